Source: an optimization exercise on an open RTL-to-GDS flow (aim: small area, a short achievable clock period and few clock cycles per item). Production flows keep margins and buffers that such runs may drop.
RTL that was checked went through simulation tests only; none was proved equivalent to the original.
Order is by start time. A run may have started before the one above it ended, and the first run may already hold edits.
The series may have gaps, and a smaller design here may also do less where the tests do not look.
The RTL of runs 3 to 14 and 37 to 47 was laid out without a check of its function.

==> flow/design.v <==
module division(input clk, input rst, input start, input [31:0] dividendo, divisor,
                output [31:0] cociente, residuo, output done);
reg [31:0] shift_register;
reg [31:0] pre_divisor;
reg [31:0] cont;
reg idle;                       
reg done_r;                     
reg [15:0] resta, pre_cocido, res, cocido;
always @ (posedge clk) begin
  done_r <= 1'b0;
  if (rst) begin
    idle = 1'b1;
  end else if (idle) begin
    if (start) begin
      cont = 32'b0;
      shift_register = {8'b0, dividendo[15:0]};
      pre_cocido = 16'b0;
      pre_divisor = divisor;
      shift_register = shift_register << 1;
      cont = cont + 1'b1;
      idle = 1'b0;
    end
  end else begin
    if (cont < 5'd17) begin
      if (shift_register[31:16] < pre_divisor[15:0]) begin
        pre_cocido = pre_cocido << 1;
      end else begin
        resta = shift_register[31:16] - pre_divisor[15:0];
        pre_cocido = pre_cocido << 1;
        pre_cocido[0] = 1'b1;
        shift_register[31:16] = resta;
      end
      shift_register = shift_register << 1;
      cont = cont + 1'b1;
    end else begin
      cocido = pre_cocido;
      res = shift_register[31:16]>>1;
      idle = 1'b1;
      done_r <= 1'b1;
    end
  end
end
assign cociente = {16'b0, cocido};
assign residuo = {16'b0, res};
assign done = done_r;
endmodule
==> flow/run.sh <==
#!/bin/bash
# synth_recipe.tcl (not shown) runs the flow's synth.tcl, then flattens the netlist and writes it again
# the make line also repeats each setting of config.mk as NAME=value (left out here)
make -C /OpenROAD-flow-scripts/flow DESIGN_CONFIG=/design/flow/config.mk WORK_HOME=/design/flow/orfs CLKGATE_MAP_FILE= SYNTH_SCRIPT=/design/flow/synth_recipe.tcl finish
==> flow/config.mk <==
export PLATFORM = sky130hd
export DESIGN_NAME = division
export DESIGN_NICKNAME = division
export VERILOG_FILES = /design/flow/design.v
export SDC_FILE = /design/flow/constraint.sdc
export NUM_CORES = 4
export LEC_CHECK = 0
export CAP_MARGIN = 20
export CORE_MARGIN = 2
export CORE_UTILIZATION = 40
export PLACE_DENSITY = 0.6
export SLEW_MARGIN = 20
==> flow/constraint.sdc <==
create_clock -name core_clock -period 10.0 [get_ports {clk}]
set_input_delay 2.0000 -clock core_clock [delete_from_list [all_inputs] [get_ports {clk}]]
set_output_delay 2.0000 -clock core_clock [all_outputs]
set_load 0.01 [all_outputs]
==> results of run 1 <==
-- layout make-up --
type | instances | area share
Clock inverter | 5 | 0.0103
Timing Repair Buffer | 69 | 0.0906
Tap cell | 188 | 0.0312
Sequential cell | 128 | 0.507
Inverter | 23 | 0.0114
Clock buffer | 27 | 0.0680
Multi-Input combinational cell | 317 | 0.281
-- Yosys cell counts, drive strengths merged, types with 2 or more instances --
library cell  count  area, um2
edfxtp          126       3780
nor2             52        205
buf              39        304
xor2             27        236
inv              22       82.6
nand2            22       85.1
a21oi            20        104
ha               18        225
mux2             17        199
nor2b            17        106
o21ai            15       75.1
nand3            12       60.1
xnor2            12        105
mux2i            11        110
nand4            10       77.6
nor3              8       62.6
clkbuf            7       26.3
nand2b            6       37.5
nor4              6       37.5
and3              3       18.8
or3               3       18.8
a211oi            2       25.0
a21o              2       15.0
and2              2       15.0
and4              2       17.5
dfxtp             2       40.0
nor3b             2       20.0
o211ai            2       15.0
o21bai            2       18.8
-- layout by cell type (no fill, tap or decap), types with 2 or more instances in the layout --
cell type | Yosys | layout
inv_1 | 22 | 21
mux2_2 | 15 | 15
clkbuf_1 | 7 | 5
o21ai_0 | 14 | 14
nor3_4 | 2 | 2
bufinv_16 | 0 | 2
buf_4 | 33 | 3
or3_1 | 3 | 3
clkbuf_16 | 0 | 17
a21oi_1 | 19 | 19
edfxtp_1 | 126 | 126
nor4_1 | 6 | 6
xnor2_1 | 12 | 12
nor3_1 | 6 | 5
xor2_1 | 27 | 27
nand3_1 | 12 | 12
mux2i_1 | 11 | 11
nor2_2 | 4 | 4
conb_1 | 1 | 33
nand2_1 | 21 | 21
nor2b_1 | 17 | 17
clkbuf_8 | 0 | 5
and3_1 | 3 | 3
clkdlybuf4s50_1 | 0 | 66
o211ai_1 | 2 | 2
and4_1 | 2 | 2
clkinv_2 | 0 | 2
mux2_4 | 2 | 2
a211oi_2 | 2 | 2
nand2b_1 | 6 | 6
nand4_1 | 9 | 9
nor2_1 | 48 | 48
a21o_1 | 2 | 2
ha_1 | 18 | 18
-- routing by layer --
layer | vias up | global-route usage | part of all wire
li1 | 1814 | - | -
met5 | - | 0 | 0
met4 | 0 | 0.0537 | 0.013
met3 | 12 | 0.0416 | 0.036
met1 | 1771 | 0.166 | 0.44
met2 | 64 | 0.237 | 0.51
-- kinds of logic after synthesis --
logic type	count (synthesis)	synth area share
other cells	1	0.000601
xor+xnor	39	0.0548
fa+ha+maj	19	0.0393
compound gates	49	0.0491
simple gates	149	0.127
mux	28	0.0495
buf+inv	69	0.0668
flops	128	0.613
-- stage by stage --
stage / instances / hold WS, ns / setup WS, ns / instance area (um2) / utilization
after floorplan: 514 / 0.400 / 5.35 / 6360 / -
after global placement: 725 / 0.409 / 5.19 / 6950 / 0.457
after detailed placement: 725 / 0.421 / 5.11 / 6950 / 0.457
after CTS: 757 / 0.434 / 5.55 / 7540 / 0.496
after global routing: 757 / 0.447 / 5.42 / 7540 / 0.496
final: 757 / 0.432 / 5.63 / 7540 / 0.496
-- worst max path at each step --
stage / start / end / slack [ns] / depth (start not counted)
2_1_floorplan: rst / cont[0]$_SDFFCE_PP1P_ / 5.35 / 3
6_report: rst / cont[16]$_SDFFCE_PP0P_ / 5.63 / 5
5_1_grt: rst / shift_register[22]$_SDFFCE_PP0P_ / 5.42 / 5
3_5_place_dp: rst / shift_register[10]$_DFFE_PP_ / 5.11 / 5
4_1_cts: rst / cont[25]$_SDFFCE_PP0P_ / 5.55 / 5
3_3_place_gp: rst / shift_register[17]$_SDFFCE_PP0P_ / 5.19 / 5
-- state kept, by name (all words and copies together) (netlist names) --
name	count
done_r	1
pre_cocido	16
cocido	16
res	15
idle	1
cont	32
shift_register	31
pre_divisor	16
-- worst max-delay path, stage by stage --
cell and delay (ns):
clkdlybuf4s50_1 0.49, and3b_1 0.84, a21oi_1 0.15, inv_2 0.08, buf_4 0.78
==> impl_metrics.yaml, run 1 <==
outcome:
  status: "no timing/DRC/antenna violations"
clocking:
  clock_sinks: 128
  tritoncts: "built"
  cts-buffers-inserted: 17
  ctsHtreeMaxLevel: 4
  clock_insertion_delay_worst_skew_ns: 0.41
  post_cts_hold_buffer_count: 0
  clk_transition_reported_paths_ns: 0.05
  post_cts_setup_buffer_count: 0
  cts_root_buf: "clkbuf_16"
  buffers_from_clock_root_to_sink_at_most: 2
  post_cts.resized_instances: 0
cells_and_area:
  layout.area.seq_um2: 3820
  multi_input_area_um2: 2120
  antenna_cells: 0
  final_layout_size_suffix_gt1_frac: 0.112
  syn_to_final_growth_pct: 20.9
  final.fill_count: 1358
  finalNetCount: 642
yosys:
  ys_ff_latch: 128
  number_of_synthesized_flops_with_an_enable_pin: 126
  post_synth.cell_area_avg_um2: 12.9
  seq_total_area_yosys: 0.613
  synthDistinctLibCells: 55
  postSynthCellCount: 482
  synthArstFlopShare: 0
  mappedNetlistArea_um2: 6240
  ys.warnings.count: 1
  ys.flop_type: "edfxtp_1"
place:
  gp_congestion: 0.811
  placed_wire_length_estimate_after_detailed_placement_mm: 7.08
  io_buffers: 66
sta:
  setup_viol_count_final: 0
  timing.final.hold_violations: 0
  timing_worst_slew_pin_value_ns: 1.04
  max_freq_mhz: 229
  post-route-period-util: 0.437
  grt_setup_unrepaired: "false"
  finalSetupTns_ns: 0
  layout_min_cycle_time_ns: 4.37
  finalMaxSlewViolations: 0
  maxSlewHeadroom: 0.305
  clock-skew-final_ns: 0.0100
die:
  design.portCount: 132
  die_height_um: 129
  coreArea_um2: 15200
  fp-row-count: 45
  floorplan.initialDensity: 0.410
  die_width_um: 129
  design.die.area_um2: 16600
grt:
  first_global_vias: 3598
  grt_start_max_net_pins: 84
  grtUsageTotal: 0.139
  initial_antenna_violation_count: 0
  first_pass_grt_wire_length_mm: 17.7
  grt_overflow_total: 0
detailed_routing:
  drcViolationCount: 0
  wl_per_instance_um: 14.4
  drtAntennaViolNets: 0
  drt-initial-drc-count: 159
  dr_total_vias: 3661
  firstDrtPassIters: 4
  detail_route.wirelength_mm: 10.9
  route.detailed.vias_per_inst: 4.84
min_path:
  min_delay_src: "pre_cocido[15]$_SDFFCE_PP0P_"
  hold-path-endpoint: "cocido[15]$_DFFE_PP_"
  hold_path_depth: 0
  hold_crit_class: "reg2reg"
worst_setup_path:
  critical_path.endpoint_type: "flip-flop"
  critical_path.reg2reg.endpoint: "shift_register[22]$_SDFFCE_PP0P_"
  worst_r2r_startpoint: "pre_divisor[0]$_DFFE_PP_"
  r2r.worst_path.cells: 9
  category_of_the_most_critical_setup_path: "in2reg"
  setup.worst_path.start_class: "primary input"
  regToRegSetupSlack_ns: 6.81
  maximum_fanout_count_along_the_critical_path: 79
  timing.critical_path.required_ns: 10.03
  arrival_ns: 4.40
run:
  max-cap-violations: 0
Testbench counts, summed over its fixed seeds: cycles 72,000, items 4,000.
Power of run 1 is not shown: the default activity estimate is doubtful for this run.
==> run 2: changes to the inputs <==
==> flow/design.v (replaced) <==
module division(input clk, input rst, input start, input [31:0] dividendo, divisor,
                output [31:0] cociente, residuo, output done);
reg [15:0] d;         
reg [15:0] p;         
reg [14:0] r;         
reg [2:0]  cnt;       
reg        busy, norm, done_r;
function [4:0] lzc16(input [15:0] v);
  integer i;
  reg found;
  begin
    lzc16 = 5'd16;
    found = 1'b0;
    for (i = 15; i >= 0; i = i - 1)
      if (!found && v[i]) begin
        lzc16 = 5'd15 - i[4:0];
        found = 1'b1;
      end
  end
endfunction
wire [4:0] lzn = lzc16(p);
wire [4:0] lzd = lzc16(d);
wire       dz  = (d == 16'd0);
wire [5:0] sraw = 6'd15 + {1'b0, lzn} - {1'b0, lzd};    
wire [3:0] s2  = dz ? 4'd0 : (sraw[5] ? 4'd0 : (sraw[4:1] > 4'd8 ? 4'd8 : sraw[4:1]));
wire [31:0] sh = {16'd0, p} << {s2, 1'b0};
wire [3:0] nit = 4'd8 - s2;                               
wire [15:0] h1  = {r, p[15]};
wire        q1  = h1 >= d;
wire [15:0] r1  = q1 ? h1 - d : h1;
wire [15:0] h2  = {r1[14:0], p[14]};
wire        q2  = h2 >= d;
wire [15:0] r2  = q2 ? h2 - d : h2;
always @(posedge clk) begin
  done_r <= 1'b0;
  if (rst) begin
    busy <= 1'b0;
    norm <= 1'b0;
  end else if (!busy) begin
    if (start) begin
      busy <= 1'b1;
      norm <= 1'b1;
    end
  end else if (norm) begin
    norm <= 1'b0;
    if (nit == 4'd0) begin
      busy   <= 1'b0;
      done_r <= 1'b1;
    end
    cnt <= nit[2:0] - 3'd1;
  end else begin
    if (cnt == 3'd0) begin
      busy   <= 1'b0;
      done_r <= 1'b1;
    end
    cnt <= cnt - 3'd1;
  end
end
always @(posedge clk) begin
  if (!busy) begin
    p <= dividendo[15:0];
    d <= divisor[15:0];
  end else if (norm) begin
    p <= sh[15:0];
    r <= sh[30:16];
  end else begin
    p <= {p[13:0], q1, q2};
    r <= r2[14:0];
  end
end
assign cociente = {16'd0, p};
assign residuo  = {17'd0, r};
assign done     = done_r;
endmodule
==> run 2 against run 1 <==
Fmax decreased by 18%. Via count rose by 40%. Wire length increased by 48%. Non-clock buffer count up 1. Sequential cell count shrank 75. Final area shrank 17%. Clock skew decreased by 0.0051 ns. Core utilization shrank 2.4 points. Clock-buffer cell count decreased by 22. Sequential share of layout area shrank 28 points. Critical path depth up 13. Worst hold slack improved by 0.17 ns.
==> impl_metrics.yaml, run 2 <==
worst_setup_path:
  timing.critical_path.required_ns: 10.03
  crit_path_frequent_cell: "a31oi_1"
  arrival_ns: 5.36
  maximum_fanout_count_along_the_critical_path: 25
  critical_path.slowest_cell: "o41ai_1"
  critical_path_buf_inv_count: 3
die:
  design.portCount: 132
  die_width_um: 121
  die_height_um: 121
clocking:
  clock_insertion_delay_worst_skew_ns: 0.31
  post_cts_setup_buffer_count: 0
  cts-buffers-inserted: 5
  ctsHtreeMaxLevel: 2
  clk_transition_reported_paths_ns: 0.08
  tritoncts: "built"
detailed_routing:
  route.detailed.vias_per_inst: 5.79
  dr_total_vias: 5121
  firstDrtPassIters: 5
  drt-initial-drc-count: 505
  drcViolationCount: 0
  drtAntennaViolNets: 0
sta:
  post-route-period-util: 0.534
  finalMaxSlewViolations: 0
  finalSetupTns_ns: 0
  timing_worst_slew_pin_value_ns: 0.897
  clock-skew-final_ns: 0.00491
  postLayoutSetupSlackWorst_ns: 4.66
  layout_min_cycle_time_ns: 5.34
  setup_viol_count_final: 0
  max_freq_mhz: 187
yosys:
  synth_common_cells: "nor2_1 (54), a21oi_1 (53), inv_1 (48), nand2_1 (45), o21ai_0 (44)"
  post-synth-top-area-fraction: 0.188
  netlist.top_cell.by_area: "edfxtp_1"
  post_synth.cell_area_avg_um2: 8.23
  seq_total_area_yosys: 0.258
  mappedNetlistArea_um2: 5440
grt:
  initial_antenna_violation_count: 0
  grt_start_max_net_pins: 51
  grtUsageTotal: 0.229
  first_pass_grt_wire_length_mm: 26.1
min_path:
  hold_crit_class: "reg2reg"
outcome:
  status: "no timing/DRC/antenna violations"
cells_and_area:
  layout_commonest_cell: "clkdlybuf4s50_1"
  final.fill_count: 1301
  stdcell_count: 885
  antenna_cells: 0
  final_cell_mix: "clkdlybuf4s50_1 (66), nor2_1 (54), a21oi_1 (53)"
  layout.area.seq_um2: 1400
place:
  placedCellCount: 877
[run 2: cell families after synthesis]
kind of cell    count (synthesis)  synth area share
buf+inv                       112             0.106
other cells                     1          0.000689
mux                            35            0.0686
fa+ha+maj                      45             0.108
flops                          53             0.258
compound gates                214             0.264
simple gates                  180             0.162
xor+xnor                       21            0.0338
[run 2: worst paths after layout]
| path | startpoint | slack [ns] | end |
|---|---|---|---|
| worst max-delay path | p[15]$_DFF_P_ | 4.66 | r[5]$_DFFE_PP_ |
| worst max register to register | p[15]$_DFF_P_ | 4.66 | r[5]$_DFFE_PP_ |
| worst min-delay path | cnt[0]$_DFFE_PP_ | 0.60 | cnt[0]$_DFFE_PP_ |
| worst min register to register | cnt[0]$_DFFE_PP_ | 0.60 | cnt[0]$_DFFE_PP_ |
[run 2: cell type report]
class	count	share of cell area
clock buffers	5	0.0200
clock inverters	3	0.00401
inverters	50	0.0300
multi-input cells	528	0.576
flip-flops and latches	53	0.225
well taps	176	0.0352
repair buffers	70	0.111
[run 2: layer usage]
metal	track usage	routed length, um	vias to the layer above
li1	-	-	2479
met1	0.305	7330	2421
met2	0.365	7390	192
met3	0.0406	939	29
met4	0.0952	536	0
met5	0	0	-
[run 2: metrics by stage]
stage                util  hold slack, ns
finish              0.472           0.603
global route        0.472           0.636
CTS                 0.471           0.612
detailed placement  0.460           0.601
global placement    0.460           0.589
floorplan               -           0.570
Testbench counts for the RTL of run 2, summed over its fixed seeds: cycles 18,594, items 4,000.
Power of run 2 is not shown: the default activity estimate is doubtful for this run.
==> run 3: changes to the inputs <==
==> flow/design.v (replaced) <==
module division(input clk, input rst, input start, input [31:0] dividendo, divisor,
                output [31:0] cociente, residuo, output done);
reg [15:0] d;         
reg [15:0] p;         
reg [14:0] r;         
reg [2:0]  cnt;       
reg        busy, done_r;
function [4:0] lzc16(input [15:0] v);
  integer i;
  reg found;
  begin
    lzc16 = 5'd16;
    found = 1'b0;
    for (i = 15; i >= 0; i = i - 1)
      if (!found && v[i]) begin
        lzc16 = 5'd15 - i[4:0];
        found = 1'b1;
      end
  end
endfunction
wire [15:0] n_in = dividendo[15:0];
wire [15:0] d_in = divisor[15:0];
wire [4:0] lzn = lzc16(n_in);
wire [4:0] lzd = lzc16(d_in);
wire       dz  = (d_in == 16'd0);
wire [5:0] sraw = 6'd15 + {1'b0, lzn} - {1'b0, lzd};    
wire [3:0] s2  = dz ? 4'd0 : (sraw[5] ? 4'd0 : (sraw[4:1] > 4'd8 ? 4'd8 : sraw[4:1]));
wire [31:0] sh = {16'd0, n_in} << {s2, 1'b0};
wire [3:0] nit = 4'd8 - s2;                               
wire [15:0] h1 = {r, p[15]};
wire [16:0] t1 = {1'b0, h1} - {1'b0, d};
wire        q1 = ~t1[16];
wire [14:0] r1 = q1 ? t1[14:0] : h1[14:0];
wire [15:0] h2 = {r1, p[14]};
wire [16:0] t2 = {1'b0, h2} - {1'b0, d};
wire        q2 = ~t2[16];
wire [14:0] r2 = q2 ? t2[14:0] : h2[14:0];
wire accept = !busy && start;
always @(posedge clk) begin
  done_r <= 1'b0;
  if (rst) begin
    busy <= 1'b0;
  end else if (!busy) begin
    if (start) begin
      if (nit == 4'd0)
        done_r <= 1'b1;
      else
        busy <= 1'b1;
    end
  end else begin
    if (cnt == 3'd0) begin
      busy   <= 1'b0;
      done_r <= 1'b1;
    end
  end
end
always @(posedge clk) begin
  if (!busy) begin
    p   <= sh[15:0];
    r   <= sh[30:16];
    d   <= d_in;
    cnt <= nit[2:0] - 3'd1;
  end else begin
    p   <= {p[13:0], q1, q2};
    r   <= r2;
    cnt <= cnt - 3'd1;
  end
end
assign cociente = {16'd0, p};
assign residuo  = {17'd0, r};
assign done     = done_r;
endmodule
--- a/flow/config.mk
+++ b/flow/config.mk
@@ -6,7 +6,9 @@
 export NUM_CORES = 4
 export LEC_CHECK = 0
+export ABC_CLOCK_PERIOD_IN_PS = 4000
 export CAP_MARGIN = 20
 export CORE_MARGIN = 2
 export CORE_UTILIZATION = 40
 export PLACE_DENSITY = 0.6
+export SETUP_SLACK_MARGIN = 5
 export SLEW_MARGIN = 20
==> run 3 against run 2 <==
Final cell count is 0.79% higher. Core utilization is 8.0 points higher. Synthesized area is 7.1% lower. First-iteration DRC count is 13% lower. Sequential share of layout area is 5.0 points lower. Highest routed layer unchanged. Sequential cell count is 1 lower. Worst hold slack worse by 0.14 ns. Register-to-register slack better by 0.35 ns. Still clean on timing, DRC and antenna.
==> impl_metrics.yaml, run 3 <==
sta:
  grt_setup_unrepaired: "true"
  clock-skew-final_ns: 0.00548
  timing_worst_slew_pin_value_ns: 0.678
  finalMaxSlewViolations: 0
  post-route-period-util: 0.548
  worst_hold_check_slack_ns: 0.467
  layout_min_cycle_time_ns: 5.48
  postLayoutSetupSlackWorst_ns: 4.52
  finalSetupTns_ns: 0
min_path:
  min_delay_src: "cnt[0]$_DFF_P_"
grt:
  grt_start_max_net_pins: 50
  grtUsageTotal: 0.228
  grt_overflow_total: 0
  first_global_vias: 4710
  globalRouteMet1Util: 0.311
  globalRoute.busiestLayer: "met2"
die:
  floorplan.initialDensity: 0.405
  coreArea_um2: 12500
  fp-row-count: 41
  design.portCount: 132
cells_and_area:
  syn_to_final_growth_pct: 36.1
  final.fill_count: 1142
  antenna_cells: 0
  final_layout_size_suffix_gt1_frac: 0.293
  stdcell_count: 892
detailed_routing:
  top_routing_layer_in_use: "met4"
  detailed_route_wirelength_on_metal3_mm: 1.08
  routed-wl-met2_mm: 7.43
  detail_route.wirelength_mm: 15.8
  dr_total_vias: 5046
yosys:
  ys.flop_type: "dfxtp_1"
  postSynthCellCount: 610
  synth_common_cells: "nand2_1 (55), a21oi_1 (53), ha_1 (42), nor2_1 (41), dfxtp_1 (36)"
  mappedNetlistArea_um2: 5050
  post_synth.cell_area_avg_um2: 8.28
worst_setup_path:
  r2r.worst_path.cells: 19
  category_of_the_most_critical_setup_path: "in2reg"
  maximum_fanout_count_along_the_critical_path: 7
  critical_path_buf_inv_count: 4
  critical_path.slowest_cell: "o41ai_2"
  worst_r2r_startpoint: "d[0]$_DFFE_PN_"
  setup.worst_path.start_class: "primary input"
  worst_setup_sp: "dividendo[8]"
  slowest_delay_ns: 0.37
clocking:
  clk_transition_reported_paths_ns: 0.07
  tritoncts: "built"
  clock_insertion_delay_worst_skew_ns: 0.30
run:
  max-cap-violations: 0
outcome:
  status: "no timing/DRC/antenna violations"
-- run 3: worst paths after layout --
check,end,slack (ns)
worst max register to register,r[0]$_DFF_P_,5.01
worst min-delay path,cnt[0]$_DFF_P_,0.47
worst min register to register,cnt[0]$_DFF_P_,0.47
worst max-delay path,r[0]$_DFF_P_,4.52
-- run 3: logic make-up (layout without fill, tap and decap cells) --
kind of cell / count (synthesis) / in the layout / share of synthesized area
mux: 37 / 37 / 0.0773
compound gates: 182 / 182 / 0.244
buf+inv: 96 / 173 / 0.104
other cells: 1 / 33 / 0.000742
fa+ha+maj: 45 / 45 / 0.116
flops: 52 / 52 / 0.238
xor+xnor: 30 / 30 / 0.0550
simple gates: 167 / 168 / 0.166
-- run 3: what timing repair did --
action	4_1_cts	5_1_grt
setup endpoints to repair	36	36
pin swaps	44	34
resized for setup	151	97
buffers inserted	34	23
gates cloned	3	0
-- run 3: layout make-up --
class | count | area [um2] | share of cell area
inverter | 37 | 154 | 0.0224
timing repair inverter | 1 | 8.76 | 0.00127
tap | 172 | 215 | 0.0313
clock inverter | 3 | 46.3 | 0.00673
clock buffer | 5 | 125 | 0.0182
timing repair buffer | 127 | 1090 | 0.159
multi-input combinational | 495 | 4030 | 0.587
sequential | 52 | 1200 | 0.175
-- run 3: per-stage QoR --
stage               area, um2   util
floorplan                5270      -
global placement         5780  0.463
detailed placement       5780  0.463
CTS                      6470  0.519
global route             6880  0.552
finish                   6880  0.552
Power of run 3 is not shown: the default activity estimate is doubtful for this run.
==> run 4: changes to the inputs <==
--- a/flow/config.mk
+++ b/flow/config.mk
@@ -6,9 +6,7 @@
 export NUM_CORES = 4
 export LEC_CHECK = 0
-export ABC_CLOCK_PERIOD_IN_PS = 4000
 export CAP_MARGIN = 20
 export CORE_MARGIN = 2
 export CORE_UTILIZATION = 40
 export PLACE_DENSITY = 0.6
-export SETUP_SLACK_MARGIN = 5
 export SLEW_MARGIN = 20
==> run 4 against run 3 <==
Global-route usage fell by 1.6 points. Die area unchanged. Highest routed layer unchanged. Still clean. Via count is 7.6% lower.
==> impl_metrics.yaml, run 4 <==
outcome:
  status: "no timing/DRC/antenna violations"
worst_setup_path:
  critical_path_buf_inv_count: 3
  r2r.worst_path.cells: 20
  cpLargestDelayFamily: "adder cells"
  critical_path.reg2reg.endpoint: "r[6]$_DFF_P_"
  worst_r2r_startpoint: "p[15]$_DFF_P_"
  setup.worst_path.start_class: "primary input"
die:
  design.portCount: 132
  die_width_um: 116
  die_height_um: 116
yosys:
  yosys-mux-area-fraction: 0.0773
  mappedNetlistArea_um2: 5050
  yosys.area_share.simple: 0.166
  synthArstFlopShare: 0
  post_synth.cell_area_avg_um2: 8.28
  synth_common_cells: "nand2_1 (55), a21oi_1 (53), ha_1 (42), nor2_1 (41), dfxtp_1 (36)"
  seq_total_area_yosys: 0.238
  synthDistinctLibCells: 77
  post-synth-top-area-fraction: 0.143
  ys.warnings.count: 1
clocking:
  post_cts_setup_buffer_count: 0
  buffers_from_clock_root_to_sink_at_most: 2
  cts-buffers-inserted: 5
  clock_insertion_delay_worst_skew_ns: 0.30
  tritoncts: "built"
  ctsHtreeMaxLevel: 2
  post_cts_hold_buffer_count: 0
  post_cts.resized_instances: 0
  clock_sinks: 52
cells_and_area:
  final_layout_size_suffix_gt1_frac: 0.0817
  final.fill_count: 1239
  antenna_cells: 0
  final_area_um2: 5850
  layout.area.seq_um2: 1200
detailed_routing:
  route.detailed.vias_per_inst: 5.60
  drtAntennaViolNets: 0
  firstDrtPassIters: 5
  drcViolationCount: 0
  wl_per_instance_um: 17.0
grt:
  grtUsageTotal: 0.211
  grt_start_max_net_pins: 50
  first_global_vias: 4295
sta:
  maxSlewHeadroom: 0.313
  postLayoutSetupSlackWorst_ns: 2.74
  layout_min_cycle_time_ns: 7.26
place:
  gp_congestion: 0.934
  dp_slack_ns: 2.45
run:
  max-cap-violations: 0
min_path:
  hold_path_depth: 2
==> run 4: stage by stage <==
stage           util  std cells
3_3_place_gp   0.458        825
5_1_grt        0.469        833
4_1_cts        0.469        833
3_5_place_dp   0.458        825
6_report       0.469        833
2_1_floorplan      -        642
==> run 4: area by class of cell <==
| type | instances | area share |
|---|---|---|
| timing repair buffer | 70 | 0.118 |
| multi-input combinational | 494 | 0.591 |
| sequential | 52 | 0.205 |
| inverter | 37 | 0.0237 |
| clock inverter | 3 | 0.00321 |
| clock buffer | 5 | 0.0214 |
| tap | 172 | 0.0368 |
==> run 4: how the worst min path moves through the flow <==
stage | from | end | slack (ns)
6_report | p[11]$_DFF_P_ | p[13]$_DFF_P_ | 0.46
5_1_grt | p[11]$_DFF_P_ | p[13]$_DFF_P_ | 0.49
4_1_cts | p[11]$_DFF_P_ | p[13]$_DFF_P_ | 0.46
3_5_place_dp | p[11]$_DFF_P_ | p[13]$_DFF_P_ | 0.45
3_3_place_gp | cnt[0]$_DFF_P_ | cnt[0]$_DFF_P_ | 0.44
2_1_floorplan | cnt[0]$_DFF_P_ | cnt[0]$_DFF_P_ | 0.43
==> run 4: per-layer routing <==
metal  part of all wire  vias to the layer above  track usage
met2               0.48                      178        0.357
met4              0.019                        0       0.0675
met1               0.44                     2194        0.284
li1                   -                     2273            -
met5                  0                        -            0
met3              0.057                       19       0.0208
Power of run 4 is not shown: the default activity estimate is doubtful for this run.
==> run 5: changes to the inputs <==
==> flow/design.v (replaced) <==
module division(input clk, input rst, input start, input [31:0] dividendo, divisor,
                output [31:0] cociente, residuo, output done);
reg [15:0] rem;       
reg [15:0] dv;        
reg [15:0] quo;       
reg [3:0]  cnt;       
reg        busy, norm, done_r;
wire [15:0] mn;
genvar i;
generate for (i = 0; i < 16; i = i + 1) begin : g_mn
  assign mn[i] = |rem[15:i];
end endgenerate
wire [31:0] t8 = {16'd0, dv} << 8;
wire        c8 = (t8[31:16] == 16'd0) && ((t8[15:0] & ~mn) == 16'd0);
wire [15:0] d8 = c8 ? t8[15:0] : dv;
wire [31:0] t4 = {16'd0, d8} << 4;
wire        c4 = (t4[31:16] == 16'd0) && ((t4[15:0] & ~mn) == 16'd0);
wire [15:0] d4 = c4 ? t4[15:0] : d8;
wire [31:0] t2 = {16'd0, d4} << 2;
wire        c2 = (t2[31:16] == 16'd0) && ((t2[15:0] & ~mn) == 16'd0);
wire [15:0] d2 = c2 ? t2[15:0] : d4;
wire [31:0] t1 = {16'd0, d2} << 1;
wire        c1 = (t1[31:16] == 16'd0) && ((t1[15:0] & ~mn) == 16'd0);
wire [15:0] d1 = c1 ? t1[15:0] : d2;
wire [16:0] df = {1'b0, rem} - {1'b0, dv};
wire        q  = ~df[16];
always @(posedge clk) begin
  done_r <= 1'b0;
  if (rst) begin
    busy <= 1'b0;
    norm <= 1'b0;
  end else if (!busy) begin
    if (start) begin
      busy <= 1'b1;
      norm <= 1'b1;
    end
  end else if (norm) begin
    norm <= 1'b0;
  end else if (cnt == 4'd0) begin
    busy   <= 1'b0;
    done_r <= 1'b1;
  end
end
always @(posedge clk) begin
  if (!busy) begin
    rem <= dividendo[15:0];
    dv  <= divisor[15:0];
  end else if (norm) begin
    dv  <= d1;
  end else begin
    if (q) rem <= df[15:0];
    dv  <= {1'b0, dv[15:1]};
  end
  if (!busy || norm)
    quo <= 16'd0;
  else
    quo <= {quo[14:0], q};
  if (norm)
    cnt <= {c8, c4, c2, c1};
  else
    cnt <= cnt - 4'd1;
end
assign cociente = {16'd0, quo};
assign residuo  = {17'd0, rem[14:0]};
assign done     = done_r;
endmodule
==> run 5 against run 4 <==
Critical path depth down 1. Core utilization increased by 1.5 points. Synthesized area shrank 10%. Synthesized cell count fell by 6.9%. Worst setup slack improved by 1.2 ns. Register-to-register slack worse by 0.44 ns. Highest routed layer unchanged.
==> impl_metrics.yaml, run 5 <==
detailed_routing:
  detail_route.wirelength_mm: 15.1
  dr_total_vias: 4412
  wl_per_instance_um: 20.0
cells_and_area:
  multi_input_gate_share_of_the_layout_cell_area: 0.546
  inverters_excl_clock: 33
  area.share.sequential: 0.238
  multi_input_logic_cell_count: 450
  layout.area.seq_um2: 1260
yosys:
  ys.flop_type: "dfxtp_1"
  synthXorXnorAreaFrac: 0.0135
  netlist.top_cell.by_area: "dfxtp_1"
  synthDistinctLibCells: 85
  seq_total_area_yosys: 0.278
  post-synth-top-area-fraction: 0.172
  main_combinational_cell_family_by_area_after_synthesis: "compound AO/OA/AOI/OAI gates"
  ys.warnings.count: 1
sta:
  setup_viol_count_final: 0
  grt_setup_unrepaired: "false"
  layout_min_cycle_time_ns: 6.03
  maxSlewHeadroom: 0.358
  timing.final.hold_violations: 0
outcome:
  status: "no timing/DRC/antenna violations"
min_path:
  min_delay_src: "quo[7]$_SDFF_PP0_"
  hold-path-endpoint: "quo[8]$_SDFF_PP0_"
  hold_path_depth: 1
worst_setup_path:
  cpLargestDelayFamily: "simple AND/OR/NAND/NOR gates"
  critical_path.reg2reg.endpoint: "dv[14]$_DFF_P_"
  worst_setup_sp: "rem[15]$_DFFE_PP_"
  worst_r2r_startpoint: "rem[15]$_DFFE_PP_"
  setup.worst_path.start_class: "flip-flop"
  crit_path_frequent_cell: "a211oi_1"
  critical_path.slowest_cell: "and4b_1"
  critical_path.endpoint_type: "flip-flop"
  worst_setup_path_endpoint: "dv[14]$_DFF_P_"
  slowest_delay_ns: 0.90
grt:
  first_global_vias: 4344
  first_pass_grt_wire_length_mm: 24.4
  grt_start_max_net_pins: 35
place:
  io_buffers: 66
  gp_congestion: 0.929
  dp_slack_ns: 4.06
clocking:
  post_cts_hold_buffer_count: 0
  tritoncts: "built"
  post_cts_setup_buffer_count: 0
  clock_insertion_delay_worst_skew_ns: 0.32
  post_cts.resized_instances: 0
  cts_root_buf: "clkbuf_16"
die:
  design.die.area_um2: 12200
run:
  max-cap-violations: 0
-- run 5: cell types whose count changed after synthesis, moves of 10 or more --
cell and delta:
ha_1 -25, nand2_1 -18, a21oi_1 -17, and2_1 +17, o21ai_0 +16, nor2_1 +15, clkbuf_1 +11, mux2_2 -11
xnor2_1 -11, xor2_1 -10
-- run 5: metal layers --
metal	vias up	GRT usage	part of all wire	routed length, um
met5	-	0	0	0
met4	0	0.0850	0.026	392
met3	30	0.0285	0.056	854
met2	180	0.405	0.46	6960
met1	2097	0.341	0.46	6930
li1	2105	-	-	-
-- run 5: kinds of logic after synthesis --
family / after synthesis
multiplexers: 24
adder cells (fa/ha/maj): 18
buffers and inverters: 95
AO/OA/AOI/OAI: 183
XOR/XNOR: 7
other: 1
AND/OR/NAND/NOR: 185
flip-flops: 55
-- run 5: per-stage QoR --
step | util | cells | hold WS (ns) | area (um2)
3_5_place_dp | 0.470 | 749 | 0.442 | 5140
6_report | 0.484 | 757 | 0.454 | 5300
4_1_cts | 0.483 | 757 | 0.461 | 5290
5_1_grt | 0.484 | 757 | 0.484 | 5300
3_3_place_gp | 0.470 | 749 | 0.433 | 5140
2_1_floorplan | - | 600 | 0.426 | 4650
Power of run 5 is not shown: the default activity estimate is doubtful for this run.
==> run 6: changes to the inputs <==
--- a/flow/config.mk
+++ b/flow/config.mk
@@ -10,3 +10,4 @@
 export CORE_UTILIZATION = 40
 export PLACE_DENSITY = 0.6
+export SETUP_SLACK_MARGIN = 5
 export SLEW_MARGIN = 20
==> run 6 against run 5 <==
Global-route usage is 0.24 points higher. Synthesized area unchanged. Via count grew 1.1%. Worst setup slack improved by 1.3 ns. Clock skew is essentially flat. Still clean on timing, DRC and antenna.
==> impl_metrics.yaml, run 6 <==
cells_and_area:
  layout.sequential_cells: 55
  final_cell_mix: "clkdlybuf4s50_1 (66), nor2_1 (56), o21ai_0 (45)"
  final_area_um2: 5390
  syn_to_final_growth_pct: 19.0
  layout_commonest_cell: "clkdlybuf4s50_1"
  finalNetCount: 705
  multi_input_gate_share_of_the_layout_cell_area: 0.546
  largest_cell_class: "multi-input combinational cells"
  final_layout_size_suffix_gt1_frac: 0.0853
  inverters_excl_clock: 33
  antenna_cells: 0
  clockNetworkAreaShare: 0.0274
detailed_routing:
  dr_total_vias: 4461
  route.detailed.vias_per_inst: 5.86
  drcViolationCount: 0
  drt-initial-drc-count: 351
sta:
  clock-skew-final_ns: 0.0147
  timing_worst_slew_pin_value_ns: 0.873
  timing.final.hold_violations: 0
  finalMaxSlewViolations: 0
  maxSlewHeadroom: 0.416
yosys:
  post-synth-top-area-fraction: 0.172
  yosys-top-cells-area: "dfxtp_1 (17%), edfxtp_1 (11%), buf_4 (5.5%)"
  yosys-mux-area-fraction: 0.0624
  ys_ff_latch: 55
  synthDistinctLibCells: 85
  ys.flop_type: "dfxtp_1"
  ys.warnings.count: 1
  post_synth.cell_area_avg_um2: 7.98
  postSynthCellCount: 568
  seq_total_area_yosys: 0.278
  netlist.top_cell.by_area: "dfxtp_1"
  synth_compound_area_frac: 0.271
  synthXorXnorAreaFrac: 0.0135
  main_combinational_cell_family_by_area_after_synthesis: "compound AO/OA/AOI/OAI gates"
die:
  coreArea_um2: 10900
  design.portCount: 132
  design.die.area_um2: 12200
  die_width_um: 110
  die_height_um: 110
  floorplan.initialDensity: 0.414
  taps: 140
clocking:
  tritoncts: "built"
  post_cts_hold_buffer_count: 0
  ctsHtreeMaxLevel: 2
  cts-buffers-inserted: 5
  buffers_from_clock_root_to_sink_at_most: 2
  cts_root_buf: "clkbuf_16"
  clock_sinks: 55
worst_setup_path:
  timing.critical_path.required_ns: 10.26
  cp_num_cells: 12
  arrival_ns: 5.03
  maximum_fanout_count_along_the_critical_path: 23
  worst_setup_sp: "rem[13]$_DFFE_PP_"
  setup.worst_path.start_class: "flip-flop"
  regToRegSetupSlack_ns: 5.23
  critical_path.reg2reg.endpoint: "dv[14]$_DFF_P_"
  critical_path.slowest_cell: "edfxtp_1"
  crit_path_frequent_cell: "a21o_1"
  slowest_delay_ns: 0.58
min_path:
  min_delay_src: "quo[7]$_SDFF_PP0_"
  hold-path-endpoint: "quo[8]$_SDFF_PP0_"
  hold_path_depth: 1
  hold_crit_class: "reg2reg"
place:
  gp_congestion: 0.929
  io_buffers: 66
grt:
  grt_start_max_net_pins: 35
  first_pass_grt_wire_length_mm: 24.6
  grtUsageTotal: 0.251
  first_global_vias: 4359
outcome:
  status: "no timing/DRC/antenna violations"
[run 6: changes by cell type in the layout (fill, tap and decap cells not counted), sizes merged]
cell / previous run / this run
buf: 5 / 9
[run 6: per-layer routing]
layer  vias to the layer above  part of all wire  global-route usage  routed length (um)
met5                         -                 0                   0                   0
met4                         0             0.028              0.0742                 432
met3                        32             0.061              0.0368                 931
met2                       198              0.46               0.408                7100
met1                      2120              0.45               0.345                6910
li1                       2111                 -                   -                   -
[run 6: per-stage QoR]
| step | setup WS, ns | utilization | instances |
|---|---|---|---|
| global route | 5.00 | 0.493 | 761 |
| CTS | 5.03 | 0.488 | 760 |
| floorplan | 5.72 | - | 600 |
| finish | 5.23 | 0.493 | 761 |
| detailed placement | 4.06 | 0.470 | 749 |
| global placement | 4.03 | 0.470 | 749 |
[run 6: what timing repair did]
action | 4_1_cts | 5_1_grt
buffers inserted | 3 | 1
cloned | 0 | 0
endpoints found under the setup margin | 32 | 33
resized for setup | 5 | 9
pin swaps | 1 | 2
[run 6: worst reg2reg max path, cell delays in order (launching register included)]
cell and delay, ns:
edfxtp_1 0.58, nor4_4 0.37, nand2b_2 0.21, a21o_1 0.33, a211oi_4 0.44, o21a_2 0.36
mux2_4 0.45, or4_1 0.57, a22oi_1 0.20, and4b_4 0.49, mux2_1 0.36, a211oi_1 0.24
a21o_1 0.10
Power of run 6 is not shown: the default activity estimate is doubtful for this run.
==> run 7: changes to the inputs <==
==> flow/flow/run.sh (new file) <==
#!/bin/bash
bash standard.sh > standard.log 2>&1
==> flow/standard.sh (new file) <==
#!/bin/bash
# synth_recipe.tcl (not shown) runs the flow's synth.tcl, then flattens the netlist and writes it again
# the make line also repeats each setting of config.mk as NAME=value (left out here)
make -C /OpenROAD-flow-scripts/flow DESIGN_CONFIG=/design/flow/config.mk WORK_HOME=/design/flow/orfs CLKGATE_MAP_FILE= SYNTH_SCRIPT=/design/flow/synth_recipe.tcl "${@:-finish}"
removed: flow/run.sh
==> run 7 against run 6 <==
Still clean. Synthesized cell count did not move. Final cell count did not move. Global-route usage stayed put. Final area is the same.
==> impl_metrics.yaml, run 7 <==
outcome:
  status: "no timing/DRC/antenna violations"
die:
  die_height_um: 110
  floorplan.initialDensity: 0.414
  coreArea_um2: 10900
  design.portCount: 132
  die_width_um: 110
  design.die.area_um2: 12200
  fp-row-count: 38
detailed_routing:
  top_routing_layer_in_use: "met4"
  drcViolationCount: 0
  drtAntennaViolNets: 0
  wl_per_instance_um: 20.2
  routed-wl-met2_mm: 7.10
  route.detailed.vias_per_inst: 5.86
sta:
  clock-skew-final_ns: 0.0147
  timing_worst_slew_pin_value_ns: 0.873
  post-route-period-util: 0.477
  layout_min_cycle_time_ns: 4.77
  grt_setup_unrepaired: "false"
  maxSlewHeadroom: 0.416
  max_freq_mhz: 210
  setup_viol_count_final: 0
  timing.final.hold_violations: 0
yosys:
  main_combinational_cell_family_by_area_after_synthesis: "compound AO/OA/AOI/OAI gates"
  synthArstFlopShare: 0
  ys.warnings.count: 1
  yosys-top-cells-area: "dfxtp_1 (17%), edfxtp_1 (11%), buf_4 (5.5%)"
  post-synth-top-area-fraction: 0.172
  postSynthCellCount: 568
  yosys-mux-area-fraction: 0.0624
  netlist.top_cell.by_area: "dfxtp_1"
  post_synth.cell_area_avg_um2: 7.98
  synth_most_common_cell: "nor2_1"
  mappedNetlistArea_um2: 4530
  synthDistinctLibCells: 85
run:
  max-cap-violations: 0
grt:
  first_global_vias: 4359
  initial_antenna_violation_count: 0
  grt_start_max_net_pins: 35
  grt_overflow_total: 0
  first_pass_grt_wire_length_mm: 24.6
  globalRouteMet1Util: 0.345
  met3_usage: 0.0368
cells_and_area:
  layout.area.seq_um2: 1260
  finalNetCount: 705
  layout_commonest_cell: "clkdlybuf4s50_1"
  final.fill_count: 1119
  syn_to_final_growth_pct: 19.0
  final_area_um2: 5390
  multi_input_area_um2: 2940
  postLayoutCoreUtil: 0.493
  antenna_cells: 0
  final_cell_mix: "clkdlybuf4s50_1 (66), nor2_1 (56), o21ai_0 (45)"
clocking:
  clock_sinks: 55
  tritoncts: "built"
  clk_transition_reported_paths_ns: 0.08
  buffers_from_clock_root_to_sink_at_most: 2
  cts-buffers-inserted: 5
  ctsHtreeMaxLevel: 2
  cts_root_buf: "clkbuf_16"
place:
  dp_slack_ns: 4.06
  placed_wire_length_estimate_after_detailed_placement_mm: 11.2
  gp_congestion: 0.929
  io_buffers: 66
worst_setup_path:
  crit_path_frequent_cell: "a21o_1"
  arrival_ns: 5.03
  critical_path_buf_inv_count: 0
  timing.critical_path.required_ns: 10.26
  setup.worst_path.start_class: "flip-flop"
  category_of_the_most_critical_setup_path: "reg2reg"
  cell_by_cell_trace_of_the_critical_path: "nor4_4 -> nand2b_2 -> a21o_1 -> a211oi_4 -> o21a_2 -> mux2_4 -> or4_1 -> a22oi_1 -> and4b_4 -> mux2_1 -> a211oi_1 -> a21o_1"
[run 7: cell counts after synthesis]
No cell type changed its count.
[run 7: kinds of logic (layout without fill, tap and decap cells)]
logic type / count (synthesis) / in the layout
xor gates and xnor gates: 7 / 7
and+or+nand+nor: 185 / 185
muxes: 24 / 24
buffers and inverters: 95 / 116
AOI/OAI and AO/OA: 183 / 183
DFF: 55 / 55
adders and majority gates: 18 / 18
other: 1 / 33
[run 7: timing repair]
item,CTS,global route
gates resized for setup,5,9
setup buffers,3,1
hold endpoints to repair,0,0
endpoints found under the setup margin,32,33
pin swaps,1,2
[run 7: path summary, 6_finish.rpt]
| path | depth (start not counted) | endpoint | startpoint | slack, ns |
|---|---|---|---|---|
| worst max register to register | 12 | dv[14]$_DFF_P_ | rem[13]$_DFFE_PP_ | 5.23 |
| worst min register to register | 1 | quo[8]$_SDFF_PP0_ | quo[7]$_SDFF_PP0_ | 0.46 |
| worst min-delay path | 1 | quo[8]$_SDFF_PP0_ | quo[7]$_SDFF_PP0_ | 0.46 |
| worst max-delay path | 12 | dv[14]$_DFF_P_ | rem[13]$_DFFE_PP_ | 5.23 |
[run 7: layout make-up]
| class | instances | area share |
|---|---|---|
| multi-input combinational | 450 | 0.546 |
| sequential | 55 | 0.234 |
| timing repair buffer | 75 | 0.137 |
| tap | 140 | 0.0325 |
| clock buffer | 5 | 0.0232 |
| inverter | 33 | 0.0230 |
| clock inverter | 3 | 0.00418 |
Power of run 7 is not shown: the default activity estimate is doubtful for this run.
==> run 8: changes to the inputs <==
==> flow/flow/run.sh (replaced) <==
#!/bin/bash
# Standard layout, with repair_timing aiming at a larger setup margin.
bash standard.sh SETUP_SLACK_MARGIN=7  finish > standard.log 2>&1
==> run 8 against run 7 <==
Sequential cell count stayed put. Synthesized cell count stayed put. Critical endpoint is now dv[1]$_DFF_P_. Critical path depth is 2 higher. Core utilization is 12 points higher.
==> impl_metrics.yaml, run 8 <==
cells_and_area:
  layout_commonest_cell: "buf_4"
  postLayoutCoreUtil: 0.612
  area.share.sequential: 0.190
  inverters_excl_clock: 33
  layout.area.seq_um2: 1270
  stdcell_count: 871
  clockNetworkAreaShare: 0.0243
  number_of_non_clock_buffers: 182
  largest_cell_class: "multi-input combinational cells"
  antenna_cells: 0
  layout.sequential_cells: 55
outcome:
  status: "no timing/DRC/antenna violations"
worst_setup_path:
  arrival_ns: 4.20
  cpLargestDelayFamily: "simple AND/OR/NAND/NOR gates"
  worst_setup_path_endpoint: "dv[1]$_DFF_P_"
  maximum_fanout_count_along_the_critical_path: 6
  cp_num_cells: 14
sta:
  finalMaxSlewViolations: 0
  layout_min_cycle_time_ns: 4.01
  worst_hold_check_slack_ns: 0.454
  timing.final.hold_violations: 0
clocking:
  clock_insertion_delay_worst_skew_ns: 0.30
  cts-buffers-inserted: 5
  clk_transition_reported_paths_ns: 0.08
  cts_root_buf: "clkbuf_16"
  buffers_from_clock_root_to_sink_at_most: 2
  tritoncts: "built"
detailed_routing:
  route.detailed.vias_per_inst: 5.78
  wl_per_instance_um: 19.8
  drcViolationCount: 0
grt:
  grt_start_max_net_pins: 35
  first_pass_grt_wire_length_mm: 26.8
  initial_antenna_violation_count: 0
  grt_overflow_total: 0
die:
  fp-row-count: 38
  floorplan.initialDensity: 0.414
  design.portCount: 132
yosys:
  ys.flop_type: "dfxtp_1"
  seq_total_area_yosys: 0.278
  synth_common_cells: "nor2_1 (56), o21ai_0 (45), dfxtp_1 (39), nand2_1 (37), a21oi_1 (36)"
  ys_ff_latch: 55
  synthArstFlopShare: 0
  number_of_synthesized_flops_with_an_enable_pin: 16
  netlist.top_cell.by_area: "dfxtp_1"
place:
  placed_wire_length_estimate_after_detailed_placement_mm: 11.0
  io_buffers: 66
min_path:
  hold-path-endpoint: "quo[1]$_SDFF_PP0_"
  min_delay_src: "quo[0]$_SDFF_PP0_"
run:
  max-cap-violations: 0
-- run 8: changes by cell type in the layout (fill, tap and decap cells not counted), sizes merged, moves of 2 or more --
| cell | before | now |
|---|---|---|
| and4b | 1 | 3 |
| buf | 9 | 126 |
| clkbuf | 5 | 8 |
| clkdlybuf4s15 | 0 | 3 |
| clkdlybuf4s50 | 66 | 34 |
| clkinvlp | 0 | 2 |
| dlygate4sd2 | 0 | 17 |
| inv | 33 | 30 |
-- run 8: what timing repair did --
action / CTS / global route
resized for setup: 159 / 34
setup endpoints to repair: 76 / 56
endpoints found under the hold margin: 0 / 0
hold buffers: 0 / 0
pin swaps: 24 / 22
buffers inserted: 85 / 25
gates cloned: 3 / 0
-- run 8: kinds of logic (layout without fill, tap and decap cells) --
kind of cell / after synthesis / in the layout / share of synthesized area
and+or+nand+nor: 185 / 187 / 0.209
AOI/OAI and AO/OA: 183 / 183 / 0.271
buffers and inverters: 95 / 223 / 0.114
DFF: 55 / 55 / 0.278
muxes: 24 / 25 / 0.0624
adders and majority gates: 18 / 18 / 0.0514
xor gates and xnor gates: 7 / 7 / 0.0135
other: 1 / 33 / 0.000828
-- run 8: metal layers --
metal  GRT usage  up-vias  share of wire
met1       0.368     2383           0.44
met5           0        -              0
li1            -     2351              -
met3      0.0445       47          0.068
met2       0.440      250           0.46
met4       0.106        0          0.037
Power of run 8 is not shown: the default activity estimate is doubtful for this run.
==> run 9: changes to the inputs <==
==> flow/design.v (replaced) <==
module division(input clk, input rst, input start, input [31:0] dividendo, divisor,
                output [31:0] cociente, residuo, output done);
reg [15:0] rem;       
reg [15:0] dv;        
reg [3:0]  cnt;       
reg [15:0] quo;       
reg        busy, norm, done_r;
function [4:0] lzc16(input [15:0] v);
  integer k;
  reg found;
  begin
    lzc16 = 5'd16;
    found = 1'b0;
    for (k = 15; k >= 0; k = k - 1)
      if (!found && v[k]) begin
        lzc16 = 5'd15 - k[4:0];
        found = 1'b1;
      end
  end
endfunction
wire [4:0]  lzn = lzc16(rem);
wire [4:0]  lzd = lzc16(dv);
wire [5:0]  jr  = {1'b0, lzd} - {1'b0, lzn};
wire [3:0]  j   = lzd[4] ? 4'd15 : (jr[5] ? 4'd0 : jr[3:0]);
wire [15:0] dn  = dv << j;
wire [16:0] df = {1'b0, rem} - {1'b0, dv};
wire        q  = ~df[16];
always @(posedge clk) begin
  done_r <= 1'b0;
  if (rst) begin
    busy <= 1'b0;
    norm <= 1'b0;
  end else if (!busy) begin
    if (start) begin
      busy <= 1'b1;
      norm <= 1'b1;
    end
  end else if (norm) begin
    norm <= 1'b0;
  end else if (cnt == 4'd0) begin
    busy   <= 1'b0;
    done_r <= 1'b1;
  end
end
always @(posedge clk) begin
  if (!busy) begin
    rem <= dividendo[15:0];
    dv  <= divisor[15:0];
  end else if (norm) begin
    dv  <= dn;
  end else begin
    if (q) rem <= df[15:0];
    dv  <= {1'b0, dv[15:1]};
  end
  if (!busy || norm)
    quo <= 16'd0;
  else
    quo <= {quo[14:0], q};
  if (norm)
    cnt <= j;
  else
    cnt <= cnt - 4'd1;
end
assign cociente = {16'd0, quo};
assign residuo  = {17'd0, rem[14:0]};
assign done     = done_r;
endmodule
==> flow/run.sh (new file) <==
#!/bin/bash
# synth_recipe.tcl (not shown) runs the flow's synth.tcl, then flattens the netlist and writes it again
# the make line also repeats each setting of config.mk as NAME=value (left out here)
make -C /OpenROAD-flow-scripts/flow DESIGN_CONFIG=/design/flow/config.mk WORK_HOME=/design/flow/orfs CLKGATE_MAP_FILE= SYNTH_SCRIPT=/design/flow/synth_recipe.tcl finish
removed: flow/flow/run.sh
removed: flow/standard.sh
==> run 9 against run 8 <==
Critical path type unchanged. Sequential share of layout area is 7.7 points higher. Largest cell class unchanged. Final cell count fell by 23%. Clock-buffer cell count shrank 1.
==> impl_metrics.yaml, run 9 <==
detailed_routing:
  detail_route.wirelength_mm: 10.6
  dr_total_vias: 3676
  drtAntennaViolNets: 0
worst_setup_path:
  crit_path_frequent_cell: "o21ai_0"
  critical_path.reg2reg.endpoint: "dv[15]$_DFFE_PP_"
  arrival_ns: 4.64
  worst_r2r_startpoint: "rem[14]$_DFFE_PP_"
  cpLargestDelayFamily: "simple AND/OR/NAND/NOR gates"
  critical_path_buf_inv_count: 1
  critical_path.endpoint_type: "flip-flop"
  regToRegSetupSlack_ns: 5.51
  worst_setup_path_endpoint: "dv[15]$_DFFE_PP_"
  critical_path.slowest_cell: "nor2_1"
sta:
  postLayoutSetupSlackWorst_ns: 5.51
  finalMaxSlewViolations: 0
  maxSlewHeadroom: 0.373
  layout_min_cycle_time_ns: 4.49
  max_freq_mhz: 223
  post-route-period-util: 0.449
cells_and_area:
  layout_commonest_cell: "clkdlybuf4s50_1"
  finalNetCount: 629
  final.fill_count: 1024
  stdcell_count: 675
  postLayoutCoreUtil: 0.470
  antenna_cells: 0
  final_cell_mix: "clkdlybuf4s50_1 (66), nor2_1 (41), a21oi_1 (36), dfxtp_1 (36), conb_1 (33)"
clocking:
  cts-buffers-inserted: 5
  clk_transition_reported_paths_ns: 0.10
  post_cts.resized_instances: 0
  clock_sinks: 55
  buffers_from_clock_root_to_sink_at_most: 2
  ctsHtreeMaxLevel: 2
grt:
  grtUsageTotal: 0.186
  grt_start_max_net_pins: 29
  globalRoute.busiestLayer: "met2"
yosys:
  ys_ff_latch: 55
  post_synth.cell_area_avg_um2: 8.49
  post-synth-top-area-fraction: 0.171
  number_of_synthesized_flops_with_an_enable_pin: 19
  synth_most_common_cell: "buf_4"
  synthArstFlopShare: 0
place:
  placed_wire_length_estimate_after_detailed_placement_mm: 8.14
  gp_congestion: 0.952
  placedCellCount: 667
  place_area_um2: 4720
die:
  die_width_um: 107
  fp-row-count: 37
  die_height_um: 107
outcome:
  status: "no timing/DRC/antenna violations"
[run 9: logic make-up after synthesis]
kind of cell	Yosys count	share of synthesized area
simple gates	157	0.186
buf+inv	92	0.132
other cells	1	0.000891
fa+ha+maj	24	0.0749
mux	23	0.0586
flops	55	0.307
compound gates	129	0.210
xor+xnor	15	0.0312
[run 9: final cells by class]
type                    instances  area, um2  share of cell area
repair buffers                 67        668               0.138
clock buffers                   6       72.6              0.0150
well taps                     136        170              0.0352
multi-input cells             381       2480               0.514
flip-flops and latches         55       1290               0.267
inverters                      28        106              0.0220
clock inverters                 2       38.8             0.00803
[run 9: how the worst min path moves through the flow]
stage,end,slack [ns],start,depth (start not counted)
5_1_grt,quo[13]$_SDFF_PP0_,0.49,quo[12]$_SDFF_PP0_,1
3_5_place_dp,quo[6]$_SDFF_PP0_,0.44,quo[5]$_SDFF_PP0_,1
2_1_floorplan,cnt[0]$_DFF_P_,0.44,cnt[0]$_DFF_P_,1
3_3_place_gp,quo[11]$_SDFF_PP0_,0.44,quo[10]$_SDFF_PP0_,1
4_1_cts,quo[13]$_SDFF_PP0_,0.47,quo[12]$_SDFF_PP0_,1
6_report,quo[13]$_SDFF_PP0_,0.46,quo[12]$_SDFF_PP0_,1
[run 9: routing by layer]
| metal | up-vias | routed length, um |
|---|---|---|
| li1 | 1808 | - |
| met1 | 1684 | 4800 |
| met2 | 162 | 4810 |
| met3 | 22 | 792 |
| met4 | 0 | 212 |
| met5 | - | 0 |
Power of run 9 is not shown: the default activity estimate is doubtful for this run.
==> run 10: changes to the inputs <==
==> flow/flow/run.sh (new file) <==
#!/bin/bash
# Standard layout, with repair_timing aiming at a larger setup margin.
bash standard.sh SETUP_SLACK_MARGIN=7  finish > standard.log 2>&1
==> flow/standard.sh (new file) <==
#!/bin/bash
# synth_recipe.tcl (not shown) runs the flow's synth.tcl, then flattens the netlist and writes it again
# the make line also repeats each setting of config.mk as NAME=value (left out here)
make -C /OpenROAD-flow-scripts/flow DESIGN_CONFIG=/design/flow/config.mk WORK_HOME=/design/flow/orfs CLKGATE_MAP_FILE= SYNTH_SCRIPT=/design/flow/synth_recipe.tcl "${@:-finish}"
removed: flow/run.sh
==> run 10 against run 9 <==
First-iteration DRC count is 2.2% higher. Synthesized cell count stayed put. Die area stayed put. Highest routed layer unchanged.
==> impl_metrics.yaml, run 10 <==
cells_and_area:
  largest_cell_class: "multi-input combinational cells"
  final_area_um2: 5960
  multi_input_area_um2: 3000
  final_cell_mix: "buf_4 (50), clkdlybuf4s50_1 (35), dfxtp_1 (34)"
  layout.sequential_cells: 55
  number_of_non_clock_buffers: 138
  layout.clock_buffers: 6
  syn_to_final_growth_pct: 41.6
  inverters_excl_clock: 28
  stdcell_count: 749
  multi_input_logic_cell_count: 384
  layout.nonclk_buf_frac: 0.213
  clockNetworkAreaShare: 0.0191
  layout_commonest_cell: "buf_4"
sta:
  maxSlewHeadroom: 0.398
  postLayoutSetupSlackWorst_ns: 6.36
  max_freq_mhz: 275
  layout_min_cycle_time_ns: 3.64
  finalSetupTns_ns: 0
  post-route-period-util: 0.364
die:
  design.portCount: 132
  die_height_um: 107
  design.die.area_um2: 11400
  taps: 136
  fp-row-count: 37
place:
  placed_wire_length_estimate_after_detailed_placement_mm: 8.42
  io_buffers: 66
  placedCellCount: 667
  dp_slack_ns: 5.75
  gp_congestion: 0.945
yosys:
  postSynthCellCount: 496
  post_synth.cell_area_avg_um2: 8.49
  post-synth-top-area-fraction: 0.171
  synthDistinctLibCells: 65
  ys.warnings.count: 1
  synth_most_common_cell: "buf_4"
  netlist.top_cell.by_area: "dfxtp_1"
  synthArstFlopShare: 0
  yosys-top-cells-area: "dfxtp_1 (17%), edfxtp_1 (14%), buf_4 (8.6%)"
  ys_ff_latch: 55
  number_of_synthesized_flops_with_an_enable_pin: 19
  ys.flop_type: "dfxtp_1"
clocking:
  buffers_from_clock_root_to_sink_at_most: 2
  post_cts_hold_buffer_count: 0
  ctsHtreeMaxLevel: 2
  clk_transition_reported_paths_ns: 0.12
  cts-buffers-inserted: 5
worst_setup_path:
  critical_path.reg2reg.endpoint: "dv[14]$_DFFE_PP_"
  arrival_ns: 3.71
  setup.worst_path.start_class: "flip-flop"
  worst_r2r_startpoint: "rem[9]$_DFFE_PP_"
  category_of_the_most_critical_setup_path: "reg2reg"
  worst_setup_sp: "rem[9]$_DFFE_PP_"
  critical_path.endpoint_type: "flip-flop"
detailed_routing:
  firstDrtPassIters: 6
  dr_total_vias: 4196
  drcViolationCount: 0
  route.detailed.vias_per_inst: 5.60
  top_routing_layer_in_use: "met4"
  detail_route.wirelength_mm: 13.0
  detail_route.wirelength.met1_mm: 5.44
  drt-initial-drc-count: 277
min_path:
  hold_crit_class: "reg2reg"
  min_delay_src: "quo[14]$_SDFF_PP0_"
grt:
  globalRoute.busiestLayer: "met2"
  first_pass_grt_wire_length_mm: 20.7
  globalRouteMet1Util: 0.288
  met2_usage: 0.383
  initial_antenna_violation_count: 0
run:
  max-cap-violations: 0
outcome:
  status: "no timing/DRC/antenna violations"
==> run 10: cell counts after synthesis <==
Identical to the previous run, type by type.
==> run 10: how the worst max path moves through the flow <==
stage	endpoint	slack [ns]	cells after the start
final	dv[14]$_DFFE_PP_	6.36	14
after global routing	dv[14]$_DFFE_PP_	6.21	14
after CTS	dv[14]$_DFFE_PP_	6.45	14
after detailed placement	dv[15]$_DFFE_PP_	5.75	14
after global placement	dv[15]$_DFFE_PP_	5.78	14
after floorplan	flip-flop	6.69	16
==> run 10: critical path, cell delays in order (launching register included) <==
cell and delay, ns:
edfxtp_1 0.47, nor4_4 0.32, and2_4 0.20, nand2_4 0.07
o32ai_2 0.22, a311o_1 0.16, ha_2 0.20, inv_2 0.05
fa_2 0.61, nor2_2 0.06, nand2_1 0.08, o211ai_1 0.09
a221o_1 0.37, a222oi_1 0.35, nand3_1 0.13
==> run 10: cells by family (layout without fill, tap and decap cells) <==
kind of cell	after synthesis	in the layout	share of synthesized area
AND/OR/NAND/NOR	157	159	0.186
AO/OA/AOI/OAI	129	130	0.210
buffers and inverters	92	174	0.132
flip-flops	55	55	0.307
adder cells (fa/ha/maj)	24	24	0.0749
multiplexers	23	23	0.0586
XOR/XNOR	15	15	0.0312
other	1	33	0.000891
==> run 10: timing repair <==
action / 4_1_cts / 5_1_grt
pin swaps: 35 / 28
setup endpoints to repair: 72 / 58
gates resized for setup: 128 / 44
buffers inserted: 56 / 15
gates cloned: 3 / 0
Power of run 10 is not shown: the default activity estimate is doubtful for this run.
==> run 11: changes to the inputs <==
==> flow/design.v (replaced) <==
module division(input clk, input rst, input start, input [31:0] dividendo, divisor,
                output [31:0] cociente, residuo, output done);
reg [15:0] rem;       
reg [16:0] dv;        
reg [15:0] quo;       
reg [2:0]  cnt;       
reg        busy, done_r;
function [4:0] lzc16(input [15:0] v);
  integer k;
  reg found;
  begin
    lzc16 = 5'd16;
    found = 1'b0;
    for (k = 15; k >= 0; k = k - 1)
      if (!found && v[k]) begin
        lzc16 = 5'd15 - k[4:0];
        found = 1'b1;
      end
  end
endfunction
wire [15:0] n_in = dividendo[15:0];
wire [15:0] d_in = divisor[15:0];
wire [4:0]  lzn  = lzc16(n_in);
wire [4:0]  lzd  = lzc16(d_in);
wire [5:0]  diff = {1'b0, lzd} - {1'b0, lzn};         
wire        imm  = diff[5];                            
wire [2:0]  jh   = lzd[4] ? 3'd7 : diff[3:1];           
wire [16:0] dv0  = {d_in, 1'b0} << {jh, 1'b0};
wire        ge1 = ~dv[16] && (rem >= dv[15:0]);
wire [15:0] r1  = ge1 ? rem - dv[15:0] : rem;
wire        ge2 = (r1 >= dv[16:1]);
wire [15:0] r2  = ge2 ? r1 - dv[16:1] : r1;
always @(posedge clk) begin
  done_r <= 1'b0;
  if (rst) begin
    busy <= 1'b0;
  end else if (!busy) begin
    if (start) begin
      if (imm)
        done_r <= 1'b1;
      else
        busy <= 1'b1;
    end
  end else if (cnt == 3'd0) begin
    busy   <= 1'b0;
    done_r <= 1'b1;
  end
end
always @(posedge clk) begin
  if (!busy) begin
    rem <= n_in;
    dv  <= dv0;
    quo <= 16'd0;
    cnt <= jh;
  end else begin
    rem <= r2;
    dv  <= {2'b0, dv[16:2]};
    quo <= {quo[13:0], ge1, ge2};
    cnt <= cnt - 3'd1;
  end
end
assign cociente = {16'd0, quo};
assign residuo  = {17'd0, rem[14:0]};
assign done     = done_r;
endmodule
==> run 11 against run 10 <==
Still clean on timing, DRC and antenna. Synthesized cell count grew 20%. Non-clock buffer count is 2 higher. Die area is 13% higher. Worst setup slack worse by 1.3 ns. Wire length grew 9.5%. Sequential share of layout area shrank 5.0 points. Critical path depth is 8 higher. Fmax fell by 26%. Clock-buffer cell count unchanged. Via count up 10%. Register-to-register slack worse by 1.3 ns. Worst hold slack worse by 0.030 ns. Highest routed layer unchanged.
==> impl_metrics.yaml, run 11 <==
worst_setup_path:
  worst_r2r_startpoint: "rem[0]$_DFF_P_"
  worst_setup_sp: "rem[0]$_DFF_P_"
  r2r.worst_path.cells: 22
  maximum_fanout_count_along_the_critical_path: 11
  setup.worst_path.start_class: "flip-flop"
  critical_path.endpoint_type: "flip-flop"
  critical_path.reg2reg.endpoint: "rem[5]$_DFF_P_"
  worst_setup_path_endpoint: "rem[5]$_DFF_P_"
  regToRegSetupSlack_ns: 5.06
  arrival_ns: 5.13
die:
  design.portCount: 132
  design.die.area_um2: 12800
  die_width_um: 113
  floorplan.initialDensity: 0.415
yosys:
  post_synth.cell_area_avg_um2: 8.04
  yosys.area_share.simple: 0.196
  synth_fa_ha_area_frac: 0.108
  number_of_synthesized_flops_with_an_enable_pin: 0
  mappedNetlistArea_um2: 4780
  postSynthCellCount: 594
  main_combinational_cell_family_by_area_after_synthesis: "compound AO/OA/AOI/OAI gates"
sta:
  timing_worst_slew_pin_value_ns: 0.686
  clock-skew-final_ns: 0.00424
  finalMaxSlewViolations: 0
  maxSlewHeadroom: 0.543
  max_freq_mhz: 202
clocking:
  clock_insertion_delay_worst_skew_ns: 0.30
  clock_sinks: 54
  tritoncts: "built"
  cts_root_buf: "clkbuf_16"
run:
  max-cap-violations: 0
cells_and_area:
  layout_commonest_cell: "buf_4"
  final_area_um2: 6530
  final_cell_mix: "buf_4 (54), nand2_1 (51), dfxtp_1 (47)"
  layout.area.seq_um2: 1090
  syn_to_final_growth_pct: 36.7
min_path:
  hold_path_depth: 1
  hold-path-endpoint: "cnt[0]$_DFF_P_"
place:
  placed_wire_length_estimate_after_detailed_placement_mm: 10.1
  io_buffers: 66
  gp_congestion: 0.930
grt:
  grt_start_max_net_pins: 65
  first_pass_grt_wire_length_mm: 22.7
  first_global_vias: 4579
  grtUsageTotal: 0.220
detailed_routing:
  detailed_route_wirelength_on_metal3_um: 517
  routed-wl-met2_mm: 7.18
  firstDrtPassIters: 5
outcome:
  status: "no timing/DRC/antenna violations"
run 11: worst max-delay path, stage by stage, from the launching register on:
cell and delay (ns):
dfxtp_2 0.33, inv_2 0.06, ha_4 0.12, inv_2 0.03, fa_2 0.38, a211oi_4 0.29
o211ai_1 0.16, a21oi_2 0.23, nor3_4 0.07, a221oi_4 0.31, buf_6 0.18, buf_4 0.17
nand2_1 0.07, o31ai_1 0.10, ha_1 0.36, and3_1 0.26, a221oi_4 0.31, o21ai_1 0.12
a21oi_2 0.19, o21bai_2 0.09, a221o_4 0.44, mux2_4 0.32, mux2_4 0.25
run 11: per-layer routing:
layer | global-route usage | vias up
met1 | 0.270 | 2185
met3 | 0.0279 | 30
met5 | 0 | -
li1 | - | 2283
met2 | 0.392 | 127
met4 | 0.0854 | 0
run 11: what timing repair did:
item | CTS | global route
setup buffers | 58 | 12
gates resized for setup | 192 | 46
gates cloned | 4 | 0
pin swaps | 47 | 29
hold buffers | 0 | 0
endpoints found under the setup margin | 70 | 44
run 11: metrics by stage:
step,std cells,util
2_1_floorplan,626,-
3_3_place_gp,771,0.472
3_5_place_dp,771,0.472
4_1_cts,841,0.546
5_1_grt,853,0.567
6_report,853,0.567
run 11: area by class of cell:
cell class	instances	share of cell area
clock inverter	2	0.00268
sequential	54	0.167
clock buffer	6	0.0213
multi-input combinational	471	0.578
timing repair buffer	140	0.182
tap	143	0.0274
inverter	37	0.0216
Power of run 11 is not shown: the default activity estimate is doubtful for this run.
==> run 12: changes to the inputs <==
==> flow/run.sh (new file) <==
#!/bin/bash
# synth_recipe.tcl (not shown) runs the flow's synth.tcl, then flattens the netlist and writes it again
# the make line also repeats each setting of config.mk as NAME=value (left out here)
make -C /OpenROAD-flow-scripts/flow DESIGN_CONFIG=/design/flow/config.mk WORK_HOME=/design/flow/orfs CLKGATE_MAP_FILE= SYNTH_SCRIPT=/design/flow/synth_recipe.tcl finish
removed: flow/flow/run.sh
removed: flow/standard.sh
==> run 12 against run 11 <==
Via count decreased by 1.6%. Core utilization decreased by 2.0 points. Final area decreased by 3.5%. Sequential cell count unchanged.
==> impl_metrics.yaml, run 12 <==
worst_setup_path:
  regToRegSetupSlack_ns: 4.88
  timing.critical_path.required_ns: 10.19
  critical_path.slowest_cell: "a221o_2"
  worst_setup_path_endpoint: "rem[5]$_DFF_P_"
  category_of_the_most_critical_setup_path: "reg2reg"
  setup.worst_path.start_class: "flip-flop"
  slowest_delay_ns: 0.44
  worst_setup_sp: "rem[0]$_DFF_P_"
  worst_r2r_startpoint: "rem[0]$_DFF_P_"
  critical_path.reg2reg.endpoint: "rem[5]$_DFF_P_"
  arrival_ns: 5.31
grt:
  met2_usage: 0.377
  grt_overflow_total: 0
  globalRouteMet1Util: 0.266
  grt_start_max_net_pins: 64
  met3_usage: 0.0321
die:
  die_width_um: 113
  design.die.area_um2: 12800
  design.portCount: 132
  coreArea_um2: 11500
sta:
  clock-skew-final_ns: 0.00627
  setup_viol_count_final: 0
  timing_worst_slew_pin_value_ns: 0.637
  finalSetupTns_ns: 0
  layout_min_cycle_time_ns: 5.12
  grt_setup_unrepaired: "true"
  maxSlewHeadroom: 0.570
  finalMaxSlewViolations: 0
  max_freq_mhz: 195
place:
  place_area_um2: 5320
  io_buffers: 66
  gp_congestion: 0.930
  dp_slack_ns: 3.73
  placed_wire_length_estimate_after_detailed_placement_mm: 9.99
yosys:
  post_synth.cell_area_avg_um2: 8.04
  ys.warnings.count: 1
  ys_ff_latch: 54
  synthDistinctLibCells: 66
  seq_total_area_yosys: 0.226
  synth_common_cells: "nand2_1 (56), dfxtp_1 (54), buf_4 (49), a21oi_1 (44), nor2_1 (42)"
  mappedNetlistArea_um2: 4780
  postSynthCellCount: 594
  post-synth-top-area-fraction: 0.226
detailed_routing:
  top_routing_layer_in_use: "met4"
  firstDrtPassIters: 5
  detail_route.wirelength_mm: 14.0
  detailed_route_wirelength_on_metal3_um: 625
  route.detailed.vias_per_inst: 5.45
  drcViolationCount: 0
cells_and_area:
  stdcell_count: 836
  final.fill_count: 1083
  finalNetCount: 799
  final_layout_size_suffix_gt1_frac: 0.216
  syn_to_final_growth_pct: 31.9
  postLayoutCoreUtil: 0.547
  antenna_cells: 0
  final_cell_mix: "nand2_1 (54), dfxtp_1 (51), buf_4 (47)"
  layout_commonest_cell: "nand2_1"
  largest_register_ffs: 17
clocking:
  cts-buffers-inserted: 5
  clock_sinks: 54
  post_cts_setup_buffer_count: 40
  clock_insertion_delay_worst_skew_ns: 0.30
  buffers_from_clock_root_to_sink_at_most: 2
  clk_transition_reported_paths_ns: 0.07
  post_cts.resized_instances: 59
  post_cts_hold_buffer_count: 0
run:
  max-cap-violations: 0
min_path:
  hold_crit_class: "reg2reg"
  min_delay_src: "cnt[0]$_DFF_P_"
outcome:
  status: "no timing/DRC/antenna violations"
==> run 12: cell counts after synthesis <==
Identical to the previous run, type by type.
==> run 12: critical path, delay by kind of cell (launching register included) <==
kind	cells	cell delay, ns
AOI/OAI and AO/OA	10	2.26
adders and majority gates	3	0.86
buffers and inverters	5	0.54
DFF	1	0.33
muxes	3	0.90
and+or+nand+nor	1	0.06
==> run 12: worst min path at each step <==
stage                          end  depth (start not counted)
finish              cnt[0]$_DFF_P_                          1
global route        cnt[0]$_DFF_P_                          1
CTS                 cnt[0]$_DFF_P_                          1
detailed placement  cnt[0]$_DFF_P_                          1
global placement    cnt[0]$_DFF_P_                          1
floorplan           cnt[0]$_DFF_P_                          1
==> run 12: kinds of logic after synthesis <==
group | after synthesis | share of synthesized area
AOI/OAI and AO/OA | 149 | 0.210
xor gates and xnor gates | 27 | 0.0495
adders and majority gates | 40 | 0.108
buffers and inverters | 104 | 0.125
DFF | 54 | 0.226
muxes | 36 | 0.0848
other | 1 | 0.000785
and+or+nand+nor | 183 | 0.196
==> run 12: cell type report <==
| class | instances | area [um2] | area share |
|---|---|---|---|
| Sequential cell | 54 | 1080 | 0.172 |
| Clock inverter | 3 | 48.8 | 0.00774 |
| Timing Repair Buffer | 125 | 1120 | 0.177 |
| Inverter | 37 | 141 | 0.0224 |
| Clock buffer | 5 | 125 | 0.0199 |
| Tap cell | 143 | 179 | 0.0284 |
| Multi-Input combinational cell | 469 | 3600 | 0.572 |
Power of run 12 is not shown: the default activity estimate is doubtful for this run.
==> run 13: changes to the inputs <==
==> flow/flow/run.sh (new file) <==
#!/bin/bash
# Standard layout, with repair_timing aiming at a larger setup margin.
bash standard.sh SETUP_SLACK_MARGIN=6  finish > standard.log 2>&1
==> flow/standard.sh (new file) <==
#!/bin/bash
# synth_recipe.tcl (not shown) runs the flow's synth.tcl, then flattens the netlist and writes it again
# the make line also repeats each setting of config.mk as NAME=value (left out here)
make -C /OpenROAD-flow-scripts/flow DESIGN_CONFIG=/design/flow/config.mk WORK_HOME=/design/flow/orfs CLKGATE_MAP_FILE= SYNTH_SCRIPT=/design/flow/synth_recipe.tcl "${@:-finish}"
removed: flow/run.sh
==> run 13 against run 12 <==
Worst hold slack better by 0.0022 ns. Sequential share of layout area decreased by 0.71 points. Fmax up 1.5%. Final cell count grew 1.6%. Worst setup slack improved by 0.076 ns. Sequential cell count did not move. Die area stayed put. Register-to-register slack better by 0.08 ns. Clock-buffer cell count unchanged.
==> impl_metrics.yaml, run 13 <==
outcome:
  status: "no timing/DRC/antenna violations"
worst_setup_path:
  critical_path.endpoint_type: "flip-flop"
  category_of_the_most_critical_setup_path: "reg2reg"
  slowest_delay_ns: 0.43
  cpLargestDelayFamily: "compound AO/OA/AOI/OAI gates"
  timing.critical_path.required_ns: 10.18
  critical_path.slowest_cell: "a221o_4"
  worst_r2r_startpoint: "rem[0]$_DFF_P_"
  crit_path_frequent_cell: "inv_2"
  regToRegSetupSlack_ns: 4.95
  r2r.worst_path.cells: 23
  maximum_fanout_count_along_the_critical_path: 7
grt:
  grt_start_max_net_pins: 65
  first_pass_grt_wire_length_mm: 22.5
  initial_antenna_violation_count: 0
  first_global_vias: 4559
  globalRouteMet1Util: 0.267
  globalRoute.busiestLayer: "met2"
  met2_usage: 0.392
cells_and_area:
  postLayoutCoreUtil: 0.570
  layout_commonest_cell: "nand2_1"
  largest_register_ffs: 17
  final_cell_mix: "nand2_1 (53), dfxtp_1 (52), buf_4 (50)"
  syn_to_final_growth_pct: 37.4
  final.fill_count: 1044
  antenna_cells: 0
  final_area_um2: 6570
  finalNetCount: 813
yosys:
  synthDistinctLibCells: 66
  ys.flop_type: "dfxtp_1"
  mappedNetlistArea_um2: 4780
  post-synth-top-area-fraction: 0.226
  synth_most_common_cell: "nand2_1"
  number_of_synthesized_flops_with_an_enable_pin: 0
  ys.warnings.count: 1
  yosys-top-cells-area: "dfxtp_1 (23%), ha_1 (10%), buf_4 (7.7%)"
  seq_total_area_yosys: 0.226
  post_synth.cell_area_avg_um2: 8.04
detailed_routing:
  detailed_route_wirelength_on_metal3_um: 687
  routed-wl-met2_mm: 7.51
  wl_per_instance_um: 17.4
  dr_total_vias: 4749
  drt-initial-drc-count: 316
  detail_route.wirelength.met1_mm: 6.08
  detail_route.wirelength_mm: 14.8
  drcViolationCount: 0
  route.detailed.vias_per_inst: 5.59
  top_routing_layer_in_use: "met4"
clocking:
  clk_transition_reported_paths_ns: 0.07
  cts_root_buf: "clkbuf_16"
  tritoncts: "built"
die:
  coreArea_um2: 11500
  die_width_um: 113
  design.die.area_um2: 12800
  floorplan.initialDensity: 0.415
sta:
  finalMaxSlewViolations: 0
  setup_viol_count_final: 0
  maxSlewHeadroom: 0.496
  post-route-period-util: 0.505
  clock-skew-final_ns: 0.00453
  finalSetupTns_ns: 0
  max_freq_mhz: 198
  postLayoutSetupSlackWorst_ns: 4.95
  timing.final.hold_violations: 0
  timing_worst_slew_pin_value_ns: 0.752
  worst_hold_check_slack_ns: 0.434
place:
  gp_congestion: 0.864
  io_buffers: 66
  dp_slack_ns: 4.17
  placedCellCount: 771
run:
  max-cap-violations: 0
==> run 13: cell counts after synthesis <==
No cell type changed its count.
==> run 13: cell type report <==
cell class,instances,area [um2],area share
well taps,143,179,0.0273
multi-input cells,471,3770,0.574
repair buffers,137,1240,0.189
flip-flops and latches,54,1080,0.165
clock inverters,2,13.8,0.00210
clock buffers,5,125,0.0191
inverters,37,151,0.0231
==> run 13: worst max path at each step <==
stage	to	startpoint	slack (ns)	depth (start not counted)
after floorplan	rem[5]$_DFF_P_	rem[0]$_DFF_P_	5.21	24
after global placement	dv[9]$_DFF_P_	dividendo[14]	4.16	13
after detailed placement	dv[9]$_DFF_P_	dividendo[14]	4.17	13
after CTS	rem[5]$_DFF_P_	rem[0]$_DFF_P_	5.08	23
after global routing	rem[5]$_DFF_P_	rem[0]$_DFF_P_	4.82	23
final	rem[5]$_DFF_P_	rem[0]$_DFF_P_	4.95	23
==> run 13: what timing repair did <==
action,CTS,global route
setup endpoints to repair,38,38
hold buffers,0,0
pin swaps,47,41
buffers inserted,50,16
gates cloned,5,0
resized for setup,150,49
==> run 13: kinds of logic after synthesis <==
family / synth area share
muxes: 0.0848
xor gates and xnor gates: 0.0495
adders and majority gates: 0.108
other: 0.000785
buffers and inverters: 0.125
and+or+nand+nor: 0.196
DFF: 0.226
AOI/OAI and AO/OA: 0.210
Power of run 13 is not shown: the default activity estimate is doubtful for this run.
==> run 14: changes to the inputs <==
==> flow/run.sh (new file) <==
#!/bin/bash
# synth_recipe.tcl (not shown) runs the flow's synth.tcl, then flattens the netlist and writes it again
# the make line also repeats each setting of config.mk as NAME=value (left out here)
make -C /OpenROAD-flow-scripts/flow DESIGN_CONFIG=/design/flow/config.mk WORK_HOME=/design/flow/orfs CLKGATE_MAP_FILE= SYNTH_SCRIPT=/design/flow/synth_recipe.tcl finish
--- a/flow/config.mk
+++ b/flow/config.mk
@@ -10,4 +10,4 @@
 export CORE_UTILIZATION = 40
 export PLACE_DENSITY = 0.6
-export SETUP_SLACK_MARGIN = 5
+export SETUP_SLACK_MARGIN = 3.5
 export SLEW_MARGIN = 20
removed: flow/flow/run.sh
removed: flow/standard.sh
==> run 14 against run 13 <==
Still clean on timing, DRC and antenna. Core utilization down 9.2 points. Clock skew grew 0.0021 ns. Non-clock buffer count fell by 67. Sequential share of layout area grew 3.1 points. Final cell count shrank 8.1%. First-iteration DRC count down 38%. Sequential cell count is the same. Synthesized area unchanged. Critical path type unchanged. Largest cell class unchanged.
==> impl_metrics.yaml, run 14 <==
min_path:
  hold_path_depth: 1
  hold-path-endpoint: "cnt[0]$_DFF_P_"
  min_delay_src: "cnt[0]$_DFF_P_"
  hold_crit_class: "reg2reg"
sta:
  maxSlewHeadroom: 0.432
  layout_min_cycle_time_ns: 6.03
  timing_worst_slew_pin_value_ns: 0.829
  post-route-period-util: 0.603
  max_freq_mhz: 166
  clock-skew-final_ns: 0.00661
  grt_setup_unrepaired: "false"
  setup_viol_count_final: 0
die:
  coreArea_um2: 11500
  design.die.area_um2: 12800
  die_height_um: 113
  floorplan.initialDensity: 0.415
  design.portCount: 132
grt:
  first_pass_grt_wire_length_mm: 19.9
  first_global_vias: 4113
  initial_antenna_violation_count: 0
  grt_start_max_net_pins: 64
  grtUsageTotal: 0.193
clocking:
  ctsHtreeMaxLevel: 2
  cts_root_buf: "clkbuf_16"
  clk_transition_reported_paths_ns: 0.07
  buffers_from_clock_root_to_sink_at_most: 2
  post_cts_hold_buffer_count: 0
  clock_insertion_delay_worst_skew_ns: 0.30
  tritoncts: "built"
  clock_sinks: 54
  cts-buffers-inserted: 5
yosys:
  ys_ff_latch: 54
  synthArstFlopShare: 0
  ys.warnings.count: 1
  yosys-mux-area-fraction: 0.0848
  synth_most_common_cell: "nand2_1"
  synth_fa_ha_area_frac: 0.108
  post_synth.cell_area_avg_um2: 8.04
  postSynthCellCount: 594
  post-synth-top-area-fraction: 0.226
  synth_common_cells: "nand2_1 (56), dfxtp_1 (54), buf_4 (49), a21oi_1 (44), nor2_1 (42)"
  synthXorXnorAreaFrac: 0.0495
cells_and_area:
  largest_register_ffs: 17
  final.fill_count: 1139
  layout.area.seq_um2: 1080
  antenna_cells: 0
  syn_to_final_growth_pct: 15.3
  multi_input_area_um2: 3240
  finalNetCount: 743
detailed_routing:
  detail_route.wirelength_mm: 12.6
  dr_total_vias: 4264
  route.detailed.vias_per_inst: 5.47
  firstDrtPassIters: 5
  drt-initial-drc-count: 195
  drcViolationCount: 0
worst_setup_path:
  worst_r2r_startpoint: "rem[0]$_DFF_P_"
  slowest_delay_ns: 0.54
  critical_path.slowest_cell: "a221o_2"
  maximum_fanout_count_along_the_critical_path: 26
  worst_setup_sp: "rem[0]$_DFF_P_"
  crit_path_frequent_cell: "inv_1"
  critical_path.reg2reg.endpoint: "rem[9]$_DFF_P_"
  timing.critical_path.required_ns: 10.19
  cp_num_cells: 24
  cpLargestDelayFamily: "compound AO/OA/AOI/OAI gates"
  setup.worst_path.start_class: "flip-flop"
  category_of_the_most_critical_setup_path: "reg2reg"
  arrival_ns: 6.22
  r2r.worst_path.cells: 24
outcome:
  status: "no timing/DRC/antenna violations"
place:
  io_buffers: 66
==> run 14: cell count changes in the layout (fill, tap and decap cells not counted), sizes merged <==
cell / change
bufinv: +1
buf: -79
mux2: -2
clkbuf: -1
inv: +1
dlygate4sd2: -13
clkdlybuf4s15: -3
nor2: -1
clkdlybuf4s50: +30
clkinv: -2
==> run 14: metal layers <==
layer,track usage,wire length [um],vias to the layer above
met5,0,0,-
met4,0.0715,312,0
met3,0.0193,574,20
met2,0.337,6100,121
met1,0.246,5600,1989
li1,-,-,2134
==> run 14: cell type report <==
type,instances,share of cell area
multi-input combinational,468,0.587
sequential,54,0.197
timing repair buffer,70,0.126
tap,143,0.0325
clock buffer,6,0.0252
inverter,37,0.0252
clock inverter,2,0.00704
==> run 14: metrics by stage <==
step / hold WS (ns) / util / worst slack, ns / instance area [um2] / cells
2_1_floorplan: 0.406 / - / 4.91 / 4900 / 626
3_3_place_gp: 0.418 / 0.461 / 3.47 / 5310 / 771
3_5_place_dp: 0.421 / 0.461 / 3.43 / 5310 / 771
4_1_cts: 0.432 / 0.477 / 3.53 / 5490 / 779
5_1_grt: 0.458 / 0.478 / 3.65 / 5510 / 780
6_report: 0.429 / 0.478 / 3.97 / 5510 / 780
==> run 14: timing repair <==
action / CTS / global route
gates resized for setup: 1 / 2
setup endpoints to repair: 5 / 6
pin swaps: 0 / 1
buffers inserted: 0 / 1
Power of run 14 is not shown: the default activity estimate is doubtful for this run.
==> run 15: changes to the inputs <==
--- a/flow/design.v
+++ b/flow/design.v
@@ -24,7 +24,7 @@
 wire [4:0]  lzd  = lzc16(d_in);
 wire [5:0]  diff = {1'b0, lzd} - {1'b0, lzn};         
-wire        imm  = diff[5];                            
-wire [2:0]  jh   = lzd[4] ? 3'd7 : diff[3:1];           
-wire [16:0] dv0  = {d_in, 1'b0} << {jh, 1'b0};
+wire [4:0]  jr   = {1'b0, diff[3:0]} + 5'd1;
+wire [3:0]  jh   = lzd[4] ? 4'd8 : (diff[5] ? 4'd0 : jr[4:1]);   
+wire [16:0] dv0  = {1'b0, d_in} << {jh, 1'b0};
 wire        ge1 = ~dv[16] && (rem >= dv[15:0]);
 wire [15:0] r1  = ge1 ? rem - dv[15:0] : rem;
@@ -37,5 +37,5 @@
   end else if (!busy) begin
     if (start) begin
-      if (imm)
+      if (jh == 4'd0)
         done_r <= 1'b1;
       else
@@ -52,5 +52,5 @@
     dv  <= dv0;
     quo <= 16'd0;
-    cnt <= jh;
+    cnt <= jh[2:0] - 3'd1;
   end else begin
     rem <= r2;
@@ -60,6 +60,6 @@
   end
 end
-assign cociente = {16'd0, quo};
-assign residuo  = {17'd0, rem[14:0]};
+assign cociente = {16'd0, quo[14:0], ge1};
+assign residuo  = {17'd0, r1[14:0]};
 assign done     = done_r;
 endmodule
==> flow/flow/run.sh (new file) <==
#!/bin/bash
# Standard layout, with repair_timing aiming at a larger setup margin.
bash standard.sh SETUP_SLACK_MARGIN=6  finish > standard.log 2>&1
==> flow/standard.sh (new file) <==
#!/bin/bash
# synth_recipe.tcl (not shown) runs the flow's synth.tcl, then flattens the netlist and writes it again
# the make line also repeats each setting of config.mk as NAME=value (left out here)
make -C /OpenROAD-flow-scripts/flow DESIGN_CONFIG=/design/flow/config.mk WORK_HOME=/design/flow/orfs CLKGATE_MAP_FILE= SYNTH_SCRIPT=/design/flow/synth_recipe.tcl "${@:-finish}"
--- a/flow/config.mk
+++ b/flow/config.mk
@@ -10,4 +10,4 @@
 export CORE_UTILIZATION = 40
 export PLACE_DENSITY = 0.6
-export SETUP_SLACK_MARGIN = 3.5
+export SETUP_SLACK_MARGIN = 5
 export SLEW_MARGIN = 20
removed: flow/run.sh
==> run 15 against run 14 <==
Synthesized cell count grew 5.4%. Sequential share of layout area shrank 5.9 points. Critical endpoint is now dv[13]$_DFF_P_. Still clean. Register-to-register slack better by 1.5 ns.
==> impl_metrics.yaml, run 15 <==
outcome:
  status: "no timing/DRC/antenna violations"
worst_setup_path:
  cp_num_cells: 14
  worst_r2r_startpoint: "rem[0]$_DFF_P_"
  setup.worst_path.start_class: "primary input"
  critical_path.slowest_cell: "or4_4"
  cpLargestDelayFamily: "adder cells"
  critical_path.reg2reg.endpoint: "rem[11]$_DFF_P_"
  worst_setup_sp: "divisor[13]"
  timing.critical_path.required_ns: 10.19
  regToRegSetupSlack_ns: 5.44
  critical_path_buf_inv_count: 3
  arrival_ns: 5.39
  critical_path.endpoint_type: "flip-flop"
detailed_routing:
  detail_route.wirelength.met1_mm: 7.33
  drt-initial-drc-count: 401
  drtAntennaViolNets: 0
  detail_route.wirelength_mm: 18.0
  drcViolationCount: 0
  firstDrtPassIters: 5
  top_routing_layer_in_use: "met4"
  detailed_route_wirelength_on_metal3_um: 902
clocking:
  post_cts_setup_buffer_count: 86
  clock_insertion_delay_worst_skew_ns: 0.30
  cts-buffers-inserted: 5
  post_cts.resized_instances: 275
  ctsHtreeMaxLevel: 2
  tritoncts: "built"
  clk_transition_reported_paths_ns: 0.07
  cts_root_buf: "clkbuf_16"
  buffers_from_clock_root_to_sink_at_most: 2
cells_and_area:
  syn_to_final_growth_pct: 55.7
  layout_commonest_cell: "buf_4"
  final_cell_mix: "buf_4 (78), dfxtp_1 (49), buf_6 (47)"
  final_layout_size_suffix_gt1_frac: 0.397
grt:
  first_global_vias: 5361
  grtUsageTotal: 0.255
  initial_antenna_violation_count: 0
  grt_overflow_total: 0
run:
  max-cap-violations: 0
die:
  die_height_um: 115
  design.die.area_um2: 13300
  floorplan.initialDensity: 0.412
  coreArea_um2: 12100
  fp-row-count: 40
  die_width_um: 115
  design.portCount: 132
sta:
  finalSetupTns_ns: 0
  finalMaxSlewViolations: 0
  layout_min_cycle_time_ns: 5.20
  maxSlewHeadroom: 0.592
  clock-skew-final_ns: 0.00427
  grt_setup_unrepaired: "true"
  timing.final.hold_violations: 0
  max_freq_mhz: 192
  setup_viol_count_final: 0
yosys:
  post_synth.cell_area_avg_um2: 7.93
  mappedNetlistArea_um2: 4970
  ys.warnings.count: 1
  yosys.area_share.simple: 0.202
  postSynthCellCount: 626
  seq_total_area_yosys: 0.214
  netlist.top_cell.by_area: "dfxtp_1"
  synth_compound_area_frac: 0.256
  main_combinational_cell_family_by_area_after_synthesis: "compound AO/OA/AOI/OAI gates"
  number_of_synthesized_flops_with_an_enable_pin: 0
  ys.flop_type: "dfxtp_1"
min_path:
  hold_crit_class: "reg2reg"
  hold-path-endpoint: "quo[14]$_SDFF_PN0_"
  hold_path_depth: 1
  min_delay_src: "quo[12]$_SDFF_PN0_"
place:
  gp_congestion: 0.920
-- run 15: changes by cell type after synthesis, sizes merged, moves of 7 or more --
cell   delta
nand3     +7
buf      -19
nor2     +15
xnor2     -8
nand2    -11
nor3      +8
mux2i     -9
a31oi     +7
-- run 15: cell families after synthesis --
logic type               Yosys count
XOR/XNOR                          27
adder cells (fa/ha/maj)           43
AND/OR/NAND/NOR                  206
buffers and inverters             89
other                              1
flip-flops                        53
multiplexers                      29
AO/OA/AOI/OAI                    178
-- run 15: layout make-up --
cell class	instances	area (um2)	share of cell area
Tap cell	168	210	0.0272
Multi-Input combinational cell	518	4470	0.578
Sequential cell	53	1070	0.138
Timing Repair inverter	1	11.3	0.00146
Clock buffer	5	125	0.0162
Timing Repair Buffer	180	1650	0.213
Inverter	41	179	0.0231
Clock inverter	3	25.0	0.00324
-- run 15: stage by stage --
step                cell area [um2]  worst slack (ns)  cells   util  hold slack, ns
finish                         7730              4.80    969  0.641           0.462
global route                   7730              4.65    969  0.641           0.484
CTS                            7270              4.81    941  0.603           0.464
detailed placement             5880              3.63    845  0.488           0.447
global placement               5880              3.65    845  0.488           0.441
floorplan                      5360              4.72    658      -           0.420
-- run 15: metal layers --
metal / global-route usage / up-vias
met5: 0 / -
met4: 0.104 / 0
met3: 0.0235 / 56
met2: 0.455 / 224
met1: 0.317 / 2664
li1: - / 2598
Testbench counts for the RTL of run 15, summed over its fixed seeds: cycles 12,906, items 4,000.
Power of run 15 is left out: the tool's default activity adds up to more than one toggle a clock period on the data nets, which glitch-free logic cannot reach.
==> run 16: changes to the inputs <==
==> flow/run.sh (new file) <==
#!/bin/bash
# synth_recipe.tcl (not shown) runs the flow's synth.tcl, then flattens the netlist and writes it again
# the make line also repeats each setting of config.mk as NAME=value (left out here)
make -C /OpenROAD-flow-scripts/flow DESIGN_CONFIG=/design/flow/config.mk WORK_HOME=/design/flow/orfs CLKGATE_MAP_FILE= SYNTH_SCRIPT=/design/flow/synth_recipe.tcl finish
removed: flow/flow/run.sh
removed: flow/standard.sh
==> run 16 against run 15 <==
Register-to-register slack got worse by 0.24 ns. Clock-buffer cell count increased by 1. Final cell count shrank 4.6%. Global-route usage fell by 3.0 points. Synthesized area stayed put. Die area stayed put. Worst setup slack hardly changed. Critical endpoint is now dv[12]$_DFF_P_.
==> impl_metrics.yaml, run 16 <==
clocking:
  tritoncts: "built"
  clk_transition_reported_paths_ns: 0.07
  post_cts.resized_instances: 162
  post_cts_setup_buffer_count: 44
  post_cts_hold_buffer_count: 0
  clock_insertion_delay_worst_skew_ns: 0.29
  buffers_from_clock_root_to_sink_at_most: 2
worst_setup_path:
  regToRegSetupSlack_ns: 5.20
  setup.worst_path.start_class: "primary input"
  arrival_ns: 5.38
  r2r.worst_path.cells: 22
  timing.critical_path.required_ns: 10.18
  maximum_fanout_count_along_the_critical_path: 4
  critical_path.slowest_cell: "or4_4"
cells_and_area:
  inverters_excl_clock: 41
  clockNetworkAreaShare: 0.0210
  stdcell_count: 924
  final_layout_size_suffix_gt1_frac: 0.272
  layout_commonest_cell: "buf_4"
  largest_cell_class: "multi-input combinational cells"
  finalNetCount: 865
  largest_register_ffs: 17
  final_cell_mix: "buf_4 (56), dfxtp_1 (51), nor2_1 (46)"
  layout.area.seq_um2: 1060
  multi_input_area_um2: 4010
  syn_to_final_growth_pct: 38.0
  postLayoutCoreUtil: 0.568
  layout.sequential_cells: 53
  number_of_non_clock_buffers: 138
  multi_input_gate_share_of_the_layout_cell_area: 0.585
detailed_routing:
  dr_total_vias: 5191
  wl_per_instance_um: 17.1
  drtAntennaViolNets: 0
  firstDrtPassIters: 5
  drcViolationCount: 0
yosys:
  post_synth.cell_area_avg_um2: 7.93
  synthDistinctLibCells: 76
  synth_most_common_cell: "nor2_1"
  seq_total_area_yosys: 0.214
  yosys-top-cells-area: "dfxtp_1 (21%), ha_1 (10%), buf_4 (5.1%)"
  ys_ff_latch: 53
  mappedNetlistArea_um2: 4970
sta:
  clock-skew-final_ns: 0.00535
  setup_viol_count_final: 0
  maxSlewHeadroom: 0.616
  layout_min_cycle_time_ns: 5.20
  post-route-period-util: 0.520
  worst_hold_check_slack_ns: 0.460
  max_freq_mhz: 192
  timing.final.hold_violations: 0
  finalSetupTns_ns: 0
min_path:
  hold-path-endpoint: "quo[10]$_SDFF_PN0_"
  hold_crit_class: "reg2reg"
  min_delay_src: "quo[8]$_SDFF_PN0_"
die:
  coreArea_um2: 12100
  design.portCount: 132
  die_height_um: 115
  die_width_um: 115
  taps: 168
  floorplan.initialDensity: 0.412
  design.die.area_um2: 13300
place:
  placed_wire_length_estimate_after_detailed_placement_mm: 11.6
  io_buffers: 66
  gp_congestion: 0.893
grt:
  first_pass_grt_wire_length_mm: 24.0
  grt_start_max_net_pins: 56
  grt_overflow_total: 0
  grtUsageTotal: 0.226
  initial_antenna_violation_count: 0
run:
  max-cap-violations: 0
outcome:
  status: "no timing/DRC/antenna violations"
==> run 16: cell counts after synthesis <==
Identical to the previous run, type by type.
==> run 16: per-stage QoR <==
stage	cell area (um2)	worst slack (ns)
finish	6860	4.80
global route	6860	4.72
CTS	6400	4.82
detailed placement	5720	3.60
global placement	5720	3.64
floorplan	5160	4.72
==> run 16: worst max-delay path by stage <==
| stage | startpoint | endpoint | slack (ns) |
|---|---|---|---|
| 3_3_place_gp | divisor[14] | dv[14]$_DFF_P_ | 3.64 |
| 2_1_floorplan | divisor[15] | dv[15]$_SDFF_PP0_ | 4.72 |
| 5_1_grt | dividendo[3] | dv[8]$_DFF_P_ | 4.72 |
| 4_1_cts | divisor[13] | dv[8]$_DFF_P_ | 4.82 |
| 3_5_place_dp | divisor[14] | dv[14]$_DFF_P_ | 3.60 |
| 6_report | divisor[15] | dv[12]$_DFF_P_ | 4.80 |
==> run 16: logic make-up after synthesis <==
| group | share of synthesized area |
|---|---|
| and+or+nand+nor | 0.202 |
| AOI/OAI and AO/OA | 0.256 |
| buffers and inverters | 0.0960 |
| DFF | 0.214 |
| adders and majority gates | 0.113 |
| muxes | 0.0627 |
| xor gates and xnor gates | 0.0564 |
| other | 0.000755 |
==> run 16: layer usage <==
| layer | global-route usage | wire (um) |
|---|---|---|
| met1 | 0.286 | 6880 |
| met2 | 0.387 | 7580 |
| met3 | 0.0241 | 760 |
| met4 | 0.104 | 586 |
| met5 | 0 | 0 |
Power of run 16 is not shown: the default activity estimate is doubtful for this run.
==> run 17: changes to the inputs <==
==> flow/flow/run.sh (new file) <==
#!/bin/bash
# Standard layout with smaller port buffers and a tighter repair target.
bash standard.sh SETUP_SLACK_MARGIN=5 "BUFFER_PORTS_ARGS=-buffer_cell sky130_fd_sc_hd__buf_1"  finish > standard.log 2>&1
==> flow/standard.sh (new file) <==
#!/bin/bash
# synth_recipe.tcl (not shown) runs the flow's synth.tcl, then flattens the netlist and writes it again
# the make line also repeats each setting of config.mk as NAME=value (left out here)
make -C /OpenROAD-flow-scripts/flow DESIGN_CONFIG=/design/flow/config.mk WORK_HOME=/design/flow/orfs CLKGATE_MAP_FILE= SYNTH_SCRIPT=/design/flow/synth_recipe.tcl "${@:-finish}"
removed: flow/run.sh
==> run 17 against run 16 <==
Die area did not move. Worst hold slack better by 0.0024 ns. Via count is 2.4% lower. Register-to-register slack improved by 0.19 ns. Non-clock buffer count down 28. Critical endpoint is now dv[8]$_DFF_P_. Global-route usage is 0.51 points lower. Sequential share of layout area increased by 1.5 points. Final cell count shrank 3.0%. Core utilization shrank 4.9 points. First-iteration DRC count increased by 3.2%. Highest routed layer unchanged. Critical path type unchanged. Worst setup slack got worse by 0.025 ns. Clock skew grew 0.0035 ns.
==> impl_metrics.yaml, run 17 <==
outcome:
  status: "no timing/DRC/antenna violations"
cells_and_area:
  multi_input_logic_cell_count: 516
  largest_register_ffs: 17
  antenna_cells: 0
  final_cell_mix: "buf_1 (57), nor2_1 (54), dfxtp_1 (51)"
  final.fill_count: 1164
  largest_cell_class: "multi-input combinational cells"
  layout_commonest_cell: "buf_1"
  area.share.sequential: 0.170
  inverters_excl_clock: 41
  layout.sequential_cells: 53
worst_setup_path:
  critical_path.endpoint_type: "flip-flop"
  regToRegSetupSlack_ns: 5.39
  cell_by_cell_trace_of_the_critical_path: "buf_6 -> or4_4 -> nand2b_4 -> o32a_1 -> ha_2 -> inv_2 -> fa_1 -> ha_4 -> xor3_2 -> inv_4 -> a211oi_4 -> buf_4 -> buf_6 -> nand3b_1 -> or4_4 -> o221ai_2"
  worst_setup_sp: "divisor[15]"
  r2r.worst_path.cells: 19
  timing.critical_path.required_ns: 10.22
  critical_path.slowest_cell: "or4_4"
clocking:
  clk_transition_reported_paths_ns: 0.07
  tritoncts: "built"
  post_cts_hold_buffer_count: 0
  post_cts.resized_instances: 48
  ctsHtreeMaxLevel: 2
  cts_root_buf: "clkbuf_16"
  buffers_from_clock_root_to_sink_at_most: 2
sta:
  clock-skew-final_ns: 0.00882
  finalSetupTns_ns: 0
  timing_worst_slew_pin_value_ns: 0.605
yosys:
  number_of_synthesized_flops_with_an_enable_pin: 0
  yosys-top-cells-area: "dfxtp_1 (21%), ha_1 (10%), buf_4 (5.1%)"
  synthXorXnorAreaFrac: 0.0564
  ys_ff_latch: 53
  netlist.top_cell.by_area: "dfxtp_1"
  post_synth.cell_area_avg_um2: 7.93
  main_combinational_cell_family_by_area_after_synthesis: "compound AO/OA/AOI/OAI gates"
  yosys-mux-area-fraction: 0.0627
grt:
  first_pass_grt_wire_length_mm: 23.5
  initial_antenna_violation_count: 0
  first_global_vias: 4641
  grt_start_max_net_pins: 56
  grt_overflow_total: 0
die:
  fp-row-count: 40
  die_width_um: 115
detailed_routing:
  dr_total_vias: 5067
  firstDrtPassIters: 5
  wl_per_instance_um: 16.9
place:
  io_buffers: 66
  placed_wire_length_estimate_after_detailed_placement_mm: 11.3
min_path:
  hold-path-endpoint: "quo[8]$_SDFF_PN0_"
-- run 17: cell types whose count changed in the layout (fill, tap and decap cells not counted), sizes merged --
cell,change
clkinvlp,-2
bufinv,+1
clkdlybuf4s15,-4
buf,+15
clkbuf,+1
dlygate4sd2,-16
clkinv,+1
clkdlybuf4s50,-22
dlymetal6s2s,-2
-- run 17: metal layers --
| layer | wire length [um] | track usage | up-vias | share of wire |
|---|---|---|---|---|
| met4 | 489 | 0.0771 | 0 | 0.032 |
| met5 | 0 | 0 | - | 0 |
| met1 | 6490 | 0.286 | 2378 | 0.43 |
| li1 | - | - | 2448 | - |
| met3 | 725 | 0.0183 | 37 | 0.048 |
| met2 | 7400 | 0.386 | 204 | 0.49 |
-- run 17: worst max-delay path: cells and delay by family --
kind,cells,cell delay [ns]
adders and majority gates,3,0.85
xor gates and xnor gates,1,0.26
and+or+nand+nor,4,1.31
buffers and inverters,5,0.55
AOI/OAI and AO/OA,3,0.48
-- run 17: stage by stage --
stage | setup WS, ns | utilization | cell area (um2) | instances | hold WS (ns)
after floorplan | 4.72 | - | 5160 | 658 | 0.420
after global placement | 4.05 | 0.440 | 5310 | 845 | 0.435
after detailed placement | 4.01 | 0.440 | 5310 | 845 | 0.448
after CTS | 4.80 | 0.492 | 5930 | 880 | 0.465
after global routing | 4.68 | 0.519 | 6260 | 896 | 0.471
final | 4.78 | 0.519 | 6260 | 896 | 0.462
Power of run 17 is not shown: the default activity estimate is doubtful for this run.
==> run 18: changes to the inputs <==
==> flow/flow/run.sh (replaced) <==
#!/bin/bash
# Standard layout with smaller port buffers and a tighter repair target.
bash standard.sh SETUP_SLACK_MARGIN=5 "BUFFER_PORTS_ARGS=-buffer_cell sky130_fd_sc_hd__buf_1" GPL_TIMING_DRIVEN=1 finish > standard.log 2>&1
==> run 18 against run 17 <==
Sequential share of layout area stayed put. Via count unchanged. Final cell count unchanged. Global-route usage did not move. Worst setup slack unchanged. Synthesized cell count is the same. Fmax unchanged. Final area unchanged. Critical path depth unchanged. Critical path type unchanged.
==> impl_metrics.yaml, run 18 <==
yosys:
  synth_common_cells: "nor2_1 (58), dfxtp_1 (53), nand2_1 (46), ha_1 (40), a21oi_1 (39)"
  synthDistinctLibCells: 76
  number_of_synthesized_flops_with_an_enable_pin: 0
  postSynthCellCount: 626
  yosys-mux-area-fraction: 0.0627
  synthArstFlopShare: 0
  post_synth.cell_area_avg_um2: 7.93
  yosys-top-cells-area: "dfxtp_1 (21%), ha_1 (10%), buf_4 (5.1%)"
  synth_compound_area_frac: 0.256
  mappedNetlistArea_um2: 4970
  post-synth-top-area-fraction: 0.214
sta:
  clock-skew-final_ns: 0.00882
  postLayoutSetupSlackWorst_ns: 4.78
  timing_worst_slew_pin_value_ns: 0.605
  timing.final.hold_violations: 0
  setup_viol_count_final: 0
  maxSlewHeadroom: 0.595
  layout_min_cycle_time_ns: 5.22
detailed_routing:
  firstDrtPassIters: 5
  drtAntennaViolNets: 0
clocking:
  ctsHtreeMaxLevel: 2
  post_cts_hold_buffer_count: 0
  cts-buffers-inserted: 5
  buffers_from_clock_root_to_sink_at_most: 2
  tritoncts: "built"
  clock_sinks: 53
place:
  io_buffers: 66
  placed_wire_length_estimate_after_detailed_placement_mm: 11.3
worst_setup_path:
  worst_r2r_startpoint: "rem[0]$_DFF_P_"
  timing.critical_path.required_ns: 10.22
  maximum_fanout_count_along_the_critical_path: 5
  critical_path.reg2reg.endpoint: "rem[12]$_DFF_P_"
  setup.worst_path.start_class: "primary input"
  arrival_ns: 5.44
  cpLargestDelayFamily: "simple AND/OR/NAND/NOR gates"
outcome:
  status: "no timing/DRC/antenna violations"
grt:
  grtUsageTotal: 0.221
  initial_antenna_violation_count: 0
die:
  coreArea_um2: 12100
  die_height_um: 115
  fp-row-count: 40
  design.die.area_um2: 13300
cells_and_area:
  largest_register_ffs: 17
  final_layout_size_suffix_gt1_frac: 0.212
  finalNetCount: 837
  syn_to_final_growth_pct: 26.0
  postLayoutCoreUtil: 0.519
  final.fill_count: 1164
min_path:
  hold_path_depth: 1
==> run 18: layout make-up <==
type | instances | area, um2 | share of cell area
Multi-Input combinational cell | 516 | 3970 | 0.634
Inverter | 41 | 166 | 0.0266
Sequential cell | 53 | 1060 | 0.170
Clock inverter | 2 | 38.8 | 0.00620
Clock buffer | 6 | 129 | 0.0206
Timing Repair Buffer | 110 | 682 | 0.109
Tap cell | 168 | 210 | 0.0336
==> run 18: worst max-delay path by stage <==
stage	start	endpoint	depth (start not counted)
3_3_place_gp	divisor[14]	dv[14]$_DFF_P_	13
2_1_floorplan	divisor[15]	dv[15]$_SDFF_PP0_	13
4_1_cts	divisor[15]	dv[13]$_DFF_P_	14
3_5_place_dp	divisor[14]	dv[14]$_DFF_P_	13
6_report	divisor[15]	dv[8]$_DFF_P_	16
5_1_grt	dividendo[5]	dv[13]$_DFF_P_	15
==> run 18: metal layers <==
layer / GRT usage / vias up / routed length (um)
li1: - / 2448 / -
met1: 0.286 / 2378 / 6490
met2: 0.386 / 204 / 7400
met3: 0.0183 / 37 / 725
met4: 0.0771 / 0 / 489
met5: 0 / - / 0
==> run 18: repair_timing <==
| item | in CTS | in global routing |
|---|---|---|
| gates resized for setup | 48 | 59 |
| endpoints found under the setup margin | 54 | 43 |
| pin swaps | 12 | 21 |
| setup buffers | 27 | 16 |
Power of run 18 is not shown: the default activity estimate is doubtful for this run.
==> run 19: changes to the inputs <==
==> flow/flow/run.sh (replaced) <==
#!/bin/bash
# Standard layout with smaller port buffers and a tighter repair target.
bash standard.sh SETUP_SLACK_MARGIN=4 "BUFFER_PORTS_ARGS=-buffer_cell sky130_fd_sc_hd__buf_1"  finish > standard.log 2>&1
==> run 19 against run 18 <==
Sequential cell count unchanged. Sequential share of layout area increased by 2.5 points. Die area unchanged. Via count decreased by 5.0%. Clock skew about the same. First-iteration DRC count decreased by 3.1%. Critical path depth unchanged. Critical path type unchanged.
==> impl_metrics.yaml, run 19 <==
detailed_routing:
  drt-initial-drc-count: 313
  firstDrtPassIters: 7
  routed-wl-met2_mm: 6.70
  wl_per_instance_um: 16.2
  drcViolationCount: 0
  detailed_route_wirelength_on_metal3_um: 766
  route.detailed.vias_per_inst: 5.63
yosys:
  ys.warnings.count: 1
  ys_ff_latch: 53
  number_of_synthesized_flops_with_an_enable_pin: 0
  netlist.top_cell.by_area: "dfxtp_1"
  postSynthCellCount: 626
  post_synth.cell_area_avg_um2: 7.93
  yosys-top-cells-area: "dfxtp_1 (21%), ha_1 (10%), buf_4 (5.1%)"
  seq_total_area_yosys: 0.214
  synthArstFlopShare: 0
  mappedNetlistArea_um2: 4970
  synth_common_cells: "nor2_1 (58), dfxtp_1 (53), nand2_1 (46), ha_1 (40), a21oi_1 (39)"
  ys.flop_type: "dfxtp_1"
die:
  coreArea_um2: 12100
  design.portCount: 132
  design.die.area_um2: 13300
  die_width_um: 115
sta:
  max_freq_mhz: 176
  clock-skew-final_ns: 0.00870
  finalMaxSlewViolations: 0
  timing.final.hold_violations: 0
  postLayoutSetupSlackWorst_ns: 4.32
  post-route-period-util: 0.568
  finalSetupTns_ns: 0
  worst_hold_check_slack_ns: 0.456
  setup_viol_count_final: 0
cells_and_area:
  final_layout_size_suffix_gt1_frac: 0.0597
  final_area_um2: 5430
  layout_commonest_cell: "buf_1"
  syn_to_final_growth_pct: 9.37
  antenna_cells: 0
  final_cell_mix: "buf_1 (66), nor2_1 (58), dfxtp_1 (53)"
  finalNetCount: 796
worst_setup_path:
  setup.worst_path.start_class: "primary input"
  critical_path.reg2reg.endpoint: "rem[12]$_DFF_P_"
  cpLargestDelayFamily: "simple AND/OR/NAND/NOR gates"
  worst_r2r_startpoint: "rem[0]$_DFF_P_"
  critical_path_buf_inv_count: 3
  cp_num_cells: 16
  regToRegSetupSlack_ns: 4.63
  arrival_ns: 5.86
  r2r.worst_path.cells: 19
place:
  placed_wire_length_estimate_after_detailed_placement_mm: 11.3
  dp_slack_ns: 3.86
  io_buffers: 66
  gp_congestion: 0.862
grt:
  grt_start_max_net_pins: 55
  globalRouteMet1Util: 0.264
  initial_antenna_violation_count: 0
  grt_overflow_total: 0
  grtUsageTotal: 0.206
  first_pass_grt_wire_length_mm: 21.9
  met3_usage: 0.0235
  first_global_vias: 4392
  met2_usage: 0.358
min_path:
  hold_crit_class: "reg2reg"
  min_delay_src: "cnt[0]$_DFF_P_"
outcome:
  status: "no timing/DRC/antenna violations"
clocking:
  post_cts.resized_instances: 0
  cts-buffers-inserted: 5
  ctsHtreeMaxLevel: 2
  clock_insertion_delay_worst_skew_ns: 0.30
  clock_sinks: 53
  post_cts_setup_buffer_count: 0
  cts_root_buf: "clkbuf_16"
-- run 19: cell counts after synthesis --
Identical to the previous run, type by type.
-- run 19: kinds of logic after synthesis --
family                     Yosys count  share of synthesized area
buffers and inverters               89                     0.0960
other                                1                   0.000755
DFF                                 53                      0.214
muxes                               29                     0.0627
adders and majority gates           43                      0.113
AOI/OAI and AO/OA                  178                      0.256
and+or+nand+nor                    206                      0.202
xor gates and xnor gates            27                     0.0564
-- run 19: worst register-to-register path, delay by kind of cell, from the launching register on --
kind | cells | cell delay, ns
muxes | 1 | 0.33
and+or+nand+nor | 2 | 0.58
DFF | 1 | 0.30
buffers and inverters | 4 | 0.38
adders and majority gates | 3 | 0.94
AOI/OAI and AO/OA | 9 | 2.73
-- run 19: final cells by class --
class	count	area [um2]
fill	1260	6630
multi-input combinational	516	3560
sequential	53	1060
timing repair buffer	69	270
tap	168	210
inverter	41	159
clock buffer	5	125
clock inverter	3	43.8
-- run 19: worst max-delay path by stage --
stage                            from                end  slack [ns]
after floorplan           divisor[15]  dv[15]$_SDFF_PP0_        4.35
after global placement    divisor[14]     cnt[2]$_DFF_P_        3.91
after detailed placement  divisor[14]     cnt[2]$_DFF_P_        3.86
after CTS                 divisor[14]     cnt[2]$_DFF_P_        4.17
after global routing      divisor[14]     cnt[2]$_DFF_P_        4.07
final                     divisor[14]     cnt[2]$_DFF_P_        4.32
Power of run 19 is not shown: the default activity estimate is doubtful for this run.
==> run 20: changes to the inputs <==
==> flow/flow/run.sh (replaced) <==
#!/bin/bash
# Standard layout with smaller port buffers and a tighter repair target.
bash standard.sh SETUP_SLACK_MARGIN=6 "BUFFER_PORTS_ARGS=-buffer_cell sky130_fd_sc_hd__buf_1"  finish > standard.log 2>&1
==> run 20 against run 19 <==
Fmax up 8.9%. Clock skew down 0.00099 ns. Critical endpoint is now dv[12]$_DFF_P_. Register-to-register slack better by 0.89 ns. Still clean on timing, DRC and antenna. Non-clock buffer count up 90. First-iteration DRC count up 36%.
==> impl_metrics.yaml, run 20 <==
place:
  gp_congestion: 0.859
  io_buffers: 66
  place_area_um2: 5470
  placedCellCount: 845
  dp_slack_ns: 4.00
worst_setup_path:
  cpLargestDelayFamily: "compound AO/OA/AOI/OAI gates"
  critical_path.slowest_cell: "or4_4"
  critical_path_buf_inv_count: 3
  critical_path.endpoint_type: "flip-flop"
  category_of_the_most_critical_setup_path: "in2reg"
  maximum_fanout_count_along_the_critical_path: 5
  slowest_delay_ns: 0.50
sta:
  maxSlewHeadroom: 0.541
  clock-skew-final_ns: 0.00771
  postLayoutSetupSlackWorst_ns: 4.79
  timing_worst_slew_pin_value_ns: 0.687
  setup_viol_count_final: 0
  worst_hold_check_slack_ns: 0.462
  max_freq_mhz: 192
  timing.final.hold_violations: 0
  grt_setup_unrepaired: "true"
yosys:
  synth_compound_area_frac: 0.256
  ys.flop_type: "dfxtp_1"
  synth_fa_ha_area_frac: 0.113
  seq_total_area_yosys: 0.214
  mappedNetlistArea_um2: 4970
  netlist.top_cell.by_area: "dfxtp_1"
  synthDistinctLibCells: 76
  ys_ff_latch: 53
  yosys-top-cells-area: "dfxtp_1 (21%), ha_1 (10%), buf_4 (5.1%)"
  yosys.area_share.simple: 0.202
  post_synth.cell_area_avg_um2: 7.93
  number_of_synthesized_flops_with_an_enable_pin: 0
  synthXorXnorAreaFrac: 0.0564
  postSynthCellCount: 626
  synth_most_common_cell: "nor2_1"
  synthArstFlopShare: 0
run:
  max-cap-violations: 0
cells_and_area:
  layout.area.seq_um2: 1060
  antenna_cells: 0
  stdcell_count: 946
  multi_input_area_um2: 4510
  final.fill_count: 998
  final_layout_size_suffix_gt1_frac: 0.368
  finalNetCount: 887
die:
  design.die.area_um2: 13300
  fp-row-count: 40
  design.portCount: 132
  die_width_um: 115
  die_height_um: 115
  floorplan.initialDensity: 0.412
clocking:
  tritoncts: "built"
  post_cts_hold_buffer_count: 0
  post_cts.resized_instances: 155
  buffers_from_clock_root_to_sink_at_most: 2
  cts-buffers-inserted: 5
  ctsHtreeMaxLevel: 2
  clock_sinks: 53
detailed_routing:
  drt-initial-drc-count: 427
  route.detailed.vias_per_inst: 5.76
  drcViolationCount: 0
  firstDrtPassIters: 5
  dr_total_vias: 5453
  wl_per_instance_um: 18.0
  drtAntennaViolNets: 0
outcome:
  status: "no timing/DRC/antenna violations"
grt:
  initial_antenna_violation_count: 0
  grt_overflow_total: 0
  grtUsageTotal: 0.240
  first_global_vias: 5037
min_path:
  hold_crit_class: "reg2reg"
-- run 20: final timing paths --
kind | start | to | slack [ns] | cells past startpoint
max reg2reg | rem[0]$_DFF_P_ | rem[11]$_DFF_P_ | 5.52 | 21
max | divisor[14] | dv[12]$_DFF_P_ | 4.79 | 14
min reg2reg | quo[5]$_SDFF_PN0_ | quo[7]$_SDFF_PN0_ | 0.46 | 1
min | quo[5]$_SDFF_PN0_ | quo[7]$_SDFF_PN0_ | 0.46 | 1
-- run 20: per-layer routing --
| layer | GRT usage | wire (um) |
|---|---|---|
| met2 | 0.420 | 8710 |
| met1 | 0.304 | 7000 |
| met4 | 0.0924 | 439 |
| met5 | 0 | 0 |
| met3 | 0.0251 | 872 |
-- run 20: logic make-up (layout without fill, tap and decap cells) --
| group | count (synthesis) | after routing |
|---|---|---|
| and+or+nand+nor | 206 | 206 |
| AOI/OAI and AO/OA | 178 | 178 |
| buffers and inverters | 89 | 209 |
| DFF | 53 | 53 |
| adders and majority gates | 43 | 43 |
| muxes | 29 | 29 |
| xor gates and xnor gates | 27 | 27 |
| other | 1 | 33 |
-- run 20: cell type report --
cell class / count / share of cell area
Tap cell: 168 / 0.0285
Inverter: 41 / 0.0233
Clock buffer: 5 / 0.0170
Clock inverter: 3 / 0.00289
Timing Repair Buffer: 159 / 0.170
Sequential cell: 53 / 0.144
Timing Repair inverter: 1 / 0.00221
Multi-Input combinational cell: 516 / 0.612
Power of run 20 is not shown: default switching activity piles up to over one toggle a cycle in this logic, so the estimate is an artifact.
==> run 21: changes to the inputs <==
==> flow/flow/run.sh (replaced) <==
#!/bin/bash
# Standard layout with smaller port buffers and a tighter repair target.
bash standard.sh SETUP_SLACK_MARGIN=5 "BUFFER_PORTS_ARGS=-buffer_cell sky130_fd_sc_hd__buf_1" ADDER_MAP_FILE= finish > standard.log 2>&1
==> run 21 against run 20 <==
Final cell count grew 1.2%. Largest cell class unchanged. Highest routed layer unchanged. Fmax fell by 0.63%. Critical path depth shrank 1. Sequential cell count unchanged. Synthesized area up 8.1%. First-iteration DRC count is 8.9% higher.
==> impl_metrics.yaml, run 21 <==
outcome:
  status: "no timing/DRC/antenna violations"
cells_and_area:
  final_area_um2: 6810
  largest_register_ffs: 17
  antenna_cells: 0
  final_cell_mix: "buf_4 (54), nor2_1 (51), buf_1 (48)"
  syn_to_final_growth_pct: 26.8
  finalNetCount: 847
  final_layout_size_suffix_gt1_frac: 0.314
worst_setup_path:
  worst_setup_path_endpoint: "residuo[14]"
  r2r.worst_path.cells: 21
  critical_path_buf_inv_count: 2
  regToRegSetupSlack_ns: 5.23
  critical_path.endpoint_type: "primary output"
  category_of_the_most_critical_setup_path: "reg2out"
  worst_setup_sp: "rem[3]$_DFF_P_"
  maximum_fanout_count_along_the_critical_path: 4
  cp_num_cells: 13
  critical_path.reg2reg.endpoint: "rem[8]$_DFF_P_"
  setup.worst_path.start_class: "flip-flop"
  crit_path_frequent_cell: "a31oi_4"
  slowest_delay_ns: 0.44
  cpLargestDelayFamily: "compound AO/OA/AOI/OAI gates"
detailed_routing:
  dr_total_vias: 5386
  detail_route.wirelength_mm: 16.8
  route.detailed.vias_per_inst: 5.63
  drcViolationCount: 0
  drt-initial-drc-count: 465
  drtAntennaViolNets: 0
  wl_per_instance_um: 17.6
sta:
  setup_viol_count_final: 0
  worst_hold_check_slack_ns: 0.462
  grt_setup_unrepaired: "true"
  max_freq_mhz: 191
  postLayoutSetupSlackWorst_ns: 4.76
  clock-skew-final_ns: 0.00531
  post-route-period-util: 0.524
  timing.final.hold_violations: 0
yosys:
  mappedNetlistArea_um2: 5370
  synth_most_common_cell: "nor2_1"
  number_of_synthesized_flops_with_an_enable_pin: 0
  seq_total_area_yosys: 0.198
  post-synth-top-area-fraction: 0.198
  netlist.top_cell.by_area: "dfxtp_1"
  ys.flop_type: "dfxtp_1"
  synthArstFlopShare: 0
  post_synth.cell_area_avg_um2: 7.88
die:
  die_width_um: 120
  coreArea_um2: 13200
  design.portCount: 132
  fp-row-count: 42
  floorplan.initialDensity: 0.407
  design.die.area_um2: 14400
grt:
  initial_antenna_violation_count: 0
  first_global_vias: 4993
  grtUsageTotal: 0.221
min_path:
  hold-path-endpoint: "quo[5]$_SDFF_PN0_"
  hold_path_depth: 1
  min_delay_src: "quo[3]$_SDFF_PN0_"
  hold_crit_class: "reg2reg"
clocking:
  post_cts_hold_buffer_count: 0
  cts_root_buf: "clkbuf_16"
  cts-buffers-inserted: 5
  ctsHtreeMaxLevel: 2
  clock_insertion_delay_worst_skew_ns: 0.30
  tritoncts: "built"
  clock_sinks: 53
run:
  max-cap-violations: 0
place:
  gp_congestion: 0.932
  io_buffers: 66
  placed_wire_length_estimate_after_detailed_placement_mm: 11.7
  dp_slack_ns: 4.08
## run 21: timing repair
item | 4_1_cts | 5_1_grt
resized for setup | 67 | 102
pin swaps | 19 | 37
endpoints found under the setup margin | 53 | 37
setup buffers | 20 | 39
cloned | 2 | 0
## run 21: through the flow
| stage | instances | util |
|---|---|---|
| global route | 957 | 0.516 |
| detailed placement | 888 | 0.420 |
| global placement | 888 | 0.420 |
| finish | 957 | 0.516 |
| floorplan | 714 | - |
| CTS | 918 | 0.463 |
## run 21: metal layers
metal | wire length [um] | track usage
met5 | 0 | 0
met4 | 431 | 0.103
met3 | 1030 | 0.0276
met2 | 8290 | 0.374
met1 | 7070 | 0.279
## run 21: worst reg2reg max path, delay by kind of cell (launching register included)
family,cells,cell delay [ns]
buffers and inverters,6,1.00
XOR/XNOR,2,0.35
AO/OA/AOI/OAI,9,1.79
multiplexers,1,0.26
flip-flops,1,0.44
AND/OR/NAND/NOR,3,0.81
## run 21: kinds of logic (layout without fill, tap and decap cells)
kind of cell    count (synthesis)  after routing  synth area share
other cells                     1             33          0.000698
buf+inv                       114            181             0.113
compound gates                165            165             0.238
flops                          53             53             0.198
simple gates                  218            218             0.217
xor+xnor                       69             69             0.114
mux                            44             44            0.0855
fa+ha+maj                      18             18            0.0349
## run 21: final cells by class
cell class,count,area (um2)
timing repair buffer,130,816
clock inverter,3,28.8
multi-input combinational,547,4340
tap,176,220
inverter,43,178
fill,1230,6380
sequential,53,1100
clock buffer,5,125
Power of run 21 is not shown: the default activity estimate is doubtful for this run.
==> run 22: changes to the inputs <==
==> flow/flow/run.sh (replaced) <==
#!/bin/bash
# Standard layout with smaller port buffers and a tighter repair target.
bash standard.sh SETUP_SLACK_MARGIN=6 "BUFFER_PORTS_ARGS=-buffer_cell sky130_fd_sc_hd__buf_1" ADDER_MAP_FILE= finish > standard.log 2>&1
==> run 22 against run 21 <==
Critical path depth did not move. Sequential share of layout area down 3.5 points. Clock skew rose by 0.0043 ns. First-iteration DRC count increased by 9.0%. Sequential cell count unchanged. Critical endpoint unchanged. Largest cell class unchanged. Highest routed layer unchanged.
==> impl_metrics.yaml, run 22 <==
outcome:
  status: "no timing/DRC/antenna violations"
worst_setup_path:
  category_of_the_most_critical_setup_path: "reg2out"
  critical_path.endpoint_type: "primary output"
  maximum_fanout_count_along_the_critical_path: 3
  worst_r2r_startpoint: "rem[2]$_DFF_P_"
  worst_setup_sp: "rem[2]$_DFF_P_"
  arrival_ns: 3.22
  setup.worst_path.start_class: "flip-flop"
cells_and_area:
  area.share.sequential: 0.127
  multi_input_logic_cell_count: 550
  multi_input_area_um2: 4990
  layout_commonest_cell: "buf_4"
  inverters_excl_clock: 44
  final_layout_size_suffix_gt1_frac: 0.518
  layout.sequential_cells: 53
  multi_input_gate_share_of_the_layout_cell_area: 0.568
  final_cell_mix: "buf_4 (128), buf_6 (65), nor2_1 (45)"
  layout.area.seq_um2: 1120
  layout.clock_buffers: 5
detailed_routing:
  firstDrtPassIters: 5
  route.detailed.vias_per_inst: 5.99
  wl_per_instance_um: 20.5
  drt-initial-drc-count: 507
sta:
  clock-skew-final_ns: 0.00962
  maxSlewHeadroom: 0.470
  setup_viol_count_final: 0
grt:
  grt_overflow_total: 0
  grt_start_max_net_pins: 50
  grtUsageTotal: 0.264
  first_global_vias: 5976
min_path:
  hold-path-endpoint: "quo[13]$_SDFF_PN0_"
  min_delay_src: "quo[11]$_SDFF_PN0_"
clocking:
  tritoncts: "built"
  ctsHtreeMaxLevel: 2
  clk_transition_reported_paths_ns: 0.08
  cts_root_buf: "clkbuf_16"
place:
  io_buffers: 66
die:
  taps: 176
  floorplan.initialDensity: 0.407
  fp-row-count: 42
  die_width_um: 120
  design.portCount: 132
  die_height_um: 120
yosys:
  ys.flop_type: "dfxtp_1"
  post_synth.cell_area_avg_um2: 7.88
  synthDistinctLibCells: 93
  netlist.top_cell.by_area: "dfxtp_1"
  synth_most_common_cell: "nor2_1"
  number_of_synthesized_flops_with_an_enable_pin: 0
## run 22: cell counts after synthesis
Identical to the previous run, type by type.
## run 22: repair_timing
action	in CTS	in global routing
cloned	4	1
pin swaps	77	48
resized for setup	236	97
setup buffers	146	35
endpoints found under the setup margin	55	55
## run 22: cell families (layout without fill, tap and decap cells)
group | after synthesis | after routing | synth area share
other | 1 | 33 | 0.000698
DFF | 53 | 53 | 0.198
xor gates and xnor gates | 69 | 69 | 0.114
adders and majority gates | 18 | 18 | 0.0349
muxes | 44 | 44 | 0.0855
buffers and inverters | 114 | 301 | 0.113
AOI/OAI and AO/OA | 165 | 166 | 0.238
and+or+nand+nor | 218 | 220 | 0.217
## run 22: layer usage
metal,vias up,share of wire
met5,-,0
li1,2812,-
met3,120,0.073
met4,0,0.066
met2,379,0.50
met1,3157,0.36
## run 22: stage by stage
step / cell area (um2) / utilization / std cells
after global placement: 5800 / 0.440 / 886
after floorplan: 5870 / - / 714
after detailed placement: 5800 / 0.440 / 886
after CTS: 8070 / 0.612 / 1044
final: 8800 / 0.667 / 1080
after global routing: 8800 / 0.667 / 1080
## run 22: critical path, stage by stage (launching register included)
cell and delay, ns:
dfxtp_2 0.34, nor2b_4 0.12, maj3_2 0.32, or2_4 0.29, a31oi_4 0.22, a21oi_2 0.07, o31a_1 0.32, maj3_2 0.36
o21bai_4 0.21, xnor2_4 0.17, a21oi_2 0.10, a31oi_4 0.20, inv_2 0.07, buf_6 0.12
Power of run 22 is not shown: the default activity estimate is doubtful for this run.
==> run 23: changes to the inputs <==
==> flow/flow/run.sh (replaced) <==
#!/bin/bash
# Standard layout with smaller port buffers and a tighter repair target.
bash standard.sh SETUP_SLACK_MARGIN=2 "BUFFER_PORTS_ARGS=-buffer_cell sky130_fd_sc_hd__buf_1"  finish > standard.log 2>&1
==> run 23 against run 22 <==
Still clean. Sequential share of layout area rose by 6.9 points. Fmax decreased by 11%. First-iteration DRC count decreased by 36%. Non-clock buffer count is 180 lower. Critical endpoint is now cnt[2]$_DFF_P_.
==> impl_metrics.yaml, run 23 <==
outcome:
  status: "no timing/DRC/antenna violations"
sta:
  worst_hold_check_slack_ns: 0.458
  max_freq_mhz: 170
  postLayoutSetupSlackWorst_ns: 4.13
  finalSetupTns_ns: 0
  maxSlewHeadroom: 0.385
  setup_viol_count_final: 0
  finalMaxSlewViolations: 0
worst_setup_path:
  worst_r2r_startpoint: "rem[0]$_DFF_P_"
  arrival_ns: 6.05
  r2r.worst_path.cells: 19
  critical_path.endpoint_type: "flip-flop"
  critical_path.slowest_cell: "or4_1"
  regToRegSetupSlack_ns: 4.40
  category_of_the_most_critical_setup_path: "in2reg"
yosys:
  netlist.top_cell.by_area: "dfxtp_1"
  number_of_synthesized_flops_with_an_enable_pin: 0
  mappedNetlistArea_um2: 4970
  post-synth-top-area-fraction: 0.214
  synthDistinctLibCells: 76
  ys.warnings.count: 1
cells_and_area:
  layout_commonest_cell: "buf_1"
  final_area_um2: 5420
  postLayoutCoreUtil: 0.449
  final_cell_mix: "buf_1 (66), nor2_1 (58), dfxtp_1 (53)"
  stdcell_count: 855
  largest_register_ffs: 17
  multi_input_area_um2: 3550
  final_layout_size_suffix_gt1_frac: 0.0568
place:
  place_area_um2: 5250
  dp_slack_ns: 3.86
  io_buffers: 66
  gp_congestion: 0.862
  placedCellCount: 847
grt:
  globalRouteMet1Util: 0.264
  met2_usage: 0.358
  first_pass_grt_wire_length_mm: 21.9
  grt_overflow_total: 0
detailed_routing:
  drcViolationCount: 0
  dr_total_vias: 4830
  drtAntennaViolNets: 0
  firstDrtPassIters: 4
  route.detailed.vias_per_inst: 5.65
clocking:
  tritoncts: "built"
  cts-buffers-inserted: 5
  clk_transition_reported_paths_ns: 0.07
  clock_sinks: 53
min_path:
  hold-path-endpoint: "quo[12]$_SDFF_PN0_"
run:
  max-cap-violations: 0
==> run 23: area by class of cell <==
type                            instances  share of cell area
Sequential cell                        53               0.196
Multi-Input combinational cell        516               0.655
Timing Repair Buffer                   69              0.0499
Tap cell                              168              0.0388
Inverter                               41              0.0293
Clock buffer                            5              0.0231
Clock inverter                          3             0.00808
==> run 23: logic make-up after synthesis <==
family | Yosys count | share of synthesized area
other cells | 1 | 0.000755
fa+ha+maj | 43 | 0.113
buf+inv | 89 | 0.0960
mux | 29 | 0.0627
flops | 53 | 0.214
compound gates | 178 | 0.256
simple gates | 206 | 0.202
xor+xnor | 27 | 0.0564
==> run 23: layer usage <==
layer  vias to the layer above  wire length, um
met5                         -                0
li1                       2378                -
met4                         0              386
met1                      2239             6070
met2                       187             6670
met3                        26              763
==> run 23: worst max-delay path, delay by kind of cell <==
kind	cells	cell delay, ns
simple gates	4	1.30
fa+ha+maj	4	1.09
compound gates	3	0.99
xor+xnor	2	0.39
buf+inv	3	0.28
==> run 23: worst max-delay path by stage <==
stage / from / to / slack, ns
global route: divisor[14] / cnt[2]$_DFF_P_ / 3.83
CTS: divisor[14] / cnt[2]$_DFF_P_ / 4.17
global placement: divisor[14] / cnt[2]$_DFF_P_ / 3.91
finish: divisor[14] / cnt[2]$_DFF_P_ / 4.13
detailed placement: divisor[14] / cnt[2]$_DFF_P_ / 3.86
floorplan: divisor[15] / dv[15]$_SDFF_PP0_ / 4.35
Power of run 23 is not shown: the default activity estimate is doubtful for this run.
==> run 24: changes to the inputs <==
==> flow/flow/run.sh (replaced) <==
#!/bin/bash
# Standard layout with smaller port buffers and a tighter repair target.
bash standard.sh SETUP_SLACK_MARGIN=3 "BUFFER_PORTS_ARGS=-buffer_cell sky130_fd_sc_hd__buf_1"  finish > standard.log 2>&1
==> run 24 against run 23 <==
Worst hold slack did not move. Highest routed layer unchanged. Final area did not move. Core utilization did not move. Register-to-register slack barely moved. Clock skew did not move. Non-clock buffer count did not move. Global-route usage did not move. First-iteration DRC count did not move.
==> impl_metrics.yaml, run 24 <==
min_path:
  min_delay_src: "quo[10]$_SDFF_PN0_"
  hold_path_depth: 1
yosys:
  ys.warnings.count: 1
  synthDistinctLibCells: 76
  mappedNetlistArea_um2: 4970
  netlist.top_cell.by_area: "dfxtp_1"
  postSynthCellCount: 626
  synth_common_cells: "nor2_1 (58), dfxtp_1 (53), nand2_1 (46), ha_1 (40), a21oi_1 (39)"
  seq_total_area_yosys: 0.214
die:
  design.die.area_um2: 13300
place:
  dp_slack_ns: 3.86
  placedCellCount: 847
  placed_wire_length_estimate_after_detailed_placement_mm: 11.3
  place_area_um2: 5250
grt:
  first_global_vias: 4392
  first_pass_grt_wire_length_mm: 21.9
  globalRouteMet1Util: 0.264
  met2_usage: 0.358
  grt_overflow_total: 0
sta:
  postLayoutSetupSlackWorst_ns: 4.13
  maxSlewHeadroom: 0.385
  finalSetupTns_ns: 0
  max_freq_mhz: 170
  worst_hold_check_slack_ns: 0.458
clocking:
  clock_sinks: 53
  post_cts.resized_instances: 0
  buffers_from_clock_root_to_sink_at_most: 2
  cts-buffers-inserted: 5
  tritoncts: "built"
  clk_transition_reported_paths_ns: 0.07
  clock_insertion_delay_worst_skew_ns: 0.30
  cts_root_buf: "clkbuf_16"
cells_and_area:
  final_cell_mix: "buf_1 (66), nor2_1 (58), dfxtp_1 (53)"
  final_layout_size_suffix_gt1_frac: 0.0568
  layout_commonest_cell: "buf_1"
  finalNetCount: 796
  postLayoutCoreUtil: 0.449
  final_area_um2: 5420
worst_setup_path:
  slowest_delay_ns: 0.56
  critical_path.slowest_cell: "or4_1"
  setup.worst_path.start_class: "primary input"
  timing.critical_path.required_ns: 10.18
  r2r.worst_path.cells: 19
  regToRegSetupSlack_ns: 4.40
  category_of_the_most_critical_setup_path: "in2reg"
  maximum_fanout_count_along_the_critical_path: 9
  arrival_ns: 6.05
outcome:
  status: "no timing/DRC/antenna violations"
detailed_routing:
  firstDrtPassIters: 4
-- run 24: kinds of logic (layout without fill, tap and decap cells) --
logic type | Yosys count | in the layout | synth area share
buf+inv | 89 | 118 | 0.0960
fa+ha+maj | 43 | 43 | 0.113
xor+xnor | 27 | 27 | 0.0564
flops | 53 | 53 | 0.214
other cells | 1 | 33 | 0.000755
mux | 29 | 29 | 0.0627
compound gates | 178 | 178 | 0.256
simple gates | 206 | 206 | 0.202
-- run 24: area by class of cell --
class                           instances  area [um2]
Clock buffer                            5         125
Fill cell                            1261        6640
Multi-Input combinational cell        516        3550
Tap cell                              168         210
Sequential cell                        53        1060
Inverter                               41         159
Clock inverter                          3        43.8
Timing Repair Buffer                   69         270
-- run 24: worst max-delay path by stage --
stage | from | to | slack, ns
after CTS | divisor[14] | cnt[2]$_DFF_P_ | 4.17
after detailed placement | divisor[14] | cnt[2]$_DFF_P_ | 3.86
after global routing | divisor[14] | cnt[2]$_DFF_P_ | 3.83
after floorplan | divisor[15] | dv[15]$_SDFF_PP0_ | 4.35
final | divisor[14] | cnt[2]$_DFF_P_ | 4.13
after global placement | divisor[14] | cnt[2]$_DFF_P_ | 3.91
-- run 24: critical path, delay by kind of cell --
kind	cells	cell delay, ns
AO/OA/AOI/OAI	3	0.99
XOR/XNOR	2	0.39
adder cells (fa/ha/maj)	4	1.09
buffers and inverters	3	0.28
AND/OR/NAND/NOR	4	1.30
Power of run 24 is not shown: the default activity estimate is doubtful for this run.
==> run 25: changes to the inputs <==
==> flow/flow/run.sh (replaced) <==
#!/bin/bash
# Standard layout with smaller port buffers and a tighter repair target.
bash standard.sh SETUP_SLACK_MARGIN=3.5 "BUFFER_PORTS_ARGS=-buffer_cell sky130_fd_sc_hd__buf_1"  finish > standard.log 2>&1
==> run 25 against run 24 <==
Non-clock buffer count stayed put. Largest cell class unchanged. Critical path depth stayed put. Clock-buffer cell count stayed put. Sequential cell count stayed put. Final cell count stayed put. Final area stayed put. Worst hold slack stayed put. Via count stayed put.
==> impl_metrics.yaml, run 25 <==
outcome:
  status: "no timing/DRC/antenna violations"
sta:
  maxSlewHeadroom: 0.385
  clock-skew-final_ns: 0.00872
  timing_worst_slew_pin_value_ns: 0.916
  post-route-period-util: 0.587
  finalSetupTns_ns: 0
  max_freq_mhz: 170
  layout_min_cycle_time_ns: 5.87
  setup_viol_count_final: 0
grt:
  grt_start_max_net_pins: 55
  globalRouteMet1Util: 0.264
  grt_overflow_total: 0
  grtUsageTotal: 0.206
  first_global_vias: 4392
  met3_usage: 0.0235
  globalRoute.busiestLayer: "met2"
  first_pass_grt_wire_length_mm: 21.9
die:
  design.portCount: 132
  die_height_um: 115
  floorplan.initialDensity: 0.412
  coreArea_um2: 12100
  fp-row-count: 40
  design.die.area_um2: 13300
cells_and_area:
  multi_input_area_um2: 3550
  largest_register_ffs: 17
  layout_commonest_cell: "buf_1"
  finalNetCount: 796
  final_cell_mix: "buf_1 (66), nor2_1 (58), dfxtp_1 (53)"
  final_layout_size_suffix_gt1_frac: 0.0568
  syn_to_final_growth_pct: 9.09
worst_setup_path:
  category_of_the_most_critical_setup_path: "in2reg"
  maximum_fanout_count_along_the_critical_path: 9
  worst_setup_sp: "divisor[14]"
  r2r.worst_path.cells: 19
  critical_path.reg2reg.endpoint: "rem[12]$_DFF_P_"
  cpLargestDelayFamily: "simple AND/OR/NAND/NOR gates"
  critical_path_buf_inv_count: 3
  arrival_ns: 6.05
  cp_num_cells: 16
  critical_path.slowest_cell: "or4_1"
  critical_path.endpoint_type: "flip-flop"
  slowest_delay_ns: 0.56
  timing.critical_path.required_ns: 10.18
  worst_setup_path_endpoint: "cnt[2]$_DFF_P_"
clocking:
  clock_insertion_delay_worst_skew_ns: 0.30
  cts-buffers-inserted: 5
  cts_root_buf: "clkbuf_16"
  ctsHtreeMaxLevel: 2
  tritoncts: "built"
yosys:
  post-synth-top-area-fraction: 0.214
  synthDistinctLibCells: 76
  ys.warnings.count: 1
  ys.flop_type: "dfxtp_1"
  synth_most_common_cell: "nor2_1"
  postSynthCellCount: 626
  number_of_synthesized_flops_with_an_enable_pin: 0
  synthArstFlopShare: 0
  synth_common_cells: "nor2_1 (58), dfxtp_1 (53), nand2_1 (46), ha_1 (40), a21oi_1 (39)"
  seq_total_area_yosys: 0.214
  yosys-top-cells-area: "dfxtp_1 (21%), ha_1 (10%), buf_4 (5.1%)"
detailed_routing:
  route.detailed.vias_per_inst: 5.65
  detail_route.wirelength_mm: 13.9
  drtAntennaViolNets: 0
  drcViolationCount: 0
  drt-initial-drc-count: 327
  wl_per_instance_um: 16.3
min_path:
  hold_path_depth: 1
  hold-path-endpoint: "quo[12]$_SDFF_PN0_"
place:
  io_buffers: 66
  placed_wire_length_estimate_after_detailed_placement_mm: 11.3
run:
  max-cap-violations: 0
## run 25: cell counts after synthesis
No cell type changed its count.
## run 25: through the flow
step           hold WS (ns)  cells  setup WS, ns  cell area [um2]  utilization
4_1_cts               0.459    855          4.17             5420        0.449
5_1_grt               0.471    855          3.83             5420        0.449
3_3_place_gp          0.434    847          3.91             5250        0.435
3_5_place_dp          0.444    847          3.86             5250        0.435
6_report              0.458    855          4.13             5420        0.449
2_1_floorplan         0.420    658          4.35             5090            -
## run 25: final cells by class
| class | instances | share of cell area |
|---|---|---|
| Multi-Input combinational cell | 516 | 0.655 |
| Sequential cell | 53 | 0.196 |
| Timing Repair Buffer | 69 | 0.0499 |
| Tap cell | 168 | 0.0388 |
| Inverter | 41 | 0.0293 |
| Clock buffer | 5 | 0.0231 |
| Clock inverter | 3 | 0.00808 |
## run 25: per-layer routing
metal  wire [um]  share of wire
met1        6070           0.44
met5           0              0
met4         386          0.028
met3         763          0.055
met2        6670           0.48
## run 25: logic make-up (layout without fill, tap and decap cells)
group / Yosys count / in the layout / synth area share
simple gates: 206 / 206 / 0.202
compound gates: 178 / 178 / 0.256
xor+xnor: 27 / 27 / 0.0564
mux: 29 / 29 / 0.0627
buf+inv: 89 / 118 / 0.0960
fa+ha+maj: 43 / 43 / 0.113
other cells: 1 / 33 / 0.000755
flops: 53 / 53 / 0.214
Power of run 25 is not shown: the default activity estimate is doubtful for this run.
==> run 26: changes to the inputs <==
==> flow/flow/run.sh (replaced) <==
#!/bin/bash
# Standard layout with smaller port buffers and a tighter repair target.
bash standard.sh SETUP_SLACK_MARGIN=4.5 "BUFFER_PORTS_ARGS=-buffer_cell sky130_fd_sc_hd__buf_1"  finish > standard.log 2>&1
==> run 26 against run 25 <==
Still clean. Clock skew decreased by 0.0011 ns. Fmax is 8.8% higher. Synthesized area did not move. Clock-buffer cell count is the same. Wire length up 3.5%. Final cell count up 1.2%. Die area did not move. Register-to-register slack improved by 0.37 ns. Sequential cell count unchanged. First-iteration DRC count decreased by 8.0%. Critical path type unchanged. Largest cell class unchanged.
==> impl_metrics.yaml, run 26 <==
cells_and_area:
  antenna_cells: 0
  final.fill_count: 1218
  syn_to_final_growth_pct: 12.4
  multi_input_area_um2: 3630
  finalNetCount: 806
  largest_register_ffs: 17
  final_layout_size_suffix_gt1_frac: 0.0890
yosys:
  number_of_synthesized_flops_with_an_enable_pin: 0
  postSynthCellCount: 626
  synthDistinctLibCells: 76
  post_synth.cell_area_avg_um2: 7.93
  post-synth-top-area-fraction: 0.214
  mappedNetlistArea_um2: 4970
  seq_total_area_yosys: 0.214
  ys.flop_type: "dfxtp_1"
sta:
  layout_min_cycle_time_ns: 5.40
  maxSlewHeadroom: 0.513
  setup_viol_count_final: 0
  timing_worst_slew_pin_value_ns: 0.729
  post-route-period-util: 0.540
  timing.final.hold_violations: 0
  grt_setup_unrepaired: "true"
outcome:
  status: "no timing/DRC/antenna violations"
grt:
  grt_overflow_total: 0
  grtUsageTotal: 0.210
  grt_start_max_net_pins: 55
  met3_usage: 0.0157
  first_global_vias: 4466
  globalRouteMet1Util: 0.272
  met2_usage: 0.366
clocking:
  post_cts_hold_buffer_count: 0
  buffers_from_clock_root_to_sink_at_most: 2
  tritoncts: "built"
detailed_routing:
  drt-initial-drc-count: 301
  top_routing_layer_in_use: "met4"
  routed-wl-met2_mm: 6.99
  detailed_route_wirelength_on_metal3_um: 709
worst_setup_path:
  critical_path.endpoint_type: "flip-flop"
  timing.critical_path.required_ns: 10.19
  category_of_the_most_critical_setup_path: "in2reg"
die:
  design.die.area_um2: 13300
  die_height_um: 115
  floorplan.initialDensity: 0.412
  coreArea_um2: 12100
run:
  max-cap-violations: 0
place:
  placedCellCount: 846
  io_buffers: 66
  placed_wire_length_estimate_after_detailed_placement_mm: 11.5
min_path:
  hold_crit_class: "reg2reg"
-- run 26: cell types whose count changed in the layout (fill, tap and decap cells not counted), sizes merged --
cell	previous run	this run
buf	69	79
-- run 26: worst max-delay path: stages --
cell and delay, ns:
buf_1 0.13, or4_4 0.55, nand2b_4 0.17, o32a_1 0.39
ha_1 0.21, inv_1 0.07, fa_1 0.46, ha_4 0.19
xor3_1 0.25, inv_2 0.08, a211oi_4 0.28, buf_6 0.16
mux2i_1 0.17, o22ai_1 0.14, a221o_1 0.33
-- run 26: path summary, 6_finish.rpt --
| check | cells after the start | startpoint | endpoint | slack (ns) |
|---|---|---|---|---|
| worst max-delay path | 15 | divisor[14] | dv[13]$_DFF_P_ | 4.60 |
| worst min-delay path | 1 | quo[11]$_SDFF_PN0_ | quo[13]$_SDFF_PN0_ | 0.46 |
| worst max register to register | 19 | rem[0]$_DFF_P_ | rem[12]$_DFF_P_ | 4.77 |
| worst min register to register | 1 | quo[11]$_SDFF_PN0_ | quo[13]$_SDFF_PN0_ | 0.46 |
-- run 26: kinds of logic after synthesis --
family,synth area share
muxes,0.0627
DFF,0.214
buffers and inverters,0.0960
adders and majority gates,0.113
other,0.000755
xor gates and xnor gates,0.0564
and+or+nand+nor,0.202
AOI/OAI and AO/OA,0.256
-- run 26: layout make-up --
type,instances,share of cell area
sequential,53,0.190
timing repair buffer,79,0.0632
clock buffer,5,0.0224
multi-input combinational,516,0.650
inverter,41,0.0285
tap,168,0.0376
clock inverter,3,0.00784
Power of run 26 is not shown: the default activity estimate is doubtful for this run.
==> run 27: changes to the inputs <==
==> flow/flow/run.sh (replaced) <==
#!/bin/bash
# Standard layout with smaller port buffers and a tighter repair target.
bash standard.sh SETUP_SLACK_MARGIN=4.5 "BUFFER_PORTS_ARGS=-buffer_cell sky130_fd_sc_hd__buf_1" ABC_AREA=1 finish > standard.log 2>&1
==> run 27 against run 26 <==
Still clean. Wire length shrank 4.8%. Final cell count is 11% higher. Final area is 3.7% higher. Register-to-register slack improved by 0.26 ns. Largest cell class unchanged.
==> impl_metrics.yaml, run 27 <==
outcome:
  status: "no timing/DRC/antenna violations"
place:
  placed_wire_length_estimate_after_detailed_placement_mm: 10.4
  gp_congestion: 0.916
  io_buffers: 66
  dp_slack_ns: 3.93
cells_and_area:
  finalNetCount: 926
  final_cell_mix: "nand2_1 (174), inv_1 (92), buf_1 (62)"
  layout_commonest_cell: "nand2_1"
  postLayoutCoreUtil: 0.488
  final_layout_size_suffix_gt1_frac: 0.149
  stdcell_count: 964
  syn_to_final_growth_pct: 20.6
  antenna_cells: 0
  final_area_um2: 5790
detailed_routing:
  route.detailed.vias_per_inst: 5.22
  wl_per_instance_um: 14.2
  drcViolationCount: 0
  detailed_route_wirelength_on_metal3_um: 640
  drtAntennaViolNets: 0
grt:
  first_pass_grt_wire_length_mm: 20.8
  globalRouteMet1Util: 0.254
  grt_overflow_total: 0
  met2_usage: 0.347
  globalRoute.busiestLayer: "met2"
  met3_usage: 0.0223
  grt_start_max_net_pins: 39
sta:
  worst_hold_check_slack_ns: 0.434
  max_freq_mhz: 184
  finalSetupTns_ns: 0
  grt_setup_unrepaired: "true"
  layout_min_cycle_time_ns: 5.43
clocking:
  ctsHtreeMaxLevel: 2
  tritoncts: "built"
  buffers_from_clock_root_to_sink_at_most: 2
die:
  design.portCount: 132
  die_width_um: 114
  floorplan.initialDensity: 0.405
yosys:
  seq_total_area_yosys: 0.221
  yosys-top-cells-area: "dfxtp_1 (22%), nand2_1 (14%), ha_1 (10%)"
  synth_most_common_cell: "nand2_1"
  synth_common_cells: "nand2_1 (184), inv_1 (100), nand3_1 (66), dfxtp_1 (53), a21oi_1 (42)"
  number_of_synthesized_flops_with_an_enable_pin: 0
  yosys.area_share.simple: 0.301
  yosys-mux-area-fraction: 0
worst_setup_path:
  setup.worst_path.start_class: "primary input"
  critical_path.slowest_cell: "fa_2"
  cell_by_cell_trace_of_the_critical_path: "buf_8 -> nor2_4 -> nand4_1 -> nor2_2 -> nand4_1 -> nor2_1 -> nand2_1 -> nor2_2 -> nand2_2 -> nor2_2 -> nand2_1 -> nand4_1 -> ha_2 -> inv_2 -> fa_2 -> ha_4 -> nor2_4 -> nor3_4 -> nand2_4 -> nand2_2 -> o21ai_2 -> ha_4 -> xor2_1"
min_path:
  hold_path_depth: 2
  hold_crit_class: "reg2reg"
## run 27: changes by cell type in the layout (fill, tap and decap cells not counted), moves of 9 or more
cell / before / now
nand3_1: 14 / 51
mux2i_1: 12 / 0
nor2_1: 58 / 22
nor2_4: 0 / 9
nor2_2: 0 / 9
o21ai_0: 21 / 32
and2_1: 16 / 0
buf_4: 11 / 25
inv_1: 37 / 92
nand2_1: 44 / 174
nand3_2: 0 / 14
nor3_1: 20 / 5
mux2_2: 13 / 0
## run 27: path summary, 6_finish.rpt
kind,slack [ns],startpoint,endpoint
max,4.57,dividendo[12],cnt[2]$_DFF_P_
min,0.43,quo[8]$_SDFF_PN0_,quo[10]$_SDFF_PN0_
max reg2reg,5.03,rem[0]$_DFF_P_,rem[12]$_DFF_P_
min reg2reg,0.43,quo[8]$_SDFF_PN0_,quo[10]$_SDFF_PN0_
## run 27: worst max-delay path, delay by kind of cell
kind	cells	cell delay, ns
compound gates	1	0.08
xor+xnor	1	0.15
fa+ha+maj	4	1.15
buf+inv	2	0.14
simple gates	15	2.07
## run 27: repair_timing
item,in CTS,in global routing
setup buffers,1,26
resized for setup,9,106
pin swaps,1,37
gates cloned,0,3
endpoints found under the setup margin,18,22
hold buffers,0,0
## run 27: cell type report
cell class	instances	area, um2
timing repair buffer	97	531
fill	1182	6070
inverter	102	400
clock inverter	2	38.8
multi-input combinational	556	3440
tap	147	184
timing repair inverter	1	6.26
sequential	53	1060
clock buffer	6	129
Power of run 27 is not shown: the default activity estimate is doubtful for this run.
==> run 28: changes to the inputs <==
==> flow/flow/run.sh (replaced) <==
#!/bin/bash
# Standard layout with smaller port buffers and a tighter repair target.
bash standard.sh SETUP_SLACK_MARGIN=5 "BUFFER_PORTS_ARGS=-buffer_cell sky130_fd_sc_hd__buf_1" ABC_AREA=1 finish > standard.log 2>&1
==> run 28 against run 27 <==
Global-route usage grew 0.76 points. Synthesized cell count stayed put. Die area unchanged. Register-to-register slack improved by 0.42 ns. Via count decreased by 0.86%. Sequential share of layout area fell by 0.76 points. Clock-buffer cell count is the same. Sequential cell count unchanged. Non-clock buffer count increased by 5. Wire length is 2.2% higher. Final cell count rose by 0.83%. Highest routed layer unchanged.
==> impl_metrics.yaml, run 28 <==
outcome:
  status: "no timing/DRC/antenna violations"
yosys:
  ys_ff_latch: 53
  number_of_synthesized_flops_with_an_enable_pin: 0
  synthDistinctLibCells: 48
  netlist.top_cell.by_area: "dfxtp_1"
  synthArstFlopShare: 0
  synth_common_cells: "nand2_1 (184), inv_1 (100), nand3_1 (66), dfxtp_1 (53), a21oi_1 (42)"
  postSynthCellCount: 730
  post_synth.cell_area_avg_um2: 6.58
  ys.warnings.count: 1
die:
  coreArea_um2: 11900
  design.die.area_um2: 12900
place:
  dp_slack_ns: 4.08
  gp_congestion: 0.911
  placed_wire_length_estimate_after_detailed_placement_mm: 10.6
sta:
  clock-skew-final_ns: 0.00639
  timing.final.hold_violations: 0
  finalSetupTns_ns: 0
  layout_min_cycle_time_ns: 5.36
  maxSlewHeadroom: 0.437
  postLayoutSetupSlackWorst_ns: 4.64
grt:
  first_global_vias: 4603
  initial_antenna_violation_count: 0
  met2_usage: 0.380
  globalRoute.busiestLayer: "met2"
  grt_overflow_total: 0
  met3_usage: 0.0223
detailed_routing:
  firstDrtPassIters: 4
  top_routing_layer_in_use: "met4"
  detailed_route_wirelength_on_metal3_um: 626
  dr_total_vias: 4985
  detail_route.wirelength.met1_mm: 5.91
  detail_route.wirelength_mm: 14.0
  drt-initial-drc-count: 236
  drtAntennaViolNets: 0
  routed-wl-met2_mm: 7.13
worst_setup_path:
  worst_setup_path_endpoint: "cnt[2]$_DFF_P_"
  maximum_fanout_count_along_the_critical_path: 5
  arrival_ns: 5.59
  category_of_the_most_critical_setup_path: "in2reg"
clocking:
  ctsHtreeMaxLevel: 2
  clock_insertion_delay_worst_skew_ns: 0.30
  cts-buffers-inserted: 5
  clk_transition_reported_paths_ns: 0.07
cells_and_area:
  final_layout_size_suffix_gt1_frac: 0.187
  antenna_cells: 0
  postLayoutCoreUtil: 0.509
  largest_register_ffs: 17
min_path:
  hold_path_depth: 2
==> run 28: changes by cell type in the layout (fill, tap and decap cells not counted), sizes merged <==
cell,change
nand2,+2
inv,-1
clkinvlp,+2
buf,+5
==> run 28: timing repair <==
action,in CTS,in global routing
setup endpoints to repair,34,41
gates cloned,4,2
setup buffers,20,12
pin swaps,22,30
gates resized for setup,42,92
==> run 28: worst max-delay path: stages <==
cell     delay (ns)
buf_6          0.10
nor2_4         0.12
nand4_1        0.15
nor2_2         0.17
nand4_1        0.12
nor2_1         0.15
nand2_1        0.10
nor2_2         0.14
nand2_2        0.08
nor2_2         0.10
nand2_1        0.06
nand4_1        0.19
ha_2           0.22
inv_2          0.04
fa_2           0.33
or2_4          0.27
nand2_4        0.10
inv_4          0.05
nand3_4        0.05
nor2_2         0.05
nor3b_2        0.32
nand2_2        0.22
buf_6          0.18
o21ai_2        0.13
xor2_1         0.15
==> run 28: layout make-up <==
type	instances	share of cell area
Sequential cell	53	0.176
Multi-Input combinational cell	558	0.599
Clock inverter	2	0.00642
Timing Repair Buffer	102	0.0982
Timing Repair inverter	2	0.00228
Clock buffer	6	0.0213
Tap cell	147	0.0304
Inverter	102	0.0669
==> run 28: logic make-up after synthesis <==
logic type	share of synthesized area
other cells	0.000781
simple gates	0.301
buf+inv	0.151
fa+ha+maj	0.117
xor+xnor	0.0492
flops	0.221
compound gates	0.161
Power of run 28 is not shown: the default activity estimate is doubtful for this run.
==> run 29: changes to the inputs <==
==> flow/flow/run.sh (replaced) <==
#!/bin/bash
# Standard layout with smaller port buffers and a tighter repair target.
bash standard.sh SETUP_SLACK_MARGIN=4 "BUFFER_PORTS_ARGS=-buffer_cell sky130_fd_sc_hd__buf_1" ABC_AREA=1 finish > standard.log 2>&1
==> run 29 against run 28 <==
Synthesized area is the same. First-iteration DRC count increased by 8.5%. Wire length is 8.2% lower. Critical path depth up 2. Final area fell by 13%. Die area is the same. Final cell count shrank 3.7%. Clock-buffer cell count unchanged. Synthesized cell count stayed put. Worst setup slack got worse by 0.22 ns. Clock skew is 0.0029 ns lower. Global-route usage decreased by 0.91 points.
==> impl_metrics.yaml, run 29 <==
outcome:
  status: "no timing/DRC/antenna violations"
cells_and_area:
  final_area_um2: 5260
  postLayoutCoreUtil: 0.443
  layout_commonest_cell: "nand2_1"
  antenna_cells: 0
  largest_register_ffs: 17
  finalNetCount: 898
  syn_to_final_growth_pct: 9.54
  final.fill_count: 1225
clocking:
  tritoncts: "built"
  cts-buffers-inserted: 5
  clk_transition_reported_paths_ns: 0.07
  buffers_from_clock_root_to_sink_at_most: 2
grt:
  met2_usage: 0.345
  grt_overflow_total: 0
  grt_start_max_net_pins: 39
  grtUsageTotal: 0.198
  initial_antenna_violation_count: 0
  met3_usage: 0.0223
  first_global_vias: 4434
  first_pass_grt_wire_length_mm: 20.7
detailed_routing:
  drcViolationCount: 0
  route.detailed.vias_per_inst: 5.15
  detail_route.wirelength_mm: 12.8
  drt-initial-drc-count: 256
  wl_per_instance_um: 13.7
die:
  die_height_um: 114
  coreArea_um2: 11900
  die_width_um: 114
  design.portCount: 132
  fp-row-count: 40
min_path:
  hold_crit_class: "reg2reg"
  hold-path-endpoint: "quo[10]$_SDFF_PN0_"
  hold_path_depth: 2
  min_delay_src: "quo[8]$_SDFF_PN0_"
sta:
  worst_hold_check_slack_ns: 0.434
  max_freq_mhz: 179
  timing_worst_slew_pin_value_ns: 0.696
  post-route-period-util: 0.558
  layout_min_cycle_time_ns: 5.58
  grt_setup_unrepaired: "false"
  setup_viol_count_final: 0
  maxSlewHeadroom: 0.532
  timing.final.hold_violations: 0
worst_setup_path:
  r2r.worst_path.cells: 27
  worst_setup_sp: "dividendo[13]"
  critical_path.slowest_cell: "ha_1"
  critical_path.reg2reg.endpoint: "rem[12]$_DFF_P_"
  worst_r2r_startpoint: "rem[0]$_DFF_P_"
  regToRegSetupSlack_ns: 5.04
  timing.critical_path.required_ns: 10.23
  setup.worst_path.start_class: "primary input"
  worst_setup_path_endpoint: "dv[16]$_SDFF_PP0_"
  arrival_ns: 5.82
  category_of_the_most_critical_setup_path: "in2reg"
yosys:
  post-synth-top-area-fraction: 0.221
  synth_common_cells: "nand2_1 (184), inv_1 (100), nand3_1 (66), dfxtp_1 (53), a21oi_1 (42)"
  postSynthCellCount: 730
  ys.warnings.count: 1
  mappedNetlistArea_um2: 4800
  ys_ff_latch: 53
  number_of_synthesized_flops_with_an_enable_pin: 0
  seq_total_area_yosys: 0.221
  post_synth.cell_area_avg_um2: 6.58
  synthDistinctLibCells: 48
  ys.flop_type: "dfxtp_1"
run:
  max-cap-violations: 0
place:
  place_area_um2: 5030
  gp_congestion: 0.916
  io_buffers: 66
  placed_wire_length_estimate_after_detailed_placement_mm: 10.4
## run 29: cell families after synthesis
group / share of synthesized area
AOI/OAI and AO/OA: 0.161
xor gates and xnor gates: 0.0492
adders and majority gates: 0.117
buffers and inverters: 0.151
DFF: 0.221
other: 0.000781
and+or+nand+nor: 0.301
## run 29: repair_timing
action                     in CTS  in global routing
buffers inserted                0                  2
hold buffers                    0                  0
resized for setup               0                  8
setup endpoints to repair       0                 15
## run 29: stage by stage
stage | instances | setup WS [ns]
detailed placement | 926 | 3.93
finish | 936 | 4.42
global placement | 926 | 4.00
CTS | 934 | 4.22
global route | 936 | 4.02
floorplan | 762 | 4.66
## run 29: area by class of cell
class / instances / area [um2] / share of cell area
multi-input combinational: 555 / 3180 / 0.604
sequential: 53 / 1060 / 0.202
inverter: 102 / 387 / 0.0735
timing repair buffer: 71 / 285 / 0.0542
tap: 147 / 184 / 0.0350
clock buffer: 6 / 129 / 0.0245
clock inverter: 2 / 38.8 / 0.00737
## run 29: worst max-delay path, delay by kind of cell
family	cells	cell delay, ns
and+or+nand+nor	16	1.89
AOI/OAI and AO/OA	5	1.07
buffers and inverters	5	0.53
adders and majority gates	1	0.32
## run 29: metal layers
| layer | wire length (um) | part of all wire |
|---|---|---|
| met1 | 5760 | 0.45 |
| met3 | 575 | 0.045 |
| met4 | 285 | 0.022 |
| met5 | 0 | 0 |
| met2 | 6220 | 0.48 |
Power of run 29 is not shown: the default activity estimate is doubtful for this run.
==> run 30: changes to the inputs <==
==> flow/flow/run.sh (replaced) <==
#!/bin/bash
# Standard layout with smaller port buffers and a tighter repair target.
bash standard.sh SETUP_SLACK_MARGIN=4 "BUFFER_PORTS_ARGS=-buffer_cell sky130_fd_sc_hd__buf_1" ABC_AREA=1 ADDER_MAP_FILE= finish > standard.log 2>&1
==> run 30 against run 29 <==
Worst setup slack gained 0.37 ns. Core utilization is 1.1 points lower. Sequential share of layout area decreased by 2.3 points. Critical path depth is 7 lower. Wire length rose by 29%. Largest cell class unchanged. Synthesized cell count rose by 40%. Fmax increased by 7.2%. Register-to-register slack better by 0.83 ns.
==> impl_metrics.yaml, run 30 <==
worst_setup_path:
  arrival_ns: 5.41
  crit_path_frequent_cell: "nor2_1"
  timing.critical_path.required_ns: 10.20
  critical_path.endpoint_type: "flip-flop"
  regToRegSetupSlack_ns: 5.87
  maximum_fanout_count_along_the_critical_path: 29
  slowest_delay_ns: 0.63
  setup.worst_path.start_class: "primary input"
detailed_routing:
  detail_route.wirelength_mm: 16.5
  route.detailed.vias_per_inst: 4.89
  dr_total_vias: 6153
  firstDrtPassIters: 5
  drtAntennaViolNets: 0
  drt-initial-drc-count: 376
cells_and_area:
  stdcell_count: 1258
  finalNetCount: 1144
  antenna_cells: 0
  largest_register_ffs: 17
  final_area_um2: 5940
  final_cell_mix: "nand2_1 (357), inv_1 (141), nand3_1 (102)"
  syn_to_final_growth_pct: 6.89
  postLayoutCoreUtil: 0.433
place:
  gp_congestion: 0.975
  placedCellCount: 1250
  placed_wire_length_estimate_after_detailed_placement_mm: 13.9
  io_buffers: 66
  place_area_um2: 5780
sta:
  setup_viol_count_final: 0
  maxSlewHeadroom: 0.471
  clock-skew-final_ns: 0.00864
  timing.final.hold_violations: 0
  timing_worst_slew_pin_value_ns: 0.784
  max_freq_mhz: 192
  grt_setup_unrepaired: "false"
  worst_hold_check_slack_ns: 0.431
  finalSetupTns_ns: 0
  postLayoutSetupSlackWorst_ns: 4.79
  finalMaxSlewViolations: 0
  layout_min_cycle_time_ns: 5.21
yosys:
  netlist.top_cell.by_area: "nand2_1"
  postSynthCellCount: 1022
  synthArstFlopShare: 0
  synth_common_cells: "nand2_1 (357), inv_1 (141), nand3_1 (102), nor2_1 (94), dfxtp_1 (53)"
  seq_total_area_yosys: 0.191
  post-synth-top-area-fraction: 0.241
  mappedNetlistArea_um2: 5550
  synth_most_common_cell: "nand2_1"
  ys.warnings.count: 1
  ys_ff_latch: 53
  post_synth.cell_area_avg_um2: 5.43
clocking:
  clock_insertion_delay_worst_skew_ns: 0.30
  tritoncts: "built"
  post_cts_hold_buffer_count: 0
  cts_root_buf: "clkbuf_16"
  cts-buffers-inserted: 5
  clk_transition_reported_paths_ns: 0.07
die:
  design.die.area_um2: 14800
  die_height_um: 122
  coreArea_um2: 13700
  die_width_um: 122
  floorplan.initialDensity: 0.405
  design.portCount: 132
  fp-row-count: 43
grt:
  first_pass_grt_wire_length_mm: 26.6
  grt_overflow_total: 0
  first_global_vias: 5581
  grt_start_max_net_pins: 50
  grtUsageTotal: 0.226
  initial_antenna_violation_count: 0
outcome:
  status: "no timing/DRC/antenna violations"
run:
  max-cap-violations: 0
## run 30: final timing paths
kind / from / to / depth (start not counted)
setup / recovery: divisor[15] / dv[0]$_DFF_P_ / 20
hold / removal: quo[11]$_SDFF_PN0_ / quo[13]$_SDFF_PN0_ / 2
setup reg to reg: dv[11]$_DFF_P_ / rem[13]$_DFF_P_ / 25
hold reg to reg: quo[11]$_SDFF_PN0_ / quo[13]$_SDFF_PN0_ / 2
## run 30: area by class of cell
| cell class | instances | area [um2] |
|---|---|---|
| sequential | 53 | 1060 |
| inverter | 155 | 582 |
| multi-input combinational | 795 | 3660 |
| fill | 1615 | 7780 |
| clock buffer | 6 | 139 |
| tap | 180 | 225 |
| timing repair buffer | 67 | 255 |
| clock inverter | 2 | 13.8 |
## run 30: kinds of logic after synthesis
group           synth area share
xor+xnor                  0.0205
buf+inv                    0.172
simple gates               0.491
compound gates             0.126
other cells             0.000675
flops                      0.191
## run 30: per-layer routing
metal  part of all wire  vias up  wire length [um]  GRT usage
li1                   -     3248                 -          -
met1               0.45     2730              7410      0.294
met5                  0        -                 0          0
met2               0.48      163              8020      0.400
met4              0.011        0               186     0.0582
met3              0.055       12               915     0.0215
## run 30: worst max-delay path, delay by kind of cell
family	cells	cell delay (ns)
and+or+nand+nor	16	2.79
buffers and inverters	3	0.48
AOI/OAI and AO/OA	1	0.12
Power of run 30 is not shown: the default activity estimate is doubtful for this run.
==> run 31: changes to the inputs <==
==> flow/flow/run.sh (replaced) <==
#!/bin/bash
# Standard layout with smaller port buffers and a tighter repair target.
bash standard.sh SETUP_SLACK_MARGIN=5 "BUFFER_PORTS_ARGS=-buffer_cell sky130_fd_sc_hd__buf_1" ABC_AREA=1 ADDER_MAP_FILE= finish > standard.log 2>&1
==> run 31 against run 30 <==
Critical endpoint is now residuo[6]. Critical path depth fell by 7. Still clean on timing, DRC and antenna. Clock-buffer cell count unchanged. Global-route usage unchanged. Critical path type is now reg2out. Clock skew hardly changed. Synthesized area stayed put. Largest cell class unchanged. Worst setup slack better by 0.49 ns. Worst hold slack worse by 0.00097 ns. Wire length up 0.31%. Non-clock buffer count unchanged.
==> impl_metrics.yaml, run 31 <==
outcome:
  status: "no timing/DRC/antenna violations"
yosys:
  synth_common_cells: "nand2_1 (357), inv_1 (141), nand3_1 (102), nor2_1 (94), dfxtp_1 (53)"
  ys.flop_type: "dfxtp_1"
  post-synth-top-area-fraction: 0.241
  seq_total_area_yosys: 0.191
  post_synth.cell_area_avg_um2: 5.43
  mappedNetlistArea_um2: 5550
  yosys-top-cells-area: "nand2_1 (24%), dfxtp_1 (19%), inv_1 (9.5%)"
  synthDistinctLibCells: 47
worst_setup_path:
  r2r.worst_path.cells: 25
  maximum_fanout_count_along_the_critical_path: 20
  critical_path_buf_inv_count: 4
  cpLargestDelayFamily: "simple AND/OR/NAND/NOR gates"
  category_of_the_most_critical_setup_path: "reg2out"
  setup.worst_path.start_class: "flip-flop"
  critical_path.slowest_cell: "dfxtp_1"
clocking:
  cts-buffers-inserted: 5
  buffers_from_clock_root_to_sink_at_most: 2
  ctsHtreeMaxLevel: 2
  clock_insertion_delay_worst_skew_ns: 0.30
  cts_root_buf: "clkbuf_16"
  post_cts_setup_buffer_count: 0
grt:
  first_pass_grt_wire_length_mm: 26.6
  initial_antenna_violation_count: 0
  grt_overflow_total: 0
  grtUsageTotal: 0.226
sta:
  maxSlewHeadroom: 0.503
  max_freq_mhz: 212
  layout_min_cycle_time_ns: 4.72
  timing.final.hold_violations: 0
  postLayoutSetupSlackWorst_ns: 5.28
  post-route-period-util: 0.472
  clock-skew-final_ns: 0.00905
detailed_routing:
  top_routing_layer_in_use: "met4"
  route.detailed.vias_per_inst: 4.91
  detail_route.wirelength_mm: 16.6
  drtAntennaViolNets: 0
  drcViolationCount: 0
  detailed_route_wirelength_on_metal3_um: 812
cells_and_area:
  finalNetCount: 1144
  final_layout_size_suffix_gt1_frac: 0.0863
  layout_commonest_cell: "nand2_1"
  stdcell_count: 1258
die:
  die_width_um: 122
  fp-row-count: 43
  die_height_um: 122
  design.die.area_um2: 14800
place:
  gp_congestion: 0.975
min_path:
  hold_crit_class: "reg2reg"
## run 31: cell counts after synthesis
No cell type changed its count.
## run 31: layer usage
layer  up-vias  GRT usage
met5         -          0
met4         0     0.0582
met3        14     0.0215
met2       155      0.400
met1      2748      0.294
li1       3254          -
## run 31: area by class of cell
type | count | area (um2) | area share
multi-input combinational | 795 | 3740 | 0.622
timing repair buffer | 67 | 255 | 0.0424
tap | 180 | 225 | 0.0374
sequential | 53 | 1060 | 0.176
clock buffer | 6 | 139 | 0.0231
inverter | 155 | 584 | 0.0970
clock inverter | 2 | 13.8 | 0.00229
## run 31: worst paths after layout
check	startpoint	to	slack (ns)
hold / removal	quo[11]$_SDFF_PN0_	quo[13]$_SDFF_PN0_	0.43
setup / recovery	dv[13]$_DFF_P_	residuo[6]	5.28
setup reg to reg	dv[13]$_DFF_P_	rem[13]$_DFF_P_	6.15
hold reg to reg	quo[11]$_SDFF_PN0_	quo[13]$_SDFF_PN0_	0.43
## run 31: logic make-up after synthesis
kind of cell | Yosys count | share of synthesized area
other cells | 1 | 0.000675
simple gates | 633 | 0.491
xor+xnor | 13 | 0.0205
flops | 53 | 0.191
buf+inv | 206 | 0.172
compound gates | 116 | 0.126
## run 31: stage by stage
step	cell area (um2)	utilization
final	6020	0.439
after global routing	6020	0.439
after CTS	5940	0.433
after detailed placement	5780	0.422
after global placement	5780	0.422
after floorplan	5670	-
Power of run 31 is not shown: the default activity estimate is doubtful for this run.
==> run 32: changes to the inputs <==
==> flow/flow/run.sh (replaced) <==
#!/bin/bash
# Standard layout with smaller port buffers and a tighter repair target.
bash standard.sh SETUP_SLACK_MARGIN=6 "BUFFER_PORTS_ARGS=-buffer_cell sky130_fd_sc_hd__buf_1" ABC_AREA=1 ADDER_MAP_FILE= finish > standard.log 2>&1
==> run 32 against run 31 <==
Via count grew 19%. Sequential share of layout area shrank 5.1 points. Register-to-register slack lost 0.39 ns. Core utilization grew 21 points. Worst hold slack gained 0.0033 ns. Synthesized area is the same.
==> impl_metrics.yaml, run 32 <==
outcome:
  status: "no timing/DRC/antenna violations"
detailed_routing:
  wl_per_instance_um: 15.7
  detail_route.wirelength_mm: 22.2
  dr_total_vias: 7368
  firstDrtPassIters: 5
  drtAntennaViolNets: 0
  route.detailed.vias_per_inst: 5.22
  drcViolationCount: 0
worst_setup_path:
  slowest_delay_ns: 0.21
  critical_path_buf_inv_count: 5
  crit_path_frequent_cell: "nand2_2"
  timing.critical_path.required_ns: 10.19
  maximum_fanout_count_along_the_critical_path: 8
  category_of_the_most_critical_setup_path: "in2reg"
  setup.worst_path.start_class: "primary input"
  arrival_ns: 4.71
  cpLargestDelayFamily: "simple AND/OR/NAND/NOR gates"
  critical_path.endpoint_type: "flip-flop"
yosys:
  synth_common_cells: "nand2_1 (357), inv_1 (141), nand3_1 (102), nor2_1 (94), dfxtp_1 (53)"
  synthXorXnorAreaFrac: 0.0205
  synthDistinctLibCells: 47
  post_synth.cell_area_avg_um2: 5.43
  yosys.area_share.simple: 0.491
  synthArstFlopShare: 0
  main_combinational_cell_family_by_area_after_synthesis: "simple AND/OR/NAND/NOR gates"
  yosys-mux-area-fraction: 0
  ys.flop_type: "dfxtp_1"
  netlist.top_cell.by_area: "nand2_1"
  number_of_synthesized_flops_with_an_enable_pin: 0
  post-synth-top-area-fraction: 0.241
  synth_compound_area_frac: 0.126
  yosys-top-cells-area: "nand2_1 (24%), dfxtp_1 (19%), inv_1 (9.5%)"
  ys_ff_latch: 53
grt:
  grtUsageTotal: 0.263
  grt_overflow_total: 0
  first_pass_grt_wire_length_mm: 31.0
  first_global_vias: 6388
  grt_start_max_net_pins: 51
clocking:
  cts-buffers-inserted: 5
  tritoncts: "built"
  post_cts_hold_buffer_count: 0
  post_cts_setup_buffer_count: 95
  cts_root_buf: "clkbuf_16"
  clock_insertion_delay_worst_skew_ns: 0.30
sta:
  worst_hold_check_slack_ns: 0.434
  max_freq_mhz: 222
  layout_min_cycle_time_ns: 4.51
  timing_worst_slew_pin_value_ns: 1.01
  maxSlewHeadroom: 0.322
  clock-skew-final_ns: 0.00850
  grt_setup_unrepaired: "true"
  finalMaxSlewViolations: 0
  post-route-period-util: 0.451
cells_and_area:
  final_layout_size_suffix_gt1_frac: 0.436
  stdcell_count: 1411
  syn_to_final_growth_pct: 60.1
  final.fill_count: 1166
  multi_input_area_um2: 5150
  finalNetCount: 1297
  layout_commonest_cell: "nand2_1"
  layout.area.seq_um2: 1110
  final_cell_mix: "nand2_1 (241), buf_4 (117), inv_1 (106)"
die:
  floorplan.initialDensity: 0.405
  die_height_um: 122
  design.die.area_um2: 14800
  die_width_um: 122
  design.portCount: 132
  fp-row-count: 43
place:
  placed_wire_length_estimate_after_detailed_placement_mm: 13.8
  gp_congestion: 0.964
run:
  max-cap-violations: 0
-- run 32: cell counts after synthesis --
Identical to the previous run, type by type.
-- run 32: worst paths after layout --
kind                                           to  slack [ns]  cells after the start              start
worst max register to register     rem[0]$_DFF_P_        5.76                     35      dv[8]$_DFF_P_
worst min-delay path            quo[9]$_SDFF_PN0_        0.43                      2  quo[7]$_SDFF_PN0_
worst max-delay path            dv[16]$_SDFF_PP0_        5.49                     25      dividendo[13]
worst min register to register  quo[9]$_SDFF_PN0_        0.43                      2  quo[7]$_SDFF_PN0_
-- run 32: layer usage --
metal | share of wire | global-route usage | vias to the layer above
met4 | 0.045 | 0.0927 | 0
met2 | 0.49 | 0.460 | 362
met3 | 0.072 | 0.0187 | 74
met5 | 0 | 0 | -
met1 | 0.39 | 0.340 | 3342
li1 | - | - | 3590
-- run 32: per-stage QoR --
stage | util | setup WS (ns) | cell area (um2)
after global placement | 0.426 | 4.87 | 5840
after global routing | 0.648 | 5.38 | 8890
after CTS | 0.562 | 5.64 | 7710
after floorplan | - | 5.77 | 5750
final | 0.648 | 5.49 | 8890
after detailed placement | 0.426 | 4.88 | 5840
-- run 32: final cells by class --
cell class,instances,share of cell area
clock inverter,3,0.00281
timing repair inverter,1,0.00183
timing repair buffer,210,0.181
multi-input combinational,804,0.579
inverter,155,0.0708
sequential,53,0.125
tap,180,0.0253
clock buffer,5,0.0141
Power of run 32 is not shown: the default activity estimate is doubtful for this run.
==> run 33: changes to the inputs <==
==> flow/flow/run.sh (replaced) <==
#!/bin/bash
# The standard layout (standard.sh) with three changes to how it is made:
# - synthesis maps with ABC on a delay-targeted, area-recovering script
#   (flow/abc_custom.script) and without the adder cell step;
# - ports are buffered with the smallest buffer;
# - repair_timing aims at setup margin 4 ns.
# Each ORFS step keeps its own log under orfs/logs; make's output goes to standard.log.
set -euo pipefail
F=$(pwd)/flow
bash standard.sh SETUP_SLACK_MARGIN=4 "BUFFER_PORTS_ARGS=-buffer_cell sky130_fd_sc_hd__buf_1" ADDER_MAP_FILE= SYNTH_SCRIPT=$F/synth_custom.tcl CUSTOM_ABC_SCRIPT=$F/abc_custom.script  finish > standard.log 2>&1
==> flow/flow/abc_custom.script (new file) <==
strash
dch
map -D 2500
topo
stime -c
buffer -c
upsize -c -D 2500
dnsize -c -D 2500
==> flow/flow/synth_custom.tcl (new file) <==
# The standard flow's synthesis script (ORFS synthesis without the fsm and share passes,
# flattened, function nets renamed), with ABC run on a delay-targeted
# area-recovering script instead of the default one.
proc synth {args} { yosys synth -nofsm -noshare {*}$args }
proc abc {args} {
  set i [lsearch -exact $args -script]
  if { $i >= 0 } {
    set args [lreplace $args [expr {$i + 1}] [expr {$i + 1}] $::env(CUSTOM_ABC_SCRIPT)]
  }
  yosys abc {*}$args
}
source $::env(SCRIPTS_DIR)/synth.tcl
# left out here: clear keep_hierarchy, flatten, clean up, hide names made inside functions, write 1_2_yosys.v
--- a/flow/config.mk
+++ b/flow/config.mk
@@ -10,4 +10,4 @@
 export CORE_UTILIZATION = 40
 export PLACE_DENSITY = 0.6
-export SETUP_SLACK_MARGIN = 5
+export SETUP_SLACK_MARGIN = 4
 export SLEW_MARGIN = 20
==> run 33 against run 32 <==
Core utilization fell by 21 points. Non-clock buffer count fell by 142. Worst hold slack lost 0.016 ns. Register-to-register slack got worse by 0.13 ns. Fmax down 18%. Synthesized area fell by 12%. Clock-buffer cell count did not move. Wire length decreased by 43%. Clock skew shrank 0.0025 ns. Synthesized cell count down 24%. Die area down 12%. Final cell count is 31% lower.
==> impl_metrics.yaml, run 33 <==
outcome:
  status: "no timing/DRC/antenna violations"
cells_and_area:
  syn_to_final_growth_pct: 7.11
  layout_commonest_cell: "nor2_1"
  multi_input_area_um2: 3110
  antenna_cells: 0
  final_cell_mix: "nor2_1 (118), nand2_1 (114), inv_1 (96)"
  final.fill_count: 1330
  largest_register_ffs: 17
detailed_routing:
  routed-wl-met2_mm: 5.77
  route.detailed.vias_per_inst: 4.95
  firstDrtPassIters: 5
  top_routing_layer_in_use: "met4"
  detail_route.wirelength.met1_mm: 6.26
die:
  design.die.area_um2: 13000
  die_height_um: 114
  die_width_um: 114
yosys:
  mappedNetlistArea_um2: 4860
  synthArstFlopShare: 0
  synthDistinctLibCells: 60
  ys.flop_type: "dfxtp_1"
grt:
  grtUsageTotal: 0.194
  grt_overflow_total: 0
  initial_antenna_violation_count: 0
sta:
  post-route-period-util: 0.552
  timing_worst_slew_pin_value_ns: 0.725
  finalSetupTns_ns: 0
  clock-skew-final_ns: 0.00605
  setup_viol_count_final: 0
  max_freq_mhz: 181
  grt_setup_unrepaired: "false"
worst_setup_path:
  maximum_fanout_count_along_the_critical_path: 21
  critical_path.slowest_cell: "o21ai_0"
  critical_path.endpoint_type: "flip-flop"
  worst_setup_path_endpoint: "dv[4]$_DFF_P_"
  cp_num_cells: 23
  critical_path.reg2reg.endpoint: "rem[8]$_DFF_P_"
  category_of_the_most_critical_setup_path: "in2reg"
  regToRegSetupSlack_ns: 5.63
clocking:
  cts_root_buf: "clkbuf_16"
  ctsHtreeMaxLevel: 2
  tritoncts: "built"
  clk_transition_reported_paths_ns: 0.08
  buffers_from_clock_root_to_sink_at_most: 2
place:
  io_buffers: 66
  gp_congestion: 0.914
run:
  max-cap-violations: 0
min_path:
  hold_crit_class: "reg2reg"
  hold_path_depth: 2
  hold-path-endpoint: "quo[13]$_SDFF_PN0_"
run 33: cells by family (layout without fill, tap and decap cells):
group / Yosys count / after routing / share of synthesized area
DFF: 53 / 53 / 0.218
buffers and inverters: 169 / 193 / 0.167
AOI/OAI and AO/OA: 212 / 212 / 0.279
and+or+nand+nor: 313 / 313 / 0.290
other: 1 / 33 / 0.000772
xor gates and xnor gates: 25 / 25 / 0.0451
run 33: area by class of cell:
class	instances	share of cell area
Multi-Input combinational cell	583	0.597
Sequential cell	53	0.204
Inverter	117	0.0844
Timing Repair Buffer	68	0.0505
Tap cell	147	0.0353
Clock buffer	5	0.0240
Clock inverter	3	0.00481
run 33: metrics by stage:
step / area (um2) / util / setup slack (ns) / hold WS (ns)
after floorplan: 4980 / - / 5.11 / 0.447
after global placement: 5050 / 0.424 / 4.28 / 0.405
after detailed placement: 5050 / 0.424 / 4.26 / 0.411
after CTS: 5200 / 0.437 / 4.54 / 0.421
after global routing: 5200 / 0.437 / 4.12 / 0.437
final: 5200 / 0.437 / 4.48 / 0.418
run 33: metal layers:
metal  GRT usage  vias up
li1            -     2575
met1       0.272     2151
met2       0.318       90
met3      0.0169       13
met4      0.0553        0
met5           0        -
Power of run 33 is not shown: the default activity estimate is doubtful for this run.
==> run 34: changes to the inputs <==
==> flow/flow/abc_custom.script (replaced) <==
strash
dch
map -D 3000
topo
stime -c
buffer -c
upsize -c -D 3000
dnsize -c -D 3000
==> run 34 against run 33 <==
Still clean. Wire length increased by 2.1%. Highest routed layer unchanged. Synthesized area decreased by 0.36%. Fmax increased by 0.27%. Largest cell class unchanged.
==> impl_metrics.yaml, run 34 <==
outcome:
  status: "no timing/DRC/antenna violations"
grt:
  initial_antenna_violation_count: 0
  first_pass_grt_wire_length_mm: 20.8
  grt_start_max_net_pins: 32
  first_global_vias: 4413
detailed_routing:
  wl_per_instance_um: 13.2
  dr_total_vias: 4839
  detail_route.wirelength_mm: 12.9
  drcViolationCount: 0
  firstDrtPassIters: 4
yosys:
  synth_common_cells: "nor2_1 (122), inv_1 (108), nand2_1 (98), a21oi_1 (63), dfxtp_1 (53)"
  post_synth.cell_area_avg_um2: 6.30
  synthDistinctLibCells: 63
  seq_total_area_yosys: 0.219
  ys_ff_latch: 53
  ys.warnings.count: 1
  synth_most_common_cell: "nor2_1"
  ys.flop_type: "dfxtp_1"
  number_of_synthesized_flops_with_an_enable_pin: 0
  post-synth-top-area-fraction: 0.219
clocking:
  cts_root_buf: "clkbuf_16"
  cts-buffers-inserted: 5
  ctsHtreeMaxLevel: 2
  post_cts_hold_buffer_count: 0
  clk_transition_reported_paths_ns: 0.07
  buffers_from_clock_root_to_sink_at_most: 2
  clock_sinks: 53
  post_cts.resized_instances: 0
  clock_insertion_delay_worst_skew_ns: 0.30
  tritoncts: "built"
  post_cts_setup_buffer_count: 0
place:
  placedCellCount: 962
  io_buffers: 66
  dp_slack_ns: 4.03
  place_area_um2: 5020
cells_and_area:
  antenna_cells: 0
  final_cell_mix: "nor2_1 (121), inv_1 (106), nand2_1 (97)"
  final_area_um2: 5300
  syn_to_final_growth_pct: 9.41
  layout_commonest_cell: "nor2_1"
  final_layout_size_suffix_gt1_frac: 0.147
  postLayoutCoreUtil: 0.445
sta:
  postLayoutSetupSlackWorst_ns: 4.49
  layout_min_cycle_time_ns: 5.51
  post-route-period-util: 0.551
  setup_viol_count_final: 0
  clock-skew-final_ns: 0.00747
  timing.final.hold_violations: 0
  worst_hold_check_slack_ns: 0.420
  maxSlewHeadroom: 0.402
  finalMaxSlewViolations: 0
  max_freq_mhz: 182
min_path:
  min_delay_src: "quo[0]$_SDFF_PN0_"
  hold_path_depth: 2
worst_setup_path:
  critical_path_buf_inv_count: 2
  worst_r2r_startpoint: "dv[7]$_DFF_P_"
  regToRegSetupSlack_ns: 5.25
  r2r.worst_path.cells: 23
  critical_path.slowest_cell: "maj3_1"
  crit_path_frequent_cell: "nand2_1"
  timing.critical_path.required_ns: 10.20
  maximum_fanout_count_along_the_critical_path: 9
  slowest_delay_ns: 0.38
  critical_path.reg2reg.endpoint: "rem[0]$_DFF_P_"
  category_of_the_most_critical_setup_path: "in2reg"
  critical_path.endpoint_type: "flip-flop"
die:
  fp-row-count: 40
  floorplan.initialDensity: 0.407
  design.portCount: 132
  die_height_um: 114
run:
  max-cap-violations: 0
==> run 34: changes by cell type after synthesis, moves of 5 or more <==
cell	change
o21ai_1	+19
a21oi_1	+6
nand2_2	-5
o21ai_0	-25
nand2_1	-16
nor2_2	+9
nand3_1	-6
o211ai_1	-8
inv_1	+12
==> run 34: area by class of cell <==
class                           instances  area, um2
Fill cell                            1335       6610
Multi-Input combinational cell        563       3080
Sequential cell                        53       1060
Inverter                              133        505
Timing Repair Buffer                   75        313
Tap cell                              147        184
Clock buffer                            6        139
Clock inverter                          2       13.8
==> run 34: worst max-delay path by stage <==
stage	startpoint	end	depth (start not counted)
floorplan	dividendo[15]	dv[15]$_SDFF_PP0_	25
global placement	dividendo[15]	dv[0]$_DFF_P_	27
detailed placement	dividendo[15]	dv[14]$_DFF_P_	28
CTS	dividendo[15]	dv[14]$_DFF_P_	28
global route	dividendo[15]	dv[11]$_DFF_P_	30
finish	dividendo[15]	dv[0]$_DFF_P_	27
==> run 34: kinds of logic after synthesis <==
kind of cell,after synthesis,synth area share
simple gates,297,0.278
other cells,1,0.000774
compound gates,204,0.270
fa+ha+maj,1,0.00207
flops,53,0.219
xor+xnor,27,0.0488
buf+inv,185,0.182
==> run 34: layer usage <==
layer	up-vias	wire, um	part of all wire	track usage
met5	-	0	0	0
met1	2128	6010	0.47	0.260
met2	128	5940	0.46	0.333
met4	0	348	0.027	0.0772
met3	22	631	0.049	0.0213
li1	2561	-	-	-
Power of run 34 is not shown: the default activity estimate is doubtful for this run.
==> run 35: changes to the inputs <==
==> flow/flow/run.sh (replaced) <==
#!/bin/bash
# The standard layout (standard.sh) with three changes to how it is made:
# - synthesis maps with ABC on a delay-targeted, area-recovering script
#   (flow/abc_custom.script) and without the adder cell step;
# - ports are buffered with the smallest buffer;
# - repair_timing aims at setup margin 5 ns.
# Each ORFS step keeps its own log under orfs/logs; make's output goes to standard.log.
set -euo pipefail
F=$(pwd)/flow
bash standard.sh SETUP_SLACK_MARGIN=5 "BUFFER_PORTS_ARGS=-buffer_cell sky130_fd_sc_hd__buf_1" ADDER_MAP_FILE= SYNTH_SCRIPT=$F/synth_custom.tcl CUSTOM_ABC_SCRIPT=$F/abc_custom.script  finish > standard.log 2>&1
==> flow/flow/abc_custom.script (replaced) <==
strash
dch
map -D 2500
topo
stime -c
buffer -c
upsize -c -D 2500
dnsize -c -D 2500
==> run 35 against run 34 <==
Still clean. Critical path depth is 6 lower. Sequential cell count stayed put. Final area is 13% higher. Worst setup slack better by 0.54 ns. Non-clock buffer count is 33 higher. Wire length is 11% higher. Critical path type unchanged.
==> impl_metrics.yaml, run 35 <==
detailed_routing:
  detail_route.wirelength.met1_mm: 6.52
  drtAntennaViolNets: 0
  firstDrtPassIters: 4
  detail_route.wirelength_mm: 14.3
  detailed_route_wirelength_on_metal3_um: 542
  route.detailed.vias_per_inst: 5.07
  drt-initial-drc-count: 227
  wl_per_instance_um: 14.1
sta:
  layout_min_cycle_time_ns: 4.97
  timing_worst_slew_pin_value_ns: 0.731
  grt_setup_unrepaired: "true"
  maxSlewHeadroom: 0.511
  worst_hold_check_slack_ns: 0.418
  finalMaxSlewViolations: 0
  clock-skew-final_ns: 0.00738
  post-route-period-util: 0.497
  postLayoutSetupSlackWorst_ns: 5.03
  max_freq_mhz: 201
place:
  place_area_um2: 5050
  io_buffers: 66
  dp_slack_ns: 4.26
yosys:
  synthDistinctLibCells: 60
  synthArstFlopShare: 0
  synth_common_cells: "nor2_1 (118), nand2_1 (114), inv_1 (96), a21oi_1 (57)"
  seq_total_area_yosys: 0.218
  synth_most_common_cell: "nor2_1"
  ys.warnings.count: 1
  post-synth-top-area-fraction: 0.218
  netlist.top_cell.by_area: "dfxtp_1"
  yosys-top-cells-area: "dfxtp_1 (22%), nor2_1 (9.1%), nand2_1 (8.8%)"
  number_of_synthesized_flops_with_an_enable_pin: 0
  mappedNetlistArea_um2: 4860
  post_synth.cell_area_avg_um2: 6.29
worst_setup_path:
  critical_path.slowest_cell: "o21ai_0"
  arrival_ns: 5.16
  cp_num_cells: 21
  critical_path_buf_inv_count: 1
  r2r.worst_path.cells: 22
  crit_path_frequent_cell: "nand2_1"
  critical_path.endpoint_type: "flip-flop"
clocking:
  ctsHtreeMaxLevel: 2
  buffers_from_clock_root_to_sink_at_most: 2
  post_cts_setup_buffer_count: 28
  tritoncts: "built"
  cts_root_buf: "clkbuf_16"
  post_cts.resized_instances: 71
  clock_sinks: 53
  clock_insertion_delay_worst_skew_ns: 0.30
  cts-buffers-inserted: 5
cells_and_area:
  postLayoutCoreUtil: 0.501
  final_area_um2: 5970
  stdcell_count: 1020
  syn_to_final_growth_pct: 22.9
  layout_commonest_cell: "nor2_1"
  final_cell_mix: "nor2_1 (107), nand2_1 (101), inv_1 (90)"
  largest_register_ffs: 17
  final_layout_size_suffix_gt1_frac: 0.233
  final.fill_count: 1264
  antenna_cells: 0
grt:
  grt_start_max_net_pins: 38
  first_pass_grt_wire_length_mm: 22.0
  globalRoute.busiestLayer: "met2"
  globalRouteMet1Util: 0.279
  initial_antenna_violation_count: 0
die:
  die_width_um: 114
  coreArea_um2: 11900
  die_height_um: 114
  floorplan.initialDensity: 0.408
min_path:
  hold_path_depth: 2
run:
  max-cap-violations: 0
outcome:
  status: "no timing/DRC/antenna violations"
-- run 35: changes by cell type in the layout (fill, tap and decap cells not counted), sizes merged, moves of 4 or more --
cell	before	now
buf	75	107
nand2	104	124
nor2	149	134
inv	131	119
a21oi	72	61
nand3	20	30
o211ai	6	14
o21ai	84	92
o21a	1	6
a21o	1	5
a22oi	0	4
-- run 35: cells by family after synthesis --
logic type	share of synthesized area
AO/OA/AOI/OAI	0.279
XOR/XNOR	0.0451
AND/OR/NAND/NOR	0.290
other	0.000772
buffers and inverters	0.167
flip-flops	0.218
-- run 35: worst paths after layout --
path	slack, ns	start	to
worst max-delay path	5.03	dividendo[15]	dv[13]$_DFF_P_
worst max register to register	5.72	dv[5]$_DFF_P_	rem[11]$_DFF_P_
worst min-delay path	0.42	quo[11]$_SDFF_PN0_	quo[13]$_SDFF_PN0_
worst min register to register	0.42	quo[11]$_SDFF_PN0_	quo[13]$_SDFF_PN0_
-- run 35: cell type report --
| cell class | instances | area, um2 | share of cell area |
|---|---|---|---|
| multi-input combinational | 587 | 3510 | 0.589 |
| tap | 147 | 184 | 0.0308 |
| timing repair buffer | 108 | 614 | 0.103 |
| clock buffer | 5 | 125 | 0.0210 |
| sequential | 53 | 1060 | 0.178 |
| clock inverter | 3 | 25.0 | 0.00419 |
| inverter | 117 | 447 | 0.0748 |
Power of run 35 is not shown: the default activity estimate is doubtful for this run.
==> run 36: changes to the inputs <==
==> flow/flow/abc_custom.script (replaced) <==
strash
dch
map -D 3000
topo
stime -c
buffer -c
upsize -c -D 3000
dnsize -c -D 3000
==> run 36 against run 35 <==
Critical endpoint unchanged. Register-to-register slack worse by 0.04 ns. Synthesized area down 0.36%. Global-route usage up 2.2 points. Wire length up 13%. Highest routed layer unchanged. Clock-buffer cell count up 1. Sequential cell count unchanged.
==> impl_metrics.yaml, run 36 <==
outcome:
  status: "no timing/DRC/antenna violations"
cells_and_area:
  multi_input_area_um2: 3640
  largest_cell_class: "multi-input combinational cells"
  area.share.sequential: 0.161
  syn_to_final_growth_pct: 36.0
  clockNetworkAreaShare: 0.0232
  multi_input_logic_cell_count: 566
  layout.area.seq_um2: 1060
  number_of_non_clock_buffers: 153
  largest_register_ffs: 17
  finalNetCount: 979
  postLayoutCoreUtil: 0.553
worst_setup_path:
  arrival_ns: 5.56
  worst_setup_sp: "divisor[13]"
  critical_path.slowest_cell: "maj3_2"
  critical_path.endpoint_type: "flip-flop"
  regToRegSetupSlack_ns: 5.68
  worst_setup_path_endpoint: "dv[13]$_DFF_P_"
  critical_path_buf_inv_count: 4
  crit_path_frequent_cell: "nor2_4"
  slowest_delay_ns: 0.36
grt:
  grt_overflow_total: 0
detailed_routing:
  detail_route.wirelength_mm: 16.2
  drcViolationCount: 0
  detailed_route_wirelength_on_metal3_um: 656
  drtAntennaViolNets: 0
  detail_route.wirelength.met1_mm: 6.90
sta:
  clock-skew-final_ns: 0.00933
  postLayoutSetupSlackWorst_ns: 4.60
  max_freq_mhz: 185
  finalSetupTns_ns: 0
  maxSlewHeadroom: 0.379
  timing_worst_slew_pin_value_ns: 0.930
  grt_setup_unrepaired: "true"
yosys:
  ys_ff_latch: 53
  ys.warnings.count: 1
  synth_most_common_cell: "nor2_1"
  seq_total_area_yosys: 0.219
  netlist.top_cell.by_area: "dfxtp_1"
  postSynthCellCount: 768
clocking:
  tritoncts: "built"
  clock_insertion_delay_worst_skew_ns: 0.30
die:
  taps: 147
  floorplan.initialDensity: 0.407
  design.portCount: 132
min_path:
  min_delay_src: "quo[6]$_SDFF_PN0_"
  hold_path_depth: 2
  hold_crit_class: "reg2reg"
run:
  max-cap-violations: 0
## run 36: cell types whose count changed in the layout (fill, tap and decap cells not counted), moves of 5 or more
cell / previous run / this run
buf_4: 38 / 67
nand2_1: 101 / 79
o21ai_0: 33 / 13
nor2_4: 10 / 29
buf_6: 7 / 19
nand3_1: 22 / 11
o21ai_1: 43 / 54
a21oi_2: 11 / 19
inv_2: 24 / 32
o211ai_1: 12 / 4
inv_1: 90 / 96
a21oi_4: 2 / 7
## run 36: logic make-up (layout without fill, tap and decap cells)
logic type                 Yosys count  in the layout  share of synthesized area
adders and majority gates            1              1                    0.00207
and+or+nand+nor                    297            301                      0.278
AOI/OAI and AO/OA                  204            204                      0.270
buffers and inverters              185            294                      0.182
xor gates and xnor gates            27             27                     0.0488
DFF                                 53             53                      0.219
other                                1             33                   0.000774
## run 36: stage by stage
| stage | area [um2] | cells | hold WS, ns |
|---|---|---|---|
| finish | 6590 | 1060 | 0.419 |
| global route | 6590 | 1060 | 0.437 |
| CTS | 6110 | 1038 | 0.422 |
| detailed placement | 5020 | 962 | 0.410 |
| global placement | 5020 | 962 | 0.409 |
| floorplan | 4960 | 800 | 0.447 |
## run 36: what timing repair did
item                       4_1_cts  5_1_grt
gates cloned                     4        0
gates resized for setup        120       76
setup endpoints to repair       27       35
setup buffers                   64       22
pin swaps                       28       42
## run 36: routing by layer
metal	up-vias	global-route usage
li1	2724	-
met1	2440	0.285
met2	175	0.404
met3	52	0.0218
met4	0	0.104
met5	-	0
Power of run 36 is not shown: the default activity estimate is doubtful for this run.
==> run 37: changes to the inputs <==
--- a/flow/design.v
+++ b/flow/design.v
@@ -4,5 +4,4 @@
 reg [16:0] dv;        
 reg [15:0] quo;       
-reg [2:0]  cnt;       
 reg        busy, done_r;
 function [4:0] lzc16(input [15:0] v);
@@ -27,4 +26,5 @@
 wire [3:0]  jh   = lzd[4] ? 4'd8 : (diff[5] ? 4'd0 : jr[4:1]);   
 wire [16:0] dv0  = {1'b0, d_in} << {jh, 1'b0};
+wire [16:0] mark = 17'h10000 >> {jh, 1'b0};                               
 wire        ge1 = ~dv[16] && (rem >= dv[15:0]);
 wire [15:0] r1  = ge1 ? rem - dv[15:0] : rem;
@@ -42,5 +42,5 @@
         busy <= 1'b1;
     end
-  end else if (cnt == 3'd0) begin
+  end else if (quo[14]) begin
     busy   <= 1'b0;
     done_r <= 1'b1;
@@ -51,11 +51,9 @@
     rem <= n_in;
     dv  <= dv0;
-    quo <= 16'd0;
-    cnt <= jh[2:0] - 3'd1;
+    quo <= mark[15:0];
   end else begin
     rem <= r2;
     dv  <= {2'b0, dv[16:2]};
     quo <= {quo[13:0], ge1, ge2};
-    cnt <= cnt - 3'd1;
   end
 end
==> flow/flow/run.sh (replaced) <==
#!/bin/bash
# Standard layout with smaller port buffers and a tighter repair target.
bash standard.sh SETUP_SLACK_MARGIN=5 "BUFFER_PORTS_ARGS=-buffer_cell sky130_fd_sc_hd__buf_1" ABC_AREA=1 ADDER_MAP_FILE= finish > standard.log 2>&1
--- a/flow/config.mk
+++ b/flow/config.mk
@@ -10,4 +10,4 @@
 export CORE_UTILIZATION = 40
 export PLACE_DENSITY = 0.6
-export SETUP_SLACK_MARGIN = 4
+export SETUP_SLACK_MARGIN = 5
 export SLEW_MARGIN = 20
removed: flow/flow/abc_custom.script
removed: flow/flow/synth_custom.tcl
==> run 37 against run 36 <==
Global-route usage decreased by 0.053 points. First-iteration DRC count increased by 57%. Clock-buffer cell count decreased by 1. Synthesized cell count increased by 34%. Clock skew increased by 0.0016 ns. Worst hold slack improved by 0.014 ns. Critical path type unchanged. Largest cell class unchanged.
==> impl_metrics.yaml, run 37 <==
worst_setup_path:
  setup.worst_path.start_class: "primary input"
  critical_path.slowest_cell: "nand3_4"
  arrival_ns: 4.88
  timing.critical_path.required_ns: 10.19
  critical_path.reg2reg.endpoint: "rem[15]$_DFF_P_"
  cpLargestDelayFamily: "simple AND/OR/NAND/NOR gates"
  critical_path.endpoint_type: "flip-flop"
  regToRegSetupSlack_ns: 6.27
  critical_path_buf_inv_count: 4
yosys:
  number_of_synthesized_flops_with_an_enable_pin: 0
  netlist.top_cell.by_area: "nand2_1"
  ys.flop_type: "dfxtp_1"
  mappedNetlistArea_um2: 5670
  yosys-top-cells-area: "nand2_1 (24%), dfxtp_1 (18%), nand3_1 (8.6%)"
  yosys.area_share.simple: 0.521
  synth_compound_area_frac: 0.113
  postSynthCellCount: 1030
  synth_common_cells: "nand2_1 (370), inv_1 (119), nand3_1 (98), nor2_1 (90), dfxtp_1 (50)"
  post_synth.cell_area_avg_um2: 5.51
  seq_total_area_yosys: 0.176
min_path:
  hold_path_depth: 2
grt:
  initial_antenna_violation_count: 0
  grtUsageTotal: 0.230
  globalRoute.busiestLayer: "met2"
  first_global_vias: 5675
  grt_overflow_total: 0
  first_pass_grt_wire_length_mm: 27.7
  grt_start_max_net_pins: 44
die:
  die_width_um: 123
  fp-row-count: 43
  floorplan.initialDensity: 0.409
cells_and_area:
  final_cell_mix: "nand2_1 (369), inv_1 (119), nand3_1 (98)"
  syn_to_final_growth_pct: 9.95
  finalNetCount: 1167
  stdcell_count: 1281
detailed_routing:
  firstDrtPassIters: 5
  detail_route.wirelength_mm: 17.1
  wl_per_instance_um: 13.3
  dr_total_vias: 6234
  drtAntennaViolNets: 0
  detail_route.wirelength.met1_mm: 7.93
clocking:
  cts_root_buf: "clkbuf_16"
  buffers_from_clock_root_to_sink_at_most: 2
  clock_insertion_delay_worst_skew_ns: 0.30
sta:
  worst_hold_check_slack_ns: 0.434
  max_freq_mhz: 213
  timing_worst_slew_pin_value_ns: 0.638
outcome:
  status: "no timing/DRC/antenna violations"
place:
  placed_wire_length_estimate_after_detailed_placement_mm: 13.8
## run 37: final cells by class
class,instances,area (um2)
clock buffers,5,125
clock inverters,3,28.8
fillers,1586,7640
inverters,151,569
multi-input cells,809,3910
flip-flops and latches,50,1000
well taps,180,225
repair buffers,83,383
## run 37: worst max-delay path by stage
stage | start | to | slack [ns] | cells past startpoint
2_1_floorplan | divisor[13] | dv[14]$_DFF_P_ | 5.69 | 21
3_3_place_gp | dividendo[15] | dv[11]$_DFF_P_ | 4.60 | 22
3_5_place_dp | dividendo[15] | dv[11]$_DFF_P_ | 4.56 | 22
4_1_cts | divisor[13] | dv[9]$_DFF_P_ | 5.03 | 20
5_1_grt | dividendo[15] | dv[16]$_SDFF_PP0_ | 4.98 | 21
6_report | divisor[13] | dv[7]$_DFF_P_ | 5.30 | 22
## run 37: stage by stage
step | utilization | setup WS, ns
floorplan | - | 5.69
global placement | 0.425 | 4.60
detailed placement | 0.425 | 4.56
CTS | 0.437 | 5.03
global route | 0.449 | 4.98
finish | 0.449 | 5.30
## run 37: repair_timing
action,in CTS,in global routing
gates resized for setup,2,10
cloned,0,0
setup buffers,0,15
endpoints found under the setup margin,11,23
pin swaps,0,5
## run 37: kinds of logic after synthesis
group,after synthesis
AND/OR/NAND/NOR,659
XOR/XNOR,15
AO/OA/AOI/OAI,102
flip-flops,50
buffers and inverters,203
other,1
Power of run 37 is not shown: the default activity estimate is doubtful for this run.
==> run 38: changes to the inputs <==
==> flow/flow/run.sh (replaced) <==
#!/bin/bash
# The standard layout (standard.sh) with three changes to how it is made:
# - synthesis maps with ABC on a delay-targeted, area-recovering script
#   (flow/abc_custom.script) and without the adder cell step;
# - ports are buffered with the smallest buffer;
# - repair_timing aims at setup margin 4 ns.
# Each ORFS step keeps its own log under orfs/logs; make's output goes to standard.log.
set -euo pipefail
F=$(pwd)/flow
bash standard.sh SETUP_SLACK_MARGIN=4 "BUFFER_PORTS_ARGS=-buffer_cell sky130_fd_sc_hd__buf_1" ADDER_MAP_FILE= SYNTH_SCRIPT=$F/synth_custom.tcl CUSTOM_ABC_SCRIPT=$F/abc_custom.script  finish > standard.log 2>&1
==> flow/flow/abc_custom.script (new file) <==
strash
dch
map -D 2500
topo
stime -c
buffer -c
upsize -c -D 2500
dnsize -c -D 2500
==> flow/flow/synth_custom.tcl (new file) <==
# The standard flow's synthesis script (ORFS synthesis without the fsm and share passes,
# flattened, function nets renamed), with ABC run on a delay-targeted
# area-recovering script instead of the default one.
proc synth {args} { yosys synth -nofsm -noshare {*}$args }
proc abc {args} {
  set i [lsearch -exact $args -script]
  if { $i >= 0 } {
    set args [lreplace $args [expr {$i + 1}] [expr {$i + 1}] $::env(CUSTOM_ABC_SCRIPT)]
  }
  yosys abc {*}$args
}
source $::env(SCRIPTS_DIR)/synth.tcl
# left out here: clear keep_hierarchy, flatten, clean up, hide names made inside functions, write 1_2_yosys.v
--- a/flow/config.mk
+++ b/flow/config.mk
@@ -10,4 +10,4 @@
 export CORE_UTILIZATION = 40
 export PLACE_DENSITY = 0.6
-export SETUP_SLACK_MARGIN = 5
+export SETUP_SLACK_MARGIN = 4
 export SLEW_MARGIN = 20
==> run 38 against run 37 <==
Still clean on timing, DRC and antenna. Fmax shrank 17%. Sequential cell count did not move. Core utilization is 0.43 points lower. Worst hold slack worse by 0.012 ns.
==> impl_metrics.yaml, run 38 <==
cells_and_area:
  antenna_cells: 0
  final_cell_mix: "nor2_1 (121), inv_1 (110), nand2_1 (105)"
  final_area_um2: 5100
sta:
  finalSetupTns_ns: 0
  maxSlewHeadroom: 0.471
  timing.final.hold_violations: 0
  finalMaxSlewViolations: 0
  layout_min_cycle_time_ns: 5.63
  worst_hold_check_slack_ns: 0.422
clocking:
  cts_root_buf: "clkbuf_16"
  ctsHtreeMaxLevel: 2
  clock_sinks: 50
  post_cts_hold_buffer_count: 0
  post_cts.resized_instances: 0
worst_setup_path:
  cpLargestDelayFamily: "simple AND/OR/NAND/NOR gates"
  crit_path_frequent_cell: "nor2_1"
  timing.critical_path.required_ns: 10.22
  slowest_delay_ns: 0.54
  maximum_fanout_count_along_the_critical_path: 16
detailed_routing:
  route.detailed.vias_per_inst: 5.07
  drt-initial-drc-count: 296
  detail_route.wirelength_mm: 13.1
grt:
  grt_overflow_total: 0
  first_pass_grt_wire_length_mm: 21.5
  first_global_vias: 4451
  grt_start_max_net_pins: 41
yosys:
  synthArstFlopShare: 0
  number_of_synthesized_flops_with_an_enable_pin: 0
  ys.flop_type: "dfxtp_1"
  mappedNetlistArea_um2: 4730
  post-synth-top-area-fraction: 0.212
  yosys-top-cells-area: "dfxtp_1 (21%), nor2_1 (9.6%), inv_1 (8.7%)"
  ys.warnings.count: 1
  post_synth.cell_area_avg_um2: 6.23
  synthDistinctLibCells: 59
  ys_ff_latch: 50
  synth_common_cells: "nor2_1 (121), inv_1 (110), nand2_1 (105), dfxtp_1 (50), o21ai_0 (46)"
  synth_most_common_cell: "nor2_1"
  seq_total_area_yosys: 0.212
place:
  dp_slack_ns: 4.13
  place_area_um2: 4930
  gp_congestion: 0.893
  placedCellCount: 952
die:
  fp-row-count: 39
  die_width_um: 113
  floorplan.initialDensity: 0.412
  coreArea_um2: 11500
outcome:
  status: "no timing/DRC/antenna violations"
run:
  max-cap-violations: 0
[run 38: layout make-up]
cell class / instances / area, um2 / share of cell area
clock buffer: 5 / 125 / 0.0245
clock inverter: 3 / 47.5 / 0.00932
inverter: 124 / 465 / 0.0912
multi-input combinational: 567 / 3020 / 0.592
sequential: 50 / 1000 / 0.196
tap: 143 / 179 / 0.0351
timing repair buffer: 68 / 263 / 0.0515
[run 38: per-layer routing]
layer	global-route usage	routed length [um]	vias to the layer above
met2	0.347	6000	129
li1	-	-	2556
met4	0.0593	293	0
met5	0	0	-
met1	0.285	6260	2161
met3	0.0220	599	20
[run 38: kinds of logic (layout without fill, tap and decap cells)]
| logic type | Yosys count | after routing | synth area share |
|---|---|---|---|
| AO/OA/AOI/OAI | 201 | 201 | 0.265 |
| XOR/XNOR | 24 | 24 | 0.0445 |
| buffers and inverters | 174 | 200 | 0.174 |
| flip-flops | 50 | 50 | 0.212 |
| multiplexers | 3 | 3 | 0.00635 |
| other | 1 | 33 | 0.000794 |
| AND/OR/NAND/NOR | 306 | 306 | 0.298 |
[run 38: worst paths after layout]
path              depth (start not counted)  slack, ns           endpoint               from
setup / recovery                         23       4.37     dv[13]$_DFF_P_      dividendo[15]
hold / removal                            2       0.42  quo[9]$_SDFF_PN0_  quo[7]$_SDFF_PN0_
setup reg to reg                         23       5.39    rem[13]$_DFF_P_      dv[3]$_DFF_P_
hold reg to reg                           2       0.42  quo[9]$_SDFF_PN0_  quo[7]$_SDFF_PN0_
Power of run 38 is not shown: the default activity estimate is doubtful for this run.
==> run 39: changes to the inputs <==
==> flow/flow/run.sh (replaced) <==
#!/bin/bash
# Standard layout with smaller port buffers and a tighter repair target.
bash standard.sh SETUP_SLACK_MARGIN=4 "BUFFER_PORTS_ARGS=-buffer_cell sky130_fd_sc_hd__buf_1" ABC_AREA=1 finish > standard.log 2>&1
--- a/flow/config.mk
+++ b/flow/config.mk
@@ -10,4 +10,4 @@
 export CORE_UTILIZATION = 40
 export PLACE_DENSITY = 0.6
-export SETUP_SLACK_MARGIN = 4
+export SETUP_SLACK_MARGIN = 5
 export SLEW_MARGIN = 20
removed: flow/flow/abc_custom.script
removed: flow/flow/synth_custom.tcl
==> run 39 against run 38 <==
Wire length fell by 4.5%. Non-clock buffer count up 7. Worst setup slack lost 0.0050 ns. Critical endpoint is now dv[14]$_DFF_P_. Clock-buffer cell count unchanged.
==> impl_metrics.yaml, run 39 <==
die:
  floorplan.initialDensity: 0.406
  design.portCount: 132
  design.die.area_um2: 12300
  die_width_um: 111
  fp-row-count: 39
  die_height_um: 111
  coreArea_um2: 11300
clocking:
  buffers_from_clock_root_to_sink_at_most: 2
  cts-buffers-inserted: 5
  tritoncts: "built"
  clock_insertion_delay_worst_skew_ns: 0.30
  cts_root_buf: "clkbuf_16"
place:
  dp_slack_ns: 3.52
  placedCellCount: 889
  io_buffers: 66
  placed_wire_length_estimate_after_detailed_placement_mm: 10.3
  place_area_um2: 4820
  gp_congestion: 0.917
sta:
  timing.final.hold_violations: 0
  postLayoutSetupSlackWorst_ns: 4.37
  post-route-period-util: 0.563
  timing_worst_slew_pin_value_ns: 0.842
  maxSlewHeadroom: 0.438
  grt_setup_unrepaired: "false"
worst_setup_path:
  slowest_delay_ns: 0.37
  worst_setup_sp: "dividendo[15]"
  arrival_ns: 5.88
  crit_path_frequent_cell: "nand2_1"
  regToRegSetupSlack_ns: 4.94
  worst_setup_path_endpoint: "dv[14]$_DFF_P_"
  timing.critical_path.required_ns: 10.24
  category_of_the_most_critical_setup_path: "in2reg"
  maximum_fanout_count_along_the_critical_path: 6
grt:
  globalRouteMet1Util: 0.257
  first_pass_grt_wire_length_mm: 20.6
  grtUsageTotal: 0.202
  first_global_vias: 4448
  initial_antenna_violation_count: 0
  met2_usage: 0.345
  grt_overflow_total: 0
  globalRoute.busiestLayer: "met2"
yosys:
  ys.flop_type: "dfxtp_1"
  synth_fa_ha_area_frac: 0.117
  synth_most_common_cell: "nand2_1"
  synthDistinctLibCells: 47
  post-synth-top-area-fraction: 0.219
  post_synth.cell_area_avg_um2: 6.60
  netlist.top_cell.by_area: "dfxtp_1"
  synth_compound_area_frac: 0.188
  main_combinational_cell_family_by_area_after_synthesis: "simple AND/OR/NAND/NOR gates"
  synthXorXnorAreaFrac: 0.0536
  ys_ff_latch: 50
min_path:
  hold_crit_class: "reg2reg"
  hold-path-endpoint: "quo[7]$_SDFF_PN0_"
  hold_path_depth: 2
  min_delay_src: "quo[5]$_SDFF_PN0_"
cells_and_area:
  final_layout_size_suffix_gt1_frac: 0.0788
  stdcell_count: 904
  antenna_cells: 0
  syn_to_final_growth_pct: 11.8
  postLayoutCoreUtil: 0.454
  finalNetCount: 868
detailed_routing:
  detailed_route_wirelength_on_metal3_um: 593
  dr_total_vias: 4610
  detail_route.wirelength.met1_mm: 5.62
  drtAntennaViolNets: 0
  top_routing_layer_in_use: "met4"
  routed-wl-met2_mm: 5.97
  detail_route.wirelength_mm: 12.6
  drcViolationCount: 0
outcome:
  status: "no timing/DRC/antenna violations"
==> run 39: cell count changes after synthesis, moves of 7 or more <==
cell | before | now
o21ai_1 | 35 | 24
nand3_1 | 18 | 36
o21ai_0 | 46 | 34
o22ai_1 | 18 | 6
ha_1 | 0 | 38
inv_1 | 110 | 87
inv_2 | 14 | 7
nor2_2 | 17 | 4
nor2_1 | 121 | 29
xnor2_1 | 6 | 16
nand2_1 | 105 | 176
==> run 39: final cells by class <==
cell class | instances | area [um2]
fill | 1181 | 6150
multi-input combinational | 533 | 3110
sequential | 50 | 1000
inverter | 95 | 359
timing repair buffer | 75 | 315
tap | 143 | 179
clock buffer | 5 | 125
clock inverter | 3 | 26.3
==> run 39: cell families (layout without fill, tap and decap cells) <==
logic type / after synthesis / count (layout)
compound gates: 148 / 148
xor+xnor: 28 / 28
fa+ha+maj: 41 / 41
buf+inv: 143 / 178
flops: 50 / 50
other cells: 1 / 33
simple gates: 283 / 283
==> run 39: timing repair <==
action / CTS / global route
endpoints found under the hold margin: 0 / 0
buffers inserted: 0 / 7
setup endpoints to repair: 19 / 26
hold buffers: 0 / 0
resized for setup: 2 / 20
pin swaps: 0 / 4
==> run 39: critical path, delay by kind of cell <==
family                     cells  cell delay (ns)
adders and majority gates      2             0.54
buffers and inverters          6             0.58
and+or+nand+nor               22             2.75
Power of run 39 is not shown: the default activity estimate is doubtful for this run.
==> run 40: changes to the inputs <==
==> flow/flow/run.sh (replaced) <==
#!/bin/bash
# The standard layout (standard.sh) with three changes to how it is made:
# - synthesis maps with ABC on a delay-targeted, area-recovering script
#   (flow/abc_custom.script) and without the adder cell step;
# - ports are buffered with the smallest buffer;
# - repair_timing aims at setup margin 4.5 ns.
# Each ORFS step keeps its own log under orfs/logs; make's output goes to standard.log.
set -euo pipefail
F=$(pwd)/flow
bash standard.sh SETUP_SLACK_MARGIN=4.5 "BUFFER_PORTS_ARGS=-buffer_cell sky130_fd_sc_hd__buf_1" ADDER_MAP_FILE= SYNTH_SCRIPT=$F/synth_custom.tcl CUSTOM_ABC_SCRIPT=$F/abc_custom.script  finish > standard.log 2>&1
==> flow/flow/abc_custom.script (new file) <==
strash
dch
map -D 2500
topo
stime -c
buffer -c
upsize -c -D 2500
dnsize -c -D 2500
==> flow/flow/synth_custom.tcl (new file) <==
# The standard flow's synthesis script (ORFS synthesis without the fsm and share passes,
# flattened, function nets renamed), with ABC run on a delay-targeted
# area-recovering script instead of the default one.
proc synth {args} { yosys synth -nofsm -noshare {*}$args }
proc abc {args} {
  set i [lsearch -exact $args -script]
  if { $i >= 0 } {
    set args [lreplace $args [expr {$i + 1}] [expr {$i + 1}] $::env(CUSTOM_ABC_SCRIPT)]
  }
  yosys abc {*}$args
}
source $::env(SCRIPTS_DIR)/synth.tcl
# left out here: clear keep_hierarchy, flatten, clean up, hide names made inside functions, write 1_2_yosys.v
--- a/flow/config.mk
+++ b/flow/config.mk
@@ -10,4 +10,4 @@
 export CORE_UTILIZATION = 40
 export PLACE_DENSITY = 0.6
-export SETUP_SLACK_MARGIN = 5
+export SETUP_SLACK_MARGIN = 4
 export SLEW_MARGIN = 20
==> run 40 against run 39 <==
Still clean. Synthesized cell count increased by 9.4%. First-iteration DRC count increased by 69%. Worst setup slack better by 0.33 ns. Critical path depth shrank 7. Synthesized area increased by 3.2%.
==> impl_metrics.yaml, run 40 <==
outcome:
  status: "no timing/DRC/antenna violations"
yosys:
  number_of_synthesized_flops_with_an_enable_pin: 0
  ys.flop_type: "dfxtp_1"
  mappedNetlistArea_um2: 4730
  seq_total_area_yosys: 0.212
  postSynthCellCount: 759
  post-synth-top-area-fraction: 0.212
  synthDistinctLibCells: 59
  post_synth.cell_area_avg_um2: 6.23
place:
  gp_congestion: 0.893
  placed_wire_length_estimate_after_detailed_placement_mm: 10.7
worst_setup_path:
  arrival_ns: 5.48
  cpLargestDelayFamily: "simple AND/OR/NAND/NOR gates"
  category_of_the_most_critical_setup_path: "in2reg"
  timing.critical_path.required_ns: 10.18
  setup.worst_path.start_class: "primary input"
sta:
  clock-skew-final_ns: 0.00499
  finalMaxSlewViolations: 0
  timing_worst_slew_pin_value_ns: 0.782
  layout_min_cycle_time_ns: 5.31
  max_freq_mhz: 188
  post-route-period-util: 0.531
  timing.final.hold_violations: 0
cells_and_area:
  final_cell_mix: "nor2_1 (119), inv_1 (109), nand2_1 (104)"
  syn_to_final_growth_pct: 11.7
  stdcell_count: 976
  final.fill_count: 1243
  largest_register_ffs: 17
  antenna_cells: 0
  final_layout_size_suffix_gt1_frac: 0.121
grt:
  met2_usage: 0.348
  met3_usage: 0.0220
  initial_antenna_violation_count: 0
  globalRoute.busiestLayer: "met2"
die:
  design.die.area_um2: 12700
  fp-row-count: 39
  floorplan.initialDensity: 0.412
detailed_routing:
  wl_per_instance_um: 13.8
  route.detailed.vias_per_inst: 5.11
  dr_total_vias: 4987
  top_routing_layer_in_use: "met4"
  drtAntennaViolNets: 0
  detailed_route_wirelength_on_metal3_um: 801
clocking:
  clock_insertion_delay_worst_skew_ns: 0.30
  clk_transition_reported_paths_ns: 0.07
  tritoncts: "built"
  buffers_from_clock_root_to_sink_at_most: 2
  cts-buffers-inserted: 5
run:
  max-cap-violations: 0
-- run 40: layout make-up --
class                   instances  area share
repair buffers                 82      0.0697
clock inverters                 3     0.00900
inverters                     124      0.0889
multi-input cells             569       0.585
flip-flops and latches         50       0.190
well taps                     143      0.0339
clock buffers                   5      0.0237
-- run 40: what timing repair did --
action,CTS,global route
gates resized for setup,2,11
buffers inserted,0,14
endpoints found under the setup margin,8,20
cloned,0,2
hold buffers,0,0
pin swaps,0,8
-- run 40: path summary, 6_finish.rpt --
kind                            end  slack (ns)              start  cells past startpoint
setup / recovery     dv[11]$_DFF_P_        4.69      dividendo[15]                     23
hold / removal    quo[9]$_SDFF_PN0_        0.42  quo[7]$_SDFF_PN0_                      2
setup reg to reg    rem[13]$_DFF_P_        5.41      dv[3]$_DFF_P_                     23
hold reg to reg   quo[9]$_SDFF_PN0_        0.42  quo[7]$_SDFF_PN0_                      2
-- run 40: logic make-up after synthesis --
family          Yosys count  share of synthesized area
simple gates            306                      0.298
flops                    50                      0.212
xor+xnor                 24                     0.0445
compound gates          201                      0.265
mux                       3                    0.00635
buf+inv                 174                      0.174
other cells               1                   0.000794
-- run 40: stage by stage --
stage	instance area (um2)	utilization	worst slack, ns
2_1_floorplan	4850	-	5.21
3_3_place_gp	4930	0.430	4.11
3_5_place_dp	4930	0.430	4.13
4_1_cts	5120	0.446	4.57
5_1_grt	5280	0.460	4.45
6_report	5280	0.460	4.69
Power of run 40 is not shown: the default activity estimate is doubtful for this run.
==> run 41: changes to the inputs <==
==> flow/design.v (replaced) <==
module division(input clk, input rst, input start, input [31:0] dividendo, divisor,
                output [31:0] cociente, residuo, output done);
reg [15:0] rem;       
reg [16:0] dv;        
reg [15:0] quo;       
reg        busy, done_r;
wire [15:0] n_in = dividendo[15:0];
wire [15:0] d_in = divisor[15:0];
wire [16:0] m2;
assign m2[0] = 1'b1;
genvar i, t;
generate for (i = 1; i < 17; i = i + 1) begin : g_m2
  assign m2[i] = |n_in[15:i-1];
end endgenerate
wire [9:0] tt;
assign tt[0] = 1'b1;
assign tt[9] = 1'b0;
generate for (t = 1; t < 9; t = t + 1) begin : g_tt
  wire [32:0] sd = {17'd0, d_in} << (2 * t);
  assign tt[t] = ~|(sd & ~{16'd0, m2});
end endgenerate
wire [8:0] sel = tt[8:0] & ~tt[9:1];
reg [16:0] dv0;
integer k;
always @* begin
  dv0 = 17'd0;
  for (k = 0; k < 9; k = k + 1)
    dv0 = dv0 | ({17{sel[k]}} & ({1'b0, d_in} << (2 * k)));
end
wire [15:0] mark;
generate for (t = 0; t < 8; t = t + 1) begin : g_mark
  assign mark[15 - 2*t] = 1'b0;
  assign mark[14 - 2*t] = sel[t + 1];
end endgenerate
wire        ge1 = ~dv[16] && (rem >= dv[15:0]);
wire [15:0] r1  = ge1 ? rem - dv[15:0] : rem;
wire        ge2 = (r1 >= dv[16:1]);
wire [15:0] r2  = ge2 ? r1 - dv[16:1] : r1;
always @(posedge clk) begin
  done_r <= 1'b0;
  if (rst) begin
    busy <= 1'b0;
  end else if (!busy) begin
    if (start) begin
      if (sel[0])
        done_r <= 1'b1;
      else
        busy <= 1'b1;
    end
  end else if (quo[14]) begin
    busy   <= 1'b0;
    done_r <= 1'b1;
  end
end
always @(posedge clk) begin
  if (!busy) begin
    rem <= n_in;
    dv  <= dv0;
    quo <= mark;
  end else begin
    rem <= r2;
    dv  <= {2'b0, dv[16:2]};
    quo <= {quo[13:0], ge1, ge2};
  end
end
assign cociente = {16'd0, quo[14:0], ge1};
assign residuo  = {17'd0, r1[14:0]};
assign done     = done_r;
endmodule
==> flow/flow/run.sh (replaced) <==
#!/bin/bash
# The standard layout (standard.sh) with three changes to how it is made:
# - synthesis maps with ABC on a delay-targeted, area-recovering script
#   (flow/abc_custom.script) and without the adder cell step;
# - ports are buffered with the smallest buffer;
# - repair_timing aims at setup margin 4 ns.
# Each ORFS step keeps its own log under orfs/logs; make's output goes to standard.log.
set -euo pipefail
F=$(pwd)/flow
bash standard.sh SETUP_SLACK_MARGIN=4 "BUFFER_PORTS_ARGS=-buffer_cell sky130_fd_sc_hd__buf_1" ADDER_MAP_FILE= SYNTH_SCRIPT=$F/synth_custom.tcl CUSTOM_ABC_SCRIPT=$F/abc_custom.script  finish > standard.log 2>&1
==> run 41 against run 40 <==
Still clean. Die area up 2.6%. Non-clock buffer count down 11. Worst hold slack worse by 0.0019 ns. Critical path depth rose by 1. Synthesized cell count rose by 0.79%. Sequential share of layout area is 0.27 points higher. Clock skew rose by 0.0038 ns. Sequential cell count is the same. Largest cell class unchanged.
==> impl_metrics.yaml, run 41 <==
worst_setup_path:
  cell_by_cell_trace_of_the_critical_path: "buf_1 -> nor2_1 -> inv_2 -> nor2_1 -> inv_2 -> nor2_1 -> inv_2 -> nor2_1 -> inv_1 -> nor2_2 -> nand2_2 -> nor3_4 -> nand2_1 -> o22ai_1 -> a21o_1 -> nor4_1 -> nand2_2 -> inv_2 -> nand2_1 -> o22ai_1 -> a221oi_1 -> o221ai_1 -> a21oi_1 -> a21oi_1"
  category_of_the_most_critical_setup_path: "in2reg"
  setup.worst_path.start_class: "primary input"
  critical_path.endpoint_type: "flip-flop"
  arrival_ns: 5.60
  regToRegSetupSlack_ns: 5.02
  maximum_fanout_count_along_the_critical_path: 10
  worst_r2r_startpoint: "dv[7]$_DFF_P_"
  timing.critical_path.required_ns: 10.13
  critical_path.reg2reg.endpoint: "rem[7]$_DFF_P_"
  critical_path_buf_inv_count: 6
yosys:
  synth_most_common_cell: "nor2_1"
  number_of_synthesized_flops_with_an_enable_pin: 0
  synth_compound_area_frac: 0.320
  synth_common_cells: "nor2_1 (118), nand2_1 (100), inv_1 (85), dfxtp_1 (50), a21oi_1 (49)"
  synthArstFlopShare: 0
  main_combinational_cell_family_by_area_after_synthesis: "compound AO/OA/AOI/OAI gates"
  ys_ff_latch: 50
run:
  max-cap-violations: 0
cells_and_area:
  antenna_cells: 0
  final_cell_mix: "nor2_1 (117), nand2_1 (98), inv_1 (85)"
  largest_register_ffs: 17
  layout_commonest_cell: "nor2_1"
  syn_to_final_growth_pct: 7.45
clocking:
  clock_sinks: 50
  clk_transition_reported_paths_ns: 0.07
  tritoncts: "built"
  post_cts_hold_buffer_count: 0
  cts_root_buf: "clkbuf_16"
  clock_insertion_delay_worst_skew_ns: 0.30
  cts-buffers-inserted: 5
place:
  placed_wire_length_estimate_after_detailed_placement_mm: 11.9
  gp_congestion: 0.956
grt:
  met2_usage: 0.372
  met3_usage: 0.0249
  globalRouteMet1Util: 0.323
  first_global_vias: 4894
die:
  floorplan.initialDensity: 0.407
  design.die.area_um2: 13000
  die_height_um: 114
  die_width_um: 114
sta:
  grt_setup_unrepaired: "false"
  layout_min_cycle_time_ns: 5.47
  timing.final.hold_violations: 0
  finalMaxSlewViolations: 0
  finalSetupTns_ns: 0
  post-route-period-util: 0.547
  setup_viol_count_final: 0
outcome:
  status: "no timing/DRC/antenna violations"
==> run 41: cell types whose count changed in the layout (fill, tap and decap cells not counted), moves of 7 or more <==
cell,change
nor4_1,+9
nor2_2,-10
o221ai_1,+10
o21ai_0,-9
inv_1,-24
o22ai_1,+13
buf_4,-11
a21oi_1,+7
o21ai_1,-10
==> run 41: area by class of cell <==
cell class	instances	area, um2
Fill cell	1314	6700
Multi-Input combinational cell	584	3190
Sequential cell	50	1000
Inverter	106	398
Timing Repair Buffer	71	285
Tap cell	147	184
Clock buffer	7	143
Clock inverter	1	8.76
==> run 41: worst max path at each step <==
stage,start,to,cells past startpoint
2_1_floorplan,dividendo[15],dv[16]$_SDFF_PP0_,23
3_3_place_gp,dividendo[15],dv[16]$_SDFF_PP0_,24
3_5_place_dp,dividendo[15],dv[16]$_SDFF_PP0_,24
4_1_cts,dividendo[15],dv[12]$_DFF_P_,24
5_1_grt,dividendo[15],dv[12]$_DFF_P_,24
6_report,dividendo[15],dv[16]$_SDFF_PP0_,24
==> run 41: metrics by stage <==
step,hold slack (ns),setup WS (ns),area [um2],util,std cells
floorplan,0.447,5.04,4970,-,797
global placement,0.409,3.86,5020,0.422,955
detailed placement,0.413,3.90,5020,0.422,955
CTS,0.423,4.21,5180,0.435,963
global route,0.442,4.09,5210,0.438,966
finish,0.421,4.53,5210,0.438,966
==> run 41: tightest hold or removal path, cell delays in order (launching register included) <==
cell	delay [ns]
dfxtp_1	0.31
inv_1	0.05
nor2_1	0.03
Power of run 41 is not shown: the default activity estimate is doubtful for this run.
==> run 42: changes to the inputs <==
--- a/flow/flow/run.sh
+++ b/flow/flow/run.sh
@@ -8,3 +8,3 @@
 set -euo pipefail
 F=$(pwd)/flow
-bash standard.sh SETUP_SLACK_MARGIN=4 "BUFFER_PORTS_ARGS=-buffer_cell sky130_fd_sc_hd__buf_1" ADDER_MAP_FILE= SYNTH_SCRIPT=$F/synth_custom.tcl CUSTOM_ABC_SCRIPT=$F/abc_custom.script  finish > standard.log 2>&1
+bash standard.sh SETUP_SLACK_MARGIN=4 "BUFFER_PORTS_ARGS=-buffer_cell sky130_fd_sc_hd__buf_1" ADDER_MAP_FILE= SYNTH_SCRIPT=$F/synth_custom.tcl CUSTOM_ABC_SCRIPT=$F/abc_custom.script CTS_BUF_LIST=sky130_fd_sc_hd__clkbuf_8 finish > standard.log 2>&1
==> run 42 against run 41 <==
Still clean on timing, DRC and antenna. Worst setup slack worse by 0.095 ns. Clock skew up 0.0038 ns. Critical path type unchanged. Final area down 1.1%. Synthesized area unchanged. Via count up 0.57%. Core utilization down 0.49 points. Synthesized cell count unchanged. Sequential cell count unchanged. Global-route usage up 0.056 points. Wire length up 0.32%. Non-clock buffer count unchanged. Worst hold slack better by 0.0012 ns.
==> impl_metrics.yaml, run 42 <==
detailed_routing:
  top_routing_layer_in_use: "met4"
  wl_per_instance_um: 15.7
  drcViolationCount: 0
  drt-initial-drc-count: 326
  routed-wl-met2_mm: 6.64
  route.detailed.vias_per_inst: 5.51
  dr_total_vias: 5318
cells_and_area:
  final_layout_size_suffix_gt1_frac: 0.104
  antenna_cells: 0
  layout_commonest_cell: "nor2_1"
  final_cell_mix: "nor2_1 (118), nand2_1 (98), inv_1 (86)"
die:
  die_height_um: 114
  coreArea_um2: 11900
  die_width_um: 114
  design.portCount: 132
  design.die.area_um2: 13000
sta:
  timing.final.hold_violations: 0
  post-route-period-util: 0.556
  max_freq_mhz: 180
  setup_viol_count_final: 0
  timing_worst_slew_pin_value_ns: 0.980
  maxSlewHeadroom: 0.347
  clock-skew-final_ns: 0.0126
  layout_min_cycle_time_ns: 5.56
grt:
  globalRouteMet1Util: 0.324
  met3_usage: 0.0249
  met2_usage: 0.370
  first_global_vias: 4876
  grt_overflow_total: 0
yosys:
  yosys.area_share.simple: 0.274
  postSynthCellCount: 765
  number_of_synthesized_flops_with_an_enable_pin: 0
  synth_most_common_cell: "nor2_1"
  mappedNetlistArea_um2: 4850
  yosys-mux-area-fraction: 0
  main_combinational_cell_family_by_area_after_synthesis: "compound AO/OA/AOI/OAI gates"
  ys_ff_latch: 50
  synthDistinctLibCells: 60
  synth_compound_area_frac: 0.320
  synth_fa_ha_area_frac: 0
outcome:
  status: "no timing/DRC/antenna violations"
clocking:
  clock_sinks: 50
  clk_transition_reported_paths_ns: 0.10
worst_setup_path:
  maximum_fanout_count_along_the_critical_path: 10
  arrival_ns: 5.73
  crit_path_frequent_cell: "nor2_1"
  category_of_the_most_critical_setup_path: "in2reg"
place:
  io_buffers: 66
run:
  max-cap-violations: 0
[run 42: final cells by class]
cell class                      count  area [um2]
Clock buffer                        6        82.6
Clock inverter                      2        12.5
Fill cell                        1321        6760
Inverter                          106         398
Multi-Input combinational cell    584        3190
Sequential cell                    50        1000
Tap cell                          147         184
Timing Repair Buffer               71         285
[run 42: through the flow]
stage               utilization  cells  worst slack [ns]  cell area, um2  hold slack, ns
global placement          0.422    955              3.86            5020           0.409
detailed placement        0.422    955              3.90            5020           0.413
global route              0.433    966              4.03            5150           0.443
finish                    0.433    966              4.44            5150           0.422
CTS                       0.430    963              4.24            5120           0.426
floorplan                     -    797              5.04            4970           0.447
[run 42: worst max-delay path, delay by kind of cell]
family	cells	cell delay [ns]
AOI/OAI and AO/OA	7	0.97
and+or+nand+nor	11	1.95
buffers and inverters	6	0.79
[run 42: final timing paths]
kind	startpoint	endpoint	slack (ns)	cells after the start
min reg2reg	cociente[6]$_SDFF_PN0_	cociente[8]$_SDFF_PN0_	0.42	2
min	cociente[6]$_SDFF_PN0_	cociente[8]$_SDFF_PN0_	0.42	2
max reg2reg	dv[7]$_DFF_P_	rem[7]$_DFF_P_	5.04	17
max	dividendo[15]	dv[16]$_SDFF_PP0_	4.44	24
[run 42: timing repair]
item,4_1_cts,5_1_grt
endpoints found under the setup margin,0,9
gates resized for setup,0,3
hold buffers,0,0
endpoints found under the hold margin,0,0
buffers inserted,0,3
Power of run 42 is not shown: the default activity estimate is doubtful for this run.
==> run 43: changes to the inputs <==
==> flow/design.v (replaced) <==
module division(input clk, input rst, input start, input [31:0] dividendo, divisor,
                output [31:0] cociente, residuo, output done);
reg [15:0] rem;       
reg [16:0] dv;        
reg [15:0] quo;       
reg        busy, done_r;
wire [16:0] dv0;
wire [15:0] mark;
wire        imm;
division_norm u_norm(.n_in(dividendo[15:0]), .d_in(divisor[15:0]),
                     .dv0(dv0), .mark(mark), .imm(imm));
wire        ge1, ge2;
wire [15:0] r1, r2;
division_step1 u_s1(.rem(rem), .dv(dv), .ge(ge1), .r(r1));
division_step2 u_s2(.rem(r1), .dv(dv[16:1]), .ge(ge2), .r(r2));
always @(posedge clk) begin
  done_r <= 1'b0;
  if (rst) begin
    busy <= 1'b0;
  end else if (!busy) begin
    if (start) begin
      if (imm)
        done_r <= 1'b1;
      else
        busy <= 1'b1;
    end
  end else if (quo[14]) begin
    busy   <= 1'b0;
    done_r <= 1'b1;
  end
end
always @(posedge clk) begin
  if (!busy) begin
    rem <= dividendo[15:0];
    dv  <= dv0;
    quo <= mark;
  end else begin
    rem <= r2;
    dv  <= {2'b0, dv[16:2]};
    quo <= {quo[13:0], ge1, ge2};
  end
end
assign cociente = {16'd0, quo[14:0], ge1};
assign residuo  = {17'd0, r1[14:0]};
assign done     = done_r;
endmodule
module division_norm(input [15:0] n_in, d_in, output reg [16:0] dv0,
                     output [15:0] mark, output imm);
wire [16:0] m2;
assign m2[0] = 1'b1;
genvar i, t;
generate for (i = 1; i < 17; i = i + 1) begin : g_m2
  assign m2[i] = |n_in[15:i-1];
end endgenerate
wire [9:0] tt;
assign tt[0] = 1'b1;
assign tt[9] = 1'b0;
generate for (t = 1; t < 9; t = t + 1) begin : g_tt
  wire [32:0] sd = {17'd0, d_in} << (2 * t);
  assign tt[t] = ~|(sd & ~{16'd0, m2});
end endgenerate
wire [8:0] sel = tt[8:0] & ~tt[9:1];
integer k;
always @* begin
  dv0 = 17'd0;
  for (k = 0; k < 9; k = k + 1)
    dv0 = dv0 | ({17{sel[k]}} & ({1'b0, d_in} << (2 * k)));
end
generate for (t = 0; t < 8; t = t + 1) begin : g_mark
  assign mark[15 - 2*t] = 1'b0;
  assign mark[14 - 2*t] = sel[t + 1];
end endgenerate
assign imm = sel[0];
endmodule
module division_step1(input [15:0] rem, input [16:0] dv, output ge, output [15:0] r);
assign ge = ~dv[16] && (rem >= dv[15:0]);
assign r  = ge ? rem - dv[15:0] : rem;
endmodule
module division_step2(input [15:0] rem, input [15:0] dv, output ge, output [15:0] r);
assign ge = rem >= dv;
assign r  = ge ? rem - dv : rem;
endmodule
==> flow/flow/run.sh (replaced) <==
#!/bin/bash
# The standard layout (standard.sh) with these changes to how it is made:
# - synthesis keeps the three combinational modules apart until ABC maps
#   them, and ABC maps each module with its own delay-targeted,
#   area-recovering script (flow/abc_*.script: normalisation 1500 ps, first
#   step 1500 ps, second step 2000 ps, top 2500 ps), without the adder cell
#   step; the netlist is then flattened as in the standard synthesis;
# - ports are buffered with the smallest buffer;
# - repair_timing aims at setup margin 4 ns.
# Each ORFS step keeps its own log under orfs/logs; make's output goes to standard.log.
set -euo pipefail
F=$(pwd)/flow
bash standard.sh SETUP_SLACK_MARGIN=4 "BUFFER_PORTS_ARGS=-buffer_cell sky130_fd_sc_hd__buf_1" ADDER_MAP_FILE= \
  SYNTH_SCRIPT=$F/synth_mod.tcl "SYNTH_KEEP_MODULES=division_norm division_step1 division_step2" \
  "ABC_MODULES=division division_norm division_step1 division_step2" \
  CUSTOM_ABC_SCRIPT=$F/abc_top.script ABC_SCRIPT_division_norm=$F/abc_norm.script \
  ABC_SCRIPT_division_step1=$F/abc_step1.script ABC_SCRIPT_division_step2=$F/abc_step2.script \
   finish > standard.log 2>&1
==> flow/flow/abc_norm.script (new file) <==
strash
dch
map -D 1500
topo
stime -c
buffer -c
upsize -c -D 1500
dnsize -c -D 1500
==> flow/flow/abc_step1.script (new file) <==
strash
dch
map -D 1500
topo
stime -c
buffer -c
upsize -c -D 1500
dnsize -c -D 1500
==> flow/flow/abc_step2.script (new file) <==
strash
dch
map -D 2000
topo
stime -c
buffer -c
upsize -c -D 2000
dnsize -c -D 2000
==> flow/flow/abc_top.script (new file) <==
strash
dch
map -D 2500
topo
stime -c
buffer -c
upsize -c -D 2500
dnsize -c -D 2500
==> flow/flow/synth_mod.tcl (new file) <==
# The standard flow's synthesis script (ORFS synthesis without the fsm and share passes,
# flattened, function nets renamed).  ABC maps each module of ABC_MODULES
# (the top and the combinational modules kept by SYNTH_KEEP_MODULES) with its
# own delay-targeted script: ABC_SCRIPT_<module> if set, else CUSTOM_ABC_SCRIPT.
proc synth {args} { yosys synth -nofsm -noshare {*}$args }
proc abc {args} {
  set i [lsearch -exact $args -script]
  foreach m $::env(ABC_MODULES) {
    set key ABC_SCRIPT_$m
    set s $::env(CUSTOM_ABC_SCRIPT)
    if { [info exists ::env($key)] } { set s $::env($key) }
    set a [lreplace $args [expr {$i + 1}] [expr {$i + 1}] $s]
    yosys abc {*}$a $m
  }
}
source $::env(SCRIPTS_DIR)/synth.tcl
# left out here: clear keep_hierarchy, flatten, clean up, hide names made inside functions, write 1_2_yosys.v
removed: flow/flow/abc_custom.script
removed: flow/flow/synth_custom.tcl
==> run 43 against run 42 <==
Still clean. Global-route usage decreased by 1.6 points. First-iteration DRC count grew 17%. Via count up 4.2%.
==> impl_metrics.yaml, run 43 <==
worst_setup_path:
  slowest_delay_ns: 0.52
  cpLargestDelayFamily: "simple AND/OR/NAND/NOR gates"
  r2r.worst_path.cells: 21
  arrival_ns: 3.08
  maximum_fanout_count_along_the_critical_path: 33
  critical_path.slowest_cell: "nand2_2"
  category_of_the_most_critical_setup_path: "reg2out"
  cp_num_cells: 9
  setup.worst_path.start_class: "flip-flop"
  timing.critical_path.required_ns: 8.00
  critical_path.endpoint_type: "primary output"
  crit_path_frequent_cell: "nor2_1"
clocking:
  ctsHtreeMaxLevel: 2
  clk_transition_reported_paths_ns: 0.06
  buffers_from_clock_root_to_sink_at_most: 2
  post_cts.resized_instances: 0
  clock_sinks: 50
  post_cts_setup_buffer_count: 0
  cts_root_buf: "clkbuf_16"
  clock_insertion_delay_worst_skew_ns: 0.29
  post_cts_hold_buffer_count: 0
detailed_routing:
  detail_route.wirelength_mm: 15.4
  route.detailed.vias_per_inst: 5.06
  firstDrtPassIters: 5
  drcViolationCount: 0
  drt-initial-drc-count: 382
  dr_total_vias: 5543
  wl_per_instance_um: 14.1
  drtAntennaViolNets: 0
cells_and_area:
  final_cell_mix: "nand2_1 (237), nor2_1 (121), inv_1 (120)"
  postLayoutCoreUtil: 0.435
  finalNetCount: 990
  antenna_cells: 0
  final.fill_count: 1479
  final_layout_size_suffix_gt1_frac: 0.0737
  layout_commonest_cell: "nand2_1"
grt:
  grt_start_max_net_pins: 53
  first_global_vias: 4974
  initial_antenna_violation_count: 0
  first_pass_grt_wire_length_mm: 24.8
  grtUsageTotal: 0.217
min_path:
  hold_path_depth: 2
  hold_crit_class: "reg2reg"
die:
  design.portCount: 132
  die_height_um: 118
  coreArea_um2: 12600
  fp-row-count: 41
  design.die.area_um2: 13800
  die_width_um: 118
sta:
  timing.final.hold_violations: 0
  maxSlewHeadroom: 0.366
  finalMaxSlewViolations: 0
  finalSetupTns_ns: 0
  layout_min_cycle_time_ns: 5.08
  max_freq_mhz: 197
  timing_worst_slew_pin_value_ns: 0.951
  clock-skew-final_ns: 0.00819
  postLayoutSetupSlackWorst_ns: 4.92
  setup_viol_count_final: 0
  post-route-period-util: 0.508
  worst_hold_check_slack_ns: 0.450
  grt_setup_unrepaired: "false"
place:
  placed_wire_length_estimate_after_detailed_placement_mm: 12.1
  io_buffers: 66
  dp_slack_ns: 5.24
  gp_congestion: 0.968
yosys:
  postSynthCellCount: 875
  ys.warnings.count: 2
  mappedNetlistArea_um2: 5170
run:
  max-cap-violations: 0
outcome:
  status: "no timing/DRC/antenna violations"
[run 43: layout make-up]
class / instances / area (um2) / area share
multi-input combinational: 663 / 3370 / 0.613
timing repair buffer: 68 / 263 / 0.0479
tap: 172 / 215 / 0.0392
sequential: 50 / 1000 / 0.183
clock buffer: 6 / 129 / 0.0235
clock inverter: 1 / 7.51 / 0.00137
inverter: 135 / 507 / 0.0923
[run 43: worst min-delay path: cells and delay by family (launching register included)]
kind	cells	cell delay (ns)
flip-flops	1	0.31
AND/OR/NAND/NOR	2	0.10
[run 43: worst paths after layout]
| path | from | end | slack [ns] |
|---|---|---|---|
| max | dv[6]$_DFF_P_ | residuo[1] | 4.92 |
| min reg2reg | quo[8]$_DFF_P_ | quo[10]$_DFF_P_ | 0.45 |
| min | quo[8]$_DFF_P_ | quo[10]$_DFF_P_ | 0.45 |
| max reg2reg | dv[6]$_DFF_P_ | rem[5]$_DFF_P_ | 5.25 |
[run 43: stage by stage]
| step | std cells | area (um2) |
|---|---|---|
| floorplan | 913 | 5310 |
| global placement | 1088 | 5350 |
| detailed placement | 1088 | 5350 |
| CTS | 1095 | 5490 |
| global route | 1095 | 5490 |
| finish | 1095 | 5490 |
[run 43: routing by layer]
layer,vias to the layer above,global-route usage,share of wire
met2,193,0.343,0.44
met1,2453,0.296,0.47
met4,0,0.0881,0.035
met5,-,0,0
li1,2854,-,-
met3,43,0.0310,0.060
Power of run 43 is not shown: the default activity estimate is doubtful for this run.
==> run 44: changes to the inputs <==
--- a/flow/flow/run.sh
+++ b/flow/flow/run.sh
@@ -3,6 +3,6 @@
 # - synthesis keeps the three combinational modules apart until ABC maps
 #   them, and ABC maps each module with its own delay-targeted,
-#   area-recovering script (flow/abc_*.script: normalisation 1500 ps, first
-#   step 1500 ps, second step 2000 ps, top 2500 ps), without the adder cell
+#   area-recovering script (flow/abc_*.script: normalisation 1000 ps, first
+#   step 1200 ps, second step 2000 ps, top 2500 ps), without the adder cell
 #   step; the netlist is then flattened as in the standard synthesis;
 # - ports are buffered with the smallest buffer;
==> flow/flow/abc_norm.script (replaced) <==
strash
dch
map -D 1000
topo
stime -c
buffer -c
upsize -c -D 1000
dnsize -c -D 1000
==> flow/flow/abc_step1.script (replaced) <==
strash
dch
map -D 1200
topo
stime -c
buffer -c
upsize -c -D 1200
dnsize -c -D 1200
==> run 44 against run 43 <==
Still clean. Global-route usage is 1.6 points higher. Fmax rose by 5.5%. Final area rose by 5.4%. Final cell count rose by 5.0%. Non-clock buffer count is the same. Sequential share of layout area decreased by 0.93 points. Worst hold slack lost 0.0017 ns. Sequential cell count unchanged. Synthesized area grew 5.9%. First-iteration DRC count shrank 13%. Via count up 7.0%. Critical endpoint unchanged.
==> impl_metrics.yaml, run 44 <==
die:
  die_height_um: 121
  floorplan.initialDensity: 0.412
sta:
  timing_worst_slew_pin_value_ns: 0.928
  clock-skew-final_ns: 0.00767
  maxSlewHeadroom: 0.381
  timing.final.hold_violations: 0
  postLayoutSetupSlackWorst_ns: 5.19
  finalMaxSlewViolations: 0
  post-route-period-util: 0.481
worst_setup_path:
  regToRegSetupSlack_ns: 5.54
  critical_path.reg2reg.endpoint: "rem[15]$_DFF_P_"
  arrival_ns: 2.81
  setup.worst_path.start_class: "flip-flop"
  slowest_delay_ns: 0.42
  timing.critical_path.required_ns: 8.00
  critical_path_buf_inv_count: 3
  maximum_fanout_count_along_the_critical_path: 27
  cell_by_cell_trace_of_the_critical_path: "inv_1 -> nor2_1 -> nor2_4 -> a31oi_1 -> nand2_2 -> a31oi_2 -> o311ai_2 -> nand2_4 -> clkinv_2 -> o21ai_1 -> buf_1"
place:
  dp_slack_ns: 5.43
  placedCellCount: 1142
  placed_wire_length_estimate_after_detailed_placement_mm: 13.4
  place_area_um2: 5630
detailed_routing:
  wl_per_instance_um: 14.6
  detail_route.wirelength_mm: 16.8
  firstDrtPassIters: 5
  dr_total_vias: 5932
  drt-initial-drc-count: 332
grt:
  first_pass_grt_wire_length_mm: 27.5
  first_global_vias: 5580
  grt_start_max_net_pins: 53
  initial_antenna_violation_count: 0
  grtUsageTotal: 0.233
cells_and_area:
  largest_register_ffs: 17
  final_cell_mix: "nand2_1 (268), nor2_1 (128), inv_1 (118)"
  final_layout_size_suffix_gt1_frac: 0.0637
  layout_commonest_cell: "nand2_1"
  finalNetCount: 1040
  stdcell_count: 1150
  syn_to_final_growth_pct: 5.69
yosys:
  mappedNetlistArea_um2: 5470
  ys.warnings.count: 2
clocking:
  clk_transition_reported_paths_ns: 0.07
  cts_root_buf: "clkbuf_16"
  clock_insertion_delay_worst_skew_ns: 0.29
  clock_sinks: 50
outcome:
  status: "no timing/DRC/antenna violations"
run:
  max-cap-violations: 0
min_path:
  min_delay_src: "quo[7]$_DFF_P_"
  hold-path-endpoint: "quo[9]$_DFF_P_"
-- run 44: cell types whose count changed in the layout (fill, tap and decap cells not counted), moves of 7 or more --
cell,before,now
nand3_1,15,26
o21ai_1,4,12
inv_2,14,1
a21oi_1,42,30
nand2_1,237,268
o22ai_1,22,6
nor2_1,121,128
nand4_1,3,24
-- run 44: layout make-up --
class	count	area, um2
fillers	1515	7510
repair buffers	68	263
clock inverters	3	26.3
flip-flops and latches	50	1000
multi-input cells	728	3690
inverters	120	452
well taps	176	220
clock buffers	5	125
-- run 44: metal layers --
metal  wire [um]  global-route usage
met1        7580               0.310
met2        7770               0.390
met3        1060              0.0301
met4         430              0.0734
met5           0                   0
-- run 44: worst max path at each step --
stage / startpoint / endpoint / cells past startpoint / slack [ns]
floorplan: dv[11]$_DFF_P_ / residuo[5] / 7 / 6.20
global placement: dividendo[15] / dv[10]$_DFF_P_ / 10 / 5.37
detailed placement: dividendo[15] / dv[12]$_DFF_P_ / 10 / 5.43
CTS: dv[3]$_DFF_P_ / residuo[1] / 11 / 5.16
global route: rem[5]$_DFF_P_ / residuo[1] / 11 / 4.91
finish: dv[3]$_DFF_P_ / residuo[1] / 11 / 5.19
-- run 44: tightest hold or removal path, delay by kind of cell, from the launching register on --
kind,cells,cell delay (ns)
DFF,1,0.31
and+or+nand+nor,2,0.10
Power of run 44 is not shown: the default activity estimate is doubtful for this run.
==> run 45: changes to the inputs <==
--- a/flow/flow/run.sh
+++ b/flow/flow/run.sh
@@ -3,6 +3,6 @@
 # - synthesis keeps the three combinational modules apart until ABC maps
 #   them, and ABC maps each module with its own delay-targeted,
-#   area-recovering script (flow/abc_*.script: normalisation 1000 ps, first
-#   step 1200 ps, second step 2000 ps, top 2500 ps), without the adder cell
+#   area-recovering script (flow/abc_*.script: normalisation 1500 ps, first
+#   step 1000 ps, second step 1500 ps, top 2500 ps), without the adder cell
 #   step; the netlist is then flattened as in the standard synthesis;
 # - ports are buffered with the smallest buffer;
==> flow/flow/abc_norm.script (replaced) <==
strash
dch
map -D 1500
topo
stime -c
buffer -c
upsize -c -D 1500
dnsize -c -D 1500
==> flow/flow/abc_step1.script (replaced) <==
strash
dch
map -D 1000
topo
stime -c
buffer -c
upsize -c -D 1000
dnsize -c -D 1000
==> flow/flow/abc_step2.script (replaced) <==
strash
dch
map -D 1500
topo
stime -c
buffer -c
upsize -c -D 1500
dnsize -c -D 1500
==> run 45 against run 44 <==
Clock skew shrank 0.0041 ns. Die area grew 1.8%. Critical path depth shrank 2. Synthesized cell count shrank 0.75%. First-iteration DRC count grew 19%. Final cell count grew 0.26%. Worst setup slack gained 0.11 ns. Fmax grew 2.3%. Final area grew 1.9%. Clock-buffer cell count grew 2. Critical path type unchanged. Critical endpoint is now residuo[0].
==> impl_metrics.yaml, run 45 <==
sta:
  timing_worst_slew_pin_value_ns: 0.961
  finalSetupTns_ns: 0
  timing.final.hold_violations: 0
  grt_setup_unrepaired: "false"
  layout_min_cycle_time_ns: 4.71
  maxSlewHeadroom: 0.359
  max_freq_mhz: 213
  setup_viol_count_final: 0
  post-route-period-util: 0.471
  finalMaxSlewViolations: 0
clocking:
  cts-buffers-inserted: 5
  post_cts.resized_instances: 0
  buffers_from_clock_root_to_sink_at_most: 2
  tritoncts: "built"
  clk_transition_reported_paths_ns: 0.07
  post_cts_setup_buffer_count: 0
  clock_insertion_delay_worst_skew_ns: 0.29
  cts_root_buf: "clkbuf_16"
  ctsHtreeMaxLevel: 2
  post_cts_hold_buffer_count: 0
worst_setup_path:
  worst_r2r_startpoint: "dv[14]$_DFF_P_"
  critical_path.slowest_cell: "nor2_8"
  setup.worst_path.start_class: "flip-flop"
  category_of_the_most_critical_setup_path: "reg2out"
  worst_setup_sp: "dv[14]$_DFF_P_"
  critical_path_buf_inv_count: 1
  arrival_ns: 2.71
  cell_by_cell_trace_of_the_critical_path: "nor2_1 -> nor2_1 -> nand3_2 -> nor3_4 -> a21oi_4 -> nor2_8 -> o21ai_0 -> o21ai_2 -> buf_1"
  cpLargestDelayFamily: "simple AND/OR/NAND/NOR gates"
  slowest_delay_ns: 0.53
  timing.critical_path.required_ns: 8.00
  critical_path.endpoint_type: "primary output"
cells_and_area:
  antenna_cells: 0
  final_area_um2: 5890
  final_cell_mix: "nand2_1 (243), nor2_1 (112), inv_1 (104)"
  largest_register_ffs: 17
  layout_commonest_cell: "nand2_1"
  syn_to_final_growth_pct: 5.79
  final.fill_count: 1577
  final_layout_size_suffix_gt1_frac: 0.122
place:
  placed_wire_length_estimate_after_detailed_placement_mm: 13.4
  gp_congestion: 0.953
  io_buffers: 66
  place_area_um2: 5750
detailed_routing:
  drtAntennaViolNets: 0
  route.detailed.vias_per_inst: 5.15
  dr_total_vias: 5940
  detail_route.wirelength_mm: 16.8
  firstDrtPassIters: 5
  wl_per_instance_um: 14.6
  drcViolationCount: 0
  drt-initial-drc-count: 394
grt:
  first_global_vias: 5385
  grt_start_max_net_pins: 53
  grtUsageTotal: 0.226
  initial_antenna_violation_count: 0
  first_pass_grt_wire_length_mm: 26.8
outcome:
  status: "no timing/DRC/antenna violations"
die:
  fp-row-count: 43
  coreArea_um2: 13700
  floorplan.initialDensity: 0.406
  die_width_um: 122
  design.die.area_um2: 14900
  die_height_um: 122
yosys:
  mappedNetlistArea_um2: 5570
  ys.warnings.count: 2
  post_synth.cell_area_avg_um2: 6.03
  postSynthCellCount: 924
min_path:
  min_delay_src: "quo[5]$_DFF_P_"
  hold_crit_class: "reg2reg"
run:
  max-cap-violations: 0
## run 45: area by class of cell
cell class                 count  area, um2  share of cell area
clock buffer                   7        143              0.0242
clock inverter                 1       5.00            0.000849
inverter                     131        492              0.0834
multi-input combinational    716       3760               0.639
sequential                    50       1000               0.170
tap                          180        225              0.0382
timing repair buffer          68        263              0.0446
## run 45: metrics by stage
step / util / setup WS, ns / instances
after floorplan: - / 6.28 / 962
after global placement: 0.419 / 5.27 / 1145
after detailed placement: 0.419 / 5.31 / 1145
after CTS: 0.430 / 5.28 / 1153
after global routing: 0.430 / 5.03 / 1153
final: 0.430 / 5.29 / 1153
## run 45: path summary, 6_finish.rpt
path	to	slack (ns)	cells after the start
worst min-delay path	quo[7]$_DFF_P_	0.45	2
worst max register to register	rem[2]$_DFF_P_	5.65	21
worst min register to register	quo[7]$_DFF_P_	0.45	2
worst max-delay path	residuo[0]	5.29	9
## run 45: per-layer routing
metal  track usage  wire length [um]
met3        0.0234               987
met1         0.311              7780
met2         0.370              7670
met4        0.0769               375
met5             0                 0
Power of run 45 is not shown: the default activity estimate is doubtful for this run.
==> run 46: changes to the inputs <==
--- a/flow/flow/run.sh
+++ b/flow/flow/run.sh
@@ -4,5 +4,5 @@
 #   them, and ABC maps each module with its own delay-targeted,
 #   area-recovering script (flow/abc_*.script: normalisation 1500 ps, first
-#   step 1000 ps, second step 1500 ps, top 2500 ps), without the adder cell
+#   step 1200 ps, second step 1800 ps, top 2500 ps), without the adder cell
 #   step; the netlist is then flattened as in the standard synthesis;
 # - ports are buffered with the smallest buffer;
==> flow/flow/abc_step1.script (replaced) <==
strash
dch
map -D 1200
topo
stime -c
buffer -c
upsize -c -D 1200
dnsize -c -D 1200
==> flow/flow/abc_step2.script (replaced) <==
strash
dch
map -D 1800
topo
stime -c
buffer -c
upsize -c -D 1800
dnsize -c -D 1800
==> run 46 against run 45 <==
Fmax shrank 2.6%. Via count shrank 7.6%. Worst setup slack lost 0.13 ns. Non-clock buffer count is the same. Final cell count shrank 4.5%. Sequential share of layout area grew 1.0 points. Final area shrank 5.7%. Register-to-register slack lost 0.09 ns. Sequential cell count is the same. First-iteration DRC count grew 6.6%.
==> impl_metrics.yaml, run 46 <==
cells_and_area:
  final_cell_mix: "nand2_1 (240), inv_1 (119), nor2_1 (118)"
  finalNetCount: 995
  largest_register_ffs: 17
  layout_commonest_cell: "nand2_1"
  syn_to_final_growth_pct: 6.75
  final_layout_size_suffix_gt1_frac: 0.0732
  antenna_cells: 0
die:
  floorplan.initialDensity: 0.411
  fp-row-count: 41
  design.die.area_um2: 13900
  die_height_um: 118
  design.portCount: 132
place:
  placedCellCount: 1093
  place_area_um2: 5400
  placed_wire_length_estimate_after_detailed_placement_mm: 12.0
clocking:
  cts-buffers-inserted: 5
  post_cts_setup_buffer_count: 0
  ctsHtreeMaxLevel: 2
  post_cts_hold_buffer_count: 0
  clock_insertion_delay_worst_skew_ns: 0.30
worst_setup_path:
  slowest_delay_ns: 0.47
  arrival_ns: 2.83
  worst_r2r_startpoint: "dv[3]$_DFF_P_"
  regToRegSetupSlack_ns: 5.56
  r2r.worst_path.cells: 23
  timing.critical_path.required_ns: 8.00
yosys:
  ys.warnings.count: 2
  postSynthCellCount: 879
  mappedNetlistArea_um2: 5200
detailed_routing:
  drt-initial-drc-count: 420
  dr_total_vias: 5489
  detail_route.wirelength_mm: 15.4
  drcViolationCount: 0
  wl_per_instance_um: 14.0
  drtAntennaViolNets: 0
sta:
  worst_hold_check_slack_ns: 0.448
  maxSlewHeadroom: 0.358
  postLayoutSetupSlackWorst_ns: 5.17
  grt_setup_unrepaired: "false"
  finalMaxSlewViolations: 0
  layout_min_cycle_time_ns: 4.83
  setup_viol_count_final: 0
  max_freq_mhz: 207
  post-route-period-util: 0.483
  finalSetupTns_ns: 0
outcome:
  status: "no timing/DRC/antenna violations"
grt:
  grtUsageTotal: 0.217
  grt_overflow_total: 0
min_path:
  hold_crit_class: "reg2reg"
[run 46: cell type report]
| class | count | area [um2] |
|---|---|---|
| Clock buffer | 5 | 125 |
| Clock inverter | 3 | 28.8 |
| Fill cell | 1437 | 7110 |
| Inverter | 132 | 497 |
| Multi-Input combinational cell | 671 | 3430 |
| Sequential cell | 50 | 1000 |
| Tap cell | 172 | 215 |
| Timing Repair Buffer | 68 | 263 |
[run 46: per-layer routing]
metal / vias to the layer above / global-route usage / share of wire
met5: - / 0 / 0
met2: 215 / 0.352 / 0.45
met4: 0 / 0.0610 / 0.019
met1: 2380 / 0.303 / 0.47
li1: 2867 / - / -
met3: 27 / 0.0247 / 0.063
[run 46: worst max-delay path, delay by kind of cell, from the launching register on]
kind | cells | cell delay (ns)
flip-flops | 1 | 0.47
AND/OR/NAND/NOR | 4 | 0.65
buffers and inverters | 3 | 0.53
AO/OA/AOI/OAI | 4 | 0.86
[run 46: worst min-delay path by stage]
stage,to,start
after CTS,quo[9]$_DFF_P_,quo[7]$_DFF_P_
after detailed placement,quo[9]$_DFF_P_,quo[7]$_DFF_P_
after global placement,quo[11]$_DFF_P_,quo[9]$_DFF_P_
after global routing,quo[7]$_DFF_P_,quo[5]$_DFF_P_
final,quo[9]$_DFF_P_,quo[7]$_DFF_P_
after floorplan,dv[14]$_DFF_P_,dv[16]$_SDFF_PP0_
Power of run 46 is not shown: the default activity estimate is doubtful for this run.
==> run 47: changes to the inputs <==
--- a/flow/flow/run.sh
+++ b/flow/flow/run.sh
@@ -3,6 +3,6 @@
 # - synthesis keeps the three combinational modules apart until ABC maps
 #   them, and ABC maps each module with its own delay-targeted,
-#   area-recovering script (flow/abc_*.script: normalisation 1500 ps, first
-#   step 1200 ps, second step 1800 ps, top 2500 ps), without the adder cell
+#   area-recovering script (flow/abc_*.script: normalisation 2000 ps, first
+#   step 1000 ps, second step 2000 ps, top 2500 ps), without the adder cell
 #   step; the netlist is then flattened as in the standard synthesis;
 # - ports are buffered with the smallest buffer;
==> flow/flow/abc_norm.script (replaced) <==
strash
dch
map -D 2000
topo
stime -c
buffer -c
upsize -c -D 2000
dnsize -c -D 2000
==> flow/flow/abc_step1.script (replaced) <==
strash
dch
map -D 1000
topo
stime -c
buffer -c
upsize -c -D 1000
dnsize -c -D 1000
==> flow/flow/abc_step2.script (replaced) <==
strash
dch
map -D 2000
topo
stime -c
buffer -c
upsize -c -D 2000
dnsize -c -D 2000
==> run 47 against run 46 <==
First-iteration DRC count decreased by 8.3%. Sequential cell count unchanged. Core utilization increased by 0.25 points. Critical path type unchanged. Critical endpoint is now residuo[0]. Largest cell class unchanged.
==> impl_metrics.yaml, run 47 <==
clocking:
  cts-buffers-inserted: 5
  post_cts_setup_buffer_count: 0
  post_cts_hold_buffer_count: 0
  cts_root_buf: "clkbuf_16"
  clock_sinks: 50
  post_cts.resized_instances: 0
  tritoncts: "built"
  buffers_from_clock_root_to_sink_at_most: 2
  ctsHtreeMaxLevel: 2
  clock_insertion_delay_worst_skew_ns: 0.29
  clk_transition_reported_paths_ns: 0.07
yosys:
  postSynthCellCount: 933
  post_synth.cell_area_avg_um2: 5.82
sta:
  timing_worst_slew_pin_value_ns: 0.709
  postLayoutSetupSlackWorst_ns: 5.24
  finalMaxSlewViolations: 0
  max_freq_mhz: 210
  timing.final.hold_violations: 0
  clock-skew-final_ns: 0.00813
  finalSetupTns_ns: 0
  layout_min_cycle_time_ns: 4.76
  setup_viol_count_final: 0
  maxSlewHeadroom: 0.527
  grt_setup_unrepaired: "false"
  post-route-period-util: 0.476
die:
  floorplan.initialDensity: 0.410
  fp-row-count: 42
  coreArea_um2: 13200
  die_height_um: 121
  design.portCount: 132
  die_width_um: 121
  design.die.area_um2: 14500
cells_and_area:
  antenna_cells: 0
  syn_to_final_growth_pct: 7.48
  largest_register_ffs: 17
  stdcell_count: 1162
  final_layout_size_suffix_gt1_frac: 0.0903
  final_cell_mix: "nand2_1 (254), nor2_1 (133), inv_1 (115)"
  final.fill_count: 1534
  finalNetCount: 1052
detailed_routing:
  firstDrtPassIters: 5
  drt-initial-drc-count: 385
  dr_total_vias: 5910
  detail_route.wirelength_mm: 16.4
  drtAntennaViolNets: 0
  drcViolationCount: 0
  route.detailed.vias_per_inst: 5.09
  wl_per_instance_um: 14.1
place:
  gp_congestion: 0.949
  dp_slack_ns: 5.14
  placedCellCount: 1154
  io_buffers: 66
worst_setup_path:
  setup.worst_path.start_class: "flip-flop"
  cell_by_cell_trace_of_the_critical_path: "nor2_1 -> nor2_1 -> nand3_2 -> nor3_4 -> a21oi_4 -> nor2_8 -> o21ai_0 -> o21ai_2 -> buf_1"
  timing.critical_path.required_ns: 8.00
  critical_path.slowest_cell: "nor2_8"
  maximum_fanout_count_along_the_critical_path: 34
  arrival_ns: 2.76
  slowest_delay_ns: 0.55
  category_of_the_most_critical_setup_path: "reg2out"
  crit_path_frequent_cell: "nor2_1"
  critical_path.endpoint_type: "primary output"
grt:
  grt_overflow_total: 0
  first_global_vias: 5416
  grtUsageTotal: 0.226
  initial_antenna_violation_count: 0
  first_pass_grt_wire_length_mm: 26.6
  grt_start_max_net_pins: 52
min_path:
  hold_crit_class: "reg2reg"
run:
  max-cap-violations: 0
outcome:
  status: "no timing/DRC/antenna violations"
==> run 47: worst paths after layout <==
kind                   from        endpoint  slack [ns]  cells after the start
max          dv[14]$_DFF_P_      residuo[0]        5.24                      9
max reg2reg  dv[14]$_DFF_P_  rem[5]$_DFF_P_        5.52                     22
min reg2reg  quo[7]$_DFF_P_  quo[9]$_DFF_P_        0.45                      2
min          quo[7]$_DFF_P_  quo[9]$_DFF_P_        0.45                      2
==> run 47: layout make-up <==
class / instances / area (um2) / share of cell area
timing repair buffer: 69 / 270 / 0.0463
tap: 176 / 220 / 0.0377
multi-input combinational: 728 / 3660 / 0.627
inverter: 131 / 492 / 0.0842
clock buffer: 5 / 125 / 0.0214
clock inverter: 3 / 68.8 / 0.0118
sequential: 50 / 1000 / 0.171
==> run 47: critical path, delay by kind of cell (launching register included) <==
kind,cells,cell delay [ns]
AND/OR/NAND/NOR,5,1.35
flip-flops,1,0.46
AO/OA/AOI/OAI,3,0.45
buffers and inverters,1,0.18
==> run 47: stage by stage <==
step                      instance area (um2)  utilization  hold WS (ns)
final                                    5840        0.441         0.447
after detailed placement                 5650        0.426         0.435
after CTS                                5840        0.441         0.451
after global routing                     5840        0.441         0.472
after floorplan                          5580            -         0.470
after global placement                   5650        0.426         0.433
==> run 47: routing by layer <==
metal  wire length [um]  vias to the layer above  global-route usage
met5                  0                        -                   0
met4                512                        0              0.0887
met3                714                       37              0.0151
met2               7490                      171               0.375
met1               7710                     2630               0.305
li1                   -                     3072                   -
Power of run 47 is not shown: the default activity estimate is doubtful for this run.
==> run 48: changes to the inputs <==
--- a/flow/design.v
+++ b/flow/design.v
@@ -6,8 +6,14 @@
 reg        busy, done_r;
 wire [16:0] dv0;
+wire [8:0]  sel;
+division_norm u_norm(.n_in(dividendo[15:0]), .d_in(divisor[15:0]),
+                     .dv0(dv0), .sel(sel));
+wire        imm = sel[0];
 wire [15:0] mark;
-wire        imm;
-division_norm u_norm(.n_in(dividendo[15:0]), .d_in(divisor[15:0]),
-                     .dv0(dv0), .mark(mark), .imm(imm));
+genvar t;
+generate for (t = 0; t < 8; t = t + 1) begin : g_mark
+  assign mark[15 - 2*t] = 1'b0;
+  assign mark[14 - 2*t] = sel[t + 1];
+end endgenerate
 wire        ge1, ge2;
 wire [15:0] r1, r2;
@@ -46,5 +52,5 @@
 endmodule
 module division_norm(input [15:0] n_in, d_in, output reg [16:0] dv0,
-                     output [15:0] mark, output imm);
+                     output [8:0] sel);
 wire [16:0] m2;
 assign m2[0] = 1'b1;
@@ -60,5 +66,5 @@
   assign tt[t] = ~|(sd & ~{16'd0, m2});
 end endgenerate
-wire [8:0] sel = tt[8:0] & ~tt[9:1];
+assign sel = tt[8:0] & ~tt[9:1];
 integer k;
 always @* begin
@@ -67,9 +73,4 @@
     dv0 = dv0 | ({17{sel[k]}} & ({1'b0, d_in} << (2 * k)));
 end
-generate for (t = 0; t < 8; t = t + 1) begin : g_mark
-  assign mark[15 - 2*t] = 1'b0;
-  assign mark[14 - 2*t] = sel[t + 1];
-end endgenerate
-assign imm = sel[0];
 endmodule
 module division_step1(input [15:0] rem, input [16:0] dv, output ge, output [15:0] r);
--- a/flow/flow/run.sh
+++ b/flow/flow/run.sh
@@ -3,6 +3,6 @@
 # - synthesis keeps the three combinational modules apart until ABC maps
 #   them, and ABC maps each module with its own delay-targeted,
-#   area-recovering script (flow/abc_*.script: normalisation 2000 ps, first
-#   step 1000 ps, second step 2000 ps, top 2500 ps), without the adder cell
+#   area-recovering script (flow/abc_*.script: normalisation 1500 ps, first
+#   step 1200 ps, second step 1800 ps, top 2500 ps), without the adder cell
 #   step; the netlist is then flattened as in the standard synthesis;
 # - ports are buffered with the smallest buffer;
==> flow/flow/abc_norm.script (replaced) <==
strash
dch
map -D 1500
topo
stime -c
buffer -c
upsize -c -D 1500
dnsize -c -D 1500
==> flow/flow/abc_step1.script (replaced) <==
strash
dch
map -D 1200
topo
stime -c
buffer -c
upsize -c -D 1200
dnsize -c -D 1200
==> flow/flow/abc_step2.script (replaced) <==
strash
dch
map -D 1800
topo
stime -c
buffer -c
upsize -c -D 1800
dnsize -c -D 1800
==> run 48 against run 47 <==
Clock-buffer cell count unchanged. Fmax decreased by 2.6%. Sequential share of layout area increased by 0.96 points. First-iteration DRC count decreased by 15%. Critical path type unchanged. Critical endpoint is now residuo[1].
==> impl_metrics.yaml, run 48 <==
outcome:
  status: "no timing/DRC/antenna violations"
detailed_routing:
  dr_total_vias: 5497
  route.detailed.vias_per_inst: 5.05
  drt-initial-drc-count: 326
  wl_per_instance_um: 13.9
  drtAntennaViolNets: 0
yosys:
  synth_common_cells: "nand2_1 (219), inv_1 (126), nor2_1 (125), dfxtp_1 (50), o21ai_0 (40)"
  ys.warnings.count: 2
  yosys-top-cells-area: "dfxtp_1 (20%), nand2_1 (16%), inv_1 (9.2%)"
  seq_total_area_yosys: 0.196
  ys.flop_type: "dfxtp_1"
  netlist.top_cell.by_area: "dfxtp_1"
  synthArstFlopShare: 0
  synth_most_common_cell: "nand2_1"
  ys_ff_latch: 50
sta:
  grt_setup_unrepaired: "false"
  timing.final.hold_violations: 0
  maxSlewHeadroom: 0.615
  finalMaxSlewViolations: 0
  layout_min_cycle_time_ns: 4.89
  timing_worst_slew_pin_value_ns: 0.577
worst_setup_path:
  cp_num_cells: 11
  critical_path.endpoint_type: "primary output"
  cell_by_cell_trace_of_the_critical_path: "inv_1 -> nor2_1 -> nor2_4 -> a31oi_1 -> nand2_2 -> a31oi_2 -> o311ai_2 -> nand2_4 -> clkinv_2 -> o21ai_1 -> buf_1"
  worst_setup_path_endpoint: "residuo[1]"
  maximum_fanout_count_along_the_critical_path: 27
  slowest_delay_ns: 0.45
  critical_path.reg2reg.endpoint: "rem[2]$_DFF_P_"
  regToRegSetupSlack_ns: 5.52
  timing.critical_path.required_ns: 8.00
place:
  placed_wire_length_estimate_after_detailed_placement_mm: 12.0
grt:
  first_pass_grt_wire_length_mm: 24.2
  grt_start_max_net_pins: 45
  initial_antenna_violation_count: 0
  grt_overflow_total: 0
min_path:
  hold-path-endpoint: "cociente[6]$_SDFF_PN0_"
  min_delay_src: "cociente[4]$_SDFF_PN0_"
  hold_crit_class: "reg2reg"
clocking:
  clock_insertion_delay_worst_skew_ns: 0.30
  ctsHtreeMaxLevel: 2
  cts-buffers-inserted: 5
  post_cts_setup_buffer_count: 0
die:
  die_width_um: 117
  floorplan.initialDensity: 0.407
  coreArea_um2: 12600
  fp-row-count: 41
cells_and_area:
  final_layout_size_suffix_gt1_frac: 0.0742
  finalNetCount: 982
run:
  max-cap-violations: 0
==> run 48: stage by stage <==
| step | std cells | worst slack, ns | utilization | area [um2] | hold slack [ns] |
|---|---|---|---|---|---|
| after global routing | 1088 | 4.92 | 0.440 | 5530 | 0.436 |
| after detailed placement | 1080 | 5.30 | 0.426 | 5360 | 0.412 |
| after CTS | 1088 | 5.12 | 0.440 | 5530 | 0.422 |
| after floorplan | 895 | 6.20 | - | 5240 | 0.447 |
| final | 1088 | 5.11 | 0.440 | 5530 | 0.417 |
| after global placement | 1080 | 5.26 | 0.426 | 5360 | 0.406 |
==> run 48: cell type report <==
cell class,count,area [um2]
Fill cell,1435,7040
Multi-Input combinational cell,650,3350
Sequential cell,50,1000
Inverter,139,523
Timing Repair Buffer,69,270
Tap cell,172,215
Clock buffer,5,125
Clock inverter,3,48.8
==> run 48: logic make-up after synthesis <==
logic type | Yosys count | share of synthesized area
AO/OA/AOI/OAI | 182 | 0.241
flip-flops | 50 | 0.196
XOR/XNOR | 25 | 0.0428
AND/OR/NAND/NOR | 410 | 0.345
buffers and inverters | 195 | 0.175
other | 1 | 0.000733
==> run 48: layer usage <==
| metal | vias to the layer above | part of all wire | GRT usage |
|---|---|---|---|
| met4 | 0 | 0.028 | 0.0863 |
| met3 | 37 | 0.055 | 0.0283 |
| li1 | 2843 | - | - |
| met5 | - | 0 | 0 |
| met1 | 2397 | 0.47 | 0.304 |
| met2 | 220 | 0.45 | 0.362 |
Testbench counts for the RTL of run 48, summed over its fixed seeds: cycles 12,906, items 4,000.
Power of run 48 is not shown: the default activity estimate is doubtful for this run.
==> run 49: changes to the inputs <==
--- a/flow/flow/run.sh
+++ b/flow/flow/run.sh
@@ -3,6 +3,6 @@
 # - synthesis keeps the three combinational modules apart until ABC maps
 #   them, and ABC maps each module with its own delay-targeted,
-#   area-recovering script (flow/abc_*.script: normalisation 1500 ps, first
-#   step 1200 ps, second step 1800 ps, top 2500 ps), without the adder cell
+#   area-recovering script (flow/abc_*.script: normalisation 1800 ps, first
+#   step 1200 ps, second step 1800 ps, top 3000 ps), without the adder cell
 #   step; the netlist is then flattened as in the standard synthesis;
 # - ports are buffered with the smallest buffer;
==> flow/flow/abc_norm.script (replaced) <==
strash
dch
map -D 1800
topo
stime -c
buffer -c
upsize -c -D 1800
dnsize -c -D 1800
==> flow/flow/abc_top.script (replaced) <==
strash
dch
map -D 3000
topo
stime -c
buffer -c
upsize -c -D 3000
dnsize -c -D 3000
==> run 49 against run 48 <==
Non-clock buffer count did not move. Die area down 1.0%. Worst setup slack improved by 0.036 ns. Worst hold slack improved by 0.0053 ns. Critical path depth fell by 2. Via count is 0.82% higher. Clock-buffer cell count rose by 1. Still clean on timing, DRC and antenna. Global-route usage increased by 0.76 points. Synthesized area shrank 1.1%. Largest cell class unchanged. Sequential share of layout area increased by 0.19 points. Synthesized cell count rose by 0.93%.
==> impl_metrics.yaml, run 49 <==
worst_setup_path:
  critical_path.reg2reg.endpoint: "rem[15]$_DFF_P_"
  critical_path.slowest_cell: "o21ai_0"
  regToRegSetupSlack_ns: 5.58
  cell_by_cell_trace_of_the_critical_path: "nor2_1 -> nor2_1 -> inv_1 -> nor2_1 -> a31oi_2 -> o311ai_2 -> nand2_4 -> o21ai_0 -> buf_1"
  worst_setup_path_endpoint: "residuo[5]"
  worst_setup_sp: "dv[5]$_DFF_P_"
yosys:
  mappedNetlistArea_um2: 5060
  ys_ff_latch: 50
  postSynthCellCount: 871
  synthArstFlopShare: 0
  synth_common_cells: "nand2_1 (224), nor2_1 (138), inv_1 (132), dfxtp_1 (50), o21ai_0 (43)"
  synth_most_common_cell: "nand2_1"
  netlist.top_cell.by_area: "dfxtp_1"
  ys.warnings.count: 2
detailed_routing:
  drt-initial-drc-count: 318
  top_routing_layer_in_use: "met4"
  dr_total_vias: 5542
  routed-wl-met2_mm: 6.76
  detail_route.wirelength.met1_mm: 6.97
  detail_route.wirelength_mm: 15.5
  wl_per_instance_um: 14.1
  route.detailed.vias_per_inst: 5.04
  firstDrtPassIters: 5
grt:
  met3_usage: 0.0296
  grt_start_max_net_pins: 45
sta:
  layout_min_cycle_time_ns: 4.85
  max_freq_mhz: 206
  finalMaxSlewViolations: 0
  timing.final.hold_violations: 0
  timing_worst_slew_pin_value_ns: 0.612
  finalSetupTns_ns: 0
  maxSlewHeadroom: 0.592
cells_and_area:
  final_cell_mix: "nand2_1 (224), nor2_1 (138), inv_1 (132)"
  stdcell_count: 1099
  final_layout_size_suffix_gt1_frac: 0.0583
die:
  die_height_um: 117
  die_width_um: 117
  design.die.area_um2: 13600
  fp-row-count: 41
clocking:
  buffers_from_clock_root_to_sink_at_most: 2
  cts_root_buf: "clkbuf_16"
  clock_sinks: 50
  cts-buffers-inserted: 5
outcome:
  status: "no timing/DRC/antenna violations"
min_path:
  hold_crit_class: "reg2reg"
  hold_path_depth: 2
run:
  max-cap-violations: 0
place:
  gp_congestion: 0.949
  placed_wire_length_estimate_after_detailed_placement_mm: 12.4
[run 49: worst max-delay path, delay by kind of cell (launching register included)]
family	cells	cell delay, ns
flops	1	0.44
buf+inv	2	0.30
compound gates	3	1.06
simple gates	4	0.76
[run 49: cells by family (layout without fill, tap and decap cells)]
logic type | after synthesis | count (layout) | share of synthesized area
DFF | 50 | 50 | 0.198
AOI/OAI and AO/OA | 181 | 181 | 0.241
and+or+nand+nor | 421 | 421 | 0.345
xor gates and xnor gates | 25 | 25 | 0.0432
other | 1 | 33 | 0.000740
buffers and inverters | 193 | 217 | 0.173
[run 49: area by class of cell]
type,count,area [um2]
Timing Repair Buffer,69,270
Clock buffer,6,129
Clock inverter,2,13.8
Fill cell,1426,6990
Inverter,140,527
Sequential cell,50,1000
Tap cell,172,215
Multi-Input combinational cell,660,3320
[run 49: modules after synthesis (local to each module, per instance)]
module          area (um2)  flops+latches
division_norm         1110              0
division_step1        1100              0
division_step2        1010              0
division              1840             50
[run 49: metrics by stage]
| step | setup WS (ns) | hold WS [ns] | instance area, um2 |
|---|---|---|---|
| after floorplan | 6.20 | 0.447 | 5180 |
| after global placement | 5.31 | 0.406 | 5330 |
| after detailed placement | 5.36 | 0.414 | 5330 |
| after CTS | 5.15 | 0.426 | 5470 |
| after global routing | 4.90 | 0.440 | 5470 |
| final | 5.15 | 0.423 | 5470 |
Power of run 49 is not shown: the default activity estimate is doubtful for this run.
==> run 50: changes to the inputs <==
--- a/flow/flow/run.sh
+++ b/flow/flow/run.sh
@@ -3,6 +3,6 @@
 # - synthesis keeps the three combinational modules apart until ABC maps
 #   them, and ABC maps each module with its own delay-targeted,
-#   area-recovering script (flow/abc_*.script: normalisation 1800 ps, first
-#   step 1200 ps, second step 1800 ps, top 3000 ps), without the adder cell
+#   area-recovering script (flow/abc_*.script: normalisation 1500 ps, first
+#   step 1100 ps, second step 1800 ps, top 2500 ps), without the adder cell
 #   step; the netlist is then flattened as in the standard synthesis;
 # - ports are buffered with the smallest buffer;
==> flow/flow/abc_norm.script (replaced) <==
strash
dch
map -D 1500
topo
stime -c
buffer -c
upsize -c -D 1500
dnsize -c -D 1500
==> flow/flow/abc_step1.script (replaced) <==
strash
dch
map -D 1100
topo
stime -c
buffer -c
upsize -c -D 1100
dnsize -c -D 1100
==> flow/flow/abc_top.script (replaced) <==
strash
dch
map -D 2500
topo
stime -c
buffer -c
upsize -c -D 2500
dnsize -c -D 2500
==> run 50 against run 49 <==
Clock skew grew 0.0046 ns. Worst setup slack gained 0.20 ns. Final area grew 1.6%. Core utilization grew 0.16 points. Still clean on timing, DRC and antenna. Via count grew 2.0%. Critical path type unchanged.
==> impl_metrics.yaml, run 50 <==
clocking:
  post_cts_hold_buffer_count: 0
  clk_transition_reported_paths_ns: 0.06
  clock_sinks: 50
  clock_insertion_delay_worst_skew_ns: 0.30
  cts-buffers-inserted: 5
  buffers_from_clock_root_to_sink_at_most: 2
  cts_root_buf: "clkbuf_16"
die:
  design.die.area_um2: 13900
  fp-row-count: 41
  die_height_um: 118
  design.portCount: 132
  die_width_um: 118
  coreArea_um2: 12600
detailed_routing:
  route.detailed.vias_per_inst: 5.15
  dr_total_vias: 5655
  drcViolationCount: 0
  drt-initial-drc-count: 428
cells_and_area:
  final_layout_size_suffix_gt1_frac: 0.0864
  antenna_cells: 0
  syn_to_final_growth_pct: 7.19
run:
  max-cap-violations: 0
worst_setup_path:
  worst_r2r_startpoint: "dv[7]$_DFF_P_"
  maximum_fanout_count_along_the_critical_path: 16
  slowest_delay_ns: 0.49
  critical_path.reg2reg.endpoint: "rem[15]$_DFF_P_"
  timing.critical_path.required_ns: 8.00
  r2r.worst_path.cells: 22
  category_of_the_most_critical_setup_path: "reg2out"
  setup.worst_path.start_class: "flip-flop"
  crit_path_frequent_cell: "nand2_1"
  worst_setup_sp: "dv[7]$_DFF_P_"
yosys:
  netlist.top_cell.by_area: "dfxtp_1"
  synthArstFlopShare: 0
  synthDistinctLibCells: 66
  synth_most_common_cell: "nand2_1"
  seq_total_area_yosys: 0.193
  post_synth.cell_area_avg_um2: 5.93
  post-synth-top-area-fraction: 0.193
  ys.warnings.count: 2
sta:
  clock-skew-final_ns: 0.0118
  max_freq_mhz: 215
  finalMaxSlewViolations: 0
grt:
  initial_antenna_violation_count: 0
  grt_overflow_total: 0
  first_pass_grt_wire_length_mm: 24.9
outcome:
  status: "no timing/DRC/antenna violations"
min_path:
  min_delay_src: "cociente[10]$_SDFF_PN0_"
place:
  placed_wire_length_estimate_after_detailed_placement_mm: 12.3
  io_buffers: 66
-- run 50: cell type report --
class / count / area, um2
clock buffers: 5 / 125
multi-input cells: 664 / 3420
fillers: 1439 / 7060
inverters: 135 / 507
well taps: 172 / 215
clock inverters: 3 / 21.3
flip-flops and latches: 50 / 1000
repair buffers: 69 / 270
-- run 50: per-stage QoR --
stage	cells	instance area, um2	setup slack (ns)	utilization
floorplan	906	5310	6.28	-
global placement	1090	5410	5.23	0.429
finish	1098	5560	5.34	0.441
detailed placement	1090	5410	5.28	0.429
global route	1098	5560	5.14	0.441
CTS	1098	5560	5.32	0.441
-- run 50: worst max-delay path: cells and delay by family, from the launching register on --
family                 cells  cell delay (ns)
AOI/OAI and AO/OA          4             0.96
buffers and inverters      1             0.20
and+or+nand+nor            4             0.72
DFF                        1             0.47
-- run 50: metal layers --
metal | track usage | wire length, um
met1 | 0.299 | 7040
met2 | 0.358 | 6970
met3 | 0.0131 | 979
met4 | 0.0821 | 440
met5 | 0 | 0
-- run 50: logic make-up after synthesis --
family,share of synthesized area
flip-flops,0.193
other,0.000723
buffers and inverters,0.172
AO/OA/AOI/OAI,0.253
XOR/XNOR,0.0369
AND/OR/NAND/NOR,0.344
-- run 50: Yosys stat by module (local to each module, per instance) --
module          copies in the design  flops+latches  cells  cell area [um2]
division                           1             50    237             1840
division_norm                      1              0    186             1160
division_step1                     1              0    225             1170
division_step2                     1              0    226             1010
Power of run 50 is not shown: the default activity estimate is doubtful for this run.
==> run 51: changes to the inputs <==
--- a/flow/flow/run.sh
+++ b/flow/flow/run.sh
@@ -7,9 +7,9 @@
 #   step; the netlist is then flattened as in the standard synthesis;
 # - ports are buffered with the smallest buffer;
-# - repair_timing aims at setup margin 4 ns.
+# - repair_timing aims at setup margin 5.3 ns.
 # Each ORFS step keeps its own log under orfs/logs; make's output goes to standard.log.
 set -euo pipefail
 F=$(pwd)/flow
-bash standard.sh SETUP_SLACK_MARGIN=4 "BUFFER_PORTS_ARGS=-buffer_cell sky130_fd_sc_hd__buf_1" ADDER_MAP_FILE= \
+bash standard.sh SETUP_SLACK_MARGIN=5.3 "BUFFER_PORTS_ARGS=-buffer_cell sky130_fd_sc_hd__buf_1" ADDER_MAP_FILE= \
   SYNTH_SCRIPT=$F/synth_mod.tcl "SYNTH_KEEP_MODULES=division_norm division_step1 division_step2" \
   "ABC_MODULES=division division_norm division_step1 division_step2" \
--- a/flow/config.mk
+++ b/flow/config.mk
@@ -10,4 +10,3 @@
 export CORE_UTILIZATION = 40
 export PLACE_DENSITY = 0.6
-export SETUP_SLACK_MARGIN = 4
 export SLEW_MARGIN = 20
==> run 51 against run 50 <==
Still clean on timing, DRC and antenna. Final area barely moved. Fmax rose by 3.8%. Wire length fell by 0.23%. Worst setup slack improved by 0.17 ns. Clock-buffer cell count did not move. Sequential cell count did not move. Critical path depth rose by 4. Core utilization barely moved. Global-route usage did not move. Largest cell class unchanged.
==> impl_metrics.yaml, run 51 <==
yosys:
  synth_common_cells: "nand2_1 (228), inv_1 (118), nor2_1 (114), o21ai_0 (52), dfxtp_1 (50)"
  yosys.area_share.simple: 0.344
  seq_total_area_yosys: 0.193
  synthDistinctLibCells: 66
  netlist.top_cell.by_area: "dfxtp_1"
  mappedNetlistArea_um2: 5190
  synth_compound_area_frac: 0.253
  post-synth-top-area-fraction: 0.193
  synthXorXnorAreaFrac: 0.0369
  synthArstFlopShare: 0
  ys_ff_latch: 50
  ys.warnings.count: 2
  yosys-mux-area-fraction: 0
detailed_routing:
  route.detailed.vias_per_inst: 5.13
  detail_route.wirelength_mm: 15.4
  firstDrtPassIters: 5
min_path:
  min_delay_src: "cociente[10]$_SDFF_PN0_"
  hold_crit_class: "reg2reg"
grt:
  grt_start_max_net_pins: 45
  grt_overflow_total: 0
die:
  die_height_um: 118
  fp-row-count: 41
  die_width_um: 118
  design.portCount: 132
  design.die.area_um2: 13900
  coreArea_um2: 12600
sta:
  max_freq_mhz: 223
  finalMaxSlewViolations: 0
  grt_setup_unrepaired: "false"
  clock-skew-final_ns: 0.0117
place:
  dp_slack_ns: 5.28
  io_buffers: 66
  placedCellCount: 1090
clocking:
  post_cts.resized_instances: 0
  clk_transition_reported_paths_ns: 0.06
  post_cts_setup_buffer_count: 0
  clock_insertion_delay_worst_skew_ns: 0.30
  ctsHtreeMaxLevel: 2
cells_and_area:
  stdcell_count: 1098
  finalNetCount: 992
worst_setup_path:
  critical_path.slowest_cell: "a221oi_1"
  setup.worst_path.start_class: "primary input"
  worst_r2r_startpoint: "dv[8]$_DFF_P_"
  timing.critical_path.required_ns: 10.24
  crit_path_frequent_cell: "nand2_1"
  cell_by_cell_trace_of_the_critical_path: "buf_1 -> inv_1 -> a221oi_1 -> o211ai_1 -> a2111oi_2 -> nand2_2 -> nor2_4 -> inv_2 -> o22ai_1 -> a21oi_1 -> o21ai_1 -> nand2_1 -> nand2_1"
  worst_setup_sp: "dividendo[15]"
run:
  max-cap-violations: 0
outcome:
  status: "no timing/DRC/antenna violations"
run 51: final cells by class:
cell class / instances / area (um2)
fillers: 1438 / 7060
multi-input cells: 664 / 3420
flip-flops and latches: 50 / 1000
inverters: 135 / 507
repair buffers: 69 / 270
well taps: 172 / 215
clock buffers: 5 / 125
clock inverters: 3 / 21.3
run 51: per-module statistics from Yosys (local to each module, per instance):
| module | area, um2 | flops+latches | cells | times used |
|---|---|---|---|---|
| division | 1840 | 50 | 237 | 1 |
| division_step1 | 1170 | 0 | 225 | 1 |
| division_norm | 1160 | 0 | 186 | 1 |
| division_step2 | 1010 | 0 | 226 | 1 |
run 51: kinds of logic after synthesis:
family	count (synthesis)
AO/OA/AOI/OAI	194
AND/OR/NAND/NOR	416
buffers and inverters	192
XOR/XNOR	21
other	1
flip-flops	50
run 51: per-layer routing:
| layer | vias to the layer above | track usage | share of wire |
|---|---|---|---|
| li1 | 2890 | - | - |
| met1 | 2498 | 0.299 | 0.46 |
| met2 | 215 | 0.358 | 0.45 |
| met3 | 34 | 0.0131 | 0.059 |
| met4 | 0 | 0.0821 | 0.029 |
| met5 | - | 0 | 0 |
run 51: final timing paths:
check | end | slack (ns) | depth (start not counted)
worst max register to register | rem[15]$_DFF_P_ | 6.01 | 24
worst max-delay path | dv[7]$_DFF_P_ | 5.51 | 13
worst min-delay path | cociente[12]$_SDFF_PN0_ | 0.42 | 2
worst min register to register | cociente[12]$_SDFF_PN0_ | 0.42 | 2
Power of run 51 is not shown: the default activity estimate is doubtful for this run.
==> run 52: changes to the inputs <==
--- a/flow/flow/run.sh
+++ b/flow/flow/run.sh
@@ -7,12 +7,12 @@
 #   step; the netlist is then flattened as in the standard synthesis;
 # - ports are buffered with the smallest buffer;
-# - repair_timing aims at setup margin 5.3 ns.
+# - repair_timing aims at setup margin 4 ns.
 # Each ORFS step keeps its own log under orfs/logs; make's output goes to standard.log.
 set -euo pipefail
 F=$(pwd)/flow
-bash standard.sh SETUP_SLACK_MARGIN=5.3 "BUFFER_PORTS_ARGS=-buffer_cell sky130_fd_sc_hd__buf_1" ADDER_MAP_FILE= \
+bash standard.sh SETUP_SLACK_MARGIN=4 "BUFFER_PORTS_ARGS=-buffer_cell sky130_fd_sc_hd__buf_1" ADDER_MAP_FILE= \
   SYNTH_SCRIPT=$F/synth_mod.tcl "SYNTH_KEEP_MODULES=division_norm division_step1 division_step2" \
   "ABC_MODULES=division division_norm division_step1 division_step2" \
   CUSTOM_ABC_SCRIPT=$F/abc_top.script ABC_SCRIPT_division_norm=$F/abc_norm.script \
   ABC_SCRIPT_division_step1=$F/abc_step1.script ABC_SCRIPT_division_step2=$F/abc_step2.script \
-   finish > standard.log 2>&1
+  CORE_UTILIZATION=60 PLACE_DENSITY=0.75 finish > standard.log 2>&1
==> run 52 against run 51 <==
Still clean. Core utilization is 21 points higher. Register-to-register slack worse by 0.36 ns. Clock skew about the same. Highest routed layer unchanged.
==> impl_metrics.yaml, run 52 <==
worst_setup_path:
  worst_setup_path_endpoint: "residuo[5]"
  worst_r2r_startpoint: "dv[8]$_DFF_P_"
  r2r.worst_path.cells: 24
  critical_path.slowest_cell: "o21ai_0"
  critical_path_buf_inv_count: 3
  maximum_fanout_count_along_the_critical_path: 16
  arrival_ns: 2.66
  cp_num_cells: 11
  crit_path_frequent_cell: "nand2_2"
  category_of_the_most_critical_setup_path: "reg2out"
detailed_routing:
  top_routing_layer_in_use: "met4"
  detailed_route_wirelength_on_metal3_mm: 1.26
  drcViolationCount: 0
  firstDrtPassIters: 5
  dr_total_vias: 5903
sta:
  timing_worst_slew_pin_value_ns: 0.766
  clock-skew-final_ns: 0.0116
  max_freq_mhz: 215
  maxSlewHeadroom: 0.489
  worst_hold_check_slack_ns: 0.418
  setup_viol_count_final: 0
  finalSetupTns_ns: 0
yosys:
  synth_most_common_cell: "nand2_1"
  seq_total_area_yosys: 0.193
  post_synth.cell_area_avg_um2: 5.93
  mappedNetlistArea_um2: 5190
  synth_common_cells: "nand2_1 (228), inv_1 (118), nor2_1 (114), o21ai_0 (52), dfxtp_1 (50)"
  netlist.top_cell.by_area: "dfxtp_1"
  ys_ff_latch: 50
place:
  io_buffers: 66
  placed_wire_length_estimate_after_detailed_placement_mm: 12.2
  placedCellCount: 1022
clocking:
  cts_root_buf: "clkbuf_8"
  post_cts_setup_buffer_count: 0
  clock_insertion_delay_worst_skew_ns: 0.30
cells_and_area:
  antenna_cells: 0
  finalNetCount: 991
  final_cell_mix: "nand2_1 (228), inv_1 (118), nor2_1 (114)"
  layout.area.seq_um2: 1000
  layout.sequential_cells: 50
  multi_input_gate_share_of_the_layout_cell_area: 0.633
  layout.clock_buffers: 5
  syn_to_final_growth_pct: 4.56
  clockNetworkAreaShare: 0.0152
die:
  taps: 105
grt:
  initial_antenna_violation_count: 0
  grt_overflow_total: 0
  first_global_vias: 5521
outcome:
  status: "no timing/DRC/antenna violations"
[run 52: changes by cell type in the layout (fill, tap and decap cells not counted), moves of 2 or more]
cell and change:
o21ai_0 +4, o21ai_1 -4, clkbuf_8 +5, buf_4 -2, clkbuf_16 -5
[run 52: worst min path at each step]
stage               slack [ns]                 endpoint  cells after the start
global route              0.43   cociente[8]$_SDFF_PN0_                      2
detailed placement        0.41  cociente[12]$_SDFF_PN0_                      2
floorplan                 0.45  cociente[10]$_SDFF_PN0_                      2
global placement          0.40  cociente[10]$_SDFF_PN0_                      2
CTS                       0.42   cociente[8]$_SDFF_PN0_                      2
finish                    0.42   cociente[8]$_SDFF_PN0_                      2
[run 52: cell families (layout without fill, tap and decap cells)]
logic type | after synthesis | count (layout)
AOI/OAI and AO/OA | 194 | 194
xor gates and xnor gates | 21 | 21
DFF | 50 | 50
and+or+nand+nor | 416 | 416
buffers and inverters | 192 | 210
other | 1 | 33
[run 52: through the flow]
| stage | utilization | instance area (um2) | worst slack [ns] |
|---|---|---|---|
| after floorplan | - | 5310 | 6.28 |
| after global placement | 0.640 | 5310 | 5.40 |
| after detailed placement | 0.642 | 5330 | 5.45 |
| after CTS | 0.652 | 5410 | 5.35 |
| after global routing | 0.653 | 5420 | 5.06 |
| final | 0.653 | 5420 | 5.34 |
[run 52: layer usage]
metal,vias to the layer above,global-route usage
met5,-,0
li1,2881,-
met3,62,0.0347
met1,2633,0.403
met2,327,0.546
met4,0,0.143
Power of run 52 is not shown: the default activity estimate is doubtful for this run.
==> run 53: changes to the inputs <==
--- a/flow/flow/run.sh
+++ b/flow/flow/run.sh
@@ -4,5 +4,5 @@
 #   them, and ABC maps each module with its own delay-targeted,
 #   area-recovering script (flow/abc_*.script: normalisation 1500 ps, first
-#   step 1100 ps, second step 1800 ps, top 2500 ps), without the adder cell
+#   step 1000 ps, second step 1800 ps, top 2500 ps), without the adder cell
 #   step; the netlist is then flattened as in the standard synthesis;
 # - ports are buffered with the smallest buffer;
@@ -16,3 +16,3 @@
   CUSTOM_ABC_SCRIPT=$F/abc_top.script ABC_SCRIPT_division_norm=$F/abc_norm.script \
   ABC_SCRIPT_division_step1=$F/abc_step1.script ABC_SCRIPT_division_step2=$F/abc_step2.script \
-  CORE_UTILIZATION=60 PLACE_DENSITY=0.75 finish > standard.log 2>&1
+   finish > standard.log 2>&1
==> flow/flow/abc_step1.script (replaced) <==
strash
dch
map -D 1000
topo
stime -c
buffer -c
upsize -c -D 1000
dnsize -c -D 1000
==> run 53 against run 52 <==
Via count fell by 0.61%. Largest cell class unchanged. First-iteration DRC count rose by 11%. Clock-buffer cell count did not move. Global-route usage fell by 9.0 points. Sequential cell count did not move. Clock skew fell by 0.0033 ns. Register-to-register slack barely moved. Final cell count rose by 10%. Fmax fell by 2.1%.
==> impl_metrics.yaml, run 53 <==
outcome:
  status: "no timing/DRC/antenna violations"
worst_setup_path:
  cp_num_cells: 9
  r2r.worst_path.cells: 22
  cell_by_cell_trace_of_the_critical_path: "nor2_1 -> nor2_1 -> nand3_2 -> nor3_4 -> a21oi_4 -> nor2_8 -> o21ai_0 -> o21ai_2 -> buf_1"
  worst_r2r_startpoint: "dv[14]$_DFF_P_"
  slowest_delay_ns: 0.53
  critical_path_buf_inv_count: 1
  critical_path.reg2reg.endpoint: "rem[15]$_DFF_P_"
yosys:
  ys_ff_latch: 50
  synthArstFlopShare: 0
  yosys-top-cells-area: "dfxtp_1 (18%), nand2_1 (15%), nor2_1 (8.7%)"
  post-synth-top-area-fraction: 0.183
  synthDistinctLibCells: 65
  number_of_synthesized_flops_with_an_enable_pin: 0
  ys.flop_type: "dfxtp_1"
  netlist.top_cell.by_area: "dfxtp_1"
place:
  dp_slack_ns: 5.34
  io_buffers: 66
clocking:
  post_cts_setup_buffer_count: 0
  cts-buffers-inserted: 5
  cts_root_buf: "clkbuf_16"
  ctsHtreeMaxLevel: 2
  clock_insertion_delay_worst_skew_ns: 0.30
  clk_transition_reported_paths_ns: 0.08
  post_cts.resized_instances: 0
sta:
  timing.final.hold_violations: 0
  max_freq_mhz: 210
  setup_viol_count_final: 0
  finalSetupTns_ns: 0
  maxSlewHeadroom: 0.533
  timing_worst_slew_pin_value_ns: 0.701
  grt_setup_unrepaired: "false"
  post-route-period-util: 0.476
die:
  fp-row-count: 42
  design.die.area_um2: 14600
  floorplan.initialDensity: 0.411
  design.portCount: 132
  die_width_um: 121
cells_and_area:
  postLayoutCoreUtil: 0.439
  final_layout_size_suffix_gt1_frac: 0.123
  layout_commonest_cell: "nand2_1"
  stdcell_count: 1137
  largest_register_ffs: 17
grt:
  first_global_vias: 5498
  initial_antenna_violation_count: 0
min_path:
  min_delay_src: "cociente[8]$_SDFF_PN0_"
  hold_path_depth: 2
detailed_routing:
  drt-initial-drc-count: 429
  wl_per_instance_um: 14.6
run 53: cell count changes after synthesis, moves of 3 or more:
cell / previous run / this run
nand2_1: 228 / 224
nor2_2: 5 / 12
nand3_2: 1 / 7
o21a_1: 1 / 4
o211ai_1: 2 / 5
o21ai_2: 9 / 21
xor2_1: 12 / 7
inv_2: 16 / 26
inv_1: 118 / 110
nor2_1: 114 / 127
o21ai_1: 9 / 6
run 53: modules after synthesis (local to each module, per instance):
module	copies in the design	cell area, um2	cells	flip-flops and latches
division_step1	1	1450	260	0
division_step2	1	1010	226	0
division_norm	1	1160	186	0
division	1	1840	237	50
run 53: area by class of cell:
cell class	count	area [um2]	area share
sequential	50	1000	0.171
inverter	137	514	0.0880
clock inverter	3	28.8	0.00493
timing repair buffer	69	270	0.0463
clock buffer	5	125	0.0214
multi-input combinational	697	3680	0.630
tap	176	220	0.0377
run 53: kinds of logic (layout without fill, tap and decap cells):
kind of cell              after synthesis  in the layout  synth area share
and+or+nand+nor                       443            443             0.361
xor gates and xnor gates               13             13            0.0208
AOI/OAI and AO/OA                     208            208             0.268
buffers and inverters                 194            214             0.167
DFF                                    50             50             0.183
other                                   1             33          0.000686
run 53: per-layer routing:
metal  wire, um  GRT usage  vias up
li1           -          -     3019
met1       7640      0.312     2634
met2       7540      0.371      179
met3        914     0.0244       35
met4        502     0.0865        0
met5          0          0        -
Power of run 53 is not shown: the default activity estimate is doubtful for this run.
==> run 54: changes to the inputs <==
--- a/flow/flow/run.sh
+++ b/flow/flow/run.sh
@@ -4,12 +4,12 @@
 #   them, and ABC maps each module with its own delay-targeted,
 #   area-recovering script (flow/abc_*.script: normalisation 1500 ps, first
-#   step 1000 ps, second step 1800 ps, top 2500 ps), without the adder cell
+#   step 1100 ps, second step 1800 ps, top 2500 ps), without the adder cell
 #   step; the netlist is then flattened as in the standard synthesis;
 # - ports are buffered with the smallest buffer;
-# - repair_timing aims at setup margin 4 ns.
+# - repair_timing aims at setup margin 6 ns.
 # Each ORFS step keeps its own log under orfs/logs; make's output goes to standard.log.
 set -euo pipefail
 F=$(pwd)/flow
-bash standard.sh SETUP_SLACK_MARGIN=4 "BUFFER_PORTS_ARGS=-buffer_cell sky130_fd_sc_hd__buf_1" ADDER_MAP_FILE= \
+bash standard.sh SETUP_SLACK_MARGIN=6 "BUFFER_PORTS_ARGS=-buffer_cell sky130_fd_sc_hd__buf_1" ADDER_MAP_FILE= \
   SYNTH_SCRIPT=$F/synth_mod.tcl "SYNTH_KEEP_MODULES=division_norm division_step1 division_step2" \
   "ABC_MODULES=division division_norm division_step1 division_step2" \
==> flow/flow/abc_step1.script (replaced) <==
strash
dch
map -D 1100
topo
stime -c
buffer -c
upsize -c -D 1100
dnsize -c -D 1100
==> run 54 against run 53 <==
Non-clock buffer count increased by 50. Die area decreased by 5.0%. Synthesized cell count decreased by 3.9%. Final cell count increased by 1.1%. Via count increased by 2.3%. Register-to-register slack improved by 0.65 ns.
==> impl_metrics.yaml, run 54 <==
sta:
  maxSlewHeadroom: 0.607
  grt_setup_unrepaired: "true"
  worst_hold_check_slack_ns: 0.419
  postLayoutSetupSlackWorst_ns: 5.75
  finalMaxSlewViolations: 0
  layout_min_cycle_time_ns: 4.25
  post-route-period-util: 0.425
cells_and_area:
  final_layout_size_suffix_gt1_frac: 0.258
  final.fill_count: 1330
  postLayoutCoreUtil: 0.525
  layout_commonest_cell: "nand2_1"
yosys:
  yosys-top-cells-area: "dfxtp_1 (19%), nand2_1 (17%), inv_1 (8.5%)"
  synth_common_cells: "nand2_1 (228), inv_1 (118), nor2_1 (114), o21ai_0 (52), dfxtp_1 (50)"
  synthDistinctLibCells: 66
  netlist.top_cell.by_area: "dfxtp_1"
  ys.warnings.count: 2
  ys_ff_latch: 50
  number_of_synthesized_flops_with_an_enable_pin: 0
  ys.flop_type: "dfxtp_1"
grt:
  grt_start_max_net_pins: 45
  first_global_vias: 5431
  first_pass_grt_wire_length_mm: 26.6
detailed_routing:
  wl_per_instance_um: 14.6
  drcViolationCount: 0
  firstDrtPassIters: 7
  route.detailed.vias_per_inst: 5.22
  dr_total_vias: 6000
worst_setup_path:
  setup.worst_path.start_class: "flip-flop"
  regToRegSetupSlack_ns: 6.30
  cell_by_cell_trace_of_the_critical_path: "inv_4 -> nand2_4 -> nand2_4 -> buf_6 -> nor3_4 -> nand4_1 -> o21ai_4 -> and2_4 -> nand3b_1 -> o21ai_4 -> buf_2"
  critical_path.endpoint_type: "primary output"
  cpLargestDelayFamily: "simple AND/OR/NAND/NOR gates"
  slowest_delay_ns: 0.40
  arrival_ns: 2.25
  maximum_fanout_count_along_the_critical_path: 7
clocking:
  cts-buffers-inserted: 5
  post_cts.resized_instances: 108
  buffers_from_clock_root_to_sink_at_most: 2
  tritoncts: "built"
  ctsHtreeMaxLevel: 2
  post_cts_hold_buffer_count: 0
run:
  max-cap-violations: 0
die:
  coreArea_um2: 12600
  die_width_um: 118
  die_height_um: 118
  fp-row-count: 41
outcome:
  status: "no timing/DRC/antenna violations"
place:
  dp_slack_ns: 5.28
  gp_congestion: 0.959
-- run 54: changes by cell type after synthesis, sizes merged, moves of 3 or more --
cell    delta
o211ai     -3
xor2       +6
o21ai      -8
nor2      -21
o21a       -3
nand3      -6
-- run 54: per-module statistics from Yosys (local to each module, per instance) --
module | times used | cell area (um2)
division | 1 | 1840
division_norm | 1 | 1160
division_step1 | 1 | 1170
division_step2 | 1 | 1010
-- run 54: path summary, 6_finish.rpt --
path / cells after the start / to / from
setup / recovery: 11 / residuo[1] / dv[11]$_DFF_P_
hold / removal: 2 / cociente[12]$_SDFF_PN0_ / cociente[10]$_SDFF_PN0_
setup reg to reg: 24 / rem[2]$_DFF_P_ / dv[11]$_DFF_P_
hold reg to reg: 2 / cociente[12]$_SDFF_PN0_ / cociente[10]$_SDFF_PN0_
-- run 54: cell families after synthesis --
logic type / count (synthesis) / synth area share
xor+xnor: 21 / 0.0369
simple gates: 416 / 0.344
buf+inv: 192 / 0.172
compound gates: 194 / 0.253
flops: 50 / 0.193
other cells: 1 / 0.000723
-- run 54: per-layer routing --
metal  vias to the layer above  GRT usage  share of wire
met5                         -          0              0
met4                         0      0.108          0.038
met3                        55     0.0145          0.066
met2                       267      0.380           0.46
met1                      2686      0.314           0.43
li1                       2992          -              -
-- run 54: final cells by class --
class,count,share of cell area
clock buffers,5,0.0189
clock inverters,3,0.00321
inverters,135,0.0778
multi-input cells,665,0.596
flip-flops and latches,50,0.159
well taps,172,0.0325
repair buffers,119,0.112
Power of run 54 is not shown: the default activity estimate is doubtful for this run.
==> run 55: changes to the inputs <==
--- a/flow/flow/run.sh
+++ b/flow/flow/run.sh
@@ -7,9 +7,9 @@
 #   step; the netlist is then flattened as in the standard synthesis;
 # - ports are buffered with the smallest buffer;
-# - repair_timing aims at setup margin 6 ns.
+# - repair_timing aims at setup margin 5.45 ns.
 # Each ORFS step keeps its own log under orfs/logs; make's output goes to standard.log.
 set -euo pipefail
 F=$(pwd)/flow
-bash standard.sh SETUP_SLACK_MARGIN=6 "BUFFER_PORTS_ARGS=-buffer_cell sky130_fd_sc_hd__buf_1" ADDER_MAP_FILE= \
+bash standard.sh SETUP_SLACK_MARGIN=5.45 "BUFFER_PORTS_ARGS=-buffer_cell sky130_fd_sc_hd__buf_1" ADDER_MAP_FILE= \
   SYNTH_SCRIPT=$F/synth_mod.tcl "SYNTH_KEEP_MODULES=division_norm division_step1 division_step2" \
   "ABC_MODULES=division division_norm division_step1 division_step2" \
==> run 55 against run 54 <==
Worst setup slack got worse by 0.17 ns. Worst hold slack barely moved. Sequential cell count did not move. Critical path type unchanged.
==> impl_metrics.yaml, run 55 <==
grt:
  initial_antenna_violation_count: 0
  met3_usage: 0.0131
  grt_start_max_net_pins: 45
  globalRouteMet1Util: 0.299
worst_setup_path:
  critical_path.slowest_cell: "dfxtp_1"
  arrival_ns: 2.43
  cell_by_cell_trace_of_the_critical_path: "inv_1 -> nand2_2 -> nand2_2 -> nor2_4 -> inv_2 -> nor3_2 -> nand4_1 -> o21ai_2 -> and2_4 -> o21ai_0 -> o21ai_2 -> buf_1"
  regToRegSetupSlack_ns: 5.99
  worst_r2r_startpoint: "dv[8]$_DFF_P_"
clocking:
  cts-buffers-inserted: 5
  ctsHtreeMaxLevel: 2
  tritoncts: "built"
  buffers_from_clock_root_to_sink_at_most: 2
  post_cts_hold_buffer_count: 0
cells_and_area:
  largest_register_ffs: 17
  layout_commonest_cell: "nand2_1"
  layout.area.seq_um2: 1000
  syn_to_final_growth_pct: 8.03
  antenna_cells: 0
  finalNetCount: 996
  number_of_non_clock_buffers: 73
  clockNetworkAreaShare: 0.0261
  layout.sequential_cells: 50
detailed_routing:
  firstDrtPassIters: 5
  detail_route.wirelength_mm: 15.5
  drcViolationCount: 0
  detail_route.wirelength.met1_mm: 7.14
  drtAntennaViolNets: 0
  top_routing_layer_in_use: "met4"
  dr_total_vias: 5643
yosys:
  mappedNetlistArea_um2: 5190
  netlist.top_cell.by_area: "dfxtp_1"
  synthDistinctLibCells: 66
  number_of_synthesized_flops_with_an_enable_pin: 0
  postSynthCellCount: 874
  ys.flop_type: "dfxtp_1"
  seq_total_area_yosys: 0.193
sta:
  timing_worst_slew_pin_value_ns: 0.610
  max_freq_mhz: 226
  timing.final.hold_violations: 0
  clock-skew-final_ns: 0.0121
  layout_min_cycle_time_ns: 4.43
  finalMaxSlewViolations: 0
outcome:
  status: "no timing/DRC/antenna violations"
place:
  placed_wire_length_estimate_after_detailed_placement_mm: 12.3
die:
  floorplan.initialDensity: 0.411
  fp-row-count: 41
  design.die.area_um2: 13900
  coreArea_um2: 12600
run 55: changes by cell type in the layout (fill, tap and decap cells not counted), moves of 12 or more:
cell	change
buf_1	+13
buf_4	-36
buf_6	-12
dfxtp_1	+20
nand2_1	+12
nor2_1	+17
nor2_2	-14
run 55: Yosys stat by module (local to each module, per instance):
module / cells / flops+latches / times used
division_step2: 226 / 0 / 1
division_step1: 225 / 0 / 1
division: 237 / 50 / 1
division_norm: 186 / 0 / 1
run 55: critical path: cells and delay by family, from the launching register on:
kind	cells	cell delay, ns
AOI/OAI and AO/OA	3	0.45
DFF	1	0.44
buffers and inverters	3	0.32
and+or+nand+nor	6	0.92
run 55: logic make-up after synthesis:
group,after synthesis,share of synthesized area
AND/OR/NAND/NOR,416,0.344
AO/OA/AOI/OAI,194,0.253
buffers and inverters,192,0.172
flip-flops,50,0.193
XOR/XNOR,21,0.0369
other,1,0.000723
run 55: stage by stage:
stage               area (um2)  instances  hold slack, ns  utilization  worst slack (ns)
floorplan                 5310        906           0.447            -              6.28
global placement          5410       1090           0.406        0.429              5.23
detailed placement        5410       1090           0.413        0.429              5.28
CTS                       5560       1098           0.422        0.441              5.53
global route              5600       1102           0.437        0.444              5.42
finish                    5600       1102           0.419        0.444              5.57
run 55: timing repair:
action / in CTS / in global routing
pin swaps: 0 / 1
cloned: 0 / 0
gates resized for setup: 3 / 8
buffers inserted: 0 / 4
endpoints found under the setup margin: 4 / 14
Power of run 55 is not shown: the default activity estimate is doubtful for this run.
==> run 56: changes to the inputs <==
--- a/flow/flow/run.sh
+++ b/flow/flow/run.sh
@@ -7,9 +7,9 @@
 #   step; the netlist is then flattened as in the standard synthesis;
 # - ports are buffered with the smallest buffer;
-# - repair_timing aims at setup margin 5.45 ns.
+# - repair_timing aims at setup margin 5.8 ns.
 # Each ORFS step keeps its own log under orfs/logs; make's output goes to standard.log.
 set -euo pipefail
 F=$(pwd)/flow
-bash standard.sh SETUP_SLACK_MARGIN=5.45 "BUFFER_PORTS_ARGS=-buffer_cell sky130_fd_sc_hd__buf_1" ADDER_MAP_FILE= \
+bash standard.sh SETUP_SLACK_MARGIN=5.8 "BUFFER_PORTS_ARGS=-buffer_cell sky130_fd_sc_hd__buf_1" ADDER_MAP_FILE= \
   SYNTH_SCRIPT=$F/synth_mod.tcl "SYNTH_KEEP_MODULES=division_norm division_step1 division_step2" \
   "ABC_MODULES=division division_norm division_step1 division_step2" \
==> run 56 against run 55 <==
Clock skew fell by 0.0016 ns. Critical path type unchanged. Register-to-register slack improved by 0.20 ns. Highest routed layer unchanged. Fmax increased by 3.9%. Synthesized cell count did not move. Synthesized area is the same. Critical path depth decreased by 2. Via count is 4.4% higher.
==> impl_metrics.yaml, run 56 <==
worst_setup_path:
  critical_path_buf_inv_count: 2
  setup.worst_path.start_class: "flip-flop"
  cell_by_cell_trace_of_the_critical_path: "xor2_4 -> nor2_4 -> inv_2 -> nor3_4 -> nand4_1 -> o21ai_4 -> and2_4 -> nand3b_1 -> o21ai_4 -> buf_2"
  r2r.worst_path.cells: 23
  category_of_the_most_critical_setup_path: "reg2out"
  cpLargestDelayFamily: "simple AND/OR/NAND/NOR gates"
  critical_path.slowest_cell: "dfxtp_4"
  slowest_delay_ns: 0.37
  critical_path.endpoint_type: "primary output"
  timing.critical_path.required_ns: 8.00
clocking:
  cts_root_buf: "clkbuf_16"
  tritoncts: "built"
  clock_sinks: 50
  clock_insertion_delay_worst_skew_ns: 0.30
  ctsHtreeMaxLevel: 2
  clk_transition_reported_paths_ns: 0.07
cells_and_area:
  finalNetCount: 1019
  layout_commonest_cell: "nand2_1"
  largest_register_ffs: 17
  final_area_um2: 6070
  antenna_cells: 0
die:
  die_height_um: 118
  fp-row-count: 41
  floorplan.initialDensity: 0.411
grt:
  grtUsageTotal: 0.224
  initial_antenna_violation_count: 0
  first_pass_grt_wire_length_mm: 25.6
  first_global_vias: 5188
  grt_start_max_net_pins: 45
outcome:
  status: "no timing/DRC/antenna violations"
detailed_routing:
  detail_route.wirelength_mm: 16.3
  drtAntennaViolNets: 0
  drcViolationCount: 0
  dr_total_vias: 5892
sta:
  post-route-period-util: 0.426
  grt_setup_unrepaired: "true"
  maxSlewHeadroom: 0.622
  setup_viol_count_final: 0
  max_freq_mhz: 235
  layout_min_cycle_time_ns: 4.26
  finalSetupTns_ns: 0
yosys:
  synth_most_common_cell: "nand2_1"
  synthDistinctLibCells: 66
  ys.warnings.count: 2
  synth_common_cells: "nand2_1 (228), inv_1 (118), nor2_1 (114), o21ai_0 (52), dfxtp_1 (50)"
  post-synth-top-area-fraction: 0.193
place:
  io_buffers: 66
  placed_wire_length_estimate_after_detailed_placement_mm: 12.3
min_path:
  hold_crit_class: "reg2reg"
## run 56: cell counts after synthesis
Identical to the previous run, type by type.
## run 56: cells by family after synthesis
kind of cell | synth area share
simple gates | 0.344
xor+xnor | 0.0369
other cells | 0.000723
compound gates | 0.253
flops | 0.193
buf+inv | 0.172
## run 56: what timing repair did
action                                  in CTS  in global routing
pin swaps                                   10                 10
buffers inserted                            14                 12
endpoints found under the setup margin      27                 36
gates resized for setup                     61                 45
gates cloned                                 1                  0
## run 56: path summary, 6_finish.rpt
kind / end / slack, ns / startpoint
worst max-delay path: residuo[1] / 5.74 / rem[9]$_DFF_P_
worst min-delay path: cociente[12]$_SDFF_PN0_ / 0.42 / cociente[10]$_SDFF_PN0_
worst max register to register: rem[2]$_DFF_P_ / 6.19 / rem[9]$_DFF_P_
worst min register to register: cociente[12]$_SDFF_PN0_ / 0.42 / cociente[10]$_SDFF_PN0_
## run 56: Yosys stat by module, one instance, submodules excluded
module          flops+latches  cells  cell area (um2)  times used
division_step2              0    226             1010           1
division                   50    237             1840           1
division_step1              0    225             1170           1
division_norm               0    186             1160           1
## run 56: area by class of cell
class	instances	area [um2]
Clock buffer	5	125
Clock inverter	3	21.3
Fill cell	1390	6550
Inverter	135	509
Multi-Input combinational cell	665	3680
Sequential cell	50	1030
Tap cell	172	215
Timing Repair Buffer	95	487
## run 56: per-layer routing
metal,track usage,part of all wire
met5,0,0
met4,0.0926,0.033
met3,0.0141,0.064
met2,0.367,0.45
met1,0.304,0.45
Power of run 56 is not shown: the default activity estimate is doubtful for this run.
==> run 57: changes to the inputs <==
--- a/flow/flow/run.sh
+++ b/flow/flow/run.sh
@@ -7,12 +7,12 @@
 #   step; the netlist is then flattened as in the standard synthesis;
 # - ports are buffered with the smallest buffer;
-# - repair_timing aims at setup margin 5.8 ns.
+# - repair_timing aims at setup margin 5.6 ns.
 # Each ORFS step keeps its own log under orfs/logs; make's output goes to standard.log.
 set -euo pipefail
 F=$(pwd)/flow
-bash standard.sh SETUP_SLACK_MARGIN=5.8 "BUFFER_PORTS_ARGS=-buffer_cell sky130_fd_sc_hd__buf_1" ADDER_MAP_FILE= \
+bash standard.sh SETUP_SLACK_MARGIN=5.6 "BUFFER_PORTS_ARGS=-buffer_cell sky130_fd_sc_hd__buf_1" ADDER_MAP_FILE= \
   SYNTH_SCRIPT=$F/synth_mod.tcl "SYNTH_KEEP_MODULES=division_norm division_step1 division_step2" \
   "ABC_MODULES=division division_norm division_step1 division_step2" \
   CUSTOM_ABC_SCRIPT=$F/abc_top.script ABC_SCRIPT_division_norm=$F/abc_norm.script \
   ABC_SCRIPT_division_step1=$F/abc_step1.script ABC_SCRIPT_division_step2=$F/abc_step2.script \
-   finish > standard.log 2>&1
+  CORE_UTILIZATION=60 PLACE_DENSITY=0.75 finish > standard.log 2>&1
==> run 57 against run 56 <==
Fmax down 2.5%. Core utilization rose by 20 points. Register-to-register slack lost 0.33 ns. Clock-buffer cell count did not move. Via count increased by 2.0%. Final cell count fell by 7.8%. Synthesized area is the same. Global-route usage rose by 9.7 points. Worst setup slack worse by 0.11 ns. Die area down 32%. Critical path type unchanged.
==> impl_metrics.yaml, run 57 <==
outcome:
  status: "no timing/DRC/antenna violations"
worst_setup_path:
  arrival_ns: 2.37
  cpLargestDelayFamily: "simple AND/OR/NAND/NOR gates"
  critical_path.reg2reg.endpoint: "rem[1]$_DFF_P_"
  r2r.worst_path.cells: 23
  slowest_delay_ns: 0.37
  critical_path_buf_inv_count: 3
  worst_setup_sp: "dv[11]$_DFF_P_"
yosys:
  number_of_synthesized_flops_with_an_enable_pin: 0
  ys.flop_type: "dfxtp_1"
  ys.warnings.count: 2
  synthArstFlopShare: 0
  ys_ff_latch: 50
  post_synth.cell_area_avg_um2: 5.93
  synth_common_cells: "nand2_1 (228), inv_1 (118), nor2_1 (114), o21ai_0 (52), dfxtp_1 (50)"
  seq_total_area_yosys: 0.193
clocking:
  buffers_from_clock_root_to_sink_at_most: 2
  clock_insertion_delay_worst_skew_ns: 0.30
  tritoncts: "built"
  clock_sinks: 50
  clk_transition_reported_paths_ns: 0.10
place:
  place_area_um2: 5330
  gp_congestion: 1.03
  placed_wire_length_estimate_after_detailed_placement_mm: 12.2
grt:
  first_pass_grt_wire_length_mm: 25.5
  grt_overflow_total: 0
  first_global_vias: 5557
  grt_start_max_net_pins: 46
detailed_routing:
  drt-initial-drc-count: 463
  dr_total_vias: 6010
  wl_per_instance_um: 15.5
  route.detailed.vias_per_inst: 5.80
die:
  design.portCount: 132
  die_width_um: 97.0
  die_height_um: 97.0
  floorplan.initialDensity: 0.625
  fp-row-count: 33
sta:
  layout_min_cycle_time_ns: 4.37
  max_freq_mhz: 229
  setup_viol_count_final: 0
  finalSetupTns_ns: 0
min_path:
  hold_path_depth: 2
  hold_crit_class: "reg2reg"
  hold-path-endpoint: "cociente[8]$_SDFF_PN0_"
  min_delay_src: "cociente[6]$_SDFF_PN0_"
cells_and_area:
  layout_commonest_cell: "nand2_1"
  largest_register_ffs: 17
  antenna_cells: 0
  final_cell_mix: "nand2_1 (226), inv_1 (118), nor2_1 (110)"
-- run 57: cell count changes in the layout (fill, tap and decap cells not counted), moves of 5 or more --
cell	delta
clkbuf_16	-5
buf_2	-6
dfxtp_1	+7
buf_4	-20
buf_1	+5
nor2_2	-7
o21ai_2	-6
o21ai_1	+5
nand2_1	+5
clkbuf_8	+5
nor2_1	+7
-- run 57: cell families (layout without fill, tap and decap cells) --
kind of cell           Yosys count  after routing  synth area share
AO/OA/AOI/OAI                  194            194             0.253
buffers and inverters          192            217             0.172
other                            1             33          0.000723
flip-flops                      50             50             0.193
XOR/XNOR                        21             21            0.0369
AND/OR/NAND/NOR                416            417             0.344
-- run 57: repair_timing --
action | in CTS | in global routing
gates resized for setup | 10 | 43
buffers inserted | 2 | 5
cloned | 0 | 1
endpoints found under the setup margin | 21 | 37
pin swaps | 1 | 3
hold endpoints to repair | 0 | 0
-- run 57: metal layers --
metal  global-route usage  vias up  share of wire
li1                     -     2900              -
met1                0.403     2674           0.40
met2                0.550      351           0.47
met3               0.0347       85          0.084
met4                0.143        0          0.044
met5                    0        -              0
-- run 57: final cells by class --
type                            count  share of cell area
Multi-Input combinational cell    665               0.632
Inverter                          135              0.0901
Tap cell                          105              0.0234
Clock buffer                        5              0.0122
Timing Repair Buffer               75              0.0594
Clock inverter                      2             0.00245
Sequential cell                    50               0.181
Power of run 57 is not shown: the default activity estimate is doubtful for this run.
==> run 58: changes to the inputs <==
--- a/flow/flow/run.sh
+++ b/flow/flow/run.sh
@@ -16,3 +16,3 @@
   CUSTOM_ABC_SCRIPT=$F/abc_top.script ABC_SCRIPT_division_norm=$F/abc_norm.script \
   ABC_SCRIPT_division_step1=$F/abc_step1.script ABC_SCRIPT_division_step2=$F/abc_step2.script \
-  CORE_UTILIZATION=60 PLACE_DENSITY=0.75 finish > standard.log 2>&1
+   finish > standard.log 2>&1
==> run 58 against run 57 <==
Synthesized cell count is the same. Non-clock buffer count shrank 2. Register-to-register slack better by 0.19 ns. Fmax rose by 1.0%. Clock-buffer cell count stayed put. Via count decreased by 4.3%. Global-route usage is 10 points lower. Sequential cell count did not move. Final cell count increased by 6.4%. Critical path depth did not move. Clock skew grew 0.0034 ns. First-iteration DRC count rose by 16%.
==> impl_metrics.yaml, run 58 <==
cells_and_area:
  final_cell_mix: "nand2_1 (224), inv_1 (118), nor2_1 (113)"
  stdcell_count: 1103
  layout_commonest_cell: "nand2_1"
  antenna_cells: 0
  final_layout_size_suffix_gt1_frac: 0.127
  largest_register_ffs: 17
worst_setup_path:
  setup.worst_path.start_class: "flip-flop"
  critical_path.reg2reg.endpoint: "rem[15]$_DFF_P_"
  regToRegSetupSlack_ns: 6.05
  arrival_ns: 2.32
  worst_setup_path_endpoint: "residuo[1]"
  category_of_the_most_critical_setup_path: "reg2out"
  worst_setup_sp: "dv[14]$_DFF_P_"
yosys:
  ys.flop_type: "dfxtp_1"
  post-synth-top-area-fraction: 0.193
  synth_common_cells: "nand2_1 (228), inv_1 (118), nor2_1 (114), o21ai_0 (52), dfxtp_1 (50)"
  ys.warnings.count: 2
  synthDistinctLibCells: 66
  ys_ff_latch: 50
  number_of_synthesized_flops_with_an_enable_pin: 0
  seq_total_area_yosys: 0.193
clocking:
  cts_root_buf: "clkbuf_16"
  ctsHtreeMaxLevel: 2
  cts-buffers-inserted: 5
  clock_insertion_delay_worst_skew_ns: 0.30
  buffers_from_clock_root_to_sink_at_most: 2
  post_cts_hold_buffer_count: 0
die:
  die_height_um: 118
  design.die.area_um2: 13900
sta:
  layout_min_cycle_time_ns: 4.32
  postLayoutSetupSlackWorst_ns: 5.68
  maxSlewHeadroom: 0.601
  timing.final.hold_violations: 0
  finalMaxSlewViolations: 0
outcome:
  status: "no timing/DRC/antenna violations"
grt:
  first_pass_grt_wire_length_mm: 25.0
  first_global_vias: 5043
detailed_routing:
  wl_per_instance_um: 14.3
  dr_total_vias: 5754
  drcViolationCount: 0
  drtAntennaViolNets: 0
  firstDrtPassIters: 5
  detail_route.wirelength_mm: 15.8
  route.detailed.vias_per_inst: 5.22
place:
  placed_wire_length_estimate_after_detailed_placement_mm: 12.3
  place_area_um2: 5410
  placedCellCount: 1090
min_path:
  hold_path_depth: 2
  hold_crit_class: "reg2reg"
==> run 58: cell counts after synthesis <==
Identical to the previous run, type by type.
==> run 58: cell families (layout without fill, tap and decap cells) <==
| kind of cell | Yosys count | in the layout | share of synthesized area |
|---|---|---|---|
| and+or+nand+nor | 416 | 417 | 0.344 |
| AOI/OAI and AO/OA | 194 | 194 | 0.253 |
| buffers and inverters | 192 | 216 | 0.172 |
| DFF | 50 | 50 | 0.193 |
| xor gates and xnor gates | 21 | 21 | 0.0369 |
| other | 1 | 33 | 0.000723 |
==> run 58: area by class of cell <==
class | count | area, um2 | share of cell area
clock buffers | 5 | 125 | 0.0220
clock inverters | 3 | 21.3 | 0.00374
inverters | 135 | 507 | 0.0890
multi-input cells | 665 | 3500 | 0.615
flip-flops and latches | 50 | 1020 | 0.179
well taps | 172 | 215 | 0.0378
repair buffers | 73 | 308 | 0.0541
==> run 58: metal layers <==
layer / GRT usage / part of all wire / up-vias
li1: - / - / 2907
met1: 0.299 / 0.46 / 2581
met2: 0.356 / 0.45 / 223
met3: 0.0131 / 0.058 / 43
met4: 0.0851 / 0.032 / 0
met5: 0 / 0 / -
==> run 58: worst max-delay path, stage by stage (launching register included) <==
cell and delay (ns):
dfxtp_1 0.45, inv_1 0.06, nand2_1 0.09, nand2_1 0.09, inv_1 0.15, nand2_1 0.09, nor3_1 0.24, nor3_2 0.09
o21ai_4 0.10, and2_4 0.24, nand3b_1 0.11, o21ai_2 0.12, buf_1 0.18
Power of run 58 is not shown: the default activity estimate is doubtful for this run.
==> run 59: changes to the inputs <==
==> flow/flow/run.sh (replaced) <==
#!/bin/bash
# The standard layout (standard.sh) with these changes to how it is made:
# - synthesis keeps the three combinational modules apart until ABC maps
#   them, and ABC maps each module with its own delay-targeted,
#   area-recovering script (flow/abc_*.script: normalisation 1300 ps, first
#   step 1100 ps, second step 2000 ps, top 2500 ps), without the adder cell
#   step; the netlist is then flattened as in the standard synthesis;
# - ports are buffered with the smallest buffer;
# - repair_timing aims at setup margin 5.5 ns.
# Each ORFS step keeps its own log under orfs/logs; make's output goes to standard.log.
set -euo pipefail
F=$(pwd)/flow
bash standard.sh SETUP_SLACK_MARGIN=5.5 "BUFFER_PORTS_ARGS=-buffer_cell sky130_fd_sc_hd__buf_1" ADDER_MAP_FILE= \
  SYNTH_SCRIPT=$F/synth_mod.tcl "SYNTH_KEEP_MODULES=division_norm division_step1 division_step2" \
  "ABC_MODULES=division division_norm division_step1 division_step2" \
  CUSTOM_ABC_SCRIPT=$F/abc_top.script ABC_SCRIPT_division_norm=$F/abc_norm.script \
  ABC_SCRIPT_division_step1=$F/abc_step1.script ABC_SCRIPT_division_step2=$F/abc_step2.script \
   finish > standard.log 2>&1
==> flow/flow/abc_norm.script (replaced) <==
strash
dch
map -D 1300
topo
stime -c
buffer -c
upsize -c -D 1300
dnsize -c -D 1300
==> flow/flow/abc_step2.script (replaced) <==
strash
dch
map -D 2000
topo
stime -c
buffer -c
upsize -c -D 2000
dnsize -c -D 2000
==> run 59 against run 58 <==
Via count hardly changed. Synthesized cell count is 0.57% higher. Global-route usage is 0.24 points higher. Clock-buffer cell count is 1 higher. Clock skew is 0.0039 ns lower. Sequential cell count stayed put. Fmax is 2.4% lower. Critical path depth is 2 lower. First-iteration DRC count is 33% lower. Final cell count is 0.45% higher. Register-to-register slack worse by 0.20 ns. Highest routed layer unchanged.
==> impl_metrics.yaml, run 59 <==
detailed_routing:
  drcViolationCount: 0
  drt-initial-drc-count: 362
  detail_route.wirelength.met1_mm: 6.78
  wl_per_instance_um: 14.2
  route.detailed.vias_per_inst: 5.19
  firstDrtPassIters: 5
  routed-wl-met2_mm: 7.36
sta:
  post-route-period-util: 0.443
  setup_viol_count_final: 0
  timing.final.hold_violations: 0
  clock-skew-final_ns: 0.00781
  maxSlewHeadroom: 0.598
  layout_min_cycle_time_ns: 4.43
  max_freq_mhz: 226
  finalMaxSlewViolations: 0
grt:
  met3_usage: 0.0329
  first_global_vias: 5180
  grt_start_max_net_pins: 45
  first_pass_grt_wire_length_mm: 25.3
  grt_overflow_total: 0
cells_and_area:
  finalNetCount: 1002
  final_cell_mix: "nand2_1 (235), inv_1 (121), nor2_1 (116)"
  syn_to_final_growth_pct: 9.01
  antenna_cells: 0
  final_layout_size_suffix_gt1_frac: 0.0983
yosys:
  synthArstFlopShare: 0
  synthXorXnorAreaFrac: 0.0368
  synth_most_common_cell: "nand2_1"
  post-synth-top-area-fraction: 0.193
  yosys-mux-area-fraction: 0
  post_synth.cell_area_avg_um2: 5.91
place:
  placed_wire_length_estimate_after_detailed_placement_mm: 12.3
  gp_congestion: 0.943
worst_setup_path:
  critical_path.slowest_cell: "dfxtp_1"
  critical_path.endpoint_type: "primary output"
  critical_path.reg2reg.endpoint: "rem[2]$_DFF_P_"
  worst_setup_sp: "dv[6]$_DFF_P_"
  cell_by_cell_trace_of_the_critical_path: "nor2_1 -> nor2_2 -> nand2_1 -> nor2_2 -> a21oi_4 -> o21ai_2 -> and2_4 -> o21ai_0 -> o21ai_2 -> buf_1"
  category_of_the_most_critical_setup_path: "reg2out"
  setup.worst_path.start_class: "flip-flop"
run:
  max-cap-violations: 0
die:
  design.portCount: 132
  die_width_um: 118
outcome:
  status: "no timing/DRC/antenna violations"
clocking:
  cts_root_buf: "clkbuf_16"
  ctsHtreeMaxLevel: 2
  clk_transition_reported_paths_ns: 0.07
  buffers_from_clock_root_to_sink_at_most: 2
min_path:
  min_delay_src: "cociente[10]$_SDFF_PN0_"
## run 59: cell types whose count changed in the layout (fill, tap and decap cells not counted), moves of 3 or more
cell / delta
a21oi_1: -4
a22oi_1: +6
buf_1: +5
clkbuf_2: -3
dfxtp_1: +7
dfxtp_2: -6
inv_1: +3
inv_2: -7
nand2_1: +11
nor2_1: +3
nor3_1: +3
o221ai_1: -3
o22ai_1: -6
## run 59: per-stage QoR
stage | utilization | hold slack (ns) | instance area [um2] | worst slack (ns) | cells
global route | 0.447 | 0.441 | 5660 | 5.45 | 1108
global placement | 0.426 | 0.406 | 5400 | 5.24 | 1093
finish | 0.447 | 0.416 | 5660 | 5.57 | 1108
floorplan | - | 0.447 | 5320 | 6.24 | 911
detailed placement | 0.426 | 0.408 | 5400 | 5.28 | 1093
CTS | 0.438 | 0.419 | 5550 | 5.49 | 1101
## run 59: area by class of cell
type / instances / area, um2
Fill cell: 1405 / 7010
Tap cell: 172 / 215
Timing Repair Buffer: 75 / 317
Clock buffer: 6 / 139
Sequential cell: 50 / 1010
Clock inverter: 2 / 16.3
Inverter: 131 / 493
Multi-Input combinational cell: 672 / 3480
## run 59: worst max-delay path: cells and delay by family, from the launching register on
kind	cells	cell delay [ns]
and+or+nand+nor	5	0.90
AOI/OAI and AO/OA	4	0.61
buffers and inverters	1	0.19
DFF	1	0.44
Power of run 59 is not shown: the default activity estimate is doubtful for this run.
==> run 60: changes to the inputs <==
--- a/flow/flow/run.sh
+++ b/flow/flow/run.sh
@@ -3,6 +3,6 @@
 # - synthesis keeps the three combinational modules apart until ABC maps
 #   them, and ABC maps each module with its own delay-targeted,
-#   area-recovering script (flow/abc_*.script: normalisation 1300 ps, first
-#   step 1100 ps, second step 2000 ps, top 2500 ps), without the adder cell
+#   area-recovering script (flow/abc_*.script: normalisation 1500 ps, first
+#   step 1200 ps, second step 2000 ps, top 3000 ps), without the adder cell
 #   step; the netlist is then flattened as in the standard synthesis;
 # - ports are buffered with the smallest buffer;
==> flow/flow/abc_norm.script (replaced) <==
strash
dch
map -D 1500
topo
stime -c
buffer -c
upsize -c -D 1500
dnsize -c -D 1500
==> flow/flow/abc_step1.script (replaced) <==
strash
dch
map -D 1200
topo
stime -c
buffer -c
upsize -c -D 1200
dnsize -c -D 1200
==> flow/flow/abc_top.script (replaced) <==
strash
dch
map -D 3000
topo
stime -c
buffer -c
upsize -c -D 3000
dnsize -c -D 3000
==> run 60 against run 59 <==
Non-clock buffer count up 2. Sequential cell count stayed put. Clock skew is 0.0013 ns lower. Worst hold slack better by 0.0021 ns. Final cell count shrank 0.99%. Fmax up 0.90%. Final area is 2.4% higher.
==> impl_metrics.yaml, run 60 <==
outcome:
  status: "no timing/DRC/antenna violations"
min_path:
  hold_crit_class: "reg2reg"
  hold_path_depth: 2
yosys:
  synth_common_cells: "nand2_1 (219), inv_1 (126), nor2_1 (125), dfxtp_1 (50), o21ai_0 (40)"
  yosys-top-cells-area: "dfxtp_1 (20%), nand2_1 (16%), inv_1 (9.3%)"
  postSynthCellCount: 863
  synthXorXnorAreaFrac: 0.0428
  mappedNetlistArea_um2: 5110
  ys.flop_type: "dfxtp_1"
  ys_ff_latch: 50
  main_combinational_cell_family_by_area_after_synthesis: "simple AND/OR/NAND/NOR gates"
  post_synth.cell_area_avg_um2: 5.92
  yosys.area_share.simple: 0.345
die:
  design.die.area_um2: 13700
  floorplan.initialDensity: 0.407
  die_height_um: 117
  fp-row-count: 41
grt:
  met2_usage: 0.378
  grtUsageTotal: 0.229
  grt_start_max_net_pins: 45
detailed_routing:
  wl_per_instance_um: 14.3
  route.detailed.vias_per_inst: 5.11
  detailed_route_wirelength_on_metal3_mm: 1.03
  drt-initial-drc-count: 411
  drtAntennaViolNets: 0
cells_and_area:
  layout.clock_buffers: 5
  largest_register_ffs: 17
  largest_cell_class: "multi-input combinational cells"
  final_cell_mix: "nand2_1 (215), inv_1 (125), nor2_1 (117)"
  finalNetCount: 991
  final.fill_count: 1390
  syn_to_final_growth_pct: 13.5
  final_layout_size_suffix_gt1_frac: 0.129
  multi_input_logic_cell_count: 651
  clockNetworkAreaShare: 0.0334
  area.share.sequential: 0.176
sta:
  finalSetupTns_ns: 0
  finalMaxSlewViolations: 0
  max_freq_mhz: 228
  post-route-period-util: 0.439
  timing_worst_slew_pin_value_ns: 0.597
worst_setup_path:
  regToRegSetupSlack_ns: 5.85
  worst_r2r_startpoint: "dv[14]$_DFF_P_"
  arrival_ns: 2.39
  r2r.worst_path.cells: 21
  category_of_the_most_critical_setup_path: "reg2out"
clocking:
  clock_sinks: 50
  tritoncts: "built"
place:
  gp_congestion: 0.931
[run 60: worst max-delay path: stages (launching register included)]
cell	delay, ns
dfxtp_1	0.45
nor2_1	0.13
nor2_2	0.27
nand3_2	0.16
o311ai_4	0.38
buf_6	0.18
nand2_8	0.12
o21ai_4	0.22
buf_1	0.17
[run 60: worst max-delay path by stage]
| stage | cells after the start | to | slack (ns) | from |
|---|---|---|---|---|
| 3_3_place_gp | 13 | dv[7]$_DFF_P_ | 5.34 | dividendo[15] |
| 2_1_floorplan | 7 | residuo[5] | 6.20 | dv[11]$_DFF_P_ |
| 5_1_grt | 12 | residuo[11] | 5.49 | rem[5]$_DFF_P_ |
| 3_5_place_dp | 13 | dv[7]$_DFF_P_ | 5.36 | dividendo[15] |
| 6_report | 8 | residuo[12] | 5.61 | dv[14]$_DFF_P_ |
| 4_1_cts | 11 | residuo[1] | 5.50 | dv[6]$_DFF_P_ |
[run 60: Yosys stat by module (local to each module, per instance)]
module          area (um2)  cells inside
division_norm         1160           186
division_step1        1100           214
division_step2        1010           226
division              1840           237
[run 60: through the flow]
stage / std cells / hold slack, ns / utilization / instance area (um2)
after floorplan: 895 / 0.447 / - / 5230
after global placement: 1080 / 0.406 / 0.426 / 5350
after detailed placement: 1080 / 0.413 / 0.426 / 5350
after CTS: 1093 / 0.423 / 0.450 / 5660
after global routing: 1097 / 0.432 / 0.462 / 5800
final: 1097 / 0.418 / 0.462 / 5800
Power of run 60 is not shown: the default activity estimate is doubtful for this run.
==> run 61: changes to the inputs <==
--- a/flow/design.v
+++ b/flow/design.v
@@ -5,8 +5,8 @@
 reg [15:0] quo;       
 reg        busy, done_r;
-wire [16:0] dv0;
+wire [16:0] dv_n;
 wire [8:0]  sel;
 division_norm u_norm(.n_in(dividendo[15:0]), .d_in(divisor[15:0]),
-                     .dv0(dv0), .sel(sel));
+                     .busy(busy), .dv(dv), .dv_n(dv_n), .sel(sel));
 wire        imm = sel[0];
 wire [15:0] mark;
@@ -17,7 +17,8 @@
 end endgenerate
 wire        ge1, ge2;
-wire [15:0] r1, r2;
+wire [15:0] r1, rem_n;
 division_step1 u_s1(.rem(rem), .dv(dv), .ge(ge1), .r(r1));
-division_step2 u_s2(.rem(r1), .dv(dv[16:1]), .ge(ge2), .r(r2));
+division_step2 u_s2(.rem(r1), .dv(dv[16:1]), .busy(busy), .n_in(dividendo[15:0]),
+                    .ge(ge2), .rem_n(rem_n));
 always @(posedge clk) begin
   done_r <= 1'b0;
@@ -37,13 +38,10 @@
 end
 always @(posedge clk) begin
-  if (!busy) begin
-    rem <= dividendo[15:0];
-    dv  <= dv0;
+  rem <= rem_n;
+  dv  <= dv_n;
+  if (!busy)
     quo <= mark;
-  end else begin
-    rem <= r2;
-    dv  <= {2'b0, dv[16:2]};
+  else
     quo <= {quo[13:0], ge1, ge2};
-  end
 end
 assign cociente = {16'd0, quo[14:0], ge1};
@@ -51,6 +49,6 @@
 assign done     = done_r;
 endmodule
-module division_norm(input [15:0] n_in, d_in, output reg [16:0] dv0,
-                     output [8:0] sel);
+module division_norm(input [15:0] n_in, d_in, input busy, input [16:0] dv,
+                     output reg [16:0] dv_n, output [8:0] sel);
 wire [16:0] m2;
 assign m2[0] = 1'b1;
@@ -69,7 +67,7 @@
 integer k;
 always @* begin
-  dv0 = 17'd0;
+  dv_n = {17{busy}} & {2'b0, dv[16:2]};
   for (k = 0; k < 9; k = k + 1)
-    dv0 = dv0 | ({17{sel[k]}} & ({1'b0, d_in} << (2 * k)));
+    dv_n = dv_n | ({17{sel[k] & ~busy}} & ({1'b0, d_in} << (2 * k)));
 end
 endmodule
@@ -78,6 +76,7 @@
 assign r  = ge ? rem - dv[15:0] : rem;
 endmodule
-module division_step2(input [15:0] rem, input [15:0] dv, output ge, output [15:0] r);
-assign ge = rem >= dv;
-assign r  = ge ? rem - dv : rem;
+module division_step2(input [15:0] rem, input [15:0] dv, input busy, input [15:0] n_in,
+                      output ge, output [15:0] rem_n);
+assign ge    = rem >= dv;
+assign rem_n = !busy ? n_in : (ge ? rem - dv : rem);
 endmodule
--- a/flow/flow/run.sh
+++ b/flow/flow/run.sh
@@ -4,5 +4,5 @@
 #   them, and ABC maps each module with its own delay-targeted,
 #   area-recovering script (flow/abc_*.script: normalisation 1500 ps, first
-#   step 1200 ps, second step 2000 ps, top 3000 ps), without the adder cell
+#   step 1100 ps, second step 1800 ps, top 2500 ps), without the adder cell
 #   step; the netlist is then flattened as in the standard synthesis;
 # - ports are buffered with the smallest buffer;
@@ -16,3 +16,3 @@
   CUSTOM_ABC_SCRIPT=$F/abc_top.script ABC_SCRIPT_division_norm=$F/abc_norm.script \
   ABC_SCRIPT_division_step1=$F/abc_step1.script ABC_SCRIPT_division_step2=$F/abc_step2.script \
-   finish > standard.log 2>&1
+  CTS_BUF_LIST=sky130_fd_sc_hd__clkbuf_8 finish > standard.log 2>&1
==> flow/flow/abc_step1.script (replaced) <==
strash
dch
map -D 1100
topo
stime -c
buffer -c
upsize -c -D 1100
dnsize -c -D 1100
==> flow/flow/abc_step2.script (replaced) <==
strash
dch
map -D 1800
topo
stime -c
buffer -c
upsize -c -D 1800
dnsize -c -D 1800
==> flow/flow/abc_top.script (replaced) <==
strash
dch
map -D 2500
topo
stime -c
buffer -c
upsize -c -D 2500
dnsize -c -D 2500
==> run 61 against run 60 <==
Still clean. Clock skew is essentially flat. Critical path depth up 4. Critical endpoint is now residuo[8]. Synthesized cell count decreased by 5.1%. Register-to-register slack better by 0.08 ns. Highest routed layer unchanged. Wire length is 2.1% higher. Non-clock buffer count down 2. Worst hold slack gained 0.0040 ns.
==> impl_metrics.yaml, run 61 <==
sta:
  timing.final.hold_violations: 0
  timing_worst_slew_pin_value_ns: 0.789
  post-route-period-util: 0.439
  grt_setup_unrepaired: "false"
  finalMaxSlewViolations: 0
  max_freq_mhz: 228
  clock-skew-final_ns: 0.00668
  finalSetupTns_ns: 0
  setup_viol_count_final: 0
min_path:
  hold_crit_class: "reg2reg"
detailed_routing:
  firstDrtPassIters: 5
  routed-wl-met2_mm: 7.36
  drt-initial-drc-count: 461
  drtAntennaViolNets: 0
  route.detailed.vias_per_inst: 5.24
  detailed_route_wirelength_on_metal3_mm: 1.02
  detail_route.wirelength_mm: 16.0
  wl_per_instance_um: 15.1
  drcViolationCount: 0
cells_and_area:
  final.fill_count: 1383
  syn_to_final_growth_pct: 9.66
  multi_input_logic_cell_count: 626
  layout.nonclk_buf_frac: 0.0568
  largest_register_ffs: 17
  layout.area.seq_um2: 1020
  layout_commonest_cell: "nand2_1"
  largest_cell_class: "multi-input combinational cells"
  multi_input_area_um2: 3510
yosys:
  yosys-mux-area-fraction: 0
  synth_fa_ha_area_frac: 0
  synthDistinctLibCells: 70
  post-synth-top-area-fraction: 0.195
  synth_compound_area_frac: 0.273
  post_synth.cell_area_avg_um2: 6.28
  yosys-top-cells-area: "dfxtp_1 (19%), nand2_1 (12%), inv_1 (8.3%)"
  postSynthCellCount: 819
  synth_most_common_cell: "nand2_1"
  ys.flop_type: "dfxtp_1"
  netlist.top_cell.by_area: "dfxtp_1"
  synth_common_cells: "nand2_1 (167), inv_1 (114), nor2_1 (110), o21ai_0 (56), dfxtp_1 (50)"
  mappedNetlistArea_um2: 5140
  seq_total_area_yosys: 0.195
  synthXorXnorAreaFrac: 0.0389
  synthArstFlopShare: 0
  number_of_synthesized_flops_with_an_enable_pin: 0
outcome:
  status: "no timing/DRC/antenna violations"
die:
  floorplan.initialDensity: 0.409
  fp-row-count: 41
  design.portCount: 132
  coreArea_um2: 12600
grt:
  grt_overflow_total: 0
  initial_antenna_violation_count: 0
  globalRoute.busiestLayer: "met2"
  first_global_vias: 5156
  grt_start_max_net_pins: 39
worst_setup_path:
  timing.critical_path.required_ns: 8.00
  maximum_fanout_count_along_the_critical_path: 8
  critical_path.endpoint_type: "primary output"
  setup.worst_path.start_class: "flip-flop"
  regToRegSetupSlack_ns: 5.93
clocking:
  clk_transition_reported_paths_ns: 0.10
  cts_root_buf: "clkbuf_8"
  ctsHtreeMaxLevel: 2
  buffers_from_clock_root_to_sink_at_most: 2
  post_cts_hold_buffer_count: 0
  post_cts_setup_buffer_count: 5
  clock_sinks: 50
  post_cts.resized_instances: 9
  tritoncts: "built"
place:
  io_buffers: 66
  placed_wire_length_estimate_after_detailed_placement_mm: 12.5
run 61: logic make-up after synthesis:
| family | count (synthesis) |
|---|---|
| flops | 50 |
| simple gates | 365 |
| other cells | 1 |
| xor+xnor | 22 |
| buf+inv | 176 |
| compound gates | 205 |
run 61: per-stage QoR:
step	cells	area, um2	hold WS, ns	worst slack (ns)	utilization
2_1_floorplan	851	5260	0.447	6.28	-
3_3_place_gp	1041	5360	0.407	5.28	0.426
3_5_place_dp	1041	5360	0.411	5.35	0.426
4_1_cts	1054	5500	0.425	5.53	0.438
5_1_grt	1058	5640	0.445	5.45	0.449
6_report	1058	5640	0.422	5.61	0.449
run 61: final timing paths:
kind                             endpoint  cells after the start                   start
setup reg to reg          rem[12]$_DFF_P_                     26           dv[1]$_DFF_P_
hold reg to reg   cociente[10]$_SDFF_PN0_                      2  cociente[8]$_SDFF_PN0_
setup / recovery               residuo[8]                     12           dv[1]$_DFF_P_
hold / removal    cociente[10]$_SDFF_PN0_                      2  cociente[8]$_SDFF_PN0_
run 61: critical path, cell delays in order (launching register included):
cell and delay, ns:
dfxtp_1 0.38, inv_1 0.05, nand2_1 0.16, nand3_2 0.14, nand2_2 0.13, nand3b_1 0.10, nand2_2 0.12, a21oi_4 0.09
o21ai_4 0.21, and2_4 0.26, o21ai_0 0.16, o21ai_4 0.12, buf_1 0.17
Testbench counts for the RTL of run 61, summed over its fixed seeds: cycles 12,906, items 4,000.
Power of run 61 is not shown: the default activity estimate is doubtful for this run.
==> run 62: changes to the inputs <==
--- a/flow/flow/run.sh
+++ b/flow/flow/run.sh
@@ -7,12 +7,12 @@
 #   step; the netlist is then flattened as in the standard synthesis;
 # - ports are buffered with the smallest buffer;
-# - repair_timing aims at setup margin 5.5 ns.
+# - repair_timing aims at setup margin 5.3 ns.
 # Each ORFS step keeps its own log under orfs/logs; make's output goes to standard.log.
 set -euo pipefail
 F=$(pwd)/flow
-bash standard.sh SETUP_SLACK_MARGIN=5.5 "BUFFER_PORTS_ARGS=-buffer_cell sky130_fd_sc_hd__buf_1" ADDER_MAP_FILE= \
+bash standard.sh SETUP_SLACK_MARGIN=5.3 "BUFFER_PORTS_ARGS=-buffer_cell sky130_fd_sc_hd__buf_1" ADDER_MAP_FILE= \
   SYNTH_SCRIPT=$F/synth_mod.tcl "SYNTH_KEEP_MODULES=division_norm division_step1 division_step2" \
   "ABC_MODULES=division division_norm division_step1 division_step2" \
   CUSTOM_ABC_SCRIPT=$F/abc_top.script ABC_SCRIPT_division_norm=$F/abc_norm.script \
   ABC_SCRIPT_division_step1=$F/abc_step1.script ABC_SCRIPT_division_step2=$F/abc_step2.script \
-  CTS_BUF_LIST=sky130_fd_sc_hd__clkbuf_8 finish > standard.log 2>&1
+   finish > standard.log 2>&1
==> run 62 against run 61 <==
Clock skew decreased by 0.0014 ns. Non-clock buffer count decreased by 4. Global-route usage decreased by 0.092 points. Worst setup slack got worse by 0.13 ns. Still clean on timing, DRC and antenna. First-iteration DRC count decreased by 14%.
==> impl_metrics.yaml, run 62 <==
outcome:
  status: "no timing/DRC/antenna violations"
worst_setup_path:
  critical_path.reg2reg.endpoint: "rem[12]$_DFF_P_"
  timing.critical_path.required_ns: 10.16
  slowest_delay_ns: 0.57
  r2r.worst_path.cells: 26
  worst_r2r_startpoint: "dv[8]$_DFF_P_"
  category_of_the_most_critical_setup_path: "in2reg"
  critical_path_buf_inv_count: 2
  cp_num_cells: 11
  cell_by_cell_trace_of_the_critical_path: "buf_1 -> nor2_8 -> nand3_4 -> o22ai_1 -> a2111oi_0 -> nand4_1 -> and3_4 -> nand2_4 -> inv_2 -> a221oi_2 -> o221ai_1"
  critical_path.endpoint_type: "flip-flop"
  cpLargestDelayFamily: "compound AO/OA/AOI/OAI gates"
yosys:
  ys_ff_latch: 50
  ys.warnings.count: 2
  mappedNetlistArea_um2: 5140
  post_synth.cell_area_avg_um2: 6.28
  synth_common_cells: "nand2_1 (167), inv_1 (114), nor2_1 (110), o21ai_0 (56), dfxtp_1 (50)"
  ys.flop_type: "dfxtp_1"
clocking:
  buffers_from_clock_root_to_sink_at_most: 2
  cts_root_buf: "clkbuf_16"
  post_cts_hold_buffer_count: 0
  tritoncts: "built"
  clock_sinks: 50
  cts-buffers-inserted: 5
  ctsHtreeMaxLevel: 2
die:
  design.die.area_um2: 13800
  fp-row-count: 41
  coreArea_um2: 12600
  floorplan.initialDensity: 0.409
grt:
  globalRouteMet1Util: 0.299
  globalRoute.busiestLayer: "met2"
  met3_usage: 0.0253
  met2_usage: 0.371
cells_and_area:
  final_layout_size_suffix_gt1_frac: 0.109
  layout.area.seq_um2: 1000
  final_area_um2: 5550
  largest_register_ffs: 17
sta:
  setup_viol_count_final: 0
  max_freq_mhz: 221
  timing_worst_slew_pin_value_ns: 0.776
  finalSetupTns_ns: 0
  grt_setup_unrepaired: "true"
run:
  max-cap-violations: 0
detailed_routing:
  firstDrtPassIters: 5
  wl_per_instance_um: 14.9
  dr_total_vias: 5501
place:
  placed_wire_length_estimate_after_detailed_placement_mm: 12.5
min_path:
  min_delay_src: "cociente[8]$_SDFF_PN0_"
  hold_crit_class: "reg2reg"
## run 62: cell counts after synthesis
Identical to the previous run, type by type.
## run 62: routing by layer
layer  vias to the layer above  wire [um]
met5                         -          0
met2                       199       7190
met1                      2477       7040
met3                        33        949
li1                       2792          -
met4                         0        484
## run 62: cell families after synthesis
family / count (synthesis) / share of synthesized area
flip-flops: 50 / 0.195
other: 1 / 0.000729
AND/OR/NAND/NOR: 365 / 0.326
AO/OA/AOI/OAI: 205 / 0.273
buffers and inverters: 176 / 0.166
XOR/XNOR: 22 / 0.0389
## run 62: per-stage QoR
stage / hold slack (ns) / setup WS, ns / utilization / instances
2_1_floorplan: 0.447 / 6.28 / - / 851
3_3_place_gp: 0.407 / 5.28 / 0.426 / 1041
3_5_place_dp: 0.411 / 5.35 / 0.426 / 1041
4_1_cts: 0.423 / 5.31 / 0.438 / 1049
5_1_grt: 0.440 / 5.29 / 0.442 / 1053
6_report: 0.418 / 5.48 / 0.442 / 1053
## run 62: timing repair
item,CTS,global route
endpoints found under the setup margin,2,19
resized for setup,2,8
pin swaps,0,1
setup buffers,0,4
## run 62: cell type report
| type | count | area share |
|---|---|---|
| sequential | 50 | 0.180 |
| timing repair buffer | 71 | 0.0514 |
| clock inverter | 3 | 0.00451 |
| multi-input combinational | 625 | 0.616 |
| tap | 172 | 0.0387 |
| inverter | 127 | 0.0867 |
| clock buffer | 5 | 0.0225 |
Power of run 62 is not shown: the default activity estimate is doubtful for this run.
==> run 63: changes to the inputs <==
--- a/flow/flow/run.sh
+++ b/flow/flow/run.sh
@@ -7,9 +7,9 @@
 #   step; the netlist is then flattened as in the standard synthesis;
 # - ports are buffered with the smallest buffer;
-# - repair_timing aims at setup margin 5.3 ns.
+# - repair_timing aims at setup margin 5.5 ns.
 # Each ORFS step keeps its own log under orfs/logs; make's output goes to standard.log.
 set -euo pipefail
 F=$(pwd)/flow
-bash standard.sh SETUP_SLACK_MARGIN=5.3 "BUFFER_PORTS_ARGS=-buffer_cell sky130_fd_sc_hd__buf_1" ADDER_MAP_FILE= \
+bash standard.sh SETUP_SLACK_MARGIN=5.5 "BUFFER_PORTS_ARGS=-buffer_cell sky130_fd_sc_hd__buf_1" ADDER_MAP_FILE= \
   SYNTH_SCRIPT=$F/synth_mod.tcl "SYNTH_KEEP_MODULES=division_norm division_step1 division_step2" \
   "ABC_MODULES=division division_norm division_step1 division_step2" \
==> run 63 against run 62 <==
Still clean on timing, DRC and antenna. Sequential cell count unchanged. Fmax rose by 4.4%. Worst setup slack better by 0.19 ns. Clock-buffer cell count unchanged. Global-route usage about the same. Worst hold slack worse by 0.0013 ns. Non-clock buffer count rose by 2. First-iteration DRC count up 8.1%. Core utilization is 0.75 points higher. Synthesized cell count unchanged. Critical path type is now reg2out.
==> impl_metrics.yaml, run 63 <==
place:
  placed_wire_length_estimate_after_detailed_placement_mm: 12.5
  gp_congestion: 1.04
  dp_slack_ns: 5.35
cells_and_area:
  final_cell_mix: "nand2_1 (165), inv_1 (114), nor2_1 (109)"
  layout_commonest_cell: "nand2_1"
  postLayoutCoreUtil: 0.449
  final_area_um2: 5650
  stdcell_count: 1056
  largest_register_ffs: 17
  antenna_cells: 0
  final_layout_size_suffix_gt1_frac: 0.132
sta:
  worst_hold_check_slack_ns: 0.417
  grt_setup_unrepaired: "true"
  layout_min_cycle_time_ns: 4.33
  maxSlewHeadroom: 0.483
  finalMaxSlewViolations: 0
  finalSetupTns_ns: 0
  clock-skew-final_ns: 0.00700
  postLayoutSetupSlackWorst_ns: 5.67
grt:
  met3_usage: 0.0253
  grt_overflow_total: 0
  grtUsageTotal: 0.224
  globalRoute.busiestLayer: "met2"
  first_pass_grt_wire_length_mm: 25.4
detailed_routing:
  detailed_route_wirelength_on_metal3_um: 925
  dr_total_vias: 5526
  detail_route.wirelength_mm: 15.8
  detail_route.wirelength.met1_mm: 7.14
  route.detailed.vias_per_inst: 5.23
  wl_per_instance_um: 15.0
  routed-wl-met2_mm: 7.26
  firstDrtPassIters: 5
yosys:
  netlist.top_cell.by_area: "dfxtp_1"
  yosys-mux-area-fraction: 0
  synth_fa_ha_area_frac: 0
  yosys-top-cells-area: "dfxtp_1 (19%), nand2_1 (12%), inv_1 (8.3%)"
  synth_compound_area_frac: 0.273
  seq_total_area_yosys: 0.195
  mappedNetlistArea_um2: 5140
  synth_most_common_cell: "nand2_1"
  synthXorXnorAreaFrac: 0.0389
outcome:
  status: "no timing/DRC/antenna violations"
min_path:
  hold_crit_class: "reg2reg"
die:
  coreArea_um2: 12600
  die_height_um: 117
worst_setup_path:
  category_of_the_most_critical_setup_path: "reg2out"
  critical_path_buf_inv_count: 2
clocking:
  clock_insertion_delay_worst_skew_ns: 0.29
  ctsHtreeMaxLevel: 2
run 63: cell counts after synthesis:
Identical to the previous run, type by type.
run 63: layout make-up:
class | instances | share of cell area
Clock inverter | 3 | 0.00443
Inverter | 127 | 0.0857
Sequential cell | 50 | 0.179
Timing Repair Buffer | 73 | 0.0534
Multi-Input combinational cell | 626 | 0.617
Clock buffer | 5 | 0.0222
Tap cell | 172 | 0.0381
run 63: path summary, 6_finish.rpt:
path | from | end | depth (start not counted)
hold reg to reg | cociente[8]$_SDFF_PN0_ | cociente[10]$_SDFF_PN0_ | 2
setup / recovery | dv[1]$_DFF_P_ | residuo[8] | 12
hold / removal | cociente[8]$_SDFF_PN0_ | cociente[10]$_SDFF_PN0_ | 2
setup reg to reg | dv[1]$_DFF_P_ | rem[12]$_DFF_P_ | 27
run 63: cells by family after synthesis:
| family | count (synthesis) |
|---|---|
| simple gates | 365 |
| compound gates | 205 |
| buf+inv | 176 |
| flops | 50 |
| xor+xnor | 22 |
| other cells | 1 |
run 63: timing repair:
action / in CTS / in global routing
hold buffers: 0 / 0
setup endpoints to repair: 8 / 29
gates cloned: 0 / 1
pin swaps: 0 / 4
resized for setup: 9 / 26
buffers inserted: 0 / 6
run 63: modules after synthesis (local to each module, per instance):
| module | area, um2 | flip-flops and latches | cells inside |
|---|---|---|---|
| division_step1 | 1170 | 0 | 225 |
| division_step2 | 1110 | 0 | 238 |
| division | 1440 | 50 | 132 |
| division_norm | 1410 | 0 | 224 |
Power of run 63 is not shown: the default activity estimate is doubtful for this run.
==> run 64: changes to the inputs <==
--- a/flow/flow/run.sh
+++ b/flow/flow/run.sh
@@ -3,6 +3,6 @@
 # - synthesis keeps the three combinational modules apart until ABC maps
 #   them, and ABC maps each module with its own delay-targeted,
-#   area-recovering script (flow/abc_*.script: normalisation 1500 ps, first
-#   step 1100 ps, second step 1800 ps, top 2500 ps), without the adder cell
+#   area-recovering script (flow/abc_*.script: normalisation 1300 ps, first
+#   step 1000 ps, second step 1800 ps, top 2500 ps), without the adder cell
 #   step; the netlist is then flattened as in the standard synthesis;
 # - ports are buffered with the smallest buffer;
==> flow/flow/abc_norm.script (replaced) <==
strash
dch
map -D 1300
topo
stime -c
buffer -c
upsize -c -D 1300
dnsize -c -D 1300
==> flow/flow/abc_step1.script (replaced) <==
strash
dch
map -D 1000
topo
stime -c
buffer -c
upsize -c -D 1000
dnsize -c -D 1000
==> run 64 against run 63 <==
Still clean. Worst setup slack lost 0.050 ns. Sequential cell count is the same. Wire length grew 7.6%. Final cell count grew 4.5%. Synthesized cell count grew 5.7%. Clock-buffer cell count grew 1. Critical endpoint unchanged.
==> impl_metrics.yaml, run 64 <==
worst_setup_path:
  category_of_the_most_critical_setup_path: "reg2out"
  maximum_fanout_count_along_the_critical_path: 8
  slowest_delay_ns: 0.44
  arrival_ns: 2.38
yosys:
  yosys.area_share.simple: 0.349
  postSynthCellCount: 866
  seq_total_area_yosys: 0.183
  synth_compound_area_frac: 0.282
  post-synth-top-area-fraction: 0.183
  synth_common_cells: "nand2_1 (174), nor2_1 (122), inv_1 (97), o21ai_0 (55), dfxtp_1 (50)"
  main_combinational_cell_family_by_area_after_synthesis: "simple AND/OR/NAND/NOR gates"
  yosys-mux-area-fraction: 0
  ys.warnings.count: 2
  yosys-top-cells-area: "dfxtp_1 (18%), nand2_1 (12%), nor2_1 (8.4%)"
detailed_routing:
  detail_route.wirelength_mm: 17.0
  detailed_route_wirelength_on_metal3_um: 850
  detail_route.wirelength.met1_mm: 7.67
  drt-initial-drc-count: 447
  drcViolationCount: 0
  dr_total_vias: 5873
  routed-wl-met2_mm: 7.98
sta:
  post-route-period-util: 0.438
  timing_worst_slew_pin_value_ns: 0.832
  clock-skew-final_ns: 0.00883
  postLayoutSetupSlackWorst_ns: 5.62
  max_freq_mhz: 228
  timing.final.hold_violations: 0
  finalSetupTns_ns: 0
  layout_min_cycle_time_ns: 4.38
die:
  design.portCount: 132
  fp-row-count: 42
  die_width_um: 121
cells_and_area:
  syn_to_final_growth_pct: 9.10
  postLayoutCoreUtil: 0.449
  final_layout_size_suffix_gt1_frac: 0.175
  layout.area.seq_um2: 1020
  final.fill_count: 1478
  stdcell_count: 1104
  final_cell_mix: "nand2_1 (171), nor2_1 (115), inv_1 (97)"
place:
  io_buffers: 66
  gp_congestion: 0.966
  dp_slack_ns: 5.24
grt:
  initial_antenna_violation_count: 0
  first_global_vias: 5415
  grt_overflow_total: 0
clocking:
  cts-buffers-inserted: 5
  tritoncts: "built"
  post_cts_setup_buffer_count: 3
outcome:
  status: "no timing/DRC/antenna violations"
==> run 64: per-layer routing <==
metal  vias up  GRT usage
met5         -          0
met4         0     0.0734
met3        31     0.0169
met2       208      0.382
met1      2675      0.320
li1       2959          -
==> run 64: kinds of logic after synthesis <==
family / after synthesis
buf+inv: 175
xor+xnor: 14
flops: 50
other cells: 1
simple gates: 407
compound gates: 219
==> run 64: per-module statistics from Yosys, one instance, submodules excluded <==
module,cell area (um2),flip-flops and latches,times used
division_step1,1450,0,1
division_step2,1110,0,1
division,1440,50,1
division_norm,1460,0,1
==> run 64: layout make-up <==
| type | count | area share |
|---|---|---|
| Clock buffer | 6 | 0.0216 |
| Clock inverter | 2 | 0.00629 |
| Inverter | 120 | 0.0754 |
| Multi-Input combinational cell | 675 | 0.634 |
| Sequential cell | 50 | 0.170 |
| Tap cell | 176 | 0.0369 |
| Timing Repair Buffer | 75 | 0.0557 |
==> run 64: path summary, 6_finish.rpt <==
| check | startpoint | to | slack [ns] | cells past startpoint |
|---|---|---|---|---|
| worst max-delay path | dv[3]$_DFF_P_ | residuo[8] | 5.62 | 10 |
| worst min register to register | cociente[10]$_SDFF_PN0_ | cociente[12]$_SDFF_PN0_ | 0.42 | 2 |
| worst min-delay path | cociente[10]$_SDFF_PN0_ | cociente[12]$_SDFF_PN0_ | 0.42 | 2 |
| worst max register to register | dv[3]$_DFF_P_ | rem[14]$_DFF_P_ | 5.90 | 25 |
Power of run 64 is not shown: the default activity estimate is doubtful for this run.
==> run 65: changes to the inputs <==
--- a/flow/flow/run.sh
+++ b/flow/flow/run.sh
@@ -3,6 +3,6 @@
 # - synthesis keeps the three combinational modules apart until ABC maps
 #   them, and ABC maps each module with its own delay-targeted,
-#   area-recovering script (flow/abc_*.script: normalisation 1300 ps, first
-#   step 1000 ps, second step 1800 ps, top 2500 ps), without the adder cell
+#   area-recovering script (flow/abc_*.script: normalisation 1500 ps, first
+#   step 1100 ps, second step 2200 ps, top 3000 ps), without the adder cell
 #   step; the netlist is then flattened as in the standard synthesis;
 # - ports are buffered with the smallest buffer;
==> flow/flow/abc_norm.script (replaced) <==
strash
dch
map -D 1500
topo
stime -c
buffer -c
upsize -c -D 1500
dnsize -c -D 1500
==> flow/flow/abc_step1.script (replaced) <==
strash
dch
map -D 1100
topo
stime -c
buffer -c
upsize -c -D 1100
dnsize -c -D 1100
==> flow/flow/abc_step2.script (replaced) <==
strash
dch
map -D 2200
topo
stime -c
buffer -c
upsize -c -D 2200
dnsize -c -D 2200
==> flow/flow/abc_top.script (replaced) <==
strash
dch
map -D 3000
topo
stime -c
buffer -c
upsize -c -D 3000
dnsize -c -D 3000
==> run 65 against run 64 <==
Still clean on timing, DRC and antenna. Clock-buffer cell count shrank 1. Worst setup slack lost 0.052 ns. Sequential cell count is the same. Critical path type unchanged. Critical endpoint is now residuo[14].
==> impl_metrics.yaml, run 65 <==
outcome:
  status: "no timing/DRC/antenna violations"
cells_and_area:
  stdcell_count: 1059
  largest_cell_class: "multi-input combinational cells"
  layout.area.seq_um2: 1010
  final_cell_mix: "nand2_1 (164), inv_1 (116), nor2_1 (109)"
  syn_to_final_growth_pct: 11.5
  final_area_um2: 5710
  largest_register_ffs: 17
  layout.sequential_cells: 50
  inverters_excl_clock: 129
  antenna_cells: 0
  number_of_non_clock_buffers: 75
  layout.clock_buffers: 5
  area.share.sequential: 0.177
  multi_input_logic_cell_count: 625
  multi_input_gate_share_of_the_layout_cell_area: 0.608
sta:
  finalMaxSlewViolations: 0
  timing_worst_slew_pin_value_ns: 0.773
  clock-skew-final_ns: 0.00676
  timing.final.hold_violations: 0
  worst_hold_check_slack_ns: 0.422
  postLayoutSetupSlackWorst_ns: 5.57
  max_freq_mhz: 226
  layout_min_cycle_time_ns: 4.43
  finalSetupTns_ns: 0
  grt_setup_unrepaired: "true"
worst_setup_path:
  worst_setup_path_endpoint: "residuo[14]"
  critical_path.slowest_cell: "dfxtp_1"
  arrival_ns: 2.43
  category_of_the_most_critical_setup_path: "reg2out"
  regToRegSetupSlack_ns: 5.94
  slowest_delay_ns: 0.38
  timing.critical_path.required_ns: 8.00
  worst_setup_sp: "rem[7]$_DFF_P_"
  r2r.worst_path.cells: 28
  maximum_fanout_count_along_the_critical_path: 7
grt:
  first_global_vias: 5060
  grt_start_max_net_pins: 29
  first_pass_grt_wire_length_mm: 25.2
  initial_antenna_violation_count: 0
min_path:
  hold_path_depth: 2
  min_delay_src: "cociente[8]$_SDFF_PN0_"
  hold_crit_class: "reg2reg"
die:
  taps: 172
  die_width_um: 117
  design.portCount: 132
  die_height_um: 117
  design.die.area_um2: 13700
  coreArea_um2: 12600
yosys:
  synth_most_common_cell: "nand2_1"
  netlist.top_cell.by_area: "dfxtp_1"
  synth_common_cells: "nand2_1 (167), inv_1 (116), nor2_1 (112), o21ai_0 (59), dfxtp_1 (50)"
  ys.flop_type: "dfxtp_1"
  yosys-top-cells-area: "dfxtp_1 (20%), nand2_1 (12%), inv_1 (8.5%)"
  mappedNetlistArea_um2: 5120
detailed_routing:
  drt-initial-drc-count: 391
  drcViolationCount: 0
  firstDrtPassIters: 5
  drtAntennaViolNets: 0
  route.detailed.vias_per_inst: 5.22
  dr_total_vias: 5533
  wl_per_instance_um: 15.1
place:
  placedCellCount: 1043
  dp_slack_ns: 4.88
  gp_congestion: 1.00
  place_area_um2: 5350
run:
  max-cap-violations: 0
clocking:
  clk_transition_reported_paths_ns: 0.07
  cts_root_buf: "clkbuf_16"
  tritoncts: "built"
  ctsHtreeMaxLevel: 2
-- run 65: cell count changes after synthesis, sizes merged, moves of 5 or more --
cell and delta:
nor2 -20, nand2 -8, inv +7, a22oi -6
buf -6, o221ai +6, or2 -6, nor3 -5
o211ai -5, o21ai -5, o22ai +5
-- run 65: per-module statistics from Yosys, one instance, submodules excluded --
| module | times used | cell area [um2] |
|---|---|---|
| division | 1 | 1440 |
| division_norm | 1 | 1410 |
| division_step1 | 1 | 1170 |
| division_step2 | 1 | 1090 |
-- run 65: critical path, delay by kind of cell (launching register included) --
| kind | cells | cell delay (ns) |
|---|---|---|
| flops | 1 | 0.38 |
| simple gates | 5 | 0.70 |
| compound gates | 3 | 0.48 |
| buf+inv | 4 | 0.59 |
-- run 65: kinds of logic after synthesis --
| kind of cell | after synthesis | synth area share |
|---|---|---|
| AO/OA/AOI/OAI | 207 | 0.275 |
| XOR/XNOR | 21 | 0.0374 |
| buffers and inverters | 178 | 0.167 |
| flip-flops | 50 | 0.195 |
| other | 1 | 0.000732 |
| AND/OR/NAND/NOR | 364 | 0.325 |
-- run 65: metal layers --
metal  up-vias  share of wire  GRT usage
li1       2798              -          -
met1      2526           0.46      0.320
met2       177           0.46      0.379
met3        32          0.045     0.0232
met4         0          0.030     0.0776
met5         -              0          0
-- run 65: timing repair --
action,CTS,global route
setup buffers,3,5
pin swaps,1,3
resized for setup,16,32
setup endpoints to repair,25,31
cloned,0,0
Power of run 65 is not shown: the default activity estimate is doubtful for this run.
==> run 66: changes to the inputs <==
--- a/flow/flow/run.sh
+++ b/flow/flow/run.sh
@@ -3,6 +3,6 @@
 # - synthesis keeps the three combinational modules apart until ABC maps
 #   them, and ABC maps each module with its own delay-targeted,
-#   area-recovering script (flow/abc_*.script: normalisation 1500 ps, first
-#   step 1100 ps, second step 2200 ps, top 3000 ps), without the adder cell
+#   area-recovering script (flow/abc_*.script: normalisation 1700 ps, first
+#   step 1000 ps, second step 2000 ps, top 2500 ps), without the adder cell
 #   step; the netlist is then flattened as in the standard synthesis;
 # - ports are buffered with the smallest buffer;
==> flow/flow/abc_norm.script (replaced) <==
strash
dch
map -D 1700
topo
stime -c
buffer -c
upsize -c -D 1700
dnsize -c -D 1700
==> flow/flow/abc_step1.script (replaced) <==
strash
dch
map -D 1000
topo
stime -c
buffer -c
upsize -c -D 1000
dnsize -c -D 1000
==> flow/flow/abc_step2.script (replaced) <==
strash
dch
map -D 2000
topo
stime -c
buffer -c
upsize -c -D 2000
dnsize -c -D 2000
==> flow/flow/abc_top.script (replaced) <==
strash
dch
map -D 2500
topo
stime -c
buffer -c
upsize -c -D 2500
dnsize -c -D 2500
==> run 66 against run 65 <==
Non-clock buffer count is 7 higher. Sequential cell count stayed put. Critical path depth is 2 lower. Synthesized cell count is 3.9% higher. Register-to-register slack better by 0.03 ns. Sequential share of layout area is 1.1 points lower. Via count is 4.5% higher. Largest cell class unchanged.
==> impl_metrics.yaml, run 66 <==
detailed_routing:
  drtAntennaViolNets: 0
  wl_per_instance_um: 15.2
  drcViolationCount: 0
  drt-initial-drc-count: 325
  routed-wl-met2_mm: 7.85
  firstDrtPassIters: 4
worst_setup_path:
  critical_path_buf_inv_count: 3
  critical_path.endpoint_type: "primary output"
  arrival_ns: 2.36
  cpLargestDelayFamily: "compound AO/OA/AOI/OAI gates"
  cell_by_cell_trace_of_the_critical_path: "nor2_2 -> o21a_1 -> o21bai_1 -> o21bai_4 -> a21oi_4 -> nor2_8 -> buf_12 -> buf_4 -> o21ai_2 -> clkbuf_2"
yosys:
  yosys.area_share.simple: 0.342
  netlist.top_cell.by_area: "dfxtp_1"
  mappedNetlistArea_um2: 5440
  synthArstFlopShare: 0
  yosys-mux-area-fraction: 0
  ys.flop_type: "dfxtp_1"
  post-synth-top-area-fraction: 0.184
grt:
  initial_antenna_violation_count: 0
  first_pass_grt_wire_length_mm: 26.9
  grtUsageTotal: 0.232
  globalRoute.busiestLayer: "met2"
  met3_usage: 0.0245
sta:
  timing.final.hold_violations: 0
  grt_setup_unrepaired: "false"
  finalMaxSlewViolations: 0
  layout_min_cycle_time_ns: 4.36
  maxSlewHeadroom: 0.484
  postLayoutSetupSlackWorst_ns: 5.64
  timing_worst_slew_pin_value_ns: 0.769
  finalSetupTns_ns: 0
  clock-skew-final_ns: 0.00770
cells_and_area:
  stdcell_count: 1104
  layout_commonest_cell: "nand2_1"
  postLayoutCoreUtil: 0.458
  final_layout_size_suffix_gt1_frac: 0.172
  antenna_cells: 0
clocking:
  clk_transition_reported_paths_ns: 0.07
  post_cts_hold_buffer_count: 0
place:
  placed_wire_length_estimate_after_detailed_placement_mm: 13.3
  gp_congestion: 0.966
  place_area_um2: 5670
die:
  die_width_um: 121
  floorplan.initialDensity: 0.411
  design.portCount: 132
  die_height_um: 121
  fp-row-count: 42
outcome:
  status: "no timing/DRC/antenna violations"
run:
  max-cap-violations: 0
run 66: changes by cell type in the layout (fill, tap and decap cells not counted), sizes merged, moves of 3 or more:
cell / delta
inv: +3
o21a: +3
nor3: +4
nand2: -10
o21ai: +10
buf: +11
xor2: -6
nor2: +26
nand3: +3
a221oi: +4
clkbuf: -3
run 66: timing repair:
action | CTS | global route
pin swaps | 2 | 3
buffers inserted | 8 | 7
gates resized for setup | 2 | 24
gates cloned | 1 | 0
setup endpoints to repair | 26 | 31
run 66: layout make-up:
type | count | area, um2 | area share
inverter | 131 | 512 | 0.0844
clock inverter | 2 | 16.3 | 0.00268
tap | 176 | 220 | 0.0363
multi-input combinational | 657 | 3740 | 0.618
timing repair buffer | 82 | 419 | 0.0692
sequential | 50 | 1010 | 0.167
clock buffer | 6 | 139 | 0.0229
run 66: worst paths after layout:
kind,endpoint,depth (start not counted)
worst min register to register,cociente[8]$_SDFF_PN0_,2
worst min-delay path,cociente[8]$_SDFF_PN0_,2
worst max-delay path,residuo[0],10
worst max register to register,rem[15]$_DFF_P_,26
run 66: cells by family (layout without fill, tap and decap cells):
family	Yosys count	in the layout
simple gates	388	389
compound gates	222	222
buf+inv	179	221
flops	50	50
xor+xnor	13	13
other cells	1	33
run 66: modules after synthesis, one instance, submodules excluded:
module	flops+latches	area, um2	times used	cells
division_step1	0	1450	1	260
division_step2	0	1100	1	240
division	50	1440	1	132
division_norm	0	1440	1	221
Power of run 66 is not shown: the default activity estimate is doubtful for this run.
==> run 67: changes to the inputs <==
==> flow/flow/run.sh (replaced) <==
#!/bin/bash
# The standard layout (standard.sh) with these changes to how it is made:
# - synthesis keeps the three combinational modules apart until ABC maps
#   them, and ABC maps each module with its own delay-targeted,
#   area-recovering script (flow/abc_*.script: normalisation 1500 ps, first
#   step 1100 ps, second step 1800 ps, top 2500 ps), without the adder cell
#   step; the netlist is then flattened as in the standard synthesis;
# - ports are buffered with the smallest buffer;
# - repair_timing aims at setup margin 5.7 ns.
# Each ORFS step keeps its own log under orfs/logs; make's output goes to standard.log.
set -euo pipefail
F=$(pwd)/flow
bash standard.sh SETUP_SLACK_MARGIN=5.7 "BUFFER_PORTS_ARGS=-buffer_cell sky130_fd_sc_hd__buf_1" ADDER_MAP_FILE= \
  SYNTH_SCRIPT=$F/synth_mod.tcl "SYNTH_KEEP_MODULES=division_norm division_step1 division_step2" \
  "ABC_MODULES=division division_norm division_step1 division_step2" \
  CUSTOM_ABC_SCRIPT=$F/abc_top.script ABC_SCRIPT_division_norm=$F/abc_norm.script \
  ABC_SCRIPT_division_step1=$F/abc_step1.script ABC_SCRIPT_division_step2=$F/abc_step2.script \
   finish > standard.log 2>&1
==> flow/flow/abc_norm.script (replaced) <==
strash
dch
map -D 1500
topo
stime -c
buffer -c
upsize -c -D 1500
dnsize -c -D 1500
==> flow/flow/abc_step1.script (replaced) <==
strash
dch
map -D 1100
topo
stime -c
buffer -c
upsize -c -D 1100
dnsize -c -D 1100
==> flow/flow/abc_step2.script (replaced) <==
strash
dch
map -D 1800
topo
stime -c
buffer -c
upsize -c -D 1800
dnsize -c -D 1800
==> run 67 against run 66 <==
Still clean. Die area fell by 5.4%. Critical path depth did not move. Synthesized area fell by 5.5%. Final cell count fell by 2.3%. Via count barely moved. Register-to-register slack improved by 0.04 ns. Largest cell class unchanged. Highest routed layer unchanged.
==> impl_metrics.yaml, run 67 <==
grt:
  grt_overflow_total: 0
  grtUsageTotal: 0.228
  met3_usage: 0.0253
  globalRouteMet1Util: 0.303
  grt_start_max_net_pins: 39
  globalRoute.busiestLayer: "met2"
cells_and_area:
  finalNetCount: 973
  final_layout_size_suffix_gt1_frac: 0.218
  antenna_cells: 0
  syn_to_final_growth_pct: 19.4
place:
  placed_wire_length_estimate_after_detailed_placement_mm: 12.5
sta:
  finalSetupTns_ns: 0
  timing.final.hold_violations: 0
  layout_min_cycle_time_ns: 4.27
  grt_setup_unrepaired: "true"
  max_freq_mhz: 234
yosys:
  seq_total_area_yosys: 0.195
  number_of_synthesized_flops_with_an_enable_pin: 0
  yosys-top-cells-area: "dfxtp_1 (19%), nand2_1 (12%), inv_1 (8.3%)"
  main_combinational_cell_family_by_area_after_synthesis: "simple AND/OR/NAND/NOR gates"
  synthXorXnorAreaFrac: 0.0389
  synth_fa_ha_area_frac: 0
  synthDistinctLibCells: 70
  mappedNetlistArea_um2: 5140
  synth_compound_area_frac: 0.273
  synthArstFlopShare: 0
  ys.warnings.count: 2
  ys_ff_latch: 50
  post-synth-top-area-fraction: 0.195
  postSynthCellCount: 819
  yosys-mux-area-fraction: 0
  synth_most_common_cell: "nand2_1"
  netlist.top_cell.by_area: "dfxtp_1"
clocking:
  post_cts_hold_buffer_count: 0
  clk_transition_reported_paths_ns: 0.07
  tritoncts: "built"
  ctsHtreeMaxLevel: 2
  clock_sinks: 50
worst_setup_path:
  setup.worst_path.start_class: "flip-flop"
  cp_num_cells: 10
  timing.critical_path.required_ns: 8.00
  category_of_the_most_critical_setup_path: "reg2out"
  arrival_ns: 2.27
  worst_setup_sp: "dv[9]$_DFF_P_"
  critical_path.endpoint_type: "primary output"
  crit_path_frequent_cell: "o21ai_4"
  critical_path_buf_inv_count: 2
  r2r.worst_path.cells: 24
  worst_r2r_startpoint: "dv[9]$_DFF_P_"
  critical_path.slowest_cell: "dfxtp_4"
  cpLargestDelayFamily: "simple AND/OR/NAND/NOR gates"
  regToRegSetupSlack_ns: 6.01
min_path:
  min_delay_src: "cociente[8]$_SDFF_PN0_"
  hold_path_depth: 2
  hold_crit_class: "reg2reg"
  hold-path-endpoint: "cociente[10]$_SDFF_PN0_"
die:
  design.portCount: 132
  fp-row-count: 41
  coreArea_um2: 12600
  die_height_um: 117
  floorplan.initialDensity: 0.409
detailed_routing:
  drt-initial-drc-count: 429
  detail_route.wirelength_mm: 16.7
  firstDrtPassIters: 5
  wl_per_instance_um: 15.5
  detailed_route_wirelength_on_metal3_mm: 1.09
  drtAntennaViolNets: 0
  detail_route.wirelength.met1_mm: 7.24
  top_routing_layer_in_use: "met4"
  routed-wl-met2_mm: 7.75
outcome:
  status: "no timing/DRC/antenna violations"
==> run 67: changes by cell type in the layout (fill, tap and decap cells not counted), moves of 7 or more <==
cell	before	now
o21ai_0	58	44
dfxtp_4	0	7
nand2_4	4	11
buf_1	65	58
nor3_1	19	12
nand3_2	8	1
o21ai_2	24	16
inv_2	22	13
dfxtp_1	43	29
nor2_1	120	99
dfxtp_2	7	14
o21ai_4	1	9
buf_4	12	29
==> run 67: through the flow <==
stage               setup WS (ns)  instances  cell area, um2   util
global placement             5.28       1041            5360  0.426
finish                       5.73       1079            6140  0.489
CTS                          5.70       1056            5660  0.450
global route                 5.65       1079            6140  0.489
detailed placement           5.35       1041            5360  0.426
floorplan                    6.28        851            5260      -
==> run 67: Yosys stat by module, one instance, submodules excluded <==
module | times used | flip-flops and latches | area, um2
division | 1 | 50 | 1440
division_norm | 1 | 0 | 1410
division_step1 | 1 | 0 | 1170
division_step2 | 1 | 0 | 1110
==> run 67: layout make-up <==
class	instances	area (um2)
Inverter	127	489
Multi-Input combinational cell	626	3730
Tap cell	172	215
Fill cell	1304	6430
Timing Repair Buffer	96	512
Clock inverter	3	25.0
Clock buffer	5	125
Sequential cell	50	1040
==> run 67: repair_timing <==
item,4_1_cts,5_1_grt
pin swaps,2,20
endpoints found under the setup margin,17,26
buffers inserted,6,23
cloned,1,0
gates resized for setup,39,101
Power of run 67 is not shown: the default activity estimate is doubtful for this run.
==> run 68: changes to the inputs <==
--- a/flow/flow/run.sh
+++ b/flow/flow/run.sh
@@ -7,9 +7,9 @@
 #   step; the netlist is then flattened as in the standard synthesis;
 # - ports are buffered with the smallest buffer;
-# - repair_timing aims at setup margin 5.7 ns.
+# - repair_timing aims at setup margin 5.5 ns.
 # Each ORFS step keeps its own log under orfs/logs; make's output goes to standard.log.
 set -euo pipefail
 F=$(pwd)/flow
-bash standard.sh SETUP_SLACK_MARGIN=5.7 "BUFFER_PORTS_ARGS=-buffer_cell sky130_fd_sc_hd__buf_1" ADDER_MAP_FILE= \
+bash standard.sh SETUP_SLACK_MARGIN=5.5 "BUFFER_PORTS_ARGS=-buffer_cell sky130_fd_sc_hd__buf_1" ADDER_MAP_FILE= \
   SYNTH_SCRIPT=$F/synth_mod.tcl "SYNTH_KEEP_MODULES=division_norm division_step1 division_step2" \
   "ABC_MODULES=division division_norm division_step1 division_step2" \
==> flow/flow/abc_norm.script (replaced) <==
strash
dch
map -D 1500
topo
stime -c
upsize -c -D 1500
dnsize -c -D 1500
==> flow/flow/abc_step1.script (replaced) <==
strash
dch
map -D 1100
topo
stime -c
upsize -c -D 1100
dnsize -c -D 1100
==> flow/flow/abc_step2.script (replaced) <==
strash
dch
map -D 1800
topo
stime -c
upsize -c -D 1800
dnsize -c -D 1800
==> flow/flow/abc_top.script (replaced) <==
strash
dch
map -D 2500
topo
stime -c
upsize -c -D 2500
dnsize -c -D 2500
==> run 68 against run 67 <==
Still clean on timing, DRC and antenna. Clock skew is 0.0013 ns higher. Critical path depth is 1 higher. Worst setup slack worse by 0.12 ns. Final area is 8.6% lower.
==> impl_metrics.yaml, run 68 <==
outcome:
  status: "no timing/DRC/antenna violations"
place:
  placed_wire_length_estimate_after_detailed_placement_mm: 12.5
  io_buffers: 66
clocking:
  cts-buffers-inserted: 5
  cts_root_buf: "clkbuf_16"
  clock_insertion_delay_worst_skew_ns: 0.30
worst_setup_path:
  cp_num_cells: 11
  setup.worst_path.start_class: "flip-flop"
  r2r.worst_path.cells: 24
  cell_by_cell_trace_of_the_critical_path: "nand2_1 -> nand2_1 -> nor2_1 -> a21oi_2 -> nor3_1 -> nor3_2 -> o21ai_4 -> and2_4 -> buf_4 -> o21ai_2 -> clkbuf_2"
  worst_r2r_startpoint: "dv[11]$_DFF_P_"
  timing.critical_path.required_ns: 8.00
  maximum_fanout_count_along_the_critical_path: 8
cells_and_area:
  final_layout_size_suffix_gt1_frac: 0.134
  syn_to_final_growth_pct: 13.9
  final.fill_count: 1344
  final_cell_mix: "nand2_1 (167), nor2_1 (109), clkinv_1 (103)"
  layout_commonest_cell: "nand2_1"
  largest_register_ffs: 17
yosys:
  postSynthCellCount: 804
  main_combinational_cell_family_by_area_after_synthesis: "simple AND/OR/NAND/NOR gates"
  synthArstFlopShare: 0
  yosys-mux-area-fraction: 0
  number_of_synthesized_flops_with_an_enable_pin: 0
  synth_most_common_cell: "nand2_1"
  yosys.area_share.simple: 0.333
  netlist.top_cell.by_area: "dfxtp_1"
  mappedNetlistArea_um2: 4930
  ys.warnings.count: 2
  synthXorXnorAreaFrac: 0.0406
  post_synth.cell_area_avg_um2: 6.13
sta:
  maxSlewHeadroom: 0.442
  timing_worst_slew_pin_value_ns: 0.832
  finalSetupTns_ns: 0
  layout_min_cycle_time_ns: 4.39
detailed_routing:
  route.detailed.vias_per_inst: 5.38
  routed-wl-met2_mm: 7.41
  detail_route.wirelength.met1_mm: 7.26
  drt-initial-drc-count: 373
  drtAntennaViolNets: 0
  wl_per_instance_um: 15.7
grt:
  met3_usage: 0.0264
  initial_antenna_violation_count: 0
  met2_usage: 0.399
die:
  floorplan.initialDensity: 0.411
  design.portCount: 132
  design.die.area_um2: 13200
  fp-row-count: 40
min_path:
  min_delay_src: "cociente[10]$_SDFF_PN0_"
[run 68: changes by cell type in the layout (fill, tap and decap cells not counted), sizes merged]
cell,before,now
buf,96,67
bufinv,0,2
clkbuf,5,10
clkinv,3,105
clkinvlp,1,0
inv,126,22
nand2,180,181
[run 68: area by class of cell]
| type | instances | area, um2 | share of cell area |
|---|---|---|---|
| Sequential cell | 50 | 1010 | 0.180 |
| Tap cell | 147 | 184 | 0.0328 |
| Clock inverter | 2 | 60.1 | 0.0107 |
| Timing Repair Buffer | 71 | 290 | 0.0517 |
| Inverter | 127 | 489 | 0.0871 |
| Clock buffer | 6 | 139 | 0.0247 |
| Multi-Input combinational cell | 627 | 3440 | 0.613 |
[run 68: through the flow]
stage | util | cell area (um2) | instances | hold WS [ns] | worst slack (ns)
floorplan | - | 5050 | 836 | 0.441 | 6.29
global placement | 0.436 | 5240 | 1016 | 0.401 | 5.42
detailed placement | 0.436 | 5240 | 1016 | 0.402 | 5.42
CTS | 0.454 | 5450 | 1026 | 0.413 | 5.50
global route | 0.467 | 5610 | 1030 | 0.428 | 5.49
finish | 0.467 | 5610 | 1030 | 0.411 | 5.61
[run 68: what timing repair did]
action	in CTS	in global routing
setup endpoints to repair	3	23
gates resized for setup	1	43
endpoints found under the hold margin	0	0
cloned	0	2
pin swaps	1	4
setup buffers	2	2
[run 68: modules after synthesis, one instance, submodules excluded]
module	copies in the design	cells inside
division_step1	1	222
division_norm	1	218
division_step2	1	234
division	1	130
Power of run 68 is not shown: the default activity estimate is doubtful for this run.
==> run 69: changes to the inputs <==
==> flow/flow/abc_norm.script (replaced) <==
strash
dc2
dch
map -D 1500
topo
stime -c
buffer -c
upsize -c -D 1500
dnsize -c -D 1500
==> flow/flow/abc_step1.script (replaced) <==
strash
dc2
dch
map -D 1100
topo
stime -c
buffer -c
upsize -c -D 1100
dnsize -c -D 1100
==> flow/flow/abc_step2.script (replaced) <==
strash
dc2
dch
map -D 1800
topo
stime -c
buffer -c
upsize -c -D 1800
dnsize -c -D 1800
==> flow/flow/abc_top.script (replaced) <==
strash
dc2
dch
map -D 2500
topo
stime -c
buffer -c
upsize -c -D 2500
dnsize -c -D 2500
==> run 69 against run 68 <==
Synthesized cell count down 6.7%. Synthesized area fell by 2.5%. Die area fell by 2.4%. Via count shrank 4.0%. First-iteration DRC count rose by 12%. Register-to-register slack got worse by 0.33 ns. Core utilization increased by 3.7 points. Clock-buffer cell count stayed put. Clock skew increased by 0.0037 ns. Final cell count is 2.8% lower. Wire length fell by 3.5%. Critical path type unchanged. Largest cell class unchanged.
==> impl_metrics.yaml, run 69 <==
outcome:
  status: "no timing/DRC/antenna violations"
cells_and_area:
  layout.nonclk_buf_frac: 0.120
  multi_input_logic_cell_count: 559
  final_layout_size_suffix_gt1_frac: 0.222
  number_of_non_clock_buffers: 111
  syn_to_final_growth_pct: 24.4
  final.fill_count: 1239
  layout.area.seq_um2: 1010
  inverters_excl_clock: 126
  finalNetCount: 920
  layout.clock_buffers: 6
  largest_register_ffs: 17
  antenna_cells: 0
  final_cell_mix: "nand2_1 (126), inv_1 (117), nor2_1 (101)"
  multi_input_gate_share_of_the_layout_cell_area: 0.571
worst_setup_path:
  critical_path.endpoint_type: "primary output"
  setup.worst_path.start_class: "flip-flop"
  category_of_the_most_critical_setup_path: "reg2out"
  cell_by_cell_trace_of_the_critical_path: "inv_1 -> nor2_1 -> o21ai_0 -> o21ai_0 -> a21oi_2 -> o221ai_4 -> buf_12 -> nand2_8 -> buf_6 -> nor3_4 -> a21oi_4 -> buf_2"
  maximum_fanout_count_along_the_critical_path: 6
sta:
  layout_min_cycle_time_ns: 4.55
  post-route-period-util: 0.455
  grt_setup_unrepaired: "true"
  setup_viol_count_final: 0
  postLayoutSetupSlackWorst_ns: 5.45
  finalSetupTns_ns: 0
yosys:
  seq_total_area_yosys: 0.208
  netlist.top_cell.by_area: "dfxtp_1"
  yosys-top-cells-area: "dfxtp_1 (21%), nand2_1 (11%), inv_1 (9.1%)"
  ys_ff_latch: 50
  mappedNetlistArea_um2: 4810
  synth_common_cells: "nand2_1 (141), inv_1 (117), nor2_1 (107), dfxtp_1 (50), buf_4 (35)"
grt:
  grt_overflow_total: 0
  initial_antenna_violation_count: 0
  first_pass_grt_wire_length_mm: 24.2
place:
  place_area_um2: 5000
  placed_wire_length_estimate_after_detailed_placement_mm: 10.9
detailed_routing:
  drt-initial-drc-count: 417
  firstDrtPassIters: 5
  route.detailed.vias_per_inst: 5.31
  detail_route.wirelength_mm: 15.6
clocking:
  post_cts_setup_buffer_count: 24
  cts_root_buf: "clkbuf_16"
  post_cts_hold_buffer_count: 0
die:
  design.die.area_um2: 12900
  floorplan.initialDensity: 0.405
  taps: 147
  design.portCount: 132
  fp-row-count: 40
run 69: routing by layer:
metal / GRT usage / vias to the layer above / share of wire / wire length [um]
met3: 0.0313 / 44 / 0.066 / 1020
met2: 0.380 / 217 / 0.46 / 7180
li1: - / 2610 / - / -
met4: 0.0789 / 0 / 0.030 / 470
met5: 0 / - / 0 / 0
met1: 0.320 / 2449 / 0.44 / 6890
run 69: worst paths after layout:
check                                from                       to  slack, ns  cells past startpoint
setup / recovery           rem[8]$_DFF_P_               residuo[0]       5.45                     12
hold / removal    cociente[12]$_SDFF_PN0_  cociente[14]$_SDFF_PN0_       0.42                      2
setup reg to reg           rem[8]$_DFF_P_           rem[0]$_DFF_P_       5.64                     27
hold reg to reg   cociente[12]$_SDFF_PN0_  cociente[14]$_SDFF_PN0_       0.42                      2
run 69: cells by family after synthesis:
group | share of synthesized area
AOI/OAI and AO/OA | 0.280
xor gates and xnor gates | 0.0419
buffers and inverters | 0.174
DFF | 0.208
other | 0.000780
and+or+nand+nor | 0.295
run 69: critical path: cells and delay by family, from the launching register on:
kind | cells | cell delay, ns
AO/OA/AOI/OAI | 5 | 0.86
buffers and inverters | 4 | 0.54
AND/OR/NAND/NOR | 3 | 0.47
flip-flops | 1 | 0.37
run 69: modules after synthesis, one instance, submodules excluded:
module,flops+latches,area (um2)
division_step2,0,1070
division_norm,0,1230
division,50,1450
division_step1,0,1060
Power of run 69 is not shown: the default activity estimate is doubtful for this run.
==> run 70: changes to the inputs <==
==> flow/flow/abc_norm.script (replaced) <==
strash
dc2
dch
map -D 1500
topo
stime -c
upsize -c -D 1500
dnsize -c -D 1500
==> flow/flow/abc_step1.script (replaced) <==
strash
dc2
dch
map -D 1100
topo
stime -c
upsize -c -D 1100
dnsize -c -D 1100
==> flow/flow/abc_step2.script (replaced) <==
strash
dc2
dch
map -D 1800
topo
stime -c
upsize -c -D 1800
dnsize -c -D 1800
==> flow/flow/abc_top.script (replaced) <==
strash
dc2
dch
map -D 2500
topo
stime -c
upsize -c -D 2500
dnsize -c -D 2500
==> run 70 against run 69 <==
Still clean on timing, DRC and antenna. Die area decreased by 2.3%. Wire length increased by 0.24%. Clock-buffer cell count unchanged. Global-route usage increased by 0.91 points. Worst setup slack improved by 0.080 ns. Final cell count decreased by 2.6%. Final area decreased by 5.5%. Via count decreased by 1.6%. First-iteration DRC count decreased by 4.3%.
==> impl_metrics.yaml, run 70 <==
place:
  placed_wire_length_estimate_after_detailed_placement_mm: 11.4
  gp_congestion: 0.962
sta:
  max_freq_mhz: 224
  timing_worst_slew_pin_value_ns: 0.649
  grt_setup_unrepaired: "true"
  finalMaxSlewViolations: 0
yosys:
  number_of_synthesized_flops_with_an_enable_pin: 0
  ys.flop_type: "dfxtp_1"
  seq_total_area_yosys: 0.213
  synthXorXnorAreaFrac: 0.0429
  synth_most_common_cell: "nand2_1"
  netlist.top_cell.by_area: "dfxtp_1"
  postSynthCellCount: 734
  mappedNetlistArea_um2: 4700
  synth_common_cells: "nand2_1 (139), clkinv_1 (109), nor2_1 (104), dfxtp_1 (50), o21ai_0 (46)"
  yosys-mux-area-fraction: 0
  synthArstFlopShare: 0
  yosys.area_share.simple: 0.306
cells_and_area:
  final.fill_count: 1186
  final_cell_mix: "nand2_1 (134), clkinv_1 (109), nor2_1 (96)"
  antenna_cells: 0
  final_layout_size_suffix_gt1_frac: 0.204
  layout_commonest_cell: "nand2_1"
grt:
  initial_antenna_violation_count: 0
  met2_usage: 0.410
  grt_overflow_total: 0
  grtUsageTotal: 0.242
  met3_usage: 0.0313
  first_pass_grt_wire_length_mm: 24.6
  globalRouteMet1Util: 0.311
clocking:
  post_cts_hold_buffer_count: 0
  buffers_from_clock_root_to_sink_at_most: 2
  cts-buffers-inserted: 5
  ctsHtreeMaxLevel: 2
  clk_transition_reported_paths_ns: 0.07
die:
  design.die.area_um2: 12600
  die_width_um: 112
  design.portCount: 132
  fp-row-count: 39
detailed_routing:
  dr_total_vias: 5233
  drt-initial-drc-count: 399
  drcViolationCount: 0
  firstDrtPassIters: 5
  top_routing_layer_in_use: "met4"
  route.detailed.vias_per_inst: 5.37
outcome:
  status: "no timing/DRC/antenna violations"
worst_setup_path:
  setup.worst_path.start_class: "flip-flop"
  critical_path.slowest_cell: "dfxtp_2"
  timing.critical_path.required_ns: 8.00
[run 70: worst paths after layout]
kind              depth (start not counted)  slack [ns]                    start                      end
setup / recovery                         14        5.53            dv[1]$_DFF_P_              residuo[13]
hold / removal                            2        0.41  cociente[12]$_SDFF_PN0_  cociente[14]$_SDFF_PN0_
setup reg to reg                         27        5.83            dv[1]$_DFF_P_          rem[14]$_DFF_P_
hold reg to reg                           2        0.41  cociente[12]$_SDFF_PN0_  cociente[14]$_SDFF_PN0_
[run 70: area by class of cell]
class / count / area, um2 / share of cell area
Multi-Input combinational cell: 558 / 3320 / 0.588
Clock inverter: 1 / 30.0 / 0.00531
Clock buffer: 6 / 139 / 0.0246
Sequential cell: 50 / 1020 / 0.180
Tap cell: 143 / 179 / 0.0316
Timing Repair Buffer: 91 / 475 / 0.0841
Inverter: 126 / 490 / 0.0867
[run 70: through the flow]
stage / util / cell area (um2) / hold WS (ns) / cells
finish: 0.495 / 5650 / 0.413 / 975
global route: 0.495 / 5650 / 0.431 / 975
CTS: 0.480 / 5480 / 0.418 / 967
detailed placement: 0.438 / 5000 / 0.407 / 942
global placement: 0.438 / 5000 / 0.400 / 942
floorplan: - / 4820 / 0.441 / 766
[run 70: repair_timing]
action	CTS	global route
endpoints found under the setup margin	16	31
pin swaps	15	9
gates cloned	2	0
resized for setup	57	38
buffers inserted	16	8
[run 70: worst min-delay path: stages (launching register included)]
cell and delay, ns:
dfxtp_1 0.31, clkinv_1 0.04, nor2_1 0.03
Power of run 70 is not shown: the default activity estimate is doubtful for this run.
==> run 71: changes to the inputs <==
--- a/flow/flow/run.sh
+++ b/flow/flow/run.sh
@@ -4,12 +4,12 @@
 #   them, and ABC maps each module with its own delay-targeted,
 #   area-recovering script (flow/abc_*.script: normalisation 1500 ps, first
-#   step 1100 ps, second step 1800 ps, top 2500 ps), without the adder cell
+#   step 900 ps, second step 2200 ps, top 2500 ps), without the adder cell
 #   step; the netlist is then flattened as in the standard synthesis;
 # - ports are buffered with the smallest buffer;
-# - repair_timing aims at setup margin 5.5 ns.
+# - repair_timing aims at setup margin 5.6 ns.
 # Each ORFS step keeps its own log under orfs/logs; make's output goes to standard.log.
 set -euo pipefail
 F=$(pwd)/flow
-bash standard.sh SETUP_SLACK_MARGIN=5.5 "BUFFER_PORTS_ARGS=-buffer_cell sky130_fd_sc_hd__buf_1" ADDER_MAP_FILE= \
+bash standard.sh SETUP_SLACK_MARGIN=5.6 "BUFFER_PORTS_ARGS=-buffer_cell sky130_fd_sc_hd__buf_1" ADDER_MAP_FILE= \
   SYNTH_SCRIPT=$F/synth_mod.tcl "SYNTH_KEEP_MODULES=division_norm division_step1 division_step2" \
   "ABC_MODULES=division division_norm division_step1 division_step2" \
==> flow/flow/abc_norm.script (replaced) <==
strash
dch
map -D 1500
topo
stime -c
buffer -c
upsize -c -D 1500
dnsize -c -D 1500
==> flow/flow/abc_step1.script (replaced) <==
strash
dch
map -D 900
topo
stime -c
buffer -c
upsize -c -D 900
dnsize -c -D 900
==> flow/flow/abc_step2.script (replaced) <==
strash
dch
map -D 2200
topo
stime -c
buffer -c
upsize -c -D 2200
dnsize -c -D 2200
==> flow/flow/abc_top.script (replaced) <==
strash
dch
map -D 2500
topo
stime -c
buffer -c
upsize -c -D 2500
dnsize -c -D 2500
==> run 71 against run 70 <==
Still clean. Sequential cell count unchanged. Worst hold slack improved by 0.0063 ns. Register-to-register slack improved by 0.23 ns.
==> impl_metrics.yaml, run 71 <==
clocking:
  buffers_from_clock_root_to_sink_at_most: 2
  clk_transition_reported_paths_ns: 0.06
  tritoncts: "built"
  clock_sinks: 50
  clock_insertion_delay_worst_skew_ns: 0.29
  post_cts_hold_buffer_count: 0
  ctsHtreeMaxLevel: 2
sta:
  postLayoutSetupSlackWorst_ns: 5.68
  clock-skew-final_ns: 0.00834
  layout_min_cycle_time_ns: 4.32
  worst_hold_check_slack_ns: 0.419
  timing_worst_slew_pin_value_ns: 0.803
  maxSlewHeadroom: 0.462
  finalSetupTns_ns: 0
  timing.final.hold_violations: 0
  setup_viol_count_final: 0
  grt_setup_unrepaired: "true"
  max_freq_mhz: 232
yosys:
  ys.warnings.count: 2
  synth_most_common_cell: "nand2_1"
  ys_ff_latch: 50
  synthDistinctLibCells: 69
  ys.flop_type: "dfxtp_1"
  post_synth.cell_area_avg_um2: 6.16
  netlist.top_cell.by_area: "dfxtp_1"
  synthArstFlopShare: 0
  yosys-top-cells-area: "dfxtp_1 (18%), nand2_1 (13%), inv_1 (8.4%)"
detailed_routing:
  detail_route.wirelength_mm: 18.4
  drcViolationCount: 0
  wl_per_instance_um: 16.2
  dr_total_vias: 6183
  route.detailed.vias_per_inst: 5.43
  drt-initial-drc-count: 377
  drtAntennaViolNets: 0
grt:
  grtUsageTotal: 0.248
  initial_antenna_violation_count: 0
  first_global_vias: 5762
  grt_start_max_net_pins: 29
  first_pass_grt_wire_length_mm: 28.8
  grt_overflow_total: 0
die:
  design.die.area_um2: 14500
  fp-row-count: 42
  die_width_um: 120
  die_height_um: 120
  floorplan.initialDensity: 0.409
  design.portCount: 132
worst_setup_path:
  critical_path.reg2reg.endpoint: "rem[12]$_DFF_P_"
  setup.worst_path.start_class: "flip-flop"
  category_of_the_most_critical_setup_path: "reg2out"
  critical_path.endpoint_type: "primary output"
  worst_setup_path_endpoint: "residuo[6]"
  r2r.worst_path.cells: 27
  regToRegSetupSlack_ns: 6.06
  worst_r2r_startpoint: "rem[9]$_DFF_P_"
  arrival_ns: 2.32
  worst_setup_sp: "rem[9]$_DFF_P_"
  maximum_fanout_count_along_the_critical_path: 7
cells_and_area:
  final_cell_mix: "nand2_1 (177), inv_1 (121), nor2_1 (117)"
  largest_register_ffs: 17
  postLayoutCoreUtil: 0.475
  final_layout_size_suffix_gt1_frac: 0.155
  stdcell_count: 1138
place:
  placed_wire_length_estimate_after_detailed_placement_mm: 14.5
  dp_slack_ns: 4.91
  gp_congestion: 0.999
  placedCellCount: 1108
  io_buffers: 66
run:
  max-cap-violations: 0
outcome:
  status: "no timing/DRC/antenna violations"
min_path:
  hold_path_depth: 2
  hold_crit_class: "reg2reg"
==> run 71: critical path, cell delays in order (launching register included) <==
cell and delay, ns:
dfxtp_1 0.43, inv_1 0.07, nand2_1 0.11, nand4_2 0.16, nor2_2 0.20, nand2_2 0.09
o21bai_1 0.20, a21oi_4 0.29, buf_4 0.17, o21ai_1 0.13, buf_1 0.17
==> run 71: cell families (layout without fill, tap and decap cells) <==
| group | count (synthesis) | after routing | share of synthesized area |
|---|---|---|---|
| xor gates and xnor gates | 19 | 19 | 0.0321 |
| buffers and inverters | 177 | 227 | 0.154 |
| DFF | 50 | 50 | 0.185 |
| and+or+nand+nor | 404 | 404 | 0.343 |
| other | 1 | 33 | 0.000692 |
| AOI/OAI and AO/OA | 229 | 229 | 0.285 |
==> run 71: per-layer routing <==
| layer | track usage | wire length (um) | share of wire |
|---|---|---|---|
| met3 | 0.0283 | 1080 | 0.059 |
| met4 | 0.0756 | 392 | 0.021 |
| met2 | 0.435 | 8940 | 0.49 |
| met1 | 0.319 | 8000 | 0.43 |
| met5 | 0 | 0 | 0 |
==> run 71: final cells by class <==
class                   instances  area [um2]
fillers                      1471        6950
flip-flops and latches         50        1030
well taps                     176         220
multi-input cells             685        3920
repair buffers                 89         439
inverters                     130         498
clock buffers                   6         139
clock inverters                 2        38.8
==> run 71: what timing repair did <==
action                                  CTS  global route
pin swaps                                 4            15
setup buffers                             8            14
endpoints found under the setup margin   31            46
gates resized for setup                  30            54
Power of run 71 is not shown: the default activity estimate is doubtful for this run.
==> run 72: changes to the inputs <==
==> flow/flow/run.sh (replaced) <==
#!/bin/bash
# The standard layout (standard.sh) with these changes to how it is made:
# - synthesis keeps the three combinational modules apart until ABC maps
#   them, and ABC maps each module with its own delay-targeted,
#   area-recovering script (flow/abc_*.script: normalisation 1500 ps, first
#   step 1100 ps, second step 1800 ps, top 2500 ps), without the adder cell
#   step; the netlist is then flattened as in the standard synthesis;
# - ports are buffered with the smallest buffer;
# - repair_timing aims at setup margin 5.5 ns.
# Each ORFS step keeps its own log under orfs/logs; make's output goes to standard.log.
set -euo pipefail
F=$(pwd)/flow
bash standard.sh SETUP_SLACK_MARGIN=5.5 "BUFFER_PORTS_ARGS=-buffer_cell sky130_fd_sc_hd__buf_1" ADDER_MAP_FILE= \
  SYNTH_SCRIPT=$F/synth_mod.tcl "SYNTH_KEEP_MODULES=division_norm division_step1 division_step2" \
  "ABC_MODULES=division division_norm division_step1 division_step2" \
  CUSTOM_ABC_SCRIPT=$F/abc_top.script ABC_SCRIPT_division_norm=$F/abc_norm.script \
  ABC_SCRIPT_division_step1=$F/abc_step1.script ABC_SCRIPT_division_step2=$F/abc_step2.script \
  SKIP_REPAIR_TIE_FANOUT=1 finish > standard.log 2>&1
==> flow/flow/abc_step1.script (replaced) <==
strash
dch
map -D 1100
topo
stime -c
buffer -c
upsize -c -D 1100
dnsize -c -D 1100
==> flow/flow/abc_step2.script (replaced) <==
strash
dch
map -D 1800
topo
stime -c
buffer -c
upsize -c -D 1800
dnsize -c -D 1800
==> run 72 against run 71 <==
Clock-buffer cell count fell by 1. Register-to-register slack got worse by 0.07 ns. First-iteration DRC count increased by 8.2%. Critical path depth up 3. Largest cell class unchanged. Via count down 12%. Still clean.
==> impl_metrics.yaml, run 72 <==
die:
  fp-row-count: 41
  die_width_um: 117
  design.die.area_um2: 13800
  design.portCount: 132
worst_setup_path:
  cpLargestDelayFamily: "simple AND/OR/NAND/NOR gates"
  critical_path_buf_inv_count: 5
  timing.critical_path.required_ns: 8.00
  worst_setup_path_endpoint: "residuo[3]"
  critical_path.slowest_cell: "dfxtp_2"
  worst_r2r_startpoint: "dv[8]$_DFF_P_"
  category_of_the_most_critical_setup_path: "reg2out"
  critical_path.endpoint_type: "primary output"
  r2r.worst_path.cells: 27
yosys:
  yosys-top-cells-area: "dfxtp_1 (19%), nand2_1 (12%), inv_1 (8.3%)"
  ys.flop_type: "dfxtp_1"
  yosys-mux-area-fraction: 0
  number_of_synthesized_flops_with_an_enable_pin: 0
  synth_common_cells: "nand2_1 (167), inv_1 (114), nor2_1 (110), o21ai_0 (56), dfxtp_1 (50)"
  post-synth-top-area-fraction: 0.195
  post_synth.cell_area_avg_um2: 6.28
  ys.warnings.count: 2
  synth_most_common_cell: "nand2_1"
  synth_fa_ha_area_frac: 0
  ys_ff_latch: 50
run:
  max-cap-violations: 0
place:
  placedCellCount: 1009
  dp_slack_ns: 5.37
  placed_wire_length_estimate_after_detailed_placement_mm: 12.5
  place_area_um2: 5240
detailed_routing:
  dr_total_vias: 5419
  firstDrtPassIters: 5
  wl_per_instance_um: 15.2
sta:
  timing.final.hold_violations: 0
  timing_worst_slew_pin_value_ns: 0.805
  maxSlewHeadroom: 0.460
  post-route-period-util: 0.438
  finalMaxSlewViolations: 0
min_path:
  hold-path-endpoint: "cociente[14]$_SDFF_PN0_"
cells_and_area:
  stdcell_count: 1033
  final_cell_mix: "nand2_1 (164), inv_1 (114), nor2_1 (105)"
  layout_commonest_cell: "nand2_1"
  largest_register_ffs: 17
outcome:
  status: "no timing/DRC/antenna violations"
clocking:
  post_cts_hold_buffer_count: 0
  clock_insertion_delay_worst_skew_ns: 0.29
  ctsHtreeMaxLevel: 2
  clock_sinks: 50
grt:
  first_global_vias: 5115
  grt_overflow_total: 0
[run 72: cell types whose count changed after synthesis, sizes merged, moves of 5 or more]
cell   delta
nor2      -5
a21oi     -8
xor2      +7
nand4    -17
nor3      +5
nand2    -18
[run 72: repair_timing]
| item | CTS | global route |
|---|---|---|
| resized for setup | 8 | 38 |
| pin swaps | 1 | 5 |
| endpoints found under the setup margin | 9 | 22 |
| buffers inserted | 5 | 11 |
[run 72: routing by layer]
metal / vias to the layer above / share of wire / track usage
li1: 2790 / - / -
met3: 24 / 0.053 / 0.0243
met1: 2422 / 0.47 / 0.306
met2: 183 / 0.46 / 0.381
met4: 0 / 0.020 / 0.0625
met5: - / 0 / 0
[run 72: cell type report]
type,count,area (um2)
Clock buffer,5,125
Timing Repair Buffer,83,393
Fill cell,1394,6940
Sequential cell,50,1020
Tap cell,172,215
Multi-Input combinational cell,593,3370
Clock inverter,3,21.3
Inverter,127,482
[run 72: modules after synthesis, one instance, submodules excluded]
| module | area (um2) | flops+latches | copies in the design | cells inside |
|---|---|---|---|---|
| division | 1440 | 50 | 1 | 132 |
| division_step1 | 1170 | 0 | 1 | 225 |
| division_step2 | 1110 | 0 | 1 | 238 |
| division_norm | 1410 | 0 | 1 | 224 |
[run 72: per-stage QoR]
stage	util	hold WS (ns)
global placement	0.417	0.406
finish	0.447	0.421
global route	0.447	0.441
floorplan	-	0.447
detailed placement	0.417	0.414
CTS	0.432	0.424
Power of run 72 is not shown: the default activity estimate is doubtful for this run.
==> run 73: changes to the inputs <==
--- a/flow/flow/run.sh
+++ b/flow/flow/run.sh
@@ -4,5 +4,5 @@
 #   them, and ABC maps each module with its own delay-targeted,
 #   area-recovering script (flow/abc_*.script: normalisation 1500 ps, first
-#   step 1100 ps, second step 1800 ps, top 2500 ps), without the adder cell
+#   step 1100 ps, second step 1800 ps, top 3500 ps), without the adder cell
 #   step; the netlist is then flattened as in the standard synthesis;
 # - ports are buffered with the smallest buffer;
@@ -16,3 +16,3 @@
   CUSTOM_ABC_SCRIPT=$F/abc_top.script ABC_SCRIPT_division_norm=$F/abc_norm.script \
   ABC_SCRIPT_division_step1=$F/abc_step1.script ABC_SCRIPT_division_step2=$F/abc_step2.script \
-  SKIP_REPAIR_TIE_FANOUT=1 finish > standard.log 2>&1
+   finish > standard.log 2>&1
==> flow/flow/abc_top.script (replaced) <==
strash
dch
map -D 3500
topo
stime -c
buffer -c
upsize -c -D 3500
dnsize -c -D 3500
==> run 73 against run 72 <==
Worst hold slack got worse by 0.0039 ns. Clock-buffer cell count unchanged. Global-route usage is 0.20 points lower. Final area grew 0.42%. Critical path depth down 1. Non-clock buffer count down 10. Via count up 2.0%.
==> impl_metrics.yaml, run 73 <==
outcome:
  status: "no timing/DRC/antenna violations"
yosys:
  ys.flop_type: "dfxtp_1"
  yosys-top-cells-area: "dfxtp_1 (19%), nand2_1 (12%), inv_1 (8.3%)"
  post-synth-top-area-fraction: 0.195
  synth_most_common_cell: "nand2_1"
  netlist.top_cell.by_area: "dfxtp_1"
  number_of_synthesized_flops_with_an_enable_pin: 0
  ys.warnings.count: 2
cells_and_area:
  antenna_cells: 0
  largest_cell_class: "multi-input combinational cells"
  multi_input_gate_share_of_the_layout_cell_area: 0.617
  layout.sequential_cells: 50
  largest_register_ffs: 17
  multi_input_area_um2: 3490
  final_cell_mix: "nand2_1 (165), inv_1 (114), nor2_1 (109)"
  inverters_excl_clock: 127
  syn_to_final_growth_pct: 9.83
  area.share.sequential: 0.179
  layout.clock_buffers: 5
clocking:
  cts-buffers-inserted: 5
  ctsHtreeMaxLevel: 2
  clk_transition_reported_paths_ns: 0.07
die:
  die_width_um: 117
  coreArea_um2: 12600
  taps: 172
  die_height_um: 117
grt:
  initial_antenna_violation_count: 0
  grt_overflow_total: 0
  met3_usage: 0.0253
place:
  gp_congestion: 1.04
sta:
  setup_viol_count_final: 0
  max_freq_mhz: 231
  clock-skew-final_ns: 0.00700
detailed_routing:
  top_routing_layer_in_use: "met4"
  routed-wl-met2_mm: 7.26
  detail_route.wirelength.met1_mm: 7.14
  detail_route.wirelength_mm: 15.8
  route.detailed.vias_per_inst: 5.23
  drt-initial-drc-count: 428
  firstDrtPassIters: 5
worst_setup_path:
  cpLargestDelayFamily: "simple AND/OR/NAND/NOR gates"
  worst_setup_path_endpoint: "residuo[8]"
  critical_path.reg2reg.endpoint: "rem[12]$_DFF_P_"
  timing.critical_path.required_ns: 8.00
  category_of_the_most_critical_setup_path: "reg2out"
  worst_setup_sp: "dv[1]$_DFF_P_"
  slowest_delay_ns: 0.37
  arrival_ns: 2.33
min_path:
  hold_crit_class: "reg2reg"
run 73: what timing repair did:
action / 4_1_cts / 5_1_grt
resized for setup: 9 / 26
buffers inserted: 0 / 6
pin swaps: 0 / 4
endpoints found under the setup margin: 8 / 29
gates cloned: 0 / 1
run 73: cells by family after synthesis:
kind of cell	after synthesis	share of synthesized area
buffers and inverters	176	0.166
DFF	50	0.195
xor gates and xnor gates	22	0.0389
other	1	0.000729
and+or+nand+nor	365	0.326
AOI/OAI and AO/OA	205	0.273
run 73: metrics by stage:
step	hold slack (ns)	area, um2	setup WS, ns	util	cells
after floorplan	0.447	5260	6.28	-	851
after global placement	0.407	5360	5.28	0.426	1041
after detailed placement	0.411	5360	5.35	0.426	1041
after CTS	0.423	5520	5.49	0.439	1049
after global routing	0.440	5650	5.49	0.449	1056
final	0.417	5650	5.67	0.449	1056
run 73: worst min-delay path by stage:
| stage | endpoint | slack (ns) | cells after the start |
|---|---|---|---|
| global route | cociente[14]$_SDFF_PN0_ | 0.44 | 2 |
| global placement | cociente[10]$_SDFF_PN0_ | 0.41 | 2 |
| CTS | cociente[10]$_SDFF_PN0_ | 0.42 | 2 |
| floorplan | cociente[10]$_SDFF_PN0_ | 0.45 | 2 |
| detailed placement | cociente[10]$_SDFF_PN0_ | 0.41 | 2 |
| finish | cociente[10]$_SDFF_PN0_ | 0.42 | 2 |
Power of run 73 is not shown: the default activity estimate is doubtful for this run.
==> run 74: changes to the inputs <==
--- a/flow/flow/run.sh
+++ b/flow/flow/run.sh
@@ -4,5 +4,5 @@
 #   them, and ABC maps each module with its own delay-targeted,
 #   area-recovering script (flow/abc_*.script: normalisation 1500 ps, first
-#   step 1100 ps, second step 1800 ps, top 3500 ps), without the adder cell
+#   step 1100 ps, second step 2000 ps, top 2500 ps), without the adder cell
 #   step; the netlist is then flattened as in the standard synthesis;
 # - ports are buffered with the smallest buffer;
==> flow/flow/abc_step2.script (replaced) <==
strash
dch
map -D 2000
topo
stime -c
buffer -c
upsize -c -D 2000
dnsize -c -D 2000
==> flow/flow/abc_top.script (replaced) <==
strash
dch
map -D 2500
topo
stime -c
buffer -c
upsize -c -D 2500
dnsize -c -D 2500
==> run 74 against run 73 <==
Fmax decreased by 0.42%. Wire length decreased by 1.1%. Global-route usage increased by 0.65 points. Critical path type unchanged. Core utilization about the same. Sequential cell count unchanged. Synthesized area decreased by 0.19%. Register-to-register slack got worse by 0.02 ns. Still clean. Critical path depth unchanged. Sequential share of layout area increased by 0.077 points. Die area decreased by 0.19%.
==> impl_metrics.yaml, run 74 <==
outcome:
  status: "no timing/DRC/antenna violations"
grt:
  grt_overflow_total: 0
  grtUsageTotal: 0.230
  first_global_vias: 5102
  initial_antenna_violation_count: 0
  first_pass_grt_wire_length_mm: 25.0
  globalRoute.busiestLayer: "met2"
detailed_routing:
  firstDrtPassIters: 7
  detail_route.wirelength.met1_mm: 7.16
  detail_route.wirelength_mm: 15.6
  wl_per_instance_um: 14.8
  detailed_route_wirelength_on_metal3_um: 848
  dr_total_vias: 5453
cells_and_area:
  stdcell_count: 1059
  final.fill_count: 1387
  multi_input_gate_share_of_the_layout_cell_area: 0.610
  syn_to_final_growth_pct: 10.1
  clockNetworkAreaShare: 0.0292
  final_layout_size_suffix_gt1_frac: 0.133
  layout.sequential_cells: 50
  antenna_cells: 0
  multi_input_area_um2: 3450
  inverters_excl_clock: 129
worst_setup_path:
  r2r.worst_path.cells: 29
  critical_path.slowest_cell: "dfxtp_2"
  worst_setup_sp: "dv[10]$_DFF_P_"
  critical_path_buf_inv_count: 2
  slowest_delay_ns: 0.35
  regToRegSetupSlack_ns: 5.98
  cell_by_cell_trace_of_the_critical_path: "inv_1 -> nand2_1 -> nand2_1 -> nor2_2 -> a21oi_2 -> nor3_1 -> nor3_1 -> o21ai_2 -> nand2_2 -> nand2_1 -> o21ai_1 -> buf_1"
  timing.critical_path.required_ns: 8.00
  maximum_fanout_count_along_the_critical_path: 16
  setup.worst_path.start_class: "flip-flop"
  cpLargestDelayFamily: "simple AND/OR/NAND/NOR gates"
clocking:
  buffers_from_clock_root_to_sink_at_most: 2
  cts_root_buf: "clkbuf_16"
  clk_transition_reported_paths_ns: 0.07
  cts-buffers-inserted: 5
  ctsHtreeMaxLevel: 2
yosys:
  seq_total_area_yosys: 0.195
  post-synth-top-area-fraction: 0.195
  ys.warnings.count: 2
  ys_ff_latch: 50
sta:
  grt_setup_unrepaired: "true"
  post-route-period-util: 0.435
  worst_hold_check_slack_ns: 0.417
die:
  design.die.area_um2: 13800
  floorplan.initialDensity: 0.408
place:
  gp_congestion: 0.996
[run 74: changes by cell type after synthesis, moves of 2 or more]
cell / delta
inv_1: +2
nor2_1: +2
nor2_2: -2
o21ai_0: +3
o21ai_1: -2
xor2_1: -2
[run 74: worst min path at each step]
stage                              end  slack [ns]  cells after the start
2_1_floorplan  cociente[10]$_SDFF_PN0_        0.45                      2
3_3_place_gp   cociente[14]$_SDFF_PN0_        0.41                      2
3_5_place_dp   cociente[14]$_SDFF_PN0_        0.41                      2
4_1_cts        cociente[10]$_SDFF_PN0_        0.42                      2
5_1_grt         cociente[8]$_SDFF_PN0_        0.44                      2
6_report       cociente[10]$_SDFF_PN0_        0.42                      2
[run 74: cell families after synthesis]
| kind of cell | share of synthesized area |
|---|---|
| XOR/XNOR | 0.0373 |
| other | 0.000731 |
| AND/OR/NAND/NOR | 0.324 |
| AO/OA/AOI/OAI | 0.276 |
| flip-flops | 0.195 |
| buffers and inverters | 0.167 |
[run 74: per-module statistics from Yosys, one instance, submodules excluded]
module	area, um2	times used
division	1440	1
division_norm	1410	1
division_step1	1170	1
division_step2	1100	1
[run 74: what timing repair did]
item,4_1_cts,5_1_grt
hold buffers,0,0
buffers inserted,0,8
endpoints found under the setup margin,19,32
resized for setup,9,29
pin swaps,0,4
[run 74: tightest hold or removal path, cell delays in order, from the launching register on]
cell     delay [ns]
dfxtp_1        0.31
inv_1          0.04
nor2_1         0.03
Power of run 74 is not shown: the default activity estimate is doubtful for this run.
==> run 75: changes to the inputs <==
--- a/flow/flow/run.sh
+++ b/flow/flow/run.sh
@@ -3,6 +3,6 @@
 # - synthesis keeps the three combinational modules apart until ABC maps
 #   them, and ABC maps each module with its own delay-targeted,
-#   area-recovering script (flow/abc_*.script: normalisation 1500 ps, first
-#   step 1100 ps, second step 2000 ps, top 2500 ps), without the adder cell
+#   area-recovering script (flow/abc_*.script: normalisation 1700 ps, first
+#   step 1100 ps, second step 1800 ps, top 2500 ps), without the adder cell
 #   step; the netlist is then flattened as in the standard synthesis;
 # - ports are buffered with the smallest buffer;
==> flow/flow/abc_norm.script (replaced) <==
strash
dch
map -D 1700
topo
stime -c
buffer -c
upsize -c -D 1700
dnsize -c -D 1700
==> flow/flow/abc_step2.script (replaced) <==
strash
dch
map -D 1800
topo
stime -c
buffer -c
upsize -c -D 1800
dnsize -c -D 1800
==> run 75 against run 74 <==
Still clean. Critical path depth fell by 2. Wire length fell by 0.36%. Fmax fell by 0.90%. Via count rose by 0.59%. Register-to-register slack got worse by 0.10 ns. Global-route usage fell by 1.4 points.
==> impl_metrics.yaml, run 75 <==
cells_and_area:
  finalNetCount: 948
  final_layout_size_suffix_gt1_frac: 0.133
  final_area_um2: 5720
  postLayoutCoreUtil: 0.454
min_path:
  min_delay_src: "cociente[12]$_SDFF_PN0_"
  hold-path-endpoint: "cociente[14]$_SDFF_PN0_"
  hold_crit_class: "reg2reg"
  hold_path_depth: 2
detailed_routing:
  detail_route.wirelength_mm: 15.6
  detailed_route_wirelength_on_metal3_mm: 1.12
  route.detailed.vias_per_inst: 5.20
  dr_total_vias: 5485
  drtAntennaViolNets: 0
  drt-initial-drc-count: 346
  wl_per_instance_um: 14.8
yosys:
  main_combinational_cell_family_by_area_after_synthesis: "simple AND/OR/NAND/NOR gates"
  ys_ff_latch: 50
  synth_compound_area_frac: 0.277
  mappedNetlistArea_um2: 5170
  yosys-top-cells-area: "dfxtp_1 (19%), nand2_1 (12%), inv_1 (8.0%)"
  yosys.area_share.simple: 0.327
  post-synth-top-area-fraction: 0.194
  netlist.top_cell.by_area: "dfxtp_1"
clocking:
  clock_sinks: 50
  clk_transition_reported_paths_ns: 0.07
  cts_root_buf: "clkbuf_16"
  ctsHtreeMaxLevel: 2
sta:
  grt_setup_unrepaired: "true"
  setup_viol_count_final: 0
  layout_min_cycle_time_ns: 4.39
  post-route-period-util: 0.439
  maxSlewHeadroom: 0.485
  finalSetupTns_ns: 0
outcome:
  status: "no timing/DRC/antenna violations"
place:
  gp_congestion: 1.00
  placed_wire_length_estimate_after_detailed_placement_mm: 12.4
  io_buffers: 66
die:
  die_width_um: 118
  design.die.area_um2: 13900
worst_setup_path:
  critical_path.endpoint_type: "primary output"
  cpLargestDelayFamily: "compound AO/OA/AOI/OAI gates"
  arrival_ns: 2.39
  cp_num_cells: 10
  worst_setup_path_endpoint: "residuo[8]"
  slowest_delay_ns: 0.45
  critical_path_buf_inv_count: 1
grt:
  grt_start_max_net_pins: 37
  first_pass_grt_wire_length_mm: 24.6
  first_global_vias: 4878
## run 75: cell types whose count changed in the layout (fill, tap and decap cells not counted), sizes merged, moves of 2 or more
cell,previous run,this run
a221oi,8,12
buf,74,72
clkinv,4,1
nand2,179,172
nand3,24,21
nor2,123,127
nor3,20,24
o211ai,5,3
o221ai,8,6
o22ai,14,12
xor2,13,15
## run 75: metal layers
layer  global-route usage  vias to the layer above
met5                    0                        -
met4               0.0723                        0
met3               0.0286                       29
met2                0.355                      215
met1                0.291                     2449
li1                     -                     2792
## run 75: worst register-to-register path: cells and delay by family (launching register included)
family          cells  cell delay, ns
flops               1            0.45
buf+inv             4            0.50
compound gates      8            1.11
simple gates       13            1.96
## run 75: per-module statistics from Yosys (local to each module, per instance)
module,cell area [um2],cells
division_norm,1440,221
division,1440,132
division_step2,1110,238
division_step1,1170,225
## run 75: repair_timing
item                       CTS  global route
gates cloned                 0             1
pin swaps                    0             1
setup endpoints to repair    8            25
resized for setup            8            21
setup buffers                0             6
## run 75: layout make-up
cell class	count	area, um2
Multi-Input combinational cell	624	3510
Clock inverter	2	60.1
Inverter	127	487
Timing Repair Buffer	73	302
Tap cell	172	215
Clock buffer	6	139
Fill cell	1356	6900
Sequential cell	50	1010
## run 75: metrics by stage
stage	setup WS, ns	hold slack, ns
detailed placement	5.55	0.412
floorplan	6.28	0.447
finish	5.61	0.419
global placement	5.51	0.406
CTS	5.50	0.423
global route	5.45	0.433
Power of run 75 is not shown: the default activity estimate is doubtful for this run.
==> run 76: changes to the inputs <==
--- a/flow/flow/run.sh
+++ b/flow/flow/run.sh
@@ -3,6 +3,6 @@
 # - synthesis keeps the three combinational modules apart until ABC maps
 #   them, and ABC maps each module with its own delay-targeted,
-#   area-recovering script (flow/abc_*.script: normalisation 1700 ps, first
-#   step 1100 ps, second step 1800 ps, top 2500 ps), without the adder cell
+#   area-recovering script (flow/abc_*.script: normalisation 1500 ps, first
+#   step 1150 ps, second step 1800 ps, top 2500 ps), without the adder cell
 #   step; the netlist is then flattened as in the standard synthesis;
 # - ports are buffered with the smallest buffer;
==> flow/flow/abc_norm.script (replaced) <==
strash
dch
map -D 1500
topo
stime -c
buffer -c
upsize -c -D 1500
dnsize -c -D 1500
==> flow/flow/abc_step1.script (replaced) <==
strash
dch
map -D 1150
topo
stime -c
buffer -c
upsize -c -D 1150
dnsize -c -D 1150
==> run 76 against run 75 <==
Still clean on timing, DRC and antenna. Global-route usage rose by 1.6 points. Wire length rose by 3.2%. Worst hold slack improved by 0.0018 ns. Sequential cell count is the same.
==> impl_metrics.yaml, run 76 <==
sta:
  timing.final.hold_violations: 0
  timing_worst_slew_pin_value_ns: 0.794
  layout_min_cycle_time_ns: 4.37
  post-route-period-util: 0.437
  finalSetupTns_ns: 0
  max_freq_mhz: 229
  maxSlewHeadroom: 0.467
  setup_viol_count_final: 0
die:
  design.portCount: 132
  design.die.area_um2: 13600
  die_height_um: 117
  taps: 172
  die_width_um: 117
grt:
  grt_start_max_net_pins: 29
  grtUsageTotal: 0.231
  initial_antenna_violation_count: 0
  first_pass_grt_wire_length_mm: 24.8
  first_global_vias: 4942
clocking:
  tritoncts: "built"
  post_cts.resized_instances: 10
  clk_transition_reported_paths_ns: 0.08
  clock_sinks: 50
worst_setup_path:
  regToRegSetupSlack_ns: 5.93
  r2r.worst_path.cells: 26
  cpLargestDelayFamily: "compound AO/OA/AOI/OAI gates"
  critical_path.reg2reg.endpoint: "rem[11]$_DFF_P_"
  maximum_fanout_count_along_the_critical_path: 8
  critical_path_buf_inv_count: 3
  critical_path.endpoint_type: "primary output"
  worst_r2r_startpoint: "rem[3]$_DFF_P_"
  timing.critical_path.required_ns: 8.00
  cp_num_cells: 11
  category_of_the_most_critical_setup_path: "reg2out"
  critical_path.slowest_cell: "dfxtp_1"
  worst_setup_path_endpoint: "residuo[0]"
  arrival_ns: 2.37
min_path:
  hold-path-endpoint: "cociente[6]$_SDFF_PN0_"
  hold_path_depth: 2
  hold_crit_class: "reg2reg"
detailed_routing:
  wl_per_instance_um: 15.3
  firstDrtPassIters: 6
  detail_route.wirelength_mm: 16.1
  dr_total_vias: 5561
cells_and_area:
  syn_to_final_growth_pct: 14.1
  clockNetworkAreaShare: 0.0265
  largest_register_ffs: 17
  area.share.sequential: 0.176
  layout_commonest_cell: "nand2_1"
  layout.nonclk_buf_frac: 0.0522
  layout.clock_buffers: 5
  number_of_non_clock_buffers: 72
  antenna_cells: 0
  multi_input_gate_share_of_the_layout_cell_area: 0.625
  largest_cell_class: "multi-input combinational cells"
  multi_input_logic_cell_count: 625
  multi_input_area_um2: 3620
yosys:
  yosys-top-cells-area: "dfxtp_1 (20%), nand2_1 (13%), inv_1 (8.6%)"
  seq_total_area_yosys: 0.197
  mappedNetlistArea_um2: 5080
  synthArstFlopShare: 0
  netlist.top_cell.by_area: "dfxtp_1"
  synth_common_cells: "nand2_1 (176), inv_1 (116), nor2_1 (112), dfxtp_1 (50), o21ai_0 (46)"
  number_of_synthesized_flops_with_an_enable_pin: 0
  ys.flop_type: "dfxtp_1"
  synth_most_common_cell: "nand2_1"
  synthDistinctLibCells: 68
  postSynthCellCount: 816
place:
  placed_wire_length_estimate_after_detailed_placement_mm: 12.6
  gp_congestion: 0.941
run:
  max-cap-violations: 0
outcome:
  status: "no timing/DRC/antenna violations"
-- run 76: changes by cell type in the layout (fill, tap and decap cells not counted), moves of 8 or more --
cell / delta
o21ai_2: -13
o21ai_4: +10
dfxtp_1: -10
nor3_1: -8
o21ai_0: -9
nand2_1: +10
dfxtp_2: +10
-- run 76: logic make-up (layout without fill, tap and decap cells) --
group                  count (synthesis)  count (layout)  synth area share
buffers and inverters                175             206             0.165
AND/OR/NAND/NOR                      371             373             0.336
other                                  1              33          0.000738
flip-flops                            50              50             0.197
AO/OA/AOI/OAI                        196             196             0.262
XOR/XNOR                              23              23            0.0396
-- run 76: routing by layer --
layer | GRT usage | up-vias | share of wire
li1 | - | 2774 | -
met1 | 0.322 | 2480 | 0.46
met2 | 0.373 | 268 | 0.44
met3 | 0.0368 | 39 | 0.080
met4 | 0.0620 | 0 | 0.025
met5 | 0 | - | 0
-- run 76: metrics by stage --
stage / hold WS [ns] / std cells / utilization / worst slack, ns / instance area (um2)
after floorplan: 0.447 / 848 / - / 6.21 / 5200
after global placement: 0.412 / 1038 / 0.424 / 5.36 / 5310
after detailed placement: 0.414 / 1038 / 0.424 / 5.35 / 5310
after CTS: 0.426 / 1049 / 0.441 / 5.51 / 5520
after global routing: 0.439 / 1053 / 0.463 / 5.49 / 5800
final: 0.421 / 1053 / 0.463 / 5.63 / 5800
Power of run 76 is not shown: the default activity estimate is doubtful for this run.
==> run 77: changes to the inputs <==
--- a/flow/flow/run.sh
+++ b/flow/flow/run.sh
@@ -4,5 +4,5 @@
 #   them, and ABC maps each module with its own delay-targeted,
 #   area-recovering script (flow/abc_*.script: normalisation 1500 ps, first
-#   step 1150 ps, second step 1800 ps, top 2500 ps), without the adder cell
+#   step 1100 ps, second step 1800 ps, top 2500 ps), without the adder cell
 #   step; the netlist is then flattened as in the standard synthesis;
 # - ports are buffered with the smallest buffer;
@@ -16,3 +16,3 @@
   CUSTOM_ABC_SCRIPT=$F/abc_top.script ABC_SCRIPT_division_norm=$F/abc_norm.script \
   ABC_SCRIPT_division_step1=$F/abc_step1.script ABC_SCRIPT_division_step2=$F/abc_step2.script \
-   finish > standard.log 2>&1
+  PLACE_DENSITY=0.5 finish > standard.log 2>&1
==> flow/flow/abc_step1.script (replaced) <==
strash
dch
map -D 1100
topo
stime -c
buffer -c
upsize -c -D 1100
dnsize -c -D 1100
==> run 77 against run 76 <==
Clock skew down 0.0015 ns. Core utilization decreased by 1.5 points. Highest routed layer unchanged. Synthesized area rose by 1.2%. Final area shrank 2.9%. Via count rose by 0.32%. Non-clock buffer count decreased by 3. Final cell count barely moved. Sequential share of layout area up 0.48 points. Die area is 1.1% higher.
==> impl_metrics.yaml, run 77 <==
detailed_routing:
  dr_total_vias: 5579
  detailed_route_wirelength_on_metal3_um: 984
  routed-wl-met2_mm: 9.02
  wl_per_instance_um: 17.1
  drtAntennaViolNets: 0
  drcViolationCount: 0
  top_routing_layer_in_use: "met4"
  route.detailed.vias_per_inst: 5.30
  detail_route.wirelength_mm: 18.0
cells_and_area:
  final_area_um2: 5630
  clockNetworkAreaShare: 0.0296
  area.share.sequential: 0.180
  layout.clock_buffers: 6
  postLayoutCoreUtil: 0.448
  antenna_cells: 0
  layout.area.seq_um2: 1020
  largest_cell_class: "multi-input combinational cells"
  finalNetCount: 946
  final_cell_mix: "nand2_1 (166), inv_1 (114), nor2_1 (110)"
  stdcell_count: 1052
grt:
  grtUsageTotal: 0.252
  grt_start_max_net_pins: 39
  first_pass_grt_wire_length_mm: 27.4
yosys:
  synth_most_common_cell: "nand2_1"
  post-synth-top-area-fraction: 0.195
  synth_common_cells: "nand2_1 (167), inv_1 (114), nor2_1 (110), o21ai_0 (56), dfxtp_1 (50)"
  ys.flop_type: "dfxtp_1"
worst_setup_path:
  critical_path_buf_inv_count: 2
  category_of_the_most_critical_setup_path: "reg2out"
  cell_by_cell_trace_of_the_critical_path: "inv_1 -> nand2_1 -> nand3_1 -> nand2_1 -> nand3b_1 -> nand2_2 -> a21oi_4 -> o21ai_4 -> and2_4 -> o21ai_0 -> o21ai_2 -> buf_1"
  timing.critical_path.required_ns: 8.00
  worst_r2r_startpoint: "dv[1]$_DFF_P_"
  cpLargestDelayFamily: "simple AND/OR/NAND/NOR gates"
  regToRegSetupSlack_ns: 5.88
place:
  dp_slack_ns: 5.37
  gp_congestion: 0.944
min_path:
  hold_crit_class: "reg2reg"
sta:
  finalSetupTns_ns: 0
  timing.final.hold_violations: 0
  postLayoutSetupSlackWorst_ns: 5.66
  timing_worst_slew_pin_value_ns: 0.775
  layout_min_cycle_time_ns: 4.34
  post-route-period-util: 0.434
clocking:
  clk_transition_reported_paths_ns: 0.07
  ctsHtreeMaxLevel: 2
  buffers_from_clock_root_to_sink_at_most: 2
  post_cts_hold_buffer_count: 0
  cts-buffers-inserted: 5
outcome:
  status: "no timing/DRC/antenna violations"
## run 77: cell types whose count changed in the layout (fill, tap and decap cells not counted), sizes merged, moves of 4 or more
cell   delta
nor3      +5
o21ai    +11
a31oi     -4
or2       -5
nand2     -8
## run 77: per-layer routing
layer,global-route usage,vias up
met4,0.127,0
li1,-,2785
met5,0,-
met3,0.0355,37
met1,0.299,2560
met2,0.442,197
## run 77: worst max-delay path by stage
stage / startpoint / slack (ns) / to / cells past startpoint
finish: dv[1]$_DFF_P_ / 5.66 / residuo[13] / 12
global route: rem[13]$_DFF_P_ / 5.45 / residuo[13] / 12
CTS: dv[6]$_DFF_P_ / 5.49 / residuo[13] / 10
global placement: dividendo[15] / 5.33 / dv[16]$_DFF_P_ / 12
detailed placement: dividendo[15] / 5.37 / dv[16]$_DFF_P_ / 12
floorplan: dv[8]$_DFF_P_ / 6.28 / residuo[0] / 10
## run 77: tightest hold or removal path, cell delays in order (launching register included)
cell and delay (ns):
dfxtp_1 0.31, inv_1 0.04, nor2_1 0.03
## run 77: Yosys stat by module, one instance, submodules excluded
module | cell area, um2 | cells
division_norm | 1410 | 224
division_step1 | 1170 | 225
division_step2 | 1110 | 238
division | 1440 | 132
## run 77: logic make-up after synthesis
group / Yosys count / synth area share
AO/OA/AOI/OAI: 205 / 0.273
XOR/XNOR: 22 / 0.0389
buffers and inverters: 176 / 0.166
flip-flops: 50 / 0.195
other: 1 / 0.000729
AND/OR/NAND/NOR: 365 / 0.326
Power of run 77 is not shown: the default activity estimate is doubtful for this run.
==> run 78: changes to the inputs <==
--- a/flow/flow/run.sh
+++ b/flow/flow/run.sh
@@ -16,3 +16,3 @@
   CUSTOM_ABC_SCRIPT=$F/abc_top.script ABC_SCRIPT_division_norm=$F/abc_norm.script \
   ABC_SCRIPT_division_step1=$F/abc_step1.script ABC_SCRIPT_division_step2=$F/abc_step2.script \
-  PLACE_DENSITY=0.5 finish > standard.log 2>&1
+  PLACE_DENSITY=0.8 CORE_UTILIZATION=55 finish > standard.log 2>&1
==> run 78 against run 77 <==
Register-to-register slack got worse by 0.04 ns. Worst hold slack better by 0.0030 ns. Synthesized area unchanged. Synthesized cell count unchanged. Wire length is 16% lower. Sequential share of layout area increased by 0.24 points. Final cell count down 5.4%. Clock-buffer cell count down 1. Critical endpoint is now residuo[3]. Largest cell class unchanged.
==> impl_metrics.yaml, run 78 <==
yosys:
  ys.flop_type: "dfxtp_1"
  postSynthCellCount: 819
  main_combinational_cell_family_by_area_after_synthesis: "simple AND/OR/NAND/NOR gates"
  synthArstFlopShare: 0
  yosys.area_share.simple: 0.326
  ys_ff_latch: 50
  synth_compound_area_frac: 0.273
  number_of_synthesized_flops_with_an_enable_pin: 0
  post-synth-top-area-fraction: 0.195
run:
  max-cap-violations: 0
sta:
  post-route-period-util: 0.444
  layout_min_cycle_time_ns: 4.44
  clock-skew-final_ns: 0.0133
  finalMaxSlewViolations: 0
  timing_worst_slew_pin_value_ns: 0.762
  setup_viol_count_final: 0
detailed_routing:
  drt-initial-drc-count: 327
  routed-wl-met2_mm: 7.10
  firstDrtPassIters: 5
  top_routing_layer_in_use: "met4"
  drcViolationCount: 0
  route.detailed.vias_per_inst: 5.62
  detail_route.wirelength.met1_mm: 6.26
grt:
  initial_antenna_violation_count: 0
  globalRoute.busiestLayer: "met2"
  grt_start_max_net_pins: 31
  first_global_vias: 5014
  grtUsageTotal: 0.289
die:
  taps: 111
  floorplan.initialDensity: 0.562
worst_setup_path:
  regToRegSetupSlack_ns: 5.84
  cell_by_cell_trace_of_the_critical_path: "inv_1 -> nand2_2 -> nand2_2 -> nor2_4 -> inv_2 -> nor3_2 -> nand4_1 -> o21ai_2 -> and2_4 -> o21ai_0 -> o21ai_2 -> buf_1"
  critical_path.slowest_cell: "dfxtp_2"
  maximum_fanout_count_along_the_critical_path: 9
  critical_path.endpoint_type: "primary output"
  timing.critical_path.required_ns: 8.00
  worst_setup_sp: "dv[8]$_DFF_P_"
cells_and_area:
  final_cell_mix: "nand2_1 (164), inv_1 (114), nor2_1 (110)"
  area.share.sequential: 0.183
  clockNetworkAreaShare: 0.0204
  inverters_excl_clock: 127
  multi_input_logic_cell_count: 626
  antenna_cells: 0
  largest_register_ffs: 17
  layout.sequential_cells: 50
clocking:
  clk_transition_reported_paths_ns: 0.10
  ctsHtreeMaxLevel: 2
place:
  placed_wire_length_estimate_after_detailed_placement_mm: 11.8
outcome:
  status: "no timing/DRC/antenna violations"
## run 78: per-stage QoR
stage | hold slack [ns] | worst slack [ns] | util | instances | cell area, um2
CTS | 0.424 | 5.50 | 0.590 | 988 | 5400
finish | 0.423 | 5.56 | 0.603 | 995 | 5520
detailed placement | 0.413 | 5.34 | 0.577 | 980 | 5280
floorplan | 0.447 | 6.28 | - | 851 | 5260
global placement | 0.406 | 5.35 | 0.577 | 980 | 5280
global route | 0.446 | 5.42 | 0.603 | 995 | 5520
## run 78: repair_timing
item	4_1_cts	5_1_grt
gates resized for setup	8	23
setup buffers	0	6
endpoints found under the setup margin	8	22
pin swaps	0	1
gates cloned	0	1
## run 78: modules after synthesis (local to each module, per instance)
| module | area (um2) | flip-flops and latches | copies in the design | cells inside |
|---|---|---|---|---|
| division_norm | 1410 | 0 | 1 | 224 |
| division | 1440 | 50 | 1 | 132 |
| division_step2 | 1110 | 0 | 1 | 238 |
| division_step1 | 1170 | 0 | 1 | 225 |
## run 78: worst paths after layout
kind                        endpoint  cells after the start
min          cociente[10]$_SDFF_PN0_                      2
max reg2reg          rem[12]$_DFF_P_                     27
max                       residuo[3]                     12
min reg2reg  cociente[10]$_SDFF_PN0_                      2
## run 78: worst max-delay path, delay by kind of cell, from the launching register on
kind / cells / cell delay (ns)
buf+inv: 3 / 0.30
flops: 1 / 0.41
simple gates: 6 / 0.90
compound gates: 3 / 0.53
Power of run 78 is not shown: the default activity estimate is doubtful for this run.

==> re-timing with driven ports <==
In the flow no input, the clock included, has a driving cell. The finished layouts below were timed again as built, in two steps.
Step 1: set_driving_cell puts a clkbuf_16 on clk and a buf_2 on each other input, an assumption about the parent block.
Step 2 moves the port delays by t, midway between the first and last clock arrival at a register: inputs arrive t later, outputs are due t later. That takes back most of the time a late clock gives input paths.
a / b / c = ideal ports / drivers / drivers and shift; a / b = the first two.
run	shift t [ns]	slack for setup (ns)	clock arrival spread, ns	slew at the worst register clock pin (ns)	worst slew at a driven data input, ns
run 1	0.447	5.630 / 5.650 / 5.203	0.010 / 0.010	0.06 / 0.06	0.05
run 2	0.350	4.664 / 4.664 / 4.664	0.005 / 0.005	0.08 / 0.08	0.03
run 3	0.337	4.516 / 4.512 / 4.176	0.005 / 0.005	0.07 / 0.07	0.06
run 4	0.331	2.739 / 2.755 / 2.424	0.007 / 0.006	0.07 / 0.07	0.04
run 5	0.342	3.969 / 3.969 / 3.969	0.014 / 0.014	0.09 / 0.09	0.04
run 6	0.348	5.232 / 5.232 / 5.232	0.014 / 0.014	0.09 / 0.09	0.04
run 7	0.348	5.232 / 5.232 / 5.232	0.014 / 0.014	0.09 / 0.09	0.04
run 8	0.341	5.995 / 5.995 / 5.995	0.006 / 0.006	0.08 / 0.08	0.04
run 9	0.333	5.513 / 5.513 / 5.513	0.010 / 0.010	0.10 / 0.10	0.04
run 10	0.362	6.361 / 6.361 / 6.361	0.013 / 0.013	0.12 / 0.12	0.04
run 11	0.331	5.061 / 5.061 / 4.939	0.004 / 0.004	0.07 / 0.07	0.05
run 12	0.331	4.875 / 4.875 / 4.752	0.007 / 0.006	0.08 / 0.08	0.04
run 13	0.329	4.951 / 4.951 / 4.898	0.005 / 0.005	0.07 / 0.07	0.05
run 14	0.330	3.971 / 3.971 / 3.695	0.006 / 0.007	0.07 / 0.07	0.06
run 15	0.333	4.800 / 4.800 / 4.467	0.005 / 0.004	0.07 / 0.07	0.05
run 16	0.328	4.801 / 4.797 / 4.469	0.005 / 0.005	0.07 / 0.07	0.05
run 17	0.329	4.776 / 4.779 / 4.450	0.009 / 0.009	0.07 / 0.07	0.05
run 18	0.329	4.776 / 4.779 / 4.450	0.009 / 0.009	0.07 / 0.07	0.05
run 19	0.330	4.324 / 4.342 / 4.012	0.008 / 0.009	0.07 / 0.07	0.03
run 20	0.332	4.790 / 4.787 / 4.455	0.008 / 0.008	0.07 / 0.07	0.05
run 21	0.338	4.757 / 4.720 / 4.767	0.005 / 0.005	0.08 / 0.08	0.04
run 22	0.343	4.779 / 4.739 / 4.830	0.010 / 0.010	0.08 / 0.08	0.06
run 23	0.329	4.127 / 4.145 / 3.817	0.009 / 0.009	0.07 / 0.07	0.03
run 24	0.329	4.127 / 4.145 / 3.817	0.009 / 0.009	0.07 / 0.07	0.03
run 25	0.329	4.127 / 4.145 / 3.817	0.009 / 0.009	0.07 / 0.07	0.03
run 26	0.330	4.604 / 4.618 / 4.288	0.007 / 0.008	0.07 / 0.07	0.03
run 27	0.329	4.574 / 4.564 / 4.235	0.004 / 0.004	0.07 / 0.07	0.06
run 28	0.334	4.639 / 4.641 / 4.308	0.007 / 0.007	0.07 / 0.07	0.08
run 29	0.329	4.416 / 4.421 / 4.092	0.003 / 0.003	0.07 / 0.07	0.05
run 30	0.331	4.790 / 4.803 / 4.472	0.008 / 0.009	0.07 / 0.07	0.04
run 31	0.330	5.278 / 5.240 / 5.030	0.009 / 0.009	0.07 / 0.07	0.04
run 32	0.335	5.486 / 5.488 / 5.154	0.011 / 0.011	0.08 / 0.08	0.05
run 33	0.331	4.478 / 4.485 / 4.154	0.007 / 0.006	0.08 / 0.08	0.04
run 34	0.334	4.493 / 4.507 / 4.174	0.008 / 0.007	0.07 / 0.07	0.03
run 35	0.334	5.031 / 5.019 / 4.686	0.008 / 0.007	0.08 / 0.08	0.06
run 36	0.334	4.603 / 4.599 / 4.265	0.009 / 0.010	0.08 / 0.08	0.06
run 37	0.333	5.304 / 5.321 / 4.989	0.010 / 0.011	0.08 / 0.08	0.05
run 38	0.329	4.371 / 4.385 / 4.056	0.003 / 0.003	0.07 / 0.07	0.03
run 39	0.330	4.366 / 4.375 / 4.046	0.009 / 0.009	0.07 / 0.07	0.03
run 40	0.330	4.695 / 4.709 / 4.379	0.005 / 0.005	0.07 / 0.07	0.03
run 41	0.329	4.532 / 4.550 / 4.221	0.009 / 0.009	0.07 / 0.07	0.04
run 42	0.349	4.437 / 4.448 / 4.099	0.013 / 0.012	0.10 / 0.10	0.04
run 43	0.323	4.923 / 4.886 / 5.189	0.008 / 0.008	0.07 / 0.07	0.04
run 44	0.328	5.187 / 5.150 / 5.310	0.008 / 0.008	0.07 / 0.07	0.03
run 45	0.324	5.295 / 5.257 / 5.169	0.003 / 0.004	0.07 / 0.07	0.04
run 46	0.332	5.169 / 5.130 / 5.331	0.005 / 0.005	0.07 / 0.07	0.04
run 47	0.327	5.238 / 5.201 / 5.030	0.008 / 0.009	0.07 / 0.07	0.03
run 48	0.332	5.109 / 5.071 / 5.231	0.008 / 0.008	0.07 / 0.07	0.03
run 49	0.325	5.145 / 5.106 / 5.282	0.007 / 0.007	0.07 / 0.07	0.03
run 50	0.328	5.343 / 5.309 / 5.192	0.012 / 0.012	0.07 / 0.07	0.04
run 51	0.329	5.513 / 5.505 / 5.196	0.012 / 0.011	0.07 / 0.07	0.04
run 52	0.331	5.340 / 5.308 / 5.340	0.012 / 0.011	0.10 / 0.10	0.04
run 53	0.333	5.240 / 5.202 / 5.250	0.008 / 0.009	0.08 / 0.08	0.04
run 54	0.329	5.749 / 5.714 / 5.686	0.013 / 0.013	0.07 / 0.07	0.06
run 55	0.328	5.575 / 5.540 / 5.415	0.012 / 0.012	0.07 / 0.07	0.04
run 56	0.327	5.742 / 5.707 / 5.657	0.011 / 0.011	0.07 / 0.07	0.04
run 57	0.329	5.635 / 5.603 / 5.423	0.008 / 0.008	0.10 / 0.10	0.04
run 58	0.329	5.678 / 5.644 / 5.430	0.012 / 0.012	0.07 / 0.07	0.04
run 59	0.332	5.570 / 5.532 / 5.331	0.008 / 0.007	0.07 / 0.07	0.04
run 60	0.325	5.610 / 5.573 / 5.465	0.007 / 0.007	0.07 / 0.07	0.03
run 61	0.344	5.609 / 5.575 / 5.458	0.007 / 0.007	0.10 / 0.10	0.04
run 62	0.330	5.477 / 5.479 / 5.150	0.005 / 0.005	0.07 / 0.07	0.04
run 63	0.330	5.668 / 5.629 / 5.443	0.007 / 0.007	0.07 / 0.07	0.04
run 64	0.322	5.618 / 5.583 / 5.401	0.009 / 0.010	0.07 / 0.07	0.04
run 65	0.321	5.566 / 5.532 / 5.321	0.007 / 0.007	0.07 / 0.07	0.03
run 66	0.331	5.635 / 5.596 / 5.502	0.008 / 0.007	0.07 / 0.07	0.04
run 67	0.330	5.727 / 5.688 / 5.486	0.006 / 0.006	0.07 / 0.07	0.04
run 68	0.331	5.611 / 5.571 / 5.301	0.007 / 0.008	0.07 / 0.07	0.03
run 69	0.334	5.446 / 5.409 / 5.507	0.012 / 0.012	0.07 / 0.07	0.05
run 70	0.330	5.526 / 5.491 / 5.480	0.009 / 0.009	0.07 / 0.07	0.06
run 71	0.329	5.682 / 5.644 / 5.544	0.008 / 0.009	0.07 / 0.07	0.04
run 72	0.329	5.616 / 5.578 / 5.300	0.007 / 0.007	0.07 / 0.07	0.03
run 73	0.330	5.668 / 5.629 / 5.443	0.007 / 0.007	0.07 / 0.07	0.04
run 74	0.327	5.650 / 5.611 / 5.336	0.007 / 0.007	0.07 / 0.07	0.04
run 75	0.324	5.611 / 5.573 / 5.501	0.011 / 0.012	0.07 / 0.07	0.03
run 76	0.326	5.627 / 5.588 / 5.415	0.008 / 0.009	0.08 / 0.08	0.04
run 77	0.330	5.658 / 5.619 / 5.465	0.006 / 0.007	0.07 / 0.07	0.03
run 78	0.334	5.559 / 5.528 / 5.356	0.013 / 0.013	0.10 / 0.10	0.04
After both steps setup and hold are still met in every run listed. The setup slack of run 1, which loses most, moves by +0.020 ns with the drivers and by -0.427 ns with both steps.
